From an optimization exercise on the open Yosys and OpenROAD flow, aimed at small area and a short achievable clock period; shortcuts taken in it are not production practice. RTL that was checked went through simulation tests only; none was proved equivalent to the original. The runs stand in the order in which they began. Some may have run side by side, so a run need not build on the results above it, and the first need not be the original design. Not every run is shown, and edits may drop behaviour that the tests do not exercise. Function not checked in runs 2, 6, 9, 13 to 16, 18 and 26: the RTL went through the layout flow alone.

==> flow/design.v <==
`timescale 1ns/1ps
module systolic_2x2 #(parameter DATA_TYPE = 3'b011) (
    input clk,
    input rst,
    input load_in,
    input [31:0] row_in_row0, row_in_row1,  
    input [31:0] col_in_col0, col_in_col1,  
    output [63:0] result_row00, result_row01, result_row10, result_row11, 
    output carry_00, carry_01, carry_10, carry_11,
    output reg done,
    output reg valid_op
);
    wire [31:0] pe00_row_out, pe00_col_out;
    wire [31:0] pe01_row_out, pe01_col_out;
    wire [31:0] pe10_row_out, pe10_col_out;
    wire [31:0] pe11_row_out, pe11_col_out;
    wire [64:0] pe00_result, pe01_result, pe10_result, pe11_result;
    pe #(DATA_TYPE) pe00 (
        .clk(clk),
        .rst(rst),
        .load_in(load_in),
        .row_in(row_in_row0),
        .col_in(col_in_col0),
        .row_out(pe00_row_out),
        .col_out(pe00_col_out),
        .pe_result(pe00_result),
        .done_pe(pe00_done)
    );
    pe #(DATA_TYPE) pe01 (
        .clk(clk),
        .rst(rst),
        .load_in(load_in),
        .row_in(pe00_row_out),  
        .col_in(col_in_col1),
        .row_out(pe01_row_out),
        .col_out(pe01_col_out),
        .pe_result(pe01_result),
        .done_pe(pe01_done)
    );
    pe #(DATA_TYPE) pe10 (
        .clk(clk),
        .rst(rst),
        .load_in(load_in),
        .row_in(row_in_row1),
        .col_in(pe00_col_out),  
        .row_out(pe10_row_out),
        .col_out(pe10_col_out),
        .pe_result(pe10_result),
        .done_pe(pe10_done)
    );
    pe #(DATA_TYPE) pe11 (
        .clk(clk),
        .rst(rst),
        .load_in(load_in),
        .row_in(pe10_row_out),  
        .col_in(pe01_col_out),  
        .row_out(pe11_row_out),
        .col_out(pe11_col_out),
        .pe_result(pe11_result),
        .done_pe(pe11_done)
    );
    assign {carry_00, result_row00} = pe00_result;
    assign {carry_01, result_row01} = pe01_result;
    assign {carry_10, result_row10} = pe10_result;
    assign {carry_11, result_row11} = pe11_result;
    reg done00, done01, done10, done11;
    assign all_done = done00 & done01 & done10 & done11;
    always @(posedge clk) begin 
        if(rst) begin
            done <= 0;
        end else begin
            if (all_done & !done) begin
                done <= 1'b1;
            end else begin
                done <= 1'b0;
            end
        end
    end
    always @(posedge clk) begin 
        if(rst) begin
            done00 <= 0;
        end else begin
            if (pe00_done) begin
                done00 <= 1'b1;
            end else if (done) begin
                done00 <= 1'b0;
            end else begin
                done00 <= done00;
            end
        end
    end
       always @(posedge clk) begin 
        if(rst) begin
            done01 <= 0;
        end else begin
            if (pe10_done) begin
                done01 <= 1'b1;
            end else if (done) begin
                done01 <= 1'b0;
            end else begin
                done01 <= done01;
            end
        end
    end
       always @(posedge clk) begin 
        if(rst) begin
            done10 <= 0;
        end else begin
            if (pe10_done) begin
                done10 <= 1'b1;
            end else if (done) begin
                done10 <= 1'b0;
            end else begin
                done10 <= done10;
            end
        end
    end
       always @(posedge clk) begin 
        if(rst) begin
            done11 <= 0;
        end else begin
            if (pe11_done) begin
                done11 <= 1'b1;
            end else if (done) begin
                done11 <= 1'b0;
            end else begin
                done11 <= done11;
            end
        end
    end
      reg [2:0] count;
    always @(posedge clk) begin 
        if(rst) begin
            count <= 0;
            valid_op  <= 0;
        end else begin
            if (pe11_done) begin
                count <= count + 1;
                valid_op  <= 0;
            end else if (count == 3'b100) begin
                valid_op  <= 1'b1;
                count <= 3'b000;
            end else begin
                valid_op  <= 0;
                count <= count;
            end
        end
    end
endmodule
module pe #(parameter DATA_TYPE = 3'b011 )
( 
    input             clk,
    input             rst,
    input             load_in,
    input [31:0]      row_in,  
    input [31:0]      col_in, 
    output reg [31:0] col_out, 
    output reg [31:0] row_out, 
    output reg [64:0] pe_result,
    output reg        done_pe
);
    wire [31:0] a;
    wire [31:0] b;
    wire [63:0] result;
    wire do_mul;
    reg do_mul_reg;
    vedic32x32 inst_vedic32x32 (.clk(clk), .reset(rst), .a(a), .b(b), .start(do_mul), .result(result), .done(done));
    assign do_mul = do_mul_reg;
    reg [31:0] a_in_reg;
    reg [31:0] b_in_reg;
    assign a = a_in_reg;
    assign b = b_in_reg;
    always @(posedge clk) begin 
        if(rst) begin
            a_in_reg <= 0;
            b_in_reg <= 0;
            pe_result <= 0;
            col_out <= 0;
            row_out <= 0;
            do_mul_reg <= 1'b0;
            done_pe  <= 1'b0;
        end else begin
            if (load_in) begin
                a_in_reg   <= row_in;
                b_in_reg   <= col_in;
                do_mul_reg <= 1'b1;
                done_pe    <= 1'b0;
            end else begin
                if(done) begin
                    pe_result <= pe_result + result;
                    done_pe   <= 1'b1;
                    do_mul_reg <= 1'b0;
                    row_out  <= a_in_reg;
                    col_out  <= b_in_reg;
                end else begin
                    pe_result  <= pe_result;
                    done_pe    <= 1'b0;
                    do_mul_reg <= 1'b0;
                end
            end
        end
    end
endmodule
`timescale 1ns / 1ps
module vedic32x32(
    input wire        clk,
    input wire        reset,
    input wire [31:0] a, b,
    input wire        start,
    output reg [63:0] result,
    output reg        done
);
    wire [64:0] result_w;
    wire       result_pad;
    wire [31:0] t1, t2, t3, t6;
    wire [31:0] t1_buff_1, t1_buff_2;
    wire [31:0] t6_buff_1, t6_buff_2;
    wire [34:0] t4, t5;
    wire do_s2, do_s3, do_s4;
    vedic16x16 M4(clk, reset, a[31:16], b[31:16], start, t6, done_s1_1);
    vedic16x16 M3(clk, reset, a[15:0],  b[31:16], start, t3, done_s1_2);
    vedic16x16 M2(clk, reset, a[31:16], b[15:0],  start, t2, done_s1_3);
    vedic16x16 M1(clk, reset, a[15:0],  b[15:0],  start, t1, done_s1_4);
    assign do_s2 = done_s1_1 & done_s1_2 & done_s1_3 & done_s1_4;
    PIPO #(32) B2(clk, reset, t6,                     do_s2, t6_buff_1, done_s2_1);
    adder  #(34) A1(clk, reset, {2'b0, t2}, {2'b0, t3}, do_s2, t4,        done_s2_2);    
    PIPO #(32) B1(clk, reset, t1,                     do_s2, t1_buff_1, done_s2_3);
    assign do_s3 = done_s2_1 & done_s2_2 & done_s2_3;
    PIPO #(32) B3(clk, reset, t6_buff_1,                           do_s3, t6_buff_2, done_s3_1);
    adder  #(34) A2(clk, reset, t4[33:0], {18'b0, t1_buff_1[31:16]}, do_s3, t5,        done_s3_2);
    PIPO #(32) B4(clk, reset, t1_buff_1,                           do_s3, t1_buff_2, done_s3_3);
    assign do_s4 = done_s3_1 & done_s3_2 & done_s3_3;
    adder  #(32) A3(clk, reset, t6_buff_2, {{14'b0}, t5[33:16]}, do_s4,{result_pad, result_w[63:32]}, done_s4_1);
    PIPO #(16) B5(clk, reset, t5[15:0],                        do_s4, result_w [31:16],             done_s4_2);
    PIPO #(16) B6(clk, reset, t1_buff_2[15:0],                 do_s4, result_w [15:0],              done_s4_3);
    always @(posedge clk) begin
        if (reset) begin
            done <= 1'b0;
        end else begin
            result <= result_w;
            done <= done_s4_1 & done_s4_2 & done_s4_3;
        end
    end
endmodule
`timescale 1ns/1ps
module vedic16x16(
    input wire        clk,
    input wire        reset,
    input wire [15:0] a, b,
    input wire        start,
    output reg [31:0] result,
    output reg        done
);
    wire [31:0] result_w;
    wire        result_pad;
    wire [15:0] t1, t2, t3, t6;
    wire [15:0] t1_buff_1, t1_buff_2;
    wire [15:0] t6_buff_1, t6_buff_2;
    wire [18:0] t4, t5;
    wire do_s2, do_s3, do_s4;
    vedic8x8 M4(clk, reset, a[15:8], b[15:8], start, t6, done_s1_1);
    vedic8x8 M3(clk, reset, a[7:0],  b[15:8], start, t3, done_s1_2);
    vedic8x8 M2(clk, reset, a[15:8], b[7:0],  start, t2, done_s1_3);
    vedic8x8 M1(clk, reset, a[7:0],  b[7:0],  start, t1, done_s1_4);
    assign do_s2 = done_s1_1 & done_s1_2 & done_s1_3 & done_s1_4;
    PIPO #(16) B2(clk, reset, t6,                       do_s2, t6_buff_1, done_s2_1);
    adder  #(18) A1(clk, reset, {2'b00, t2}, {2'b00, t3}, do_s2, t4,        done_s2_2);
    PIPO #(16) B1(clk, reset, t1,                       do_s2, t1_buff_1, done_s2_3);
    assign do_s3 = done_s2_1 & done_s2_2 & done_s2_3;
    PIPO #(16) B3(clk, reset, t6_buff_1,                          do_s3, t6_buff_2, done_s3_1);
    adder  #(18) A2(clk, reset, t4[17:0], {10'b0, t1_buff_1[15:8]}, do_s3, t5,        done_s3_2);
    PIPO #(16) B4(clk, reset, t1_buff_1,                          do_s3, t1_buff_2, done_s3_3);
    assign do_s4 = done_s3_1 & done_s3_2 & done_s3_3;
    adder  #(16) A3(clk, reset, t6_buff_2, {6'b000000,t5[17:8]}, do_s4, {result_pad, result_w[31:16]}, done_s4_1);
    PIPO #(8)  B5(clk, reset, t5[7:0],                         do_s4, result_w [15:8],               done_s4_2);
    PIPO #(8)  B6(clk, reset, t1_buff_2[7:0],                  do_s4, result_w [7:0],                done_s4_3);    
    always @(posedge clk) begin
        if (reset) begin
            done <= 1'b0;
        end else begin
            result <= result_w;
            done <= done_s4_1 & done_s4_2 & done_s4_3;
        end
    end
endmodule
`timescale 1ns / 1ps
module vedic8x8(
    input wire        clk,
    input wire        reset,
    input wire [7 :0] a, b,
    input wire        start,
    output reg [15:0] result,   
    output reg        done
);
    wire [15:0] result_w;
    wire        result_pad;
    wire [7:0] t1, t2, t3, t6;
    wire [7:0] t1_buff_1, t1_buff_2;
    wire [7:0] t6_buff_1, t6_buff_2;
    wire [10:0] t4, t5;
    wire do_s2, do_s3, do_s4;
    vedic4x4 M4(clk, reset, a[7:4], b[7:4], start, t6, done_s1_1);    
    vedic4x4 M3(clk, reset, a[3:0], b[7:4], start, t3, done_s1_2);
    vedic4x4 M2(clk, reset, a[7:4], b[3:0], start, t2, done_s1_3);
    vedic4x4 M1(clk, reset, a[3:0], b[3:0], start, t1, done_s1_4);
    assign do_s2 = done_s1_1 & done_s1_2 & done_s1_3 & done_s1_4;
    PIPO #(8)  B2(clk, reset, t6,                       do_s2, t6_buff_1, done_s2_1);
    adder  #(10) A1(clk, reset, {2'b00, t2}, {2'b00, t3}, do_s2, t4,        done_s2_2);
    PIPO #(8)  B1(clk, reset, t1,                       do_s2, t1_buff_1, done_s2_3);
    assign do_s3 = done_s2_1 & done_s2_2 & done_s2_3;
    PIPO #(8)  B3(clk, reset, t6_buff_1,                            do_s3, t6_buff_2, done_s3_1);
    adder  #(10) A2(clk, reset, t4[9:0], {6'b000000, t1_buff_1[7:4]}, do_s3, t5,        done_s3_2);
    PIPO #(8)  B4(clk, reset, t1_buff_1,                            do_s3, t1_buff_2, done_s3_3);
    assign do_s4 = done_s3_1 & done_s3_2 & done_s3_3;
    adder  #(8) A3(clk, reset, t6_buff_2, {2'b00, t5[9:4]}, do_s4, {result_pad, result_w[15:8]}, done_s4_1);
    PIPO #(4) B6(clk, reset, t1_buff_2[3:0],              do_s4, result_w [3:0],               done_s4_2);
    PIPO #(4) B5(clk, reset, t5[3:0],                     do_s4, result_w [7:4],               done_s4_3);
    always @(posedge clk) begin 
        if (reset) begin
            done <= 1'b0;
        end else begin
            result <= result_w;
            done <= done_s4_1 & done_s4_2 & done_s4_3;
        end
    end
endmodule
`timescale 1ns / 1ps
module vedic4x4(
    input wire       clk,
    input wire       reset,
    input wire [3:0] a, b,
    input wire       start,
    output reg [7:0] result,
    output reg       done
);
    wire [7:0] result_w;
    wire       result_pad;
    wire [3:0] t1, t2, t3, t6;
    wire [3:0] t1_buff_1, t1_buff_2;
    wire [3:0] t6_buff_1, t6_buff_2;
    wire [6:0] t4, t5;  	
    wire do_s2, do_s3, do_s4;
    vedic2x2 M4(clk, reset, a[3:2], b[3:2], start, t6, done_s1_1);
    vedic2x2 M3(clk, reset, a[1:0], b[3:2], start, t3, done_s1_2);
    vedic2x2 M2(clk, reset, a[3:2], b[1:0], start, t2, done_s1_3);
    vedic2x2 M1(clk, reset, a[1:0], b[1:0], start, t1, done_s1_4);
    assign do_s2 = done_s1_1 & done_s1_2 & done_s1_3 & done_s1_4;
    PIPO #(4) B2(clk, reset, t6,                       do_s2, t6_buff_1, done_s2_1);
    adder  #(6) A1(clk, reset, {2'b00, t3}, {2'b00, t2}, do_s2, t4       , done_s2_2);
    PIPO #(4) B1(clk, reset, t1,                       do_s2, t1_buff_1, done_s2_3);
    assign do_s3 = done_s2_1 & done_s2_2 & done_s2_3;
    PIPO #(4) B3(clk, reset, t6_buff_1,                          do_s3, t6_buff_2, done_s3_1);
    adder  #(6) A2(clk, reset, t4[5:0], {4'b0000, t1_buff_1[3:2]}, do_s3, t5       , done_s3_2);
    PIPO #(4) B4(clk, reset, t1_buff_1,                          do_s3, t1_buff_2, done_s3_3);
    assign do_s4 = done_s3_1 & done_s3_2 & done_s3_3;
    adder  #(4) A3(clk, reset, t6_buff_2, t5[5:2], do_s4, {result_pad, result_w [7:4]}, done_s4_1);
    PIPO #(2) B5(clk, reset, t5[1:0],            do_s4, result_w [3:2]              , done_s4_2);
    PIPO #(2) B6(clk, reset, t1_buff_2[1:0],     do_s4, result_w [1:0]              , done_s4_3);
    always @(posedge clk) begin 
        if (reset) begin
            done <= 1'b0;
        end else begin
            result <= result_w;
            done <= done_s4_1 & done_s4_2 & done_s4_3;
        end
    end
endmodule
module vedic2x2(
    input wire       clk,
    input wire       reset,
    input wire [1:0] a, b,
    input wire       start,
    output reg [3:0] result,
    output reg       done
);
    wire w0, w1, w2, w3, w4, w5;  
    wire w2_buf_1; 
    wire w5_buf_1; 
    wire do_s2;
    wire [3:0] result_w;
    assign w0 = a[0] & b[1];
    assign w1 = a[1] & b[0];
    assign w2 = a[1] & b[1];
    assign w5 = a[0] & b[0];
    PIPO #(1)B2(clk, reset, w5,     start, w5_buf_1, done_s1_1);
    adder  #(1)H0(clk, reset, w0, w1, start, {w3, w4}, done_s1_2);
    PIPO #(1)B1(clk, reset, w2,     start, w2_buf_1, done_s1_3);
    assign do_s2 = done_s1_1 & done_s1_2 & done_s1_3;
    PIPO #(1)B3(clk, reset, w5_buf_1,     do_s2, result_w[0],   done_s2_1);
    PIPO #(1)B0(clk, reset, w4,           do_s2, result_w[1],   done_s2_2);
    adder  #(1)H1(clk, reset, w2_buf_1, w3, do_s2, result_w[3:2], done_s2_3);
    always @(posedge clk) begin
        if (reset) begin
            done <= 1'b0;
        end else begin
          result <= result_w;
          done <= done_s2_1 & done_s2_2 & done_s2_3;
        end
    end
endmodule
module PIPO #(
    parameter N = 1
) (
    input wire clk,
    input wire reset,
    input wire [N-1:0] d_in,
    input wire start,
    output reg [N-1:0] d_out,
    output reg done
);
    always @(posedge clk) begin
        if (reset) begin
            done <= 1'b0;
        end else if (start) begin
            d_out <= d_in;
            done <= 1'b1;
        end else begin
            done <= 1'b0;
        end
    end
endmodule
module adder #(
    parameter N = 1
) (
    input wire clk,
    input wire reset,
    input wire [N-1:0] a_in, b_in,
    input wire start,
    output reg [N :0] result_out,
    output reg done
);
    always @(posedge clk) begin
        if (reset) begin
            done <= 1'b0;
        end else if (start) begin
            result_out <= a_in + b_in;
            done <= 1'b1;
        end else begin
            done <= 1'b0;
        end
    end
endmodule
==> flow/run.sh <==
#!/bin/bash
# synth_recipe.tcl (not shown) runs the flow's synth.tcl, then flattens the netlist and writes it again
# the make line also repeats each setting of config.mk as NAME=value (left out here)
make -C /OpenROAD-flow-scripts/flow DESIGN_CONFIG=/design/flow/config.mk WORK_HOME=/design/flow/orfs CLKGATE_MAP_FILE= SYNTH_SCRIPT=/design/flow/synth_recipe.tcl finish
==> flow/config.mk <==
export PLATFORM = sky130hd
export DESIGN_NAME = systolic_2x2
export DESIGN_NICKNAME = systolic_2x2
export VERILOG_FILES = /design/flow/design.v
export SDC_FILE = /design/flow/constraint.sdc
export NUM_CORES = 8
export LEC_CHECK = 0
export CAP_MARGIN = 20
export CELL_PAD_IN_SITES_DETAIL_PLACEMENT = 1
export CORE_MARGIN = 2
export CORE_UTILIZATION = 35
export PLACE_DENSITY = 0.5
export SLEW_MARGIN = 20
==> flow/constraint.sdc <==
create_clock -name core_clock -period 5.0 [get_ports {clk}]
set_input_delay 1.0000 -clock core_clock [delete_from_list [all_inputs] [get_ports {clk}]]
set_output_delay 1.0000 -clock core_clock [all_outputs]
set_load 0.01 [all_outputs]
==> results of run 1 <==
## logic make-up (layout without fill, tap and decap cells)
| family | Yosys count | in the layout | share of synthesized area |
|---|---|---|---|
| DFF | 32200 | 32200 | 0.791 |
| and+or+nand+nor | 9476 | 9476 | 0.0428 |
| adders and majority gates | 7594 | 7594 | 0.0845 |
| buffers and inverters | 5909 | 12600 | 0.0183 |
| AOI/OAI and AO/OA | 5855 | 5855 | 0.0295 |
| xor gates and xnor gates | 4431 | 4431 | 0.0319 |
| muxes | 271 | 271 | 0.00224 |
| other | 0 | 242 | 0 |
## repair_timing
action / CTS / global route
endpoints found under the hold margin: 199 / 0
hold buffers: 110 / 0
resized for setup: 1 / 0
setup endpoints to repair: 1 / 0
## through the flow
step,instance area [um2],cells,utilization,worst slack [ns],hold WS [ns]
4_1_cts,1390000,118000,0.402,0.195,0.164
3_3_place_gp,1290000,112000,0.371,0.645,0.400
2_1_floorplan,1220000,65800,-,-57.33,0.400
6_report,1390000,119000,0.402,0.446,0.297
5_1_grt,1390000,118000,0.402,0.295,0.220
3_5_place_dp,1290000,112000,0.371,0.755,0.405
## synth_stat cells, types with 9 or more instances
cell and count:
a31o_2 20, nor3b_1 129, nor3_1 113, buf_2 10, a221o_1 12, dfxtp_1 671, nor4_1 15, inv_1 4836
xnor2_1 3242, nand3_1 371, fa_1 1024, a211oi_1 37, o21a_1 75, clkbuf_1 1026, buf_1 35, o21bai_1 446
nand4_1 115, a221oi_1 14, or2_2 17, nor2b_1 720, nand2b_1 475, ha_1 6570, nor2_1 1345, nand3b_1 15
or3_1 42, a21o_1 1389, and3_1 185, and4_1 179, a41oi_1 9, mux2i_1 266, o2111ai_1 39, xor2_1 1189
o21ai_0 1124, a211o_1 21, a21boi_0 122, a21oi_1 2280, nand2_1 1593, edfxtp_1 31500, and2_1 4124, o31ai_1 27
o211ai_1 44, o31a_1 22, a31oi_1 62, o41ai_1 10
## per-layer routing
| metal | track usage | part of all wire |
|---|---|---|
| met4 | 0.0370 | 0.025 |
| met1 | 0.215 | 0.47 |
| met2 | 0.245 | 0.46 |
| met5 | 0 | 0.000056 |
| met3 | 0.0201 | 0.047 |
## layout make-up
class                      count  area (um2)  share of cell area
antenna                      242         606            0.000434
clock buffer                4207       88900              0.0637
clock inverter              1911       17600              0.0126
inverter                    4836       18200              0.0130
multi-input combinational  27600      232000               0.167
sequential                 32200      961000               0.689
tap                        46000       57500              0.0412
timing repair buffer        1642       18000              0.0129
## layout by cell type (no fill, tap or decap), drive strengths merged, types with 242 or more instances in the layout
cell | Yosys | layout
fa | 1024 | 1024
inv | 4836 | 4930
mux2i | 266 | 266
nor2b | 720 | 720
diode | 0 | 242
nand2b | 475 | 475
dfxtp | 671 | 671
and2 | 4124 | 4124
edfxtp | 31500 | 31500
clkbuf | 1026 | 4207
nand2 | 1594 | 1594
nor2 | 1345 | 1345
bufinv | 0 | 284
clkdlybuf4s50 | 0 | 349
buf | 47 | 1182
nand3 | 371 | 371
o21ai | 1133 | 1133
xor2 | 1189 | 1189
a21oi | 2282 | 2282
o21bai | 447 | 447
xnor2 | 3242 | 3242
ha | 6570 | 6570
a21o | 1389 | 1389
clkinv | 0 | 1449
## how the worst min path moves through the flow
stage,end,cells after the start
after floorplan,pe00.inst_vedic32x32.B1.d_out[0],0
after global routing,pe10.a_in_reg[22],3
final,pe01.inst_vedic32x32.M3.M4.M3.B4.d_out[0],0
after detailed placement,pe01.inst_vedic32x32.M4.M4.B5.d_out[0],0
after global placement,pe00.inst_vedic32x32.M4.M2.M1.result[5],0
after CTS,pe10.a_in_reg[30],3
==> impl_metrics.env, run 1 <==
export IMPL_worstSetupEndpoint="carry_01"
export IMPL_path_clk_slew_ns=0.06
export IMPL_final_layout_size_suffix_gt1_frac=0.0849
export IMPL_critPathKind="flip-flop to output pin"
export IMPL_finClkSkew_ns=0.172
export IMPL_setup_viol=0
export IMPL_yosys_area_top_type_share=0.780
export IMPL_reg2reg_depth=13
export IMPL_worstMarginPinSlew_ns=1.26
export IMPL_dieArea_mm2=3.49
export IMPL_initial_utilization=0.351
export IMPL_synth_seq_cells=32200
export IMPL_max_slew_margin=0.162
export IMPL_vias=542000
export IMPL_yosys_top_cells_area="edfxtp_1, ha_1, xnor2_1, and2_1, fa_1"
export IMPL_slew_violations=0
export IMPL_fin_nets=77400
export IMPL_crit_fanout=3
export IMPL_wirelength_mm=2690
export IMPL_critPathTopFamily="buffers and inverters"
export IMPL_root_buffer="clkbuf_16"
export IMPL_arrival_ns=3.55
export IMPL_vias_per_cell=4.57
export IMPL_status="timing/DRC/antenna clean"
export IMPL_hold_viol=0
export IMPL_fmax_mhz=220
export IMPL_period_minus_slack_ns=4.55
export IMPL_synth_largest_area_cell="edfxtp_1"
export IMPL_crit_start="pe01.pe_result[64]"
export IMPL_postCtsSetupBuffers=0
export IMPL_yosysSeqAreaShare=0.791
export IMPL_hold_path_class="flip-flop to flip-flop"
export IMPL_ys_warn_count=86
export IMPL_grt_pass1_vias=569000
export IMPL_reg2reg_setup_slack_ns=0.67
export IMPL_fin_tns_setup_ns=0
export IMPL_hp_start="pe01.inst_vedic32x32.M3.M4.M3.B1.d_out[0]"
export IMPL_dpl_hpwl_mm=1820
export IMPL_synth_distinct_cells=100
export IMPL_io_pins=393
export IMPL_rsz0062_at_grt="false"
export IMPL_maxCapViolCount=0
export IMPL_grt_pass1_wl_mm=3890
export IMPL_timing_rr_end="pe01.pe_result[63]"
export IMPL_grt_util_all_layers=0.150
export IMPL_drtPass1Iterations=6
export IMPL_rows=684
export IMPL_startpoint_type="flip-flop"
export IMPL_drt_iter0_drc=41600
export IMPL_drc=0
export IMPL_synth_edf_count=31500
export IMPL_required_ns=4.00
export IMPL_critical_path_cell_chain="dlygate4sd2_1"
export IMPL_cts_sinks=32200
export IMPL_port_buffers=392
export IMPL_clk_latency_ns=1.71
export IMPL_crit_path_end_kind="output pin"
export IMPL_postSynth_asyncResetShare=0
export IMPL_cts_tree="yes"
export IMPL_syn_inst=65800
export IMPL_numCtsBuffers=3369
export IMPL_antenna_found_initial=583
export IMPL_antenna_left=0
export IMPL_synth_ff_type="edfxtp_1"
export IMPL_area_delta_synth_final_pct=14.8
export IMPL_routedWlPerCell_um=22.7
export IMPL_regToRegStartpoint="pe01.inst_vedic32x32.result[1]"
export IMPL_grt_max_degree=168
export IMPL_fp_dieH_mm=1.87
export IMPL_die_x_mm=1.87
export IMPL_cp_depth=1
export IMPL_slowest_stage="dlygate4sd2_1"
export IMPL_cts_max_path_buffers=7
export IMPL_cp_num_buf_inv=1
export IMPL_place_congestion=0.783
export IMPL_synthesis_area_mm2=1.22
export IMPL_htreeDepth=8
export IMPL_grt_overflow=0
export IMPL_fillCellCount=334000
export IMPL_slowest_delay_ns=0.95
export IMPL_post_route_period_util=0.911
export IMPL_synth_area_per_cell_um2=18.5
export IMPL_coreArea_mm2=3.47
Power of run 1 is not shown: the default activity estimate is doubtful for this run.
==> run 2: too many edits to list; what changed since run 1 <==
flow/design.v: 442 -> 2799 lines; modules unchanged: 0
  systolic_2x2: edited, 148 -> 62 lines
  pe: edited, 54 -> 38 lines
  mul32_pipe: new, 2697 lines, shown in part
  removed: vedic32x32, vedic16x16, vedic8x8, vedic4x4, vedic2x2, PIPO, adder
  code outside the modules changed too, not shown
==> module systolic_2x2 as of run 2 <==
module systolic_2x2 #(parameter DATA_TYPE = 3'b011) (
    input clk,
    input rst,
    input load_in,
    input [31:0] row_in_row0, row_in_row1,
    input [31:0] col_in_col0, col_in_col1,
    output [63:0] result_row00, result_row01, result_row10, result_row11,
    output carry_00, carry_01, carry_10, carry_11,
    output reg done,
    output reg valid_op
);
    wire [31:0] pe00_row_out, pe00_col_out;
    wire [31:0] pe01_row_out, pe01_col_out;
    wire [31:0] pe10_row_out, pe10_col_out;
    wire [31:0] pe11_row_out, pe11_col_out;
    wire [64:0] pe00_result, pe01_result, pe10_result, pe11_result;
    wire pe00_done, pe01_done, pe10_done, pe11_done;
    pe #(.HOLD_A(1), .HOLD_B(1)) pe00 (.clk(clk), .rst(rst), .load_in(load_in),
        .row_in(row_in_row0), .col_in(col_in_col0),
        .row_out(pe00_row_out), .col_out(pe00_col_out), .pe_result(pe00_result), .done_pe(pe00_done));
    pe #(.HOLD_A(0), .HOLD_B(1)) pe01 (.clk(clk), .rst(rst), .load_in(load_in),
        .row_in(pe00_row_out), .col_in(col_in_col1),
        .row_out(pe01_row_out), .col_out(pe01_col_out), .pe_result(pe01_result), .done_pe(pe01_done));
    pe #(.HOLD_A(1), .HOLD_B(0)) pe10 (.clk(clk), .rst(rst), .load_in(load_in),
        .row_in(row_in_row1), .col_in(pe00_col_out),
        .row_out(pe10_row_out), .col_out(pe10_col_out), .pe_result(pe10_result), .done_pe(pe10_done));
    pe #(.HOLD_A(0), .HOLD_B(0)) pe11 (.clk(clk), .rst(rst), .load_in(load_in),
        .row_in(pe10_row_out), .col_in(pe01_col_out),
        .row_out(pe11_row_out), .col_out(pe11_col_out), .pe_result(pe11_result), .done_pe(pe11_done));
    assign {carry_00, result_row00} = pe00_result;
    assign {carry_01, result_row01} = pe01_result;
    assign {carry_10, result_row10} = pe10_result;
    assign {carry_11, result_row11} = pe11_result;
    reg done00, done01, done10, done11;
    reg [2:0] count;
    always @(posedge clk) begin
        if (rst) begin
            done     <= 1'b0;
            done00   <= 1'b0;
            done01   <= 1'b0;
            done10   <= 1'b0;
            done11   <= 1'b0;
            count    <= 3'b0;
            valid_op <= 1'b0;
        end else begin
            done   <= done00 & done01 & done10 & done11 & ~done;
            done00 <= pe00_done | (done00 & ~done);
            done01 <= pe10_done | (done01 & ~done);
            done10 <= pe10_done | (done10 & ~done);
            done11 <= pe11_done | (done11 & ~done);
            if (pe11_done) begin
                count    <= count + 3'b1;
                valid_op <= 1'b0;
            end else if (count == 3'b100) begin
                valid_op <= 1'b1;
                count    <= 3'b000;
            end else begin
                valid_op <= 1'b0;
            end
        end
    end
endmodule
==> module pe as of run 2 <==
module pe #(parameter HOLD_A = 1, parameter HOLD_B = 1) (
    input             clk,
    input             rst,
    input             load_in,
    input      [31:0] row_in,
    input      [31:0] col_in,
    output reg [31:0] col_out,
    output reg [31:0] row_out,
    output reg [64:0] pe_result,
    output reg        done_pe
);
    reg  [31:0] a_in_reg, b_in_reg;
    reg  [19:0] vld;             
    wire [63:0] product;
    mul32_pipe mul (.clk(clk), .a(a_in_reg), .b(b_in_reg), .p(product));
    wire acc_en = vld[19] & ~load_in;
    always @(posedge clk) begin
        if (!HOLD_A || load_in) a_in_reg <= row_in;
        if (!HOLD_B || load_in) b_in_reg <= col_in;
    end
    always @(posedge clk) begin
        if (rst) begin
            vld       <= 20'b0;
            pe_result <= 65'b0;
            row_out   <= 32'b0;
            col_out   <= 32'b0;
            done_pe   <= 1'b0;
        end else begin
            vld     <= {vld[18:0], load_in};
            done_pe <= acc_en;
            if (acc_en) begin
                pe_result <= pe_result + {1'b0, product};
                row_out   <= a_in_reg;
                col_out   <= b_in_reg;
            end
        end
    end
endmodule
==> module mul32_pipe as of run 2, first 42 of 2697 lines <==
module mul32_pipe (input clk, input [31:0] a, input [31:0] b, output reg [63:0] p);
  reg [31:0] da0, db0;
  always @(posedge clk) begin da0 <= a; db0 <= b; end
  reg [31:0] da1, db1;
  always @(posedge clk) begin da1 <= da0; db1 <= db0; end
  reg [31:0] da2, db2;
  always @(posedge clk) begin da2 <= da1; db2 <= db1; end
  reg [31:0] da3, db3;
  always @(posedge clk) begin da3 <= da2; db3 <= db2; end
  reg [31:0] da4, db4;
  always @(posedge clk) begin da4 <= da3; db4 <= db3; end
  reg [31:0] da5, db5;
  always @(posedge clk) begin da5 <= da4; db5 <= db4; end
  reg [31:0] da6, db6;
  always @(posedge clk) begin da6 <= da5; db6 <= db5; end
  reg [31:0] da7, db7;
  always @(posedge clk) begin da7 <= da6; db7 <= db6; end
  reg [31:0] da8, db8;
  always @(posedge clk) begin da8 <= da7; db8 <= db7; end
  reg [31:0] da9, db9;
  always @(posedge clk) begin da9 <= da8; db9 <= db8; end
  reg [31:0] da10, db10;
  always @(posedge clk) begin da10 <= da9; db10 <= db9; end
  reg [31:0] da11, db11;
  always @(posedge clk) begin da11 <= da10; db11 <= db10; end
  reg [31:0] da12, db12;
  always @(posedge clk) begin da12 <= da11; db12 <= db11; end
  reg [31:0] da13, db13;
  always @(posedge clk) begin da13 <= da12; db13 <= db12; end
  wire [31:0] bb = db13;
  reg [31:0] ta;
  reg [16:0] one, two, neg;
  wire e_one0 = bb[0] ^ 1'b0;
  wire e_two0 = (bb[1] & ~bb[0] & ~1'b0) | (~bb[1] & bb[0] & 1'b0);
  wire e_neg0 = bb[1] & ~(bb[0] & 1'b0);
  wire e_one1 = bb[2] ^ bb[1];
  wire e_two1 = (bb[3] & ~bb[2] & ~bb[1]) | (~bb[3] & bb[2] & bb[1]);
  wire e_neg1 = bb[3] & ~(bb[2] & bb[1]);
  wire e_one2 = bb[4] ^ bb[3];
  wire e_two2 = (bb[5] & ~bb[4] & ~bb[3]) | (~bb[5] & bb[4] & bb[3]);
  wire e_neg2 = bb[5] & ~(bb[4] & bb[3]);
  wire e_one3 = bb[6] ^ bb[5];
==> run 2 against run 1 <==
Effect of this change: still clean; via count shrank 70%; die area decreased by 78%; flip-flop and latch count fell by 25041; global-route usage rose by 5.3 points; synthesized cell count down 67%; setup slack improved by 0.073 ns; core utilization rose by 0.16 points; register-to-register slack worse by 0.15 ns; highest routed layer unchanged.
==> impl_metrics.env, run 2 <==
export IMPL_yosys_area_top_type_share=0.533
export IMPL_period_minus_slack_ns=4.48
export IMPL_timing_rr_end="pe01.mul.p[62]"
export IMPL_coreArea_mm2=0.754
export IMPL_grt_busiest_layer="met2"
export IMPL_arrival_ns=5.44
export IMPL_path_clk_slew_ns=0.06
export IMPL_reg2reg_setup_slack_ns=0.52
export IMPL_postCtsSetupBuffers=0
export IMPL_antenna_left=0
export IMPL_crit_start="pe01.mul.qx[0]"
export IMPL_synthesis_area_mm2=0.265
export IMPL_max_slew_margin=0.120
export IMPL_port_buffers=392
export IMPL_syn_inst=21900
export IMPL_slowest_delay_ns=0.70
export IMPL_placed_cells=31100
export IMPL_slew_violations=0
export IMPL_cts_max_path_buffers=4
export IMPL_grt_max_degree=103
export IMPL_root_buffer="clkbuf_16"
export IMPL_synth_seq_cells=7178
export IMPL_rows=319
export IMPL_multi_input_area_mm2=0.108
export IMPL_synth_edf_count=128
export IMPL_place_congestion=0.860
export IMPL_cts_tree="yes"
export IMPL_synth_distinct_cells=89
export IMPL_fmax_mhz=223
export IMPL_yosys_top_cells_area="dfxtp_1, fa_1, xnor2_1, a22oi_1, ha_1"
export IMPL_synth_largest_area_cell="dfxtp_1"
export IMPL_vias_per_cell=5.00
export IMPL_vias=162000
export IMPL_grt_pass1_wl_mm=1170
export IMPL_seqCellArea_mm2=0.145
export IMPL_hold_path_class="flip-flop to flip-flop"
export IMPL_grt_pass1_vias=176000
export IMPL_fin_nets=24600
export IMPL_met2_usage=0.330
export IMPL_crit_path_end_kind="flip-flop"
export IMPL_wirelength_mm=798
export IMPL_grt_overflow=0
export IMPL_maxCapViolCount=0
export IMPL_drt_iter0_drc=13100
export IMPL_setup_viol=0
export IMPL_rsz0062_at_grt="false"
export IMPL_cts_sinks=7178
export IMPL_synth_ff_type="dfxtp_1"
export IMPL_final_cell_mix="dfxtp_1, xnor2_1, a22oi_1, fa_1, inv_1"
export IMPL_worstMarginPinSlew_ns=1.32
export IMPL_drc=0
export IMPL_ys_warn_count=6
export IMPL_yosysSeqAreaShare=0.548
export IMPL_regToRegStartpoint="pe01.mul.qx[0]"
export IMPL_fin_tns_setup_ns=0
export IMPL_pre_cts_slack_ns=0.609
export IMPL_drtPass1Iterations=6
export IMPL_hold_path_cell_count=0
export IMPL_area_delta_synth_final_pct=15.1
export IMPL_crit_fanout=4
export IMPL_fin_ws_ns=0.519
export IMPL_final_cells=32500
export IMPL_htreeDepth=6
export IMPL_reg2reg_depth=13
export IMPL_numCtsBuffers=750
export IMPL_clk_latency_ns=1.17
export IMPL_initial_utilization=0.351
export IMPL_slowest_stage="nor4_1"
export IMPL_fillCellCount=78700
export IMPL_whs_endpoint="pe01.mul.db3[7]"
export IMPL_dpl_hpwl_mm=520
export IMPL_final_common_cell="dfxtp_1"
export IMPL_die_x_um=874
export IMPL_hold_viol=0
export IMPL_hp_start="pe01.mul.db2[7]"
export IMPL_antenna_found_initial=52
export IMPL_fp_dieH_um=874
export IMPL_holdBufCountCts=0
export IMPL_postSynth_asyncResetShare=0
export IMPL_ys_top_cells_by_count="dfxtp_1, xnor2_1, a22oi_1"
export IMPL_startpoint_type="flip-flop"
export IMPL_synth_most_common_cell="dfxtp_1"
export IMPL_critical_path_cell_chain="ha_1 > ha_1 > nand4_1 > o21ai_1 > nand4_1 > o31ai_1 > a41oi_1 > nor4_1 > o21ai_1 > a21oi_1 > a311o_1 > a31oi_1 > xnor2_1"
export IMPL_critPathKind="flip-flop to flip-flop"
export IMPL_dieArea_mm2=0.763
export IMPL_synth_area_per_cell_um2=12.1
export IMPL_grt_util_met3=0.0406
export IMPL_finClkSkew_ns=0.102
export IMPL_grt_util_all_layers=0.203
export IMPL_met1_usage=0.268
export IMPL_status="timing/DRC/antenna clean"
export IMPL_io_pins=393
export IMPL_final_core_util=0.404
export IMPL_routedWlPerCell_um=24.6
export IMPL_final_layout_size_suffix_gt1_frac=0.0831
export IMPL_post_route_period_util=0.896
export IMPL_cts_repair_resized=0
export IMPL_required_ns=5.96
run 2: cell count changes in the layout (fill, tap and decap cells not counted), moves of 1985 or more:
cell       change
and2_1      -4007
edfxtp_1   -31400
inv_1       -3055
ha_1        -5876
clkbuf_16   -2655
dfxtp_1     +6337
a22oi_1     +1985
run 2: how the worst max path moves through the flow:
stage | cells after the start | end | slack, ns
floorplan | 13 | pe11.pe_result[64] | 1.74
global placement | 13 | pe01.mul.p[62] | 0.54
detailed placement | 13 | pe01.mul.p[62] | 0.61
CTS | 13 | pe01.mul.p[62] | 0.56
global route | 13 | pe01.mul.p[62] | 0.20
finish | 13 | pe01.mul.p[62] | 0.52
run 2: kinds of logic (layout without fill, tap and decap cells):
kind of cell,Yosys count,count (layout),share of synthesized area
and+or+nand+nor,2293,2293,0.0405
adders and majority gates,2582,2582,0.176
other,0,17,0
xor gates and xnor gates,2586,2586,0.0856
buffers and inverters,3231,3832,0.0459
muxes,30,30,0.00127
DFF,7178,7178,0.548
AOI/OAI and AO/OA,4017,4017,0.103
run 2: per-stage QoR:
stage          area, um2  hold slack (ns)
4_1_cts           305000            0.210
2_1_floorplan     265000            0.310
5_1_grt           305000            0.251
3_5_place_dp      278000            0.313
6_report          305000            0.252
3_3_place_gp      278000            0.310
run 2: cell type report:
cell class                 count  share of cell area
multi-input combinational  11500               0.353
tap                         9951              0.0409
timing repair buffer         633              0.0195
clock inverter               337              0.0157
inverter                    1814              0.0224
antenna                       17            0.000140
clock buffer                1048              0.0711
sequential                  7178               0.477
run 2: critical path, delay by kind of cell (launching register included):
family,cells,cell delay [ns]
adders and majority gates,2,0.41
xor gates and xnor gates,1,0.14
DFF,1,0.32
AOI/OAI and AO/OA,7,2.40
and+or+nand+nor,3,1.09
run 2: per-layer routing:
layer | share of wire | wire (um)
met3 | 0.076 | 60900
met4 | 0.043 | 34500
met5 | 0.00016 | 124
met1 | 0.42 | 339000
met2 | 0.46 | 364000
Power of run 2 is not shown: the default activity estimate is doubtful for this run.
==> run 3: too many edits to list; what changed since run 2 <==
flow/design.v: 2799 -> 2303 lines; modules unchanged: 2
  mul32_pipe: edited, 2697 -> 2201 lines, shown in part
==> module mul32_pipe, changes in run 3, first 37 of 2286 lines <==
@@ -27,7 +27,9 @@
   always @(posedge clk) begin da12 <= da11; db12 <= db11; end
   reg [31:0] da13, db13;
   always @(posedge clk) begin da13 <= da12; db13 <= db12; end
-  wire [31:0] bb = db13;
+  reg [31:0] da14, db14;
+  always @(posedge clk) begin da14 <= da13; db14 <= db13; end
+  wire [31:0] bb = db14;
   reg [31:0] ta;
   reg [16:0] one, two, neg;
   wire e_one0 = bb[0] ^ 1'b0;
@@ -81,7 +83,7 @@
   wire e_one16 = 1'b0 ^ bb[31];
   wire e_two16 = (1'b0 & ~1'b0 & ~bb[31]) | (~1'b0 & 1'b0 & bb[31]);
   wire e_neg16 = 1'b0 & ~(1'b0 & bb[31]);
-  always @(posedge clk) begin ta <= da13;
+  always @(posedge clk) begin ta <= da14;
     one[0] <= e_one0; two[0] <= e_two0; neg[0] <= e_neg0;
     one[1] <= e_one1; two[1] <= e_two1; neg[1] <= e_neg1;
     one[2] <= e_one2; two[2] <= e_two2; neg[2] <= e_neg2;
@@ -1295,388 +1297,388 @@
   wire c600 = (c356 & s357) | (c356 & 1'b1) | (s357 & 1'b1);
   wire s601 = c362 ^ nn15 ^ pp16_31;
   wire c602 = (c362 & nn15) | (c362 & pp16_31) | (nn15 & pp16_31);
-  wire s603 = r2_c364 ^ r2_s3 ^ r2_neg2;
-  wire c604 = (r2_c364 & r2_s3) | (r2_c364 & r2_neg2) | (r2_s3 & r2_neg2);
-  wire s605 = r2_c370 ^ r2_s371 ^ r2_pp3_3;
-  wire c606 = (r2_c370 & r2_s371) | (r2_c370 & r2_pp3_3) | (r2_s371 & r2_pp3_3);
-  wire s607 = r2_c372 ^ r2_s373 ^ r2_neg5;
-  wire c608 = (r2_c372 & r2_s373) | (r2_c372 & r2_neg5) | (r2_s373 & r2_neg5);
-  wire s609 = r2_c374 ^ r2_s375 ^ r2_s23;
-  wire c610 = (r2_c374 & r2_s375) | (r2_c374 & r2_s23) | (r2_s375 & r2_s23);
-  wire s611 = r2_c376 ^ r2_s377 ^ r2_s379;
-  wire c612 = (r2_c376 & r2_s377) | (r2_c376 & r2_s379) | (r2_s377 & r2_s379);
-  wire s613 = r2_c378 ^ r2_c380 ^ r2_s381;
-  wire c614 = (r2_c378 & r2_c380) | (r2_c378 & r2_s381) | (r2_c380 & r2_s381);
-  wire s615 = r2_c382 ^ r2_s383 ^ r2_s35;
--- a/flow/config.mk
+++ b/flow/config.mk
@@ -10,4 +10,5 @@
 export CORE_MARGIN = 2
 export CORE_UTILIZATION = 35
 export PLACE_DENSITY = 0.5
+export SETUP_SLACK_MARGIN = 2.0
 export SLEW_MARGIN = 20
==> run 3 against run 2 <==
Effect of this change: still clean on timing, DRC and antenna; synthesized area down 5.6%; synthesized cell count down 3.5%; global-route usage up 1.2 points; first-iteration DRC count up 15%; non-clock buffer count up 644; hold slack worse by 0.016 ns; die area down 5.5%; critical path type unchanged; largest cell class unchanged.
==> impl_metrics.env, run 3 <==
export IMPL_status="timing/DRC/antenna clean"
export IMPL_fmax_mhz=311
export IMPL_dpl_cell_area_mm2=0.263
export IMPL_max_slew_margin=0.354
export IMPL_synth_area_per_cell_um2=11.8
export IMPL_setup_viol=0
export IMPL_fin_tns_setup_ns=0
export IMPL_vias=164000
export IMPL_antenna_left=0
export IMPL_final_layout_size_suffix_gt1_frac=0.146
export IMPL_period_minus_slack_ns=3.21
export IMPL_numCtsBuffers=673
export IMPL_cts_tree="yes"
export IMPL_io_pins=393
export IMPL_maxCapViolCount=0
export IMPL_rows=310
export IMPL_drt_iter0_drc=15000
export IMPL_synth_most_common_cell="dfxtp_1"
export IMPL_fin_nets=24400
export IMPL_synth_edf_count=128
export IMPL_holdBufCountCts=0
export IMPL_fp_dieH_um=849
export IMPL_required_ns=5.97
export IMPL_synth_distinct_cells=110
export IMPL_grt_pass1_vias=172000
export IMPL_grt_max_degree=104
export IMPL_final_cell_area_mm2=0.300
export IMPL_grt_util_all_layers=0.215
export IMPL_drc=0
export IMPL_yosys_top_cells_area="dfxtp_1, fa_1, xnor2_1, a22oi_1, ha_1"
export IMPL_postSynth_asyncResetShare=0
export IMPL_dpl_hpwl_mm=504
export IMPL_antenna_found_initial=53
export IMPL_synthesis_area_mm2=0.250
export IMPL_grt_overflow=0
export IMPL_port_buffers=392
export IMPL_coreArea_mm2=0.712
export IMPL_placed_cells=29900
export IMPL_dieArea_mm2=0.721
export IMPL_rsz0062_at_grt="true"
export IMPL_final_cell_mix="dfxtp_1, xnor2_1, a22oi_1, fa_1, inv_1"
export IMPL_synth_ff_type="dfxtp_1"
export IMPL_cts_max_path_buffers=4
export IMPL_crit_top_cell="buf_6"
export IMPL_area_delta_synth_final_pct=20.2
export IMPL_critical_path_cell_chain="ha_4 > fa_2 > a211oi_4 > o21ai_2 > a211oi_2 > buf_4 > o21ai_4 > buf_6 > a21oi_4 > o31ai_4 > a21oi_2 > buf_6 > nor2_4 > a31oi_1 > xor2_1 > o21ai_0"
export IMPL_routedWlPerCell_um=26.4
export IMPL_htreeDepth=6
export IMPL_die_x_um=849
export IMPL_finClkSkew_ns=0.0876
export IMPL_startpoint_type="flip-flop"
export IMPL_slew_violations=0
export IMPL_wirelength_mm=840
export IMPL_hold_path_class="primary input to flip-flop"
export IMPL_synth_seq_cells=6442
export IMPL_ys_warn_count=6
export IMPL_slowest_delay_ns=0.40
export IMPL_arrival_ns=4.18
export IMPL_place_congestion=0.866
export IMPL_grt_pass1_wl_mm=1160
export IMPL_yosysSeqAreaShare=0.521
export IMPL_clk_latency_ns=1.14
export IMPL_fillCellCount=74400
export IMPL_crit_fanout=4
export IMPL_root_buffer="clkbuf_16"
export IMPL_drtPass1Iterations=6
export IMPL_hold_viol=0
export IMPL_crit_path_end_kind="flip-flop"
export IMPL_post_route_period_util=0.643
export IMPL_final_common_cell="dfxtp_1"
export IMPL_path_clk_slew_ns=0.06
export IMPL_vias_per_cell=5.15
export IMPL_syn_inst=21100
export IMPL_slowest_stage="fa_2"
export IMPL_ys_top_cells_by_count="dfxtp_1, xnor2_1, a22oi_1"
export IMPL_cts_sinks=6442
export IMPL_yosys_area_top_type_share=0.506
export IMPL_synth_largest_area_cell="dfxtp_1"
export IMPL_initial_utilization=0.351
export IMPL_final_cells=31800
export IMPL_critPathKind="flip-flop to flip-flop"
export IMPL_worstMarginPinSlew_ns=0.970
-- run 3: layout make-up --
cell class	count	area, um2	area share
clock buffer	910	19200	0.0639
tap	9516	11900	0.0397
clock inverter	321	4470	0.0149
inverter	1798	6810	0.0227
timing repair buffer	1277	14000	0.0468
multi-input combinational	11500	112000	0.374
antenna	16	40.0	0.000133
sequential	6442	131000	0.438
-- run 3: cell families (layout without fill, tap and decap cells) --
logic type | count (synthesis) | in the layout | synth area share
simple gates | 2269 | 2269 | 0.0424
xor+xnor | 2588 | 2588 | 0.0907
other cells | 0 | 16 | 0
fa+ha+maj | 2578 | 2578 | 0.186
mux | 30 | 30 | 0.00126
flops | 6442 | 6442 | 0.521
buf+inv | 3205 | 4306 | 0.0486
compound gates | 4031 | 4031 | 0.110
-- run 3: path summary, 6_finish.rpt --
check / depth (start not counted) / slack [ns] / to / start
setup / recovery: 16 / 1.79 / pe01.pe_result[52] / pe01.pe_result[0]
hold reg to reg: 0 / 0.26 / pe01.mul.ta[1] / pe01.mul.da14[1]
setup reg to reg: 16 / 1.79 / pe01.pe_result[52] / pe01.pe_result[0]
hold / removal: 2 / 0.24 / pe01.pe_result[43] / rst
-- run 3: worst max-delay path, delay by kind of cell (launching register included) --
family                   cells  cell delay, ns
XOR/XNOR                     1            0.16
AO/OA/AOI/OAI                9            1.48
buffers and inverters        3            0.48
adder cells (fa/ha/maj)      2            0.56
AND/OR/NAND/NOR              1            0.05
flip-flops                   1            0.35
-- run 3: stage by stage --
stage	worst slack, ns	util	hold WS [ns]
2_1_floorplan	2.00	-	0.310
4_1_cts	1.76	0.411	0.112
3_5_place_dp	0.928	0.369	0.313
6_report	1.79	0.422	0.236
3_3_place_gp	0.859	0.369	0.310
5_1_grt	1.67	0.422	0.150
-- run 3: what timing repair did --
item | in CTS | in global routing
gates cloned | 0 | 3
setup endpoints to repair | 1123 | 351
hold endpoints to repair | 0 | 0
pin swaps | 173 | 309
setup buffers | 218 | 400
resized for setup | 1414 | 642
-- run 3: routing by layer --
layer / GRT usage / wire length [um]
met1: 0.277 / 338000
met2: 0.341 / 371000
met3: 0.0492 / 78200
met4: 0.105 / 52600
met5: 0 / 249
Power of run 3 is not shown: the default activity estimate is doubtful for this run.
## Run 4: large edit since run 3, in outline
flow/design.v: 2303 -> 2844 lines; modules unchanged: 1
  pe: edited, 38 -> 40 lines
  mul32_pipe: edited, 2201 -> 1623 lines, shown in part
  pfx_add64pg: new, 454 lines, not shown
  pfx_add65: new, 457 lines, not shown
  pfx_add34x: new, 206 lines, not shown
==> module pe, changes in run 4 <==
@@ -11,8 +11,10 @@
 );
     reg  [31:0] a_in_reg, b_in_reg;
     reg  [19:0] vld;             
-    wire [63:0] product;
-    mul32_pipe mul (.clk(clk), .a(a_in_reg), .b(b_in_reg), .p(product));
+    wire [63:0] product, product_n;
+    wire [65:0] sum;
+    mul32_pipe mul (.clk(clk), .a(a_in_reg), .b(b_in_reg), .p(product), .pn(product_n));
+    pfx_add65 acc_add (.x(pe_result), .y({1'b0, product}), .y2({1'b1, product_n}), .s(sum));
     wire acc_en = vld[19] & ~load_in;
     always @(posedge clk) begin
         if (!HOLD_A || load_in) a_in_reg <= row_in;
@@ -29,7 +31,7 @@
             vld     <= {vld[18:0], load_in};
             done_pe <= acc_en;
             if (acc_en) begin
-                pe_result <= pe_result + {1'b0, product};
+                pe_result <= sum[64:0];
                 row_out   <= a_in_reg;
                 col_out   <= b_in_reg;
             end
==> module mul32_pipe as of run 4, first 40 of 1623 lines <==
module mul32_pipe (input clk, input [31:0] a, input [31:0] b, output reg [63:0] p, output reg [63:0] pn);
  reg [31:0] da0, db0;
  always @(posedge clk) begin da0 <= a; db0 <= b; end
  reg [31:0] da1, db1;
  always @(posedge clk) begin da1 <= da0; db1 <= db0; end
  reg [31:0] da2, db2;
  always @(posedge clk) begin da2 <= da1; db2 <= db1; end
  reg [31:0] da3, db3;
  always @(posedge clk) begin da3 <= da2; db3 <= db2; end
  reg [31:0] da4, db4;
  always @(posedge clk) begin da4 <= da3; db4 <= db3; end
  reg [31:0] da5, db5;
  always @(posedge clk) begin da5 <= da4; db5 <= db4; end
  reg [31:0] da6, db6;
  always @(posedge clk) begin da6 <= da5; db6 <= db5; end
  reg [31:0] da7, db7;
  always @(posedge clk) begin da7 <= da6; db7 <= db6; end
  reg [31:0] da8, db8;
  always @(posedge clk) begin da8 <= da7; db8 <= db7; end
  reg [31:0] da9, db9;
  always @(posedge clk) begin da9 <= da8; db9 <= db8; end
  reg [31:0] da10, db10;
  always @(posedge clk) begin da10 <= da9; db10 <= db9; end
  reg [31:0] da11, db11;
  always @(posedge clk) begin da11 <= da10; db11 <= db10; end
  reg [31:0] da12, db12;
  always @(posedge clk) begin da12 <= da11; db12 <= db11; end
  reg [31:0] da13, db13;
  always @(posedge clk) begin da13 <= da12; db13 <= db12; end
  reg [31:0] da14, db14;
  always @(posedge clk) begin da14 <= da13; db14 <= db13; end
  wire [31:0] bb = db14;
  reg [31:0] ta;
  reg [33:0] t3;
  reg [10:0] s1, s2, s3, s4, neg;
  wire [3:0] g0 = {bb[2], bb[1], bb[0], 1'b0};
  wire e_s10 = (g0 == 4'd1) | (g0 == 4'd2) | (g0 == 4'd13) | (g0 == 4'd14);
  wire e_s20 = (g0 == 4'd3) | (g0 == 4'd4) | (g0 == 4'd11) | (g0 == 4'd12);
  wire e_s30 = (g0 == 4'd5) | (g0 == 4'd6) | (g0 == 4'd9) | (g0 == 4'd10);
  wire e_s40 = (g0 == 4'd7) | (g0 == 4'd8);
removed: flow/run.sh
==> flow/flow/run.sh (new file) <==
#!/bin/bash
# Own layout flow: the standard flow, except that synthesis maps the prefix
# adder modules (pfx_add*) with a delay-oriented ABC script. Everything else,
# including the registers, is exactly the standard synthesis.
set -euo pipefail
W=$(pwd)
F=$W/flow
# same make call as standard.sh, with our synthesis script in place of synth_recipe.tcl
sed "s#SYNTH_SCRIPT=[^ ]*synth_recipe.tcl#SYNTH_SCRIPT=$W/my_synth.tcl#" standard.sh > my_standard.sh
grep -q "SYNTH_SCRIPT=$W/my_synth.tcl" my_standard.sh
sed "s#@FLOW_SYNTH@#$W/synth_recipe.tcl#" $F/my_synth.tcl.in > $W/my_synth.tcl
export MY_ABC_SCRIPT=$F/adder.abc
export MY_ABC_MODS="pfx_add*"
bash my_standard.sh synth > $W/synth.log 2>&1
bash standard.sh finish > $W/layout.log 2>&1
test -f out/final.def
==> flow/flow/adder.abc (new file) <==
strash
dch
map -D 1600
buffer -c
topo
upsize -c
dnsize -c
==> flow/flow/my_synth.tcl.in (new file) <==
# synth_recipe.tcl, with ABC run first on the adder modules with another script
proc abc {args} {
  set i [lsearch -exact $args -script]
  set fast $args
  lset fast [expr {$i + 1}] $::env(MY_ABC_SCRIPT)
  puts "own flow: abc with $::env(MY_ABC_SCRIPT) on $::env(MY_ABC_MODS)"
  yosys abc {*}$fast {*}$::env(MY_ABC_MODS)
  yosys abc {*}$args
}
source @FLOW_SYNTH@
==> flow/standard.sh (new file) <==
#!/bin/bash
# synth_recipe.tcl (not shown) runs the flow's synth.tcl, then flattens the netlist and writes it again
# the make line also repeats each setting of config.mk as NAME=value (left out here)
make -C /OpenROAD-flow-scripts/flow DESIGN_CONFIG=/design/flow/config.mk WORK_HOME=/design/flow/orfs CLKGATE_MAP_FILE= SYNTH_SCRIPT=/design/flow/synth_recipe.tcl "${@:-finish}"
--- a/flow/config.mk
+++ b/flow/config.mk
@@ -10,5 +10,6 @@
 export CORE_MARGIN = 2
 export CORE_UTILIZATION = 35
 export PLACE_DENSITY = 0.5
-export SETUP_SLACK_MARGIN = 2.0
+export SETUP_SLACK_MARGIN = 2.2
 export SLEW_MARGIN = 20
+export SYNTH_HIERARCHICAL = 1
==> run 4 against run 3 <==
Effect of this change: still clean; routed wire length is 4.4% lower; hold slack better by 0.045 ns; non-clock buffer count is 454 lower; setup slack better by 0.39 ns; clock-buffer cell count is 103 higher; die area is 3.6% higher; register-to-register slack better by 0.39 ns; synthesized area is 3.6% higher.
==> impl_metrics.env, run 4 <==
export IMPL_fp_dieH_um=864
export IMPL_drc=0
export IMPL_die_x_um=864
export IMPL_grt_overflow=0
export IMPL_cts_sinks=6888
export IMPL_cts_tree="yes"
export IMPL_fin_nets=24100
export IMPL_slew_violations=0
export IMPL_clk_latency_ns=1.12
export IMPL_htreeDepth=6
export IMPL_dpl_hpwl_mm=520
export IMPL_multi_input_area_mm2=0.104
export IMPL_startpoint_type="flip-flop"
export IMPL_port_buffers=392
export IMPL_drtPass1Iterations=9
export IMPL_grt_pass1_wl_mm=1180
export IMPL_area_delta_synth_final_pct=15.5
export IMPL_vias_per_cell=5.15
export IMPL_cts_max_path_buffers=4
export IMPL_seqCellArea_mm2=0.141
export IMPL_required_ns=5.96
export IMPL_place_congestion=0.878
export IMPL_grt_max_degree=143
export IMPL_dieArea_mm2=0.746
export IMPL_finClkSkew_ns=0.0799
export IMPL_numCtsBuffers=710
export IMPL_period_minus_slack_ns=2.82
export IMPL_routedWlPerCell_um=24.5
export IMPL_critPathKind="flip-flop to flip-flop"
export IMPL_hold_viol=0
export IMPL_fillCellCount=78100
export IMPL_max_slew_margin=0.210
export IMPL_worstMarginPinSlew_ns=1.18
export IMPL_final_cell_mix="dfxtp_1, inv_1, xnor2_1, a22o_1, fa_1"
export IMPL_crit_top_cell="fa_1"
export IMPL_maxCapViolCount=0
export IMPL_grt_pass1_vias=179000
export IMPL_slowest_stage="dfxtp_1"
export IMPL_critPathTopFamily="flip-flops"
export IMPL_fmax_mhz=354
export IMPL_crit_fanout=11
export IMPL_root_buffer="clkbuf_16"
export IMPL_slowest_delay_ns=1.02
export IMPL_coreArea_mm2=0.736
export IMPL_grt_util_all_layers=0.207
export IMPL_cp_num_buf_inv=0
export IMPL_setup_viol=0
export IMPL_status="timing/DRC/antenna clean"
export IMPL_vias=169000
export IMPL_synthesis_area_mm2=0.259
export IMPL_initial_utilization=0.352
export IMPL_drt_iter0_drc=14400
export IMPL_crit_path_end_kind="flip-flop"
export IMPL_rsz0062_at_grt="true"
export IMPL_final_common_cell="dfxtp_1"
export IMPL_syn_inst=22400
export IMPL_synth_area_per_cell_um2=11.6
export IMPL_critical_path_cell_chain="a22o_1 > a221oi_1 > xnor2_1 > fa_1 > fa_1"
export IMPL_arrival_ns=3.78
export IMPL_io_pins=393
export IMPL_antenna_found_initial=40
export IMPL_final_layout_size_suffix_gt1_frac=0.144
export IMPL_fin_tns_setup_ns=0
export IMPL_holdBufCountCts=0
export IMPL_wirelength_mm=803
export IMPL_hold_path_class="flip-flop to flip-flop"
export IMPL_antenna_left=0
export IMPL_rows=315
export IMPL_ys_warn_count=12
export IMPL_post_route_period_util=0.564
export IMPL_reg2reg_setup_slack_ns=2.18
export IMPL_path_clk_slew_ns=0.06
-- run 4: layout make-up --
type / count / share of cell area
clock buffer: 1013 / 0.0693
antenna: 41 / 0.000343
timing repair buffer: 823 / 0.0244
multi-input combinational: 11500 / 0.349
sequential: 6888 / 0.471
tap: 9827 / 0.0411
inverter: 2423 / 0.0306
clock inverter: 293 / 0.0144
-- run 4: what timing repair did --
action / CTS / global route
resized for setup: 1845 / 394
pin swaps: 16 / 80
cloned: 1 / 10
setup buffers: 56 / 103
hold endpoints to repair: 0 / 0
setup endpoints to repair: 890 / 586
-- run 4: worst paths after layout --
check	to	depth (start not counted)	from
min reg2reg	pe11.mul.da10[1]	0	pe11.mul.da9[1]
max	pe10.mul.r2_fs335	5	pe10.mul.t3[27]
max reg2reg	pe10.mul.r2_fs335	5	pe10.mul.t3[27]
min	pe11.mul.da10[1]	0	pe11.mul.da9[1]
-- run 4: worst reg2reg max path, delay by kind of cell (launching register included) --
family          cells  cell delay [ns]
compound gates      2             0.32
xor+xnor            1             0.33
flops               1             1.02
fa+ha+maj           2             1.00
-- run 4: stage by stage --
stage	util	hold WS, ns	cells	area [um2]	setup slack [ns]
after floorplan	-	0.310	22400	259000	2.62
final	0.406	0.281	32800	299000	2.18
after detailed placement	0.367	0.313	31300	270000	1.76
after CTS	0.402	0.274	32600	296000	2.01
after global routing	0.406	0.284	32800	299000	2.07
after global placement	0.367	0.310	31300	270000	1.72
-- run 4: metal layers --
layer | track usage | vias to the layer above | wire (um)
li1 | - | 75100 | -
met1 | 0.261 | 84000 | 331000
met2 | 0.337 | 7201 | 365000
met3 | 0.0468 | 2423 | 64100
met4 | 0.0957 | 6 | 42500
met5 | 0 | - | 42
Power of run 4 is not shown: the default activity estimate is doubtful for this run.
==> inputs of run 5 (changes only) <==
--- a/flow/config.mk
+++ b/flow/config.mk
@@ -9,6 +9,8 @@
 export CELL_PAD_IN_SITES_DETAIL_PLACEMENT = 1
 export CORE_MARGIN = 2
 export CORE_UTILIZATION = 35
+export CTS_CLUSTER_DIAMETER = 70
+export CTS_CLUSTER_SIZE = 24
 export PLACE_DENSITY = 0.5
 export SETUP_SLACK_MARGIN = 2.2
 export SLEW_MARGIN = 20
==> run 5 against run 4 <==
Effect of this change: flip-flop and latch count is the same; hold slack gained 0.0017 ns; synthesized cell count is the same; setup slack lost 0.014 ns; critical endpoint is now pe01.mul.r2_fs251.
==> impl_metrics.env, run 5 <==
export IMPL_port_buffers=392
export IMPL_grt_pass1_wl_mm=1160
export IMPL_place_congestion=0.878
export IMPL_seqCellArea_mm2=0.141
export IMPL_root_buffer="clkbuf_16"
export IMPL_fin_ws_ns=2.16
export IMPL_regToRegStartpoint="pe01.mul.t3[18]"
export IMPL_htreeDepth=5
export IMPL_fin_tns_setup_ns=0
export IMPL_numCtsBuffers=441
export IMPL_setup_viol=0
export IMPL_period_minus_slack_ns=2.84
export IMPL_slew_violations=0
export IMPL_arrival_ns=3.85
export IMPL_reg2reg_setup_slack_ns=2.16
export IMPL_crit_path_end_kind="flip-flop"
export IMPL_slowest_stage="dfxtp_1"
export IMPL_critPathKind="flip-flop to flip-flop"
export IMPL_clk_latency_ns=1.10
export IMPL_hp_start="pe10.mul.da11[19]"
export IMPL_drtPass1Iterations=7
export IMPL_multi_input_area_mm2=0.104
export IMPL_io_pins=393
export IMPL_pre_cts_slack_ns=1.76
export IMPL_drc=0
export IMPL_dpl_cell_area_mm2=0.270
export IMPL_fmax_mhz=353
export IMPL_grt_max_degree=143
export IMPL_cts_max_path_buffers=4
export IMPL_wirelength_mm=792
export IMPL_timing_rr_end="pe01.mul.r2_fs251"
export IMPL_area_delta_synth_final_pct=11.5
export IMPL_whs_endpoint="pe10.mul.da12[19]"
export IMPL_critPathTopFamily="adder cells"
export IMPL_worstMarginPinSlew_ns=1.15
export IMPL_fin_nets=23900
export IMPL_crit_top_cell="fa_1"
export IMPL_required_ns=6.01
export IMPL_crit_start="pe01.mul.t3[18]"
export IMPL_drt_iter0_drc=13800
export IMPL_rows=315
export IMPL_dieArea_mm2=0.746
export IMPL_holdBufCountCts=0
export IMPL_synth_area_per_cell_um2=11.6
export IMPL_die_x_um=864
export IMPL_fillCellCount=78600
export IMPL_post_route_period_util=0.567
export IMPL_final_cell_area_mm2=0.289
export IMPL_rsz0062_at_grt="true"
export IMPL_final_common_cell="dfxtp_1"
export IMPL_cp_num_buf_inv=0
export IMPL_cts_tree="yes"
export IMPL_synthesis_area_mm2=0.259
export IMPL_path_clk_slew_ns=0.09
export IMPL_final_core_util=0.392
export IMPL_slowest_delay_ns=1.08
export IMPL_grt_pass1_vias=175000
export IMPL_grt_overflow=0
export IMPL_critical_path_cell_chain="a22o_1 > a221oi_1 > xnor2_1 > fa_1 > fa_1"
export IMPL_routedWlPerCell_um=24.6
export IMPL_final_cell_mix="dfxtp_1, inv_1, xnor2_1, a22o_1, fa_1"
export IMPL_hold_path_class="flip-flop to flip-flop"
export IMPL_antenna_found_initial=41
export IMPL_hold_viol=0
export IMPL_startpoint_type="flip-flop"
export IMPL_syn_inst=22400
export IMPL_vias=166000
export IMPL_hold_path_cell_count=0
export IMPL_vias_per_cell=5.16
export IMPL_grt_util_all_layers=0.204
export IMPL_final_layout_size_suffix_gt1_frac=0.124
export IMPL_dpl_hpwl_mm=520
export IMPL_antenna_left=0
export IMPL_status="timing/DRC/antenna clean"
export IMPL_maxCapViolCount=0
export IMPL_cts_sinks=6888
export IMPL_max_slew_margin=0.231
export IMPL_crit_fanout=11
export IMPL_fp_dieH_um=864
export IMPL_finClkSkew_ns=0.0743
export IMPL_ys_warn_count=12
export IMPL_initial_utilization=0.352
export IMPL_coreArea_mm2=0.736
export IMPL_reg2reg_depth=5
## run 5: changes by cell type in the layout (fill, tap and decap cells not counted), moves of 20 or more
cell,change
clkbuf_16,-271
buf_6,-29
clkinv_8,+41
clkinvlp_4,-20
inv_16,+30
clkbuf_1,-96
bufinv_16,-50
clkinv_2,-88
inv_8,+22
clkbuf_8,-155
inv_12,+28
## run 5: stage by stage
| stage | hold WS [ns] | cells |
|---|---|---|
| finish | 0.283 | 32200 |
| global route | 0.259 | 32200 |
| CTS | 0.261 | 32100 |
| detailed placement | 0.313 | 31300 |
| global placement | 0.310 | 31300 |
| floorplan | 0.310 | 22400 |
## run 5: final cells by class
type / instances / area share
Sequential cell: 6888 / 0.487
Multi-Input combinational cell: 11500 / 0.360
Tap cell: 9827 / 0.0426
Clock buffer: 492 / 0.0398
Inverter: 2423 / 0.0316
Timing Repair Buffer: 823 / 0.0251
Clock inverter: 246 / 0.0130
Antenna cell: 48 / 0.000416
## run 5: timing repair
| action | CTS | global route |
|---|---|---|
| resized for setup | 1775 | 330 |
| cloned | 1 | 6 |
| pin swaps | 15 | 47 |
| hold endpoints to repair | 0 | 0 |
| endpoints found under the setup margin | 829 | 558 |
| buffers inserted | 87 | 75 |
## run 5: layer usage
layer | track usage | vias up | wire length, um
li1 | - | 74300 | -
met1 | 0.258 | 82800 | 327000
met2 | 0.334 | 6954 | 361000
met3 | 0.0463 | 2182 | 62400
met4 | 0.0918 | 8 | 40800
met5 | 0 | - | 106
## run 5: how the worst max path moves through the flow
stage,endpoint,cells after the start
2_1_floorplan,pe00.mul.qp[37],8
3_3_place_gp,pe11.pe_result[49],15
3_5_place_dp,pe10.pe_result[55],16
4_1_cts,result_row10[60],1
5_1_grt,pe00.pe_result[60],16
6_report,pe01.mul.r2_fs251,5
Power of run 5 is not shown: the default activity estimate is doubtful for this run.
==> inputs of run 6 (changes only) <==
--- a/flow/design.v
+++ b/flow/design.v
@@ -15,19 +15,30 @@
     wire [31:0] pe10_row_out, pe10_col_out;
     wire [31:0] pe11_row_out, pe11_col_out;
     wire [64:0] pe00_result, pe01_result, pe10_result, pe11_result;
-    wire pe00_done, pe01_done, pe10_done, pe11_done;
-    pe #(.HOLD_A(1), .HOLD_B(1)) pe00 (.clk(clk), .rst(rst), .load_in(load_in),
+    reg  [19:0] vld;
+    reg         pe_done;
+    wire pe00_done = pe_done, pe01_done = pe_done, pe10_done = pe_done, pe11_done = pe_done;
+    always @(posedge clk) begin
+        if (rst) begin
+            vld     <= 20'b0;
+            pe_done <= 1'b0;
+        end else begin
+            vld     <= {vld[18:0], load_in};
+            pe_done <= vld[19] & ~load_in;
+        end
+    end
+    pe #(.HOLD_A(1), .HOLD_B(1)) pe00 (.clk(clk), .rst(rst), .load_in(load_in), .mul_done(vld[19]),
         .row_in(row_in_row0), .col_in(col_in_col0),
-        .row_out(pe00_row_out), .col_out(pe00_col_out), .pe_result(pe00_result), .done_pe(pe00_done));
-    pe #(.HOLD_A(0), .HOLD_B(1)) pe01 (.clk(clk), .rst(rst), .load_in(load_in),
+        .row_out(pe00_row_out), .col_out(pe00_col_out), .pe_result(pe00_result));
+    pe #(.HOLD_A(0), .HOLD_B(1)) pe01 (.clk(clk), .rst(rst), .load_in(load_in), .mul_done(vld[19]),
         .row_in(pe00_row_out), .col_in(col_in_col1),
-        .row_out(pe01_row_out), .col_out(pe01_col_out), .pe_result(pe01_result), .done_pe(pe01_done));
-    pe #(.HOLD_A(1), .HOLD_B(0)) pe10 (.clk(clk), .rst(rst), .load_in(load_in),
+        .row_out(pe01_row_out), .col_out(pe01_col_out), .pe_result(pe01_result));
+    pe #(.HOLD_A(1), .HOLD_B(0)) pe10 (.clk(clk), .rst(rst), .load_in(load_in), .mul_done(vld[19]),
         .row_in(row_in_row1), .col_in(pe00_col_out),
-        .row_out(pe10_row_out), .col_out(pe10_col_out), .pe_result(pe10_result), .done_pe(pe10_done));
-    pe #(.HOLD_A(0), .HOLD_B(0)) pe11 (.clk(clk), .rst(rst), .load_in(load_in),
+        .row_out(pe10_row_out), .col_out(pe10_col_out), .pe_result(pe10_result));
+    pe #(.HOLD_A(0), .HOLD_B(0)) pe11 (.clk(clk), .rst(rst), .load_in(load_in), .mul_done(vld[19]),
         .row_in(pe10_row_out), .col_in(pe01_col_out),
-        .row_out(pe11_row_out), .col_out(pe11_col_out), .pe_result(pe11_result), .done_pe(pe11_done));
+        .row_out(pe11_row_out), .col_out(pe11_col_out), .pe_result(pe11_result));
     assign {carry_00, result_row00} = pe00_result;
     assign {carry_01, result_row01} = pe01_result;
     assign {carry_10, result_row10} = pe10_result;
@@ -65,39 +76,32 @@
     input             clk,
     input             rst,
     input             load_in,
+    input             mul_done,
     input      [31:0] row_in,
     input      [31:0] col_in,
     output reg [31:0] col_out,
     output reg [31:0] row_out,
-    output reg [64:0] pe_result,
-    output reg        done_pe
+    output reg [64:0] pe_result
 );
     reg  [31:0] a_in_reg, b_in_reg;
-    reg  [19:0] vld;             
     wire [63:0] product, product_n;
     wire [65:0] sum;
     mul32_pipe mul (.clk(clk), .a(a_in_reg), .b(b_in_reg), .p(product), .pn(product_n));
     pfx_add65 acc_add (.x(pe_result), .y({1'b0, product}), .y2({1'b1, product_n}), .s(sum));
-    wire acc_en = vld[19] & ~load_in;
+    wire acc_en = mul_done & ~load_in;
     always @(posedge clk) begin
         if (!HOLD_A || load_in) a_in_reg <= row_in;
         if (!HOLD_B || load_in) b_in_reg <= col_in;
     end
     always @(posedge clk) begin
         if (rst) begin
-            vld       <= 20'b0;
             pe_result <= 65'b0;
             row_out   <= 32'b0;
             col_out   <= 32'b0;
-            done_pe   <= 1'b0;
-        end else begin
-            vld     <= {vld[18:0], load_in};
-            done_pe <= acc_en;
-            if (acc_en) begin
-                pe_result <= sum[64:0];
-                row_out   <= a_in_reg;
-                col_out   <= b_in_reg;
-            end
+        end else if (acc_en) begin
+            pe_result <= sum[64:0];
+            row_out   <= a_in_reg;
+            col_out   <= b_in_reg;
         end
     end
 endmodule
--- a/flow/config.mk
+++ b/flow/config.mk
@@ -8,10 +8,10 @@
 export CAP_MARGIN = 20
 export CELL_PAD_IN_SITES_DETAIL_PLACEMENT = 1
 export CORE_MARGIN = 2
-export CORE_UTILIZATION = 35
+export CORE_UTILIZATION = 50
 export CTS_CLUSTER_DIAMETER = 70
 export CTS_CLUSTER_SIZE = 24
-export PLACE_DENSITY = 0.5
+export PLACE_DENSITY = 0.62
 export SETUP_SLACK_MARGIN = 2.2
 export SLEW_MARGIN = 20
 export SYNTH_HIERARCHICAL = 1
==> run 6 against run 5 <==
Effect of this change: final area shrank 2.6%; register-to-register slack got worse by 0.05 ns; clock skew up 0.029 ns; sequential share of layout area is 0.77 points higher; largest cell class unchanged; setup slack worse by 0.049 ns.
==> impl_metrics.env, run 6 <==
export IMPL_vias_per_cell=5.84
export IMPL_crit_fanout=33
export IMPL_place_congestion=0.938
export IMPL_dpl_hpwl_mm=484
export IMPL_ys_warn_count=12
export IMPL_clk_latency_ns=1.08
export IMPL_antenna_left=0
export IMPL_area_delta_synth_final_pct=9.25
export IMPL_hold_viol=0
export IMPL_path_clk_slew_ns=0.09
export IMPL_wirelength_mm=748
export IMPL_fp_dieH_um=721
export IMPL_die_x_um=721
export IMPL_final_layout_size_suffix_gt1_frac=0.107
export IMPL_port_buffers=392
export IMPL_coreArea_mm2=0.513
export IMPL_io_pins=393
export IMPL_hold_path_class="flip-flop to flip-flop"
export IMPL_grt_overflow=0
export IMPL_reg2reg_depth=6
export IMPL_max_slew_margin=0.156
export IMPL_final_cell_mix="dfxtp_1, inv_1, xnor2_1, a22o_1, fa_1"
export IMPL_cts_max_path_buffers=4
export IMPL_crit_path_end_kind="flip-flop"
export IMPL_initial_utilization=0.502
export IMPL_startpoint_type="flip-flop"
export IMPL_drtPass1Iterations=10
export IMPL_numCtsBuffers=413
export IMPL_antenna_found_initial=40
export IMPL_drc=0
export IMPL_final_common_cell="dfxtp_1"
export IMPL_slew_violations=0
export IMPL_arrival_ns=3.76
export IMPL_maxCapViolCount=0
export IMPL_rsz0062_at_grt="true"
export IMPL_grt_util_all_layers=0.278
export IMPL_fin_tns_setup_ns=0
export IMPL_hold_path_cell_count=0
export IMPL_cts_sinks=6826
export IMPL_grt_pass1_wl_mm=1110
export IMPL_worstMarginPinSlew_ns=1.26
export IMPL_dieArea_mm2=0.520
export IMPL_vias=168000
export IMPL_grt_max_degree=199
export IMPL_drt_iter0_drc=16800
export IMPL_cts_tree="yes"
export IMPL_post_route_period_util=0.577
export IMPL_period_minus_slack_ns=2.88
export IMPL_setup_viol=0
export IMPL_syn_inst=22200
export IMPL_htreeDepth=5
export IMPL_routedWlPerCell_um=26.0
export IMPL_fin_nets=23600
export IMPL_synthesis_area_mm2=0.257
export IMPL_critPathKind="flip-flop to flip-flop"
export IMPL_finClkSkew_ns=0.103
export IMPL_holdBufCountCts=0
export IMPL_root_buffer="clkbuf_16"
export IMPL_synth_area_per_cell_um2=11.6
export IMPL_fmax_mhz=347
export IMPL_reg2reg_setup_slack_ns=2.12
export IMPL_grt_pass1_vias=178000
export IMPL_rows=263
export IMPL_status="timing/DRC/antenna clean"
export IMPL_required_ns=5.87
[run 6: cell count changes in the layout (fill, tap and decap cells not counted), sizes merged, moves of 2 or more]
cell | previous run | this run
nor2 | 863 | 861
bufinv | 11 | 15
nor2b | 131 | 68
clkinvlp | 14 | 8
inv | 2534 | 2512
clkbuf | 495 | 469
clkinv | 110 | 103
dlygate4sd2 | 0 | 81
buf | 645 | 405
diode | 48 | 15
dfxtp | 6760 | 6698
clkdlybuf4s15 | 47 | 86
[run 6: repair_timing]
item	CTS	global route
resized for setup	1091	374
endpoints found under the setup margin	703	573
setup buffers	32	72
pin swaps	15	61
gates cloned	1	7
[run 6: critical path, stage by stage (launching register included)]
cell,delay (ns)
dfxtp_2,1.03
a22o_1,0.26
a221oi_2,0.05
xor2_1,0.22
fa_1,0.58
inv_1,0.06
fa_1,0.49
[run 6: stage by stage]
step / hold WS (ns) / setup WS, ns / cells / util / cell area (um2)
floorplan: 0.310 / 2.62 / 22300 / - / 258000
global placement: 0.310 / 1.48 / 28000 / 0.515 / 264000
detailed placement: 0.313 / 1.41 / 28000 / 0.515 / 264000
CTS: 0.274 / 1.90 / 28700 / 0.544 / 279000
global route: 0.271 / 2.00 / 28800 / 0.548 / 281000
finish: 0.285 / 2.12 / 28800 / 0.548 / 281000
[run 6: cell type report]
type,count,area [um2]
Sequential cell,6826,139000
Tap cell,6757,8450
Timing Repair Buffer,706,6470
Multi-Input combinational cell,11400,104000
Inverter,2423,9130
Clock inverter,215,3540
Clock buffer,464,10700
Fill cell,51800,232000
Antenna cell,15,37.5
[run 6: worst paths after layout]
kind | start | end
min | pe10.mul.da7[29] | pe10.mul.da8[29]
max | pe11.mul.ta[18] | pe11.mul.r2_fs291
min reg2reg | pe10.mul.da7[29] | pe10.mul.da8[29]
max reg2reg | pe11.mul.ta[18] | pe11.mul.r2_fs291
[run 6: routing by layer]
layer,global-route usage,part of all wire
met1,0.345,0.39
met2,0.453,0.46
met3,0.0637,0.089
met5,0,0.00019
met4,0.145,0.063
Power of run 6 is not shown: the default activity estimate is doubtful for this run.
==> inputs of run 7 (changes only) <==
--- a/flow/design.v
+++ b/flow/design.v
@@ -139,7 +139,6 @@
   always @(posedge clk) begin da14 <= da13; db14 <= db13; end
   wire [31:0] bb = db14;
   reg [31:0] ta;
-  reg [33:0] t3;
   reg [10:0] s1, s2, s3, s4, neg;
   wire [3:0] g0 = {bb[2], bb[1], bb[0], 1'b0};
   wire e_s10 = (g0 == 4'd1) | (g0 == 4'd2) | (g0 == 4'd13) | (g0 == 4'd14);
@@ -207,9 +206,11 @@
   wire e_s310 = (g10 == 4'd5) | (g10 == 4'd6) | (g10 == 4'd9) | (g10 == 4'd10);
   wire e_s410 = (g10 == 4'd7) | (g10 == 4'd8);
   wire e_neg10 = 1'b0 & ~(bb[31] & bb[30] & bb[29]);
-  wire [34:0] t3s;
-  pfx_add34x t3add (.x({2'b00, da14}), .y({1'b0, da14, 1'b0}), .s(t3s));
-  always @(posedge clk) begin ta <= da14; t3 <= t3s[33:0];
+  wire [32:0] t3s;
+  pfx_add32x t3add (.x({1'b0, da14[31:1]}), .y(da14), .s(t3s));
+  reg [33:1] t3r;
+  wire [33:0] t3 = {t3r, ta[0]};
+  always @(posedge clk) begin ta <= da14; t3r <= t3s;
     s1[0] <= e_s10; s2[0] <= e_s20; s3[0] <= e_s30; s4[0] <= e_s40; neg[0] <= e_neg0;
     s1[1] <= e_s11; s2[1] <= e_s21; s3[1] <= e_s31; s4[1] <= e_s41; neg[1] <= e_neg1;
     s1[2] <= e_s12; s2[2] <= e_s22; s3[2] <= e_s32; s4[2] <= e_s42; neg[2] <= e_neg2;
@@ -2640,10 +2641,10 @@
   assign s[64] = t0[64] ^ gg192;
   assign s[65] = gg193;
 endmodule
-module pfx_add34x (input [33:0] x, input [33:0] y, output [34:0] s);
-  wire [33:0] p0 = x ^ y;
-  wire [33:0] g0 = x & y;
-  wire [33:0] t0 = p0;
+module pfx_add32x (input [31:0] x, input [31:0] y, output [32:0] s);
+  wire [31:0] p0 = x ^ y;
+  wire [31:0] g0 = x & y;
+  wire [31:0] t0 = p0;
   wire gg1 = g0[1] | (p0[1] & g0[0]);
   wire pp1 = p0[1] & p0[0];
   wire gg2 = g0[3] | (p0[3] & g0[2]);
@@ -2676,173 +2677,165 @@
   wire pp15 = p0[29] & p0[28];
   wire gg16 = g0[31] | (p0[31] & g0[30]);
   wire pp16 = p0[31] & p0[30];
-  wire gg17 = g0[33] | (p0[33] & g0[32]);
-  wire pp17 = p0[33] & p0[32];
-  wire gg18 = g0[2] | (p0[2] & gg1);
-  wire pp18 = p0[2] & pp1;
-  wire gg19 = gg2 | (pp2 & gg1);
-  wire pp19 = pp2 & pp1;
-  wire gg20 = g0[6] | (p0[6] & gg3);
-  wire pp20 = p0[6] & pp3;
-  wire gg21 = gg4 | (pp4 & gg3);
-  wire pp21 = pp4 & pp3;
-  wire gg22 = g0[10] | (p0[10] & gg5);
-  wire pp22 = p0[10] & pp5;
-  wire gg23 = gg6 | (pp6 & gg5);
-  wire pp23 = pp6 & pp5;
-  wire gg24 = g0[14] | (p0[14] & gg7);
-  wire pp24 = p0[14] & pp7;
-  wire gg25 = gg8 | (pp8 & gg7);
-  wire pp25 = pp8 & pp7;
-  wire gg26 = g0[18] | (p0[18] & gg9);
-  wire pp26 = p0[18] & pp9;
-  wire gg27 = gg10 | (pp10 & gg9);
-  wire pp27 = pp10 & pp9;
-  wire gg28 = g0[22] | (p0[22] & gg11);
-  wire pp28 = p0[22] & pp11;
-  wire gg29 = gg12 | (pp12 & gg11);
-  wire pp29 = pp12 & pp11;
-  wire gg30 = g0[26] | (p0[26] & gg13);
-  wire pp30 = p0[26] & pp13;
-  wire gg31 = gg14 | (pp14 & gg13);
-  wire pp31 = pp14 & pp13;
-  wire gg32 = g0[30] | (p0[30] & gg15);
-  wire pp32 = p0[30] & pp15;
-  wire gg33 = gg16 | (pp16 & gg15);
-  wire pp33 = pp16 & pp15;
-  wire gg34 = g0[4] | (p0[4] & gg19);
-  wire pp34 = p0[4] & pp19;
-  wire gg35 = gg3 | (pp3 & gg19);
-  wire pp35 = pp3 & pp19;
-  wire gg36 = gg20 | (pp20 & gg19);
-  wire pp36 = pp20 & pp19;
-  wire gg37 = gg21 | (pp21 & gg19);
-  wire pp37 = pp21 & pp19;
-  wire gg38 = g0[12] | (p0[12] & gg23);
-  wire pp38 = p0[12] & pp23;
-  wire gg39 = gg7 | (pp7 & gg23);
-  wire pp39 = pp7 & pp23;
-  wire gg40 = gg24 | (pp24 & gg23);
-  wire pp40 = pp24 & pp23;
-  wire gg41 = gg25 | (pp25 & gg23);
-  wire pp41 = pp25 & pp23;
-  wire gg42 = g0[20] | (p0[20] & gg27);
-  wire pp42 = p0[20] & pp27;
-  wire gg43 = gg11 | (pp11 & gg27);
-  wire pp43 = pp11 & pp27;
-  wire gg44 = gg28 | (pp28 & gg27);
-  wire pp44 = pp28 & pp27;
-  wire gg45 = gg29 | (pp29 & gg27);
-  wire pp45 = pp29 & pp27;
-  wire gg46 = g0[28] | (p0[28] & gg31);
-  wire pp46 = p0[28] & pp31;
-  wire gg47 = gg15 | (pp15 & gg31);
-  wire pp47 = pp15 & pp31;
-  wire gg48 = gg32 | (pp32 & gg31);
-  wire pp48 = pp32 & pp31;
-  wire gg49 = gg33 | (pp33 & gg31);
-  wire pp49 = pp33 & pp31;
-  wire gg50 = g0[8] | (p0[8] & gg37);
-  wire pp50 = p0[8] & pp37;
-  wire gg51 = gg5 | (pp5 & gg37);
-  wire pp51 = pp5 & pp37;
-  wire gg52 = gg22 | (pp22 & gg37);
-  wire pp52 = pp22 & pp37;
-  wire gg53 = gg23 | (pp23 & gg37);
-  wire pp53 = pp23 & pp37;
-  wire gg54 = gg38 | (pp38 & gg37);
-  wire pp54 = pp38 & pp37;
-  wire gg55 = gg39 | (pp39 & gg37);
-  wire pp55 = pp39 & pp37;
-  wire gg56 = gg40 | (pp40 & gg37);
-  wire pp56 = pp40 & pp37;
-  wire gg57 = gg41 | (pp41 & gg37);
-  wire pp57 = pp41 & pp37;
-  wire gg58 = g0[24] | (p0[24] & gg45);
-  wire pp58 = p0[24] & pp45;
-  wire gg59 = gg13 | (pp13 & gg45);
-  wire pp59 = pp13 & pp45;
-  wire gg60 = gg30 | (pp30 & gg45);
-  wire pp60 = pp30 & pp45;
-  wire gg61 = gg31 | (pp31 & gg45);
-  wire pp61 = pp31 & pp45;
-  wire gg62 = gg46 | (pp46 & gg45);
-  wire pp62 = pp46 & pp45;
-  wire gg63 = gg47 | (pp47 & gg45);
-  wire pp63 = pp47 & pp45;
-  wire gg64 = gg48 | (pp48 & gg45);
-  wire pp64 = pp48 & pp45;
-  wire gg65 = gg49 | (pp49 & gg45);
-  wire pp65 = pp49 & pp45;
-  wire gg66 = g0[16] | (p0[16] & gg57);
-  wire pp66 = p0[16] & pp57;
-  wire gg67 = gg9 | (pp9 & gg57);
-  wire pp67 = pp9 & pp57;
-  wire gg68 = gg26 | (pp26 & gg57);
-  wire pp68 = pp26 & pp57;
-  wire gg69 = gg27 | (pp27 & gg57);
-  wire pp69 = pp27 & pp57;
-  wire gg70 = gg42 | (pp42 & gg57);
-  wire pp70 = pp42 & pp57;
-  wire gg71 = gg43 | (pp43 & gg57);
-  wire pp71 = pp43 & pp57;
-  wire gg72 = gg44 | (pp44 & gg57);
-  wire pp72 = pp44 & pp57;
-  wire gg73 = gg45 | (pp45 & gg57);
-  wire pp73 = pp45 & pp57;
-  wire gg74 = gg58 | (pp58 & gg57);
-  wire pp74 = pp58 & pp57;
-  wire gg75 = gg59 | (pp59 & gg57);
-  wire pp75 = pp59 & pp57;
-  wire gg76 = gg60 | (pp60 & gg57);
-  wire pp76 = pp60 & pp57;
-  wire gg77 = gg61 | (pp61 & gg57);
-  wire pp77 = pp61 & pp57;
-  wire gg78 = gg62 | (pp62 & gg57);
-  wire pp78 = pp62 & pp57;
-  wire gg79 = gg63 | (pp63 & gg57);
-  wire pp79 = pp63 & pp57;
-  wire gg80 = gg64 | (pp64 & gg57);
-  wire pp80 = pp64 & pp57;
-  wire gg81 = gg65 | (pp65 & gg57);
-  wire pp81 = pp65 & pp57;
-  wire gg82 = g0[32] | (p0[32] & gg81);
-  wire pp82 = p0[32] & pp81;
-  wire gg83 = gg17 | (pp17 & gg81);
-  wire pp83 = pp17 & pp81;
+  wire gg17 = g0[2] | (p0[2] & gg1);
+  wire pp17 = p0[2] & pp1;
+  wire gg18 = gg2 | (pp2 & gg1);
+  wire pp18 = pp2 & pp1;
+  wire gg19 = g0[6] | (p0[6] & gg3);
+  wire pp19 = p0[6] & pp3;
+  wire gg20 = gg4 | (pp4 & gg3);
+  wire pp20 = pp4 & pp3;
+  wire gg21 = g0[10] | (p0[10] & gg5);
+  wire pp21 = p0[10] & pp5;
+  wire gg22 = gg6 | (pp6 & gg5);
+  wire pp22 = pp6 & pp5;
+  wire gg23 = g0[14] | (p0[14] & gg7);
+  wire pp23 = p0[14] & pp7;
+  wire gg24 = gg8 | (pp8 & gg7);
+  wire pp24 = pp8 & pp7;
+  wire gg25 = g0[18] | (p0[18] & gg9);
+  wire pp25 = p0[18] & pp9;
+  wire gg26 = gg10 | (pp10 & gg9);
+  wire pp26 = pp10 & pp9;
+  wire gg27 = g0[22] | (p0[22] & gg11);
+  wire pp27 = p0[22] & pp11;
+  wire gg28 = gg12 | (pp12 & gg11);
+  wire pp28 = pp12 & pp11;
+  wire gg29 = g0[26] | (p0[26] & gg13);
+  wire pp29 = p0[26] & pp13;
+  wire gg30 = gg14 | (pp14 & gg13);
+  wire pp30 = pp14 & pp13;
+  wire gg31 = g0[30] | (p0[30] & gg15);
+  wire pp31 = p0[30] & pp15;
+  wire gg32 = gg16 | (pp16 & gg15);
+  wire pp32 = pp16 & pp15;
+  wire gg33 = g0[4] | (p0[4] & gg18);
+  wire pp33 = p0[4] & pp18;
+  wire gg34 = gg3 | (pp3 & gg18);
+  wire pp34 = pp3 & pp18;
+  wire gg35 = gg19 | (pp19 & gg18);
+  wire pp35 = pp19 & pp18;
+  wire gg36 = gg20 | (pp20 & gg18);
+  wire pp36 = pp20 & pp18;
+  wire gg37 = g0[12] | (p0[12] & gg22);
+  wire pp37 = p0[12] & pp22;
+  wire gg38 = gg7 | (pp7 & gg22);
+  wire pp38 = pp7 & pp22;
+  wire gg39 = gg23 | (pp23 & gg22);
+  wire pp39 = pp23 & pp22;
+  wire gg40 = gg24 | (pp24 & gg22);
+  wire pp40 = pp24 & pp22;
+  wire gg41 = g0[20] | (p0[20] & gg26);
+  wire pp41 = p0[20] & pp26;
+  wire gg42 = gg11 | (pp11 & gg26);
+  wire pp42 = pp11 & pp26;
+  wire gg43 = gg27 | (pp27 & gg26);
+  wire pp43 = pp27 & pp26;
+  wire gg44 = gg28 | (pp28 & gg26);
+  wire pp44 = pp28 & pp26;
+  wire gg45 = g0[28] | (p0[28] & gg30);
+  wire pp45 = p0[28] & pp30;
+  wire gg46 = gg15 | (pp15 & gg30);
+  wire pp46 = pp15 & pp30;
+  wire gg47 = gg31 | (pp31 & gg30);
+  wire pp47 = pp31 & pp30;
+  wire gg48 = gg32 | (pp32 & gg30);
+  wire pp48 = pp32 & pp30;
+  wire gg49 = g0[8] | (p0[8] & gg36);
+  wire pp49 = p0[8] & pp36;
+  wire gg50 = gg5 | (pp5 & gg36);
+  wire pp50 = pp5 & pp36;
+  wire gg51 = gg21 | (pp21 & gg36);
+  wire pp51 = pp21 & pp36;
+  wire gg52 = gg22 | (pp22 & gg36);
+  wire pp52 = pp22 & pp36;
+  wire gg53 = gg37 | (pp37 & gg36);
+  wire pp53 = pp37 & pp36;
+  wire gg54 = gg38 | (pp38 & gg36);
+  wire pp54 = pp38 & pp36;
+  wire gg55 = gg39 | (pp39 & gg36);
+  wire pp55 = pp39 & pp36;
+  wire gg56 = gg40 | (pp40 & gg36);
+  wire pp56 = pp40 & pp36;
+  wire gg57 = g0[24] | (p0[24] & gg44);
+  wire pp57 = p0[24] & pp44;
+  wire gg58 = gg13 | (pp13 & gg44);
+  wire pp58 = pp13 & pp44;
+  wire gg59 = gg29 | (pp29 & gg44);
+  wire pp59 = pp29 & pp44;
+  wire gg60 = gg30 | (pp30 & gg44);
+  wire pp60 = pp30 & pp44;
+  wire gg61 = gg45 | (pp45 & gg44);
+  wire pp61 = pp45 & pp44;
+  wire gg62 = gg46 | (pp46 & gg44);
+  wire pp62 = pp46 & pp44;
+  wire gg63 = gg47 | (pp47 & gg44);
+  wire pp63 = pp47 & pp44;
+  wire gg64 = gg48 | (pp48 & gg44);
+  wire pp64 = pp48 & pp44;
+  wire gg65 = g0[16] | (p0[16] & gg56);
+  wire pp65 = p0[16] & pp56;
+  wire gg66 = gg9 | (pp9 & gg56);
+  wire pp66 = pp9 & pp56;
+  wire gg67 = gg25 | (pp25 & gg56);
+  wire pp67 = pp25 & pp56;
+  wire gg68 = gg26 | (pp26 & gg56);
+  wire pp68 = pp26 & pp56;
+  wire gg69 = gg41 | (pp41 & gg56);
+  wire pp69 = pp41 & pp56;
+  wire gg70 = gg42 | (pp42 & gg56);
+  wire pp70 = pp42 & pp56;
+  wire gg71 = gg43 | (pp43 & gg56);
+  wire pp71 = pp43 & pp56;
+  wire gg72 = gg44 | (pp44 & gg56);
+  wire pp72 = pp44 & pp56;
+  wire gg73 = gg57 | (pp57 & gg56);
+  wire pp73 = pp57 & pp56;
+  wire gg74 = gg58 | (pp58 & gg56);
+  wire pp74 = pp58 & pp56;
+  wire gg75 = gg59 | (pp59 & gg56);
+  wire pp75 = pp59 & pp56;
+  wire gg76 = gg60 | (pp60 & gg56);
+  wire pp76 = pp60 & pp56;
+  wire gg77 = gg61 | (pp61 & gg56);
+  wire pp77 = pp61 & pp56;
+  wire gg78 = gg62 | (pp62 & gg56);
+  wire pp78 = pp62 & pp56;
+  wire gg79 = gg63 | (pp63 & gg56);
+  wire pp79 = pp63 & pp56;
+  wire gg80 = gg64 | (pp64 & gg56);
+  wire pp80 = pp64 & pp56;
   assign s[0] = t0[0];
   assign s[1] = t0[1] ^ g0[0];
   assign s[2] = t0[2] ^ gg1;
-  assign s[3] = t0[3] ^ gg18;
-  assign s[4] = t0[4] ^ gg19;
-  assign s[5] = t0[5] ^ gg34;
-  assign s[6] = t0[6] ^ gg35;
-  assign s[7] = t0[7] ^ gg36;
-  assign s[8] = t0[8] ^ gg37;
-  assign s[9] = t0[9] ^ gg50;
-  assign s[10] = t0[10] ^ gg51;
-  assign s[11] = t0[11] ^ gg52;
-  assign s[12] = t0[12] ^ gg53;
-  assign s[13] = t0[13] ^ gg54;
-  assign s[14] = t0[14] ^ gg55;
-  assign s[15] = t0[15] ^ gg56;
-  assign s[16] = t0[16] ^ gg57;
-  assign s[17] = t0[17] ^ gg66;
-  assign s[18] = t0[18] ^ gg67;
-  assign s[19] = t0[19] ^ gg68;
-  assign s[20] = t0[20] ^ gg69;
-  assign s[21] = t0[21] ^ gg70;
-  assign s[22] = t0[22] ^ gg71;
-  assign s[23] = t0[23] ^ gg72;
-  assign s[24] = t0[24] ^ gg73;
-  assign s[25] = t0[25] ^ gg74;
-  assign s[26] = t0[26] ^ gg75;
-  assign s[27] = t0[27] ^ gg76;
-  assign s[28] = t0[28] ^ gg77;
-  assign s[29] = t0[29] ^ gg78;
-  assign s[30] = t0[30] ^ gg79;
-  assign s[31] = t0[31] ^ gg80;
-  assign s[32] = t0[32] ^ gg81;
-  assign s[33] = t0[33] ^ gg82;
-  assign s[34] = gg83;
+  assign s[3] = t0[3] ^ gg17;
+  assign s[4] = t0[4] ^ gg18;
+  assign s[5] = t0[5] ^ gg33;
+  assign s[6] = t0[6] ^ gg34;
+  assign s[7] = t0[7] ^ gg35;
+  assign s[8] = t0[8] ^ gg36;
+  assign s[9] = t0[9] ^ gg49;
+  assign s[10] = t0[10] ^ gg50;
+  assign s[11] = t0[11] ^ gg51;
+  assign s[12] = t0[12] ^ gg52;
+  assign s[13] = t0[13] ^ gg53;
+  assign s[14] = t0[14] ^ gg54;
+  assign s[15] = t0[15] ^ gg55;
+  assign s[16] = t0[16] ^ gg56;
+  assign s[17] = t0[17] ^ gg65;
+  assign s[18] = t0[18] ^ gg66;
+  assign s[19] = t0[19] ^ gg67;
+  assign s[20] = t0[20] ^ gg68;
+  assign s[21] = t0[21] ^ gg69;
+  assign s[22] = t0[22] ^ gg70;
+  assign s[23] = t0[23] ^ gg71;
+  assign s[24] = t0[24] ^ gg72;
+  assign s[25] = t0[25] ^ gg73;
+  assign s[26] = t0[26] ^ gg74;
+  assign s[27] = t0[27] ^ gg75;
+  assign s[28] = t0[28] ^ gg76;
+  assign s[29] = t0[29] ^ gg77;
+  assign s[30] = t0[30] ^ gg78;
+  assign s[31] = t0[31] ^ gg79;
+  assign s[32] = gg80;
 endmodule
==> flow/flow/run.sh (replaced) <==
#!/bin/bash
# Own layout flow: the standard flow, except that synthesis keeps the prefix
# adder modules (pfx_add*) apart until the end and maps them with a
# delay-oriented ABC script. Everything else, including every register, is the
# standard synthesis; the design is flattened before it is written out.
set -euo pipefail
W=$(pwd)
F=$W/flow
KEEP="pfx_add32x pfx_add64pg pfx_add65"
# same make call as standard.sh, with our synthesis script in place of synth_recipe.tcl
sed -e "s#SYNTH_SCRIPT=[^ ]*synth_recipe.tcl#SYNTH_SCRIPT=$W/my_synth.tcl#" \
    -e "s#CLKGATE_MAP_FILE= #CLKGATE_MAP_FILE= 'SYNTH_KEEP_MODULES=$KEEP' #" standard.sh > my_standard.sh
grep -q "SYNTH_SCRIPT=$W/my_synth.tcl" my_standard.sh
grep -q "SYNTH_KEEP_MODULES=" my_standard.sh
sed "s#@FLOW_SYNTH@#$W/synth_recipe.tcl#" $F/my_synth.tcl.in > $W/my_synth.tcl
export MY_ABC_SCRIPT=$F/adder.abc
export MY_ABC_MODS="pfx_add*"
bash my_standard.sh synth > $W/synth.log 2>&1
bash standard.sh finish > $W/layout.log 2>&1
test -f out/final.def
--- a/flow/config.mk
+++ b/flow/config.mk
@@ -8,10 +8,9 @@
 export CAP_MARGIN = 20
 export CELL_PAD_IN_SITES_DETAIL_PLACEMENT = 1
 export CORE_MARGIN = 2
-export CORE_UTILIZATION = 50
+export CORE_UTILIZATION = 35
 export CTS_CLUSTER_DIAMETER = 70
 export CTS_CLUSTER_SIZE = 24
-export PLACE_DENSITY = 0.62
+export PLACE_DENSITY = 0.5
 export SETUP_SLACK_MARGIN = 2.2
 export SLEW_MARGIN = 20
-export SYNTH_HIERARCHICAL = 1
==> run 7 against run 6 <==
Effect of this change: die area is 41% higher; flip-flop and latch count is 4 lower; synthesized cell count is 0.59% lower; clock-buffer cell count is 43 higher; maximum frequency is 0.53% lower; clock skew is 0.0047 ns higher; critical endpoint is now pe11.mul.r2_fs271.
==> impl_metrics.env, run 7 <==
export IMPL_status="timing/DRC/antenna clean"
export IMPL_drc=0
export IMPL_grt_util_all_layers=0.194
export IMPL_final_layout_size_suffix_gt1_frac=0.133
export IMPL_timing_rr_end="pe11.mul.r2_fs271"
export IMPL_fp_dieH_um=855
export IMPL_slowest_delay_ns=1.10
export IMPL_place_congestion=0.862
export IMPL_reg2reg_setup_slack_ns=2.10
export IMPL_area_delta_synth_final_pct=12.3
export IMPL_hold_viol=0
export IMPL_routedWlPerCell_um=23.1
export IMPL_synth_area_per_cell_um2=11.5
export IMPL_hold_path_cell_count=0
export IMPL_cts_max_path_buffers=4
export IMPL_clk_latency_ns=1.10
export IMPL_crit_fanout=11
export IMPL_synthesis_area_mm2=0.253
export IMPL_rsz0062_at_grt="true"
export IMPL_grt_overflow=0
export IMPL_dpl_hpwl_mm=485
export IMPL_period_minus_slack_ns=2.90
export IMPL_io_pins=393
export IMPL_fin_tns_setup_ns=0
export IMPL_numCtsBuffers=451
export IMPL_antenna_left=0
export IMPL_whs_endpoint="pe11.mul.da14[31]"
export IMPL_grt_pass1_wl_mm=1090
export IMPL_ys_warn_count=6
export IMPL_worstMarginPinSlew_ns=1.17
export IMPL_fmax_mhz=345
export IMPL_hold_worst_slack_ns=0.263
export IMPL_vias_per_cell=5.09
export IMPL_final_core_util=0.394
export IMPL_slew_violations=0
export IMPL_htreeDepth=5
export IMPL_startpoint_type="flip-flop"
export IMPL_grt_pass1_vias=169000
export IMPL_vias=162000
export IMPL_cts_sinks=6822
export IMPL_grt_max_degree=103
export IMPL_path_clk_slew_ns=0.08
export IMPL_final_common_cell="dfxtp_1"
export IMPL_drt_iter0_drc=13000
export IMPL_wirelength_mm=736
export IMPL_slowest_stage="dfxtp_1"
export IMPL_reg2reg_depth=7
export IMPL_dieArea_mm2=0.731
export IMPL_regToRegStartpoint="pe11.mul.t3r[9]"
export IMPL_setup_viol=0
export IMPL_rows=312
export IMPL_hp_start="pe11.mul.da13[31]"
export IMPL_syn_inst=22100
export IMPL_die_x_um=855
export IMPL_final_cell_mix="dfxtp_1, inv_1, xnor2_1, nand2_1, a22o_1"
export IMPL_hold_path_class="flip-flop to flip-flop"
export IMPL_required_ns=5.96
export IMPL_initial_utilization=0.351
export IMPL_cts_tree="yes"
export IMPL_critPathKind="flip-flop to flip-flop"
export IMPL_cp_num_buf_inv=2
export IMPL_finClkSkew_ns=0.108
export IMPL_root_buffer="clkbuf_16"
export IMPL_critical_path_cell_chain="a22o_1 > a221oi_2 > xnor2_1 > fa_1 > inv_1 > fa_1 > inv_1"
export IMPL_port_buffers=392
export IMPL_fin_nets=23700
export IMPL_critPathTopFamily="flip-flops"
export IMPL_max_slew_margin=0.219
export IMPL_maxCapViolCount=0
export IMPL_drtPass1Iterations=6
export IMPL_antenna_found_initial=43
export IMPL_post_route_period_util=0.580
export IMPL_coreArea_mm2=0.722
export IMPL_arrival_ns=3.86
export IMPL_crit_path_end_kind="flip-flop"
run 7: cell count changes in the layout (fill, tap and decap cells not counted), sizes merged, moves of 44 or more:
cell	before	now
nand2	747	1503
buf	405	587
dlygate4sd2	81	0
clkbuf	469	513
nand4bb	388	0
nand2b	388	8
inv	2512	2559
o21ai	740	393
a21oi	432	809
run 7: per-layer routing:
layer,track usage,vias up,part of all wire,routed length (um)
met5,0,-,0.00018,130
met4,0.0771,18,0.045,33200
met3,0.0423,1844,0.077,56400
met2,0.311,6080,0.45,330000
met1,0.255,80900,0.43,316000
li1,-,73100,-,-
run 7: area by class of cell:
cell class / instances / area (um2)
fillers: 76700 / 437000
flip-flops and latches: 6822 / 139000
multi-input cells: 11400 / 100000
well taps: 9577 / 12000
clock buffers: 507 / 11800
inverters: 2427 / 9150
repair buffers: 836 / 7590
clock inverters: 280 / 4240
diodes: 12 / 30.0
run 7: stage by stage:
step	setup WS [ns]	cell area, um2	cells
3_3_place_gp	1.62	265000	30800
5_1_grt	2.06	285000	31800
3_5_place_dp	1.59	265000	30800
4_1_cts	2.02	282000	31700
2_1_floorplan	2.60	254000	22200
6_report	2.10	285000	31800
run 7: how the worst max path moves through the flow:
stage | start | to | slack [ns] | cells after the start
5_1_grt | pe10.pe_result[4] | pe10.pe_result[60] | 2.06 | 18
3_3_place_gp | pe11.pe_result[3] | pe11.pe_result[49] | 1.62 | 15
6_report | pe11.mul.t3r[9] | pe11.mul.r2_fs271 | 2.10 | 7
2_1_floorplan | pe10.mul.ta[13] | pe10.mul.r2_fs271 | 2.60 | 9
4_1_cts | pe01.pe_result[5] | result_row01[5] | 2.02 | 1
3_5_place_dp | pe11.pe_result[3] | pe11.pe_result[34] | 1.59 | 16
run 7: repair_timing:
item | 4_1_cts | 5_1_grt
hold endpoints to repair | 0 | 0
setup buffers | 111 | 78
pin swaps | 11 | 75
setup endpoints to repair | 922 | 539
resized for setup | 1588 | 361
gates cloned | 3 | 7
hold buffers | 0 | 0
Power of run 7 is not shown: the default activity estimate is doubtful for this run.
==> inputs of run 8 (changes only) <==
--- a/flow/config.mk
+++ b/flow/config.mk
@@ -12,5 +12,5 @@
 export CTS_CLUSTER_DIAMETER = 70
 export CTS_CLUSTER_SIZE = 24
 export PLACE_DENSITY = 0.5
-export SETUP_SLACK_MARGIN = 2.2
+export SETUP_SLACK_MARGIN = 2.45
 export SLEW_MARGIN = 20
==> run 8 against run 7 <==
Effect of this change: core utilization rose by 1.7 points; clock skew fell by 0.00085 ns; sequential share of layout area fell by 1.7 points; hold slack got worse by 0.0051 ns; final cell count rose by 1.7%; setup slack improved by 0.13 ns; register-to-register slack improved by 0.13 ns; synthesized cell count did not move; critical endpoint is now pe00.pe_result[60]; highest routed layer unchanged.
==> impl_metrics.env, run 8 <==
export IMPL_status="timing/DRC/antenna clean"
export IMPL_rsz0062_at_grt="true"
export IMPL_drc=0
export IMPL_place_congestion=0.862
export IMPL_htreeDepth=5
export IMPL_synth_area_per_cell_um2=11.5
export IMPL_synthesis_area_mm2=0.253
export IMPL_final_common_cell="dfxtp_1"
export IMPL_critPathKind="flip-flop to flip-flop"
export IMPL_fillCellCount=75900
export IMPL_final_cell_mix="dfxtp_1, inv_1, xnor2_1, nand2_1, a22o_1"
export IMPL_grt_pass1_wl_mm=1110
export IMPL_io_pins=393
export IMPL_multi_input_area_mm2=0.104
export IMPL_final_layout_size_suffix_gt1_frac=0.186
export IMPL_fin_ws_ns=2.23
export IMPL_slowest_delay_ns=0.34
export IMPL_fin_tns_setup_ns=0
export IMPL_cts_sinks=6822
export IMPL_area_delta_synth_final_pct=17.0
export IMPL_seqCellArea_mm2=0.140
export IMPL_antenna_found_initial=44
export IMPL_critical_path_cell_chain="buf_6 > inv_4 > nor2_2 > maj3_2 > a211oi_4 > nor2_1 > a211oi_2 > o21ai_4 > buf_6 > a21oi_4 > buf_6 > o31ai_2 > xor2_1 > nand2_1 > a21oi_2"
export IMPL_grt_util_all_layers=0.198
export IMPL_hold_viol=0
export IMPL_critPathTopFamily="compound AO/OA/AOI/OAI gates"
export IMPL_fp_dieH_um=855
export IMPL_startpoint_type="flip-flop"
export IMPL_drtPass1Iterations=12
export IMPL_numCtsBuffers=451
export IMPL_required_ns=5.99
export IMPL_clk_latency_ns=1.10
export IMPL_crit_top_cell="buf_6"
export IMPL_grt_pass1_vias=172000
export IMPL_cts_max_path_buffers=4
export IMPL_grt_max_degree=103
export IMPL_rows=312
export IMPL_slowest_stage="dfxtp_2"
export IMPL_routedWlPerCell_um=24.2
export IMPL_initial_utilization=0.351
export IMPL_die_x_um=855
export IMPL_maxCapViolCount=0
export IMPL_cts_tree="yes"
export IMPL_arrival_ns=3.76
export IMPL_path_clk_slew_ns=0.09
export IMPL_max_slew_margin=0.343
export IMPL_finClkSkew_ns=0.107
export IMPL_crit_path_end_kind="flip-flop"
export IMPL_slew_violations=0
export IMPL_fmax_mhz=360
export IMPL_wirelength_mm=785
export IMPL_worstMarginPinSlew_ns=0.986
export IMPL_dieArea_mm2=0.731
export IMPL_setup_viol=0
export IMPL_drt_iter0_drc=14400
export IMPL_hold_path_class="flip-flop to flip-flop"
export IMPL_pre_cts_slack_ns=1.59
export IMPL_holdBufCountCts=0
export IMPL_fin_nets=24300
export IMPL_ys_warn_count=6
export IMPL_crit_fanout=4
export IMPL_cp_num_buf_inv=4
export IMPL_coreArea_mm2=0.722
export IMPL_vias=167000
export IMPL_port_buffers=392
export IMPL_grt_overflow=0
export IMPL_dpl_hpwl_mm=485
export IMPL_syn_inst=22100
export IMPL_root_buffer="clkbuf_16"
export IMPL_post_route_period_util=0.555
export IMPL_period_minus_slack_ns=2.77
export IMPL_vias_per_cell=5.15
export IMPL_antenna_left=0
==> run 8: routing by layer <==
layer,vias up,track usage,share of wire
met5,-,0,0.00027
met4,22,0.0807,0.053
met3,2304,0.0435,0.087
met2,7307,0.318,0.45
met1,82900,0.259,0.41
li1,74200,-,-
==> run 8: per-stage QoR <==
stage,hold slack (ns),instances,cell area [um2],util
finish,0.258,32400,297000,0.411
global route,0.283,32400,297000,0.411
CTS,0.259,32100,289000,0.400
detailed placement,0.313,30800,265000,0.367
global placement,0.310,30800,265000,0.367
floorplan,0.310,22200,254000,-
==> run 8: worst register-to-register path: cells and delay by family, from the launching register on <==
family	cells	cell delay [ns]
AOI/OAI and AO/OA	6	1.12
xor gates and xnor gates	1	0.19
adders and majority gates	1	0.33
buffers and inverters	4	0.48
DFF	1	0.34
and+or+nand+nor	3	0.25
==> run 8: path summary, 6_finish.rpt <==
kind                       from                  to  slack (ns)  depth (start not counted)
max          pe00.pe_result[16]  pe00.pe_result[60]        2.23                         15
min           pe11.mul.da13[31]   pe11.mul.da14[31]        0.26                          0
max reg2reg  pe00.pe_result[16]  pe00.pe_result[60]        2.23                         15
min reg2reg   pe11.mul.da13[31]   pe11.mul.da14[31]        0.26                          0
==> run 8: timing repair <==
item                       4_1_cts  5_1_grt
buffers inserted               425      302
resized for setup             2838      862
pin swaps                      169      331
cloned                          15        1
hold endpoints to repair         0        0
setup endpoints to repair     1426      972
==> run 8: cell type report <==
type | count | share of cell area
flip-flops and latches | 6822 | 0.472
multi-input cells | 11400 | 0.352
repair buffers | 1378 | 0.0504
well taps | 9577 | 0.0404
clock buffers | 507 | 0.0398
inverters | 2427 | 0.0311
clock inverters | 280 | 0.0143
repair inverters | 3 | 0.000122
diodes | 13 | 0.000110
Power of run 8 is not shown: the default activity estimate is doubtful for this run.
==> inputs of run 9 (changes only) <==
--- a/flow/design.v
+++ b/flow/design.v
@@ -1726,11 +1726,11 @@
   wire [63:0] ry = {1'b0, 1'b0, r2_fs385, 1'b0, 1'b0, fs499, fs669, 1'b0, fs567, fs665, 1'b0, fs565, fs661, fs659, fs657, fs655, fs653, fs651, fs649, fs647, fs645, fs643, fs641, fs639, fs637, fs635, fs633, fs631, fs629, fs627, fs625, fs623, fs621, fs619, fs617, fs615, fs613, fs611, fs609, fs607, fs605, fs603, fs601, fs599, fs597, fs595, fs593, fs591, fs589, fs587, fs585, fs583, fs581, fs579, fs577, fs575, 1'b0, 1'b0, 1'b0, 1'b0, 1'b0, 1'b0, 1'b0, r2_neg0};
   reg [63:0] qp, qg;
   always @(posedge clk) begin qp <= rx ^ ry; qg <= rx & ry; end
-  wire [64:0] cs;
+  wire [63:0] cs;
   pfx_add64pg cpa (.x(qp), .y(qg), .s(cs));
   always @(posedge clk) begin p <= cs[63:0]; pn <= ~cs[63:0]; end
 endmodule
-module pfx_add64pg (input [63:0] x, input [63:0] y, output [64:0] s);
+module pfx_add64pg (input [63:0] x, input [63:0] y, output [63:0] s);
   wire [63:0] p0 = x;
   wire [63:0] g0 = y;
   wire [63:0] t0 = x;
@@ -2182,464 +2182,669 @@
   assign s[61] = t0[61] ^ gg189;
   assign s[62] = t0[62] ^ gg190;
   assign s[63] = t0[63] ^ gg191;
-  assign s[64] = gg192;
 endmodule
 module pfx_add65 (input [64:0] x, input [64:0] y, input [64:0] y2, output [65:0] s);
   wire [64:0] p0 = x | ~y2;
   wire [64:0] g0 = x & ~y2;
   wire [64:0] t0 = x ^ y;
   wire gg1 = g0[1] | (p0[1] & g0[0]);
-  wire pp1 = p0[1] & p0[0];
-  wire gg2 = g0[3] | (p0[3] & g0[2]);
-  wire pp2 = p0[3] & p0[2];
-  wire gg3 = g0[5] | (p0[5] & g0[4]);
-  wire pp3 = p0[5] & p0[4];
-  wire gg4 = g0[7] | (p0[7] & g0[6]);
-  wire pp4 = p0[7] & p0[6];
-  wire gg5 = g0[9] | (p0[9] & g0[8]);
-  wire pp5 = p0[9] & p0[8];
-  wire gg6 = g0[11] | (p0[11] & g0[10]);
-  wire pp6 = p0[11] & p0[10];
-  wire gg7 = g0[13] | (p0[13] & g0[12]);
-  wire pp7 = p0[13] & p0[12];
-  wire gg8 = g0[15] | (p0[15] & g0[14]);
-  wire pp8 = p0[15] & p0[14];
-  wire gg9 = g0[17] | (p0[17] & g0[16]);
-  wire pp9 = p0[17] & p0[16];
-  wire gg10 = g0[19] | (p0[19] & g0[18]);
-  wire pp10 = p0[19] & p0[18];
-  wire gg11 = g0[21] | (p0[21] & g0[20]);
-  wire pp11 = p0[21] & p0[20];
-  wire gg12 = g0[23] | (p0[23] & g0[22]);
-  wire pp12 = p0[23] & p0[22];
-  wire gg13 = g0[25] | (p0[25] & g0[24]);
-  wire pp13 = p0[25] & p0[24];
-  wire gg14 = g0[27] | (p0[27] & g0[26]);
-  wire pp14 = p0[27] & p0[26];
-  wire gg15 = g0[29] | (p0[29] & g0[28]);
-  wire pp15 = p0[29] & p0[28];
-  wire gg16 = g0[31] | (p0[31] & g0[30]);
-  wire pp16 = p0[31] & p0[30];
-  wire gg17 = g0[33] | (p0[33] & g0[32]);
-  wire pp17 = p0[33] & p0[32];
-  wire gg18 = g0[35] | (p0[35] & g0[34]);
-  wire pp18 = p0[35] & p0[34];
-  wire gg19 = g0[37] | (p0[37] & g0[36]);
-  wire pp19 = p0[37] & p0[36];
-  wire gg20 = g0[39] | (p0[39] & g0[38]);
-  wire pp20 = p0[39] & p0[38];
-  wire gg21 = g0[41] | (p0[41] & g0[40]);
-  wire pp21 = p0[41] & p0[40];
-  wire gg22 = g0[43] | (p0[43] & g0[42]);
-  wire pp22 = p0[43] & p0[42];
-  wire gg23 = g0[45] | (p0[45] & g0[44]);
-  wire pp23 = p0[45] & p0[44];
-  wire gg24 = g0[47] | (p0[47] & g0[46]);
-  wire pp24 = p0[47] & p0[46];
-  wire gg25 = g0[49] | (p0[49] & g0[48]);
-  wire pp25 = p0[49] & p0[48];
-  wire gg26 = g0[51] | (p0[51] & g0[50]);
-  wire pp26 = p0[51] & p0[50];
-  wire gg27 = g0[53] | (p0[53] & g0[52]);
-  wire pp27 = p0[53] & p0[52];
-  wire gg28 = g0[55] | (p0[55] & g0[54]);
-  wire pp28 = p0[55] & p0[54];
-  wire gg29 = g0[57] | (p0[57] & g0[56]);
-  wire pp29 = p0[57] & p0[56];
-  wire gg30 = g0[59] | (p0[59] & g0[58]);
-  wire pp30 = p0[59] & p0[58];
-  wire gg31 = g0[61] | (p0[61] & g0[60]);
-  wire pp31 = p0[61] & p0[60];
-  wire gg32 = g0[63] | (p0[63] & g0[62]);
-  wire pp32 = p0[63] & p0[62];
-  wire gg33 = g0[2] | (p0[2] & gg1);
-  wire pp33 = p0[2] & pp1;
-  wire gg34 = gg2 | (pp2 & gg1);
-  wire pp34 = pp2 & pp1;
-  wire gg35 = g0[6] | (p0[6] & gg3);
-  wire pp35 = p0[6] & pp3;
-  wire gg36 = gg4 | (pp4 & gg3);
-  wire pp36 = pp4 & pp3;
-  wire gg37 = g0[10] | (p0[10] & gg5);
-  wire pp37 = p0[10] & pp5;
-  wire gg38 = gg6 | (pp6 & gg5);
-  wire pp38 = pp6 & pp5;
-  wire gg39 = g0[14] | (p0[14] & gg7);
-  wire pp39 = p0[14] & pp7;
-  wire gg40 = gg8 | (pp8 & gg7);
-  wire pp40 = pp8 & pp7;
-  wire gg41 = g0[18] | (p0[18] & gg9);
-  wire pp41 = p0[18] & pp9;
-  wire gg42 = gg10 | (pp10 & gg9);
-  wire pp42 = pp10 & pp9;
-  wire gg43 = g0[22] | (p0[22] & gg11);
-  wire pp43 = p0[22] & pp11;
-  wire gg44 = gg12 | (pp12 & gg11);
-  wire pp44 = pp12 & pp11;
-  wire gg45 = g0[26] | (p0[26] & gg13);
-  wire pp45 = p0[26] & pp13;
-  wire gg46 = gg14 | (pp14 & gg13);
-  wire pp46 = pp14 & pp13;
-  wire gg47 = g0[30] | (p0[30] & gg15);
-  wire pp47 = p0[30] & pp15;
-  wire gg48 = gg16 | (pp16 & gg15);
-  wire pp48 = pp16 & pp15;
-  wire gg49 = g0[34] | (p0[34] & gg17);
-  wire pp49 = p0[34] & pp17;
-  wire gg50 = gg18 | (pp18 & gg17);
-  wire pp50 = pp18 & pp17;
-  wire gg51 = g0[38] | (p0[38] & gg19);
-  wire pp51 = p0[38] & pp19;
-  wire gg52 = gg20 | (pp20 & gg19);
-  wire pp52 = pp20 & pp19;
-  wire gg53 = g0[42] | (p0[42] & gg21);
-  wire pp53 = p0[42] & pp21;
-  wire gg54 = gg22 | (pp22 & gg21);
-  wire pp54 = pp22 & pp21;
-  wire gg55 = g0[46] | (p0[46] & gg23);
-  wire pp55 = p0[46] & pp23;
-  wire gg56 = gg24 | (pp24 & gg23);
-  wire pp56 = pp24 & pp23;
-  wire gg57 = g0[50] | (p0[50] & gg25);
-  wire pp57 = p0[50] & pp25;
-  wire gg58 = gg26 | (pp26 & gg25);
-  wire pp58 = pp26 & pp25;
-  wire gg59 = g0[54] | (p0[54] & gg27);
-  wire pp59 = p0[54] & pp27;
-  wire gg60 = gg28 | (pp28 & gg27);
-  wire pp60 = pp28 & pp27;
-  wire gg61 = g0[58] | (p0[58] & gg29);
-  wire pp61 = p0[58] & pp29;
-  wire gg62 = gg30 | (pp30 & gg29);
-  wire pp62 = pp30 & pp29;
-  wire gg63 = g0[62] | (p0[62] & gg31);
-  wire pp63 = p0[62] & pp31;
-  wire gg64 = gg32 | (pp32 & gg31);
-  wire pp64 = pp32 & pp31;
-  wire gg65 = g0[4] | (p0[4] & gg34);
-  wire pp65 = p0[4] & pp34;
-  wire gg66 = gg3 | (pp3 & gg34);
-  wire pp66 = pp3 & pp34;
-  wire gg67 = gg35 | (pp35 & gg34);
-  wire pp67 = pp35 & pp34;
-  wire gg68 = gg36 | (pp36 & gg34);
-  wire pp68 = pp36 & pp34;
-  wire gg69 = g0[12] | (p0[12] & gg38);
-  wire pp69 = p0[12] & pp38;
-  wire gg70 = gg7 | (pp7 & gg38);
-  wire pp70 = pp7 & pp38;
-  wire gg71 = gg39 | (pp39 & gg38);
-  wire pp71 = pp39 & pp38;
-  wire gg72 = gg40 | (pp40 & gg38);
-  wire pp72 = pp40 & pp38;
-  wire gg73 = g0[20] | (p0[20] & gg42);
-  wire pp73 = p0[20] & pp42;
-  wire gg74 = gg11 | (pp11 & gg42);
-  wire pp74 = pp11 & pp42;
-  wire gg75 = gg43 | (pp43 & gg42);
-  wire pp75 = pp43 & pp42;
-  wire gg76 = gg44 | (pp44 & gg42);
-  wire pp76 = pp44 & pp42;
-  wire gg77 = g0[28] | (p0[28] & gg46);
-  wire pp77 = p0[28] & pp46;
-  wire gg78 = gg15 | (pp15 & gg46);
-  wire pp78 = pp15 & pp46;
-  wire gg79 = gg47 | (pp47 & gg46);
-  wire pp79 = pp47 & pp46;
-  wire gg80 = gg48 | (pp48 & gg46);
-  wire pp80 = pp48 & pp46;
-  wire gg81 = g0[36] | (p0[36] & gg50);
-  wire pp81 = p0[36] & pp50;
-  wire gg82 = gg19 | (pp19 & gg50);
-  wire pp82 = pp19 & pp50;
-  wire gg83 = gg51 | (pp51 & gg50);
-  wire pp83 = pp51 & pp50;
-  wire gg84 = gg52 | (pp52 & gg50);
-  wire pp84 = pp52 & pp50;
-  wire gg85 = g0[44] | (p0[44] & gg54);
-  wire pp85 = p0[44] & pp54;
-  wire gg86 = gg23 | (pp23 & gg54);
-  wire pp86 = pp23 & pp54;
-  wire gg87 = gg55 | (pp55 & gg54);
-  wire pp87 = pp55 & pp54;
-  wire gg88 = gg56 | (pp56 & gg54);
-  wire pp88 = pp56 & pp54;
-  wire gg89 = g0[52] | (p0[52] & gg58);
-  wire pp89 = p0[52] & pp58;
-  wire gg90 = gg27 | (pp27 & gg58);
-  wire pp90 = pp27 & pp58;
-  wire gg91 = gg59 | (pp59 & gg58);
-  wire pp91 = pp59 & pp58;
-  wire gg92 = gg60 | (pp60 & gg58);
-  wire pp92 = pp60 & pp58;
-  wire gg93 = g0[60] | (p0[60] & gg62);
-  wire pp93 = p0[60] & pp62;
-  wire gg94 = gg31 | (pp31 & gg62);
-  wire pp94 = pp31 & pp62;
-  wire gg95 = gg63 | (pp63 & gg62);
-  wire pp95 = pp63 & pp62;
-  wire gg96 = gg64 | (pp64 & gg62);
-  wire pp96 = pp64 & pp62;
-  wire gg97 = g0[8] | (p0[8] & gg68);
-  wire pp97 = p0[8] & pp68;
-  wire gg98 = gg5 | (pp5 & gg68);
-  wire pp98 = pp5 & pp68;
-  wire gg99 = gg37 | (pp37 & gg68);
-  wire pp99 = pp37 & pp68;
-  wire gg100 = gg38 | (pp38 & gg68);
-  wire pp100 = pp38 & pp68;
-  wire gg101 = gg69 | (pp69 & gg68);
-  wire pp101 = pp69 & pp68;
-  wire gg102 = gg70 | (pp70 & gg68);
-  wire pp102 = pp70 & pp68;
-  wire gg103 = gg71 | (pp71 & gg68);
-  wire pp103 = pp71 & pp68;
-  wire gg104 = gg72 | (pp72 & gg68);
-  wire pp104 = pp72 & pp68;
-  wire gg105 = g0[24] | (p0[24] & gg76);
-  wire pp105 = p0[24] & pp76;
-  wire gg106 = gg13 | (pp13 & gg76);
-  wire pp106 = pp13 & pp76;
-  wire gg107 = gg45 | (pp45 & gg76);
-  wire pp107 = pp45 & pp76;
-  wire gg108 = gg46 | (pp46 & gg76);
-  wire pp108 = pp46 & pp76;
-  wire gg109 = gg77 | (pp77 & gg76);
-  wire pp109 = pp77 & pp76;
-  wire gg110 = gg78 | (pp78 & gg76);
-  wire pp110 = pp78 & pp76;
-  wire gg111 = gg79 | (pp79 & gg76);
-  wire pp111 = pp79 & pp76;
-  wire gg112 = gg80 | (pp80 & gg76);
-  wire pp112 = pp80 & pp76;
-  wire gg113 = g0[40] | (p0[40] & gg84);
-  wire pp113 = p0[40] & pp84;
-  wire gg114 = gg21 | (pp21 & gg84);
-  wire pp114 = pp21 & pp84;
-  wire gg115 = gg53 | (pp53 & gg84);
-  wire pp115 = pp53 & pp84;
-  wire gg116 = gg54 | (pp54 & gg84);
-  wire pp116 = pp54 & pp84;
-  wire gg117 = gg85 | (pp85 & gg84);
-  wire pp117 = pp85 & pp84;
-  wire gg118 = gg86 | (pp86 & gg84);
-  wire pp118 = pp86 & pp84;
-  wire gg119 = gg87 | (pp87 & gg84);
-  wire pp119 = pp87 & pp84;
-  wire gg120 = gg88 | (pp88 & gg84);
-  wire pp120 = pp88 & pp84;
-  wire gg121 = g0[56] | (p0[56] & gg92);
-  wire pp121 = p0[56] & pp92;
-  wire gg122 = gg29 | (pp29 & gg92);
-  wire pp122 = pp29 & pp92;
-  wire gg123 = gg61 | (pp61 & gg92);
-  wire pp123 = pp61 & pp92;
-  wire gg124 = gg62 | (pp62 & gg92);
-  wire pp124 = pp62 & pp92;
-  wire gg125 = gg93 | (pp93 & gg92);
-  wire pp125 = pp93 & pp92;
-  wire gg126 = gg94 | (pp94 & gg92);
-  wire pp126 = pp94 & pp92;
-  wire gg127 = gg95 | (pp95 & gg92);
-  wire pp127 = pp95 & pp92;
-  wire gg128 = gg96 | (pp96 & gg92);
-  wire pp128 = pp96 & pp92;
-  wire gg129 = g0[16] | (p0[16] & gg104);
-  wire pp129 = p0[16] & pp104;
-  wire gg130 = gg9 | (pp9 & gg104);
-  wire pp130 = pp9 & pp104;
-  wire gg131 = gg41 | (pp41 & gg104);
-  wire pp131 = pp41 & pp104;
-  wire gg132 = gg42 | (pp42 & gg104);
-  wire pp132 = pp42 & pp104;
-  wire gg133 = gg73 | (pp73 & gg104);
-  wire pp133 = pp73 & pp104;
-  wire gg134 = gg74 | (pp74 & gg104);
-  wire pp134 = pp74 & pp104;
-  wire gg135 = gg75 | (pp75 & gg104);
-  wire pp135 = pp75 & pp104;
-  wire gg136 = gg76 | (pp76 & gg104);
-  wire pp136 = pp76 & pp104;
-  wire gg137 = gg105 | (pp105 & gg104);
-  wire pp137 = pp105 & pp104;
-  wire gg138 = gg106 | (pp106 & gg104);
-  wire pp138 = pp106 & pp104;
-  wire gg139 = gg107 | (pp107 & gg104);
-  wire pp139 = pp107 & pp104;
-  wire gg140 = gg108 | (pp108 & gg104);
-  wire pp140 = pp108 & pp104;
-  wire gg141 = gg109 | (pp109 & gg104);
-  wire pp141 = pp109 & pp104;
-  wire gg142 = gg110 | (pp110 & gg104);
-  wire pp142 = pp110 & pp104;
-  wire gg143 = gg111 | (pp111 & gg104);
-  wire pp143 = pp111 & pp104;
-  wire gg144 = gg112 | (pp112 & gg104);
-  wire pp144 = pp112 & pp104;
-  wire gg145 = g0[48] | (p0[48] & gg120);
-  wire pp145 = p0[48] & pp120;
-  wire gg146 = gg25 | (pp25 & gg120);
-  wire pp146 = pp25 & pp120;
-  wire gg147 = gg57 | (pp57 & gg120);
-  wire pp147 = pp57 & pp120;
-  wire gg148 = gg58 | (pp58 & gg120);
-  wire pp148 = pp58 & pp120;
-  wire gg149 = gg89 | (pp89 & gg120);
-  wire pp149 = pp89 & pp120;
-  wire gg150 = gg90 | (pp90 & gg120);
-  wire pp150 = pp90 & pp120;
-  wire gg151 = gg91 | (pp91 & gg120);
-  wire pp151 = pp91 & pp120;
-  wire gg152 = gg92 | (pp92 & gg120);
-  wire pp152 = pp92 & pp120;
-  wire gg153 = gg121 | (pp121 & gg120);
-  wire pp153 = pp121 & pp120;
-  wire gg154 = gg122 | (pp122 & gg120);
-  wire pp154 = pp122 & pp120;
-  wire gg155 = gg123 | (pp123 & gg120);
-  wire pp155 = pp123 & pp120;
-  wire gg156 = gg124 | (pp124 & gg120);
-  wire pp156 = pp124 & pp120;
-  wire gg157 = gg125 | (pp125 & gg120);
-  wire pp157 = pp125 & pp120;
-  wire gg158 = gg126 | (pp126 & gg120);
-  wire pp158 = pp126 & pp120;
-  wire gg159 = gg127 | (pp127 & gg120);
-  wire pp159 = pp127 & pp120;
-  wire gg160 = gg128 | (pp128 & gg120);
-  wire pp160 = pp128 & pp120;
-  wire gg161 = g0[32] | (p0[32] & gg144);
-  wire pp161 = p0[32] & pp144;
-  wire gg162 = gg17 | (pp17 & gg144);
-  wire pp162 = pp17 & pp144;
-  wire gg163 = gg49 | (pp49 & gg144);
-  wire pp163 = pp49 & pp144;
-  wire gg164 = gg50 | (pp50 & gg144);
-  wire pp164 = pp50 & pp144;
-  wire gg165 = gg81 | (pp81 & gg144);
-  wire pp165 = pp81 & pp144;
-  wire gg166 = gg82 | (pp82 & gg144);
-  wire pp166 = pp82 & pp144;
-  wire gg167 = gg83 | (pp83 & gg144);
-  wire pp167 = pp83 & pp144;
-  wire gg168 = gg84 | (pp84 & gg144);
-  wire pp168 = pp84 & pp144;
-  wire gg169 = gg113 | (pp113 & gg144);
-  wire pp169 = pp113 & pp144;
-  wire gg170 = gg114 | (pp114 & gg144);
-  wire pp170 = pp114 & pp144;
-  wire gg171 = gg115 | (pp115 & gg144);
-  wire pp171 = pp115 & pp144;
-  wire gg172 = gg116 | (pp116 & gg144);
-  wire pp172 = pp116 & pp144;
-  wire gg173 = gg117 | (pp117 & gg144);
-  wire pp173 = pp117 & pp144;
-  wire gg174 = gg118 | (pp118 & gg144);
-  wire pp174 = pp118 & pp144;
-  wire gg175 = gg119 | (pp119 & gg144);
-  wire pp175 = pp119 & pp144;
-  wire gg176 = gg120 | (pp120 & gg144);
-  wire pp176 = pp120 & pp144;
-  wire gg177 = gg145 | (pp145 & gg144);
-  wire pp177 = pp145 & pp144;
-  wire gg178 = gg146 | (pp146 & gg144);
-  wire pp178 = pp146 & pp144;
-  wire gg179 = gg147 | (pp147 & gg144);
-  wire pp179 = pp147 & pp144;
-  wire gg180 = gg148 | (pp148 & gg144);
-  wire pp180 = pp148 & pp144;
-  wire gg181 = gg149 | (pp149 & gg144);
-  wire pp181 = pp149 & pp144;
-  wire gg182 = gg150 | (pp150 & gg144);
-  wire pp182 = pp150 & pp144;
-  wire gg183 = gg151 | (pp151 & gg144);
-  wire pp183 = pp151 & pp144;
-  wire gg184 = gg152 | (pp152 & gg144);
-  wire pp184 = pp152 & pp144;
-  wire gg185 = gg153 | (pp153 & gg144);
-  wire pp185 = pp153 & pp144;
-  wire gg186 = gg154 | (pp154 & gg144);
-  wire pp186 = pp154 & pp144;
-  wire gg187 = gg155 | (pp155 & gg144);
-  wire pp187 = pp155 & pp144;
-  wire gg188 = gg156 | (pp156 & gg144);
-  wire pp188 = pp156 & pp144;
-  wire gg189 = gg157 | (pp157 & gg144);
-  wire pp189 = pp157 & pp144;
-  wire gg190 = gg158 | (pp158 & gg144);
-  wire pp190 = pp158 & pp144;
-  wire gg191 = gg159 | (pp159 & gg144);
-  wire pp191 = pp159 & pp144;
-  wire gg192 = gg160 | (pp160 & gg144);
-  wire pp192 = pp160 & pp144;
-  wire gg193 = g0[64] | (p0[64] & gg192);
-  wire pp193 = p0[64] & pp192;
+  wire gg2 = g0[2] | (p0[2] & g0[1]);
+  wire pp2 = p0[2] & p0[1];
+  wire gg3 = g0[3] | (p0[3] & g0[2]);
+  wire pp3 = p0[3] & p0[2];
+  wire gg4 = g0[4] | (p0[4] & g0[3]);
+  wire pp4 = p0[4] & p0[3];
+  wire gg5 = g0[5] | (p0[5] & g0[4]);
+  wire pp5 = p0[5] & p0[4];
+  wire gg6 = g0[6] | (p0[6] & g0[5]);
+  wire pp6 = p0[6] & p0[5];
+  wire gg7 = g0[7] | (p0[7] & g0[6]);
+  wire pp7 = p0[7] & p0[6];
+  wire gg8 = g0[8] | (p0[8] & g0[7]);
+  wire pp8 = p0[8] & p0[7];
+  wire gg9 = g0[9] | (p0[9] & g0[8]);
+  wire pp9 = p0[9] & p0[8];
+  wire gg10 = g0[10] | (p0[10] & g0[9]);
+  wire pp10 = p0[10] & p0[9];
+  wire gg11 = g0[11] | (p0[11] & g0[10]);
+  wire pp11 = p0[11] & p0[10];
+  wire gg12 = g0[12] | (p0[12] & g0[11]);
+  wire pp12 = p0[12] & p0[11];
+  wire gg13 = g0[13] | (p0[13] & g0[12]);
+  wire pp13 = p0[13] & p0[12];
+  wire gg14 = g0[14] | (p0[14] & g0[13]);
+  wire pp14 = p0[14] & p0[13];
+  wire gg15 = g0[15] | (p0[15] & g0[14]);
+  wire pp15 = p0[15] & p0[14];
+  wire gg16 = g0[16] | (p0[16] & g0[15]);
+  wire pp16 = p0[16] & p0[15];
+  wire gg17 = g0[17] | (p0[17] & g0[16]);
+  wire pp17 = p0[17] & p0[16];
+  wire gg18 = g0[18] | (p0[18] & g0[17]);
+  wire pp18 = p0[18] & p0[17];
+  wire gg19 = g0[19] | (p0[19] & g0[18]);
+  wire pp19 = p0[19] & p0[18];
+  wire gg20 = g0[20] | (p0[20] & g0[19]);
+  wire pp20 = p0[20] & p0[19];
+  wire gg21 = g0[21] | (p0[21] & g0[20]);
+  wire pp21 = p0[21] & p0[20];
+  wire gg22 = g0[22] | (p0[22] & g0[21]);
+  wire pp22 = p0[22] & p0[21];
+  wire gg23 = g0[23] | (p0[23] & g0[22]);
+  wire pp23 = p0[23] & p0[22];
+  wire gg24 = g0[24] | (p0[24] & g0[23]);
+  wire pp24 = p0[24] & p0[23];
+  wire gg25 = g0[25] | (p0[25] & g0[24]);
+  wire pp25 = p0[25] & p0[24];
+  wire gg26 = g0[26] | (p0[26] & g0[25]);
+  wire pp26 = p0[26] & p0[25];
+  wire gg27 = g0[27] | (p0[27] & g0[26]);
+  wire pp27 = p0[27] & p0[26];
+  wire gg28 = g0[28] | (p0[28] & g0[27]);
+  wire pp28 = p0[28] & p0[27];
+  wire gg29 = g0[29] | (p0[29] & g0[28]);
+  wire pp29 = p0[29] & p0[28];
+  wire gg30 = g0[30] | (p0[30] & g0[29]);
+  wire pp30 = p0[30] & p0[29];
+  wire gg31 = g0[31] | (p0[31] & g0[30]);
+  wire pp31 = p0[31] & p0[30];
+  wire gg32 = g0[32] | (p0[32] & g0[31]);
+  wire pp32 = p0[32] & p0[31];
+  wire gg33 = g0[33] | (p0[33] & g0[32]);
+  wire pp33 = p0[33] & p0[32];
+  wire gg34 = g0[34] | (p0[34] & g0[33]);
+  wire pp34 = p0[34] & p0[33];
+  wire gg35 = g0[35] | (p0[35] & g0[34]);
+  wire pp35 = p0[35] & p0[34];
+  wire gg36 = g0[36] | (p0[36] & g0[35]);
+  wire pp36 = p0[36] & p0[35];
+  wire gg37 = g0[37] | (p0[37] & g0[36]);
+  wire pp37 = p0[37] & p0[36];
+  wire gg38 = g0[38] | (p0[38] & g0[37]);
+  wire pp38 = p0[38] & p0[37];
+  wire gg39 = g0[39] | (p0[39] & g0[38]);
+  wire pp39 = p0[39] & p0[38];
+  wire gg40 = g0[40] | (p0[40] & g0[39]);
+  wire pp40 = p0[40] & p0[39];
+  wire gg41 = g0[41] | (p0[41] & g0[40]);
+  wire pp41 = p0[41] & p0[40];
+  wire gg42 = g0[42] | (p0[42] & g0[41]);
+  wire pp42 = p0[42] & p0[41];
+  wire gg43 = g0[43] | (p0[43] & g0[42]);
+  wire pp43 = p0[43] & p0[42];
+  wire gg44 = g0[44] | (p0[44] & g0[43]);
+  wire pp44 = p0[44] & p0[43];
+  wire gg45 = g0[45] | (p0[45] & g0[44]);
+  wire pp45 = p0[45] & p0[44];
+  wire gg46 = g0[46] | (p0[46] & g0[45]);
+  wire pp46 = p0[46] & p0[45];
+  wire gg47 = g0[47] | (p0[47] & g0[46]);
+  wire pp47 = p0[47] & p0[46];
+  wire gg48 = g0[48] | (p0[48] & g0[47]);
+  wire pp48 = p0[48] & p0[47];
+  wire gg49 = g0[49] | (p0[49] & g0[48]);
+  wire pp49 = p0[49] & p0[48];
+  wire gg50 = g0[50] | (p0[50] & g0[49]);
+  wire pp50 = p0[50] & p0[49];
+  wire gg51 = g0[51] | (p0[51] & g0[50]);
+  wire pp51 = p0[51] & p0[50];
+  wire gg52 = g0[52] | (p0[52] & g0[51]);
+  wire pp52 = p0[52] & p0[51];
+  wire gg53 = g0[53] | (p0[53] & g0[52]);
+  wire pp53 = p0[53] & p0[52];
+  wire gg54 = g0[54] | (p0[54] & g0[53]);
+  wire pp54 = p0[54] & p0[53];
+  wire gg55 = g0[55] | (p0[55] & g0[54]);
+  wire pp55 = p0[55] & p0[54];
+  wire gg56 = g0[56] | (p0[56] & g0[55]);
+  wire pp56 = p0[56] & p0[55];
+  wire gg57 = g0[57] | (p0[57] & g0[56]);
+  wire pp57 = p0[57] & p0[56];
+  wire gg58 = g0[58] | (p0[58] & g0[57]);
+  wire pp58 = p0[58] & p0[57];
+  wire gg59 = g0[59] | (p0[59] & g0[58]);
+  wire pp59 = p0[59] & p0[58];
+  wire gg60 = g0[60] | (p0[60] & g0[59]);
+  wire pp60 = p0[60] & p0[59];
+  wire gg61 = g0[61] | (p0[61] & g0[60]);
+  wire pp61 = p0[61] & p0[60];
+  wire gg62 = g0[62] | (p0[62] & g0[61]);
+  wire pp62 = p0[62] & p0[61];
+  wire gg63 = g0[63] | (p0[63] & g0[62]);
+  wire pp63 = p0[63] & p0[62];
+  wire gg64 = g0[64] | (p0[64] & g0[63]);
+  wire pp64 = p0[64] & p0[63];
+  wire gg65 = gg2 | (pp2 & g0[0]);
+  wire gg66 = gg3 | (pp3 & gg1);
+  wire gg67 = gg4 | (pp4 & gg2);
+  wire pp67 = pp4 & pp2;
+  wire gg68 = gg5 | (pp5 & gg3);
+  wire pp68 = pp5 & pp3;
+  wire gg69 = gg6 | (pp6 & gg4);
+  wire pp69 = pp6 & pp4;
+  wire gg70 = gg7 | (pp7 & gg5);
+  wire pp70 = pp7 & pp5;
+  wire gg71 = gg8 | (pp8 & gg6);
+  wire pp71 = pp8 & pp6;
+  wire gg72 = gg9 | (pp9 & gg7);
+  wire pp72 = pp9 & pp7;
+  wire gg73 = gg10 | (pp10 & gg8);
+  wire pp73 = pp10 & pp8;
+  wire gg74 = gg11 | (pp11 & gg9);
+  wire pp74 = pp11 & pp9;
+  wire gg75 = gg12 | (pp12 & gg10);
+  wire pp75 = pp12 & pp10;
+  wire gg76 = gg13 | (pp13 & gg11);
+  wire pp76 = pp13 & pp11;
+  wire gg77 = gg14 | (pp14 & gg12);
+  wire pp77 = pp14 & pp12;
+  wire gg78 = gg15 | (pp15 & gg13);
+  wire pp78 = pp15 & pp13;
+  wire gg79 = gg16 | (pp16 & gg14);
+  wire pp79 = pp16 & pp14;
+  wire gg80 = gg17 | (pp17 & gg15);
+  wire pp80 = pp17 & pp15;
+  wire gg81 = gg18 | (pp18 & gg16);
+  wire pp81 = pp18 & pp16;
+  wire gg82 = gg19 | (pp19 & gg17);
+  wire pp82 = pp19 & pp17;
+  wire gg83 = gg20 | (pp20 & gg18);
+  wire pp83 = pp20 & pp18;
+  wire gg84 = gg21 | (pp21 & gg19);
+  wire pp84 = pp21 & pp19;
+  wire gg85 = gg22 | (pp22 & gg20);
+  wire pp85 = pp22 & pp20;
+  wire gg86 = gg23 | (pp23 & gg21);
+  wire pp86 = pp23 & pp21;
+  wire gg87 = gg24 | (pp24 & gg22);
+  wire pp87 = pp24 & pp22;
+  wire gg88 = gg25 | (pp25 & gg23);
+  wire pp88 = pp25 & pp23;
+  wire gg89 = gg26 | (pp26 & gg24);
+  wire pp89 = pp26 & pp24;
+  wire gg90 = gg27 | (pp27 & gg25);
+  wire pp90 = pp27 & pp25;
+  wire gg91 = gg28 | (pp28 & gg26);
+  wire pp91 = pp28 & pp26;
+  wire gg92 = gg29 | (pp29 & gg27);
+  wire pp92 = pp29 & pp27;
+  wire gg93 = gg30 | (pp30 & gg28);
+  wire pp93 = pp30 & pp28;
+  wire gg94 = gg31 | (pp31 & gg29);
+  wire pp94 = pp31 & pp29;
+  wire gg95 = gg32 | (pp32 & gg30);
+  wire pp95 = pp32 & pp30;
+  wire gg96 = gg33 | (pp33 & gg31);
+  wire pp96 = pp33 & pp31;
+  wire gg97 = gg34 | (pp34 & gg32);
+  wire pp97 = pp34 & pp32;
+  wire gg98 = gg35 | (pp35 & gg33);
+  wire pp98 = pp35 & pp33;
+  wire gg99 = gg36 | (pp36 & gg34);
+  wire pp99 = pp36 & pp34;
+  wire gg100 = gg37 | (pp37 & gg35);
+  wire pp100 = pp37 & pp35;
+  wire gg101 = gg38 | (pp38 & gg36);
+  wire pp101 = pp38 & pp36;
+  wire gg102 = gg39 | (pp39 & gg37);
+  wire pp102 = pp39 & pp37;
+  wire gg103 = gg40 | (pp40 & gg38);
+  wire pp103 = pp40 & pp38;
+  wire gg104 = gg41 | (pp41 & gg39);
+  wire pp104 = pp41 & pp39;
+  wire gg105 = gg42 | (pp42 & gg40);
+  wire pp105 = pp42 & pp40;
+  wire gg106 = gg43 | (pp43 & gg41);
+  wire pp106 = pp43 & pp41;
+  wire gg107 = gg44 | (pp44 & gg42);
+  wire pp107 = pp44 & pp42;
+  wire gg108 = gg45 | (pp45 & gg43);
+  wire pp108 = pp45 & pp43;
+  wire gg109 = gg46 | (pp46 & gg44);
+  wire pp109 = pp46 & pp44;
+  wire gg110 = gg47 | (pp47 & gg45);
+  wire pp110 = pp47 & pp45;
+  wire gg111 = gg48 | (pp48 & gg46);
+  wire pp111 = pp48 & pp46;
+  wire gg112 = gg49 | (pp49 & gg47);
+  wire pp112 = pp49 & pp47;
+  wire gg113 = gg50 | (pp50 & gg48);
+  wire pp113 = pp50 & pp48;
+  wire gg114 = gg51 | (pp51 & gg49);
+  wire pp114 = pp51 & pp49;
+  wire gg115 = gg52 | (pp52 & gg50);
+  wire pp115 = pp52 & pp50;
+  wire gg116 = gg53 | (pp53 & gg51);
+  wire pp116 = pp53 & pp51;
+  wire gg117 = gg54 | (pp54 & gg52);
+  wire pp117 = pp54 & pp52;
+  wire gg118 = gg55 | (pp55 & gg53);
+  wire pp118 = pp55 & pp53;
+  wire gg119 = gg56 | (pp56 & gg54);
+  wire pp119 = pp56 & pp54;
+  wire gg120 = gg57 | (pp57 & gg55);
+  wire pp120 = pp57 & pp55;
+  wire gg121 = gg58 | (pp58 & gg56);
+  wire pp121 = pp58 & pp56;
+  wire gg122 = gg59 | (pp59 & gg57);
+  wire pp122 = pp59 & pp57;
+  wire gg123 = gg60 | (pp60 & gg58);
+  wire pp123 = pp60 & pp58;
+  wire gg124 = gg61 | (pp61 & gg59);
+  wire pp124 = pp61 & pp59;
+  wire gg125 = gg62 | (pp62 & gg60);
+  wire pp125 = pp62 & pp60;
+  wire gg126 = gg63 | (pp63 & gg61);
+  wire pp126 = pp63 & pp61;
+  wire gg127 = gg64 | (pp64 & gg62);
+  wire pp127 = pp64 & pp62;
+  wire gg128 = gg67 | (pp67 & g0[0]);
+  wire gg129 = gg68 | (pp68 & gg1);
+  wire gg130 = gg69 | (pp69 & gg65);
+  wire gg131 = gg70 | (pp70 & gg66);
+  wire gg132 = gg71 | (pp71 & gg67);
+  wire pp132 = pp71 & pp67;
+  wire gg133 = gg72 | (pp72 & gg68);
+  wire pp133 = pp72 & pp68;
+  wire gg134 = gg73 | (pp73 & gg69);
+  wire pp134 = pp73 & pp69;
+  wire gg135 = gg74 | (pp74 & gg70);
+  wire pp135 = pp74 & pp70;
+  wire gg136 = gg75 | (pp75 & gg71);
+  wire pp136 = pp75 & pp71;
+  wire gg137 = gg76 | (pp76 & gg72);
+  wire pp137 = pp76 & pp72;
+  wire gg138 = gg77 | (pp77 & gg73);
+  wire pp138 = pp77 & pp73;
+  wire gg139 = gg78 | (pp78 & gg74);
+  wire pp139 = pp78 & pp74;
+  wire gg140 = gg79 | (pp79 & gg75);
+  wire pp140 = pp79 & pp75;
+  wire gg141 = gg80 | (pp80 & gg76);
+  wire pp141 = pp80 & pp76;
+  wire gg142 = gg81 | (pp81 & gg77);
+  wire pp142 = pp81 & pp77;
+  wire gg143 = gg82 | (pp82 & gg78);
+  wire pp143 = pp82 & pp78;
+  wire gg144 = gg83 | (pp83 & gg79);
+  wire pp144 = pp83 & pp79;
+  wire gg145 = gg84 | (pp84 & gg80);
+  wire pp145 = pp84 & pp80;
+  wire gg146 = gg85 | (pp85 & gg81);
+  wire pp146 = pp85 & pp81;
+  wire gg147 = gg86 | (pp86 & gg82);
+  wire pp147 = pp86 & pp82;
+  wire gg148 = gg87 | (pp87 & gg83);
+  wire pp148 = pp87 & pp83;
+  wire gg149 = gg88 | (pp88 & gg84);
+  wire pp149 = pp88 & pp84;
+  wire gg150 = gg89 | (pp89 & gg85);
+  wire pp150 = pp89 & pp85;
+  wire gg151 = gg90 | (pp90 & gg86);
+  wire pp151 = pp90 & pp86;
+  wire gg152 = gg91 | (pp91 & gg87);
+  wire pp152 = pp91 & pp87;
+  wire gg153 = gg92 | (pp92 & gg88);
+  wire pp153 = pp92 & pp88;
+  wire gg154 = gg93 | (pp93 & gg89);
+  wire pp154 = pp93 & pp89;
+  wire gg155 = gg94 | (pp94 & gg90);
+  wire pp155 = pp94 & pp90;
+  wire gg156 = gg95 | (pp95 & gg91);
+  wire pp156 = pp95 & pp91;
+  wire gg157 = gg96 | (pp96 & gg92);
+  wire pp157 = pp96 & pp92;
+  wire gg158 = gg97 | (pp97 & gg93);
+  wire pp158 = pp97 & pp93;
+  wire gg159 = gg98 | (pp98 & gg94);
+  wire pp159 = pp98 & pp94;
+  wire gg160 = gg99 | (pp99 & gg95);
+  wire pp160 = pp99 & pp95;
+  wire gg161 = gg100 | (pp100 & gg96);
+  wire pp161 = pp100 & pp96;
+  wire gg162 = gg101 | (pp101 & gg97);
+  wire pp162 = pp101 & pp97;
+  wire gg163 = gg102 | (pp102 & gg98);
+  wire pp163 = pp102 & pp98;
+  wire gg164 = gg103 | (pp103 & gg99);
+  wire pp164 = pp103 & pp99;
+  wire gg165 = gg104 | (pp104 & gg100);
+  wire pp165 = pp104 & pp100;
+  wire gg166 = gg105 | (pp105 & gg101);
+  wire pp166 = pp105 & pp101;
+  wire gg167 = gg106 | (pp106 & gg102);
+  wire pp167 = pp106 & pp102;
+  wire gg168 = gg107 | (pp107 & gg103);
+  wire pp168 = pp107 & pp103;
+  wire gg169 = gg108 | (pp108 & gg104);
+  wire pp169 = pp108 & pp104;
+  wire gg170 = gg109 | (pp109 & gg105);
+  wire pp170 = pp109 & pp105;
+  wire gg171 = gg110 | (pp110 & gg106);
+  wire pp171 = pp110 & pp106;
+  wire gg172 = gg111 | (pp111 & gg107);
+  wire pp172 = pp111 & pp107;
+  wire gg173 = gg112 | (pp112 & gg108);
+  wire pp173 = pp112 & pp108;
+  wire gg174 = gg113 | (pp113 & gg109);
+  wire pp174 = pp113 & pp109;
+  wire gg175 = gg114 | (pp114 & gg110);
+  wire pp175 = pp114 & pp110;
+  wire gg176 = gg115 | (pp115 & gg111);
+  wire pp176 = pp115 & pp111;
+  wire gg177 = gg116 | (pp116 & gg112);
+  wire pp177 = pp116 & pp112;
+  wire gg178 = gg117 | (pp117 & gg113);
+  wire pp178 = pp117 & pp113;
+  wire gg179 = gg118 | (pp118 & gg114);
+  wire pp179 = pp118 & pp114;
+  wire gg180 = gg119 | (pp119 & gg115);
+  wire pp180 = pp119 & pp115;
+  wire gg181 = gg120 | (pp120 & gg116);
+  wire pp181 = pp120 & pp116;
+  wire gg182 = gg121 | (pp121 & gg117);
+  wire pp182 = pp121 & pp117;
+  wire gg183 = gg122 | (pp122 & gg118);
+  wire pp183 = pp122 & pp118;
+  wire gg184 = gg123 | (pp123 & gg119);
+  wire pp184 = pp123 & pp119;
+  wire gg185 = gg124 | (pp124 & gg120);
+  wire pp185 = pp124 & pp120;
+  wire gg186 = gg125 | (pp125 & gg121);
+  wire pp186 = pp125 & pp121;
+  wire gg187 = gg126 | (pp126 & gg122);
+  wire pp187 = pp126 & pp122;
+  wire gg188 = gg127 | (pp127 & gg123);
+  wire pp188 = pp127 & pp123;
+  wire gg189 = gg132 | (pp132 & g0[0]);
+  wire gg190 = gg133 | (pp133 & gg1);
+  wire gg191 = gg134 | (pp134 & gg65);
+  wire gg192 = gg135 | (pp135 & gg66);
+  wire gg193 = gg136 | (pp136 & gg128);
+  wire gg194 = gg137 | (pp137 & gg129);
+  wire gg195 = gg138 | (pp138 & gg130);
+  wire gg196 = gg139 | (pp139 & gg131);
+  wire gg197 = gg140 | (pp140 & gg132);
+  wire pp197 = pp140 & pp132;
+  wire gg198 = gg141 | (pp141 & gg133);
+  wire pp198 = pp141 & pp133;
+  wire gg199 = gg142 | (pp142 & gg134);
+  wire pp199 = pp142 & pp134;
+  wire gg200 = gg143 | (pp143 & gg135);
+  wire pp200 = pp143 & pp135;
+  wire gg201 = gg144 | (pp144 & gg136);
+  wire pp201 = pp144 & pp136;
+  wire gg202 = gg145 | (pp145 & gg137);
+  wire pp202 = pp145 & pp137;
+  wire gg203 = gg146 | (pp146 & gg138);
+  wire pp203 = pp146 & pp138;
+  wire gg204 = gg147 | (pp147 & gg139);
+  wire pp204 = pp147 & pp139;
+  wire gg205 = gg148 | (pp148 & gg140);
+  wire pp205 = pp148 & pp140;
+  wire gg206 = gg149 | (pp149 & gg141);
+  wire pp206 = pp149 & pp141;
+  wire gg207 = gg150 | (pp150 & gg142);
+  wire pp207 = pp150 & pp142;
+  wire gg208 = gg151 | (pp151 & gg143);
+  wire pp208 = pp151 & pp143;
+  wire gg209 = gg152 | (pp152 & gg144);
+  wire pp209 = pp152 & pp144;
+  wire gg210 = gg153 | (pp153 & gg145);
+  wire pp210 = pp153 & pp145;
+  wire gg211 = gg154 | (pp154 & gg146);
+  wire pp211 = pp154 & pp146;
+  wire gg212 = gg155 | (pp155 & gg147);
+  wire pp212 = pp155 & pp147;
+  wire gg213 = gg156 | (pp156 & gg148);
+  wire pp213 = pp156 & pp148;
+  wire gg214 = gg157 | (pp157 & gg149);
+  wire pp214 = pp157 & pp149;
+  wire gg215 = gg158 | (pp158 & gg150);
+  wire pp215 = pp158 & pp150;
+  wire gg216 = gg159 | (pp159 & gg151);
+  wire pp216 = pp159 & pp151;
+  wire gg217 = gg160 | (pp160 & gg152);
+  wire pp217 = pp160 & pp152;
+  wire gg218 = gg161 | (pp161 & gg153);
+  wire pp218 = pp161 & pp153;
+  wire gg219 = gg162 | (pp162 & gg154);
+  wire pp219 = pp162 & pp154;
+  wire gg220 = gg163 | (pp163 & gg155);
+  wire pp220 = pp163 & pp155;
+  wire gg221 = gg164 | (pp164 & gg156);
+  wire pp221 = pp164 & pp156;
+  wire gg222 = gg165 | (pp165 & gg157);
+  wire pp222 = pp165 & pp157;
+  wire gg223 = gg166 | (pp166 & gg158);
+  wire pp223 = pp166 & pp158;
+  wire gg224 = gg167 | (pp167 & gg159);
+  wire pp224 = pp167 & pp159;
+  wire gg225 = gg168 | (pp168 & gg160);
+  wire pp225 = pp168 & pp160;
+  wire gg226 = gg169 | (pp169 & gg161);
+  wire pp226 = pp169 & pp161;
+  wire gg227 = gg170 | (pp170 & gg162);
+  wire pp227 = pp170 & pp162;
+  wire gg228 = gg171 | (pp171 & gg163);
+  wire pp228 = pp171 & pp163;
+  wire gg229 = gg172 | (pp172 & gg164);
+  wire pp229 = pp172 & pp164;
+  wire gg230 = gg173 | (pp173 & gg165);
+  wire pp230 = pp173 & pp165;
+  wire gg231 = gg174 | (pp174 & gg166);
+  wire pp231 = pp174 & pp166;
+  wire gg232 = gg175 | (pp175 & gg167);
+  wire pp232 = pp175 & pp167;
+  wire gg233 = gg176 | (pp176 & gg168);
+  wire pp233 = pp176 & pp168;
+  wire gg234 = gg177 | (pp177 & gg169);
+  wire pp234 = pp177 & pp169;
+  wire gg235 = gg178 | (pp178 & gg170);
+  wire pp235 = pp178 & pp170;
+  wire gg236 = gg179 | (pp179 & gg171);
+  wire pp236 = pp179 & pp171;
+  wire gg237 = gg180 | (pp180 & gg172);
+  wire pp237 = pp180 & pp172;
+  wire gg238 = gg181 | (pp181 & gg173);
+  wire pp238 = pp181 & pp173;
+  wire gg239 = gg182 | (pp182 & gg174);
+  wire pp239 = pp182 & pp174;
+  wire gg240 = gg183 | (pp183 & gg175);
+  wire pp240 = pp183 & pp175;
+  wire gg241 = gg184 | (pp184 & gg176);
+  wire pp241 = pp184 & pp176;
+  wire gg242 = gg185 | (pp185 & gg177);
+  wire pp242 = pp185 & pp177;
+  wire gg243 = gg186 | (pp186 & gg178);
+  wire pp243 = pp186 & pp178;
+  wire gg244 = gg187 | (pp187 & gg179);
+  wire pp244 = pp187 & pp179;
+  wire gg245 = gg188 | (pp188 & gg180);
+  wire pp245 = pp188 & pp180;
+  wire gg246 = gg197 | (pp197 & g0[0]);
+  wire gg247 = gg198 | (pp198 & gg1);
+  wire gg248 = gg199 | (pp199 & gg65);
+  wire gg249 = gg200 | (pp200 & gg66);
+  wire gg250 = gg201 | (pp201 & gg128);
+  wire gg251 = gg202 | (pp202 & gg129);
+  wire gg252 = gg203 | (pp203 & gg130);
+  wire gg253 = gg204 | (pp204 & gg131);
+  wire gg254 = gg205 | (pp205 & gg189);
+  wire gg255 = gg206 | (pp206 & gg190);
+  wire gg256 = gg207 | (pp207 & gg191);
+  wire gg257 = gg208 | (pp208 & gg192);
+  wire gg258 = gg209 | (pp209 & gg193);
+  wire gg259 = gg210 | (pp210 & gg194);
+  wire gg260 = gg211 | (pp211 & gg195);
+  wire gg261 = gg212 | (pp212 & gg196);
+  wire gg262 = gg213 | (pp213 & gg197);
+  wire pp262 = pp213 & pp197;
+  wire gg263 = gg214 | (pp214 & gg198);
+  wire pp263 = pp214 & pp198;
+  wire gg264 = gg215 | (pp215 & gg199);
+  wire pp264 = pp215 & pp199;
+  wire gg265 = gg216 | (pp216 & gg200);
+  wire pp265 = pp216 & pp200;
+  wire gg266 = gg217 | (pp217 & gg201);
+  wire pp266 = pp217 & pp201;
+  wire gg267 = gg218 | (pp218 & gg202);
+  wire pp267 = pp218 & pp202;
+  wire gg268 = gg219 | (pp219 & gg203);
+  wire pp268 = pp219 & pp203;
+  wire gg269 = gg220 | (pp220 & gg204);
+  wire pp269 = pp220 & pp204;
+  wire gg270 = gg221 | (pp221 & gg205);
+  wire pp270 = pp221 & pp205;
+  wire gg271 = gg222 | (pp222 & gg206);
+  wire pp271 = pp222 & pp206;
+  wire gg272 = gg223 | (pp223 & gg207);
+  wire pp272 = pp223 & pp207;
+  wire gg273 = gg224 | (pp224 & gg208);
+  wire pp273 = pp224 & pp208;
+  wire gg274 = gg225 | (pp225 & gg209);
+  wire pp274 = pp225 & pp209;
+  wire gg275 = gg226 | (pp226 & gg210);
+  wire pp275 = pp226 & pp210;
+  wire gg276 = gg227 | (pp227 & gg211);
+  wire pp276 = pp227 & pp211;
+  wire gg277 = gg228 | (pp228 & gg212);
+  wire pp277 = pp228 & pp212;
+  wire gg278 = gg229 | (pp229 & gg213);
+  wire pp278 = pp229 & pp213;
+  wire gg279 = gg230 | (pp230 & gg214);
+  wire pp279 = pp230 & pp214;
+  wire gg280 = gg231 | (pp231 & gg215);
+  wire pp280 = pp231 & pp215;
+  wire gg281 = gg232 | (pp232 & gg216);
+  wire pp281 = pp232 & pp216;
+  wire gg282 = gg233 | (pp233 & gg217);
+  wire pp282 = pp233 & pp217;
+  wire gg283 = gg234 | (pp234 & gg218);
+  wire pp283 = pp234 & pp218;
+  wire gg284 = gg235 | (pp235 & gg219);
+  wire pp284 = pp235 & pp219;
+  wire gg285 = gg236 | (pp236 & gg220);
+  wire pp285 = pp236 & pp220;
+  wire gg286 = gg237 | (pp237 & gg221);
+  wire pp286 = pp237 & pp221;
+  wire gg287 = gg238 | (pp238 & gg222);
+  wire pp287 = pp238 & pp222;
+  wire gg288 = gg239 | (pp239 & gg223);
+  wire pp288 = pp239 & pp223;
+  wire gg289 = gg240 | (pp240 & gg224);
+  wire pp289 = pp240 & pp224;
+  wire gg290 = gg241 | (pp241 & gg225);
+  wire pp290 = pp241 & pp225;
+  wire gg291 = gg242 | (pp242 & gg226);
+  wire pp291 = pp242 & pp226;
+  wire gg292 = gg243 | (pp243 & gg227);
+  wire pp292 = pp243 & pp227;
+  wire gg293 = gg244 | (pp244 & gg228);
+  wire pp293 = pp244 & pp228;
+  wire gg294 = gg245 | (pp245 & gg229);
+  wire pp294 = pp245 & pp229;
+  wire gg295 = gg262 | (pp262 & g0[0]);
+  wire gg296 = gg263 | (pp263 & gg1);
+  wire gg297 = gg264 | (pp264 & gg65);
+  wire gg298 = gg265 | (pp265 & gg66);
+  wire gg299 = gg266 | (pp266 & gg128);
+  wire gg300 = gg267 | (pp267 & gg129);
+  wire gg301 = gg268 | (pp268 & gg130);
+  wire gg302 = gg269 | (pp269 & gg131);
+  wire gg303 = gg270 | (pp270 & gg189);
+  wire gg304 = gg271 | (pp271 & gg190);
+  wire gg305 = gg272 | (pp272 & gg191);
+  wire gg306 = gg273 | (pp273 & gg192);
+  wire gg307 = gg274 | (pp274 & gg193);
+  wire gg308 = gg275 | (pp275 & gg194);
+  wire gg309 = gg276 | (pp276 & gg195);
+  wire gg310 = gg277 | (pp277 & gg196);
+  wire gg311 = gg278 | (pp278 & gg246);
+  wire gg312 = gg279 | (pp279 & gg247);
+  wire gg313 = gg280 | (pp280 & gg248);
+  wire gg314 = gg281 | (pp281 & gg249);
+  wire gg315 = gg282 | (pp282 & gg250);
+  wire gg316 = gg283 | (pp283 & gg251);
+  wire gg317 = gg284 | (pp284 & gg252);
+  wire gg318 = gg285 | (pp285 & gg253);
+  wire gg319 = gg286 | (pp286 & gg254);
+  wire gg320 = gg287 | (pp287 & gg255);
+  wire gg321 = gg288 | (pp288 & gg256);
+  wire gg322 = gg289 | (pp289 & gg257);
+  wire gg323 = gg290 | (pp290 & gg258);
+  wire gg324 = gg291 | (pp291 & gg259);
+  wire gg325 = gg292 | (pp292 & gg260);
+  wire gg326 = gg293 | (pp293 & gg261);
+  wire gg327 = gg294 | (pp294 & gg262);
+  wire pp327 = pp294 & pp262;
+  wire gg328 = gg327 | (pp327 & g0[0]);
   assign s[0] = t0[0];
   assign s[1] = t0[1] ^ g0[0];
   assign s[2] = t0[2] ^ gg1;
-  assign s[3] = t0[3] ^ gg33;
-  assign s[4] = t0[4] ^ gg34;
-  assign s[5] = t0[5] ^ gg65;
-  assign s[6] = t0[6] ^ gg66;
-  assign s[7] = t0[7] ^ gg67;
-  assign s[8] = t0[8] ^ gg68;
-  assign s[9] = t0[9] ^ gg97;
-  assign s[10] = t0[10] ^ gg98;
-  assign s[11] = t0[11] ^ gg99;
-  assign s[12] = t0[12] ^ gg100;
-  assign s[13] = t0[13] ^ gg101;
-  assign s[14] = t0[14] ^ gg102;
-  assign s[15] = t0[15] ^ gg103;
-  assign s[16] = t0[16] ^ gg104;
-  assign s[17] = t0[17] ^ gg129;
-  assign s[18] = t0[18] ^ gg130;
-  assign s[19] = t0[19] ^ gg131;
-  assign s[20] = t0[20] ^ gg132;
-  assign s[21] = t0[21] ^ gg133;
-  assign s[22] = t0[22] ^ gg134;
-  assign s[23] = t0[23] ^ gg135;
-  assign s[24] = t0[24] ^ gg136;
-  assign s[25] = t0[25] ^ gg137;
-  assign s[26] = t0[26] ^ gg138;
-  assign s[27] = t0[27] ^ gg139;
-  assign s[28] = t0[28] ^ gg140;
-  assign s[29] = t0[29] ^ gg141;
-  assign s[30] = t0[30] ^ gg142;
-  assign s[31] = t0[31] ^ gg143;
-  assign s[32] = t0[32] ^ gg144;
-  assign s[33] = t0[33] ^ gg161;
-  assign s[34] = t0[34] ^ gg162;
-  assign s[35] = t0[35] ^ gg163;
-  assign s[36] = t0[36] ^ gg164;
-  assign s[37] = t0[37] ^ gg165;
-  assign s[38] = t0[38] ^ gg166;
-  assign s[39] = t0[39] ^ gg167;
-  assign s[40] = t0[40] ^ gg168;
-  assign s[41] = t0[41] ^ gg169;
-  assign s[42] = t0[42] ^ gg170;
-  assign s[43] = t0[43] ^ gg171;
-  assign s[44] = t0[44] ^ gg172;
-  assign s[45] = t0[45] ^ gg173;
-  assign s[46] = t0[46] ^ gg174;
-  assign s[47] = t0[47] ^ gg175;
-  assign s[48] = t0[48] ^ gg176;
-  assign s[49] = t0[49] ^ gg177;
-  assign s[50] = t0[50] ^ gg178;
-  assign s[51] = t0[51] ^ gg179;
-  assign s[52] = t0[52] ^ gg180;
-  assign s[53] = t0[53] ^ gg181;
-  assign s[54] = t0[54] ^ gg182;
-  assign s[55] = t0[55] ^ gg183;
-  assign s[56] = t0[56] ^ gg184;
-  assign s[57] = t0[57] ^ gg185;
-  assign s[58] = t0[58] ^ gg186;
-  assign s[59] = t0[59] ^ gg187;
-  assign s[60] = t0[60] ^ gg188;
-  assign s[61] = t0[61] ^ gg189;
-  assign s[62] = t0[62] ^ gg190;
-  assign s[63] = t0[63] ^ gg191;
-  assign s[64] = t0[64] ^ gg192;
-  assign s[65] = gg193;
+  assign s[3] = t0[3] ^ gg65;
+  assign s[4] = t0[4] ^ gg66;
+  assign s[5] = t0[5] ^ gg128;
+  assign s[6] = t0[6] ^ gg129;
+  assign s[7] = t0[7] ^ gg130;
+  assign s[8] = t0[8] ^ gg131;
+  assign s[9] = t0[9] ^ gg189;
+  assign s[10] = t0[10] ^ gg190;
+  assign s[11] = t0[11] ^ gg191;
+  assign s[12] = t0[12] ^ gg192;
+  assign s[13] = t0[13] ^ gg193;
+  assign s[14] = t0[14] ^ gg194;
+  assign s[15] = t0[15] ^ gg195;
+  assign s[16] = t0[16] ^ gg196;
+  assign s[17] = t0[17] ^ gg246;
+  assign s[18] = t0[18] ^ gg247;
+  assign s[19] = t0[19] ^ gg248;
+  assign s[20] = t0[20] ^ gg249;
+  assign s[21] = t0[21] ^ gg250;
+  assign s[22] = t0[22] ^ gg251;
+  assign s[23] = t0[23] ^ gg252;
+  assign s[24] = t0[24] ^ gg253;
+  assign s[25] = t0[25] ^ gg254;
+  assign s[26] = t0[26] ^ gg255;
+  assign s[27] = t0[27] ^ gg256;
+  assign s[28] = t0[28] ^ gg257;
+  assign s[29] = t0[29] ^ gg258;
+  assign s[30] = t0[30] ^ gg259;
+  assign s[31] = t0[31] ^ gg260;
+  assign s[32] = t0[32] ^ gg261;
+  assign s[33] = t0[33] ^ gg295;
+  assign s[34] = t0[34] ^ gg296;
+  assign s[35] = t0[35] ^ gg297;
+  assign s[36] = t0[36] ^ gg298;
+  assign s[37] = t0[37] ^ gg299;
+  assign s[38] = t0[38] ^ gg300;
+  assign s[39] = t0[39] ^ gg301;
+  assign s[40] = t0[40] ^ gg302;
+  assign s[41] = t0[41] ^ gg303;
+  assign s[42] = t0[42] ^ gg304;
+  assign s[43] = t0[43] ^ gg305;
+  assign s[44] = t0[44] ^ gg306;
+  assign s[45] = t0[45] ^ gg307;
+  assign s[46] = t0[46] ^ gg308;
+  assign s[47] = t0[47] ^ gg309;
+  assign s[48] = t0[48] ^ gg310;
+  assign s[49] = t0[49] ^ gg311;
+  assign s[50] = t0[50] ^ gg312;
+  assign s[51] = t0[51] ^ gg313;
+  assign s[52] = t0[52] ^ gg314;
+  assign s[53] = t0[53] ^ gg315;
+  assign s[54] = t0[54] ^ gg316;
+  assign s[55] = t0[55] ^ gg317;
+  assign s[56] = t0[56] ^ gg318;
+  assign s[57] = t0[57] ^ gg319;
+  assign s[58] = t0[58] ^ gg320;
+  assign s[59] = t0[59] ^ gg321;
+  assign s[60] = t0[60] ^ gg322;
+  assign s[61] = t0[61] ^ gg323;
+  assign s[62] = t0[62] ^ gg324;
+  assign s[63] = t0[63] ^ gg325;
+  assign s[64] = t0[64] ^ gg326;
+  assign s[65] = gg328;
 endmodule
 module pfx_add32x (input [31:0] x, input [31:0] y, output [32:0] s);
   wire [31:0] p0 = x ^ y;
--- a/flow/config.mk
+++ b/flow/config.mk
@@ -12,5 +12,5 @@
 export CTS_CLUSTER_DIAMETER = 70
 export CTS_CLUSTER_SIZE = 24
 export PLACE_DENSITY = 0.5
-export SETUP_SLACK_MARGIN = 2.45
-export SLEW_MARGIN = 20
+export SETUP_SLACK_MARGIN = 2.2
+export SLEW_MARGIN = 60
==> run 9 against run 8 <==
Effect of this change: still clean on timing, DRC and antenna; setup slack got worse by 0.021 ns; via count is 3.3% higher; synthesized cell count increased by 6.1%; critical path type unchanged; largest cell class unchanged.
==> impl_metrics.env, run 9 <==
export IMPL_crit_path_end_kind="flip-flop"
export IMPL_rows=316
export IMPL_rsz0062_at_grt="true"
export IMPL_finClkSkew_ns=0.112
export IMPL_cts_sinks=6822
export IMPL_port_buffers=392
export IMPL_multi_input_area_mm2=0.106
export IMPL_synth_area_per_cell_um2=11.1
export IMPL_io_pins=393
export IMPL_syn_inst=23500
export IMPL_hold_path_class="primary input to flip-flop"
export IMPL_drc=0
export IMPL_path_clk_slew_ns=0.09
export IMPL_fin_nets=25200
export IMPL_fillCellCount=79400
export IMPL_fp_dieH_um=865
export IMPL_antenna_found_initial=24
export IMPL_clk_latency_ns=1.10
export IMPL_status="timing/DRC/antenna clean"
export IMPL_coreArea_mm2=0.740
export IMPL_hp_start="rst"
export IMPL_whs_endpoint="pe00.pe_result[64]"
export IMPL_grt_util_all_layers=0.208
export IMPL_timing_rr_end="pe01.pe_result[58]"
export IMPL_antenna_left=0
export IMPL_grt_pass1_wl_mm=1190
export IMPL_slowest_delay_ns=0.46
export IMPL_cp_num_buf_inv=1
export IMPL_wirelength_mm=805
export IMPL_vias=172000
export IMPL_reg2reg_depth=12
export IMPL_final_common_cell="dfxtp_1"
export IMPL_die_x_um=865
export IMPL_slowest_stage="a21oi_1"
export IMPL_grt_pass1_vias=180000
export IMPL_dpl_hpwl_mm=556
export IMPL_critPathTopFamily="compound AO/OA/AOI/OAI gates"
export IMPL_worstMarginPinSlew_ns=0.690
export IMPL_seqCellArea_mm2=0.140
export IMPL_final_layout_size_suffix_gt1_frac=0.138
export IMPL_cts_tree="yes"
export IMPL_arrival_ns=3.78
export IMPL_fmax_mhz=358
export IMPL_slew_violations=0
export IMPL_drtPass1Iterations=7
export IMPL_post_route_period_util=0.559
export IMPL_setup_viol=0
export IMPL_numCtsBuffers=464
export IMPL_regToRegStartpoint="pe01.pe_result[33]"
export IMPL_htreeDepth=5
export IMPL_drt_iter0_drc=14300
export IMPL_fin_tns_setup_ns=0
export IMPL_holdBufCountCts=0
export IMPL_root_buffer="clkbuf_16"
export IMPL_critPathKind="flip-flop to flip-flop"
export IMPL_hold_viol=0
export IMPL_area_delta_synth_final_pct=13.1
export IMPL_cts_max_path_buffers=4
export IMPL_max_slew_margin=0.536
export IMPL_final_cell_mix="dfxtp_1, inv_1, nand2_1, xnor2_1, a22o_1"
export IMPL_period_minus_slack_ns=2.80
export IMPL_crit_fanout=4
export IMPL_routedWlPerCell_um=24.0
export IMPL_ys_warn_count=6
export IMPL_reg2reg_setup_slack_ns=2.20
export IMPL_dieArea_mm2=0.749
export IMPL_required_ns=5.98
export IMPL_vias_per_cell=5.13
export IMPL_maxCapViolCount=0
export IMPL_startpoint_type="flip-flop"
export IMPL_place_congestion=0.890
export IMPL_grt_overflow=0
export IMPL_initial_utilization=0.351
export IMPL_hold_path_cell_count=2
export IMPL_synthesis_area_mm2=0.260
export IMPL_critical_path_cell_chain="inv_1 > nor2_1 > o21ai_0 > o21ai_0 > a21oi_1 > o21ai_0 > a21oi_1 > o31ai_1 > a21oi_2 > xor2_1 > nand2_1 > a21oi_1"
export IMPL_grt_max_degree=86
[run 9: worst reg2reg max path, delay by kind of cell, from the launching register on]
kind / cells / cell delay (ns)
xor gates and xnor gates: 1 / 0.18
buffers and inverters: 1 / 0.07
DFF: 1 / 0.35
AOI/OAI and AO/OA: 8 / 2.03
and+or+nand+nor: 2 / 0.12
[run 9: layer usage]
layer | share of wire | track usage | vias up
met5 | 0.000076 | 0 | -
met4 | 0.047 | 0.0835 | 8
met3 | 0.072 | 0.0404 | 1963
met2 | 0.45 | 0.338 | 6652
met1 | 0.43 | 0.273 | 85900
li1 | - | - | 77700
[run 9: layout make-up]
| cell class | count | share of cell area |
|---|---|---|
| tap | 9858 | 0.0420 |
| clock buffer | 522 | 0.0411 |
| timing repair buffer | 939 | 0.0313 |
| sequential | 6822 | 0.476 |
| antenna | 12 | 0.000102 |
| multi-input combinational | 12500 | 0.362 |
| inverter | 2659 | 0.0341 |
| clock inverter | 279 | 0.0143 |
[run 9: repair_timing]
| item | in CTS | in global routing |
|---|---|---|
| buffers inserted | 138 | 50 |
| endpoints found under the setup margin | 366 | 222 |
| resized for setup | 1533 | 186 |
| endpoints found under the hold margin | 0 | 0 |
| gates cloned | 0 | 1 |
| pin swaps | 6 | 40 |
[run 9: metrics by stage]
step	std cells	cell area, um2	utilization	setup WS, ns	hold WS (ns)
CTS	33500	291000	0.393	2.07	0.0702
floorplan	23500	260000	-	2.60	0.310
detailed placement	32500	274000	0.370	1.82	0.313
global placement	32500	271000	0.367	1.63	0.310
finish	33600	294000	0.397	2.20	0.227
global route	33600	294000	0.397	2.06	0.120
[run 9: worst max-delay path by stage]
| stage | endpoint | slack (ns) | startpoint | cells past startpoint |
|---|---|---|---|---|
| 6_report | pe01.pe_result[58] | 2.20 | pe01.pe_result[33] | 12 |
| 5_1_grt | pe01.pe_result[64] | 2.06 | pe01.pe_result[48] | 14 |
| 4_1_cts | carry_10 | 2.07 | pe10.pe_result[64] | 1 |
| 3_5_place_dp | pe01.pe_result[57] | 1.82 | pe01.pe_result[18] | 13 |
| 3_3_place_gp | pe11.pe_result[64] | 1.63 | pe11.pe_result[40] | 11 |
| 2_1_floorplan | pe11.mul.r2_fs271 | 2.60 | pe11.mul.ta[13] | 9 |
Power of run 9 is not shown: the default activity estimate is doubtful for this run.
==> inputs of run 10 (changes only) <==
==> flow/design.v: back to that of run 7 <==
--- a/flow/config.mk
+++ b/flow/config.mk
@@ -5,7 +5,7 @@
 export SDC_FILE = /design/flow/constraint.sdc
 export NUM_CORES = 8
 export LEC_CHECK = 0
-export CAP_MARGIN = 20
+export CAP_MARGIN = 50
 export CELL_PAD_IN_SITES_DETAIL_PLACEMENT = 1
 export CORE_MARGIN = 2
 export CORE_UTILIZATION = 35
@@ -13,4 +13,4 @@
 export CTS_CLUSTER_SIZE = 24
 export PLACE_DENSITY = 0.5
 export SETUP_SLACK_MARGIN = 2.2
-export SLEW_MARGIN = 60
+export SLEW_MARGIN = 80
==> run 10 against run 9 <==
Effect of this change: sequential share of layout area fell by 1.5 points; synthesized cell count down 5.8%; flip-flop and latch count stayed put; highest routed layer unchanged.
==> impl_metrics.env, run 10 <==
export IMPL_status="timing/DRC/antenna clean"
export IMPL_place_congestion=0.862
export IMPL_maxCapViolCount=0
export IMPL_seqCellArea_mm2=0.140
export IMPL_drc=0
export IMPL_multi_input_area_mm2=0.106
export IMPL_rsz0062_at_grt="true"
export IMPL_path_clk_slew_ns=0.09
export IMPL_dieArea_mm2=0.731
export IMPL_port_buffers=392
export IMPL_holdBufCountCts=0
export IMPL_vias_per_cell=5.06
export IMPL_pre_cts_slack_ns=0.248
export IMPL_rows=312
export IMPL_slowest_delay_ns=0.37
export IMPL_synthesis_area_mm2=0.253
export IMPL_final_common_cell="dfxtp_1"
export IMPL_fillCellCount=75800
export IMPL_io_pins=393
export IMPL_final_layout_size_suffix_gt1_frac=0.209
export IMPL_grt_pass1_wl_mm=1110
export IMPL_numCtsBuffers=452
export IMPL_dpl_hpwl_mm=553
export IMPL_setup_viol=0
export IMPL_wirelength_mm=751
export IMPL_antenna_left=0
export IMPL_initial_utilization=0.351
export IMPL_required_ns=5.98
export IMPL_fin_nets=24900
export IMPL_grt_util_met3=0.0424
export IMPL_post_route_period_util=0.563
export IMPL_fin_ws_ns=2.18
export IMPL_cts_tree="yes"
export IMPL_grt_overflow=0
export IMPL_syn_inst=22100
export IMPL_coreArea_mm2=0.722
export IMPL_crit_start="pe01.pe_result[16]"
export IMPL_antenna_found_initial=35
export IMPL_cts_sinks=6822
export IMPL_grt_util_all_layers=0.197
export IMPL_cts_max_path_buffers=4
export IMPL_fp_dieH_um=855
export IMPL_area_delta_synth_final_pct=20.1
export IMPL_critPathKind="flip-flop to flip-flop"
export IMPL_slew_violations=0
export IMPL_ys_warn_count=6
export IMPL_met2_usage=0.315
export IMPL_grt_max_degree=40
export IMPL_hold_path_cell_count=2
export IMPL_fin_tns_setup_ns=0
export IMPL_period_minus_slack_ns=2.82
export IMPL_startpoint_type="flip-flop"
export IMPL_root_buffer="clkbuf_16"
export IMPL_die_x_um=855
export IMPL_clk_latency_ns=1.10
export IMPL_grt_busiest_layer="met2"
export IMPL_hp_start="rst"
export IMPL_htreeDepth=5
export IMPL_finClkSkew_ns=0.0978
export IMPL_reg2reg_depth=14
export IMPL_crit_fanout=7
export IMPL_drt_iter0_drc=13000
export IMPL_met1_usage=0.259
export IMPL_synth_area_per_cell_um2=11.5
export IMPL_arrival_ns=3.80
export IMPL_routedWlPerCell_um=22.8
export IMPL_regToRegStartpoint="pe01.pe_result[16]"
export IMPL_slowest_stage="dfxtp_4"
export IMPL_grt_pass1_vias=173000
export IMPL_fmax_mhz=355
export IMPL_vias=167000
export IMPL_drtPass1Iterations=9
export IMPL_hold_worst_slack_ns=0.183
export IMPL_hold_path_class="primary input to flip-flop"
export IMPL_hold_viol=0
export IMPL_crit_path_end_kind="flip-flop"
export IMPL_reg2reg_setup_slack_ns=2.18
export IMPL_final_cell_mix="dfxtp_1, inv_1, nand2_1, xnor2_1, a22o_1"
export IMPL_critical_path_cell_chain="inv_4 > nor2_4 > maj3_2 > a211oi_4 > nor2_1 > a211oi_2 > o21ai_2 > a21oi_4 > buf_12 > buf_16 > o2111ai_4 > xnor2_2 > nand2_1 > a21oi_1"
[run 10: repair_timing]
item	in CTS	in global routing
buffers inserted	141	91
pin swaps	63	136
resized for setup	1375	350
setup endpoints to repair	493	339
cloned	0	5
[run 10: per-stage QoR]
| step | area, um2 | std cells | util |
|---|---|---|---|
| after global placement | 265000 | 30800 | 0.367 |
| after floorplan | 254000 | 22200 | - |
| after CTS | 299000 | 32800 | 0.414 |
| after global routing | 304000 | 33000 | 0.422 |
| after detailed placement | 281000 | 31800 | 0.389 |
| final | 304000 | 33000 | 0.422 |
[run 10: worst max-delay path: cells and delay by family, from the launching register on]
family / cells / cell delay, ns
buffers and inverters: 3 / 0.43
DFF: 1 / 0.37
and+or+nand+nor: 3 / 0.18
adders and majority gates: 1 / 0.34
AOI/OAI and AO/OA: 6 / 1.13
xor gates and xnor gates: 1 / 0.18
[run 10: layout make-up]
| type | count | share of cell area |
|---|---|---|
| flip-flops and latches | 6822 | 0.461 |
| diodes | 13 | 0.000107 |
| clock buffers | 519 | 0.0386 |
| clock inverters | 280 | 0.0140 |
| repair buffers | 1974 | 0.0694 |
| well taps | 9577 | 0.0394 |
| multi-input cells | 11400 | 0.347 |
| inverters | 2427 | 0.0302 |
[run 10: worst paths after layout]
check                                           to
worst max-delay path            pe01.pe_result[63]
worst min-delay path            pe00.pe_result[57]
worst max register to register  pe01.pe_result[63]
worst min register to register     pe00.mul.db8[8]
[run 10: layer usage]
layer / part of all wire / routed length (um)
met1: 0.43 / 320000
met2: 0.45 / 339000
met3: 0.075 / 56400
met4: 0.047 / 35400
met5: 0.00016 / 123
Power of run 10 is not shown: the default activity estimate is doubtful for this run.
==> inputs of run 11 (changes only) <==
--- a/flow/config.mk
+++ b/flow/config.mk
@@ -5,7 +5,7 @@
 export SDC_FILE = /design/flow/constraint.sdc
 export NUM_CORES = 8
 export LEC_CHECK = 0
-export CAP_MARGIN = 50
+export CAP_MARGIN = 20
 export CELL_PAD_IN_SITES_DETAIL_PLACEMENT = 1
 export CORE_MARGIN = 2
 export CORE_UTILIZATION = 35
@@ -13,4 +13,5 @@
 export CTS_CLUSTER_SIZE = 24
 export PLACE_DENSITY = 0.5
 export SETUP_SLACK_MARGIN = 2.2
-export SLEW_MARGIN = 80
+export SLEW_MARGIN = 60
+export TNS_END_PERCENT = 20
==> run 11 against run 10 <==
Effect of this change: largest cell class unchanged; non-clock buffer count is 1103 lower; final area fell by 6.2%; clock skew increased by 0.010 ns; final cell count is 3.4% lower; flip-flop and latch count unchanged; synthesized cell count unchanged; first-iteration DRC count up 1.0%; routed wire length fell by 2.0%; maximum frequency is 1.9% lower; via count decreased by 2.8%; die area did not move; register-to-register slack lost 0.06 ns.
==> impl_metrics.env, run 11 <==
export IMPL_reg2reg_setup_slack_ns=2.13
export IMPL_finClkSkew_ns=0.108
export IMPL_drc=0
export IMPL_fmax_mhz=348
export IMPL_met1_usage=0.256
export IMPL_root_buffer="clkbuf_16"
export IMPL_grt_pass1_wl_mm=1090
export IMPL_slowest_delay_ns=0.64
export IMPL_fin_tns_setup_ns=0
export IMPL_vias=162000
export IMPL_timing_rr_end="pe10.mul.r2_fs311"
export IMPL_worstMarginPinSlew_ns=0.659
export IMPL_slew_violations=0
export IMPL_hold_viol=0
export IMPL_coreArea_mm2=0.722
export IMPL_grt_pass1_vias=168000
export IMPL_routedWlPerCell_um=23.1
export IMPL_htreeDepth=5
export IMPL_place_congestion=0.862
export IMPL_crit_fanout=15
export IMPL_vias_per_cell=5.09
export IMPL_dieArea_mm2=0.731
export IMPL_drt_iter0_drc=13100
export IMPL_final_layout_size_suffix_gt1_frac=0.129
export IMPL_startpoint_type="flip-flop"
export IMPL_met2_usage=0.310
export IMPL_dpl_hpwl_mm=492
export IMPL_reg2reg_depth=7
export IMPL_numCtsBuffers=447
export IMPL_grt_util_met3=0.0409
export IMPL_syn_inst=22100
export IMPL_initial_utilization=0.351
export IMPL_grt_overflow=0
export IMPL_regToRegStartpoint="pe10.mul.neg[6]"
export IMPL_port_buffers=392
export IMPL_wirelength_mm=736
export IMPL_cts_sinks=6822
export IMPL_path_clk_slew_ns=0.09
export IMPL_rows=312
export IMPL_area_delta_synth_final_pct=12.6
export IMPL_cp_num_buf_inv=4
export IMPL_grt_max_degree=101
export IMPL_final_cell_mix="dfxtp_1, inv_1, xnor2_1, nand2_1, a22o_1"
export IMPL_required_ns=5.97
export IMPL_period_minus_slack_ns=2.87
export IMPL_crit_path_end_kind="flip-flop"
export IMPL_fp_dieH_um=855
export IMPL_final_common_cell="dfxtp_1"
export IMPL_antenna_found_initial=39
export IMPL_whs_endpoint="pe01.mul.db2[25]"
export IMPL_die_x_um=855
export IMPL_antenna_left=0
export IMPL_clk_latency_ns=1.08
export IMPL_cts_max_path_buffers=4
export IMPL_slowest_stage="fa_1"
export IMPL_fin_nets=23700
export IMPL_ys_warn_count=6
export IMPL_max_slew_margin=0.561
export IMPL_maxCapViolCount=0
export IMPL_hold_path_class="flip-flop to flip-flop"
export IMPL_critPathKind="flip-flop to flip-flop"
export IMPL_status="timing/DRC/antenna clean"
export IMPL_post_route_period_util=0.574
export IMPL_rsz0062_at_grt="true"
export IMPL_io_pins=393
export IMPL_hold_path_cell_count=0
export IMPL_critical_path_cell_chain="buf_4 > inv_1 > buf_4 > xnor2_1 > fa_1 > inv_1 > fa_1"
export IMPL_critPathTopFamily="buffers and inverters"
export IMPL_grt_busiest_layer="met2"
export IMPL_holdBufCountCts=0
export IMPL_synthesis_area_mm2=0.253
export IMPL_cts_tree="yes"
export IMPL_hp_start="pe01.mul.db1[25]"
export IMPL_arrival_ns=3.84
export IMPL_synth_area_per_cell_um2=11.5
export IMPL_drtPass1Iterations=9
export IMPL_setup_viol=0
export IMPL_grt_util_all_layers=0.194
[run 11: cell count changes in the layout (fill, tap and decap cells not counted), moves of 119 or more]
cell,delta
a221oi_1,+356
a221oi_2,-332
buf_2,-119
buf_6,-525
buf_8,-227
dfxtp_1,+148
dfxtp_4,-265
[run 11: area by class of cell]
| type | instances | area (um2) |
|---|---|---|
| Timing Repair Buffer | 871 | 8850 |
| Clock buffer | 514 | 11700 |
| Sequential cell | 6822 | 139000 |
| Fill cell | 76600 | 436000 |
| Clock inverter | 270 | 4060 |
| Tap cell | 9577 | 12000 |
| Antenna cell | 6 | 15.0 |
| Inverter | 2427 | 9150 |
| Multi-Input combinational cell | 11400 | 100000 |
[run 11: timing repair]
action | in CTS | in global routing
buffers inserted | 37 | 92
endpoints found under the hold margin | 0 | 0
pin swaps | 4 | 78
resized for setup | 1037 | 194
gates cloned | 0 | 9
setup endpoints to repair | 592 | 620
[run 11: layer usage]
| layer | vias to the layer above | part of all wire | wire, um |
|---|---|---|---|
| li1 | 73100 | - | - |
| met1 | 81100 | 0.43 | 316000 |
| met2 | 6244 | 0.45 | 330000 |
| met3 | 1816 | 0.076 | 55900 |
| met4 | 8 | 0.045 | 32900 |
| met5 | - | 0.000088 | 65 |
[run 11: worst max path at each step]
stage / from / end / slack, ns / cells past startpoint
finish: pe10.mul.neg[6] / pe10.mul.r2_fs311 / 2.13 / 7
global route: pe01.mul.qp[49] / pe01.mul.pn[62] / 2.03 / 14
CTS: pe10.pe_result[20] / result_row10[20] / 2.10 / 1
detailed placement: pe11.pe_result[3] / pe11.pe_result[64] / 1.72 / 18
global placement: pe11.pe_result[3] / pe11.pe_result[49] / 1.62 / 15
floorplan: pe10.mul.ta[13] / pe10.mul.r2_fs271 / 2.60 / 9
[run 11: metrics by stage]
stage / area, um2 / instances / worst slack (ns) / hold WS (ns) / utilization
after floorplan: 254000 / 22200 / 2.60 / 0.310 / -
after global placement: 265000 / 30800 / 1.62 / 0.310 / 0.367
after detailed placement: 267000 / 30900 / 1.72 / 0.313 / 0.369
after CTS: 283000 / 31700 / 2.10 / 0.120 / 0.392
after global routing: 285000 / 31800 / 2.03 / 0.190 / 0.395
final: 285000 / 31800 / 2.13 / 0.252 / 0.395
Power of run 11 is not shown: the default activity estimate is doubtful for this run.
==> inputs of run 12 (changes only) <==
--- a/flow/config.mk
+++ b/flow/config.mk
@@ -14,4 +14,3 @@
 export PLACE_DENSITY = 0.5
 export SETUP_SLACK_MARGIN = 2.2
 export SLEW_MARGIN = 60
-export TNS_END_PERCENT = 20
==> run 12 against run 11 <==
Effect of this change: maximum frequency rose by 4.6%; hold slack lost 0.0016 ns; clock skew rose by 0.0014 ns; via count grew 0.27%; global-route usage rose by 0.056 points; core utilization up 0.18 points.
==> impl_metrics.env, run 12 <==
export IMPL_coreArea_mm2=0.722
export IMPL_port_buffers=392
export IMPL_cp_num_buf_inv=4
export IMPL_htreeDepth=5
export IMPL_fin_ws_ns=2.25
export IMPL_place_congestion=0.862
export IMPL_fmax_mhz=364
export IMPL_vias_per_cell=5.10
export IMPL_drc=0
export IMPL_maxCapViolCount=0
export IMPL_syn_inst=22100
export IMPL_crit_fanout=10
export IMPL_slew_violations=0
export IMPL_vias=163000
export IMPL_arrival_ns=3.73
export IMPL_rows=312
export IMPL_status="timing/DRC/antenna clean"
export IMPL_grt_overflow=0
export IMPL_die_x_um=855
export IMPL_finClkSkew_ns=0.109
export IMPL_setup_viol=0
export IMPL_post_route_period_util=0.549
export IMPL_period_minus_slack_ns=2.75
export IMPL_cts_tree="yes"
export IMPL_final_common_cell="dfxtp_1"
export IMPL_dieArea_mm2=0.731
export IMPL_synthesis_area_mm2=0.253
export IMPL_cts_max_path_buffers=4
export IMPL_hold_viol=0
export IMPL_critPathTopFamily="compound AO/OA/AOI/OAI gates"
export IMPL_area_delta_synth_final_pct=13.1
export IMPL_slowest_delay_ns=0.33
export IMPL_wirelength_mm=738
export IMPL_critical_path_cell_chain="buf_6 > inv_4 > nor2_2 > maj3_2 > a211oi_4 > nor2_1 > a211oi_2 > o21ai_2 > a21oi_4 > buf_8 > buf_8 > nor2_1 > nor2_1 > xor2_1 > nand2_1 > a21oi_1"
export IMPL_path_clk_slew_ns=0.09
export IMPL_initial_utilization=0.351
export IMPL_fp_dieH_um=855
export IMPL_max_slew_margin=0.569
export IMPL_crit_path_end_kind="flip-flop"
export IMPL_critPathKind="flip-flop to flip-flop"
export IMPL_ys_warn_count=6
export IMPL_crit_top_cell="nor2_1"
export IMPL_synth_area_per_cell_um2=11.5
export IMPL_final_layout_size_suffix_gt1_frac=0.141
export IMPL_root_buffer="clkbuf_16"
export IMPL_dpl_hpwl_mm=492
export IMPL_numCtsBuffers=447
export IMPL_fin_tns_setup_ns=0
export IMPL_antenna_left=0
export IMPL_hold_path_class="flip-flop to flip-flop"
export IMPL_antenna_found_initial=39
export IMPL_drt_iter0_drc=13100
export IMPL_cts_sinks=6822
export IMPL_worstMarginPinSlew_ns=0.647
export IMPL_grt_util_all_layers=0.194
export IMPL_pre_cts_slack_ns=1.72
export IMPL_startpoint_type="flip-flop"
export IMPL_required_ns=5.98
export IMPL_clk_latency_ns=1.08
export IMPL_drtPass1Iterations=7
export IMPL_final_cell_mix="dfxtp_1, inv_1, xnor2_1, nand2_1, a22o_1"
export IMPL_rsz0062_at_grt="true"
export IMPL_holdBufCountCts=0
export IMPL_fin_nets=23800
export IMPL_routedWlPerCell_um=23.1
export IMPL_fillCellCount=76500
export IMPL_grt_pass1_wl_mm=1090
export IMPL_slowest_stage="dfxtp_2"
export IMPL_io_pins=393
export IMPL_grt_pass1_vias=168000
export IMPL_grt_max_degree=101
run 12: cell types whose count changed in the layout (fill, tap and decap cells not counted), sizes merged:
cell and change:
bufbuf +1, dlygate4sd2 -111, clkdlybuf4s15 +82, buf +102
diode +2, clkinvlp +2, inv -2
run 12: cell type report:
type	count	area, um2	share of cell area
sequential	6822	140000	0.487
multi-input combinational	11400	101000	0.351
tap	9577	12000	0.0418
clock buffer	514	11700	0.0407
timing repair buffer	945	9640	0.0336
inverter	2427	9150	0.0319
clock inverter	270	4060	0.0141
antenna	8	20.0	0.0000698
run 12: what timing repair did:
item                                    4_1_cts  5_1_grt
resized for setup                          1445      218
endpoints found under the setup margin      592      369
gates cloned                                  2        7
pin swaps                                    14      100
setup buffers                               101      101
run 12: stage by stage:
stage / utilization / cell area, um2 / std cells / hold WS (ns)
3_3_place_gp: 0.367 / 265000 / 30800 / 0.310
3_5_place_dp: 0.369 / 267000 / 30900 / 0.313
4_1_cts: 0.393 / 284000 / 31800 / 0.118
6_report: 0.397 / 287000 / 31900 / 0.250
2_1_floorplan: - / 254000 / 22200 / 0.310
5_1_grt: 0.397 / 287000 / 31900 / 0.188
run 12: metal layers:
layer | part of all wire | track usage
met3 | 0.076 | 0.0411
met1 | 0.43 | 0.257
met2 | 0.45 | 0.311
met5 | 0.00012 | 0
met4 | 0.045 | 0.0756
run 12: worst reg2reg max path, stage by stage (launching register included):
cell	delay [ns]
dfxtp_2	0.33
buf_6	0.12
inv_4	0.04
nor2_2	0.03
maj3_2	0.32
a211oi_4	0.28
nor2_1	0.08
a211oi_2	0.26
o21ai_2	0.10
a21oi_4	0.22
buf_8	0.17
buf_8	0.15
nor2_1	0.06
nor2_1	0.12
xor2_1	0.16
nand2_1	0.07
a21oi_1	0.15
run 12: final timing paths:
path	start	to	slack, ns	cells after the start
max	pe00.pe_result[16]	pe00.pe_result[44]	2.25	16
min	pe01.mul.db1[25]	pe01.mul.db2[25]	0.25	0
max reg2reg	pe00.pe_result[16]	pe00.pe_result[44]	2.25	16
min reg2reg	pe01.mul.db1[25]	pe01.mul.db2[25]	0.25	0
Power of run 12 is not shown: the default activity estimate is doubtful for this run.
## Run 13: large edit since run 12, in outline
flow/design.v: 2841 -> 2848 lines; modules unchanged: 4
  mul32_pipe: edited, 1624 -> 1624 lines, shown in part
  pfx_add64pg: edited, 454 -> 453 lines
  fa3: new, 4 lines
  ha2: new, 4 lines
==> module mul32_pipe as of run 13, first 40 of 1624 lines <==
module mul32_pipe (input clk, input [31:0] a, input [31:0] b, output reg [63:0] p, output reg [63:0] pn);
  reg [31:0] da0, db0;
  always @(posedge clk) begin da0 <= a; db0 <= b; end
  reg [31:0] da1, db1;
  always @(posedge clk) begin da1 <= da0; db1 <= db0; end
  reg [31:0] da2, db2;
  always @(posedge clk) begin da2 <= da1; db2 <= db1; end
  reg [31:0] da3, db3;
  always @(posedge clk) begin da3 <= da2; db3 <= db2; end
  reg [31:0] da4, db4;
  always @(posedge clk) begin da4 <= da3; db4 <= db3; end
  reg [31:0] da5, db5;
  always @(posedge clk) begin da5 <= da4; db5 <= db4; end
  reg [31:0] da6, db6;
  always @(posedge clk) begin da6 <= da5; db6 <= db5; end
  reg [31:0] da7, db7;
  always @(posedge clk) begin da7 <= da6; db7 <= db6; end
  reg [31:0] da8, db8;
  always @(posedge clk) begin da8 <= da7; db8 <= db7; end
  reg [31:0] da9, db9;
  always @(posedge clk) begin da9 <= da8; db9 <= db8; end
  reg [31:0] da10, db10;
  always @(posedge clk) begin da10 <= da9; db10 <= db9; end
  reg [31:0] da11, db11;
  always @(posedge clk) begin da11 <= da10; db11 <= db10; end
  reg [31:0] da12, db12;
  always @(posedge clk) begin da12 <= da11; db12 <= db11; end
  reg [31:0] da13, db13;
  always @(posedge clk) begin da13 <= da12; db13 <= db12; end
  reg [31:0] da14, db14;
  always @(posedge clk) begin da14 <= da13; db14 <= db13; end
  wire [31:0] bb = db14;
  reg [31:0] ta;
  reg [10:0] s1, s2, s3, s4, neg;
  wire [3:0] g0 = {bb[2], bb[1], bb[0], 1'b0};
  wire e_s10 = (g0 == 4'd1) | (g0 == 4'd2) | (g0 == 4'd13) | (g0 == 4'd14);
  wire e_s20 = (g0 == 4'd3) | (g0 == 4'd4) | (g0 == 4'd11) | (g0 == 4'd12);
  wire e_s30 = (g0 == 4'd5) | (g0 == 4'd6) | (g0 == 4'd9) | (g0 == 4'd10);
  wire e_s40 = (g0 == 4'd7) | (g0 == 4'd8);
  wire e_neg0 = bb[2] & ~(bb[1] & bb[0] & 1'b0);
==> module pfx_add64pg, changes in run 13 <==
@@ -1,4 +1,4 @@
-module pfx_add64pg (input [63:0] x, input [63:0] y, output [64:0] s);
+module pfx_add64pg (input [63:0] x, input [63:0] y, output [63:0] s);
   wire [63:0] p0 = x;
   wire [63:0] g0 = y;
   wire [63:0] t0 = x;
@@ -450,5 +450,4 @@
   assign s[61] = t0[61] ^ gg189;
   assign s[62] = t0[62] ^ gg190;
   assign s[63] = t0[63] ^ gg191;
-  assign s[64] = gg192;
 endmodule
==> module fa3 as of run 13 <==
module fa3 (input a, input b, input c, output s, output co);
  assign s = a ^ b ^ c;
  assign co = (a & b) | (a & c) | (b & c);
endmodule
==> module ha2 as of run 13 <==
module ha2 (input a, input b, output s, output co);
  assign s = a ^ b;
  assign co = a & b;
endmodule
--- a/flow/flow/run.sh
+++ b/flow/flow/run.sh
@@ -1,12 +1,13 @@
 #!/bin/bash
 # Own layout flow: the standard flow, except that synthesis keeps the prefix
-# adder modules (pfx_add*) apart until the end and maps them with a
-# delay-oriented ABC script. Everything else, including every register, is the
-# standard synthesis; the design is flattened before it is written out.
+# adder modules (pfx_add*) and the tree's full/half adder modules (fa3, ha2)
+# apart until the end, and maps the prefix adders with a delay-oriented ABC
+# script. Everything else, including every register, is the standard
+# synthesis; the design is flattened before it is written out.
 set -euo pipefail
 W=$(pwd)
 F=$W/flow
-KEEP="pfx_add32x pfx_add64pg pfx_add65"
+KEEP="pfx_add32x pfx_add64pg pfx_add65 fa3 ha2"
 # same make call as standard.sh, with our synthesis script in place of synth_recipe.tcl
 sed -e "s#SYNTH_SCRIPT=[^ ]*synth_recipe.tcl#SYNTH_SCRIPT=$W/my_synth.tcl#" \
     -e "s#CLKGATE_MAP_FILE= #CLKGATE_MAP_FILE= 'SYNTH_KEEP_MODULES=$KEEP' #" standard.sh > my_standard.sh
==> run 13 against run 12 <==
Effect of this change: still clean on timing, DRC and antenna; die area increased by 1.2%; non-clock buffer count increased by 83; register-to-register slack got worse by 0.11 ns; flip-flop and latch count unchanged; final area increased by 0.55%; final cell count decreased by 2.6%; clock skew decreased by 0.037 ns; maximum frequency decreased by 3.8%; critical path type unchanged.
==> impl_metrics.env, run 13 <==
export IMPL_numCtsBuffers=449
export IMPL_critPathKind="flip-flop to flip-flop"
export IMPL_initial_utilization=0.351
export IMPL_timing_rr_end="pe00.pe_result[57]"
export IMPL_grt_util_all_layers=0.187
export IMPL_placed_cells=30100
export IMPL_required_ns=5.98
export IMPL_synthesis_area_mm2=0.257
export IMPL_hold_path_class="primary input to flip-flop"
export IMPL_dieArea_mm2=0.740
export IMPL_final_layout_size_suffix_gt1_frac=0.183
export IMPL_synth_area_per_cell_um2=12.1
export IMPL_antenna_left=0
export IMPL_wirelength_mm=717
export IMPL_fp_dieH_um=860
export IMPL_arrival_ns=3.83
export IMPL_io_pins=393
export IMPL_path_clk_slew_ns=0.09
export IMPL_ys_warn_count=6
export IMPL_routedWlPerCell_um=23.1
export IMPL_cts_tree="yes"
export IMPL_cts_max_path_buffers=4
export IMPL_dpl_hpwl_mm=491
export IMPL_crit_fanout=8
export IMPL_finClkSkew_ns=0.0722
export IMPL_cts_sinks=6822
export IMPL_status="timing/DRC/antenna clean"
export IMPL_startpoint_type="flip-flop"
export IMPL_clk_latency_ns=1.07
export IMPL_drtPass1Iterations=6
export IMPL_period_minus_slack_ns=2.85
export IMPL_vias=157000
export IMPL_grt_max_degree=80
export IMPL_hold_viol=0
export IMPL_rows=314
export IMPL_die_x_um=860
export IMPL_root_buffer="clkbuf_16"
export IMPL_htreeDepth=5
export IMPL_drc=0
export IMPL_fmax_mhz=350
export IMPL_drt_iter0_drc=11100
export IMPL_antenna_found_initial=37
export IMPL_crit_start="pe00.pe_result[16]"
export IMPL_final_cells=31100
export IMPL_coreArea_mm2=0.731
export IMPL_reg2reg_depth=16
export IMPL_worstSetupEndpoint="pe00.pe_result[57]"
export IMPL_setup_viol=0
export IMPL_crit_path_end_kind="flip-flop"
export IMPL_final_core_util=0.395
export IMPL_fillCellCount=76700
export IMPL_reg2reg_setup_slack_ns=2.15
export IMPL_port_buffers=392
export IMPL_fin_tns_setup_ns=0
export IMPL_vias_per_cell=5.03
export IMPL_worstMarginPinSlew_ns=0.669
export IMPL_post_route_period_util=0.571
export IMPL_grt_pass1_wl_mm=1070
export IMPL_grt_pass1_vias=164000
export IMPL_place_congestion=0.848
export IMPL_max_slew_margin=0.554
export IMPL_area_delta_synth_final_pct=12.4
export IMPL_grt_overflow=0
export IMPL_syn_inst=21200
export IMPL_maxCapViolCount=0
export IMPL_final_common_cell="dfxtp_1"
export IMPL_fin_nets=23000
export IMPL_rsz0062_at_grt="true"
export IMPL_slew_violations=0
export IMPL_final_cell_mix="dfxtp_1, xnor2_1, nand2_1, inv_1, a22o_1"
export IMPL_regToRegStartpoint="pe00.pe_result[16]"
[run 13: worst min-delay path by stage]
stage	cells past startpoint	slack [ns]	to	start
6_report	2	0.29	count[1]	rst
4_1_cts	2	0.15	count[1]	rst
3_5_place_dp	0	0.31	pe00.mul.da14[17]	pe00.mul.da13[17]
5_1_grt	1	0.20	pe01.b_in_reg[21]	load_in
3_3_place_gp	0	0.31	pe11.mul.da6[19]	pe11.mul.da5[19]
2_1_floorplan	0	0.31	pe00.mul.da10[0]	pe00.mul.da9[0]
[run 13: metal layers]
metal  vias to the layer above  wire length (um)  share of wire  global-route usage
met1                     78800            322000           0.45               0.253
met3                      1383             44900          0.063              0.0345
li1                      71700                 -              -                   -
met5                         -                84        0.00012            0.000384
met2                      4712            326000           0.45               0.303
met4                        14             24600          0.034              0.0588
[run 13: through the flow]
stage | hold slack, ns | worst slack (ns) | area [um2]
global placement | 0.310 | 1.58 | 267000
global route | 0.202 | 2.04 | 288000
CTS | 0.153 | 1.98 | 286000
finish | 0.286 | 2.15 | 288000
detailed placement | 0.313 | 1.66 | 269000
floorplan | 0.310 | 2.79 | 257000
[run 13: layout make-up]
| class | instances | area, um2 | share of cell area |
|---|---|---|---|
| Clock buffer | 515 | 11800 | 0.0410 |
| Sequential cell | 6822 | 139000 | 0.483 |
| Multi-Input combinational cell | 11400 | 106000 | 0.366 |
| Timing Repair Buffer | 1028 | 9890 | 0.0343 |
| Inverter | 1467 | 5530 | 0.0192 |
| Antenna cell | 13 | 32.5 | 0.000113 |
| Clock inverter | 267 | 4110 | 0.0142 |
| Tap cell | 9638 | 12100 | 0.0418 |
[run 13: timing repair]
item	CTS	global route
buffers inserted	95	92
gates cloned	1	7
hold buffers	0	0
resized for setup	1495	208
pin swaps	15	87
setup endpoints to repair	555	251
[run 13: critical path, cell delays in order (launching register included)]
cell	delay, ns
dfxtp_4	0.37
inv_4	0.06
nor2_4	0.03
maj3_2	0.33
a211oi_4	0.36
nor2_2	0.07
a211oi_2	0.26
o21ai_2	0.10
a21oi_4	0.22
buf_12	0.15
buf_12	0.12
buf_12	0.13
buf_4	0.11
o311ai_2	0.09
xnor2_1	0.18
nand2_1	0.07
a21oi_1	0.12
Power of run 13 is not shown: the default activity estimate is doubtful for this run.
==> inputs of run 14 (changes only) <==
==> flow/flow/run.sh (replaced) <==
#!/bin/bash
# Own layout flow: the standard flow, except in synthesis:
#  - the prefix adder modules (pfx_add*) and the tree's full/half adder modules
#    (fa3, ha2) are kept apart until the design is flattened at the end;
#  - ABC maps the accumulator adder, the other prefix adders and the rest of the
#    design with the scripts named in MY_ABC_PLAN / MY_ABC_MAIN below.
# Every register, and everything after synthesis, is the standard flow's.
set -euo pipefail
W=$(pwd)
F=$W/flow
KEEP="pfx_add32x pfx_add64pg pfx_add65 fa3 ha2"
# same make call as standard.sh, with our synthesis script in place of synth_recipe.tcl
sed -e "s#SYNTH_SCRIPT=[^ ]*synth_recipe.tcl#SYNTH_SCRIPT=$W/my_synth.tcl#" \
    -e "s#CLKGATE_MAP_FILE= #CLKGATE_MAP_FILE= 'SYNTH_KEEP_MODULES=$KEEP' #" standard.sh > my_standard.sh
grep -q "SYNTH_SCRIPT=$W/my_synth.tcl" my_standard.sh
grep -q "SYNTH_KEEP_MODULES=" my_standard.sh
sed "s#@FLOW_SYNTH@#$W/synth_recipe.tcl#" $F/my_synth.tcl.in > $W/my_synth.tcl
export MY_FLOW=$F
export MY_ABC_PLAN="adder_fast.abc pfx_add65 adder.abc pfx_add*"
export MY_ABC_MAIN=main.abc
bash my_standard.sh synth > $W/synth.log 2>&1
bash standard.sh finish > $W/layout.log 2>&1
test -f out/final.def
==> flow/flow/adder_fast.abc (new file) <==
strash
dch
map
buffer -c
topo
upsize -c
dnsize -c
==> flow/flow/main.abc (new file) <==
strash
dch
map -D 2000
buffer -c
topo
upsize -c
dnsize -c
==> flow/flow/my_synth.tcl.in (replaced) <==
# synth_recipe.tcl, with other ABC scripts: the prefix adders first (the
# accumulator's with its own script), then the rest of the design
proc abc {args} {
  set i [lsearch -exact $args -script]
  foreach {script mods} $::env(MY_ABC_PLAN) {
    set a $args
    lset a [expr {$i + 1}] $::env(MY_FLOW)/$script
    puts "own flow: abc with $script on $mods"
    yosys abc {*}$a {*}$mods
  }
  set a $args
  lset a [expr {$i + 1}] $::env(MY_FLOW)/$::env(MY_ABC_MAIN)
  puts "own flow: abc with $::env(MY_ABC_MAIN) on the rest"
  yosys abc {*}$a
}
source @FLOW_SYNTH@
==> run 14 against run 13 <==
Effect of this change: flip-flop and latch count did not move; synthesized cell count rose by 12%; register-to-register slack got worse by 0.03 ns; non-clock buffer count fell by 222; synthesized area fell by 0.81%; critical path depth fell by 11; routed wire length rose by 13%; maximum frequency fell by 1.1%; critical path type unchanged.
==> impl_metrics.env, run 14 <==
export IMPL_status="timing/DRC/antenna clean"
export IMPL_final_cell_area_mm2=0.285
export IMPL_ys_warn_count=6
export IMPL_routedWlPerCell_um=24.1
export IMPL_reg2reg_setup_slack_ns=2.11
export IMPL_cts_tree="yes"
export IMPL_synth_area_per_cell_um2=10.7
export IMPL_drt_iter0_drc=16100
export IMPL_rsz0062_at_grt="true"
export IMPL_cp_num_buf_inv=1
export IMPL_slowest_stage="fa_1"
export IMPL_critPathKind="flip-flop to flip-flop"
export IMPL_antenna_left=0
export IMPL_antenna_found_initial=66
export IMPL_clk_latency_ns=1.07
export IMPL_arrival_ns=3.82
export IMPL_final_common_cell="dfxtp_1"
export IMPL_fp_dieH_um=857
export IMPL_maxCapViolCount=0
export IMPL_die_x_um=857
export IMPL_finClkSkew_ns=0.0632
export IMPL_period_minus_slack_ns=2.89
export IMPL_multi_input_area_mm2=0.103
export IMPL_htreeDepth=5
export IMPL_root_buffer="clkbuf_16"
export IMPL_holdBufCountCts=0
export IMPL_rows=313
export IMPL_io_pins=393
export IMPL_wirelength_mm=810
export IMPL_initial_utilization=0.351
export IMPL_final_cell_mix="dfxtp_1, a22oi_1, nand2_1, nor2_1, inv_1"
export IMPL_critical_path_cell_chain="clkinv_1 > o221ai_1 > xor2_1 > fa_1 > fa_1"
export IMPL_critPathTopFamily="adder cells"
export IMPL_hold_path_class="flip-flop to flip-flop"
export IMPL_fin_tns_setup_ns=0
export IMPL_fmax_mhz=347
export IMPL_required_ns=5.93
export IMPL_cts_sinks=6822
export IMPL_dieArea_mm2=0.734
export IMPL_place_congestion=0.903
export IMPL_cts_max_path_buffers=4
export IMPL_post_route_period_util=0.577
export IMPL_fillCellCount=78500
export IMPL_syn_inst=23700
export IMPL_worstMarginPinSlew_ns=0.673
export IMPL_dpl_cell_area_mm2=0.267
export IMPL_grt_max_degree=80
export IMPL_drc=0
export IMPL_vias_per_cell=5.18
export IMPL_path_clk_slew_ns=0.09
export IMPL_crit_path_end_kind="flip-flop"
export IMPL_dpl_hpwl_mm=566
export IMPL_coreArea_mm2=0.726
export IMPL_synthesis_area_mm2=0.255
export IMPL_crit_top_cell="fa_1"
export IMPL_final_layout_size_suffix_gt1_frac=0.106
export IMPL_drtPass1Iterations=8
export IMPL_port_buffers=392
export IMPL_fin_nets=25500
export IMPL_grt_overflow=0
export IMPL_crit_fanout=10
export IMPL_hold_viol=0
export IMPL_seqCellArea_mm2=0.140
export IMPL_startpoint_type="flip-flop"
export IMPL_slew_violations=0
export IMPL_slowest_delay_ns=0.68
export IMPL_grt_util_all_layers=0.213
export IMPL_vias=174000
export IMPL_setup_viol=0
export IMPL_grt_pass1_vias=182000
export IMPL_numCtsBuffers=433
export IMPL_grt_pass1_wl_mm=1200
export IMPL_area_delta_synth_final_pct=11.9
export IMPL_max_slew_margin=0.551
[run 14: what timing repair did]
action                      CTS  global route
cloned                        0             3
resized for setup          1362           127
pin swaps                     9            43
buffers inserted             48            37
setup endpoints to repair   462           318
[run 14: path summary, 6_finish.rpt]
path,startpoint,end,cells after the start
setup / recovery,pe11.mul.t3r[15],pe11.mul.r2_fs259,5
hold / removal,pe10.mul.db5[5],pe10.mul.db6[5],0
setup reg to reg,pe11.mul.t3r[15],pe11.mul.r2_fs259,5
hold reg to reg,pe10.mul.db5[5],pe10.mul.db6[5],0
[run 14: cell type report]
class / count / area share
diodes: 20 / 0.000176
clock buffers: 495 / 0.0399
clock inverters: 238 / 0.0130
inverters: 2032 / 0.0271
multi-input cells: 13500 / 0.361
flip-flops and latches: 6822 / 0.490
well taps: 9607 / 0.0422
repair buffers: 806 / 0.0265
[run 14: metrics by stage]
stage               hold slack, ns  utilization  std cells  worst slack, ns
floorplan                    0.310            -      23800             2.86
global placement             0.309        0.366      32700             1.14
detailed placement           0.313        0.368      32700             1.84
CTS                          0.215        0.391      33500             1.97
global route                 0.272        0.392      33600             2.13
finish                       0.287        0.392      33600             2.11
[run 14: routing by layer]
layer  routed length [um]  global-route usage  up-vias
met5                  191                   0        -
met4                40600              0.0906       30
met3                73600              0.0577     2235
met2               363000               0.341     7535
met1               333000               0.271    85800
li1                     -                   -    78200
[run 14: worst reg2reg max path: cells and delay by family (launching register included)]
kind                     cells  cell delay (ns)
AO/OA/AOI/OAI                1             0.58
XOR/XNOR                     1             0.15
adder cells (fa/ha/maj)      2             1.15
buffers and inverters        1             0.51
flip-flops                   1             0.38
Power of run 14 is not shown: the default activity estimate is doubtful for this run.
==> inputs of run 15 (changes only) <==
==> flow/flow/main.abc (replaced) <==
strash
dch
map -D 2400
topo
dnsize -c
==> run 15 against run 14 <==
Effect of this change: first-iteration DRC count shrank 5.1%; synthesized area decreased by 2.6%; routed wire length shrank 2.4%; clock skew up 0.040 ns; final area rose by 0.35%; non-clock buffer count increased by 60; global-route usage up 0.16 points; core utilization increased by 1.2 points; hold slack got worse by 0.069 ns; largest cell class unchanged.
==> impl_metrics.env, run 15 <==
export IMPL_final_common_cell="dfxtp_1"
export IMPL_worstMarginPinSlew_ns=0.732
export IMPL_rsz0062_at_grt="true"
export IMPL_arrival_ns=3.85
export IMPL_critPathTopFamily="adder cells"
export IMPL_synthesis_area_mm2=0.248
export IMPL_drt_iter0_drc=15300
export IMPL_cts_tree="yes"
export IMPL_ys_warn_count=6
export IMPL_maxCapViolCount=0
export IMPL_cts_sinks=6822
export IMPL_numCtsBuffers=450
export IMPL_routedWlPerCell_um=23.7
export IMPL_hold_path_class="primary input to flip-flop"
export IMPL_grt_max_degree=95
export IMPL_area_delta_synth_final_pct=15.2
export IMPL_htreeDepth=5
export IMPL_antenna_left=0
export IMPL_fin_nets=25600
export IMPL_final_cell_area_mm2=0.286
export IMPL_slew_violations=0
export IMPL_fillCellCount=76300
export IMPL_grt_util_all_layers=0.214
export IMPL_final_cell_mix="dfxtp_1, a22oi_1, nand2_1, nor2_1, xor2_1"
export IMPL_drtPass1Iterations=24
export IMPL_cp_num_buf_inv=2
export IMPL_slowest_stage="fa_1"
export IMPL_timing_rr_end="pe10.mul.r2_fs245"
export IMPL_hold_worst_slack_ns=0.219
export IMPL_crit_top_cell="fa_1"
export IMPL_final_layout_size_suffix_gt1_frac=0.110
export IMPL_critical_path_cell_chain="clkinv_1 > buf_4 > o221ai_1 > xor2_1 > fa_1 > fa_1"
export IMPL_regToRegStartpoint="pe10.mul.ta[13]"
export IMPL_path_clk_slew_ns=0.08
export IMPL_rows=309
export IMPL_post_route_period_util=0.575
export IMPL_reg2reg_depth=6
export IMPL_vias=174000
export IMPL_setup_viol=0
export IMPL_dieArea_mm2=0.715
export IMPL_status="timing/DRC/antenna clean"
export IMPL_cts_max_path_buffers=4
export IMPL_slowest_delay_ns=0.60
export IMPL_startpoint_type="flip-flop"
export IMPL_required_ns=5.97
export IMPL_drc=0
export IMPL_dpl_cell_area_mm2=0.267
export IMPL_initial_utilization=0.351
export IMPL_crit_path_end_kind="flip-flop"
export IMPL_synth_area_per_cell_um2=11.1
export IMPL_placed_cells=32400
export IMPL_fin_tns_setup_ns=0
export IMPL_finClkSkew_ns=0.103
export IMPL_reg2reg_setup_slack_ns=2.12
export IMPL_place_congestion=0.958
export IMPL_final_cells=33400
export IMPL_syn_inst=22400
export IMPL_grt_pass1_vias=182000
export IMPL_grt_overflow=0
export IMPL_grt_pass1_wl_mm=1180
export IMPL_critPathKind="flip-flop to flip-flop"
export IMPL_holdBufCountCts=0
export IMPL_wirelength_mm=791
export IMPL_fp_dieH_um=846
export IMPL_clk_latency_ns=1.12
export IMPL_vias_per_cell=5.20
export IMPL_cp_depth=6
export IMPL_worstSetupEndpoint="pe10.mul.r2_fs245"
export IMPL_period_minus_slack_ns=2.88
export IMPL_antenna_found_initial=71
export IMPL_dpl_hpwl_mm=536
export IMPL_crit_fanout=12
export IMPL_crit_start="pe10.mul.ta[13]"
export IMPL_hold_viol=0
export IMPL_die_x_um=846
export IMPL_max_slew_margin=0.511
export IMPL_io_pins=393
export IMPL_port_buffers=392
export IMPL_fmax_mhz=348
export IMPL_coreArea_mm2=0.707
export IMPL_root_buffer="clkbuf_16"
[run 15: cell count changes in the layout (fill, tap and decap cells not counted), moves of 14 or more]
cell,change
clkdlybuf4s15_2,+34
clkdlybuf4s15_1,-24
o21ai_1,-104
inv_12,+14
clkinv_1,+890
clkbuf_16,+19
buf_4,+41
dfxtp_1,-25
dfxtp_4,+17
inv_1,-872
inv_2,-24
o21ai_0,+104
[run 15: metal layers]
metal | track usage | part of all wire
met1 | 0.272 | 0.41
met2 | 0.346 | 0.45
met3 | 0.0509 | 0.085
met4 | 0.0993 | 0.053
met5 | 0.00152 | 0.00045
[run 15: layout make-up]
type                       instances  area (um2)  share of cell area
timing repair buffer             866        8190              0.0287
tap                             9330       11700              0.0409
clock inverter                   263        4040              0.0141
clock buffer                     515       11700              0.0411
multi-input combinational      13500      103000               0.359
antenna                           28        70.1            0.000245
sequential                      6822      140000               0.488
inverter                        2032        7740              0.0271
[run 15: how the worst min path moves through the flow]
stage,start,to,slack [ns],depth (start not counted)
finish,load_in,vld[0],0.22,3
global route,load_in,vld[0],0.18,3
CTS,load_in,vld[0],0.12,3
detailed placement,pe00.mul.da11[12],pe00.mul.da12[12],0.31,0
global placement,pe00.mul.db2[20],pe00.mul.db3[20],0.31,0
floorplan,pe00.mul.da9[0],pe00.mul.da10[0],0.31,0
[run 15: metrics by stage]
step / util / worst slack (ns)
2_1_floorplan: - / 1.89
3_3_place_gp: 0.376 / 1.59
3_5_place_dp: 0.378 / 1.66
4_1_cts: 0.402 / 1.93
5_1_grt: 0.404 / 2.17
6_report: 0.404 / 2.12
[run 15: repair_timing]
item | CTS | global route
buffers inserted | 104 | 36
pin swaps | 10 | 38
endpoints found under the setup margin | 494 | 259
gates resized for setup | 1421 | 127
cloned | 0 | 2
[run 15: worst min-delay path: stages]
cell	delay (ns)
buf_8	0.17
clkinv_16	0.08
nor2_1	0.04
Power of run 15 is not shown: the default activity estimate is doubtful for this run.
==> inputs of run 16 (changes only) <==
--- a/flow/flow/run.sh
+++ b/flow/flow/run.sh
@@ -16,7 +16,7 @@
 grep -q "SYNTH_KEEP_MODULES=" my_standard.sh
 sed "s#@FLOW_SYNTH@#$W/synth_recipe.tcl#" $F/my_synth.tcl.in > $W/my_synth.tcl
 export MY_FLOW=$F
-export MY_ABC_PLAN="adder_fast.abc pfx_add65 adder.abc pfx_add*"
+export MY_ABC_PLAN="adder_fast.abc pfx_add65 adder_fast.abc pfx_add32x adder.abc pfx_add*"
 export MY_ABC_MAIN=main.abc
 bash my_standard.sh synth > $W/synth.log 2>&1
 bash standard.sh finish > $W/layout.log 2>&1
==> flow/flow/main.abc (replaced) <==
strash
dch
map -D 2000
buffer -c
topo
upsize -c
dnsize -c
--- a/flow/config.mk
+++ b/flow/config.mk
@@ -12,5 +12,5 @@
 export CTS_CLUSTER_DIAMETER = 70
 export CTS_CLUSTER_SIZE = 24
 export PLACE_DENSITY = 0.5
-export SETUP_SLACK_MARGIN = 2.2
+export SETUP_SLACK_MARGIN = 2.3
 export SLEW_MARGIN = 60
==> run 16 against run 15 <==
Effect of this change: still clean on timing, DRC and antenna; final area increased by 1.4%; largest cell class unchanged; critical endpoint is now pe10.mul.r2_fs311; global-route usage decreased by 0.26 points; setup slack improved by 0.17 ns; clock skew decreased by 0.010 ns.
==> impl_metrics.env, run 16 <==
export IMPL_place_congestion=0.915
export IMPL_worstMarginPinSlew_ns=0.667
export IMPL_max_slew_margin=0.555
export IMPL_placed_cells=33100
export IMPL_path_clk_slew_ns=0.09
export IMPL_dpl_hpwl_mm=563
export IMPL_grt_pass1_wl_mm=1200
export IMPL_rows=314
export IMPL_finClkSkew_ns=0.0926
export IMPL_antenna_left=0
export IMPL_final_cell_area_mm2=0.290
export IMPL_final_common_cell="dfxtp_1"
export IMPL_ys_warn_count=6
export IMPL_rsz0062_at_grt="true"
export IMPL_synthesis_area_mm2=0.256
export IMPL_period_minus_slack_ns=2.70
export IMPL_required_ns=5.94
export IMPL_syn_inst=24100
export IMPL_die_x_um=860
export IMPL_coreArea_mm2=0.730
export IMPL_vias=177000
export IMPL_top_layer_used="met5"
export IMPL_post_route_period_util=0.540
export IMPL_arrival_ns=3.64
export IMPL_wirelength_mm=813
export IMPL_crit_fanout=21
export IMPL_htreeDepth=5
export IMPL_final_cells=34200
export IMPL_crit_path_end_kind="flip-flop"
export IMPL_routedWlPerCell_um=23.8
export IMPL_grt_max_degree=75
export IMPL_wl_met3_mm=66.8
export IMPL_critPathKind="flip-flop to flip-flop"
export IMPL_drt_iter0_drc=16400
export IMPL_synth_area_per_cell_um2=10.6
export IMPL_grt_overflow=0
export IMPL_drtPass1Iterations=7
export IMPL_fin_tns_setup_ns=0
export IMPL_fin_nets=26000
export IMPL_final_cell_mix="dfxtp_1, a22oi_1, nand2_1, inv_1, nor2_1"
export IMPL_area_delta_synth_final_pct=13.0
export IMPL_clk_latency_ns=1.09
export IMPL_drc=0
export IMPL_grt_util_all_layers=0.212
export IMPL_cts_sinks=6822
export IMPL_setup_viol=0
export IMPL_cts_tree="yes"
export IMPL_wl_met2_mm=363
export IMPL_cts_max_path_buffers=4
export IMPL_io_pins=393
export IMPL_hold_path_class="flip-flop to flip-flop"
export IMPL_vias_per_cell=5.17
export IMPL_status="timing/DRC/antenna clean"
export IMPL_slew_violations=0
export IMPL_startpoint_type="flip-flop"
export IMPL_grt_pass1_vias=184000
export IMPL_dpl_cell_area_mm2=0.269
export IMPL_met1_length_mm=342
export IMPL_port_buffers=392
export IMPL_final_layout_size_suffix_gt1_frac=0.120
export IMPL_maxCapViolCount=0
export IMPL_antenna_found_initial=58
export IMPL_dieArea_mm2=0.739
export IMPL_fmax_mhz=370
export IMPL_numCtsBuffers=454
export IMPL_hold_viol=0
export IMPL_fp_dieH_um=860
export IMPL_initial_utilization=0.351
export IMPL_root_buffer="clkbuf_16"
run 16: critical path: stages, from the launching register on:
cell	delay, ns
dfxtp_2	0.50
buf_4	0.35
a22oi_1	0.15
nand2_1	0.10
xor2_1	0.43
fa_1	0.55
fa_1	0.50
run 16: stage by stage:
step | hold slack [ns] | worst slack (ns) | utilization
finish | 0.263 | 2.30 | 0.397
detailed placement | 0.313 | 1.82 | 0.368
global placement | 0.310 | 1.23 | 0.367
floorplan | 0.310 | 2.85 | -
global route | 0.234 | 2.22 | 0.397
CTS | 0.197 | 2.07 | 0.394
run 16: layer usage:
| metal | up-vias | track usage |
|---|---|---|
| li1 | 79900 | - |
| met3 | 2119 | 0.0471 |
| met2 | 7341 | 0.337 |
| met1 | 87300 | 0.278 |
| met4 | 22 | 0.0895 |
| met5 | - | 0 |
run 16: final cells by class:
class | instances | area [um2]
Antenna cell | 25 | 62.6
Sequential cell | 6822 | 140000
Clock buffer | 503 | 11800
Inverter | 2060 | 7820
Clock inverter | 267 | 3900
Tap cell | 9638 | 12100
Multi-Input combinational cell | 13900 | 105000
Timing Repair Buffer | 1005 | 9310
Fill cell | 79100 | 441000
run 16: worst paths after layout:
path,from,to,slack [ns],cells past startpoint
max reg2reg,pe10.mul.ta[28],pe10.mul.r2_fs311,2.30,6
min reg2reg,pe00.mul.da4[13],pe00.mul.da5[13],0.26,0
max,pe10.mul.ta[28],pe10.mul.r2_fs311,2.30,6
min,pe00.mul.da4[13],pe00.mul.da5[13],0.26,0
run 16: timing repair:
| item | CTS | global route |
|---|---|---|
| cloned | 2 | 2 |
| hold buffers | 0 | 0 |
| pin swaps | 24 | 73 |
| endpoints found under the setup margin | 601 | 462 |
| gates resized for setup | 1875 | 246 |
| buffers inserted | 233 | 74 |
Power of run 16 is not shown: the default activity estimate is doubtful for this run.
==> inputs of run 17 (changes only) <==
--- a/flow/design.v
+++ b/flow/design.v
@@ -84,10 +84,11 @@
     output reg [64:0] pe_result
 );
     reg  [31:0] a_in_reg, b_in_reg;
-    wire [63:0] product, product_n;
-    wire [65:0] sum;
-    mul32_pipe mul (.clk(clk), .a(a_in_reg), .b(b_in_reg), .p(product), .pn(product_n));
-    pfx_add65 acc_add (.x(pe_result), .y({1'b0, product}), .y2({1'b1, product_n}), .s(sum));
+    wire [63:0] product;
+    wire [64:0] t = pe_result ^ {1'b0, product};
+    wire [64:0] sum;
+    mul32_pipe mul (.clk(clk), .a(a_in_reg), .b(b_in_reg), .p(product));
+    pfx_sum65 acc_add (.x(pe_result), .y(product), .t(t), .s(sum));
     wire acc_en = mul_done & ~load_in;
     always @(posedge clk) begin
         if (!HOLD_A || load_in) a_in_reg <= row_in;
@@ -106,7 +107,7 @@
     end
 endmodule
 `timescale 1ns / 1ps
-module mul32_pipe (input clk, input [31:0] a, input [31:0] b, output reg [63:0] p, output reg [63:0] pn);
+module mul32_pipe (input clk, input [31:0] a, input [31:0] b, output reg [63:0] p);
   reg [31:0] da0, db0;
   always @(posedge clk) begin da0 <= a; db0 <= b; end
   reg [31:0] da1, db1;
@@ -207,7 +208,9 @@
   wire e_s410 = (g10 == 4'd7) | (g10 == 4'd8);
   wire e_neg10 = 1'b0 & ~(bb[31] & bb[30] & bb[29]);
   wire [32:0] t3s;
-  pfx_add32x t3add (.x({1'b0, da14[31:1]}), .y(da14), .s(t3s));
+  wire [32:1] t3c;
+  pfx_car33 t3add (.x({1'b0, da14}), .y({1'b0, da14[31:1]}), .c(t3c));
+  assign t3s = {t3c[32], da14 ^ {1'b0, da14[31:1]} ^ {t3c[31:1], 1'b0}};
   reg [33:1] t3r;
   wire [33:0] t3 = {t3r, ta[0]};
   always @(posedge clk) begin ta <= da14; t3r <= t3s;
@@ -1728,7 +1731,7 @@
   always @(posedge clk) begin qp <= rx ^ ry; qg <= rx & ry; end
   wire [63:0] cs;
   pfx_add64pg cpa (.x(qp), .y(qg), .s(cs));
-  always @(posedge clk) begin p <= cs[63:0]; pn <= ~cs[63:0]; end
+  always @(posedge clk) begin p <= cs[63:0]; end
 endmodule
 module pfx_add64pg (input [63:0] x, input [63:0] y, output [63:0] s);
   wire [63:0] p0 = x;
@@ -2183,10 +2186,9 @@
   assign s[62] = t0[62] ^ gg190;
   assign s[63] = t0[63] ^ gg191;
 endmodule
-module pfx_add65 (input [64:0] x, input [64:0] y, input [64:0] y2, output [65:0] s);
-  wire [64:0] p0 = x | ~y2;
-  wire [64:0] g0 = x & ~y2;
-  wire [64:0] t0 = x ^ y;
+module pfx_sum65 (input [64:0] x, input [63:0] y, input [64:0] t, output [64:0] s);
+  wire [63:0] p0 = x[63:0] | y;
+  wire [63:0] g0 = x[63:0] & y;
   wire gg1 = g0[1] | (p0[1] & g0[0]);
   wire pp1 = p0[1] & p0[0];
   wire gg2 = g0[3] | (p0[3] & g0[2]);
@@ -2571,79 +2573,75 @@
   wire pp191 = pp159 & pp144;
   wire gg192 = gg160 | (pp160 & gg144);
   wire pp192 = pp160 & pp144;
-  wire gg193 = g0[64] | (p0[64] & gg192);
-  wire pp193 = p0[64] & pp192;
-  assign s[0] = t0[0];
-  assign s[1] = t0[1] ^ g0[0];
-  assign s[2] = t0[2] ^ gg1;
-  assign s[3] = t0[3] ^ gg33;
-  assign s[4] = t0[4] ^ gg34;
-  assign s[5] = t0[5] ^ gg65;
-  assign s[6] = t0[6] ^ gg66;
-  assign s[7] = t0[7] ^ gg67;
-  assign s[8] = t0[8] ^ gg68;
-  assign s[9] = t0[9] ^ gg97;
-  assign s[10] = t0[10] ^ gg98;
-  assign s[11] = t0[11] ^ gg99;
-  assign s[12] = t0[12] ^ gg100;
-  assign s[13] = t0[13] ^ gg101;
-  assign s[14] = t0[14] ^ gg102;
-  assign s[15] = t0[15] ^ gg103;
-  assign s[16] = t0[16] ^ gg104;
-  assign s[17] = t0[17] ^ gg129;
-  assign s[18] = t0[18] ^ gg130;
-  assign s[19] = t0[19] ^ gg131;
-  assign s[20] = t0[20] ^ gg132;
-  assign s[21] = t0[21] ^ gg133;
-  assign s[22] = t0[22] ^ gg134;
-  assign s[23] = t0[23] ^ gg135;
-  assign s[24] = t0[24] ^ gg136;
-  assign s[25] = t0[25] ^ gg137;
-  assign s[26] = t0[26] ^ gg138;
-  assign s[27] = t0[27] ^ gg139;
-  assign s[28] = t0[28] ^ gg140;
-  assign s[29] = t0[29] ^ gg141;
-  assign s[30] = t0[30] ^ gg142;
-  assign s[31] = t0[31] ^ gg143;
-  assign s[32] = t0[32] ^ gg144;
-  assign s[33] = t0[33] ^ gg161;
-  assign s[34] = t0[34] ^ gg162;
-  assign s[35] = t0[35] ^ gg163;
-  assign s[36] = t0[36] ^ gg164;
-  assign s[37] = t0[37] ^ gg165;
-  assign s[38] = t0[38] ^ gg166;
-  assign s[39] = t0[39] ^ gg167;
-  assign s[40] = t0[40] ^ gg168;
-  assign s[41] = t0[41] ^ gg169;
-  assign s[42] = t0[42] ^ gg170;
-  assign s[43] = t0[43] ^ gg171;
-  assign s[44] = t0[44] ^ gg172;
-  assign s[45] = t0[45] ^ gg173;
-  assign s[46] = t0[46] ^ gg174;
-  assign s[47] = t0[47] ^ gg175;
-  assign s[48] = t0[48] ^ gg176;
-  assign s[49] = t0[49] ^ gg177;
-  assign s[50] = t0[50] ^ gg178;
-  assign s[51] = t0[51] ^ gg179;
-  assign s[52] = t0[52] ^ gg180;
-  assign s[53] = t0[53] ^ gg181;
-  assign s[54] = t0[54] ^ gg182;
-  assign s[55] = t0[55] ^ gg183;
-  assign s[56] = t0[56] ^ gg184;
-  assign s[57] = t0[57] ^ gg185;
-  assign s[58] = t0[58] ^ gg186;
-  assign s[59] = t0[59] ^ gg187;
-  assign s[60] = t0[60] ^ gg188;
-  assign s[61] = t0[61] ^ gg189;
-  assign s[62] = t0[62] ^ gg190;
-  assign s[63] = t0[63] ^ gg191;
-  assign s[64] = t0[64] ^ gg192;
-  assign s[65] = gg193;
+  assign s[0] = t[0];
+  assign s[1] = t[1] ^ g0[0];
+  assign s[2] = t[2] ^ gg1;
+  assign s[3] = t[3] ^ gg33;
+  assign s[4] = t[4] ^ gg34;
+  assign s[5] = t[5] ^ gg65;
+  assign s[6] = t[6] ^ gg66;
+  assign s[7] = t[7] ^ gg67;
+  assign s[8] = t[8] ^ gg68;
+  assign s[9] = t[9] ^ gg97;
+  assign s[10] = t[10] ^ gg98;
+  assign s[11] = t[11] ^ gg99;
+  assign s[12] = t[12] ^ gg100;
+  assign s[13] = t[13] ^ gg101;
+  assign s[14] = t[14] ^ gg102;
+  assign s[15] = t[15] ^ gg103;
+  assign s[16] = t[16] ^ gg104;
+  assign s[17] = t[17] ^ gg129;
+  assign s[18] = t[18] ^ gg130;
+  assign s[19] = t[19] ^ gg131;
+  assign s[20] = t[20] ^ gg132;
+  assign s[21] = t[21] ^ gg133;
+  assign s[22] = t[22] ^ gg134;
+  assign s[23] = t[23] ^ gg135;
+  assign s[24] = t[24] ^ gg136;
+  assign s[25] = t[25] ^ gg137;
+  assign s[26] = t[26] ^ gg138;
+  assign s[27] = t[27] ^ gg139;
+  assign s[28] = t[28] ^ gg140;
+  assign s[29] = t[29] ^ gg141;
+  assign s[30] = t[30] ^ gg142;
+  assign s[31] = t[31] ^ gg143;
+  assign s[32] = t[32] ^ gg144;
+  assign s[33] = t[33] ^ gg161;
+  assign s[34] = t[34] ^ gg162;
+  assign s[35] = t[35] ^ gg163;
+  assign s[36] = t[36] ^ gg164;
+  assign s[37] = t[37] ^ gg165;
+  assign s[38] = t[38] ^ gg166;
+  assign s[39] = t[39] ^ gg167;
+  assign s[40] = t[40] ^ gg168;
+  assign s[41] = t[41] ^ gg169;
+  assign s[42] = t[42] ^ gg170;
+  assign s[43] = t[43] ^ gg171;
+  assign s[44] = t[44] ^ gg172;
+  assign s[45] = t[45] ^ gg173;
+  assign s[46] = t[46] ^ gg174;
+  assign s[47] = t[47] ^ gg175;
+  assign s[48] = t[48] ^ gg176;
+  assign s[49] = t[49] ^ gg177;
+  assign s[50] = t[50] ^ gg178;
+  assign s[51] = t[51] ^ gg179;
+  assign s[52] = t[52] ^ gg180;
+  assign s[53] = t[53] ^ gg181;
+  assign s[54] = t[54] ^ gg182;
+  assign s[55] = t[55] ^ gg183;
+  assign s[56] = t[56] ^ gg184;
+  assign s[57] = t[57] ^ gg185;
+  assign s[58] = t[58] ^ gg186;
+  assign s[59] = t[59] ^ gg187;
+  assign s[60] = t[60] ^ gg188;
+  assign s[61] = t[61] ^ gg189;
+  assign s[62] = t[62] ^ gg190;
+  assign s[63] = t[63] ^ gg191;
+  assign s[64] = t[64] ^ gg192;
 endmodule
-module pfx_add32x (input [31:0] x, input [31:0] y, output [32:0] s);
-  wire [31:0] p0 = x ^ y;
-  wire [31:0] g0 = x & y;
-  wire [31:0] t0 = p0;
+module pfx_car33 (input [32:0] x, input [31:0] y, output [32:1] c);
+  wire [31:0] p0 = x[31:0] | y;
+  wire [31:0] g0 = x[31:0] & y;
   wire gg1 = g0[1] | (p0[1] & g0[0]);
   wire pp1 = p0[1] & p0[0];
   wire gg2 = g0[3] | (p0[3] & g0[2]);
@@ -2804,39 +2802,38 @@
   wire pp79 = pp63 & pp56;
   wire gg80 = gg64 | (pp64 & gg56);
   wire pp80 = pp64 & pp56;
-  assign s[0] = t0[0];
-  assign s[1] = t0[1] ^ g0[0];
-  assign s[2] = t0[2] ^ gg1;
-  assign s[3] = t0[3] ^ gg17;
-  assign s[4] = t0[4] ^ gg18;
-  assign s[5] = t0[5] ^ gg33;
-  assign s[6] = t0[6] ^ gg34;
-  assign s[7] = t0[7] ^ gg35;
-  assign s[8] = t0[8] ^ gg36;
-  assign s[9] = t0[9] ^ gg49;
-  assign s[10] = t0[10] ^ gg50;
-  assign s[11] = t0[11] ^ gg51;
-  assign s[12] = t0[12] ^ gg52;
-  assign s[13] = t0[13] ^ gg53;
-  assign s[14] = t0[14] ^ gg54;
-  assign s[15] = t0[15] ^ gg55;
-  assign s[16] = t0[16] ^ gg56;
-  assign s[17] = t0[17] ^ gg65;
-  assign s[18] = t0[18] ^ gg66;
-  assign s[19] = t0[19] ^ gg67;
-  assign s[20] = t0[20] ^ gg68;
-  assign s[21] = t0[21] ^ gg69;
-  assign s[22] = t0[22] ^ gg70;
-  assign s[23] = t0[23] ^ gg71;
-  assign s[24] = t0[24] ^ gg72;
-  assign s[25] = t0[25] ^ gg73;
-  assign s[26] = t0[26] ^ gg74;
-  assign s[27] = t0[27] ^ gg75;
-  assign s[28] = t0[28] ^ gg76;
-  assign s[29] = t0[29] ^ gg77;
-  assign s[30] = t0[30] ^ gg78;
-  assign s[31] = t0[31] ^ gg79;
-  assign s[32] = gg80;
+  assign c[1] = g0[0];
+  assign c[2] = gg1;
+  assign c[3] = gg17;
+  assign c[4] = gg18;
+  assign c[5] = gg33;
+  assign c[6] = gg34;
+  assign c[7] = gg35;
+  assign c[8] = gg36;
+  assign c[9] = gg49;
+  assign c[10] = gg50;
+  assign c[11] = gg51;
+  assign c[12] = gg52;
+  assign c[13] = gg53;
+  assign c[14] = gg54;
+  assign c[15] = gg55;
+  assign c[16] = gg56;
+  assign c[17] = gg65;
+  assign c[18] = gg66;
+  assign c[19] = gg67;
+  assign c[20] = gg68;
+  assign c[21] = gg69;
+  assign c[22] = gg70;
+  assign c[23] = gg71;
+  assign c[24] = gg72;
+  assign c[25] = gg73;
+  assign c[26] = gg74;
+  assign c[27] = gg75;
+  assign c[28] = gg76;
+  assign c[29] = gg77;
+  assign c[30] = gg78;
+  assign c[31] = gg79;
+  assign c[32] = gg80;
 endmodule
 module fa3 (input a, input b, input c, output s, output co);
   assign s = a ^ b ^ c;
==> flow/flow/run.sh (replaced) <==
#!/bin/bash
# Own layout flow: the standard flow, except in synthesis:
#  - the prefix adder modules (pfx_*) and the tree's full/half adder modules
#    (fa3, ha2) are kept apart until the design is flattened at the end;
#  - ABC maps the accumulator adder, the other prefix adders and the rest of the
#    design with the scripts named in MY_ABC_PLAN / MY_ABC_MAIN below.
# Every register, and everything after synthesis, is the standard flow's.
set -euo pipefail
W=$(pwd)
F=$W/flow
KEEP="pfx_car33 pfx_add64pg pfx_sum65 fa3 ha2"
# same make call as standard.sh, with our synthesis script in place of synth_recipe.tcl
sed -e "s#SYNTH_SCRIPT=[^ ]*synth_recipe.tcl#SYNTH_SCRIPT=$W/my_synth.tcl#" \
    -e "s#CLKGATE_MAP_FILE= #CLKGATE_MAP_FILE= 'SYNTH_KEEP_MODULES=$KEEP' #" standard.sh > my_standard.sh
grep -q "SYNTH_SCRIPT=$W/my_synth.tcl" my_standard.sh
grep -q "SYNTH_KEEP_MODULES=" my_standard.sh
sed "s#@FLOW_SYNTH@#$W/synth_recipe.tcl#" $F/my_synth.tcl.in > $W/my_synth.tcl
export MY_FLOW=$F
export MY_ABC_PLAN="adder_fast.abc pfx_sum65 adder_fast.abc pfx_car33 adder.abc pfx_add64pg"
export MY_ABC_MAIN=main.abc
bash my_standard.sh synth > $W/synth.log 2>&1
bash standard.sh finish > $W/layout.log 2>&1
test -f out/final.def
--- a/flow/config.mk
+++ b/flow/config.mk
@@ -12,5 +12,5 @@
 export CTS_CLUSTER_DIAMETER = 70
 export CTS_CLUSTER_SIZE = 24
 export PLACE_DENSITY = 0.5
-export SETUP_SLACK_MARGIN = 2.3
+export SETUP_SLACK_MARGIN = 2.2
 export SLEW_MARGIN = 60
==> run 17 against run 16 <==
Effect of this change: setup slack lost 0.14 ns; non-clock buffer count is 233 lower; final area shrank 3.9%; clock-buffer cell count fell by 14; die area down 2.7%; global-route usage shrank 0.27 points; core utilization decreased by 0.54 points; critical path type unchanged; largest cell class unchanged; highest routed layer unchanged.
==> impl_metrics.env, run 17 <==
export IMPL_hp_start="pe11.mul.db13[27]"
export IMPL_maxCapViolCount=0
export IMPL_fp_dieH_um=848
export IMPL_hold_path_class="flip-flop to flip-flop"
export IMPL_cts_sinks=6566
export IMPL_post_route_period_util=0.568
export IMPL_fmax_mhz=352
export IMPL_status="timing/DRC/antenna clean"
export IMPL_hold_path_cell_count=0
export IMPL_vias_per_cell=5.19
export IMPL_synth_edf_count=128
export IMPL_drc=0
export IMPL_drt_iter0_drc=14700
export IMPL_root_buffer="clkbuf_16"
export IMPL_io_pins=393
export IMPL_crit_fanout=10
export IMPL_finClkSkew_ns=0.105
export IMPL_die_x_um=848
export IMPL_slew_violations=0
export IMPL_dpl_cell_area_mm2=0.261
export IMPL_port_buffers=392
export IMPL_path_clk_slew_ns=0.09
export IMPL_numCtsBuffers=440
export IMPL_hold_viol=0
export IMPL_htreeDepth=5
export IMPL_wirelength_mm=778
export IMPL_required_ns=5.97
export IMPL_grt_max_degree=97
export IMPL_fin_ws_ns=2.16
export IMPL_ys_top_cells_by_count="dfxtp_1, nand2_1, a22oi_1"
export IMPL_yosys_top_cells_area="dfxtp_1, fa_1, a22oi_1, xor2_1, nand2_1"
export IMPL_drtPass1Iterations=10
export IMPL_initial_utilization=0.351
export IMPL_synth_seq_cells=6566
export IMPL_dieArea_mm2=0.719
export IMPL_fin_nets=24700
export IMPL_grt_pass1_wl_mm=1160
export IMPL_worstMarginPinSlew_ns=0.655
export IMPL_area_delta_synth_final_pct=11.6
export IMPL_synth_area_per_cell_um2=10.7
export IMPL_routedWlPerCell_um=23.6
export IMPL_max_slew_margin=0.563
export IMPL_final_common_cell="dfxtp_1"
export IMPL_yosys_area_top_type_share=0.517
export IMPL_yosysSeqAreaShare=0.532
export IMPL_critPathKind="flip-flop to flip-flop"
export IMPL_synth_distinct_cells=76
export IMPL_syn_inst=23300
export IMPL_dpl_hpwl_mm=529
export IMPL_pre_cts_slack_ns=1.59
export IMPL_antenna_left=0
export IMPL_rsz0062_at_grt="true"
export IMPL_clk_latency_ns=1.11
export IMPL_synth_most_common_cell="dfxtp_1"
export IMPL_period_minus_slack_ns=2.84
export IMPL_grt_util_all_layers=0.209
export IMPL_vias=171000
export IMPL_reg2reg_setup_slack_ns=2.16
export IMPL_startpoint_type="flip-flop"
export IMPL_reg2reg_depth=5
export IMPL_fin_tns_setup_ns=0
export IMPL_coreArea_mm2=0.711
export IMPL_regToRegStartpoint="pe10.mul.t3r[15]"
export IMPL_timing_rr_end="pe10.mul.r2_fs259"
export IMPL_final_cell_mix="dfxtp_1, nand2_1, a22oi_1, xor2_1, nor2_1"
export IMPL_holdBufCountCts=0
export IMPL_cts_max_path_buffers=4
export IMPL_grt_overflow=0
export IMPL_final_layout_size_suffix_gt1_frac=0.109
export IMPL_antenna_found_initial=45
export IMPL_final_cell_area_mm2=0.278
export IMPL_setup_viol=0
export IMPL_synth_largest_area_cell="dfxtp_1"
export IMPL_cts_tree="yes"
export IMPL_place_congestion=0.896
export IMPL_grt_pass1_vias=179000
export IMPL_synth_ff_type="dfxtp_1"
export IMPL_rows=310
export IMPL_whs_endpoint="pe11.mul.db14[27]"
export IMPL_arrival_ns=3.81
export IMPL_crit_path_end_kind="flip-flop"
export IMPL_ys_warn_count=6
export IMPL_postSynth_asyncResetShare=0
export IMPL_synthesis_area_mm2=0.249
==> run 17: layout make-up <==
type                       count  area (um2)
inverter                    1476        5610
clock buffer                 489       11400
multi-input combinational  13800      104000
clock inverter               260        4090
tap                         9516       11900
fill                       77400      433000
timing repair buffer         772        7260
antenna                       23        57.6
sequential                  6566      134000
==> run 17: repair_timing <==
action,CTS,global route
gates resized for setup,1420,87
cloned,0,1
setup endpoints to repair,378,203
setup buffers,60,42
pin swaps,5,21
==> run 17: layer usage <==
layer	part of all wire	wire length (um)	track usage	vias up
li1	-	-	-	77000
met1	0.42	329000	0.276	84300
met2	0.45	347000	0.332	7393
met3	0.082	63900	0.0441	2119
met4	0.049	38300	0.0881	14
met5	0.00012	96	0	-
==> run 17: worst max path at each step <==
stage | endpoint | start | depth (start not counted)
final | pe10.mul.r2_fs259 | pe10.mul.t3r[15] | 5
after global routing | pe01.mul.p[55] | pe01.mul.qg[0] | 13
after CTS | result_row01[3] | pe01.pe_result[3] | 1
after detailed placement | pe10.row_out[3] | load_in | 10
after global placement | pe10.row_out[10] | load_in | 7
after floorplan | pe00.mul.qp[43] | pe00.mul.r2_fc346 | 4
==> run 17: critical path, stage by stage, from the launching register on <==
cell,delay [ns]
dfxtp_1,0.54
clkinv_2,0.35
o221ai_1,0.57
xor2_1,0.16
fa_1,0.61
fa_1,0.44
==> run 17: logic make-up (layout without fill, tap and decap cells) <==
kind of cell / after synthesis / in the layout / synth area share
AOI/OAI and AO/OA: 5217 / 5217 / 0.147
adders and majority gates: 1558 / 1558 / 0.112
buffers and inverters: 3049 / 2997 / 0.0559
xor gates and xnor gates: 2172 / 2172 / 0.0763
DFF: 6566 / 6566 / 0.532
other: 1 / 99 / 0.0000150
and+or+nand+nor: 4768 / 4768 / 0.0769
==> run 17: Yosys stat by module (local to each module, per instance) <==
module | flops+latches | copies in the design | area (um2)
systolic_2x2 | 6566 | 1 | 195000
pfx_sum65 | 0 | 4 | 3950
ha2 | 0 | 136 | 12.5
pfx_add64pg | 0 | 4 | 2320
pfx_car33 | 0 | 4 | 1290
fa3 | 0 | 1124 | 20.0
==> run 17: metrics by stage <==
| step | std cells | hold WS [ns] | utilization |
|---|---|---|---|
| floorplan | 23400 | 0.310 | - |
| global placement | 32000 | 0.310 | 0.365 |
| detailed placement | 32000 | 0.313 | 0.367 |
| CTS | 32800 | 0.274 | 0.390 |
| global route | 32900 | 0.280 | 0.391 |
| finish | 32900 | 0.278 | 0.391 |
Power of run 17 is not shown: the default activity estimate is doubtful for this run.
## Run 18: large edit since run 17, in outline
flow/design.v: 2845 -> 2871 lines; modules unchanged: 7
  mul32_pipe: edited, 1626 -> 1652 lines, shown in part
==> module mul32_pipe, changes in run 18, first 26 of 643 lines <==
@@ -32,6 +32,8 @@
   wire [31:0] bb = db14;
   reg [31:0] ta;
   reg [10:0] s1, s2, s3, s4, neg;
+  reg [10:0] s1n, s2n, s3n, s4n, negn;
+  reg [31:0] tan;
   wire [3:0] g0 = {bb[2], bb[1], bb[0], 1'b0};
   wire e_s10 = (g0 == 4'd1) | (g0 == 4'd2) | (g0 == 4'd13) | (g0 == 4'd14);
   wire e_s20 = (g0 == 4'd3) | (g0 == 4'd4) | (g0 == 4'd11) | (g0 == 4'd12);
@@ -116,18 +118,42 @@
     s1[8] <= e_s18; s2[8] <= e_s28; s3[8] <= e_s38; s4[8] <= e_s48; neg[8] <= e_neg8;
     s1[9] <= e_s19; s2[9] <= e_s29; s3[9] <= e_s39; s4[9] <= e_s49; neg[9] <= e_neg9;
     s1[10] <= e_s110; s2[10] <= e_s210; s3[10] <= e_s310; s4[10] <= e_s410; neg[10] <= e_neg10;
+    tan <= ~da14;
+    s1n[0] <= ~e_s10; s2n[0] <= ~e_s20; s3n[0] <= ~e_s30; s4n[0] <= ~e_s40; negn[0] <= ~e_neg0;
+    s1n[1] <= ~e_s11; s2n[1] <= ~e_s21; s3n[1] <= ~e_s31; s4n[1] <= ~e_s41; negn[1] <= ~e_neg1;
+    s1n[2] <= ~e_s12; s2n[2] <= ~e_s22; s3n[2] <= ~e_s32; s4n[2] <= ~e_s42; negn[2] <= ~e_neg2;
+    s1n[3] <= ~e_s13; s2n[3] <= ~e_s23; s3n[3] <= ~e_s33; s4n[3] <= ~e_s43; negn[3] <= ~e_neg3;
+    s1n[4] <= ~e_s14; s2n[4] <= ~e_s24; s3n[4] <= ~e_s34; s4n[4] <= ~e_s44; negn[4] <= ~e_neg4;
+    s1n[5] <= ~e_s15; s2n[5] <= ~e_s25; s3n[5] <= ~e_s35; s4n[5] <= ~e_s45; negn[5] <= ~e_neg5;
+    s1n[6] <= ~e_s16; s2n[6] <= ~e_s26; s3n[6] <= ~e_s36; s4n[6] <= ~e_s46; negn[6] <= ~e_neg6;
+    s1n[7] <= ~e_s17; s2n[7] <= ~e_s27; s3n[7] <= ~e_s37; s4n[7] <= ~e_s47; negn[7] <= ~e_neg7;
+    s1n[8] <= ~e_s18; s2n[8] <= ~e_s28; s3n[8] <= ~e_s38; s4n[8] <= ~e_s48; negn[8] <= ~e_neg8;
+    s1n[9] <= ~e_s19; s2n[9] <= ~e_s29; s3n[9] <= ~e_s39; s4n[9] <= ~e_s49; negn[9] <= ~e_neg9;
+    s1n[10] <= ~e_s110; s2n[10] <= ~e_s210; s3n[10] <= ~e_s310; s4n[10] <= ~e_s410; negn[10] <= ~e_neg10;
   end
--- a/flow/config.mk
+++ b/flow/config.mk
@@ -12,5 +12,5 @@
 export CTS_CLUSTER_DIAMETER = 70
 export CTS_CLUSTER_SIZE = 24
 export PLACE_DENSITY = 0.5
-export SETUP_SLACK_MARGIN = 2.2
+export SETUP_SLACK_MARGIN = 2.3
 export SLEW_MARGIN = 60
==> run 18 against run 17 <==
Effect of this change: still clean on timing, DRC and antenna; register-to-register slack improved by 0.13 ns; global-route usage decreased by 0.76 points; sequential share of layout area increased by 0.62 points; non-clock buffer count increased by 120.
==> impl_metrics.env, run 18 <==
export IMPL_setup_viol=0
export IMPL_drt_iter0_drc=13700
export IMPL_hp_start="pe01.mul.db4[26]"
export IMPL_cts_tree="yes"
export IMPL_grt_util_met3=0.0322
export IMPL_grt_busiest_layer="met2"
export IMPL_syn_inst=23900
export IMPL_path_clk_slew_ns=0.09
export IMPL_status="timing/DRC/antenna clean"
export IMPL_wirelength_mm=775
export IMPL_ys_warn_count=6
export IMPL_worstMarginPinSlew_ns=0.689
export IMPL_hold_path_cell_count=0
export IMPL_synth_most_common_cell="dfxtp_1"
export IMPL_cts_max_path_buffers=4
export IMPL_synth_largest_area_cell="dfxtp_1"
export IMPL_seqCellArea_mm2=0.141
export IMPL_crit_fanout=14
export IMPL_synthesis_area_mm2=0.257
export IMPL_io_pins=393
export IMPL_pre_cts_slack_ns=1.48
export IMPL_required_ns=5.93
export IMPL_vias_per_cell=5.01
export IMPL_area_delta_synth_final_pct=12.2
export IMPL_grt_util_all_layers=0.201
export IMPL_routedWlPerCell_um=22.8
export IMPL_fin_ws_ns=2.29
export IMPL_synth_seq_cells=6910
export IMPL_postSynth_asyncResetShare=0
export IMPL_final_layout_size_suffix_gt1_frac=0.128
export IMPL_slew_violations=0
export IMPL_final_core_util=0.395
export IMPL_fillCellCount=79100
export IMPL_cts_sinks=6910
export IMPL_period_minus_slack_ns=2.71
export IMPL_drc=0
export IMPL_htreeDepth=5
export IMPL_grt_max_degree=82
export IMPL_whs_endpoint="pe01.mul.db5[26]"
export IMPL_synth_ff_type="dfxtp_1"
export IMPL_coreArea_mm2=0.732
export IMPL_multi_input_area_mm2=0.103
export IMPL_startpoint_type="flip-flop"
export IMPL_reg2reg_depth=7
export IMPL_grt_pass1_wl_mm=1150
export IMPL_fin_tns_setup_ns=0
export IMPL_antenna_found_initial=54
export IMPL_grt_overflow=0
export IMPL_met2_usage=0.317
export IMPL_yosysSeqAreaShare=0.543
export IMPL_reg2reg_setup_slack_ns=2.29
export IMPL_yosys_top_cells_area="dfxtp_1, fa_1, xor2_1, a22oi_1, nand2_1"
export IMPL_hold_path_class="flip-flop to flip-flop"
export IMPL_root_buffer="clkbuf_16"
export IMPL_dieArea_mm2=0.742
export IMPL_final_cell_mix="dfxtp_1, nand2_1, xor2_1, inv_1, a22oi_1"
export IMPL_vias=170000
export IMPL_final_cell_area_mm2=0.289
export IMPL_dpl_cell_area_mm2=0.268
export IMPL_dpl_hpwl_mm=571
export IMPL_initial_utilization=0.351
export IMPL_synth_area_per_cell_um2=10.8
export IMPL_hold_viol=0
export IMPL_maxCapViolCount=0
export IMPL_numCtsBuffers=461
export IMPL_crit_path_end_kind="flip-flop"
export IMPL_synth_edf_count=128
export IMPL_fmax_mhz=369
export IMPL_place_congestion=0.911
export IMPL_regToRegStartpoint="pe10.mul.s2n[2]"
export IMPL_synth_distinct_cells=73
export IMPL_fp_dieH_um=861
export IMPL_post_route_period_util=0.542
export IMPL_rows=314
export IMPL_max_slew_margin=0.538
export IMPL_drtPass1Iterations=6
export IMPL_met1_usage=0.277
export IMPL_rsz0062_at_grt="true"
export IMPL_ys_top_cells_by_count="dfxtp_1, nand2_1, xor2_1"
export IMPL_port_buffers=392
export IMPL_timing_rr_end="pe10.mul.r2_fs327"
export IMPL_finClkSkew_ns=0.0849
export IMPL_grt_pass1_vias=176000
export IMPL_fin_nets=25600
export IMPL_antenna_left=0
export IMPL_final_common_cell="dfxtp_1"
export IMPL_clk_latency_ns=1.10
export IMPL_die_x_um=861
export IMPL_critPathKind="flip-flop to flip-flop"
export IMPL_arrival_ns=3.64
export IMPL_yosys_area_top_type_share=0.528
==> run 18: cell types whose count changed after synthesis, moves of 78 or more <==
| cell | delta |
|---|---|
| a22oi_1 | -685 |
| inv_1 | +493 |
| nand2_1 | -426 |
| dfxtp_1 | +344 |
| clkbuf_1 | -302 |
| a21oi_1 | +281 |
| o22ai_1 | +269 |
| o221ai_1 | +193 |
| xor2_1 | +154 |
| xnor2_1 | -118 |
| o21ai_0 | +105 |
| buf_2 | +88 |
| o21ai_1 | +78 |
==> run 18: how the worst max path moves through the flow <==
stage / from / to / slack, ns / cells past startpoint
6_report: pe10.mul.s2n[2] / pe10.mul.r2_fs327 / 2.29 / 7
5_1_grt: pe00.mul.s2n[5] / pe00.mul.r2_fs311 / 2.26 / 6
4_1_cts: pe00.pe_result[57] / result_row00[57] / 1.96 / 1
3_5_place_dp: load_in / pe10.pe_result[49] / 1.48 / 8
3_3_place_gp: load_in / pe11.pe_result[9] / 1.27 / 7
2_1_floorplan: pe10.mul.s1[6] / pe10.mul.r2_fs271 / 2.86 / 7
==> run 18: modules after synthesis, one instance, submodules excluded <==
module | copies in the design | flip-flops and latches
ha2 | 136 | 0
pfx_sum65 | 4 | 0
fa3 | 1124 | 0
systolic_2x2 | 1 | 6910
pfx_car33 | 4 | 0
pfx_add64pg | 4 | 0
==> run 18: area by class of cell <==
class | count | area share
Timing Repair Buffer | 892 | 0.0298
Tap cell | 9796 | 0.0424
Multi-Input combinational cell | 13600 | 0.356
Inverter | 2008 | 0.0268
Clock inverter | 268 | 0.0134
Timing Repair inverter | 1 | 0.0000260
Antenna cell | 36 | 0.000312
Sequential cell | 6910 | 0.489
Clock buffer | 514 | 0.0417
==> run 18: layer usage <==
layer / share of wire / vias up
li1: - / 79000
met1: 0.45 / 84300
met2: 0.44 / 5627
met3: 0.062 / 1452
met4: 0.046 / 6
met5: 0.000088 / -
==> run 18: cells by family (layout without fill, tap and decap cells) <==
family | count (synthesis) | in the layout | synth area share
adder cells (fa/ha/maj) | 1558 | 1558 | 0.109
AND/OR/NAND/NOR | 4323 | 4323 | 0.0677
AO/OA/AOI/OAI | 5433 | 5435 | 0.144
buffers and inverters | 3458 | 3683 | 0.0618
flip-flops | 6910 | 6910 | 0.543
other | 1 | 112 | 0.0000146
XOR/XNOR | 2208 | 2208 | 0.0752
==> run 18: per-stage QoR <==
step           hold WS (ns)  cells
5_1_grt               0.294  34000
2_1_floorplan         0.310  24000
3_5_place_dp          0.313  32800
4_1_cts               0.302  33900
6_report              0.272  34000
3_3_place_gp          0.310  32800
==> run 18: repair_timing <==
action,CTS,global route
gates resized for setup,1977,212
pin swaps,9,42
hold buffers,0,0
buffers inserted,253,110
endpoints found under the hold margin,0,0
setup endpoints to repair,432,515
gates cloned,0,5
==> run 18: critical path, stage by stage, from the launching register on <==
cell and delay (ns):
dfxtp_1 0.46, clkinvlp_4 0.17, buf_12 0.17, a22oi_1 0.16
nand2_1 0.09, xor2_1 0.48, fa_1 0.55, fa_1 0.48
Power of run 18 is not shown: the default activity estimate is doubtful for this run.
==> inputs of run 19 (changes only) <==
==> flow/design.v: back to that of run 17 <==
==> run 19 against run 18 <==
Effect of this change: still clean on timing, DRC and antenna; global-route usage rose by 0.85 points; core utilization increased by 0.081 points; via count increased by 1.1%; die area shrank 3.0%; sequential share of layout area fell by 0.99 points; synthesized area shrank 3.1%; non-clock buffer count up 104; register-to-register slack worse by 0.03 ns; maximum frequency down 1.2%.
==> impl_metrics.env, run 19 <==
export IMPL_rsz0062_at_grt="true"
export IMPL_hold_path_cell_count=0
export IMPL_antenna_left=0
export IMPL_synth_ff_type="dfxtp_1"
export IMPL_postSynth_asyncResetShare=0
export IMPL_arrival_ns=3.76
export IMPL_crit_fanout=10
export IMPL_grt_util_all_layers=0.210
export IMPL_wirelength_mm=787
export IMPL_path_clk_slew_ns=0.09
export IMPL_drc=0
export IMPL_ys_top_cells_by_count="dfxtp_1, nand2_1, a22oi_1"
export IMPL_dieArea_mm2=0.719
export IMPL_drt_iter0_drc=15000
export IMPL_synth_largest_area_cell="dfxtp_1"
export IMPL_yosys_area_top_type_share=0.517
export IMPL_ys_warn_count=6
export IMPL_synth_distinct_cells=76
export IMPL_dpl_hpwl_mm=529
export IMPL_grt_pass1_wl_mm=1160
export IMPL_startpoint_type="flip-flop"
export IMPL_worstMarginPinSlew_ns=0.665
export IMPL_port_buffers=392
export IMPL_htreeDepth=5
export IMPL_syn_inst=23300
export IMPL_synth_area_per_cell_um2=10.7
export IMPL_grt_max_degree=97
export IMPL_area_delta_synth_final_pct=12.8
export IMPL_drtPass1Iterations=7
export IMPL_rows=310
export IMPL_vias=172000
export IMPL_io_pins=393
export IMPL_numCtsBuffers=440
export IMPL_finClkSkew_ns=0.107
export IMPL_post_route_period_util=0.548
export IMPL_final_layout_size_suffix_gt1_frac=0.122
export IMPL_yosys_top_cells_area="dfxtp_1, fa_1, a22oi_1, xor2_1, nand2_1"
export IMPL_period_minus_slack_ns=2.74
export IMPL_die_x_um=848
export IMPL_regToRegStartpoint="pe10.mul.t3r[15]"
export IMPL_final_common_cell="dfxtp_1"
export IMPL_hold_path_class="flip-flop to flip-flop"
export IMPL_required_ns=6.02
export IMPL_hold_viol=0
export IMPL_final_cell_mix="dfxtp_1, a22oi_1, nand2_1, xor2_1, nor2_1"
export IMPL_vias_per_cell=5.20
export IMPL_root_buffer="clkbuf_16"
export IMPL_setup_viol=0
export IMPL_fin_nets=25000
export IMPL_antenna_found_initial=44
export IMPL_initial_utilization=0.351
export IMPL_fp_dieH_um=848
export IMPL_cts_max_path_buffers=4
export IMPL_grt_overflow=0
export IMPL_routedWlPerCell_um=23.8
export IMPL_cts_sinks=6566
export IMPL_synth_seq_cells=6566
export IMPL_synth_edf_count=128
export IMPL_maxCapViolCount=0
export IMPL_place_congestion=0.896
export IMPL_yosysSeqAreaShare=0.532
export IMPL_crit_start="pe10.mul.t3r[15]"
export IMPL_reg2reg_depth=5
export IMPL_holdBufCountCts=0
export IMPL_hp_start="pe11.mul.db13[27]"
export IMPL_grt_pass1_vias=180000
export IMPL_crit_path_end_kind="flip-flop"
export IMPL_slew_violations=0
export IMPL_synth_most_common_cell="dfxtp_1"
export IMPL_fin_tns_setup_ns=0
export IMPL_clk_latency_ns=1.12
export IMPL_coreArea_mm2=0.711
export IMPL_fmax_mhz=365
export IMPL_max_slew_margin=0.556
export IMPL_synthesis_area_mm2=0.249
export IMPL_critPathKind="flip-flop to flip-flop"
export IMPL_cts_tree="yes"
export IMPL_status="timing/DRC/antenna clean"
[run 19: cell types whose count changed after synthesis, moves of 269 or more]
cell and change:
dfxtp_1 -344, o22ai_1 -269, a22oi_1 +685, inv_1 -493, clkbuf_1 +302, nand2_1 +426, a21oi_1 -281
[run 19: cell type report]
type                       count  area (um2)
fill                       77300      430000
sequential                  6566      135000
multi-input combinational  13800      104000
tap                         9516       11900
clock buffer                 489       11400
timing repair buffer         996        9470
inverter                    1476        5630
clock inverter               260        4090
antenna                       27        67.6
[run 19: timing repair]
action | CTS | global route
pin swaps | 13 | 64
gates cloned | 1 | 5
buffers inserted | 204 | 120
gates resized for setup | 1894 | 191
endpoints found under the setup margin | 514 | 331
[run 19: kinds of logic after synthesis]
| kind of cell | after synthesis | share of synthesized area |
|---|---|---|
| adders and majority gates | 1558 | 0.112 |
| AOI/OAI and AO/OA | 5217 | 0.147 |
| buffers and inverters | 3049 | 0.0559 |
| DFF | 6566 | 0.532 |
| other | 1 | 0.0000150 |
| xor gates and xnor gates | 2172 | 0.0763 |
| and+or+nand+nor | 4768 | 0.0769 |
[run 19: critical path, cell delays in order (launching register included)]
cell and delay [ns]:
dfxtp_1 0.56, clkinv_2 0.39, o221ai_1 0.31, xor2_1 0.33, fa_1 0.54, fa_1 0.49
[run 19: final timing paths]
check	end	slack [ns]
hold reg to reg	pe11.mul.db14[27]	0.28
hold / removal	pe11.mul.db14[27]	0.28
setup reg to reg	pe10.mul.r2_fs283	2.26
setup / recovery	pe10.mul.r2_fs283	2.26
[run 19: Yosys stat by module, one instance, submodules excluded]
| module | cells | area, um2 |
|---|---|---|
| systolic_2x2 | 16600 | 195000 |
| pfx_sum65 | 732 | 3950 |
| pfx_add64pg | 397 | 2320 |
| pfx_car33 | 251 | 1290 |
| fa3 | 1 | 20.0 |
| ha2 | 1 | 12.5 |
[run 19: per-layer routing]
layer,GRT usage,part of all wire,vias to the layer above
met3,0.0458,0.082,2153
li1,-,-,77400
met2,0.335,0.45,7432
met5,0,0.00019,-
met1,0.276,0.42,85300
met4,0.0883,0.050,16
[run 19: metrics by stage]
stage                     setup WS, ns  instances  utilization  hold slack [ns]  area (um2)
after CTS                         2.01      33000        0.392            0.274      279000
final                             2.26      33100        0.395            0.279      281000
after global placement            1.42      32000        0.365            0.310      259000
after global routing              2.22      33100        0.395            0.280      281000
after detailed placement          1.59      32000        0.367            0.313      261000
after floorplan                   2.87      23400            -            0.310      250000
Power of run 19 is not shown: the default activity estimate is doubtful for this run.
==> inputs of run 20 (changes only) <==
==> flow/flow/run.sh (replaced) <==
#!/bin/bash
# Own layout flow: the standard flow, except in synthesis:
#  - the prefix adder modules (pfx_*) and the tree's full/half adder modules
#    (fa3, ha2) are kept apart until the design is flattened at the end;
#  - ABC maps the accumulator adder, the other prefix adders and the rest of the
#    design with the scripts named in MY_ABC_PLAN / MY_ABC_MAIN below.
#  - clock tree synthesis adds no dummy loads (CTS_ARGS below).
# Every register, and everything else, is the standard flow's.
set -euo pipefail
W=$(pwd)
F=$W/flow
KEEP="pfx_car33 pfx_add64pg pfx_sum65 fa3 ha2"
# CTS as the standard flow runs it (same clustering as config.mk), without the
# dummy loads it adds at the tree's leaves
CTS="-sink_clustering_enable -repair_clock_nets -sink_clustering_size 28 -sink_clustering_max_diameter 80 -dont_use_dummy_load"
# same make call as standard.sh, with our synthesis script in place of synth_recipe.tcl
sed -e "s#SYNTH_SCRIPT=[^ ]*synth_recipe.tcl#SYNTH_SCRIPT=$W/my_synth.tcl#" \
    -e "s#CLKGATE_MAP_FILE= #CLKGATE_MAP_FILE= 'SYNTH_KEEP_MODULES=$KEEP' 'CTS_ARGS=$CTS' #" standard.sh > my_standard.sh
grep -q "SYNTH_SCRIPT=$W/my_synth.tcl" my_standard.sh
grep -q "SYNTH_KEEP_MODULES=" my_standard.sh
grep -q "CTS_ARGS=" my_standard.sh
sed "s#@FLOW_SYNTH@#$W/synth_recipe.tcl#" $F/my_synth.tcl.in > $W/my_synth.tcl
export MY_FLOW=$F
export MY_ABC_PLAN="adder_fast.abc pfx_sum65 adder_fast.abc pfx_car33 adder.abc pfx_add64pg"
export MY_ABC_MAIN=main.abc
bash my_standard.sh synth > $W/synth.log 2>&1
bash my_standard.sh finish > $W/layout.log 2>&1
test -f out/final.def
--- a/flow/config.mk
+++ b/flow/config.mk
@@ -9,8 +9,8 @@
 export CELL_PAD_IN_SITES_DETAIL_PLACEMENT = 1
 export CORE_MARGIN = 2
 export CORE_UTILIZATION = 35
-export CTS_CLUSTER_DIAMETER = 70
-export CTS_CLUSTER_SIZE = 24
+export CTS_CLUSTER_DIAMETER = 80
+export CTS_CLUSTER_SIZE = 28
 export PLACE_DENSITY = 0.5
 export SETUP_SLACK_MARGIN = 2.3
 export SLEW_MARGIN = 60
==> run 20 against run 19 <==
Effect of this change: sequential share of layout area rose by 1.3 points; still clean on timing, DRC and antenna; critical path type unchanged; clock-buffer cell count is 107 lower; hold slack got worse by 0.091 ns.
==> impl_metrics.env, run 20 <==
export IMPL_fmax_mhz=366
export IMPL_cp_num_buf_inv=1
export IMPL_syn_inst=23300
export IMPL_hold_viol=0
export IMPL_final_common_cell="dfxtp_1"
export IMPL_antenna_found_initial=46
export IMPL_vias_per_cell=5.22
export IMPL_critPathKind="flip-flop to flip-flop"
export IMPL_synth_distinct_cells=76
export IMPL_die_x_um=848
export IMPL_rsz0062_at_grt="true"
export IMPL_port_buffers=392
export IMPL_period_minus_slack_ns=2.73
export IMPL_cts_sinks=6566
export IMPL_cts_max_path_buffers=4
export IMPL_yosysSeqAreaShare=0.532
export IMPL_coreArea_mm2=0.711
export IMPL_synth_edf_count=128
export IMPL_initial_utilization=0.351
export IMPL_numCtsBuffers=382
export IMPL_path_clk_slew_ns=0.09
export IMPL_final_layout_size_suffix_gt1_frac=0.103
export IMPL_reg2reg_setup_slack_ns=2.27
export IMPL_maxCapViolCount=0
export IMPL_synth_largest_area_cell="dfxtp_1"
export IMPL_area_delta_synth_final_pct=9.74
export IMPL_io_pins=393
export IMPL_postSynth_asyncResetShare=0
export IMPL_max_slew_margin=0.563
export IMPL_root_buffer="clkbuf_16"
export IMPL_crit_fanout=10
export IMPL_drtPass1Iterations=9
export IMPL_grt_util_all_layers=0.209
export IMPL_synthesis_area_mm2=0.249
export IMPL_hold_path_cell_count=0
export IMPL_synth_most_common_cell="dfxtp_1"
export IMPL_post_route_period_util=0.547
export IMPL_drt_iter0_drc=15000
export IMPL_regToRegStartpoint="pe10.mul.t3r[15]"
export IMPL_fp_dieH_um=848
export IMPL_dieArea_mm2=0.719
export IMPL_hold_path_class="flip-flop to flip-flop"
export IMPL_worstMarginPinSlew_ns=0.655
export IMPL_arrival_ns=3.61
export IMPL_synth_ff_type="dfxtp_1"
export IMPL_synth_seq_cells=6566
export IMPL_yosys_area_top_type_share=0.517
export IMPL_routedWlPerCell_um=23.9
export IMPL_fin_tns_setup_ns=0
export IMPL_hp_start="pe01.mul.da6[5]"
export IMPL_grt_pass1_vias=178000
export IMPL_critPathTopFamily="adder cells"
export IMPL_rows=310
export IMPL_cts_tree="yes"
export IMPL_slowest_delay_ns=0.55
export IMPL_slowest_stage="dfxtp_1"
export IMPL_grt_overflow=0
export IMPL_critical_path_cell_chain="clkinv_2 > o221ai_1 > xor2_1 > fa_1 > fa_1"
export IMPL_whs_endpoint="pe01.mul.da7[5]"
export IMPL_final_cell_mix="dfxtp_1, a22oi_1, nand2_1, xor2_1, nor2_1"
export IMPL_ys_top_cells_by_count="dfxtp_1, nand2_1, a22oi_1"
export IMPL_wirelength_mm=781
export IMPL_clk_latency_ns=1.08
export IMPL_grt_max_degree=97
export IMPL_fin_nets=24800
export IMPL_finClkSkew_ns=0.143
export IMPL_reg2reg_depth=5
export IMPL_drc=0
export IMPL_antenna_left=0
export IMPL_yosys_top_cells_area="dfxtp_1, fa_1, a22oi_1, xor2_1, nand2_1"
export IMPL_status="timing/DRC/antenna clean"
export IMPL_crit_path_end_kind="flip-flop"
export IMPL_dpl_hpwl_mm=529
export IMPL_crit_top_cell="fa_1"
export IMPL_htreeDepth=5
export IMPL_vias=170000
export IMPL_startpoint_type="flip-flop"
export IMPL_slew_violations=0
export IMPL_synth_area_per_cell_um2=10.7
export IMPL_timing_rr_end="pe10.mul.r2_fs245"
export IMPL_ys_warn_count=6
export IMPL_setup_viol=0
export IMPL_required_ns=5.88
export IMPL_grt_pass1_wl_mm=1150
export IMPL_place_congestion=0.896
## run 20: cell counts after synthesis
Identical to the previous run, type by type.
## run 20: cell type report
cell class / instances / area (um2)
Clock buffer: 382 / 9560
Fill cell: 77800 / 438000
Timing Repair Buffer: 870 / 8140
Multi-Input combinational cell: 13800 / 104000
Antenna cell: 24 / 60.1
Sequential cell: 6566 / 135000
Tap cell: 9516 / 11900
Inverter: 1476 / 5620
## run 20: timing repair
item,CTS,global route
setup buffers,110,88
hold endpoints to repair,0,0
endpoints found under the setup margin,498,298
pin swaps,16,59
gates cloned,0,5
hold buffers,0,0
resized for setup,1749,158
## run 20: through the flow
step | instance area [um2] | cells | utilization | hold slack [ns] | setup WS [ns]
floorplan | 250000 | 23400 | - | 0.310 | 2.87
global placement | 259000 | 32000 | 0.365 | 0.310 | 1.42
detailed placement | 261000 | 32000 | 0.367 | 0.313 | 1.59
CTS | 272000 | 32500 | 0.382 | 0.189 | 2.13
global route | 274000 | 32600 | 0.385 | 0.212 | 2.25
finish | 274000 | 32600 | 0.385 | 0.189 | 2.27
## run 20: cells by family (layout without fill, tap and decap cells)
kind of cell / Yosys count / in the layout / share of synthesized area
AO/OA/AOI/OAI: 5217 / 5218 / 0.147
XOR/XNOR: 2172 / 2172 / 0.0763
adder cells (fa/ha/maj): 1558 / 1558 / 0.112
buffers and inverters: 3049 / 2728 / 0.0559
flip-flops: 6566 / 6566 / 0.532
other: 1 / 100 / 0.0000150
AND/OR/NAND/NOR: 4768 / 4769 / 0.0769
## run 20: worst reg2reg max path, cell delays in order, from the launching register on
cell and delay [ns]:
dfxtp_1 0.55, clkinv_2 0.38, o221ai_1 0.48, xor2_1 0.28
fa_1 0.46, fa_1 0.45
## run 20: worst max-delay path by stage
stage / start / end / slack (ns) / cells past startpoint
after floorplan: pe00.mul.r2_fc346 / pe00.mul.qp[43] / 2.87 / 4
after global placement: load_in / pe10.row_out[10] / 1.42 / 7
after detailed placement: load_in / pe10.row_out[3] / 1.59 / 10
after CTS: pe01.pe_result[3] / result_row01[3] / 2.13 / 1
after global routing: pe11.pe_result[34] / result_row11[34] / 2.25 / 2
final: pe10.mul.t3r[15] / pe10.mul.r2_fs245 / 2.27 / 5
## run 20: layer usage
metal / global-route usage / part of all wire
met5: 0 / 0.00022
met1: 0.275 / 0.42
met3: 0.0463 / 0.085
met4: 0.0833 / 0.048
met2: 0.332 / 0.44
## run 20: per-module statistics from Yosys (local to each module, per instance)
module / times used / area (um2)
systolic_2x2: 1 / 195000
pfx_add64pg: 4 / 2320
ha2: 136 / 12.5
pfx_sum65: 4 / 3950
fa3: 1124 / 20.0
pfx_car33: 4 / 1290
Power of run 20 is not shown: the default activity estimate is doubtful for this run.
==> inputs of run 21 (changes only) <==
--- a/flow/flow/run.sh
+++ b/flow/flow/run.sh
@@ -12,7 +12,7 @@
 KEEP="pfx_car33 pfx_add64pg pfx_sum65 fa3 ha2"
 # CTS as the standard flow runs it (same clustering as config.mk), without the
 # dummy loads it adds at the tree's leaves
-CTS="-sink_clustering_enable -repair_clock_nets -sink_clustering_size 28 -sink_clustering_max_diameter 80 -dont_use_dummy_load"
+CTS="-sink_clustering_enable -repair_clock_nets -sink_clustering_size 24 -sink_clustering_max_diameter 70 -dont_use_dummy_load"
 # same make call as standard.sh, with our synthesis script in place of synth_recipe.tcl
 sed -e "s#SYNTH_SCRIPT=[^ ]*synth_recipe.tcl#SYNTH_SCRIPT=$W/my_synth.tcl#" \
     -e "s#CLKGATE_MAP_FILE= #CLKGATE_MAP_FILE= 'SYNTH_KEEP_MODULES=$KEEP' 'CTS_ARGS=$CTS' #" standard.sh > my_standard.sh
--- a/flow/config.mk
+++ b/flow/config.mk
@@ -9,8 +9,8 @@
 export CELL_PAD_IN_SITES_DETAIL_PLACEMENT = 1
 export CORE_MARGIN = 2
 export CORE_UTILIZATION = 35
-export CTS_CLUSTER_DIAMETER = 80
-export CTS_CLUSTER_SIZE = 28
+export CTS_CLUSTER_DIAMETER = 70
+export CTS_CLUSTER_SIZE = 24
 export PLACE_DENSITY = 0.5
-export SETUP_SLACK_MARGIN = 2.3
+export SETUP_SLACK_MARGIN = 2.4
 export SLEW_MARGIN = 60
==> run 21 against run 20 <==
Effect of this change: still clean on timing, DRC and antenna; synthesized area is the same; setup slack better by 0.051 ns; first-iteration DRC count grew 3.1%; clock-buffer cell count up 58; via count rose by 1.4%; maximum frequency rose by 1.9%; final cell count up 0.98%; routed wire length rose by 2.0%; global-route usage up 0.23 points; final area increased by 2.2%; hold slack improved by 0.047 ns; critical endpoint is now pe10.mul.r2_fs307; highest routed layer unchanged.
==> impl_metrics.env, run 21 <==
export IMPL_grt_util_all_layers=0.211
export IMPL_cts_max_path_buffers=4
export IMPL_port_buffers=392
export IMPL_grt_pass1_wl_mm=1170
export IMPL_ys_top_cells_by_count="dfxtp_1, nand2_1, a22oi_1"
export IMPL_place_congestion=0.896
export IMPL_worstMarginPinSlew_ns=0.653
export IMPL_synth_most_common_cell="dfxtp_1"
export IMPL_die_x_um=848
export IMPL_startpoint_type="flip-flop"
export IMPL_final_common_cell="dfxtp_1"
export IMPL_crit_fanout=10
export IMPL_holdBufCountCts=0
export IMPL_crit_path_end_kind="flip-flop"
export IMPL_synth_edf_count=128
export IMPL_vias_per_cell=5.24
export IMPL_yosys_top_cells_area="dfxtp_1, fa_1, a22oi_1, xor2_1, nand2_1"
export IMPL_period_minus_slack_ns=2.68
export IMPL_status="timing/DRC/antenna clean"
export IMPL_routedWlPerCell_um=24.2
export IMPL_seqCellArea_mm2=0.135
export IMPL_root_buffer="clkbuf_16"
export IMPL_grt_pass1_vias=180000
export IMPL_grt_overflow=0
export IMPL_arrival_ns=3.58
export IMPL_path_clk_slew_ns=0.09
export IMPL_yosys_area_top_type_share=0.517
export IMPL_area_delta_synth_final_pct=12.2
export IMPL_coreArea_mm2=0.711
export IMPL_initial_utilization=0.351
export IMPL_yosysSeqAreaShare=0.532
export IMPL_rows=310
export IMPL_final_cell_mix="dfxtp_1, a22oi_1, nand2_1, xor2_1, nor2_1"
export IMPL_synth_largest_area_cell="dfxtp_1"
export IMPL_post_route_period_util=0.537
export IMPL_antenna_found_initial=46
export IMPL_drt_iter0_drc=15500
export IMPL_required_ns=5.90
export IMPL_synth_ff_type="dfxtp_1"
export IMPL_slew_violations=0
export IMPL_finClkSkew_ns=0.162
export IMPL_maxCapViolCount=0
export IMPL_hold_path_class="flip-flop to flip-flop"
export IMPL_synthesis_area_mm2=0.249
export IMPL_clk_latency_ns=1.11
export IMPL_fillCellCount=77300
export IMPL_multi_input_area_mm2=0.104
export IMPL_htreeDepth=5
export IMPL_critPathKind="flip-flop to flip-flop"
export IMPL_fmax_mhz=373
export IMPL_grt_max_degree=97
export IMPL_vias=173000
export IMPL_syn_inst=23300
export IMPL_cts_sinks=6566
export IMPL_fp_dieH_um=848
export IMPL_io_pins=393
export IMPL_max_slew_margin=0.565
export IMPL_synth_area_per_cell_um2=10.7
export IMPL_drc=0
export IMPL_fin_nets=25100
export IMPL_postSynth_asyncResetShare=0
export IMPL_wirelength_mm=797
export IMPL_antenna_left=0
export IMPL_synth_distinct_cells=76
export IMPL_numCtsBuffers=440
export IMPL_ys_warn_count=6
export IMPL_fin_tns_setup_ns=0
export IMPL_setup_viol=0
export IMPL_dieArea_mm2=0.719
export IMPL_final_layout_size_suffix_gt1_frac=0.121
export IMPL_dpl_hpwl_mm=529
export IMPL_cts_tree="yes"
export IMPL_synth_seq_cells=6566
export IMPL_hold_viol=0
export IMPL_rsz0062_at_grt="true"
export IMPL_drtPass1Iterations=7
-- run 21: cell counts after synthesis --
No cell type changed its count.
-- run 21: area by class of cell --
class,instances,share of cell area
flip-flops and latches,6566,0.482
repair buffers,1127,0.0424
multi-input cells,13800,0.373
clock buffers,440,0.0393
well taps,9516,0.0426
diodes,29,0.000259
inverters,1476,0.0202
-- run 21: logic make-up (layout without fill, tap and decap cells) --
family,Yosys count,count (layout),synth area share
DFF,6566,6566,0.532
AOI/OAI and AO/OA,5217,5217,0.147
and+or+nand+nor,4768,4771,0.0769
buffers and inverters,3049,3043,0.0559
xor gates and xnor gates,2172,2172,0.0763
adders and majority gates,1558,1558,0.112
other,1,105,0.0000150
-- run 21: stage by stage --
stage | worst slack (ns) | hold slack, ns | cells | area [um2] | utilization
after floorplan | 2.87 | 0.310 | 23400 | 250000 | -
after global placement | 1.42 | 0.310 | 32000 | 259000 | 0.365
after detailed placement | 1.59 | 0.313 | 32000 | 261000 | 0.367
after CTS | 2.24 | 0.229 | 32700 | 276000 | 0.388
after global routing | 2.26 | 0.232 | 32900 | 280000 | 0.393
final | 2.32 | 0.235 | 32900 | 280000 | 0.393
-- run 21: worst max-delay path: stages, from the launching register on --
cell      delay [ns]
dfxtp_1         0.59
clkinv_4        0.27
o221ai_1        0.27
xor2_1          0.27
fa_1            0.50
fa_1            0.56
-- run 21: what timing repair did --
action,in CTS,in global routing
cloned,1,11
gates resized for setup,2169,337
pin swaps,30,100
setup buffers,276,176
setup endpoints to repair,748,501
-- run 21: worst paths after layout --
kind / from / end / slack (ns) / cells past startpoint
hold / removal: pe10.mul.da2[26] / pe10.mul.da3[26] / 0.24 / 0
setup / recovery: pe10.mul.t3r[15] / pe10.mul.r2_fs307 / 2.32 / 5
setup reg to reg: pe10.mul.t3r[15] / pe10.mul.r2_fs307 / 2.32 / 5
hold reg to reg: pe10.mul.da2[26] / pe10.mul.da3[26] / 0.24 / 0
-- run 21: layer usage --
metal  global-route usage  vias to the layer above  share of wire
li1                     -                    77300              -
met3               0.0457                     2223          0.085
met5                    0                        -        0.00013
met1                0.276                    85400           0.42
met4               0.0897                       14          0.052
met2                0.337                     7644           0.45
-- run 21: modules after synthesis (local to each module, per instance) --
module,cells,copies in the design,flops+latches
fa3,1,1124,0
pfx_sum65,732,4,0
pfx_car33,251,4,0
pfx_add64pg,397,4,0
systolic_2x2,16600,1,6566
ha2,1,136,0
Power of run 21 is not shown: the default activity estimate is doubtful for this run.
==> inputs of run 22 (changes only) <==
--- a/flow/config.mk
+++ b/flow/config.mk
@@ -12,5 +12,5 @@
 export CTS_CLUSTER_DIAMETER = 70
 export CTS_CLUSTER_SIZE = 24
 export PLACE_DENSITY = 0.5
-export SETUP_SLACK_MARGIN = 2.4
+export SETUP_SLACK_MARGIN = 2.3
 export SLEW_MARGIN = 60
==> run 22 against run 21 <==
Effect of this change: maximum frequency fell by 2.7%; synthesized area did not move; final cell count fell by 0.71%; core utilization fell by 0.57 points; non-clock buffer count fell by 231; via count fell by 1.1%; synthesized cell count did not move; sequential share of layout area rose by 0.61 points; critical path depth did not move; routed wire length fell by 1.7%; hold slack improved by 0.00063 ns; critical path type unchanged; critical endpoint is now pe10.mul.r2_fs251.
==> impl_metrics.env, run 22 <==
export IMPL_cts_sinks=6566
export IMPL_grt_max_degree=97
export IMPL_crit_fanout=10
export IMPL_postSynth_asyncResetShare=0
export IMPL_startpoint_type="flip-flop"
export IMPL_synth_largest_area_cell="dfxtp_1"
export IMPL_final_layout_size_suffix_gt1_frac=0.108
export IMPL_status="timing/DRC/antenna clean"
export IMPL_dieArea_mm2=0.719
export IMPL_initial_utilization=0.351
export IMPL_grt_pass1_wl_mm=1160
export IMPL_ys_warn_count=6
export IMPL_post_route_period_util=0.551
export IMPL_synth_ff_type="dfxtp_1"
export IMPL_antenna_found_initial=45
export IMPL_io_pins=393
export IMPL_worstMarginPinSlew_ns=0.647
export IMPL_vias=171000
export IMPL_grt_util_all_layers=0.209
export IMPL_place_congestion=0.896
export IMPL_yosysSeqAreaShare=0.532
export IMPL_hp_start="pe10.mul.da2[26]"
export IMPL_period_minus_slack_ns=2.76
export IMPL_synth_most_common_cell="dfxtp_1"
export IMPL_routedWlPerCell_um=23.9
export IMPL_synth_area_per_cell_um2=10.7
export IMPL_fp_dieH_um=848
export IMPL_fmax_mhz=363
export IMPL_hold_path_cell_count=0
export IMPL_rows=310
export IMPL_fin_tns_setup_ns=0
export IMPL_grt_pass1_vias=178000
export IMPL_grt_busiest_layer="met2"
export IMPL_port_buffers=392
export IMPL_synth_seq_cells=6566
export IMPL_slew_violations=0
export IMPL_hold_viol=0
export IMPL_cts_tree="yes"
export IMPL_final_cells=32700
export IMPL_grt_util_met3=0.0443
export IMPL_clk_latency_ns=1.11
export IMPL_antenna_left=0
export IMPL_hold_path_class="flip-flop to flip-flop"
export IMPL_drtPass1Iterations=7
export IMPL_crit_path_end_kind="flip-flop"
export IMPL_final_common_cell="dfxtp_1"
export IMPL_synthesis_area_mm2=0.249
export IMPL_wirelength_mm=783
export IMPL_fin_nets=24900
export IMPL_cts_max_path_buffers=4
export IMPL_synth_edf_count=128
export IMPL_drt_iter0_drc=14800
export IMPL_numCtsBuffers=440
export IMPL_holdBufCountCts=0
export IMPL_max_slew_margin=0.569
export IMPL_maxCapViolCount=0
export IMPL_syn_inst=23300
export IMPL_placed_cells=32000
export IMPL_reg2reg_depth=5
export IMPL_path_clk_slew_ns=0.09
export IMPL_final_cell_mix="dfxtp_1, a22oi_1, nand2_1, xor2_1, nor2_1"
export IMPL_rsz0062_at_grt="true"
export IMPL_area_delta_synth_final_pct=10.6
export IMPL_grt_overflow=0
export IMPL_regToRegStartpoint="pe10.mul.t3r[15]"
export IMPL_crit_start="pe10.mul.t3r[15]"
export IMPL_root_buffer="clkbuf_16"
export IMPL_finClkSkew_ns=0.163
export IMPL_met2_usage=0.334
export IMPL_drc=0
export IMPL_die_x_um=848
export IMPL_vias_per_cell=5.22
export IMPL_arrival_ns=3.64
export IMPL_synth_distinct_cells=76
export IMPL_htreeDepth=5
export IMPL_coreArea_mm2=0.711
export IMPL_yosys_top_cells_area="dfxtp_1, fa_1, a22oi_1, xor2_1, nand2_1"
export IMPL_dpl_hpwl_mm=529
export IMPL_required_ns=5.89
export IMPL_ys_top_cells_by_count="dfxtp_1, nand2_1, a22oi_1"
export IMPL_critPathKind="flip-flop to flip-flop"
export IMPL_yosys_area_top_type_share=0.517
export IMPL_setup_viol=0
export IMPL_met1_usage=0.275
export IMPL_fillCellCount=77600
-- run 22: worst max-delay path, cell delays in order, from the launching register on --
cell      delay (ns)
dfxtp_1         0.54
clkinv_2        0.39
o221ai_2        0.43
xor2_1          0.24
fa_1            0.49
fa_1            0.44
-- run 22: per-layer routing --
layer | part of all wire | up-vias | routed length (um)
li1 | - | 76900 | -
met1 | 0.42 | 84400 | 330000
met2 | 0.45 | 7255 | 349000
met3 | 0.082 | 2113 | 64100
met4 | 0.050 | 12 | 39200
met5 | 0.00059 | - | 463
-- run 22: repair_timing --
action | 4_1_cts | 5_1_grt
setup endpoints to repair | 539 | 330
buffers inserted | 113 | 112
pin swaps | 14 | 52
resized for setup | 1700 | 209
gates cloned | 1 | 2
-- run 22: final timing paths --
check,end,slack (ns)
setup / recovery,pe10.mul.r2_fs251,2.24
hold / removal,pe10.mul.da3[26],0.24
setup reg to reg,pe10.mul.r2_fs251,2.24
hold reg to reg,pe10.mul.da3[26],0.24
-- run 22: cells by family (layout without fill, tap and decap cells) --
family                     Yosys count  in the layout  synth area share
AOI/OAI and AO/OA                 5217           5217             0.147
DFF                               6566           6566             0.532
adders and majority gates         1558           1558             0.112
xor gates and xnor gates          2172           2172            0.0763
and+or+nand+nor                   4768           4768            0.0769
buffers and inverters             3049           2812            0.0559
other                                1            105         0.0000150
-- run 22: stage by stage --
step	setup WS [ns]	hold WS (ns)	cell area [um2]	util
2_1_floorplan	2.87	0.310	250000	-
3_3_place_gp	1.42	0.310	259000	0.365
3_5_place_dp	1.59	0.313	261000	0.367
4_1_cts	1.98	0.229	273000	0.384
5_1_grt	2.27	0.232	276000	0.388
6_report	2.24	0.236	276000	0.388
-- run 22: final cells by class --
cell class,instances,area (um2),share of cell area
well taps,9516,11900,0.0432
clock buffers,440,11000,0.0399
flip-flops and latches,6566,135000,0.488
repair buffers,896,8660,0.0314
diodes,29,72.6,0.000263
inverters,1476,5620,0.0204
multi-input cells,13800,104000,0.377
-- run 22: Yosys stat by module, one instance, submodules excluded --
module | area [um2] | copies in the design | cells inside | flip-flops and latches
ha2 | 12.5 | 136 | 1 | 0
fa3 | 20.0 | 1124 | 1 | 0
systolic_2x2 | 195000 | 1 | 16600 | 6566
pfx_sum65 | 3950 | 4 | 732 | 0
pfx_car33 | 1290 | 4 | 251 | 0
pfx_add64pg | 2320 | 4 | 397 | 0
Power of run 22 is not shown: the default activity estimate is doubtful for this run.
==> inputs of run 23 (changes only) <==
--- a/flow/config.mk
+++ b/flow/config.mk
@@ -12,5 +12,5 @@
 export CTS_CLUSTER_DIAMETER = 70
 export CTS_CLUSTER_SIZE = 24
 export PLACE_DENSITY = 0.5
-export SETUP_SLACK_MARGIN = 2.3
+export SETUP_SLACK_MARGIN = 2.5
 export SLEW_MARGIN = 60
==> run 23 against run 22 <==
Effect of this change: non-clock buffer count up 571; sequential share of layout area decreased by 1.7 points; setup slack better by 0.062 ns; core utilization increased by 1.5 points; critical endpoint is now result_row11[34]; flip-flop and latch count is the same; clock-buffer cell count did not move; first-iteration DRC count grew 10%; register-to-register slack improved by 0.18 ns; still clean on timing, DRC and antenna; clock skew is essentially flat; via count grew 2.8%; routed wire length is 5.6% higher.
==> impl_metrics.env, run 23 <==
export IMPL_pre_cts_slack_ns=1.59
export IMPL_slowest_delay_ns=0.34
export IMPL_fin_nets=25400
export IMPL_final_core_util=0.402
export IMPL_coreArea_mm2=0.711
export IMPL_routedWlPerCell_um=24.8
export IMPL_synth_ff_type="dfxtp_1"
export IMPL_post_route_period_util=0.539
export IMPL_crit_path_end_kind="output pin"
export IMPL_fp_dieH_um=848
export IMPL_place_congestion=0.896
export IMPL_dpl_hpwl_mm=529
export IMPL_antenna_left=0
export IMPL_postSynth_asyncResetShare=0
export IMPL_yosysSeqAreaShare=0.532
export IMPL_reg2reg_setup_slack_ns=2.42
export IMPL_port_buffers=392
export IMPL_grt_overflow=0
export IMPL_initial_utilization=0.351
export IMPL_placed_cells=32000
export IMPL_hold_path_cell_count=0
export IMPL_fillCellCount=76900
export IMPL_slowest_stage="dfxtp_2"
export IMPL_synthesis_area_mm2=0.249
export IMPL_synth_edf_count=128
export IMPL_synth_most_common_cell="dfxtp_1"
export IMPL_fin_ws_ns=2.31
export IMPL_startpoint_type="flip-flop"
export IMPL_die_x_um=848
export IMPL_vias_per_cell=5.27
export IMPL_synth_seq_cells=6566
export IMPL_final_cell_mix="dfxtp_1, a22oi_1, nand2_1, xor2_1, nor2_1"
export IMPL_htreeDepth=5
export IMPL_crit_start="pe11.pe_result[34]"
export IMPL_cts_tree="yes"
export IMPL_ys_warn_count=6
export IMPL_fmax_mhz=371
export IMPL_grt_util_all_layers=0.215
export IMPL_maxCapViolCount=0
export IMPL_max_slew_margin=0.559
export IMPL_ys_top_cells_by_count="dfxtp_1, nand2_1, a22oi_1"
export IMPL_cts_sinks=6566
export IMPL_status="timing/DRC/antenna clean"
export IMPL_hold_viol=0
export IMPL_path_clk_slew_ns=0.09
export IMPL_hp_start="pe10.mul.da2[26]"
export IMPL_reg2reg_depth=14
export IMPL_root_buffer="clkbuf_16"
export IMPL_final_common_cell="dfxtp_1"
export IMPL_antenna_found_initial=49
export IMPL_wirelength_mm=826
export IMPL_slew_violations=0
export IMPL_arrival_ns=1.69
export IMPL_period_minus_slack_ns=2.69
export IMPL_drt_iter0_drc=16300
export IMPL_vias=175000
export IMPL_numCtsBuffers=440
export IMPL_fin_tns_setup_ns=0
export IMPL_grt_pass1_vias=181000
export IMPL_required_ns=4.00
export IMPL_final_cells=33300
export IMPL_syn_inst=23300
export IMPL_finClkSkew_ns=0.163
export IMPL_dieArea_mm2=0.719
export IMPL_regToRegStartpoint="pe00.pe_result[1]"
export IMPL_worstMarginPinSlew_ns=0.662
export IMPL_drtPass1Iterations=9
export IMPL_drc=0
export IMPL_rsz0062_at_grt="true"
export IMPL_critical_path_cell_chain="buf_8 > buf_6"
export IMPL_cts_max_path_buffers=4
export IMPL_area_delta_synth_final_pct=14.8
export IMPL_critPathTopFamily="flip-flops"
export IMPL_crit_fanout=2
export IMPL_grt_max_degree=97
export IMPL_critPathKind="flip-flop to output pin"
export IMPL_hold_path_class="flip-flop to flip-flop"
export IMPL_yosys_area_top_type_share=0.517
export IMPL_synth_area_per_cell_um2=10.7
export IMPL_grt_pass1_wl_mm=1180
export IMPL_synth_largest_area_cell="dfxtp_1"
export IMPL_clk_latency_ns=1.16
export IMPL_final_layout_size_suffix_gt1_frac=0.144
export IMPL_timing_rr_end="pe00.pe_result[46]"
export IMPL_io_pins=393
export IMPL_rows=310
export IMPL_whs_endpoint="pe10.mul.da3[26]"
export IMPL_holdBufCountCts=0
export IMPL_synth_distinct_cells=76
export IMPL_cp_num_buf_inv=2
export IMPL_setup_viol=0
export IMPL_yosys_top_cells_area="dfxtp_1, fa_1, a22oi_1, xor2_1, nand2_1"
## run 23: repair_timing
item	4_1_cts	5_1_grt
pin swaps	77	270
cloned	7	21
endpoints found under the setup margin	942	750
setup buffers	407	372
resized for setup	2402	666
## run 23: per-stage QoR
stage	hold slack, ns	cell area (um2)
2_1_floorplan	0.310	250000
3_5_place_dp	0.313	261000
5_1_grt	0.232	286000
6_report	0.235	286000
3_3_place_gp	0.310	259000
4_1_cts	0.229	279000
## run 23: how the worst max path moves through the flow
stage / slack (ns) / depth (start not counted) / endpoint
2_1_floorplan: 2.87 / 4 / pe00.mul.qp[43]
3_3_place_gp: 1.42 / 7 / pe10.row_out[10]
3_5_place_dp: 1.59 / 10 / pe10.row_out[3]
4_1_cts: 2.24 / 2 / result_row11[34]
5_1_grt: 2.23 / 2 / result_row11[34]
6_report: 2.31 / 2 / result_row11[34]
## run 23: cells by family (layout without fill, tap and decap cells)
logic type	count (synthesis)	in the layout	share of synthesized area
compound gates	5217	5217	0.147
xor+xnor	2172	2172	0.0763
fa+ha+maj	1558	1558	0.112
buf+inv	3049	3385	0.0559
flops	6566	6566	0.532
other cells	1	98	0.0000150
simple gates	4768	4770	0.0769
## run 23: cell type report
| class | count | area (um2) | area share |
|---|---|---|---|
| timing repair buffer | 1467 | 16600 | 0.0581 |
| inverter | 1476 | 5710 | 0.0199 |
| multi-input combinational | 13800 | 106000 | 0.370 |
| tap | 9516 | 11900 | 0.0416 |
| clock buffer | 440 | 11000 | 0.0385 |
| antenna | 22 | 55.1 | 0.000192 |
| timing repair inverter | 2 | 22.5 | 0.0000787 |
| sequential | 6566 | 135000 | 0.472 |
## run 23: per-module statistics from Yosys (local to each module, per instance)
| module | flip-flops and latches | copies in the design |
|---|---|---|
| fa3 | 0 | 1124 |
| pfx_sum65 | 0 | 4 |
| ha2 | 0 | 136 |
| pfx_add64pg | 0 | 4 |
| systolic_2x2 | 6566 | 1 |
| pfx_car33 | 0 | 4 |
## run 23: per-layer routing
layer	vias up	GRT usage	routed length, um
met5	-	0	172
met4	24	0.0966	46600
met3	2560	0.0503	74900
met2	8284	0.340	365000
met1	86500	0.279	340000
li1	78000	-	-
Power of run 23 is not shown: the default activity estimate is doubtful for this run.
==> inputs of run 24 (changes only) <==
--- a/flow/flow/run.sh
+++ b/flow/flow/run.sh
@@ -12,7 +12,7 @@
 KEEP="pfx_car33 pfx_add64pg pfx_sum65 fa3 ha2"
 # CTS as the standard flow runs it (same clustering as config.mk), without the
 # dummy loads it adds at the tree's leaves
-CTS="-sink_clustering_enable -repair_clock_nets -sink_clustering_size 24 -sink_clustering_max_diameter 70 -dont_use_dummy_load"
+CTS="-sink_clustering_enable -repair_clock_nets -sink_clustering_size 28 -sink_clustering_max_diameter 80 -dont_use_dummy_load"
 # same make call as standard.sh, with our synthesis script in place of synth_recipe.tcl
 sed -e "s#SYNTH_SCRIPT=[^ ]*synth_recipe.tcl#SYNTH_SCRIPT=$W/my_synth.tcl#" \
     -e "s#CLKGATE_MAP_FILE= #CLKGATE_MAP_FILE= 'SYNTH_KEEP_MODULES=$KEEP' 'CTS_ARGS=$CTS' #" standard.sh > my_standard.sh
--- a/flow/config.mk
+++ b/flow/config.mk
@@ -9,8 +9,8 @@
 export CELL_PAD_IN_SITES_DETAIL_PLACEMENT = 1
 export CORE_MARGIN = 2
 export CORE_UTILIZATION = 35
-export CTS_CLUSTER_DIAMETER = 70
-export CTS_CLUSTER_SIZE = 24
+export CTS_CLUSTER_DIAMETER = 80
+export CTS_CLUSTER_SIZE = 28
 export PLACE_DENSITY = 0.5
-export SETUP_SLACK_MARGIN = 2.5
+export SETUP_SLACK_MARGIN = 2.4
 export SLEW_MARGIN = 60
==> run 24 against run 23 <==
Effect of this change: global-route usage shrank 0.40 points; final area is 2.7% lower; sequential share of layout area rose by 1.2 points; largest cell class unchanged; register-to-register slack worse by 0.04 ns; hold slack got worse by 0.047 ns; still clean on timing, DRC and antenna; synthesized area unchanged; synthesized cell count stayed put; maximum frequency is 2.6% higher; die area unchanged; critical path type unchanged.
==> impl_metrics.env, run 24 <==
export IMPL_status="timing/DRC/antenna clean"
export IMPL_final_layout_size_suffix_gt1_frac=0.120
export IMPL_drt_iter0_drc=15800
export IMPL_post_route_period_util=0.525
export IMPL_grt_util_all_layers=0.211
export IMPL_vias=172000
export IMPL_synth_distinct_cells=76
export IMPL_crit_path_end_kind="output pin"
export IMPL_dpl_hpwl_mm=529
export IMPL_fin_ws_ns=2.37
export IMPL_arrival_ns=1.63
export IMPL_cts_max_path_buffers=4
export IMPL_reg2reg_setup_slack_ns=2.38
export IMPL_rsz0062_at_grt="true"
export IMPL_synth_area_per_cell_um2=10.7
export IMPL_grt_overflow=0
export IMPL_synthesis_area_mm2=0.249
export IMPL_period_minus_slack_ns=2.63
export IMPL_antenna_left=0
export IMPL_coreArea_mm2=0.711
export IMPL_pre_cts_slack_ns=1.59
export IMPL_grt_pass1_wl_mm=1160
export IMPL_ys_top_cells_by_count="dfxtp_1, nand2_1, a22oi_1"
export IMPL_fin_tns_setup_ns=0
export IMPL_path_clk_slew_ns=0.09
export IMPL_timing_rr_end="pe10.mul.r2_fs295"
export IMPL_drc=0
export IMPL_yosys_top_cells_area="dfxtp_1, fa_1, a22oi_1, xor2_1, nand2_1"
export IMPL_area_delta_synth_final_pct=11.7
export IMPL_finClkSkew_ns=0.143
export IMPL_htreeDepth=5
export IMPL_reg2reg_depth=5
export IMPL_slew_violations=0
export IMPL_worstSetupEndpoint="result_row11[34]"
export IMPL_fillCellCount=77400
export IMPL_maxCapViolCount=0
export IMPL_max_slew_margin=0.553
export IMPL_antenna_found_initial=43
export IMPL_synth_ff_type="dfxtp_1"
export IMPL_startpoint_type="flip-flop"
export IMPL_grt_max_degree=97
export IMPL_hold_viol=0
export IMPL_synth_most_common_cell="dfxtp_1"
export IMPL_initial_utilization=0.351
export IMPL_numCtsBuffers=382
export IMPL_drtPass1Iterations=9
export IMPL_syn_inst=23300
export IMPL_crit_fanout=2
export IMPL_fin_nets=25000
export IMPL_place_congestion=0.896
export IMPL_hold_path_class="flip-flop to flip-flop"
export IMPL_rows=310
export IMPL_die_x_um=848
export IMPL_synth_edf_count=128
export IMPL_postSynth_asyncResetShare=0
export IMPL_wirelength_mm=798
export IMPL_synth_largest_area_cell="dfxtp_1"
export IMPL_yosysSeqAreaShare=0.532
export IMPL_root_buffer="clkbuf_16"
export IMPL_clk_latency_ns=1.09
export IMPL_vias_per_cell=5.24
export IMPL_regToRegStartpoint="pe10.mul.s4[5]"
export IMPL_fp_dieH_um=848
export IMPL_setup_viol=0
export IMPL_crit_start="pe11.pe_result[34]"
export IMPL_cts_tree="yes"
export IMPL_synth_seq_cells=6566
export IMPL_required_ns=4.00
export IMPL_dieArea_mm2=0.719
export IMPL_port_buffers=392
export IMPL_yosys_area_top_type_share=0.517
export IMPL_routedWlPerCell_um=24.3
export IMPL_worstMarginPinSlew_ns=0.671
export IMPL_final_common_cell="dfxtp_1"
export IMPL_io_pins=393
export IMPL_grt_pass1_vias=179000
export IMPL_cts_sinks=6566
export IMPL_fmax_mhz=381
export IMPL_final_cell_mix="dfxtp_1, a22oi_1, nand2_1, xor2_1, nor2_1"
export IMPL_ys_warn_count=6
export IMPL_critPathKind="flip-flop to output pin"
run 24: worst min-delay path by stage:
stage | cells after the start | slack (ns) | start | endpoint
2_1_floorplan | 0 | 0.31 | pe00.mul.da9[0] | pe00.mul.da10[0]
3_3_place_gp | 0 | 0.31 | pe00.mul.db1[19] | pe00.mul.db2[19]
3_5_place_dp | 0 | 0.31 | pe00.mul.da9[10] | pe00.mul.da10[10]
4_1_cts | 0 | 0.19 | pe01.mul.da6[5] | pe01.mul.da7[5]
5_1_grt | 0 | 0.21 | pe01.mul.da6[5] | pe01.mul.da7[5]
6_report | 0 | 0.19 | pe01.mul.da6[5] | pe01.mul.da7[5]
run 24: per-module statistics from Yosys (local to each module, per instance):
| module | cell area [um2] | flops+latches |
|---|---|---|
| pfx_sum65 | 3950 | 0 |
| pfx_car33 | 1290 | 0 |
| ha2 | 12.5 | 0 |
| systolic_2x2 | 195000 | 6566 |
| pfx_add64pg | 2320 | 0 |
| fa3 | 20.0 | 0 |
run 24: area by class of cell:
cell class | instances | area, um2 | share of cell area
timing repair inverter | 1 | 8.76 | 0.0000314
inverter | 1476 | 5660 | 0.0203
sequential | 6566 | 135000 | 0.484
multi-input combinational | 13800 | 104000 | 0.374
clock buffer | 382 | 9560 | 0.0343
timing repair buffer | 1141 | 12200 | 0.0439
tap | 9516 | 11900 | 0.0427
antenna | 15 | 37.5 | 0.000135
run 24: what timing repair did:
item | 4_1_cts | 5_1_grt
pin swaps | 31 | 104
setup buffers | 286 | 169
hold buffers | 0 | 0
gates cloned | 1 | 16
gates resized for setup | 2170 | 352
endpoints found under the setup margin | 717 | 519
run 24: critical path, stage by stage, from the launching register on:
cell,delay [ns]
dfxtp_2,0.34
buf_12,0.14
buf_6,0.12
run 24: stage by stage:
step	hold WS, ns	utilization	cells	cell area (um2)
2_1_floorplan	0.310	-	23400	250000
3_3_place_gp	0.310	0.365	32000	259000
3_5_place_dp	0.313	0.367	32000	261000
4_1_cts	0.189	0.386	32700	275000
5_1_grt	0.212	0.392	32900	279000
6_report	0.188	0.392	32900	279000
run 24: layer usage:
layer | GRT usage | up-vias | wire length [um]
met1 | 0.277 | 85100 | 334000
li1 | - | 77300 | -
met4 | 0.0855 | 16 | 40800
met5 | 0 | - | 85
met2 | 0.336 | 7702 | 354000
met3 | 0.0471 | 2267 | 69200
run 24: cells by family (layout without fill, tap and decap cells):
family | count (synthesis) | in the layout | share of synthesized area
flops | 6566 | 6566 | 0.532
compound gates | 5217 | 5217 | 0.147
simple gates | 4768 | 4768 | 0.0769
buf+inv | 3049 | 3000 | 0.0559
xor+xnor | 2172 | 2172 | 0.0763
fa+ha+maj | 1558 | 1558 | 0.112
other cells | 1 | 91 | 0.0000150
Power of run 24 is not shown: the default activity estimate is doubtful for this run.
==> inputs of run 25 (changes only) <==
--- a/flow/config.mk
+++ b/flow/config.mk
@@ -11,6 +11,7 @@
 export CORE_UTILIZATION = 35
 export CTS_CLUSTER_DIAMETER = 80
 export CTS_CLUSTER_SIZE = 28
+export GPL_ROUTABILITY_DRIVEN = 0
 export PLACE_DENSITY = 0.5
 export SETUP_SLACK_MARGIN = 2.4
 export SLEW_MARGIN = 60
==> run 25 against run 24 <==
Effect of this change: core utilization about the same; synthesized cell count unchanged; clock-buffer cell count decreased by 2; sequential share of layout area about the same; register-to-register slack got worse by 0.05 ns; setup slack got worse by 0.040 ns; critical path type is now flip-flop to flip-flop.
==> impl_metrics.env, run 25 <==
export IMPL_critPathKind="flip-flop to flip-flop"
export IMPL_wirelength_mm=797
export IMPL_rsz0062_at_grt="true"
export IMPL_die_x_um=848
export IMPL_hold_viol=0
export IMPL_cts_max_path_buffers=4
export IMPL_cts_tree="yes"
export IMPL_yosysSeqAreaShare=0.532
export IMPL_synth_seq_cells=6566
export IMPL_critical_path_cell_chain="buf_6 > a22oi_1 > nand2_1 > xor2_1 > fa_1 > fa_1"
export IMPL_synth_most_common_cell="dfxtp_1"
export IMPL_syn_inst=23300
export IMPL_fmax_mhz=375
export IMPL_crit_fanout=18
export IMPL_root_buffer="clkbuf_16"
export IMPL_grt_overflow=0
export IMPL_holdBufCountCts=0
export IMPL_slowest_delay_ns=0.70
export IMPL_slowest_stage="fa_1"
export IMPL_required_ns=5.89
export IMPL_path_clk_slew_ns=0.09
export IMPL_postSynth_asyncResetShare=0
export IMPL_status="timing/DRC/antenna clean"
export IMPL_numCtsBuffers=380
export IMPL_hold_path_class="flip-flop to flip-flop"
export IMPL_drc=0
export IMPL_fillCellCount=77400
export IMPL_maxCapViolCount=0
export IMPL_ys_top_cells_by_count="dfxtp_1, nand2_1, a22oi_1"
export IMPL_max_slew_margin=0.539
export IMPL_vias_per_cell=5.24
export IMPL_critPathTopFamily="adder cells"
export IMPL_grt_util_all_layers=0.210
export IMPL_fin_nets=25100
export IMPL_slew_violations=0
export IMPL_area_delta_synth_final_pct=11.8
export IMPL_fp_dieH_um=848
export IMPL_setup_viol=0
export IMPL_synth_distinct_cells=76
export IMPL_multi_input_area_mm2=0.104
export IMPL_crit_start="pe01.mul.s4[5]"
export IMPL_regToRegStartpoint="pe01.mul.s4[5]"
export IMPL_routedWlPerCell_um=24.2
export IMPL_drtPass1Iterations=9
export IMPL_seqCellArea_mm2=0.135
export IMPL_grt_max_degree=101
export IMPL_finClkSkew_ns=0.147
export IMPL_synth_ff_type="dfxtp_1"
export IMPL_crit_path_end_kind="flip-flop"
export IMPL_synth_area_per_cell_um2=10.7
export IMPL_final_layout_size_suffix_gt1_frac=0.121
export IMPL_antenna_found_initial=38
export IMPL_drt_iter0_drc=15800
export IMPL_yosys_area_top_type_share=0.517
export IMPL_worstMarginPinSlew_ns=0.691
export IMPL_fin_tns_setup_ns=0
export IMPL_hp_start="pe00.mul.da6[6]"
export IMPL_clk_latency_ns=1.09
export IMPL_period_minus_slack_ns=2.67
export IMPL_startpoint_type="flip-flop"
export IMPL_arrival_ns=3.56
export IMPL_cts_sinks=6566
export IMPL_dpl_hpwl_mm=530
export IMPL_synth_largest_area_cell="dfxtp_1"
export IMPL_rows=310
export IMPL_vias=173000
export IMPL_port_buffers=392
export IMPL_final_cell_mix="dfxtp_1, a22oi_1, nand2_1, xor2_1, nor2_1"
export IMPL_synth_edf_count=128
export IMPL_final_common_cell="dfxtp_1"
export IMPL_dieArea_mm2=0.719
export IMPL_io_pins=393
export IMPL_initial_utilization=0.351
export IMPL_grt_pass1_vias=180000
export IMPL_coreArea_mm2=0.711
export IMPL_antenna_left=0
export IMPL_post_route_period_util=0.533
export IMPL_htreeDepth=5
export IMPL_synthesis_area_mm2=0.249
export IMPL_yosys_top_cells_area="dfxtp_1, fa_1, a22oi_1, xor2_1, nand2_1"
export IMPL_cp_num_buf_inv=1
export IMPL_crit_top_cell="fa_1"
export IMPL_grt_pass1_wl_mm=1160
export IMPL_ys_warn_count=6
[run 25: worst reg2reg max path: cells and delay by family (launching register included)]
| kind | cells | cell delay [ns] |
|---|---|---|
| AO/OA/AOI/OAI | 1 | 0.14 |
| adder cells (fa/ha/maj) | 2 | 1.22 |
| AND/OR/NAND/NOR | 1 | 0.11 |
| buffers and inverters | 1 | 0.32 |
| flip-flops | 1 | 0.59 |
| XOR/XNOR | 1 | 0.19 |
[run 25: final timing paths]
path | end | slack [ns] | cells past startpoint
min | pe00.mul.da7[6] | 0.23 | 0
max | pe01.mul.r2_fs299 | 2.33 | 6
min reg2reg | pe00.mul.da7[6] | 0.23 | 0
max reg2reg | pe01.mul.r2_fs299 | 2.33 | 6
[run 25: kinds of logic after synthesis]
logic type | Yosys count | share of synthesized area
flops | 6566 | 0.532
other cells | 1 | 0.0000150
fa+ha+maj | 1558 | 0.112
compound gates | 5217 | 0.147
simple gates | 4768 | 0.0769
xor+xnor | 2172 | 0.0763
buf+inv | 3049 | 0.0559
[run 25: what timing repair did]
item	4_1_cts	5_1_grt
resized for setup	2161	352
setup buffers	297	214
cloned	1	19
endpoints found under the setup margin	698	515
pin swaps	21	120
[run 25: area by class of cell]
class                   count  area share
inverters                1476      0.0202
repair buffers           1199      0.0452
flip-flops and latches   6566       0.484
well taps                9516      0.0427
clock buffers             380      0.0341
diodes                     14    0.000126
multi-input cells       13800       0.374
[run 25: through the flow]
stage	util	hold WS (ns)	std cells	area, um2	setup slack (ns)
detailed placement	0.367	0.313	32000	261000	1.86
global placement	0.365	0.310	32000	259000	1.42
floorplan	-	0.310	23400	250000	2.87
CTS	0.386	0.232	32700	275000	2.19
finish	0.392	0.234	32900	279000	2.33
global route	0.392	0.232	32900	279000	2.26
[run 25: per-module statistics from Yosys, one instance, submodules excluded]
module        cell area [um2]  copies in the design
systolic_2x2           195000                     1
fa3                      20.0                  1124
pfx_car33                1290                     4
pfx_sum65                3950                     4
ha2                      12.5                   136
pfx_add64pg              2320                     4
[run 25: routing by layer]
layer	wire, um	track usage	vias up
met5	295	0	-
met4	42400	0.0907	20
met3	69500	0.0474	2235
met2	352000	0.333	7783
met1	333000	0.275	85400
li1	-	-	77300
Power of run 25 is not shown: the default activity estimate is doubtful for this run.
==> inputs of run 26 (changes only) <==
--- a/flow/design.v
+++ b/flow/design.v
@@ -141,6 +141,7 @@
   wire [31:0] bb = db14;
   reg [31:0] ta;
   reg [10:0] s1, s2, s3, s4, neg;
+  reg [10:0] s1n, s2n, s3n, s4n, negn;
   wire [3:0] g0 = {bb[2], bb[1], bb[0], 1'b0};
   wire e_s10 = (g0 == 4'd1) | (g0 == 4'd2) | (g0 == 4'd13) | (g0 == 4'd14);
   wire e_s20 = (g0 == 4'd3) | (g0 == 4'd4) | (g0 == 4'd11) | (g0 == 4'd12);
@@ -225,18 +226,40 @@
     s1[8] <= e_s18; s2[8] <= e_s28; s3[8] <= e_s38; s4[8] <= e_s48; neg[8] <= e_neg8;
     s1[9] <= e_s19; s2[9] <= e_s29; s3[9] <= e_s39; s4[9] <= e_s49; neg[9] <= e_neg9;
     s1[10] <= e_s110; s2[10] <= e_s210; s3[10] <= e_s310; s4[10] <= e_s410; neg[10] <= e_neg10;
+    s1n[0] <= ~e_s10; s2n[0] <= ~e_s20; s3n[0] <= ~e_s30; s4n[0] <= ~e_s40; negn[0] <= ~e_neg0;
+    s1n[1] <= ~e_s11; s2n[1] <= ~e_s21; s3n[1] <= ~e_s31; s4n[1] <= ~e_s41; negn[1] <= ~e_neg1;
+    s1n[2] <= ~e_s12; s2n[2] <= ~e_s22; s3n[2] <= ~e_s32; s4n[2] <= ~e_s42; negn[2] <= ~e_neg2;
+    s1n[3] <= ~e_s13; s2n[3] <= ~e_s23; s3n[3] <= ~e_s33; s4n[3] <= ~e_s43; negn[3] <= ~e_neg3;
+    s1n[4] <= ~e_s14; s2n[4] <= ~e_s24; s3n[4] <= ~e_s34; s4n[4] <= ~e_s44; negn[4] <= ~e_neg4;
+    s1n[5] <= ~e_s15; s2n[5] <= ~e_s25; s3n[5] <= ~e_s35; s4n[5] <= ~e_s45; negn[5] <= ~e_neg5;
+    s1n[6] <= ~e_s16; s2n[6] <= ~e_s26; s3n[6] <= ~e_s36; s4n[6] <= ~e_s46; negn[6] <= ~e_neg6;
+    s1n[7] <= ~e_s17; s2n[7] <= ~e_s27; s3n[7] <= ~e_s37; s4n[7] <= ~e_s47; negn[7] <= ~e_neg7;
+    s1n[8] <= ~e_s18; s2n[8] <= ~e_s28; s3n[8] <= ~e_s38; s4n[8] <= ~e_s48; negn[8] <= ~e_neg8;
+    s1n[9] <= ~e_s19; s2n[9] <= ~e_s29; s3n[9] <= ~e_s39; s4n[9] <= ~e_s49; negn[9] <= ~e_neg9;
+    s1n[10] <= ~e_s110; s2n[10] <= ~e_s210; s3n[10] <= ~e_s310; s4n[10] <= ~e_s410; negn[10] <= ~e_neg10;
   end
   wire s10 = s1[0], s20 = s2[0], s30 = s3[0], s40 = s4[0], neg0 = neg[0];
+  wire s10h = ~s1n[0], s20h = ~s2n[0], s30h = ~s3n[0], s40h = ~s4n[0], neg0h = ~negn[0];
   wire s11 = s1[1], s21 = s2[1], s31 = s3[1], s41 = s4[1], neg1 = neg[1];
+  wire s11h = ~s1n[1], s21h = ~s2n[1], s31h = ~s3n[1], s41h = ~s4n[1], neg1h = ~negn[1];
   wire s12 = s1[2], s22 = s2[2], s32 = s3[2], s42 = s4[2], neg2 = neg[2];
+  wire s12h = ~s1n[2], s22h = ~s2n[2], s32h = ~s3n[2], s42h = ~s4n[2], neg2h = ~negn[2];
   wire s13 = s1[3], s23 = s2[3], s33 = s3[3], s43 = s4[3], neg3 = neg[3];
+  wire s13h = ~s1n[3], s23h = ~s2n[3], s33h = ~s3n[3], s43h = ~s4n[3], neg3h = ~negn[3];
   wire s14 = s1[4], s24 = s2[4], s34 = s3[4], s44 = s4[4], neg4 = neg[4];
+  wire s14h = ~s1n[4], s24h = ~s2n[4], s34h = ~s3n[4], s44h = ~s4n[4], neg4h = ~negn[4];
   wire s15 = s1[5], s25 = s2[5], s35 = s3[5], s45 = s4[5], neg5 = neg[5];
+  wire s15h = ~s1n[5], s25h = ~s2n[5], s35h = ~s3n[5], s45h = ~s4n[5], neg5h = ~negn[5];
   wire s16 = s1[6], s26 = s2[6], s36 = s3[6], s46 = s4[6], neg6 = neg[6];
+  wire s16h = ~s1n[6], s26h = ~s2n[6], s36h = ~s3n[6], s46h = ~s4n[6], neg6h = ~negn[6];
   wire s17 = s1[7], s27 = s2[7], s37 = s3[7], s47 = s4[7], neg7 = neg[7];
+  wire s17h = ~s1n[7], s27h = ~s2n[7], s37h = ~s3n[7], s47h = ~s4n[7], neg7h = ~negn[7];
   wire s18 = s1[8], s28 = s2[8], s38 = s3[8], s48 = s4[8], neg8 = neg[8];
+  wire s18h = ~s1n[8], s28h = ~s2n[8], s38h = ~s3n[8], s48h = ~s4n[8], neg8h = ~negn[8];
   wire s19 = s1[9], s29 = s2[9], s39 = s3[9], s49 = s4[9], neg9 = neg[9];
+  wire s19h = ~s1n[9], s29h = ~s2n[9], s39h = ~s3n[9], s49h = ~s4n[9], neg9h = ~negn[9];
   wire s110 = s1[10], s210 = s2[10], s310 = s3[10], s410 = s4[10], neg10 = neg[10];
+  wire s110h = ~s1n[10], s210h = ~s2n[10], s310h = ~s3n[10], s410h = ~s4n[10], neg10h = ~negn[10];
   wire pp0_0 = ((s10 & ta[0]) | (s30 & t3[0])) ^ neg0;
   wire pp0_1 = ((s10 & ta[1]) | (s20 & ta[0]) | (s30 & t3[1])) ^ neg0;
   wire pp0_2 = ((s10 & ta[2]) | (s20 & ta[1]) | (s30 & t3[2]) | (s40 & ta[0])) ^ neg0;
@@ -254,23 +277,23 @@
   wire pp0_14 = ((s10 & ta[14]) | (s20 & ta[13]) | (s30 & t3[14]) | (s40 & ta[12])) ^ neg0;
   wire pp0_15 = ((s10 & ta[15]) | (s20 & ta[14]) | (s30 & t3[15]) | (s40 & ta[13])) ^ neg0;
   wire pp0_16 = ((s10 & ta[16]) | (s20 & ta[15]) | (s30 & t3[16]) | (s40 & ta[14])) ^ neg0;
-  wire pp0_17 = ((s10 & ta[17]) | (s20 & ta[16]) | (s30 & t3[17]) | (s40 & ta[15])) ^ neg0;
-  wire pp0_18 = ((s10 & ta[18]) | (s20 & ta[17]) | (s30 & t3[18]) | (s40 & ta[16])) ^ neg0;
-  wire pp0_19 = ((s10 & ta[19]) | (s20 & ta[18]) | (s30 & t3[19]) | (s40 & ta[17])) ^ neg0;
-  wire pp0_20 = ((s10 & ta[20]) | (s20 & ta[19]) | (s30 & t3[20]) | (s40 & ta[18])) ^ neg0;
-  wire pp0_21 = ((s10 & ta[21]) | (s20 & ta[20]) | (s30 & t3[21]) | (s40 & ta[19])) ^ neg0;
-  wire pp0_22 = ((s10 & ta[22]) | (s20 & ta[21]) | (s30 & t3[22]) | (s40 & ta[20])) ^ neg0;
-  wire pp0_23 = ((s10 & ta[23]) | (s20 & ta[22]) | (s30 & t3[23]) | (s40 & ta[21])) ^ neg0;
-  wire pp0_24 = ((s10 & ta[24]) | (s20 & ta[23]) | (s30 & t3[24]) | (s40 & ta[22])) ^ neg0;
-  wire pp0_25 = ((s10 & ta[25]) | (s20 & ta[24]) | (s30 & t3[25]) | (s40 & ta[23])) ^ neg0;
-  wire pp0_26 = ((s10 & ta[26]) | (s20 & ta[25]) | (s30 & t3[26]) | (s40 & ta[24])) ^ neg0;
-  wire pp0_27 = ((s10 & ta[27]) | (s20 & ta[26]) | (s30 & t3[27]) | (s40 & ta[25])) ^ neg0;
-  wire pp0_28 = ((s10 & ta[28]) | (s20 & ta[27]) | (s30 & t3[28]) | (s40 & ta[26])) ^ neg0;
-  wire pp0_29 = ((s10 & ta[29]) | (s20 & ta[28]) | (s30 & t3[29]) | (s40 & ta[27])) ^ neg0;
-  wire pp0_30 = ((s10 & ta[30]) | (s20 & ta[29]) | (s30 & t3[30]) | (s40 & ta[28])) ^ neg0;
-  wire pp0_31 = ((s10 & ta[31]) | (s20 & ta[30]) | (s30 & t3[31]) | (s40 & ta[29])) ^ neg0;
-  wire pp0_32 = ((s20 & ta[31]) | (s30 & t3[32]) | (s40 & ta[30])) ^ neg0;
-  wire pp0_33 = ((s30 & t3[33]) | (s40 & ta[31])) ^ neg0;
+  wire pp0_17 = ((s10h & ta[17]) | (s20h & ta[16]) | (s30h & t3[17]) | (s40h & ta[15])) ^ neg0h;
+  wire pp0_18 = ((s10h & ta[18]) | (s20h & ta[17]) | (s30h & t3[18]) | (s40h & ta[16])) ^ neg0h;
+  wire pp0_19 = ((s10h & ta[19]) | (s20h & ta[18]) | (s30h & t3[19]) | (s40h & ta[17])) ^ neg0h;
+  wire pp0_20 = ((s10h & ta[20]) | (s20h & ta[19]) | (s30h & t3[20]) | (s40h & ta[18])) ^ neg0h;
+  wire pp0_21 = ((s10h & ta[21]) | (s20h & ta[20]) | (s30h & t3[21]) | (s40h & ta[19])) ^ neg0h;
+  wire pp0_22 = ((s10h & ta[22]) | (s20h & ta[21]) | (s30h & t3[22]) | (s40h & ta[20])) ^ neg0h;
+  wire pp0_23 = ((s10h & ta[23]) | (s20h & ta[22]) | (s30h & t3[23]) | (s40h & ta[21])) ^ neg0h;
+  wire pp0_24 = ((s10h & ta[24]) | (s20h & ta[23]) | (s30h & t3[24]) | (s40h & ta[22])) ^ neg0h;
+  wire pp0_25 = ((s10h & ta[25]) | (s20h & ta[24]) | (s30h & t3[25]) | (s40h & ta[23])) ^ neg0h;
+  wire pp0_26 = ((s10h & ta[26]) | (s20h & ta[25]) | (s30h & t3[26]) | (s40h & ta[24])) ^ neg0h;
+  wire pp0_27 = ((s10h & ta[27]) | (s20h & ta[26]) | (s30h & t3[27]) | (s40h & ta[25])) ^ neg0h;
+  wire pp0_28 = ((s10h & ta[28]) | (s20h & ta[27]) | (s30h & t3[28]) | (s40h & ta[26])) ^ neg0h;
+  wire pp0_29 = ((s10h & ta[29]) | (s20h & ta[28]) | (s30h & t3[29]) | (s40h & ta[27])) ^ neg0h;
+  wire pp0_30 = ((s10h & ta[30]) | (s20h & ta[29]) | (s30h & t3[30]) | (s40h & ta[28])) ^ neg0h;
+  wire pp0_31 = ((s10h & ta[31]) | (s20h & ta[30]) | (s30h & t3[31]) | (s40h & ta[29])) ^ neg0h;
+  wire pp0_32 = ((s20h & ta[31]) | (s30h & t3[32]) | (s40h & ta[30])) ^ neg0h;
+  wire pp0_33 = ((s30h & t3[33]) | (s40h & ta[31])) ^ neg0h;
   wire nn0 = ~neg0;
   wire pp1_0 = ((s11 & ta[0]) | (s31 & t3[0])) ^ neg1;
   wire pp1_1 = ((s11 & ta[1]) | (s21 & ta[0]) | (s31 & t3[1])) ^ neg1;
@@ -289,23 +312,23 @@
   wire pp1_14 = ((s11 & ta[14]) | (s21 & ta[13]) | (s31 & t3[14]) | (s41 & ta[12])) ^ neg1;
   wire pp1_15 = ((s11 & ta[15]) | (s21 & ta[14]) | (s31 & t3[15]) | (s41 & ta[13])) ^ neg1;
   wire pp1_16 = ((s11 & ta[16]) | (s21 & ta[15]) | (s31 & t3[16]) | (s41 & ta[14])) ^ neg1;
-  wire pp1_17 = ((s11 & ta[17]) | (s21 & ta[16]) | (s31 & t3[17]) | (s41 & ta[15])) ^ neg1;
-  wire pp1_18 = ((s11 & ta[18]) | (s21 & ta[17]) | (s31 & t3[18]) | (s41 & ta[16])) ^ neg1;
-  wire pp1_19 = ((s11 & ta[19]) | (s21 & ta[18]) | (s31 & t3[19]) | (s41 & ta[17])) ^ neg1;
-  wire pp1_20 = ((s11 & ta[20]) | (s21 & ta[19]) | (s31 & t3[20]) | (s41 & ta[18])) ^ neg1;
-  wire pp1_21 = ((s11 & ta[21]) | (s21 & ta[20]) | (s31 & t3[21]) | (s41 & ta[19])) ^ neg1;
-  wire pp1_22 = ((s11 & ta[22]) | (s21 & ta[21]) | (s31 & t3[22]) | (s41 & ta[20])) ^ neg1;
-  wire pp1_23 = ((s11 & ta[23]) | (s21 & ta[22]) | (s31 & t3[23]) | (s41 & ta[21])) ^ neg1;
-  wire pp1_24 = ((s11 & ta[24]) | (s21 & ta[23]) | (s31 & t3[24]) | (s41 & ta[22])) ^ neg1;
-  wire pp1_25 = ((s11 & ta[25]) | (s21 & ta[24]) | (s31 & t3[25]) | (s41 & ta[23])) ^ neg1;
-  wire pp1_26 = ((s11 & ta[26]) | (s21 & ta[25]) | (s31 & t3[26]) | (s41 & ta[24])) ^ neg1;
-  wire pp1_27 = ((s11 & ta[27]) | (s21 & ta[26]) | (s31 & t3[27]) | (s41 & ta[25])) ^ neg1;
-  wire pp1_28 = ((s11 & ta[28]) | (s21 & ta[27]) | (s31 & t3[28]) | (s41 & ta[26])) ^ neg1;
-  wire pp1_29 = ((s11 & ta[29]) | (s21 & ta[28]) | (s31 & t3[29]) | (s41 & ta[27])) ^ neg1;
-  wire pp1_30 = ((s11 & ta[30]) | (s21 & ta[29]) | (s31 & t3[30]) | (s41 & ta[28])) ^ neg1;
-  wire pp1_31 = ((s11 & ta[31]) | (s21 & ta[30]) | (s31 & t3[31]) | (s41 & ta[29])) ^ neg1;
-  wire pp1_32 = ((s21 & ta[31]) | (s31 & t3[32]) | (s41 & ta[30])) ^ neg1;
-  wire pp1_33 = ((s31 & t3[33]) | (s41 & ta[31])) ^ neg1;
+  wire pp1_17 = ((s11h & ta[17]) | (s21h & ta[16]) | (s31h & t3[17]) | (s41h & ta[15])) ^ neg1h;
+  wire pp1_18 = ((s11h & ta[18]) | (s21h & ta[17]) | (s31h & t3[18]) | (s41h & ta[16])) ^ neg1h;
+  wire pp1_19 = ((s11h & ta[19]) | (s21h & ta[18]) | (s31h & t3[19]) | (s41h & ta[17])) ^ neg1h;
+  wire pp1_20 = ((s11h & ta[20]) | (s21h & ta[19]) | (s31h & t3[20]) | (s41h & ta[18])) ^ neg1h;
+  wire pp1_21 = ((s11h & ta[21]) | (s21h & ta[20]) | (s31h & t3[21]) | (s41h & ta[19])) ^ neg1h;
+  wire pp1_22 = ((s11h & ta[22]) | (s21h & ta[21]) | (s31h & t3[22]) | (s41h & ta[20])) ^ neg1h;
+  wire pp1_23 = ((s11h & ta[23]) | (s21h & ta[22]) | (s31h & t3[23]) | (s41h & ta[21])) ^ neg1h;
+  wire pp1_24 = ((s11h & ta[24]) | (s21h & ta[23]) | (s31h & t3[24]) | (s41h & ta[22])) ^ neg1h;
+  wire pp1_25 = ((s11h & ta[25]) | (s21h & ta[24]) | (s31h & t3[25]) | (s41h & ta[23])) ^ neg1h;
+  wire pp1_26 = ((s11h & ta[26]) | (s21h & ta[25]) | (s31h & t3[26]) | (s41h & ta[24])) ^ neg1h;
+  wire pp1_27 = ((s11h & ta[27]) | (s21h & ta[26]) | (s31h & t3[27]) | (s41h & ta[25])) ^ neg1h;
+  wire pp1_28 = ((s11h & ta[28]) | (s21h & ta[27]) | (s31h & t3[28]) | (s41h & ta[26])) ^ neg1h;
+  wire pp1_29 = ((s11h & ta[29]) | (s21h & ta[28]) | (s31h & t3[29]) | (s41h & ta[27])) ^ neg1h;
+  wire pp1_30 = ((s11h & ta[30]) | (s21h & ta[29]) | (s31h & t3[30]) | (s41h & ta[28])) ^ neg1h;
+  wire pp1_31 = ((s11h & ta[31]) | (s21h & ta[30]) | (s31h & t3[31]) | (s41h & ta[29])) ^ neg1h;
+  wire pp1_32 = ((s21h & ta[31]) | (s31h & t3[32]) | (s41h & ta[30])) ^ neg1h;
+  wire pp1_33 = ((s31h & t3[33]) | (s41h & ta[31])) ^ neg1h;
   wire nn1 = ~neg1;
   wire pp2_0 = ((s12 & ta[0]) | (s32 & t3[0])) ^ neg2;
   wire pp2_1 = ((s12 & ta[1]) | (s22 & ta[0]) | (s32 & t3[1])) ^ neg2;
@@ -324,23 +347,23 @@
   wire pp2_14 = ((s12 & ta[14]) | (s22 & ta[13]) | (s32 & t3[14]) | (s42 & ta[12])) ^ neg2;
   wire pp2_15 = ((s12 & ta[15]) | (s22 & ta[14]) | (s32 & t3[15]) | (s42 & ta[13])) ^ neg2;
   wire pp2_16 = ((s12 & ta[16]) | (s22 & ta[15]) | (s32 & t3[16]) | (s42 & ta[14])) ^ neg2;
-  wire pp2_17 = ((s12 & ta[17]) | (s22 & ta[16]) | (s32 & t3[17]) | (s42 & ta[15])) ^ neg2;
-  wire pp2_18 = ((s12 & ta[18]) | (s22 & ta[17]) | (s32 & t3[18]) | (s42 & ta[16])) ^ neg2;
-  wire pp2_19 = ((s12 & ta[19]) | (s22 & ta[18]) | (s32 & t3[19]) | (s42 & ta[17])) ^ neg2;
-  wire pp2_20 = ((s12 & ta[20]) | (s22 & ta[19]) | (s32 & t3[20]) | (s42 & ta[18])) ^ neg2;
-  wire pp2_21 = ((s12 & ta[21]) | (s22 & ta[20]) | (s32 & t3[21]) | (s42 & ta[19])) ^ neg2;
-  wire pp2_22 = ((s12 & ta[22]) | (s22 & ta[21]) | (s32 & t3[22]) | (s42 & ta[20])) ^ neg2;
-  wire pp2_23 = ((s12 & ta[23]) | (s22 & ta[22]) | (s32 & t3[23]) | (s42 & ta[21])) ^ neg2;
-  wire pp2_24 = ((s12 & ta[24]) | (s22 & ta[23]) | (s32 & t3[24]) | (s42 & ta[22])) ^ neg2;
-  wire pp2_25 = ((s12 & ta[25]) | (s22 & ta[24]) | (s32 & t3[25]) | (s42 & ta[23])) ^ neg2;
-  wire pp2_26 = ((s12 & ta[26]) | (s22 & ta[25]) | (s32 & t3[26]) | (s42 & ta[24])) ^ neg2;
-  wire pp2_27 = ((s12 & ta[27]) | (s22 & ta[26]) | (s32 & t3[27]) | (s42 & ta[25])) ^ neg2;
-  wire pp2_28 = ((s12 & ta[28]) | (s22 & ta[27]) | (s32 & t3[28]) | (s42 & ta[26])) ^ neg2;
-  wire pp2_29 = ((s12 & ta[29]) | (s22 & ta[28]) | (s32 & t3[29]) | (s42 & ta[27])) ^ neg2;
-  wire pp2_30 = ((s12 & ta[30]) | (s22 & ta[29]) | (s32 & t3[30]) | (s42 & ta[28])) ^ neg2;
-  wire pp2_31 = ((s12 & ta[31]) | (s22 & ta[30]) | (s32 & t3[31]) | (s42 & ta[29])) ^ neg2;
-  wire pp2_32 = ((s22 & ta[31]) | (s32 & t3[32]) | (s42 & ta[30])) ^ neg2;
-  wire pp2_33 = ((s32 & t3[33]) | (s42 & ta[31])) ^ neg2;
+  wire pp2_17 = ((s12h & ta[17]) | (s22h & ta[16]) | (s32h & t3[17]) | (s42h & ta[15])) ^ neg2h;
+  wire pp2_18 = ((s12h & ta[18]) | (s22h & ta[17]) | (s32h & t3[18]) | (s42h & ta[16])) ^ neg2h;
+  wire pp2_19 = ((s12h & ta[19]) | (s22h & ta[18]) | (s32h & t3[19]) | (s42h & ta[17])) ^ neg2h;
+  wire pp2_20 = ((s12h & ta[20]) | (s22h & ta[19]) | (s32h & t3[20]) | (s42h & ta[18])) ^ neg2h;
+  wire pp2_21 = ((s12h & ta[21]) | (s22h & ta[20]) | (s32h & t3[21]) | (s42h & ta[19])) ^ neg2h;
+  wire pp2_22 = ((s12h & ta[22]) | (s22h & ta[21]) | (s32h & t3[22]) | (s42h & ta[20])) ^ neg2h;
+  wire pp2_23 = ((s12h & ta[23]) | (s22h & ta[22]) | (s32h & t3[23]) | (s42h & ta[21])) ^ neg2h;
+  wire pp2_24 = ((s12h & ta[24]) | (s22h & ta[23]) | (s32h & t3[24]) | (s42h & ta[22])) ^ neg2h;
+  wire pp2_25 = ((s12h & ta[25]) | (s22h & ta[24]) | (s32h & t3[25]) | (s42h & ta[23])) ^ neg2h;
+  wire pp2_26 = ((s12h & ta[26]) | (s22h & ta[25]) | (s32h & t3[26]) | (s42h & ta[24])) ^ neg2h;
+  wire pp2_27 = ((s12h & ta[27]) | (s22h & ta[26]) | (s32h & t3[27]) | (s42h & ta[25])) ^ neg2h;
+  wire pp2_28 = ((s12h & ta[28]) | (s22h & ta[27]) | (s32h & t3[28]) | (s42h & ta[26])) ^ neg2h;
+  wire pp2_29 = ((s12h & ta[29]) | (s22h & ta[28]) | (s32h & t3[29]) | (s42h & ta[27])) ^ neg2h;
+  wire pp2_30 = ((s12h & ta[30]) | (s22h & ta[29]) | (s32h & t3[30]) | (s42h & ta[28])) ^ neg2h;
+  wire pp2_31 = ((s12h & ta[31]) | (s22h & ta[30]) | (s32h & t3[31]) | (s42h & ta[29])) ^ neg2h;
+  wire pp2_32 = ((s22h & ta[31]) | (s32h & t3[32]) | (s42h & ta[30])) ^ neg2h;
+  wire pp2_33 = ((s32h & t3[33]) | (s42h & ta[31])) ^ neg2h;
   wire nn2 = ~neg2;
   wire pp3_0 = ((s13 & ta[0]) | (s33 & t3[0])) ^ neg3;
   wire pp3_1 = ((s13 & ta[1]) | (s23 & ta[0]) | (s33 & t3[1])) ^ neg3;
@@ -359,23 +382,23 @@
   wire pp3_14 = ((s13 & ta[14]) | (s23 & ta[13]) | (s33 & t3[14]) | (s43 & ta[12])) ^ neg3;
   wire pp3_15 = ((s13 & ta[15]) | (s23 & ta[14]) | (s33 & t3[15]) | (s43 & ta[13])) ^ neg3;
   wire pp3_16 = ((s13 & ta[16]) | (s23 & ta[15]) | (s33 & t3[16]) | (s43 & ta[14])) ^ neg3;
-  wire pp3_17 = ((s13 & ta[17]) | (s23 & ta[16]) | (s33 & t3[17]) | (s43 & ta[15])) ^ neg3;
-  wire pp3_18 = ((s13 & ta[18]) | (s23 & ta[17]) | (s33 & t3[18]) | (s43 & ta[16])) ^ neg3;
-  wire pp3_19 = ((s13 & ta[19]) | (s23 & ta[18]) | (s33 & t3[19]) | (s43 & ta[17])) ^ neg3;
-  wire pp3_20 = ((s13 & ta[20]) | (s23 & ta[19]) | (s33 & t3[20]) | (s43 & ta[18])) ^ neg3;
-  wire pp3_21 = ((s13 & ta[21]) | (s23 & ta[20]) | (s33 & t3[21]) | (s43 & ta[19])) ^ neg3;
-  wire pp3_22 = ((s13 & ta[22]) | (s23 & ta[21]) | (s33 & t3[22]) | (s43 & ta[20])) ^ neg3;
-  wire pp3_23 = ((s13 & ta[23]) | (s23 & ta[22]) | (s33 & t3[23]) | (s43 & ta[21])) ^ neg3;
-  wire pp3_24 = ((s13 & ta[24]) | (s23 & ta[23]) | (s33 & t3[24]) | (s43 & ta[22])) ^ neg3;
-  wire pp3_25 = ((s13 & ta[25]) | (s23 & ta[24]) | (s33 & t3[25]) | (s43 & ta[23])) ^ neg3;
-  wire pp3_26 = ((s13 & ta[26]) | (s23 & ta[25]) | (s33 & t3[26]) | (s43 & ta[24])) ^ neg3;
-  wire pp3_27 = ((s13 & ta[27]) | (s23 & ta[26]) | (s33 & t3[27]) | (s43 & ta[25])) ^ neg3;
-  wire pp3_28 = ((s13 & ta[28]) | (s23 & ta[27]) | (s33 & t3[28]) | (s43 & ta[26])) ^ neg3;
-  wire pp3_29 = ((s13 & ta[29]) | (s23 & ta[28]) | (s33 & t3[29]) | (s43 & ta[27])) ^ neg3;
-  wire pp3_30 = ((s13 & ta[30]) | (s23 & ta[29]) | (s33 & t3[30]) | (s43 & ta[28])) ^ neg3;
-  wire pp3_31 = ((s13 & ta[31]) | (s23 & ta[30]) | (s33 & t3[31]) | (s43 & ta[29])) ^ neg3;
-  wire pp3_32 = ((s23 & ta[31]) | (s33 & t3[32]) | (s43 & ta[30])) ^ neg3;
-  wire pp3_33 = ((s33 & t3[33]) | (s43 & ta[31])) ^ neg3;
+  wire pp3_17 = ((s13h & ta[17]) | (s23h & ta[16]) | (s33h & t3[17]) | (s43h & ta[15])) ^ neg3h;
+  wire pp3_18 = ((s13h & ta[18]) | (s23h & ta[17]) | (s33h & t3[18]) | (s43h & ta[16])) ^ neg3h;
+  wire pp3_19 = ((s13h & ta[19]) | (s23h & ta[18]) | (s33h & t3[19]) | (s43h & ta[17])) ^ neg3h;
+  wire pp3_20 = ((s13h & ta[20]) | (s23h & ta[19]) | (s33h & t3[20]) | (s43h & ta[18])) ^ neg3h;
+  wire pp3_21 = ((s13h & ta[21]) | (s23h & ta[20]) | (s33h & t3[21]) | (s43h & ta[19])) ^ neg3h;
+  wire pp3_22 = ((s13h & ta[22]) | (s23h & ta[21]) | (s33h & t3[22]) | (s43h & ta[20])) ^ neg3h;
+  wire pp3_23 = ((s13h & ta[23]) | (s23h & ta[22]) | (s33h & t3[23]) | (s43h & ta[21])) ^ neg3h;
+  wire pp3_24 = ((s13h & ta[24]) | (s23h & ta[23]) | (s33h & t3[24]) | (s43h & ta[22])) ^ neg3h;
+  wire pp3_25 = ((s13h & ta[25]) | (s23h & ta[24]) | (s33h & t3[25]) | (s43h & ta[23])) ^ neg3h;
+  wire pp3_26 = ((s13h & ta[26]) | (s23h & ta[25]) | (s33h & t3[26]) | (s43h & ta[24])) ^ neg3h;
+  wire pp3_27 = ((s13h & ta[27]) | (s23h & ta[26]) | (s33h & t3[27]) | (s43h & ta[25])) ^ neg3h;
+  wire pp3_28 = ((s13h & ta[28]) | (s23h & ta[27]) | (s33h & t3[28]) | (s43h & ta[26])) ^ neg3h;
+  wire pp3_29 = ((s13h & ta[29]) | (s23h & ta[28]) | (s33h & t3[29]) | (s43h & ta[27])) ^ neg3h;
+  wire pp3_30 = ((s13h & ta[30]) | (s23h & ta[29]) | (s33h & t3[30]) | (s43h & ta[28])) ^ neg3h;
+  wire pp3_31 = ((s13h & ta[31]) | (s23h & ta[30]) | (s33h & t3[31]) | (s43h & ta[29])) ^ neg3h;
+  wire pp3_32 = ((s23h & ta[31]) | (s33h & t3[32]) | (s43h & ta[30])) ^ neg3h;
+  wire pp3_33 = ((s33h & t3[33]) | (s43h & ta[31])) ^ neg3h;
   wire nn3 = ~neg3;
   wire pp4_0 = ((s14 & ta[0]) | (s34 & t3[0])) ^ neg4;
   wire pp4_1 = ((s14 & ta[1]) | (s24 & ta[0]) | (s34 & t3[1])) ^ neg4;
@@ -394,23 +417,23 @@
   wire pp4_14 = ((s14 & ta[14]) | (s24 & ta[13]) | (s34 & t3[14]) | (s44 & ta[12])) ^ neg4;
   wire pp4_15 = ((s14 & ta[15]) | (s24 & ta[14]) | (s34 & t3[15]) | (s44 & ta[13])) ^ neg4;
   wire pp4_16 = ((s14 & ta[16]) | (s24 & ta[15]) | (s34 & t3[16]) | (s44 & ta[14])) ^ neg4;
-  wire pp4_17 = ((s14 & ta[17]) | (s24 & ta[16]) | (s34 & t3[17]) | (s44 & ta[15])) ^ neg4;
-  wire pp4_18 = ((s14 & ta[18]) | (s24 & ta[17]) | (s34 & t3[18]) | (s44 & ta[16])) ^ neg4;
-  wire pp4_19 = ((s14 & ta[19]) | (s24 & ta[18]) | (s34 & t3[19]) | (s44 & ta[17])) ^ neg4;
-  wire pp4_20 = ((s14 & ta[20]) | (s24 & ta[19]) | (s34 & t3[20]) | (s44 & ta[18])) ^ neg4;
-  wire pp4_21 = ((s14 & ta[21]) | (s24 & ta[20]) | (s34 & t3[21]) | (s44 & ta[19])) ^ neg4;
-  wire pp4_22 = ((s14 & ta[22]) | (s24 & ta[21]) | (s34 & t3[22]) | (s44 & ta[20])) ^ neg4;
-  wire pp4_23 = ((s14 & ta[23]) | (s24 & ta[22]) | (s34 & t3[23]) | (s44 & ta[21])) ^ neg4;
-  wire pp4_24 = ((s14 & ta[24]) | (s24 & ta[23]) | (s34 & t3[24]) | (s44 & ta[22])) ^ neg4;
-  wire pp4_25 = ((s14 & ta[25]) | (s24 & ta[24]) | (s34 & t3[25]) | (s44 & ta[23])) ^ neg4;
-  wire pp4_26 = ((s14 & ta[26]) | (s24 & ta[25]) | (s34 & t3[26]) | (s44 & ta[24])) ^ neg4;
-  wire pp4_27 = ((s14 & ta[27]) | (s24 & ta[26]) | (s34 & t3[27]) | (s44 & ta[25])) ^ neg4;
-  wire pp4_28 = ((s14 & ta[28]) | (s24 & ta[27]) | (s34 & t3[28]) | (s44 & ta[26])) ^ neg4;
-  wire pp4_29 = ((s14 & ta[29]) | (s24 & ta[28]) | (s34 & t3[29]) | (s44 & ta[27])) ^ neg4;
-  wire pp4_30 = ((s14 & ta[30]) | (s24 & ta[29]) | (s34 & t3[30]) | (s44 & ta[28])) ^ neg4;
-  wire pp4_31 = ((s14 & ta[31]) | (s24 & ta[30]) | (s34 & t3[31]) | (s44 & ta[29])) ^ neg4;
-  wire pp4_32 = ((s24 & ta[31]) | (s34 & t3[32]) | (s44 & ta[30])) ^ neg4;
-  wire pp4_33 = ((s34 & t3[33]) | (s44 & ta[31])) ^ neg4;
+  wire pp4_17 = ((s14h & ta[17]) | (s24h & ta[16]) | (s34h & t3[17]) | (s44h & ta[15])) ^ neg4h;
+  wire pp4_18 = ((s14h & ta[18]) | (s24h & ta[17]) | (s34h & t3[18]) | (s44h & ta[16])) ^ neg4h;
+  wire pp4_19 = ((s14h & ta[19]) | (s24h & ta[18]) | (s34h & t3[19]) | (s44h & ta[17])) ^ neg4h;
+  wire pp4_20 = ((s14h & ta[20]) | (s24h & ta[19]) | (s34h & t3[20]) | (s44h & ta[18])) ^ neg4h;
+  wire pp4_21 = ((s14h & ta[21]) | (s24h & ta[20]) | (s34h & t3[21]) | (s44h & ta[19])) ^ neg4h;
+  wire pp4_22 = ((s14h & ta[22]) | (s24h & ta[21]) | (s34h & t3[22]) | (s44h & ta[20])) ^ neg4h;
+  wire pp4_23 = ((s14h & ta[23]) | (s24h & ta[22]) | (s34h & t3[23]) | (s44h & ta[21])) ^ neg4h;
+  wire pp4_24 = ((s14h & ta[24]) | (s24h & ta[23]) | (s34h & t3[24]) | (s44h & ta[22])) ^ neg4h;
+  wire pp4_25 = ((s14h & ta[25]) | (s24h & ta[24]) | (s34h & t3[25]) | (s44h & ta[23])) ^ neg4h;
+  wire pp4_26 = ((s14h & ta[26]) | (s24h & ta[25]) | (s34h & t3[26]) | (s44h & ta[24])) ^ neg4h;
+  wire pp4_27 = ((s14h & ta[27]) | (s24h & ta[26]) | (s34h & t3[27]) | (s44h & ta[25])) ^ neg4h;
+  wire pp4_28 = ((s14h & ta[28]) | (s24h & ta[27]) | (s34h & t3[28]) | (s44h & ta[26])) ^ neg4h;
+  wire pp4_29 = ((s14h & ta[29]) | (s24h & ta[28]) | (s34h & t3[29]) | (s44h & ta[27])) ^ neg4h;
+  wire pp4_30 = ((s14h & ta[30]) | (s24h & ta[29]) | (s34h & t3[30]) | (s44h & ta[28])) ^ neg4h;
+  wire pp4_31 = ((s14h & ta[31]) | (s24h & ta[30]) | (s34h & t3[31]) | (s44h & ta[29])) ^ neg4h;
+  wire pp4_32 = ((s24h & ta[31]) | (s34h & t3[32]) | (s44h & ta[30])) ^ neg4h;
+  wire pp4_33 = ((s34h & t3[33]) | (s44h & ta[31])) ^ neg4h;
   wire nn4 = ~neg4;
   wire pp5_0 = ((s15 & ta[0]) | (s35 & t3[0])) ^ neg5;
   wire pp5_1 = ((s15 & ta[1]) | (s25 & ta[0]) | (s35 & t3[1])) ^ neg5;
@@ -429,23 +452,23 @@
   wire pp5_14 = ((s15 & ta[14]) | (s25 & ta[13]) | (s35 & t3[14]) | (s45 & ta[12])) ^ neg5;
   wire pp5_15 = ((s15 & ta[15]) | (s25 & ta[14]) | (s35 & t3[15]) | (s45 & ta[13])) ^ neg5;
   wire pp5_16 = ((s15 & ta[16]) | (s25 & ta[15]) | (s35 & t3[16]) | (s45 & ta[14])) ^ neg5;
-  wire pp5_17 = ((s15 & ta[17]) | (s25 & ta[16]) | (s35 & t3[17]) | (s45 & ta[15])) ^ neg5;
-  wire pp5_18 = ((s15 & ta[18]) | (s25 & ta[17]) | (s35 & t3[18]) | (s45 & ta[16])) ^ neg5;
-  wire pp5_19 = ((s15 & ta[19]) | (s25 & ta[18]) | (s35 & t3[19]) | (s45 & ta[17])) ^ neg5;
-  wire pp5_20 = ((s15 & ta[20]) | (s25 & ta[19]) | (s35 & t3[20]) | (s45 & ta[18])) ^ neg5;
-  wire pp5_21 = ((s15 & ta[21]) | (s25 & ta[20]) | (s35 & t3[21]) | (s45 & ta[19])) ^ neg5;
-  wire pp5_22 = ((s15 & ta[22]) | (s25 & ta[21]) | (s35 & t3[22]) | (s45 & ta[20])) ^ neg5;
-  wire pp5_23 = ((s15 & ta[23]) | (s25 & ta[22]) | (s35 & t3[23]) | (s45 & ta[21])) ^ neg5;
-  wire pp5_24 = ((s15 & ta[24]) | (s25 & ta[23]) | (s35 & t3[24]) | (s45 & ta[22])) ^ neg5;
-  wire pp5_25 = ((s15 & ta[25]) | (s25 & ta[24]) | (s35 & t3[25]) | (s45 & ta[23])) ^ neg5;
-  wire pp5_26 = ((s15 & ta[26]) | (s25 & ta[25]) | (s35 & t3[26]) | (s45 & ta[24])) ^ neg5;
-  wire pp5_27 = ((s15 & ta[27]) | (s25 & ta[26]) | (s35 & t3[27]) | (s45 & ta[25])) ^ neg5;
-  wire pp5_28 = ((s15 & ta[28]) | (s25 & ta[27]) | (s35 & t3[28]) | (s45 & ta[26])) ^ neg5;
-  wire pp5_29 = ((s15 & ta[29]) | (s25 & ta[28]) | (s35 & t3[29]) | (s45 & ta[27])) ^ neg5;
-  wire pp5_30 = ((s15 & ta[30]) | (s25 & ta[29]) | (s35 & t3[30]) | (s45 & ta[28])) ^ neg5;
-  wire pp5_31 = ((s15 & ta[31]) | (s25 & ta[30]) | (s35 & t3[31]) | (s45 & ta[29])) ^ neg5;
-  wire pp5_32 = ((s25 & ta[31]) | (s35 & t3[32]) | (s45 & ta[30])) ^ neg5;
-  wire pp5_33 = ((s35 & t3[33]) | (s45 & ta[31])) ^ neg5;
+  wire pp5_17 = ((s15h & ta[17]) | (s25h & ta[16]) | (s35h & t3[17]) | (s45h & ta[15])) ^ neg5h;
+  wire pp5_18 = ((s15h & ta[18]) | (s25h & ta[17]) | (s35h & t3[18]) | (s45h & ta[16])) ^ neg5h;
+  wire pp5_19 = ((s15h & ta[19]) | (s25h & ta[18]) | (s35h & t3[19]) | (s45h & ta[17])) ^ neg5h;
+  wire pp5_20 = ((s15h & ta[20]) | (s25h & ta[19]) | (s35h & t3[20]) | (s45h & ta[18])) ^ neg5h;
+  wire pp5_21 = ((s15h & ta[21]) | (s25h & ta[20]) | (s35h & t3[21]) | (s45h & ta[19])) ^ neg5h;
+  wire pp5_22 = ((s15h & ta[22]) | (s25h & ta[21]) | (s35h & t3[22]) | (s45h & ta[20])) ^ neg5h;
+  wire pp5_23 = ((s15h & ta[23]) | (s25h & ta[22]) | (s35h & t3[23]) | (s45h & ta[21])) ^ neg5h;
+  wire pp5_24 = ((s15h & ta[24]) | (s25h & ta[23]) | (s35h & t3[24]) | (s45h & ta[22])) ^ neg5h;
+  wire pp5_25 = ((s15h & ta[25]) | (s25h & ta[24]) | (s35h & t3[25]) | (s45h & ta[23])) ^ neg5h;
+  wire pp5_26 = ((s15h & ta[26]) | (s25h & ta[25]) | (s35h & t3[26]) | (s45h & ta[24])) ^ neg5h;
+  wire pp5_27 = ((s15h & ta[27]) | (s25h & ta[26]) | (s35h & t3[27]) | (s45h & ta[25])) ^ neg5h;
+  wire pp5_28 = ((s15h & ta[28]) | (s25h & ta[27]) | (s35h & t3[28]) | (s45h & ta[26])) ^ neg5h;
+  wire pp5_29 = ((s15h & ta[29]) | (s25h & ta[28]) | (s35h & t3[29]) | (s45h & ta[27])) ^ neg5h;
+  wire pp5_30 = ((s15h & ta[30]) | (s25h & ta[29]) | (s35h & t3[30]) | (s45h & ta[28])) ^ neg5h;
+  wire pp5_31 = ((s15h & ta[31]) | (s25h & ta[30]) | (s35h & t3[31]) | (s45h & ta[29])) ^ neg5h;
+  wire pp5_32 = ((s25h & ta[31]) | (s35h & t3[32]) | (s45h & ta[30])) ^ neg5h;
+  wire pp5_33 = ((s35h & t3[33]) | (s45h & ta[31])) ^ neg5h;
   wire nn5 = ~neg5;
   wire pp6_0 = ((s16 & ta[0]) | (s36 & t3[0])) ^ neg6;
   wire pp6_1 = ((s16 & ta[1]) | (s26 & ta[0]) | (s36 & t3[1])) ^ neg6;
@@ -464,23 +487,23 @@
   wire pp6_14 = ((s16 & ta[14]) | (s26 & ta[13]) | (s36 & t3[14]) | (s46 & ta[12])) ^ neg6;
   wire pp6_15 = ((s16 & ta[15]) | (s26 & ta[14]) | (s36 & t3[15]) | (s46 & ta[13])) ^ neg6;
   wire pp6_16 = ((s16 & ta[16]) | (s26 & ta[15]) | (s36 & t3[16]) | (s46 & ta[14])) ^ neg6;
-  wire pp6_17 = ((s16 & ta[17]) | (s26 & ta[16]) | (s36 & t3[17]) | (s46 & ta[15])) ^ neg6;
-  wire pp6_18 = ((s16 & ta[18]) | (s26 & ta[17]) | (s36 & t3[18]) | (s46 & ta[16])) ^ neg6;
-  wire pp6_19 = ((s16 & ta[19]) | (s26 & ta[18]) | (s36 & t3[19]) | (s46 & ta[17])) ^ neg6;
-  wire pp6_20 = ((s16 & ta[20]) | (s26 & ta[19]) | (s36 & t3[20]) | (s46 & ta[18])) ^ neg6;
-  wire pp6_21 = ((s16 & ta[21]) | (s26 & ta[20]) | (s36 & t3[21]) | (s46 & ta[19])) ^ neg6;
-  wire pp6_22 = ((s16 & ta[22]) | (s26 & ta[21]) | (s36 & t3[22]) | (s46 & ta[20])) ^ neg6;
-  wire pp6_23 = ((s16 & ta[23]) | (s26 & ta[22]) | (s36 & t3[23]) | (s46 & ta[21])) ^ neg6;
-  wire pp6_24 = ((s16 & ta[24]) | (s26 & ta[23]) | (s36 & t3[24]) | (s46 & ta[22])) ^ neg6;
-  wire pp6_25 = ((s16 & ta[25]) | (s26 & ta[24]) | (s36 & t3[25]) | (s46 & ta[23])) ^ neg6;
-  wire pp6_26 = ((s16 & ta[26]) | (s26 & ta[25]) | (s36 & t3[26]) | (s46 & ta[24])) ^ neg6;
-  wire pp6_27 = ((s16 & ta[27]) | (s26 & ta[26]) | (s36 & t3[27]) | (s46 & ta[25])) ^ neg6;
-  wire pp6_28 = ((s16 & ta[28]) | (s26 & ta[27]) | (s36 & t3[28]) | (s46 & ta[26])) ^ neg6;
-  wire pp6_29 = ((s16 & ta[29]) | (s26 & ta[28]) | (s36 & t3[29]) | (s46 & ta[27])) ^ neg6;
-  wire pp6_30 = ((s16 & ta[30]) | (s26 & ta[29]) | (s36 & t3[30]) | (s46 & ta[28])) ^ neg6;
-  wire pp6_31 = ((s16 & ta[31]) | (s26 & ta[30]) | (s36 & t3[31]) | (s46 & ta[29])) ^ neg6;
-  wire pp6_32 = ((s26 & ta[31]) | (s36 & t3[32]) | (s46 & ta[30])) ^ neg6;
-  wire pp6_33 = ((s36 & t3[33]) | (s46 & ta[31])) ^ neg6;
+  wire pp6_17 = ((s16h & ta[17]) | (s26h & ta[16]) | (s36h & t3[17]) | (s46h & ta[15])) ^ neg6h;
+  wire pp6_18 = ((s16h & ta[18]) | (s26h & ta[17]) | (s36h & t3[18]) | (s46h & ta[16])) ^ neg6h;
+  wire pp6_19 = ((s16h & ta[19]) | (s26h & ta[18]) | (s36h & t3[19]) | (s46h & ta[17])) ^ neg6h;
+  wire pp6_20 = ((s16h & ta[20]) | (s26h & ta[19]) | (s36h & t3[20]) | (s46h & ta[18])) ^ neg6h;
+  wire pp6_21 = ((s16h & ta[21]) | (s26h & ta[20]) | (s36h & t3[21]) | (s46h & ta[19])) ^ neg6h;
+  wire pp6_22 = ((s16h & ta[22]) | (s26h & ta[21]) | (s36h & t3[22]) | (s46h & ta[20])) ^ neg6h;
+  wire pp6_23 = ((s16h & ta[23]) | (s26h & ta[22]) | (s36h & t3[23]) | (s46h & ta[21])) ^ neg6h;
+  wire pp6_24 = ((s16h & ta[24]) | (s26h & ta[23]) | (s36h & t3[24]) | (s46h & ta[22])) ^ neg6h;
+  wire pp6_25 = ((s16h & ta[25]) | (s26h & ta[24]) | (s36h & t3[25]) | (s46h & ta[23])) ^ neg6h;
+  wire pp6_26 = ((s16h & ta[26]) | (s26h & ta[25]) | (s36h & t3[26]) | (s46h & ta[24])) ^ neg6h;
+  wire pp6_27 = ((s16h & ta[27]) | (s26h & ta[26]) | (s36h & t3[27]) | (s46h & ta[25])) ^ neg6h;
+  wire pp6_28 = ((s16h & ta[28]) | (s26h & ta[27]) | (s36h & t3[28]) | (s46h & ta[26])) ^ neg6h;
+  wire pp6_29 = ((s16h & ta[29]) | (s26h & ta[28]) | (s36h & t3[29]) | (s46h & ta[27])) ^ neg6h;
+  wire pp6_30 = ((s16h & ta[30]) | (s26h & ta[29]) | (s36h & t3[30]) | (s46h & ta[28])) ^ neg6h;
+  wire pp6_31 = ((s16h & ta[31]) | (s26h & ta[30]) | (s36h & t3[31]) | (s46h & ta[29])) ^ neg6h;
+  wire pp6_32 = ((s26h & ta[31]) | (s36h & t3[32]) | (s46h & ta[30])) ^ neg6h;
+  wire pp6_33 = ((s36h & t3[33]) | (s46h & ta[31])) ^ neg6h;
   wire nn6 = ~neg6;
   wire pp7_0 = ((s17 & ta[0]) | (s37 & t3[0])) ^ neg7;
   wire pp7_1 = ((s17 & ta[1]) | (s27 & ta[0]) | (s37 & t3[1])) ^ neg7;
@@ -499,23 +522,23 @@
   wire pp7_14 = ((s17 & ta[14]) | (s27 & ta[13]) | (s37 & t3[14]) | (s47 & ta[12])) ^ neg7;
   wire pp7_15 = ((s17 & ta[15]) | (s27 & ta[14]) | (s37 & t3[15]) | (s47 & ta[13])) ^ neg7;
   wire pp7_16 = ((s17 & ta[16]) | (s27 & ta[15]) | (s37 & t3[16]) | (s47 & ta[14])) ^ neg7;
-  wire pp7_17 = ((s17 & ta[17]) | (s27 & ta[16]) | (s37 & t3[17]) | (s47 & ta[15])) ^ neg7;
-  wire pp7_18 = ((s17 & ta[18]) | (s27 & ta[17]) | (s37 & t3[18]) | (s47 & ta[16])) ^ neg7;
-  wire pp7_19 = ((s17 & ta[19]) | (s27 & ta[18]) | (s37 & t3[19]) | (s47 & ta[17])) ^ neg7;
-  wire pp7_20 = ((s17 & ta[20]) | (s27 & ta[19]) | (s37 & t3[20]) | (s47 & ta[18])) ^ neg7;
-  wire pp7_21 = ((s17 & ta[21]) | (s27 & ta[20]) | (s37 & t3[21]) | (s47 & ta[19])) ^ neg7;
-  wire pp7_22 = ((s17 & ta[22]) | (s27 & ta[21]) | (s37 & t3[22]) | (s47 & ta[20])) ^ neg7;
-  wire pp7_23 = ((s17 & ta[23]) | (s27 & ta[22]) | (s37 & t3[23]) | (s47 & ta[21])) ^ neg7;
-  wire pp7_24 = ((s17 & ta[24]) | (s27 & ta[23]) | (s37 & t3[24]) | (s47 & ta[22])) ^ neg7;
-  wire pp7_25 = ((s17 & ta[25]) | (s27 & ta[24]) | (s37 & t3[25]) | (s47 & ta[23])) ^ neg7;
-  wire pp7_26 = ((s17 & ta[26]) | (s27 & ta[25]) | (s37 & t3[26]) | (s47 & ta[24])) ^ neg7;
-  wire pp7_27 = ((s17 & ta[27]) | (s27 & ta[26]) | (s37 & t3[27]) | (s47 & ta[25])) ^ neg7;
-  wire pp7_28 = ((s17 & ta[28]) | (s27 & ta[27]) | (s37 & t3[28]) | (s47 & ta[26])) ^ neg7;
-  wire pp7_29 = ((s17 & ta[29]) | (s27 & ta[28]) | (s37 & t3[29]) | (s47 & ta[27])) ^ neg7;
-  wire pp7_30 = ((s17 & ta[30]) | (s27 & ta[29]) | (s37 & t3[30]) | (s47 & ta[28])) ^ neg7;
-  wire pp7_31 = ((s17 & ta[31]) | (s27 & ta[30]) | (s37 & t3[31]) | (s47 & ta[29])) ^ neg7;
-  wire pp7_32 = ((s27 & ta[31]) | (s37 & t3[32]) | (s47 & ta[30])) ^ neg7;
-  wire pp7_33 = ((s37 & t3[33]) | (s47 & ta[31])) ^ neg7;
+  wire pp7_17 = ((s17h & ta[17]) | (s27h & ta[16]) | (s37h & t3[17]) | (s47h & ta[15])) ^ neg7h;
+  wire pp7_18 = ((s17h & ta[18]) | (s27h & ta[17]) | (s37h & t3[18]) | (s47h & ta[16])) ^ neg7h;
+  wire pp7_19 = ((s17h & ta[19]) | (s27h & ta[18]) | (s37h & t3[19]) | (s47h & ta[17])) ^ neg7h;
+  wire pp7_20 = ((s17h & ta[20]) | (s27h & ta[19]) | (s37h & t3[20]) | (s47h & ta[18])) ^ neg7h;
+  wire pp7_21 = ((s17h & ta[21]) | (s27h & ta[20]) | (s37h & t3[21]) | (s47h & ta[19])) ^ neg7h;
+  wire pp7_22 = ((s17h & ta[22]) | (s27h & ta[21]) | (s37h & t3[22]) | (s47h & ta[20])) ^ neg7h;
+  wire pp7_23 = ((s17h & ta[23]) | (s27h & ta[22]) | (s37h & t3[23]) | (s47h & ta[21])) ^ neg7h;
+  wire pp7_24 = ((s17h & ta[24]) | (s27h & ta[23]) | (s37h & t3[24]) | (s47h & ta[22])) ^ neg7h;
+  wire pp7_25 = ((s17h & ta[25]) | (s27h & ta[24]) | (s37h & t3[25]) | (s47h & ta[23])) ^ neg7h;
+  wire pp7_26 = ((s17h & ta[26]) | (s27h & ta[25]) | (s37h & t3[26]) | (s47h & ta[24])) ^ neg7h;
+  wire pp7_27 = ((s17h & ta[27]) | (s27h & ta[26]) | (s37h & t3[27]) | (s47h & ta[25])) ^ neg7h;
+  wire pp7_28 = ((s17h & ta[28]) | (s27h & ta[27]) | (s37h & t3[28]) | (s47h & ta[26])) ^ neg7h;
+  wire pp7_29 = ((s17h & ta[29]) | (s27h & ta[28]) | (s37h & t3[29]) | (s47h & ta[27])) ^ neg7h;
+  wire pp7_30 = ((s17h & ta[30]) | (s27h & ta[29]) | (s37h & t3[30]) | (s47h & ta[28])) ^ neg7h;
+  wire pp7_31 = ((s17h & ta[31]) | (s27h & ta[30]) | (s37h & t3[31]) | (s47h & ta[29])) ^ neg7h;
+  wire pp7_32 = ((s27h & ta[31]) | (s37h & t3[32]) | (s47h & ta[30])) ^ neg7h;
+  wire pp7_33 = ((s37h & t3[33]) | (s47h & ta[31])) ^ neg7h;
   wire nn7 = ~neg7;
   wire pp8_0 = ((s18 & ta[0]) | (s38 & t3[0])) ^ neg8;
   wire pp8_1 = ((s18 & ta[1]) | (s28 & ta[0]) | (s38 & t3[1])) ^ neg8;
@@ -534,23 +557,23 @@
   wire pp8_14 = ((s18 & ta[14]) | (s28 & ta[13]) | (s38 & t3[14]) | (s48 & ta[12])) ^ neg8;
   wire pp8_15 = ((s18 & ta[15]) | (s28 & ta[14]) | (s38 & t3[15]) | (s48 & ta[13])) ^ neg8;
   wire pp8_16 = ((s18 & ta[16]) | (s28 & ta[15]) | (s38 & t3[16]) | (s48 & ta[14])) ^ neg8;
-  wire pp8_17 = ((s18 & ta[17]) | (s28 & ta[16]) | (s38 & t3[17]) | (s48 & ta[15])) ^ neg8;
-  wire pp8_18 = ((s18 & ta[18]) | (s28 & ta[17]) | (s38 & t3[18]) | (s48 & ta[16])) ^ neg8;
-  wire pp8_19 = ((s18 & ta[19]) | (s28 & ta[18]) | (s38 & t3[19]) | (s48 & ta[17])) ^ neg8;
-  wire pp8_20 = ((s18 & ta[20]) | (s28 & ta[19]) | (s38 & t3[20]) | (s48 & ta[18])) ^ neg8;
-  wire pp8_21 = ((s18 & ta[21]) | (s28 & ta[20]) | (s38 & t3[21]) | (s48 & ta[19])) ^ neg8;
-  wire pp8_22 = ((s18 & ta[22]) | (s28 & ta[21]) | (s38 & t3[22]) | (s48 & ta[20])) ^ neg8;
-  wire pp8_23 = ((s18 & ta[23]) | (s28 & ta[22]) | (s38 & t3[23]) | (s48 & ta[21])) ^ neg8;
-  wire pp8_24 = ((s18 & ta[24]) | (s28 & ta[23]) | (s38 & t3[24]) | (s48 & ta[22])) ^ neg8;
-  wire pp8_25 = ((s18 & ta[25]) | (s28 & ta[24]) | (s38 & t3[25]) | (s48 & ta[23])) ^ neg8;
-  wire pp8_26 = ((s18 & ta[26]) | (s28 & ta[25]) | (s38 & t3[26]) | (s48 & ta[24])) ^ neg8;
-  wire pp8_27 = ((s18 & ta[27]) | (s28 & ta[26]) | (s38 & t3[27]) | (s48 & ta[25])) ^ neg8;
-  wire pp8_28 = ((s18 & ta[28]) | (s28 & ta[27]) | (s38 & t3[28]) | (s48 & ta[26])) ^ neg8;
-  wire pp8_29 = ((s18 & ta[29]) | (s28 & ta[28]) | (s38 & t3[29]) | (s48 & ta[27])) ^ neg8;
-  wire pp8_30 = ((s18 & ta[30]) | (s28 & ta[29]) | (s38 & t3[30]) | (s48 & ta[28])) ^ neg8;
-  wire pp8_31 = ((s18 & ta[31]) | (s28 & ta[30]) | (s38 & t3[31]) | (s48 & ta[29])) ^ neg8;
-  wire pp8_32 = ((s28 & ta[31]) | (s38 & t3[32]) | (s48 & ta[30])) ^ neg8;
-  wire pp8_33 = ((s38 & t3[33]) | (s48 & ta[31])) ^ neg8;
+  wire pp8_17 = ((s18h & ta[17]) | (s28h & ta[16]) | (s38h & t3[17]) | (s48h & ta[15])) ^ neg8h;
+  wire pp8_18 = ((s18h & ta[18]) | (s28h & ta[17]) | (s38h & t3[18]) | (s48h & ta[16])) ^ neg8h;
+  wire pp8_19 = ((s18h & ta[19]) | (s28h & ta[18]) | (s38h & t3[19]) | (s48h & ta[17])) ^ neg8h;
+  wire pp8_20 = ((s18h & ta[20]) | (s28h & ta[19]) | (s38h & t3[20]) | (s48h & ta[18])) ^ neg8h;
+  wire pp8_21 = ((s18h & ta[21]) | (s28h & ta[20]) | (s38h & t3[21]) | (s48h & ta[19])) ^ neg8h;
+  wire pp8_22 = ((s18h & ta[22]) | (s28h & ta[21]) | (s38h & t3[22]) | (s48h & ta[20])) ^ neg8h;
+  wire pp8_23 = ((s18h & ta[23]) | (s28h & ta[22]) | (s38h & t3[23]) | (s48h & ta[21])) ^ neg8h;
+  wire pp8_24 = ((s18h & ta[24]) | (s28h & ta[23]) | (s38h & t3[24]) | (s48h & ta[22])) ^ neg8h;
+  wire pp8_25 = ((s18h & ta[25]) | (s28h & ta[24]) | (s38h & t3[25]) | (s48h & ta[23])) ^ neg8h;
+  wire pp8_26 = ((s18h & ta[26]) | (s28h & ta[25]) | (s38h & t3[26]) | (s48h & ta[24])) ^ neg8h;
+  wire pp8_27 = ((s18h & ta[27]) | (s28h & ta[26]) | (s38h & t3[27]) | (s48h & ta[25])) ^ neg8h;
+  wire pp8_28 = ((s18h & ta[28]) | (s28h & ta[27]) | (s38h & t3[28]) | (s48h & ta[26])) ^ neg8h;
+  wire pp8_29 = ((s18h & ta[29]) | (s28h & ta[28]) | (s38h & t3[29]) | (s48h & ta[27])) ^ neg8h;
+  wire pp8_30 = ((s18h & ta[30]) | (s28h & ta[29]) | (s38h & t3[30]) | (s48h & ta[28])) ^ neg8h;
+  wire pp8_31 = ((s18h & ta[31]) | (s28h & ta[30]) | (s38h & t3[31]) | (s48h & ta[29])) ^ neg8h;
+  wire pp8_32 = ((s28h & ta[31]) | (s38h & t3[32]) | (s48h & ta[30])) ^ neg8h;
+  wire pp8_33 = ((s38h & t3[33]) | (s48h & ta[31])) ^ neg8h;
   wire nn8 = ~neg8;
   wire pp9_0 = ((s19 & ta[0]) | (s39 & t3[0])) ^ neg9;
   wire pp9_1 = ((s19 & ta[1]) | (s29 & ta[0]) | (s39 & t3[1])) ^ neg9;
@@ -569,23 +592,23 @@
   wire pp9_14 = ((s19 & ta[14]) | (s29 & ta[13]) | (s39 & t3[14]) | (s49 & ta[12])) ^ neg9;
   wire pp9_15 = ((s19 & ta[15]) | (s29 & ta[14]) | (s39 & t3[15]) | (s49 & ta[13])) ^ neg9;
   wire pp9_16 = ((s19 & ta[16]) | (s29 & ta[15]) | (s39 & t3[16]) | (s49 & ta[14])) ^ neg9;
-  wire pp9_17 = ((s19 & ta[17]) | (s29 & ta[16]) | (s39 & t3[17]) | (s49 & ta[15])) ^ neg9;
-  wire pp9_18 = ((s19 & ta[18]) | (s29 & ta[17]) | (s39 & t3[18]) | (s49 & ta[16])) ^ neg9;
-  wire pp9_19 = ((s19 & ta[19]) | (s29 & ta[18]) | (s39 & t3[19]) | (s49 & ta[17])) ^ neg9;
-  wire pp9_20 = ((s19 & ta[20]) | (s29 & ta[19]) | (s39 & t3[20]) | (s49 & ta[18])) ^ neg9;
-  wire pp9_21 = ((s19 & ta[21]) | (s29 & ta[20]) | (s39 & t3[21]) | (s49 & ta[19])) ^ neg9;
-  wire pp9_22 = ((s19 & ta[22]) | (s29 & ta[21]) | (s39 & t3[22]) | (s49 & ta[20])) ^ neg9;
-  wire pp9_23 = ((s19 & ta[23]) | (s29 & ta[22]) | (s39 & t3[23]) | (s49 & ta[21])) ^ neg9;
-  wire pp9_24 = ((s19 & ta[24]) | (s29 & ta[23]) | (s39 & t3[24]) | (s49 & ta[22])) ^ neg9;
-  wire pp9_25 = ((s19 & ta[25]) | (s29 & ta[24]) | (s39 & t3[25]) | (s49 & ta[23])) ^ neg9;
-  wire pp9_26 = ((s19 & ta[26]) | (s29 & ta[25]) | (s39 & t3[26]) | (s49 & ta[24])) ^ neg9;
-  wire pp9_27 = ((s19 & ta[27]) | (s29 & ta[26]) | (s39 & t3[27]) | (s49 & ta[25])) ^ neg9;
-  wire pp9_28 = ((s19 & ta[28]) | (s29 & ta[27]) | (s39 & t3[28]) | (s49 & ta[26])) ^ neg9;
-  wire pp9_29 = ((s19 & ta[29]) | (s29 & ta[28]) | (s39 & t3[29]) | (s49 & ta[27])) ^ neg9;
-  wire pp9_30 = ((s19 & ta[30]) | (s29 & ta[29]) | (s39 & t3[30]) | (s49 & ta[28])) ^ neg9;
-  wire pp9_31 = ((s19 & ta[31]) | (s29 & ta[30]) | (s39 & t3[31]) | (s49 & ta[29])) ^ neg9;
-  wire pp9_32 = ((s29 & ta[31]) | (s39 & t3[32]) | (s49 & ta[30])) ^ neg9;
-  wire pp9_33 = ((s39 & t3[33]) | (s49 & ta[31])) ^ neg9;
+  wire pp9_17 = ((s19h & ta[17]) | (s29h & ta[16]) | (s39h & t3[17]) | (s49h & ta[15])) ^ neg9h;
+  wire pp9_18 = ((s19h & ta[18]) | (s29h & ta[17]) | (s39h & t3[18]) | (s49h & ta[16])) ^ neg9h;
+  wire pp9_19 = ((s19h & ta[19]) | (s29h & ta[18]) | (s39h & t3[19]) | (s49h & ta[17])) ^ neg9h;
+  wire pp9_20 = ((s19h & ta[20]) | (s29h & ta[19]) | (s39h & t3[20]) | (s49h & ta[18])) ^ neg9h;
+  wire pp9_21 = ((s19h & ta[21]) | (s29h & ta[20]) | (s39h & t3[21]) | (s49h & ta[19])) ^ neg9h;
+  wire pp9_22 = ((s19h & ta[22]) | (s29h & ta[21]) | (s39h & t3[22]) | (s49h & ta[20])) ^ neg9h;
+  wire pp9_23 = ((s19h & ta[23]) | (s29h & ta[22]) | (s39h & t3[23]) | (s49h & ta[21])) ^ neg9h;
+  wire pp9_24 = ((s19h & ta[24]) | (s29h & ta[23]) | (s39h & t3[24]) | (s49h & ta[22])) ^ neg9h;
+  wire pp9_25 = ((s19h & ta[25]) | (s29h & ta[24]) | (s39h & t3[25]) | (s49h & ta[23])) ^ neg9h;
+  wire pp9_26 = ((s19h & ta[26]) | (s29h & ta[25]) | (s39h & t3[26]) | (s49h & ta[24])) ^ neg9h;
+  wire pp9_27 = ((s19h & ta[27]) | (s29h & ta[26]) | (s39h & t3[27]) | (s49h & ta[25])) ^ neg9h;
+  wire pp9_28 = ((s19h & ta[28]) | (s29h & ta[27]) | (s39h & t3[28]) | (s49h & ta[26])) ^ neg9h;
+  wire pp9_29 = ((s19h & ta[29]) | (s29h & ta[28]) | (s39h & t3[29]) | (s49h & ta[27])) ^ neg9h;
+  wire pp9_30 = ((s19h & ta[30]) | (s29h & ta[29]) | (s39h & t3[30]) | (s49h & ta[28])) ^ neg9h;
+  wire pp9_31 = ((s19h & ta[31]) | (s29h & ta[30]) | (s39h & t3[31]) | (s49h & ta[29])) ^ neg9h;
+  wire pp9_32 = ((s29h & ta[31]) | (s39h & t3[32]) | (s49h & ta[30])) ^ neg9h;
+  wire pp9_33 = ((s39h & t3[33]) | (s49h & ta[31])) ^ neg9h;
   wire nn9 = ~neg9;
   wire pp10_0 = (s110 & ta[0]) | (s310 & t3[0]);
   wire pp10_1 = (s110 & ta[1]) | (s210 & ta[0]) | (s310 & t3[1]);
@@ -604,23 +627,23 @@
   wire pp10_14 = (s110 & ta[14]) | (s210 & ta[13]) | (s310 & t3[14]) | (s410 & ta[12]);
   wire pp10_15 = (s110 & ta[15]) | (s210 & ta[14]) | (s310 & t3[15]) | (s410 & ta[13]);
   wire pp10_16 = (s110 & ta[16]) | (s210 & ta[15]) | (s310 & t3[16]) | (s410 & ta[14]);
-  wire pp10_17 = (s110 & ta[17]) | (s210 & ta[16]) | (s310 & t3[17]) | (s410 & ta[15]);
-  wire pp10_18 = (s110 & ta[18]) | (s210 & ta[17]) | (s310 & t3[18]) | (s410 & ta[16]);
-  wire pp10_19 = (s110 & ta[19]) | (s210 & ta[18]) | (s310 & t3[19]) | (s410 & ta[17]);
-  wire pp10_20 = (s110 & ta[20]) | (s210 & ta[19]) | (s310 & t3[20]) | (s410 & ta[18]);
-  wire pp10_21 = (s110 & ta[21]) | (s210 & ta[20]) | (s310 & t3[21]) | (s410 & ta[19]);
-  wire pp10_22 = (s110 & ta[22]) | (s210 & ta[21]) | (s310 & t3[22]) | (s410 & ta[20]);
-  wire pp10_23 = (s110 & ta[23]) | (s210 & ta[22]) | (s310 & t3[23]) | (s410 & ta[21]);
-  wire pp10_24 = (s110 & ta[24]) | (s210 & ta[23]) | (s310 & t3[24]) | (s410 & ta[22]);
-  wire pp10_25 = (s110 & ta[25]) | (s210 & ta[24]) | (s310 & t3[25]) | (s410 & ta[23]);
-  wire pp10_26 = (s110 & ta[26]) | (s210 & ta[25]) | (s310 & t3[26]) | (s410 & ta[24]);
-  wire pp10_27 = (s110 & ta[27]) | (s210 & ta[26]) | (s310 & t3[27]) | (s410 & ta[25]);
-  wire pp10_28 = (s110 & ta[28]) | (s210 & ta[27]) | (s310 & t3[28]) | (s410 & ta[26]);
-  wire pp10_29 = (s110 & ta[29]) | (s210 & ta[28]) | (s310 & t3[29]) | (s410 & ta[27]);
-  wire pp10_30 = (s110 & ta[30]) | (s210 & ta[29]) | (s310 & t3[30]) | (s410 & ta[28]);
-  wire pp10_31 = (s110 & ta[31]) | (s210 & ta[30]) | (s310 & t3[31]) | (s410 & ta[29]);
-  wire pp10_32 = (s210 & ta[31]) | (s310 & t3[32]) | (s410 & ta[30]);
-  wire pp10_33 = (s310 & t3[33]) | (s410 & ta[31]);
+  wire pp10_17 = (s110h & ta[17]) | (s210h & ta[16]) | (s310h & t3[17]) | (s410h & ta[15]);
+  wire pp10_18 = (s110h & ta[18]) | (s210h & ta[17]) | (s310h & t3[18]) | (s410h & ta[16]);
+  wire pp10_19 = (s110h & ta[19]) | (s210h & ta[18]) | (s310h & t3[19]) | (s410h & ta[17]);
+  wire pp10_20 = (s110h & ta[20]) | (s210h & ta[19]) | (s310h & t3[20]) | (s410h & ta[18]);
+  wire pp10_21 = (s110h & ta[21]) | (s210h & ta[20]) | (s310h & t3[21]) | (s410h & ta[19]);
+  wire pp10_22 = (s110h & ta[22]) | (s210h & ta[21]) | (s310h & t3[22]) | (s410h & ta[20]);
+  wire pp10_23 = (s110h & ta[23]) | (s210h & ta[22]) | (s310h & t3[23]) | (s410h & ta[21]);
+  wire pp10_24 = (s110h & ta[24]) | (s210h & ta[23]) | (s310h & t3[24]) | (s410h & ta[22]);
+  wire pp10_25 = (s110h & ta[25]) | (s210h & ta[24]) | (s310h & t3[25]) | (s410h & ta[23]);
+  wire pp10_26 = (s110h & ta[26]) | (s210h & ta[25]) | (s310h & t3[26]) | (s410h & ta[24]);
+  wire pp10_27 = (s110h & ta[27]) | (s210h & ta[26]) | (s310h & t3[27]) | (s410h & ta[25]);
+  wire pp10_28 = (s110h & ta[28]) | (s210h & ta[27]) | (s310h & t3[28]) | (s410h & ta[26]);
+  wire pp10_29 = (s110h & ta[29]) | (s210h & ta[28]) | (s310h & t3[29]) | (s410h & ta[27]);
+  wire pp10_30 = (s110h & ta[30]) | (s210h & ta[29]) | (s310h & t3[30]) | (s410h & ta[28]);
+  wire pp10_31 = (s110h & ta[31]) | (s210h & ta[30]) | (s310h & t3[31]) | (s410h & ta[29]);
+  wire pp10_32 = (s210h & ta[31]) | (s310h & t3[32]) | (s410h & ta[30]);
+  wire pp10_33 = (s310h & t3[33]) | (s410h & ta[31]);
   wire fs1, fc2;
   fa3 ufs1 (.a(pp0_3), .b(pp1_0), .c(neg1), .s(fs1), .co(fc2));
   wire fs3, fc4;
--- a/flow/config.mk
+++ b/flow/config.mk
@@ -11,7 +11,6 @@
 export CORE_UTILIZATION = 35
 export CTS_CLUSTER_DIAMETER = 80
 export CTS_CLUSTER_SIZE = 28
-export GPL_ROUTABILITY_DRIVEN = 0
 export PLACE_DENSITY = 0.5
 export SETUP_SLACK_MARGIN = 2.4
 export SLEW_MARGIN = 60
==> run 26 against run 25 <==
Effect of this change: die area grew 1.8%; still clean on timing, DRC and antenna; critical endpoint is now pe10.mul.r2_fs275; final area is 2.6% higher; clock-buffer cell count grew 11.
==> impl_metrics.env, run 26 <==
export IMPL_synth_area_per_cell_um2=10.8
export IMPL_drtPass1Iterations=6
export IMPL_hold_path_cell_count=0
export IMPL_crit_path_end_kind="flip-flop"
export IMPL_fmax_mhz=383
export IMPL_coreArea_mm2=0.722
export IMPL_required_ns=5.93
export IMPL_rsz0062_at_grt="true"
export IMPL_place_congestion=0.921
export IMPL_numCtsBuffers=391
export IMPL_drc=0
export IMPL_final_cell_area_mm2=0.286
export IMPL_fin_nets=25400
export IMPL_reg2reg_setup_slack_ns=2.39
export IMPL_htreeDepth=5
export IMPL_dpl_hpwl_mm=555
export IMPL_wirelength_mm=781
export IMPL_worstMarginPinSlew_ns=0.696
export IMPL_rows=312
export IMPL_synth_seq_cells=6782
export IMPL_cts_tree="yes"
export IMPL_die_x_um=856
export IMPL_holdBufCountCts=0
export IMPL_synth_distinct_cells=75
export IMPL_post_route_period_util=0.522
export IMPL_slew_violations=0
export IMPL_fillCellCount=78100
export IMPL_multi_input_area_mm2=0.105
export IMPL_synth_ff_type="dfxtp_1"
export IMPL_antenna_found_initial=41
export IMPL_hold_path_class="flip-flop to flip-flop"
export IMPL_drt_iter0_drc=13500
export IMPL_seqCellArea_mm2=0.139
export IMPL_fin_tns_setup_ns=0
export IMPL_yosys_top_cells_area="dfxtp_1, fa_1, xor2_1, a22oi_1, nand2_1"
export IMPL_synth_largest_area_cell="dfxtp_1"
export IMPL_finClkSkew_ns=0.124
export IMPL_grt_max_degree=81
export IMPL_grt_overflow=0
export IMPL_vias_per_cell=5.12
export IMPL_synth_most_common_cell="dfxtp_1"
export IMPL_dieArea_mm2=0.732
export IMPL_path_clk_slew_ns=0.10
export IMPL_ys_top_cells_by_count="dfxtp_1, nand2_1, a22oi_1"
export IMPL_yosys_area_top_type_share=0.525
export IMPL_wl_met2_mm=353
export IMPL_clk_latency_ns=1.08
export IMPL_wl_met3_mm=48.7
export IMPL_cts_sinks=6782
export IMPL_cts_max_path_buffers=4
export IMPL_vias=171000
export IMPL_postSynth_asyncResetShare=0
export IMPL_fp_dieH_um=856
export IMPL_final_common_cell="dfxtp_1"
export IMPL_synthesis_area_mm2=0.254
export IMPL_grt_util_all_layers=0.204
export IMPL_maxCapViolCount=0
export IMPL_dpl_cell_area_mm2=0.265
export IMPL_final_layout_size_suffix_gt1_frac=0.144
export IMPL_syn_inst=23500
export IMPL_grt_pass1_vias=178000
export IMPL_period_minus_slack_ns=2.61
export IMPL_antenna_left=0
export IMPL_reg2reg_depth=6
export IMPL_status="timing/DRC/antenna clean"
export IMPL_root_buffer="clkbuf_16"
export IMPL_setup_viol=0
export IMPL_ys_warn_count=6
export IMPL_met1_length_mm=347
export IMPL_routedWlPerCell_um=23.4
export IMPL_startpoint_type="flip-flop"
export IMPL_critPathKind="flip-flop to flip-flop"
export IMPL_crit_fanout=15
export IMPL_area_delta_synth_final_pct=12.7
export IMPL_final_cell_mix="dfxtp_1, nand2_1, a22oi_1, xor2_1, nor2_1"
export IMPL_hold_viol=0
export IMPL_max_slew_margin=0.535
export IMPL_port_buffers=392
export IMPL_arrival_ns=3.54
export IMPL_top_layer_used="met5"
export IMPL_yosysSeqAreaShare=0.540
export IMPL_synth_edf_count=128
export IMPL_grt_pass1_wl_mm=1160
export IMPL_initial_utilization=0.352
export IMPL_io_pins=393
==> run 26: area by class of cell <==
cell class,count,share of cell area
Multi-Input combinational cell,13400,0.367
Timing Repair inverter,7,0.000223
Clock buffer,391,0.0342
Timing Repair Buffer,1303,0.0450
Antenna cell,23,0.000201
Tap cell,9577,0.0419
Inverter,1855,0.0259
Sequential cell,6782,0.486
==> run 26: kinds of logic after synthesis <==
| group | count (synthesis) | synth area share |
|---|---|---|
| XOR/XNOR | 2208 | 0.0762 |
| flip-flops | 6782 | 0.540 |
| AO/OA/AOI/OAI | 5172 | 0.145 |
| adder cells (fa/ha/maj) | 1558 | 0.110 |
| AND/OR/NAND/NOR | 4391 | 0.0696 |
| other | 1 | 0.0000148 |
| buffers and inverters | 3343 | 0.0592 |
==> run 26: worst paths after layout <==
path,start,end
worst max-delay path,pe10.mul.s3n[0],pe10.mul.r2_fs275
worst min-delay path,pe11.mul.db9[19],pe11.mul.db10[19]
worst max register to register,pe10.mul.s3n[0],pe10.mul.r2_fs275
worst min register to register,pe11.mul.db9[19],pe11.mul.db10[19]
==> run 26: what timing repair did <==
item | CTS | global route
endpoints found under the hold margin | 0 | 0
setup buffers | 396 | 223
gates resized for setup | 2242 | 695
pin swaps | 45 | 194
gates cloned | 2 | 20
setup endpoints to repair | 829 | 640
==> run 26: metal layers <==
layer	up-vias	track usage
met2	5787	0.327
met3	1673	0.0307
met1	85200	0.280
met5	-	0
li1	78100	-
met4	12	0.0718
==> run 26: Yosys stat by module (local to each module, per instance) <==
module | copies in the design | area [um2] | flops+latches
systolic_2x2 | 1 | 199000 | 6782
pfx_sum65 | 4 | 3950 | 0
pfx_add64pg | 4 | 2320 | 0
pfx_car33 | 4 | 1290 | 0
fa3 | 1124 | 20.0 | 0
ha2 | 136 | 12.5 | 0
==> run 26: stage by stage <==
| stage | hold WS (ns) | instances | util | setup slack [ns] |
|---|---|---|---|---|
| 3_3_place_gp | 0.310 | 32200 | 0.365 | 1.52 |
| 5_1_grt | 0.208 | 33300 | 0.396 | 2.28 |
| 2_1_floorplan | 0.310 | 23500 | - | 2.87 |
| 6_report | 0.221 | 33300 | 0.396 | 2.39 |
| 3_5_place_dp | 0.313 | 32300 | 0.367 | 1.41 |
| 4_1_cts | 0.195 | 33100 | 0.389 | 2.28 |
==> run 26: worst max-delay path: stages (launching register included) <==
cell and delay, ns:
dfxtp_1 0.49, inv_4 0.16, a22oi_1 0.29, o221ai_1 0.23, xor2_1 0.20, fa_1 0.71, fa_1 0.43
Power of run 26 is not shown: the default activity estimate is doubtful for this run.
==> inputs of run 27 (changes only) <==
==> flow/design.v: back to that of run 17 <==
--- a/flow/config.mk
+++ b/flow/config.mk
@@ -8,9 +8,9 @@
 export CAP_MARGIN = 20
 export CELL_PAD_IN_SITES_DETAIL_PLACEMENT = 1
 export CORE_MARGIN = 2
-export CORE_UTILIZATION = 35
+export CORE_UTILIZATION = 45
 export CTS_CLUSTER_DIAMETER = 80
 export CTS_CLUSTER_SIZE = 28
-export PLACE_DENSITY = 0.5
+export PLACE_DENSITY = 0.55
 export SETUP_SLACK_MARGIN = 2.4
 export SLEW_MARGIN = 60
==> run 27 against run 26 <==
Effect of this change: core utilization grew 9.7 points; register-to-register slack worse by 0.07 ns; routed wire length decreased by 1.6%; die area is 23% lower; non-clock buffer count decreased by 285; flip-flop and latch count decreased by 216; clock skew is 0.010 ns lower; sequential share of layout area rose by 0.92 points; largest cell class unchanged.
==> impl_metrics.env, run 27 <==
export IMPL_status="timing/DRC/antenna clean"
export IMPL_final_layout_size_suffix_gt1_frac=0.112
export IMPL_synth_xor_xnor_area_share=0.0763
export IMPL_post_route_period_util=0.535
export IMPL_maxCapViolCount=0
export IMPL_required_ns=5.85
export IMPL_drtPass1Iterations=7
export IMPL_antenna_left=0
export IMPL_synth_ff_type="dfxtp_1"
export IMPL_hold_path_class="flip-flop to flip-flop"
export IMPL_grt_util_all_layers=0.262
export IMPL_final_cell_mix="dfxtp_1, nand2_1, a22oi_1, xor2_1, nor2_1"
export IMPL_fillCellCount=58700
export IMPL_cts_max_path_buffers=4
export IMPL_cp_num_buf_inv=1
export IMPL_fp_dieH_um=748
export IMPL_path_clk_slew_ns=0.10
export IMPL_crit_path_end_kind="flip-flop"
export IMPL_ys_top_cells_by_count="dfxtp_1, nand2_1, a22oi_1"
export IMPL_slew_violations=0
export IMPL_synth_edf_count=128
export IMPL_die_x_um=748
export IMPL_final_common_cell="dfxtp_1"
export IMPL_fin_tns_setup_ns=0
export IMPL_setup_viol=0
export IMPL_arrival_ns=3.53
export IMPL_clk_latency_ns=1.02
export IMPL_drt_iter0_drc=17800
export IMPL_synth_area_per_cell_um2=10.7
export IMPL_syn_inst=23300
export IMPL_port_buffers=392
export IMPL_routedWlPerCell_um=25.2
export IMPL_crit_fanout=22
export IMPL_crit_top_cell="fa_1"
export IMPL_synthesis_area_mm2=0.249
export IMPL_place_congestion=0.924
export IMPL_synth_seq_cells=6566
export IMPL_dpl_hpwl_mm=509
export IMPL_vias_per_cell=5.66
export IMPL_synthMuxAreaShare=0
export IMPL_grt_pass1_vias=179000
export IMPL_fmax_mhz=374
export IMPL_htreeDepth=5
export IMPL_rsz0062_at_grt="true"
export IMPL_max_slew_margin=0.553
export IMPL_startpoint_type="flip-flop"
export IMPL_yosys_area_top_type_share=0.517
export IMPL_hold_viol=0
export IMPL_yosys_top_cells_area="dfxtp_1, fa_1, a22oi_1, xor2_1, nand2_1"
export IMPL_fin_nets=24900
export IMPL_dieArea_mm2=0.560
export IMPL_grt_overflow=0
export IMPL_root_buffer="clkbuf_16"
export IMPL_synth_distinct_cells=76
export IMPL_coreArea_mm2=0.552
export IMPL_postSynth_asyncResetShare=0
export IMPL_ys_warn_count=6
export IMPL_critical_path_cell_chain="buf_4 > xor2_1 > fa_1 > fa_1"
export IMPL_slowest_stage="fa_1"
export IMPL_critPathKind="flip-flop to flip-flop"
export IMPL_rows=273
export IMPL_drc=0
export IMPL_period_minus_slack_ns=2.68
export IMPL_grt_pass1_wl_mm=1130
export IMPL_cts_tree="yes"
export IMPL_synth_most_common_cell="dfxtp_1"
export IMPL_yosysSeqAreaShare=0.532
export IMPL_grt_max_degree=103
export IMPL_initial_utilization=0.452
export IMPL_yosys_area_share_adder=0.112
export IMPL_antenna_found_initial=31
export IMPL_hold_worst_slack_ns=0.262
export IMPL_wirelength_mm=768
export IMPL_cts_sinks=6566
export IMPL_slowest_delay_ns=0.72
export IMPL_worstMarginPinSlew_ns=0.670
export IMPL_synth_compound_area_frac=0.147
export IMPL_synth_top_family_by_area="compound AO/OA/AOI/OAI gates"
export IMPL_synth_largest_area_cell="dfxtp_1"
export IMPL_finClkSkew_ns=0.113
export IMPL_synthSimpleGateAreaFrac=0.0769
export IMPL_io_pins=393
export IMPL_vias=173000
export IMPL_critPathTopFamily="adder cells"
export IMPL_area_delta_synth_final_pct=9.27
export IMPL_numCtsBuffers=341
run 27: cell types whose count changed after synthesis, moves of 38 or more:
cell      change
dfxtp_1     -216
clkbuf_1     +95
inv_1       -336
clkbuf_2     -38
nand2_1     +311
o21ai_0      +69
o221ai_1    -396
a22oi_1     +370
run 27: what timing repair did:
action,in CTS,in global routing
buffers inserted,186,162
cloned,2,7
hold buffers,0,0
pin swaps,25,60
resized for setup,1957,291
endpoints found under the setup margin,709,434
run 27: final timing paths:
path	startpoint	to	slack, ns	depth (start not counted)
worst min-delay path	pe00.mul.db5[20]	pe00.mul.db6[20]	0.26	0
worst max-delay path	pe01.mul.neg[3]	pe01.mul.r2_fs303	2.32	4
worst max register to register	pe01.mul.neg[3]	pe01.mul.r2_fs303	2.32	4
worst min register to register	pe00.mul.db5[20]	pe00.mul.db6[20]	0.26	0
run 27: worst reg2reg max path: stages (launching register included):
cell     delay [ns]
dfxtp_4        0.70
buf_4          0.44
xor2_1         0.17
fa_1           0.72
fa_1           0.51
run 27: kinds of logic after synthesis:
group	count (synthesis)
AOI/OAI and AO/OA	5217
other	1
and+or+nand+nor	4768
DFF	6566
xor gates and xnor gates	2172
buffers and inverters	3049
adders and majority gates	1558
run 27: through the flow:
stage,setup WS [ns],area [um2],util,cells
3_5_place_dp,1.60,258000,0.467,29800
2_1_floorplan,2.87,250000,-,23400
4_1_cts,2.17,269000,0.487,30300
5_1_grt,2.31,273000,0.493,30500
6_report,2.32,273000,0.493,30500
3_3_place_gp,1.77,256000,0.464,29700
run 27: layout make-up:
cell class / count / area (um2) / share of cell area
Timing Repair Buffer: 1018 / 10100 / 0.0369
Antenna cell: 12 / 30.0 / 0.000110
Inverter: 1476 / 5650 / 0.0207
Tap cell: 7287 / 9120 / 0.0335
Clock buffer: 341 / 8530 / 0.0313
Sequential cell: 6566 / 135000 / 0.495
Multi-Input combinational cell: 13800 / 104000 / 0.383
run 27: routing by layer:
metal  part of all wire  up-vias  global-route usage
met5            0.00030        -            0.000765
met4              0.059       10               0.122
met3              0.097     2515              0.0653
met1               0.40    84800               0.337
li1                   -    76900                   -
met2               0.44     8458               0.414
run 27: modules after synthesis (local to each module, per instance):
module | flip-flops and latches | times used | cell area [um2] | cells inside
ha2 | 0 | 136 | 12.5 | 1
systolic_2x2 | 6566 | 1 | 195000 | 16600
pfx_add64pg | 0 | 4 | 2320 | 397
pfx_sum65 | 0 | 4 | 3950 | 732
fa3 | 0 | 1124 | 20.0 | 1
pfx_car33 | 0 | 4 | 1290 | 251
Power of run 27 is not shown: the default activity estimate is doubtful for this run.
==> inputs of run 28 (changes only) <==
--- a/flow/config.mk
+++ b/flow/config.mk
@@ -8,9 +8,9 @@
 export CAP_MARGIN = 20
 export CELL_PAD_IN_SITES_DETAIL_PLACEMENT = 1
 export CORE_MARGIN = 2
-export CORE_UTILIZATION = 45
+export CORE_UTILIZATION = 35
 export CTS_CLUSTER_DIAMETER = 80
 export CTS_CLUSTER_SIZE = 28
-export PLACE_DENSITY = 0.55
+export PLACE_DENSITY = 0.5
 export SETUP_SLACK_MARGIN = 2.4
-export SLEW_MARGIN = 60
+export SLEW_MARGIN = 45
==> run 28 against run 27 <==
Effect of this change: die area rose by 28%; hold slack got worse by 0.025 ns; flip-flop and latch count did not move; critical path type is now flip-flop to output pin; highest routed layer unchanged.
==> impl_metrics.env, run 28 <==
export IMPL_die_x_um=848
export IMPL_cts_max_path_buffers=4
export IMPL_clk_latency_ns=1.05
export IMPL_grt_max_degree=126
export IMPL_synth_largest_area_cell="dfxtp_1"
export IMPL_required_ns=4.00
export IMPL_slew_violations=0
export IMPL_routedWlPerCell_um=24.5
export IMPL_hold_path_class="flip-flop to flip-flop"
export IMPL_port_buffers=392
export IMPL_initial_utilization=0.351
export IMPL_crit_path_end_kind="output pin"
export IMPL_fp_dieH_um=848
export IMPL_rows=310
export IMPL_io_pins=393
export IMPL_fin_nets=25100
export IMPL_synth_most_common_cell="dfxtp_1"
export IMPL_finClkSkew_ns=0.126
export IMPL_area_delta_synth_final_pct=11.9
export IMPL_status="timing/DRC/antenna clean"
export IMPL_root_buffer="clkbuf_16"
export IMPL_crit_fanout=2
export IMPL_yosys_area_top_type_share=0.517
export IMPL_postSynth_asyncResetShare=0
export IMPL_fillCellCount=77500
export IMPL_vias_per_cell=5.24
export IMPL_grt_pass1_wl_mm=1170
export IMPL_path_clk_slew_ns=0.10
export IMPL_cts_tree="yes"
export IMPL_dieArea_mm2=0.719
export IMPL_drtPass1Iterations=7
export IMPL_yosysSeqAreaShare=0.532
export IMPL_post_route_period_util=0.526
export IMPL_synth_area_per_cell_um2=10.7
export IMPL_ys_top_cells_by_count="dfxtp_1, nand2_1, a22oi_1"
export IMPL_worstMarginPinSlew_ns=0.871
export IMPL_synthesis_area_mm2=0.249
export IMPL_htreeDepth=5
export IMPL_cts_sinks=6566
export IMPL_grt_overflow=0
export IMPL_dpl_hpwl_mm=527
export IMPL_setup_viol=0
export IMPL_place_congestion=0.896
export IMPL_maxCapViolCount=0
export IMPL_max_slew_margin=0.419
export IMPL_vias=173000
export IMPL_syn_inst=23300
export IMPL_final_common_cell="dfxtp_1"
export IMPL_synth_edf_count=128
export IMPL_synth_seq_cells=6566
export IMPL_grt_pass1_vias=179000
export IMPL_antenna_found_initial=49
export IMPL_drt_iter0_drc=15900
export IMPL_hold_viol=0
export IMPL_yosys_top_cells_area="dfxtp_1, fa_1, a22oi_1, xor2_1, nand2_1"
export IMPL_fin_tns_setup_ns=0
export IMPL_coreArea_mm2=0.711
export IMPL_drc=0
export IMPL_startpoint_type="flip-flop"
export IMPL_synth_ff_type="dfxtp_1"
export IMPL_multi_input_area_mm2=0.105
export IMPL_numCtsBuffers=370
export IMPL_synth_distinct_cells=76
export IMPL_pre_cts_slack_ns=1.35
export IMPL_fin_ws_ns=2.37
export IMPL_hold_worst_slack_ns=0.238
export IMPL_antenna_left=0
export IMPL_final_cell_mix="dfxtp_1, a22oi_1, nand2_1, xor2_1, nor2_1"
export IMPL_wirelength_mm=807
export IMPL_final_layout_size_suffix_gt1_frac=0.122
export IMPL_grt_util_all_layers=0.211
export IMPL_fmax_mhz=380
export IMPL_critPathKind="flip-flop to output pin"
export IMPL_period_minus_slack_ns=2.63
export IMPL_ys_warn_count=6
export IMPL_arrival_ns=1.63
export IMPL_rsz0062_at_grt="true"
export IMPL_seqCellArea_mm2=0.135
==> run 28: cell counts after synthesis <==
No cell type changed its count.
==> run 28: kinds of logic (layout without fill, tap and decap cells) <==
| kind of cell | after synthesis | count (layout) | share of synthesized area |
|---|---|---|---|
| compound gates | 5217 | 5222 | 0.147 |
| xor+xnor | 2172 | 2172 | 0.0763 |
| fa+ha+maj | 1558 | 1558 | 0.112 |
| buf+inv | 3049 | 3046 | 0.0559 |
| flops | 6566 | 6566 | 0.532 |
| other cells | 1 | 100 | 0.0000150 |
| simple gates | 4768 | 4771 | 0.0769 |
==> run 28: stage by stage <==
| step | util | instances | area, um2 |
|---|---|---|---|
| floorplan | - | 23400 | 250000 |
| global placement | 0.365 | 32000 | 259000 |
| detailed placement | 0.366 | 32000 | 260000 |
| CTS | 0.386 | 32700 | 274000 |
| global route | 0.392 | 32900 | 279000 |
| finish | 0.392 | 33000 | 279000 |
==> run 28: layout make-up <==
class	instances	area share
timing repair inverter	4	0.0000807
inverter	1476	0.0204
antenna	24	0.000215
clock buffer	370	0.0332
multi-input combinational	13800	0.375
tap	9516	0.0427
sequential	6566	0.483
timing repair buffer	1196	0.0451
==> run 28: worst max-delay path, cell delays in order, from the launching register on <==
cell	delay (ns)
dfxtp_2	0.34
buf_12	0.14
buf_6	0.12
==> run 28: worst paths after layout <==
check	slack (ns)	to	depth (start not counted)	startpoint
min	0.24	pe11.mul.db12[12]	0	pe11.mul.db11[12]
max reg2reg	2.38	pe10.mul.r2_fs283	5	pe10.mul.ta[15]
min reg2reg	0.24	pe11.mul.db12[12]	0	pe11.mul.db11[12]
max	2.37	result_row11[34]	2	pe11.pe_result[34]
==> run 28: what timing repair did <==
item                                    4_1_cts  5_1_grt
buffers inserted                            292      251
pin swaps                                    29      109
gates resized for setup                    2298      410
endpoints found under the setup margin      936      553
cloned                                        6       22
hold buffers                                  0        0
==> run 28: metal layers <==
layer,vias to the layer above,part of all wire,track usage
met5,-,0.00011,0
met4,14,0.056,0.0946
met3,2379,0.086,0.0449
li1,77300,-,-
met2,7734,0.44,0.335
met1,85300,0.42,0.277
==> run 28: Yosys stat by module (local to each module, per instance) <==
module / area, um2 / copies in the design / flops+latches
systolic_2x2: 195000 / 1 / 6566
pfx_sum65: 3950 / 4 / 0
fa3: 20.0 / 1124 / 0
ha2: 12.5 / 136 / 0
pfx_car33: 1290 / 4 / 0
pfx_add64pg: 2320 / 4 / 0
Power of run 28 is not shown: the default activity estimate is doubtful for this run.
==> inputs of run 29 (changes only) <==
--- a/flow/config.mk
+++ b/flow/config.mk
@@ -8,9 +8,9 @@
 export CAP_MARGIN = 20
 export CELL_PAD_IN_SITES_DETAIL_PLACEMENT = 1
 export CORE_MARGIN = 2
-export CORE_UTILIZATION = 35
+export CORE_UTILIZATION = 45
 export CTS_CLUSTER_DIAMETER = 80
 export CTS_CLUSTER_SIZE = 28
-export PLACE_DENSITY = 0.5
+export PLACE_DENSITY = 0.55
 export SETUP_SLACK_MARGIN = 2.4
 export SLEW_MARGIN = 45
==> run 29 against run 28 <==
Effect of this change: critical endpoint is now pe00.mul.p[42]; core utilization up 10 points; flip-flop and latch count unchanged; hold slack improved by 0.0063 ns.
==> impl_metrics.env, run 29 <==
export IMPL_arrival_ns=3.52
export IMPL_vias_per_cell=5.67
export IMPL_grt_max_degree=103
export IMPL_crit_path_end_kind="flip-flop"
export IMPL_numCtsBuffers=346
export IMPL_io_pins=393
export IMPL_initial_utilization=0.452
export IMPL_fin_nets=24900
export IMPL_status="timing/DRC/antenna clean"
export IMPL_wirelength_mm=772
export IMPL_final_cell_area_mm2=0.273
export IMPL_routedWlPerCell_um=25.3
export IMPL_fillCellCount=58800
export IMPL_fp_dieH_um=748
export IMPL_synth_distinct_cells=76
export IMPL_timing_rr_end="pe00.mul.p[42]"
export IMPL_place_congestion=0.924
export IMPL_holdBufCountCts=0
export IMPL_postSynth_asyncResetShare=0
export IMPL_antenna_left=0
export IMPL_fin_tns_setup_ns=0
export IMPL_drt_iter0_drc=18000
export IMPL_post_route_period_util=0.527
export IMPL_final_common_cell="dfxtp_1"
export IMPL_clk_latency_ns=1.06
export IMPL_syn_inst=23300
export IMPL_dieArea_mm2=0.560
export IMPL_crit_fanout=7
export IMPL_final_layout_size_suffix_gt1_frac=0.112
export IMPL_wl_met3_mm=73.8
export IMPL_wl_met2_mm=339
export IMPL_slew_violations=0
export IMPL_path_clk_slew_ns=0.10
export IMPL_maxCapViolCount=0
export IMPL_hold_path_class="flip-flop to flip-flop"
export IMPL_met1_length_mm=312
export IMPL_die_x_um=748
export IMPL_synth_most_common_cell="dfxtp_1"
export IMPL_area_delta_synth_final_pct=9.43
export IMPL_fmax_mhz=379
export IMPL_grt_overflow=0
export IMPL_vias=173000
export IMPL_startpoint_type="flip-flop"
export IMPL_period_minus_slack_ns=2.64
export IMPL_synth_seq_cells=6566
export IMPL_finClkSkew_ns=0.121
export IMPL_coreArea_mm2=0.552
export IMPL_ys_top_cells_by_count="dfxtp_1, nand2_1, a22oi_1"
export IMPL_required_ns=5.89
export IMPL_hold_viol=0
export IMPL_rows=273
export IMPL_ys_warn_count=6
export IMPL_cts_max_path_buffers=4
export IMPL_reg2reg_depth=15
export IMPL_synth_ff_type="dfxtp_1"
export IMPL_worstMarginPinSlew_ns=0.889
export IMPL_reg2reg_setup_slack_ns=2.36
export IMPL_synthesis_area_mm2=0.249
export IMPL_regToRegStartpoint="pe00.mul.qg[0]"
export IMPL_hp_start="pe00.mul.db1[10]"
export IMPL_grt_pass1_vias=179000
export IMPL_cts_tree="yes"
export IMPL_whs_endpoint="pe00.mul.db2[10]"
export IMPL_synth_edf_count=128
export IMPL_grt_util_all_layers=0.262
export IMPL_final_cell_mix="dfxtp_1, a22oi_1, nand2_1, xor2_1, nor2_1"
export IMPL_placed_cells=29800
export IMPL_setup_viol=0
export IMPL_yosysSeqAreaShare=0.532
export IMPL_grt_pass1_wl_mm=1130
export IMPL_dpl_cell_area_mm2=0.257
export IMPL_dpl_hpwl_mm=508
export IMPL_final_cells=30500
export IMPL_drc=0
export IMPL_yosys_top_cells_area="dfxtp_1, fa_1, a22oi_1, xor2_1, nand2_1"
export IMPL_root_buffer="clkbuf_16"
export IMPL_rsz0062_at_grt="true"
export IMPL_cts_sinks=6566
export IMPL_critPathKind="flip-flop to flip-flop"
export IMPL_yosys_area_top_type_share=0.517
export IMPL_htreeDepth=5
export IMPL_top_layer_used="met5"
export IMPL_synth_largest_area_cell="dfxtp_1"
export IMPL_antenna_found_initial=30
export IMPL_drtPass1Iterations=12
export IMPL_max_slew_margin=0.407
export IMPL_port_buffers=392
export IMPL_hold_path_cell_count=0
export IMPL_synth_area_per_cell_um2=10.7
==> run 29: cell types whose count changed in the layout (fill, tap and decap cells not counted), sizes merged <==
| cell | previous run | this run |
|---|---|---|
| clkinvlp | 27 | 23 |
| diode | 24 | 10 |
| a21oi | 762 | 763 |
| clkdlybuf4s15 | 0 | 1 |
| inv | 1444 | 1449 |
| clkinv | 9 | 5 |
| clkbuf | 387 | 360 |
| nor2 | 1844 | 1843 |
| nand2 | 2511 | 2509 |
| buf | 1050 | 901 |
==> run 29: cell families after synthesis <==
group | after synthesis | synth area share
other | 1 | 0.0000150
flip-flops | 6566 | 0.532
AO/OA/AOI/OAI | 5217 | 0.147
XOR/XNOR | 2172 | 0.0763
adder cells (fa/ha/maj) | 1558 | 0.112
buffers and inverters | 3049 | 0.0559
AND/OR/NAND/NOR | 4768 | 0.0769
==> run 29: cell type report <==
type	instances	area (um2)	share of cell area
sequential	6566	135000	0.494
tap	7287	9120	0.0334
timing repair inverter	1	5.00	0.0000183
inverter	1476	5670	0.0208
clock buffer	346	8660	0.0317
antenna	10	25.0	0.0000917
multi-input combinational	13800	104000	0.382
timing repair buffer	1045	10300	0.0378
==> run 29: worst max-delay path by stage <==
stage	from	endpoint	slack, ns	depth (start not counted)
2_1_floorplan	pe00.mul.r2_fc346	pe00.mul.qp[43]	2.87	4
3_3_place_gp	pe11.pe_result[1]	pe11.pe_result[49]	1.77	12
3_5_place_dp	load_in	pe00.col_out[0]	1.63	8
4_1_cts	pe00.pe_result[29]	result_row00[29]	2.13	1
5_1_grt	pe00.mul.qg[0]	pe00.mul.p[42]	2.23	15
6_report	pe00.mul.qg[0]	pe00.mul.p[42]	2.36	15
==> run 29: critical path, cell delays in order, from the launching register on <==
cell and delay (ns):
dfxtp_2 0.33, ha_2 0.15, or2_1 0.13, nand3_2 0.09, a21oi_2 0.16, nor2_2 0.07
nor3_2 0.19, nor2_4 0.09, buf_6 0.13, nor3_4 0.14, nor2_4 0.06, buf_12 0.15
buf_12 0.14, buf_4 0.13, o31ai_4 0.21, xor2_2 0.28
==> run 29: per-layer routing <==
layer	up-vias	GRT usage
li1	77000	-
met1	84900	0.339
met2	8566	0.416
met3	2650	0.0629
met4	10	0.119
met5	-	0.000765
==> run 29: stage by stage <==
step | hold slack [ns] | setup slack (ns) | utilization
floorplan | 0.310 | 2.87 | -
global placement | 0.310 | 1.77 | 0.464
detailed placement | 0.313 | 1.63 | 0.466
CTS | 0.239 | 2.13 | 0.487
global route | 0.245 | 2.23 | 0.494
finish | 0.244 | 2.36 | 0.494
==> run 29: what timing repair did <==
action                      CTS  global route
cloned                        5            12
setup endpoints to repair   874           438
pin swaps                    26            71
hold endpoints to repair      0             0
gates resized for setup    2110           312
buffers inserted            215           184
==> run 29: modules after synthesis, one instance, submodules excluded <==
module,flops+latches,times used,cells,area (um2)
fa3,0,1124,1,20.0
ha2,0,136,1,12.5
pfx_add64pg,0,4,397,2320
pfx_car33,0,4,251,1290
pfx_sum65,0,4,732,3950
systolic_2x2,6566,1,16600,195000
Power of run 29 is not shown: the default activity estimate is doubtful for this run.
==> inputs of run 30 (changes only) <==
--- a/flow/config.mk
+++ b/flow/config.mk
@@ -8,9 +8,9 @@
 export CAP_MARGIN = 20
 export CELL_PAD_IN_SITES_DETAIL_PLACEMENT = 1
 export CORE_MARGIN = 2
-export CORE_UTILIZATION = 45
+export CORE_UTILIZATION = 52
 export CTS_CLUSTER_DIAMETER = 80
 export CTS_CLUSTER_SIZE = 28
-export PLACE_DENSITY = 0.55
+export PLACE_DENSITY = 0.62
 export SETUP_SLACK_MARGIN = 2.4
 export SLEW_MARGIN = 45
==> run 30 against run 29 <==
Effect of this change: still clean on timing, DRC and antenna; synthesized area is the same; sequential share of layout area grew 0.38 points; hold slack gained 0.017 ns; first-iteration DRC count grew 17%; setup slack lost 0.077 ns; routed wire length grew 0.27%; critical path type unchanged.
==> impl_metrics.env, run 30 <==
export IMPL_status="timing/DRC/antenna clean"
export IMPL_root_buffer="clkbuf_16"
export IMPL_required_ns=5.91
export IMPL_max_slew_margin=0.387
export IMPL_numCtsBuffers=318
export IMPL_grt_pass1_wl_mm=1130
export IMPL_rsz0062_at_grt="true"
export IMPL_initial_utilization=0.522
export IMPL_hold_worst_slack_ns=0.260
export IMPL_synthesis_area_mm2=0.249
export IMPL_hp_start="pe11.mul.da5[11]"
export IMPL_met2_usage=0.485
export IMPL_drtPass1Iterations=12
export IMPL_ys_top_cells_by_count="dfxtp_1, nand2_1, a22oi_1"
export IMPL_slew_violations=0
export IMPL_grt_pass1_vias=183000
export IMPL_whs_endpoint="pe11.mul.da6[11]"
export IMPL_period_minus_slack_ns=2.71
export IMPL_dpl_hpwl_mm=506
export IMPL_yosys_top_cells_area="dfxtp_1, fa_1, a22oi_1, xor2_1, nand2_1"
export IMPL_met1_usage=0.376
export IMPL_post_route_period_util=0.543
export IMPL_startpoint_type="flip-flop"
export IMPL_regToRegStartpoint="pe01.mul.ta[15]"
export IMPL_holdBufCountCts=0
export IMPL_arrival_ns=3.62
export IMPL_hold_viol=0
export IMPL_hold_path_class="flip-flop to flip-flop"
export IMPL_finClkSkew_ns=0.139
export IMPL_path_clk_slew_ns=0.11
export IMPL_rows=254
export IMPL_wirelength_mm=774
export IMPL_fillCellCount=50100
export IMPL_antenna_left=0
export IMPL_final_layout_size_suffix_gt1_frac=0.110
export IMPL_postSynth_asyncResetShare=0
export IMPL_setup_viol=0
export IMPL_fp_dieH_um=697
export IMPL_reg2reg_setup_slack_ns=2.29
export IMPL_synth_seq_cells=6566
export IMPL_reg2reg_depth=5
export IMPL_maxCapViolCount=0
export IMPL_grt_util_met3=0.0810
export IMPL_cts_max_path_buffers=4
export IMPL_synth_ff_type="dfxtp_1"
export IMPL_place_congestion=0.968
export IMPL_synth_distinct_cells=76
export IMPL_syn_inst=23300
export IMPL_final_common_cell="dfxtp_1"
export IMPL_grt_max_degree=148
export IMPL_coreArea_mm2=0.478
export IMPL_timing_rr_end="pe01.mul.r2_fs287"
export IMPL_htreeDepth=5
export IMPL_yosysSeqAreaShare=0.532
export IMPL_port_buffers=392
export IMPL_critPathKind="flip-flop to flip-flop"
export IMPL_io_pins=393
export IMPL_routedWlPerCell_um=26.1
export IMPL_synth_most_common_cell="dfxtp_1"
export IMPL_fin_nets=24900
export IMPL_area_delta_synth_final_pct=8.52
export IMPL_yosys_area_top_type_share=0.517
export IMPL_fin_tns_setup_ns=0
export IMPL_vias_per_cell=5.95
export IMPL_ys_warn_count=6
export IMPL_grt_util_all_layers=0.303
export IMPL_multi_input_area_mm2=0.104
export IMPL_vias=176000
export IMPL_crit_fanout=31
export IMPL_synth_edf_count=128
export IMPL_grt_overflow=0
export IMPL_dieArea_mm2=0.485
export IMPL_crit_path_end_kind="flip-flop"
export IMPL_worstMarginPinSlew_ns=0.918
export IMPL_cts_tree="yes"
export IMPL_die_x_um=697
export IMPL_fmax_mhz=368
export IMPL_synth_largest_area_cell="dfxtp_1"
export IMPL_drc=0
export IMPL_drt_iter0_drc=21100
export IMPL_clk_latency_ns=1.06
export IMPL_synth_area_per_cell_um2=10.7
export IMPL_hold_path_cell_count=0
export IMPL_cts_sinks=6566
export IMPL_grt_busiest_layer="met2"
export IMPL_final_cell_mix="dfxtp_1, a22oi_1, nand2_1, xor2_1, nor2_1"
export IMPL_crit_start="pe01.mul.ta[15]"
export IMPL_seqCellArea_mm2=0.135
export IMPL_antenna_found_initial=45
run 30: per-module statistics from Yosys, one instance, submodules excluded:
| module | times used | flip-flops and latches | cells inside |
|---|---|---|---|
| pfx_car33 | 4 | 0 | 251 |
| systolic_2x2 | 1 | 6566 | 16600 |
| pfx_sum65 | 4 | 0 | 732 |
| ha2 | 136 | 0 | 1 |
| fa3 | 1124 | 0 | 1 |
| pfx_add64pg | 4 | 0 | 397 |
run 30: metal layers:
| layer | vias up | wire length (um) |
|---|---|---|
| met3 | 3285 | 81500 |
| met4 | 26 | 51600 |
| met5 | - | 331 |
| li1 | 76900 | - |
| met2 | 9836 | 347000 |
| met1 | 86100 | 294000 |
run 30: timing repair:
item / CTS / global route
pin swaps: 23 / 68
gates cloned: 5 / 8
endpoints found under the setup margin: 882 / 480
gates resized for setup: 2060 / 316
setup buffers: 244 / 153
run 30: logic make-up (layout without fill, tap and decap cells):
logic type	count (synthesis)	in the layout	share of synthesized area
DFF	6566	6566	0.532
and+or+nand+nor	4768	4769	0.0769
xor gates and xnor gates	2172	2172	0.0763
AOI/OAI and AO/OA	5217	5221	0.147
adders and majority gates	1558	1558	0.112
other	1	90	0.0000150
buffers and inverters	3049	2840	0.0559
run 30: stage by stage:
step                 util  cell area [um2]  instances  setup WS, ns
global placement    0.534           255000      28900          1.79
global route        0.566           271000      29600          2.22
detailed placement  0.536           256000      28900          1.71
floorplan               -           250000      23400          2.87
CTS                 0.559           267000      29400          2.28
finish              0.566           271000      29600          2.29
run 30: worst max path at each step:
stage                         endpoint  slack (ns)  cells after the start
floorplan              pe00.mul.qp[43]        2.87                      4
global placement    pe11.pe_result[27]        1.79                      7
detailed placement     pe01.col_out[1]        1.71                      7
CTS                    result_row11[1]        2.28                      1
global route            pe00.mul.p[56]        2.22                     12
finish               pe01.mul.r2_fs287        2.29                      5
run 30: worst max-delay path, stage by stage (launching register included):
cell,delay (ns)
dfxtp_4,0.75
a22oi_1,0.24
nand2_1,0.15
xor2_1,0.23
fa_1,0.48
fa_1,0.71
run 30: area by class of cell:
type | instances | share of cell area
antenna | 14 | 0.000129
clock buffer | 318 | 0.0294
inverter | 1476 | 0.0210
multi-input combinational | 13800 | 0.385
sequential | 6566 | 0.498
tap | 6400 | 0.0296
timing repair buffer | 1045 | 0.0374
timing repair inverter | 1 | 0.0000185
Power of run 30 is not shown: the default activity estimate is doubtful for this run.
==> inputs of run 31 (changes only) <==
--- a/flow/config.mk
+++ b/flow/config.mk
@@ -8,9 +8,9 @@
 export CAP_MARGIN = 20
 export CELL_PAD_IN_SITES_DETAIL_PLACEMENT = 1
 export CORE_MARGIN = 2
-export CORE_UTILIZATION = 52
+export CORE_UTILIZATION = 45
 export CTS_CLUSTER_DIAMETER = 80
 export CTS_CLUSTER_SIZE = 28
-export PLACE_DENSITY = 0.62
-export SETUP_SLACK_MARGIN = 2.4
+export PLACE_DENSITY = 0.55
+export SETUP_SLACK_MARGIN = 2.45
 export SLEW_MARGIN = 45
==> run 31 against run 30 <==
Effect of this change: still clean on timing, DRC and antenna; register-to-register slack better by 0.04 ns; clock skew decreased by 0.014 ns; global-route usage is 3.8 points lower; critical path depth grew 2; clock-buffer cell count rose by 28; synthesized area did not move; non-clock buffer count grew 185.
==> impl_metrics.env, run 31 <==
export IMPL_status="timing/DRC/antenna clean"
export IMPL_final_cell_area_mm2=0.277
export IMPL_synth_edf_count=128
export IMPL_dpl_cell_area_mm2=0.257
export IMPL_antenna_left=0
export IMPL_yosysSeqAreaShare=0.532
export IMPL_finClkSkew_ns=0.126
export IMPL_place_congestion=0.924
export IMPL_port_buffers=392
export IMPL_fin_nets=25100
export IMPL_wirelength_mm=789
export IMPL_synthesis_area_mm2=0.249
export IMPL_synth_area_per_cell_um2=10.7
export IMPL_final_layout_size_suffix_gt1_frac=0.124
export IMPL_synth_xor_xnor_area_share=0.0763
export IMPL_root_buffer="clkbuf_16"
export IMPL_ys_top_cells_by_count="dfxtp_1, nand2_1, a22oi_1"
export IMPL_antenna_found_initial=30
export IMPL_hold_worst_slack_ns=0.243
export IMPL_holdBufCountCts=0
export IMPL_vias=175000
export IMPL_slowest_stage="o221ai_2"
export IMPL_max_slew_margin=0.391
export IMPL_drtPass1Iterations=13
export IMPL_synth_ff_type="dfxtp_1"
export IMPL_synth_seq_cells=6566
export IMPL_final_cell_mix="dfxtp_1, a22oi_1, nand2_1, xor2_1, nor2_1"
export IMPL_period_minus_slack_ns=2.68
export IMPL_postSynth_asyncResetShare=0
export IMPL_ys_warn_count=6
export IMPL_die_x_um=748
export IMPL_syn_inst=23300
export IMPL_fmax_mhz=373
export IMPL_clk_latency_ns=1.04
export IMPL_crit_top_cell="fa_1"
export IMPL_initial_utilization=0.452
export IMPL_setup_viol=0
export IMPL_cts_sinks=6566
export IMPL_synthSimpleGateAreaFrac=0.0769
export IMPL_yosys_area_top_type_share=0.517
export IMPL_grt_overflow=0
export IMPL_startpoint_type="flip-flop"
export IMPL_grt_pass1_vias=179000
export IMPL_maxCapViolCount=0
export IMPL_coreArea_mm2=0.552
export IMPL_hold_path_class="flip-flop to flip-flop"
export IMPL_post_route_period_util=0.536
export IMPL_cts_max_path_buffers=4
export IMPL_grt_max_degree=103
export IMPL_area_delta_synth_final_pct=10.9
export IMPL_critical_path_cell_chain="buf_12 > clkinvlp_4 > buf_4 > o221ai_2 > xor2_1 > fa_1 > fa_1"
export IMPL_yosys_top_cells_area="dfxtp_1, fa_1, a22oi_1, xor2_1, nand2_1"
export IMPL_grt_pass1_wl_mm=1140
export IMPL_grt_util_all_layers=0.265
export IMPL_fin_tns_setup_ns=0
export IMPL_dpl_hpwl_mm=508
export IMPL_slowest_delay_ns=0.46
export IMPL_path_clk_slew_ns=0.10
export IMPL_synthMuxAreaShare=0
export IMPL_worstMarginPinSlew_ns=0.913
export IMPL_synth_top_family_by_area="compound AO/OA/AOI/OAI gates"
export IMPL_crit_fanout=11
export IMPL_drc=0
export IMPL_drt_iter0_drc=18600
export IMPL_synth_largest_area_cell="dfxtp_1"
export IMPL_final_common_cell="dfxtp_1"
export IMPL_crit_path_end_kind="flip-flop"
export IMPL_hold_viol=0
export IMPL_yosys_area_share_adder=0.112
export IMPL_io_pins=393
export IMPL_slew_violations=0
export IMPL_cts_tree="yes"
export IMPL_arrival_ns=3.50
export IMPL_routedWlPerCell_um=25.7
export IMPL_synth_compound_area_frac=0.147
export IMPL_fp_dieH_um=748
export IMPL_vias_per_cell=5.69
export IMPL_rows=273
export IMPL_synth_most_common_cell="dfxtp_1"
export IMPL_synth_distinct_cells=76
export IMPL_dieArea_mm2=0.560
export IMPL_critPathKind="flip-flop to flip-flop"
export IMPL_htreeDepth=5
export IMPL_rsz0062_at_grt="true"
export IMPL_required_ns=5.82
export IMPL_numCtsBuffers=346
## run 31: cell counts after synthesis
No cell type changed its count.
## run 31: kinds of logic after synthesis
logic type	count (synthesis)
buffers and inverters	3049
XOR/XNOR	2172
flip-flops	6566
AO/OA/AOI/OAI	5217
adder cells (fa/ha/maj)	1558
AND/OR/NAND/NOR	4768
other	1
## run 31: layout make-up
class | count | area (um2)
fill | 58500 | 276000
sequential | 6566 | 135000
multi-input combinational | 13800 | 105000
timing repair buffer | 1230 | 13200
tap | 7287 | 9120
clock buffer | 346 | 8660
inverter | 1476 | 5720
timing repair inverter | 5 | 47.5
antenna | 14 | 35.0
## run 31: worst max-delay path, delay by kind of cell, from the launching register on
family          cells  cell delay (ns)
flops               1             0.42
compound gates      1             0.46
buf+inv             3             0.46
xor+xnor            1             0.22
fa+ha+maj           2             0.90
## run 31: path summary, 6_finish.rpt
kind / from / endpoint / slack, ns / cells past startpoint
worst min-delay path: pe00.mul.db1[10] / pe00.mul.db2[10] / 0.24 / 0
worst max-delay path: pe01.mul.ta[13] / pe01.mul.r2_fs259 / 2.32 / 7
worst min register to register: pe00.mul.db1[10] / pe00.mul.db2[10] / 0.24 / 0
worst max register to register: pe01.mul.ta[13] / pe01.mul.r2_fs259 / 2.32 / 7
## run 31: metal layers
metal | vias up | track usage | wire [um]
met4 | 12 | 0.124 | 49200
met1 | 85600 | 0.341 | 315000
met2 | 8913 | 0.419 | 346000
li1 | 77400 | - | -
met5 | - | 0.00178 | 104
met3 | 2819 | 0.0656 | 78900
## run 31: repair_timing
action                                  4_1_cts  5_1_grt
resized for setup                          2336      450
setup buffers                               308      270
cloned                                        7       20
endpoints found under the setup margin      962      573
pin swaps                                    33      152
## run 31: per-module statistics from Yosys (local to each module, per instance)
module        times used  flops+latches  cell area (um2)
systolic_2x2           1           6566           195000
fa3                 1124              0             20.0
pfx_add64pg            4              0             2320
pfx_sum65              4              0             3950
pfx_car33              4              0             1290
ha2                  136              0             12.5
## run 31: through the flow
stage                      util  std cells  worst slack (ns)
final                     0.501      30700              2.32
after global routing      0.501      30700              2.23
after CTS                 0.491      30400              2.13
after detailed placement  0.466      29800              1.63
after global placement    0.464      29700              1.77
after floorplan               -      23400              2.87
Power of run 31 is not shown: the default activity estimate is doubtful for this run.

==> port drivers added, routing unchanged <==
The flow's constraints put no driver on any port. The routed layouts listed below were extracted and timed again, unchanged, in two steps. Step 1, drivers: a clkbuf_16 drives clk and a buf_2 each remaining input, both assumed. Step 2 moves the port delays by t, midway between the first and last clock arrival at a register: inputs arrive t later, outputs are due t later. That takes back most of the time a late clock gives input paths. Slacks: ideal / step 1 / step 2; pairs: ideal / step 1.
run	t (ns)	setup slack, ns	worst register clock-pin slew, ns	worst slew at a driven data input, ns
run 1	1.845	0.446 / 0.217 / 0.506	0.08 / 0.08	0.17
run 2	1.242	0.519 / 0.519 / 0.519	0.07 / 0.07	0.08
run 3	1.232	1.787 / 1.787 / 1.315	0.08 / 0.08	0.21
run 4	1.234	2.179 / 2.111 / 1.886	0.07 / 0.07	0.30
run 5	1.193	2.165 / 2.144 / 1.896	0.09 / 0.09	0.28
run 6	1.153	2.116 / 2.116 / 1.918	0.10 / 0.10	0.13
run 7	1.170	2.100 / 2.092 / 1.916	0.10 / 0.10	0.21
run 8	1.175	2.226 / 2.132 / 1.863	0.10 / 0.10	0.22
run 9	1.183	2.205 / 2.178 / 1.839	0.10 / 0.10	0.27
run 10	1.173	2.183 / 2.095 / 1.908	0.10 / 0.10	0.22
run 11	1.173	2.128 / 2.093 / 1.917	0.10 / 0.10	0.20
run 12	1.171	2.254 / 2.133 / 1.907	0.10 / 0.10	0.23
run 13	1.176	2.147 / 2.144 / 1.730	0.09 / 0.09	0.10
run 14	1.187	2.115 / 2.115 / 1.853	0.10 / 0.10	0.10
run 15	1.206	2.124 / 2.124 / 1.628	0.09 / 0.09	0.10
run 16	1.191	2.298 / 2.229 / 1.807	0.10 / 0.10	0.14
run 17	1.203	2.159 / 2.142 / 1.636	0.10 / 0.10	0.08
run 18	1.181	2.292 / 2.199 / 1.490	0.09 / 0.09	0.10
run 19	1.208	2.260 / 2.177 / 1.641	0.10 / 0.10	0.08
run 20	1.126	2.265 / 2.235 / 1.613	0.11 / 0.11	0.08
run 21	1.163	2.316 / 2.218 / 1.653	0.10 / 0.10	0.08
run 22	1.154	2.243 / 2.236 / 1.672	0.10 / 0.10	0.08
run 23	1.170	2.306 / 2.204 / 1.619	0.09 / 0.09	0.08
run 24	1.128	2.374 / 2.238 / 1.588	0.10 / 0.10	0.08
run 25	1.121	2.334 / 2.223 / 1.797	0.11 / 0.11	0.13
run 26	1.146	2.390 / 2.275 / 1.609	0.11 / 0.11	0.19
run 27	1.115	2.323 / 2.304 / 1.662	0.11 / 0.11	0.08
run 28	1.160	2.368 / 2.231 / 1.534	0.11 / 0.11	0.08
run 29	1.112	2.363 / 2.268 / 1.646	0.11 / 0.11	0.08
run 30	1.123	2.285 / 2.259 / 1.755	0.11 / 0.11	0.09
run 31	1.119	2.321 / 2.264 / 1.712	0.11 / 0.11	0.08
After both steps setup and hold are still met in every run listed. The setup slack of run 28, which loses most, moves by -0.137 ns with the drivers and by -0.834 ns with both steps.
